This design comes from an exercise in tuning for small area, a short achievable clock period and few clock cycles per item on the open sky130 flow, not from production work. Where RTL was checked, it was by simulation tests only, not by an equivalence proof against the original. Runs are listed by start time; runs that overlapped did not see each other's results, and the first one shown may already differ from the original design. The series may have gaps, and a smaller design here may also do less where the tests do not look. Only the layout flow was run in runs 2 to 4, 8, 11, 12, 18 to 25, 29 to 31 and 34; the RTL was not checked for function there.

==> flow/design.v <==
module BSW (
    clk, rst, start,
    i_Q, i_R,
    o_Q_al,
    o_R_al,
    detail_info,
    done
);
    parameter IDLE     = 3'b000;
    parameter SCOR     = 3'b001;
    parameter TRBK     = 3'b010;
    parameter READ     = 3'b011;
    parameter DONE     = 3'b100;
    parameter o        = 3'b001;
    parameter e        = 3'b001;
    parameter match    = 3'b010;
    parameter signed mismatch = 3'b111;
    integer  i;
    input clk, rst;
    input  [2:0] i_Q, i_R;
    input  start;
    output [2:0] o_Q_al, o_R_al;
    output reg [9 - 1:0] detail_info;           
    output reg done;
    reg [1:0] pe_type;
    reg [2:0] state, state_next;
    reg [9 - 1:0] max_score;
    reg [6:0] counter_read, counter_read_next;
    reg [8:0] counter_scor, counter_scor_next;
    reg [9:0] counter_out, counter_out_next;
    reg [2:0] genes_Q [0:    6 - 1];
    reg [2:0] genes_R [0:    6 - 1];
    reg [2:0] Q       [0: 64 - 1];
    reg [2:0] R       [0: 64 - 1];
    reg [2:0] Q_next  [0: 64 - 1];
    reg [2:0] R_next  [0: 64 - 1];
    reg [2:0] Q_al    [0: 64 * 2 - 1];
    reg [2:0] R_al    [0: 64 * 2 - 1];
    reg [5   - 1:0] id_finish,   id_tb,   id_tb_next;
    reg [8 - 1:0] addr_finish, addr_tb, addr_tb_next;
    reg [2:0] re_pos_tb;
    reg [7 - 1:0] i_tb, j_tb;
    reg [2:0] Q_al_in, R_al_in;
    wire [2:0] Q_al_tmp, R_al_tmp;
    reg wen [0: 6 - 1];   
    reg [8  - 1:0] addr_RAM [0 : 6 - 1];
    reg [9 - 1:0] max_score_tmp [0 : 6 - 2];
    reg [5    - 1:0] id_finish_tmp [0 : 6 - 2];
    reg [8  - 1:0] addr_finish_next;
    reg [9 - 1:0] max_score_next;
    reg [5    - 1:0] id_finish_next;
    reg [7    - 1:0] i_start, j_start, i_finish, j_finish;
    reg signed [9 - 1:0] H1    [0: 6 - 1];
    reg signed [9 - 1:0] H2    [0: 6 - 1];
    reg signed [9 - 1:0] H3    [0: 6 - 1];
    reg signed [9 - 1:0] D1    [0: 6 - 1];
    reg signed [9 - 1:0] I2    [0: 6 - 1];
    reg signed [9 - 1:0] D_p   [0: 6 - 1];
    reg signed [9 - 1:0] I_p   [0: 6 - 1];
    reg signed [9 - 1:0] H_p   [0: 6 - 1];
    reg signed [9 - 1:0] H_p_p [0: 6 - 1];
    wire clk_Q, rst_Q;
    wire [2:0] o_data [0: 6 - 1];
    wire [2:0] re_pos [0: 6 - 1];
    wire [7 - 1:0] i_finish_next, j_finish_next;
    wire signed [9 - 1:0] H [0: 6 - 1];
    wire signed [9 - 1:0] D [0: 6 - 1];
    wire signed [9 - 1:0] I [0: 6 - 1];
    wire done_next;
    reg [2:0] genes_R_input;
    reg [2:0] genes_R_next[0: 6-1];
    genvar j;
    generate
        for (j = 0; j < 6; j = j + 1) begin: PEs_inst
            PE PEs(H1[j], D1[j], H2[j], I2[j], H3[j], genes_Q[j], genes_R[j], pe_type, wen[j], D[j], I[j], H[j], re_pos[j]);
        end
        for (j = 0; j < 6; j = j + 1) begin: RAMs_inst
            RAM RAMs (clk, rst, wen[j], addr_RAM[j], re_pos[j], o_data[j]);
        end
    endgenerate
    always@(*) begin
        case (state)
            IDLE:
                if (start) state_next = READ;
                else       state_next = IDLE;
            SCOR:
                if (counter_scor == 2 * 64 - 1) state_next = TRBK;
                else                               state_next = SCOR;
            TRBK:
                if (done_next) state_next = DONE;
                else      state_next = TRBK;
            READ:
                if (counter_read == (64 - 2)) state_next = SCOR;
                else             state_next = READ;
            DONE:
                if (o_Q_al == 0) state_next = IDLE;
                else                            state_next = state;
            default: state_next = IDLE;
        endcase 
    end
    always@(posedge clk or posedge rst) begin
        if (rst) state <= IDLE;
        else     state <= state_next;
    end
    always@(*) begin
        if (state == READ) counter_read_next = counter_read + 1;
        else               counter_read_next = 0;
    end
    always@(posedge clk or posedge rst) begin
        if (rst) counter_read <= 0;
        else     counter_read <= counter_read_next;
    end
    always@(*) begin
        for (i = 0; i < 64 - 1; i = i + 1) begin
            if (state == READ) begin
                Q_next[i] = Q[i + 1];
                R_next[i] = R[i + 1];
            end else begin
                Q_next[i] = Q[i];
                R_next[i] = R[i];
            end
        end
    end
    always@(posedge clk or posedge rst) begin
        if (rst) begin
            for (i = 0; i < 64; i = i + 1) begin
                Q[i] <= 0;
                R[i] <= 0;
            end 
        end else begin
            for (i = 0; i < 64 - 1; i = i + 1) begin
                Q[i] <= Q_next[i];
                R[i] <= R_next[i];
            end
            if (state == IDLE || state == READ) begin
                Q[64 - 1] <= i_Q;
                R[64 - 1] <= i_R;
            end
        end
    end
    always @(*) begin
        for (i = 0; i < 6; i = i + 1) begin
            wen[i] = (counter_scor >= i && counter_scor < 2 * 64 - 6 + i) && (state == SCOR);
            addr_RAM[i] = (state == SCOR) ? (counter_scor - i) : addr_tb_next;
        end
    end
    wire y;
    assign y = ((pe_type == 1 && counter_scor != (2 * 64 - 6 - 1)) || (pe_type == 2 && counter_scor == 6 - 1));
    reg [2:0] genes_Q_next [0:6 - 1];
    always@(*) begin
        if (y) begin
            for (i = 0; i < 6 - 1; i = i + 1) genes_Q_next[i] = genes_Q[i + 1];
            genes_Q_next[6 - 1] = Q[((counter_scor - 6 + 1) >> 1) + 6];
        end else if (state == READ) begin
            for (i = 0; i < 6; i = i + 1) genes_Q_next[i] = Q[i + 1];
        end else begin
            for (i = 0; i < 6; i = i + 1) genes_Q_next[i] = genes_Q[i];
        end
    end
    always@(posedge clk or posedge rst) begin
        if (rst) begin
            for (i = 0; i < 6; i = i + 1) genes_Q[i] <= 0;
        end else begin
            for (i = 0; i < 6; i = i + 1) genes_Q[i] <= genes_Q_next[i];
        end
    end
    wire x;
    assign x = (pe_type == 0 || pe_type == 3 || (pe_type == 2 && counter_scor != 6 - 1) || (counter_scor == 2 * 64 - 6 - 1));
    always@(*) begin                                 
        if (x) begin 
            for (i = 0; i < 6 - 1; i = i + 1) begin
                genes_R_next[i + 1] = genes_R[i];
            end
            genes_R_next[0] = genes_R_input;
        end else begin
            for (i = 0; i < 6; i = i + 1)
                genes_R_next[i] = genes_R[i];      
        end
    end
    always@(*) begin
        if (state == READ) genes_R_input = R_next[0];
        else if (state == SCOR && counter_scor < 6 - 1) genes_R_input = R[counter_scor + 1];
        else genes_R_input = R[(counter_scor + 6) >> 1];
    end
    always@(posedge clk or posedge rst) begin
        if (rst) begin
            for (i = 0; i < 6; i = i + 1)
                genes_R[i] <= 0;
        end else begin
            for (i = 0; i < 6; i = i + 1)
                genes_R[i] <= genes_R_next[i];
        end
    end
    always@(*) begin
        if (state == SCOR) counter_scor_next = counter_scor + 1;
        else               counter_scor_next = 0;
    end
    always@(posedge clk or posedge rst) begin
        if (rst)    counter_scor <= 0;
        else        counter_scor <= counter_scor_next;
    end
    always@(*) begin
        for (i = 0; i < 6 - 1; i = i + 1) begin
            if (counter_scor < 6 || counter_scor >= 2 * 64 - 6) begin
                H1[i] = H_p[i];
                D1[i] = D_p[i];
            end else if (pe_type) begin
                H1[i] = H_p[i];
                D1[i] = D_p[i];
            end else begin
                H1[i] = H_p[i + 1];
                D1[i] = D_p[i + 1];
            end
        end
        if (counter_scor < 6 || counter_scor >= 2 * 64 - 6) begin
            H1[6 - 1] = H_p[6 - 1];
            D1[6 - 1] = D_p[6 - 1];
        end else if (pe_type) begin
            H1[6 - 1] = H_p[6 - 1];
            D1[6 - 1] = D_p[6 - 1];
        end else begin
            H1[6 - 1] = 0;
            D1[6 - 1] = 0;
        end
    end
    always@(*) begin
        for (i = 1; i < 6; i = i + 1) begin
            if (counter_scor < 6 || counter_scor >= 2 * 64 - 6) begin
                H2[i] = H_p[i - 1];
                I2[i] = I_p[i - 1];
            end else if (pe_type) begin
                H2[i] = H_p[i - 1];
                I2[i] = I_p[i - 1];
            end else begin
                H2[i] = H_p[i];
                I2[i] = I_p[i];
            end
        end
        if (counter_scor < 6 || counter_scor >= 2 * 64 - 6) begin
            H2[0] = 0;
            I2[0] = 0;
        end else if (pe_type) begin
            H2[0] = 0;
            I2[0] = 0;
        end else begin
            H2[0] = H_p[0];
            I2[0] = I_p[0];
        end
    end
    always@(*) begin
        for (i = 1; i < 6; i = i + 1) begin
            if (counter_scor < 6 || counter_scor >= 2 * 64 - 6)
                H3[i] = H_p_p[i - 1];
            else
                H3[i] = H_p_p[i];
        end
        if (counter_scor < 6 || counter_scor >= 2 * 64 - 6) 
            H3[0] = 0;
        else
            H3[0] = H_p_p[0];
    end
    always@(posedge clk or posedge rst) begin
        if (rst) begin
            for (i = 0; i < 6; i = i + 1) begin
                D_p[i]   <= 0;
                I_p[i]   <= 0;
                H_p[i]   <= 0;
                H_p_p[i] <= 0;
            end
        end else begin
            for(i = 0; i < 6; i = i + 1) begin
                D_p[i]   <= D[i];
                I_p[i]   <= I[i];
                H_p[i]   <= H[i];
                H_p_p[i] <= H_p[i];
            end
        end
    end
    always@(*) begin
        if (state != SCOR) pe_type = 2'b11;   
        else if (counter_scor >= 6 && counter_scor < 2 * 64 - 6) pe_type = {1'b0, counter_scor[0]};
        else               pe_type = 2'b10;
    end
    always@(*) begin
        if (H[0] >= H[1]) begin 
            max_score_tmp[0]   = H[0];
            id_finish_tmp[0]   = 0;
        end else begin
            max_score_tmp[0]   = H[1];
            id_finish_tmp[0]   = 1;
        end
        for (i = 0; i < 6 - 2; i = i + 1) begin
            if (max_score_tmp[i] >= H[i + 2]) begin
                max_score_tmp[i + 1] = max_score_tmp[i];
                id_finish_tmp[i + 1] = id_finish_tmp[i];
            end else begin
                max_score_tmp[i + 1] = H[i + 2];
                id_finish_tmp[i + 1] = i + 2;
            end
        end
        if (max_score_tmp[6 - 2] > max_score) begin
            max_score_next   = max_score_tmp[6 - 2];
            id_finish_next   = id_finish_tmp[6 - 2];
            addr_finish_next = counter_scor - id_finish_tmp[6 - 2];
        end else begin
            max_score_next   = max_score;
            id_finish_next   = id_finish;
            addr_finish_next = addr_finish;
        end
    end
    always@(posedge clk or posedge rst) begin
        if (rst) begin
            max_score   <= 0;
            id_finish   <= 0;
            addr_finish <= 0;
        end else begin
            max_score   <= max_score_next;
            id_finish   <= id_finish_next;
            addr_finish <= addr_finish_next;
        end
    end
    always@(*) begin
        re_pos_tb = 3'b000;
        for (i = 0; i < 6; i = i + 1)
            if (id_tb == i) re_pos_tb = o_data[i];
    end
    always@(*) begin
        if (state == SCOR && state_next == TRBK) id_tb_next = id_finish;
        else if (re_pos_tb == 1) id_tb_next = id_tb - 1;
        else if (re_pos_tb == 2) id_tb_next = id_tb - 1;
        else if (re_pos_tb == 3) id_tb_next = id_tb;
        else if (re_pos_tb == 4) id_tb_next = id_tb;
        else if (re_pos_tb == 5) id_tb_next = id_tb;
        else if (re_pos_tb == 6) id_tb_next = id_tb + 1;
        else if (re_pos_tb == 0) id_tb_next = id_tb;
        else if (re_pos_tb == 7) id_tb_next = id_tb;
        else                     id_tb_next = 0;
    end
    always@(*) begin
        if (state == SCOR && state_next == TRBK) addr_tb_next = addr_finish;
        else if (re_pos_tb == 1) addr_tb_next = addr_tb - 1;
        else if (re_pos_tb == 2) addr_tb_next = addr_tb;
        else if (re_pos_tb == 3) addr_tb_next = addr_tb - 1;
        else if (re_pos_tb == 4) addr_tb_next = addr_tb - 2;
        else if (re_pos_tb == 5) addr_tb_next = addr_tb - 1;
        else if (re_pos_tb == 6) addr_tb_next = addr_tb - 2;
        else if (re_pos_tb == 0) addr_tb_next = addr_tb;
        else if (re_pos_tb == 7) addr_tb_next = addr_tb;
        else                     addr_tb_next = 0;
    end
    always@(*) begin
        if (state != TRBK && state != DONE) begin
            i_tb = 0;
            j_tb = 0;
        end else if (addr_tb < 6 - id_tb) begin
            i_tb = id_tb;
            j_tb = addr_tb;
        end else if (addr_tb >= 2 * 64 - 6 - id_tb) begin
            i_tb = 64 - 6 + id_tb;
            j_tb = addr_tb + 6 - 64;
        end else begin
            i_tb = (1 + id_tb) + ((addr_tb - (6 - id_tb)) >> 1);
            j_tb = (6 - id_tb - 1) + ((addr_tb - (6 - id_tb - 1)) >> 1);
        end
    end
    always@(*) begin
        case (re_pos_tb) 
            3'b000:  begin Q_al_in = Q[i_tb]; R_al_in = R[j_tb]; end
            3'b001:  begin Q_al_in = Q[i_tb]; R_al_in = R[j_tb]; end
            3'b010:  begin Q_al_in = Q[i_tb]; R_al_in = 3'd5;    end
            3'b011:  begin Q_al_in = 3'd5;    R_al_in = R[j_tb]; end
            3'b100:  begin Q_al_in = Q[i_tb]; R_al_in = R[j_tb]; end
            3'b101:  begin Q_al_in = Q[i_tb]; R_al_in = 3'd5;    end
            3'b110:  begin Q_al_in = 3'd5;    R_al_in = R[j_tb]; end
            default: begin Q_al_in = 3'd0;    R_al_in = 3'd0;    end
        endcase
    end
    reg [2:0] Q_al_next    [0: 64 * 2 - 1];
    reg [2:0] R_al_next    [0: 64 * 2 - 1];
    always@(*) begin
        if (state == DONE) begin
            for (i = 0; i < 64 * 2; i = i + 1) begin
                Q_al_next[i] = Q_al[i];
                R_al_next[i] = R_al[i];
            end
        end else begin
            for (i = 1; i < 64 * 2; i = i + 1) begin
                Q_al_next[i] = Q_al[i - 1];
                R_al_next[i] = R_al[i - 1];
            end
            Q_al_next[0] = Q_al_in;
            R_al_next[0] = R_al_in;
        end
    end
    always@(posedge clk or posedge rst) begin
        if (rst) begin
            for (i = 0; i < 64 * 2; i = i + 1) begin
                Q_al[i] <= 0;
                R_al[i] <= 0;
            end
        end else begin
            for (i = 0; i < 64 * 2; i = i + 1) begin
                Q_al[i] <= Q_al_next[i];
                R_al[i] <= R_al_next[i];
            end
        end
    end
    always@(*) begin
        if (state == DONE) counter_out_next = counter_out + 1;
        else               counter_out_next = 0;
    end
    always@(posedge clk or posedge rst) begin
        if (rst) counter_out <= 0;
        else     counter_out <= counter_out_next;
    end
    assign o_Q_al = Q_al[counter_out];
    assign o_R_al = R_al[counter_out];
    assign i_finish_next = (counter_scor == 2 * 64) ? i_tb : i_finish;
    assign j_finish_next = (counter_scor == 2 * 64) ? j_tb : j_finish;
    always@(*) begin
        case (counter_out)
            11'd0: detail_info = {3'b0, i_start};
            11'd1: detail_info = {3'b0, j_start};
            11'd2: detail_info = {3'b0, i_finish};
            11'd3: detail_info = {3'b0, j_finish};
            11'd4: detail_info = max_score;
            default: detail_info = 0;
        endcase
    end
    always@(posedge clk or posedge rst) begin
        if (rst) begin
            id_tb    <= 0;
            addr_tb  <= 0;
            i_start  <= 0;
            j_start  <= 0;
            i_finish <= 0;
            j_finish <= 0;
            done     <= 0;
        end else begin
            id_tb    <= id_tb_next;
            addr_tb  <= addr_tb_next;
            i_start  <= i_tb;
            j_start  <= j_tb;
            i_finish <= i_finish_next;
            j_finish <= j_finish_next;
            done     <= done_next;
        end
    end
    assign done_next = (re_pos_tb == 0 || (i_tb == 0 && re_pos_tb == 2) || (i_tb == 0 && re_pos_tb == 1) || (j_tb == 0 && re_pos_tb == 3) || (j_tb == 0 && re_pos_tb == 1)) && (state == TRBK || state == DONE);
endmodule
module PE (
    input signed [9 - 1:0] H1, D1, H2, I2, H3, 
    input signed [2:0] Q, R, 
    input [1:0] pe_type,
    input enable,
    output signed [9 - 1:0] D, I, H,
    output reg [2:0] re_pos
);
    parameter signed [2:0] o        = 3'sb001;
    parameter signed [2:0] e        = 3'sb001;
    parameter signed [2:0] match    = 3'sb010;
    parameter signed [2:0] mismatch = 3'sb111;
    wire signed [2:0] delta;
    wire signed [9 - 1:0] tmp1, tmp2;
    wire signed [2:0] tmp3, tmp4;
    wire [1:0] re_pos_tmp;
    assign D = (!enable) ? 0 : ((H1 - o > D1 - e) ? H1 - o : D1 - e);
    assign I = (!enable) ? 0 : ((H2 - o > I2 - e) ? H2 - o : I2 - e);
    assign delta = (Q == R) ? match : mismatch;
    assign tmp1 = (0 >= I) ? 0 : I;
    assign tmp2 = (D >= H3 + delta) ? D : H3 + delta;
    assign tmp3 = (0 >= I) ? 0 : 2'd1;
    assign tmp4 = (D >= H3 + delta) ? 2'd3 : (H3 == 0 ? 2'd0 : 2'd2);
    assign H = (!enable) ? 0 : ((tmp1 >= tmp2) ? tmp1 : tmp2);
    assign re_pos_tmp = (tmp1 >= tmp2) ? tmp3 : tmp4;
    always@(*) begin
        case ({pe_type, re_pos_tmp})
            4'b0000: re_pos = 3'd0;
            4'b0001: re_pos = 3'd5;
            4'b0010: re_pos = 3'd4;
            4'b0011: re_pos = 3'd6;
            4'b0100: re_pos = 3'd0;
            4'b0101: re_pos = 3'd2;
            4'b0110: re_pos = 3'd4;
            4'b0111: re_pos = 3'd3;
            4'b1000: re_pos = 3'd0;
            4'b1001: re_pos = 3'd2;
            4'b1010: re_pos = 3'd1;
            4'b1011: re_pos = 3'd3;
            default: re_pos = 3'b000;
        endcase
    end
endmodule
module RAM (
    input clk, rst,
    input wen,
    input  [8 - 1:0] addr,
    input  [2:0] i_data,
    output reg [2:0] o_data
);
    integer i;
    reg [2:0] m [0:2*64-6-1];
    reg [2:0] m_next [0:2*64-6-1];
    reg [2:0] o_data_next;
    always@(*) begin
        for (i=0;i<2*64-6;i=i+1) begin
            m_next[i] = (wen && (i == addr)) ? i_data : m[i];
        end
    end
    always@(*) begin
        o_data_next = 3'b111;
        for (i=0;i<2*64-6;i=i+1) begin
            if (i == addr) o_data_next = m[i];
        end
    end
    always@(posedge clk or posedge rst) begin
        if (rst) begin
            for (i=0;i<2*64-6;i=i+1) begin
                m[i] <= 0;
            end
            o_data <= 0;
        end else begin
            for (i=0;i<2*64-6;i=i+1) begin
                m[i] <= m_next[i];
            end
            o_data <= o_data_next;
        end
    end
endmodule
==> flow/run.sh <==
#!/bin/bash
# synth_recipe.tcl (not shown) runs the flow's synth.tcl, then flattens the netlist and writes it again
# the make line also repeats each setting of config.mk as NAME=value (left out here)
make -C /OpenROAD-flow-scripts/flow DESIGN_CONFIG=/design/flow/config.mk WORK_HOME=/design/flow/orfs CLKGATE_MAP_FILE= SYNTH_SCRIPT=/design/flow/synth_recipe.tcl finish
==> flow/config.mk <==
export PLATFORM = sky130hd
export DESIGN_NAME = BSW
export DESIGN_NICKNAME = BSW
export VERILOG_FILES = /design/flow/design.v
export SDC_FILE = /design/flow/constraint.sdc
export NUM_CORES = 8
export LEC_CHECK = 0
export CAP_MARGIN = 50
export CORE_MARGIN = 2
export CORE_UTILIZATION = 40
export SLEW_MARGIN = 50
==> flow/constraint.sdc <==
create_clock -name core_clock -period 24.0 [get_ports {clk}]
set_input_delay 4.8000 -clock core_clock [delete_from_list [all_inputs] [get_ports {clk}]]
set_output_delay 4.8000 -clock core_clock [all_outputs]
set_load 0.01 [all_outputs]
==> notes.md, run 1 <==
Root Buffer clkbuf_16; antenna violations before repair 46; Synthesis Warnings 55; # fillers 47.2k; routed wire length 861000 um; number of global-route vias before repair 177k; via count 185k; die area 0.495 sq mm; relative slew slack 0.431; GRT overflow 0; met2 Usage GRT 0.495; most frequent cells in the layout nand2_1 (6665), dfrtp_1 (3707), o21ai_0 (2330), nor2_1 (1293), a21oi_1 (1018); I/O Buffers 24; Critical Path AT 23660 ps; run status timing/DRC/antenna clean; reg-to-reg slack, setup 1260 ps; Hold WC Path Type flip-flop to flip-flop; most common cell after layout, fill and taps aside nand2_1; TritonCTS Buffers 415; synthesized area 0.196 sq mm; fin crit period 22740 ps; Core ar. 0.487 sq mm; clock tree sinks 3709; WP data required 24920 ps; Mapped Nets 23.3k; register area share after synthesis 0.475; critical path class flip-flop to flip-flop; hpwl dp 592000 um; global routing's busiest layer met2; Placer Congestion 1.02; worst skew pair latency 1090 ps; Netlist cell types 116; Syn Inst Count 22.9k; setup_tns 0 ps; TritonRoute pass-1 iters 12; Antenna Violating Nets Remaining 0; dominant synthesized flop cell dfrtp_1; DRC violations left 0; Final Max Tran Viols 0; Die Y 703 um; utilization after layout 0.459; most used cell, CP a21o_1; slew of the pin with the lowest slew margin 850 ps; Post-synth EDFFs 0; fin crit share 0.947; MaxCap Viol Count 0; worst-path maximum fanout 16; Critical Path Max Stage Delay 600 ps; Avg Cell Area, Syn 8.53 sq um; Crit-path slowest cell or4_4; grt met3 use 0.0837; Clock Tree Buf Depth 4; Max Fclk 44.0 MHz; #FFs+latches synth 3709; grt met1 use 0.467; Clock Skews 136 ps; row count 256; share of cells above drive strength 1 0.116; Final setup viols 0; io pins 25; CTS tree done; first-pass GRT wire length 1250000 um; Fin. Hold Viols 0; CP Capture Type flip-flop; NumNets Final 23.3k; Max H-tree Level 5; Total Routing Usage GR 0.339; CTS clock-pin slew for the worst setup and hold paths 60 ps; P&R area growth vs syn 14.1%; Die Width 703 um; pin count of the biggest net entering global routing 120; vias per cell 6.25; post-synthesis async set-or-reset flop share 1.00; DR iter-0 viols 24.7k; Hold WS 447 ps; Initial Util 0.402; Worst Setup Start Kind flip-flop; post-DR wirelength/cell 29.0 um; hold_buf cts 0
-- cell families after synthesis --
logic type                 share of synthesized area
and+or+nand+nor                                0.203
AOI/OAI and AO/OA                              0.204
xor gates and xnor gates                      0.0135
DFF                                            0.475
adders and majority gates                     0.0270
muxes                                         0.0438
buffers and inverters                         0.0343
-- sequential cells by signal, summed over array words and instances, names as in the netlist, 54 cells and up --
| signal | cells |
|---|---|
| H_p_p | 54 |
| H_p | 54 |
| R | 192 |
| R_al | 384 |
| Q_al | 384 |
| I_p | 54 |
| Q | 192 |
| D_p | 54 |
| RAMs_inst.RAMs.m | 2196 |
-- per-stage QoR --
stage	std cells	setup WS [ps]	instance area [sq um]
finish	29700	1260	223000
floorplan	22900	-32470	196000
global route	29600	-43.6	223000
detailed placement	28900	754	208000
global placement	28800	450	206000
CTS	29600	623	222000
-- Yosys cell counts, drive strengths merged, types with 327 or more instances --
cell	count	share of area
nor2	1430	0.027
ha	413	0.026
nor3	379	0.0098
dfrtp	3709	0.47
nand3	364	0.0093
a21oi	1053	0.027
o21ai	2417	0.062
a22oi	416	0.016
mux2	541	0.031
nand2	6692	0.13
clkbuf	1173	0.023
o22ai	327	0.010
-- path summary, 6_finish.rpt --
kind | from | end | cells after the start
max in group asynchronous | rst | RAMs_inst[4].RAMs.m[93][1]$_DFFE_PP0P_ | 11
worst min-delay path | Q_al[34][0]$_DFFE_PP0N_ | Q_al[35][0]$_DFFE_PP0N_ | 2
worst max register to register | counter_scor[3]$_DFF_PP0_ | max_score[2]$_DFFE_PP0N_ | 120
min in group asynchronous | rst | R[40][1]$_DFFE_PP0P_ | 3
worst max-delay path | counter_scor[3]$_DFF_PP0_ | max_score[2]$_DFFE_PP0N_ | 120
worst min register to register | Q_al[34][0]$_DFFE_PP0N_ | Q_al[35][0]$_DFFE_PP0N_ | 2
-- layout make-up --
class | count | area [sq um] | area share
Inverter | 310 | 1170 | 0.00523
Tap cell | 6450 | 8070 | 0.0362
Sequential cell | 3709 | 92800 | 0.416
Multi-Input combinational cell | 17500 | 98600 | 0.442
Clock buffer | 587 | 12100 | 0.0542
Timing Repair Buffer | 917 | 8170 | 0.0366
Antenna cell | 27 | 67.6 | 0.000303
Clock inverter | 164 | 2200 | 0.00987
-- per-layer routing --
| metal | wire length, um | up-vias | share of wire |
|---|---|---|---|
| li1 | - | 80700 | - |
| met1 | 351000 | 90800 | 0.41 |
| met2 | 361000 | 11200 | 0.42 |
| met3 | 95100 | 2771 | 0.11 |
| met4 | 52600 | 26 | 0.061 |
| met5 | 179 | - | 0.00021 |
-- worst max-delay path, delay by kind of cell, from the launching register on --
kind | cells | cell delay [ps]
AO/OA/AOI/OAI | 72 | 13220
AND/OR/NAND/NOR | 21 | 3200
adder cells (fa/ha/maj) | 11 | 2970
buffers and inverters | 11 | 1680
multiplexers | 4 | 990
flip-flops | 1 | 400
XOR/XNOR | 1 | 170
-- what timing repair did --
| item | 4_1_cts | 5_1_grt |
|---|---|---|
| setup buffers | 0 | 6 |
| resized for setup | 0 | 35 |
| setup endpoints to repair | 0 | 20 |
Testbench counts, summed over its fixed seeds: cycles 104,000, items 320.
Power of run 1 is not shown: the default activity estimate is doubtful for this run.
==> inputs of run 2 (changes only) <==
==> flow/design.v (replaced) <==
module BSW (
    clk, rst, start,
    i_Q, i_R,
    o_Q_al,
    o_R_al,
    detail_info,
    done
);
    input clk, rst;
    input  [2:0] i_Q, i_R;
    input  start;
    output [2:0] o_Q_al, o_R_al;
    output [8:0] detail_info;
    output done;
    localparam [1:0] C_STOP = 2'd0, C_I = 2'd1, C_D = 2'd2, C_G = 2'd3;
    function [9:0] pe;
        input [7:0] A, B, C;
        input mt, vld;
        reg aGEb, selM;
        reg [7:0] mx, M, G, H;
        reg [8:0] cx;
        reg [1:0] code;
        begin
            aGEb = (A >= B);
            mx   = aGEb ? A : B;
            cx   = mt ? ({1'b0, C} + 9'd3) : {1'b0, C};
            selM = ({1'b0, mx} >= cx);
            M    = (mx == 8'd0) ? 8'd0 : mx - 8'd1;
            G    = mt ? C + 8'd2 : ((C == 8'd0) ? 8'd0 : C - 8'd1);
            H    = selM ? M : G;
            if (selM) code = (mx >= 8'd2) ? (aGEb ? C_I : C_D) : C_STOP;
            else      code = (mt ? (C != 8'd0) : (C >= 8'd2)) ? C_G : C_STOP;
            if (!vld) H = 8'd0;
            pe = {code, H};
        end
    endfunction
    function [1:0] mux64x2;
        input [127:0] v;
        input [5:0] s;
        reg [127:0] t;
        integer a, l;
        begin
            t = v;
            for (l = 0; l < 6; l = l + 1)
                for (a = 0; a < (32 >> l); a = a + 1)
                    t[2*a +: 2] = s[l] ? t[2*(2*a+1) +: 2] : t[2*(2*a) +: 2];
            mux64x2 = t[1:0];
        end
    endfunction
    function [23:0] mux16x24;
        input [383:0] v;
        input [3:0] s;
        reg [383:0] t;
        integer a, l;
        begin
            t = v;
            for (l = 0; l < 4; l = l + 1)
                for (a = 0; a < (8 >> l); a = a + 1)
                    t[24*a +: 24] = s[l] ? t[24*(2*a+1) +: 24] : t[24*(2*a) +: 24];
            mux16x24 = t[23:0];
        end
    endfunction
    reg       run;           
    reg [7:0] cyc;           
    always @(posedge clk or posedge rst) begin
        if (rst) begin
            run <= 1'b0;
            cyc <= 8'd0;
        end else if (!run) begin
            if (start) run <= 1'b1;
            cyc <= 8'd0;
        end else if (cyc != 8'hff) begin
            cyc <= cyc + 8'd1;
        end
    end
    wire in_phase = !run || (cyc < 8'd63);
    wire sc_phase = run && (cyc >= 8'd3) && (cyc <= 8'd66);
    wire [6:0] m  = cyc[6:0] - 7'd3;      
    reg [127:0] qv, rv;
    always @(posedge clk) begin
        qv <= {qv[125:0], in_phase ? i_Q[1:0] : qv[127:126]};
        rv <= {rv[125:0], in_phase ? i_R[1:0] : rv[127:126]};
    end
    reg  [47:0] hpe, hpo;     
    wire [47:0] he, ho;
    wire [11:0] ce_w, co_w;
    genvar p;
    generate
        for (p = 0; p < 6; p = p + 1) begin : g_pe
            wire [7:0] ie = {1'b0, m} + p - 2;
            wire [7:0] je = {1'b0, m} + 2 - p;
            wire [7:0] jo = {1'b0, m} + 3 - p;
            wire vi  = sc_phase && ($signed(ie) >= 0) && ($signed(ie) <= 63);
            wire ve  = vi && ($signed(je) >= 0) && ($signed(je) <= 63);
            wire vo  = vi && ($signed(jo) >= 0) && ($signed(jo) <= 63);
            wire mte = (qv[2*(5-p) +: 2] == rv[2*(1+p) +: 2]);
            wire mto = (qv[2*(5-p) +: 2] == rv[2*p +: 2]);
            wire [7:0] Bo;
            wire [7:0] Ae;
            if (p == 5) begin : g_b5
                assign Bo = 8'd0;
            end else begin : g_bn
                assign Bo = hpo[8*(p+1) +: 8];
            end
            if (p == 0) begin : g_a0
                assign Ae = 8'd0;
            end else begin : g_an
                assign Ae = he[8*(p-1) +: 8];
            end
            wire [9:0] re = pe(hpo[8*p +: 8], Bo, hpe[8*p +: 8], mte, ve);
            wire [9:0] ro = pe(Ae, he[8*p +: 8], hpo[8*p +: 8], mto, vo);
            assign he[8*p +: 8]   = re[7:0];
            assign ce_w[2*p +: 2] = re[9:8];
            assign ho[8*p +: 8]   = ro[7:0];
            assign co_w[2*p +: 2] = ro[9:8];
        end
    endgenerate
    always @(posedge clk) begin
        hpe <= he;
        hpo <= ho;
    end
    reg  [383:0] bank [0:3];
    wire [23:0]  new_word = {co_w, ce_w};
    always @(posedge clk) begin
        bank[0] <= {bank[3][359:0], sc_phase ? new_word : bank[3][383:360]};
        bank[1] <= bank[0];
        bank[2] <= bank[1];
        bank[3] <= bank[2];
    end
    reg [95:0] mh;
    reg [47:0] mi;
    reg [7:0] s1_h;
    reg [3:0] s1_i;          
    reg [7:0] best_h;
    reg [5:0] best_w;
    reg       best_par;
    reg [2:0] best_p;
    integer k;
    always @(*) begin
        for (k = 0; k < 6; k = k + 1) begin
            mh[8*k +: 8]       = hpe[8*k +: 8]; mi[4*k +: 4]       = {1'b0, k[2:0]};
            mh[8*(k+6) +: 8]   = hpo[8*k +: 8]; mi[4*(k+6) +: 4]   = {1'b1, k[2:0]};
        end
        for (k = 0; k < 6; k = k + 1) begin
            if (mh[8*(2*k) +: 8] >= mh[8*(2*k+1) +: 8]) begin
                mh[8*k +: 8] = mh[8*(2*k) +: 8];   mi[4*k +: 4] = mi[4*(2*k) +: 4];
            end else begin
                mh[8*k +: 8] = mh[8*(2*k+1) +: 8]; mi[4*k +: 4] = mi[4*(2*k+1) +: 4];
            end
        end
        for (k = 0; k < 3; k = k + 1) begin
            if (mh[8*(2*k) +: 8] >= mh[8*(2*k+1) +: 8]) begin
                mh[8*k +: 8] = mh[8*(2*k) +: 8];   mi[4*k +: 4] = mi[4*(2*k) +: 4];
            end else begin
                mh[8*k +: 8] = mh[8*(2*k+1) +: 8]; mi[4*k +: 4] = mi[4*(2*k+1) +: 4];
            end
        end
        if (mh[7:0] < mh[15:8]) begin
            mh[7:0] = mh[15:8]; mi[3:0] = mi[7:4];
        end
        if (mh[7:0] < mh[23:16]) begin
            mh[7:0] = mh[23:16]; mi[3:0] = mi[11:8];
        end
    end
    wire s2_phase = (cyc >= 8'd5) && (cyc <= 8'd68);
    always @(posedge clk) begin
        s1_h <= mh[7:0];
        s1_i <= mi[3:0];
        if (!run) begin
            best_h   <= 8'd0;
            best_w   <= 6'd0;
            best_par <= 1'b0;
            best_p   <= 3'd2;          
        end else if (s2_phase && (s1_h > best_h)) begin
            best_h   <= s1_h;
            best_w   <= cyc[5:0] - 6'd5;
            best_par <= s1_i[3];
            best_p   <= s1_i[2:0];
        end
    end
    reg        tb_act;
    reg [3:0]  tb_b;
    reg [5:0]  cin_e, cin_o;            
    wire       tb_first = run && (cyc == 8'd69);
    wire       tb_go    = tb_first || tb_act;
    wire [3:0] blk      = tb_first ? best_w[5:2] : tb_b;
    wire [5:0]  base = cyc[5:0] - 6'd7 - {blk, 2'b00};
    wire [95:0] bank_out;
    wire [95:0] wd;                       
    genvar j;
    generate
        for (j = 0; j < 4; j = j + 1) begin : g_bank
            wire [1:0] jj  = j;
            wire [1:0] off = jj - base[1:0];
            wire [5:0] pos = base + {4'd0, off};
            assign bank_out[24*j +: 24] = mux16x24(bank[j], pos[5:2]);
        end
        for (j = 0; j < 4; j = j + 1) begin : g_rot
            wire [1:0] jj = j;
            wire [1:0] bj = base[1:0] + 2'd3 - jj;
            assign wd[24*j +: 24] = bank_out[24*bj +: 24];
        end
    endgenerate
    reg  [5:0]  oE, oO;
    reg  [5:0]  cE, cO;
    reg  [1:0]  ce, co;
    reg  [15:0] blk_path;                
    reg         found;
    reg  [1:0]  f_k;
    reg         f_par;
    reg  [2:0]  f_p;
    reg  [23:0] w;
    integer kk, q;
    always @(*) begin
        cE = tb_first ? 6'd0 : cin_e;
        cO = tb_first ? 6'd0 : cin_o;
        found = 1'b0; f_k = 2'd0; f_par = 1'b0; f_p = 3'd0;
        blk_path = 16'd0;
        oE = 6'd0; oO = 6'd0;
        ce = 2'd0; co = 2'd0;
        for (kk = 3; kk >= 0; kk = kk - 1) begin
            w = wd[24*kk +: 24];
            for (q = 0; q < 6; q = q + 1)
                oO[q] = cO[q] | (tb_first && best_w[1:0] == kk && best_par && best_p == q);
            for (q = 0; q < 6; q = q + 1) begin
                oE[q] = cE[q] | (tb_first && best_w[1:0] == kk && !best_par && best_p == q)
                      | (oO[q] && w[12 + 2*q +: 2] == C_D);
                if (q < 5)
                    oE[q] = oE[q] | (oO[q + 1] && w[12 + 2*(q+1) +: 2] == C_I);
            end
            for (q = 0; q < 6; q = q + 1) begin
                cE[q] = oE[q] && w[2*q +: 2] == C_G;
                cO[q] = (oO[q] && w[12 + 2*q +: 2] == C_G)
                      | (oE[q] && w[2*q +: 2] == C_I);
                if (q > 0)
                    cO[q] = cO[q] | (oE[q - 1] && w[2*(q-1) +: 2] == C_D);
            end
            for (q = 0; q < 6; q = q + 1) begin
                ce = w[2*q +: 2];
                co = w[12 + 2*q +: 2];
                if (oE[q]) begin
                    blk_path[4*kk +: 2] = blk_path[4*kk +: 2] | {ce != C_D, ce != C_I};
                    if (ce == C_STOP) begin
                        found = 1'b1; f_k = kk; f_par = 1'b0; f_p = q;
                    end
                end
                if (oO[q]) begin
                    blk_path[4*kk + 2 +: 2] = blk_path[4*kk + 2 +: 2] | {co != C_D, co != C_I};
                    if (co == C_STOP) begin
                        found = 1'b1; f_k = kk; f_par = 1'b1; f_p = q;
                    end
                end
            end
        end
    end
    always @(posedge clk or posedge rst) begin
        if (rst) begin
            tb_act <= 1'b0;
            tb_b   <= 4'd0;
        end else begin
            if (!run) tb_act <= 1'b0;
            else if (tb_go) tb_act <= !found;
            if (tb_go) tb_b <= blk - 4'd1;
        end
    end
    always @(posedge clk) begin
        cin_e <= cE;
        cin_o <= cO;
    end
    reg [127:0] pev, pod;
    always @(posedge clk) begin
        if (tb_go) begin
            for (k = 0; k < 4; k = k + 1) begin
                pev[2*(4*blk + k) +: 2] <= blk_path[4*k +: 2];
                pod[2*(4*blk + k) +: 2] <= blk_path[4*k + 2 +: 2];
            end
        end
    end
    wire [5:0] f_w = {blk, f_k};
    wire [6:0] s_i = {1'b0, f_w} + f_p - 7'd2;
    wire [6:0] s_j = {1'b0, f_w} + 7'd2 - f_p + f_par;
    wire [6:0] s_d = {f_w, f_par};
    wire [6:0] e_i = {1'b0, best_w} + best_p - 7'd2;
    wire [6:0] e_j = {1'b0, best_w} + 7'd2 - best_p + best_par;
    wire [6:0] e_d = {best_w, best_par};
    reg        sa_act;           
    reg [6:0]  sa_d;
    reg [5:0]  sa_i, sa_j;
    reg        sb_act;           
    reg        sb_end;
    reg        sb_q, sb_r;
    reg [5:0]  sb_i, sb_j;
    reg [6:0]  ed;               
    reg [6:0]  st_i, st_j, fi_i, fi_j;
    reg [7:0]  score;
    reg [2:0]  dcnt;
    reg        done_r;
    reg [2:0]  oq, orr;
    reg [8:0]  det;
    wire [5:0] ev_idx = sa_d[6:1] + 6'd1;
    wire [5:0] od_idx = sa_d[6:1] + {5'd0, sa_d[0]};
    wire [1:0] ev_e = mux64x2(pev, ev_idx);
    wire [1:0] od_e = mux64x2(pod, od_idx);
    wire [1:0] e1 = sa_d[0] ? ev_e : od_e;
    wire [1:0] e2 = sa_d[0] ? od_e : ev_e;
    wire       use1 = (e1 != 2'b00);
    wire [1:0] nc = use1 ? e1 : e2;
    wire       last = (sa_d == ed);
    always @(posedge clk or posedge rst) begin
        if (rst) begin
            sa_act <= 1'b0;
            sb_act <= 1'b0;
            sb_end <= 1'b0;
            done_r <= 1'b0;
            dcnt   <= 3'd0;
        end else if (!run) begin
            sa_act <= 1'b0;
            sb_act <= 1'b0;
            sb_end <= 1'b0;
            done_r <= 1'b0;
            dcnt   <= 3'd0;
        end else begin
            if (tb_go && found) begin
                sa_act <= 1'b1;
                sb_act <= 1'b1;
                sb_end <= 1'b0;
            end else if (sa_act) begin
                if (last) begin
                    sa_act <= 1'b0;
                    sb_end <= 1'b1;
                end
            end
            if (sb_act) begin
                done_r <= 1'b1;
                if (dcnt != 3'd7) dcnt <= dcnt + 3'd1;
            end
        end
    end
    always @(posedge clk) begin
        if (tb_go && found) begin
            sa_d <= s_d;
            sa_i <= s_i[5:0];
            sa_j <= s_j[5:0];
            sb_q <= 1'b1;
            sb_r <= 1'b1;
            sb_i <= s_i[5:0];
            sb_j <= s_j[5:0];
            st_i <= s_i;
            st_j <= s_j;
        end else if (sa_act && !last) begin
            sa_d <= use1 ? sa_d + 7'd1 : sa_d + 7'd2;
            sa_i <= sa_i + {5'd0, nc[1]};
            sa_j <= sa_j + {5'd0, nc[0]};
            sb_q <= nc[1];
            sb_r <= nc[0];
            sb_i <= sa_i + {5'd0, nc[1]};
            sb_j <= sa_j + {5'd0, nc[0]};
        end
        if (tb_first) begin
            ed    <= e_d;
            fi_i  <= e_i;
            fi_j  <= e_j;
            score <= best_h;
        end
    end
    wire [5:0] qpos = cyc[5:0] - sb_i;
    wire [5:0] rpos = cyc[5:0] - sb_j;
    wire [1:0] qb = mux64x2(qv, qpos);
    wire [1:0] rb = mux64x2(rv, rpos);
    always @(posedge clk) begin
        if (sb_end) begin
            oq  <= 3'd0;
            orr <= 3'd0;
        end else begin
            oq  <= sb_q ? ((qb == 2'd0) ? 3'd4 : {1'b0, qb}) : 3'd5;
            orr <= sb_r ? ((rb == 2'd0) ? 3'd4 : {1'b0, rb}) : 3'd5;
        end
        case (dcnt)
            3'd0: det <= {2'b0, st_i};
            3'd1: det <= {2'b0, st_j};
            3'd2: det <= {2'b0, fi_i};
            3'd3: det <= {2'b0, fi_j};
            3'd4: det <= {1'b0, score};
            default: det <= 9'd0;
        endcase
    end
    assign o_Q_al      = oq;
    assign o_R_al      = orr;
    assign detail_info = det;
    assign done        = done_r;
endmodule
==> run 2 against run 1 <==
  * Cell count decreased by 60%
  * Highest routed layer unchanged
  * Global-route usage shrank 10 points
  * Sequential share of layout area is 2.5 points higher
  * Maximum frequency increased by 64%
  * Non-clock buffer count down 734
==> notes.md, run 2 <==
run status timing/DRC/antenna clean; Post-synth EDFFs 318 (+318); DRC violations left 0 (unchanged); critical path class flip-flop to flip-flop; Placer Congestion 1.03 (+0.13%); io pins 25 (unchanged); Clock Skews 120 ps (-15.8 ps); post-synthesis async set-or-reset flop share 0.00919 (-0.991); Initial Util 0.401 (-0.000658); Worst Setup Start Kind flip-flop; Hold Crit Start bank[0][16]$_DFF_P_; share of cells above drive strength 1 0.171 (+0.0552); Die Width 500 um (-29%); Root Buffer clkbuf_16; Mapped Nets 8926 (-62%); most used cell, CP ha_1; first-pass GRT wire length 450000 um (-64%); Max H-tree Level 4 (-1); area leader, netlist dfxtp_1; TritonCTS Buffers 222 (-47%); Syn Inst Count 8466 (-63%); Core ar. 0.245 sq mm (-50%); Crit-path slowest cell or3_2; vias per cell 5.79 (-7.4%); number of global-route vias before repair 68.2k (-61%); Antenna Violating Nets Remaining 0 (unchanged); fin crit period 13870 ps (-8870 ps); register area share after synthesis 0.498 (+0.0236); ranking of synthesized cells by instance count dfxtp_1 (1946), nand2_1 (651), mux4_2 (575); Final Max Tran Viols 0 (unchanged); Clock Tree Buf Depth 3 (-1); CP Capture Type flip-flop; Critical Path AT 14470 ps (-9190 ps); via count 68.8k (-63%); TritonRoute pass-1 iters 6 (-6); Final setup viols 0 (unchanged); I/O Buffers 21 (-13%); fin crit share 0.578 (-0.370); post-DR wirelength/cell 25.7 um (-12%); most frequent cells in the layout dfxtp_1 (1946), nand2_1 (647), mux4_2 (575), nor2_1 (454), ha_1 (436); Largest register FFs 1536 (-30%); #FFs+latches synth 2285 (-38%); share of the synthesized area in the top cell type 0.396 (-0.0787); WP data required 24610 ps (-310 ps); placed cell count 11.5k (-60%); hold_buf cts 0 (unchanged); Total Routing Usage GR 0.239 (-0.0998); Avg Cell Area, Syn 11.6 sq um (+36%); largest register by flop count bank; NumNets Final 8918 (-62%); Synthesis Warnings 2 (-96%); CTS clock-pin slew for the worst setup and hold paths 60 ps (about the same); Netlist cell types 114 (-1.7%); Reg2Reg Launch Point cyc[1]$_DFFE_PP0P_; GRT overflow 0 (unchanged); CTS resizes 0 (unchanged); most common cell after layout, fill and taps aside dfxtp_1; routed wire length 305000 um (-65%); Fin. Hold Viols 0 (unchanged); CTS tree done; pin count of the biggest net entering global routing 82 (-32%); row count 182 (-29%); synthesized area 0.0984 sq mm (-50%); MaxCap Viol Count 0 (unchanged); die area 0.250 sq mm (-49%); P&R area growth vs syn 12.9%; hpwl dp 218000 um (-63%); postcts setup bufs 0 (unchanged); setup_tns 0 ps (unchanged); DR iter-0 viols 6948 (-72%); Die Y 500 um (-29%); worst skew pair latency 940 ps (-150 ps); RSZ-0062 raised after global routing no; worst-path maximum fanout 50 (+34); Max Fclk 72.1 MHz (+64%); relative slew slack 0.439 (+0.00725); Critical Path Start cyc[1]$_DFFE_PP0P_; Hold WC Path Type flip-flop to flip-flop; dominant synthesized flop cell dfxtp_1; slew of the pin with the lowest slew margin 819 ps (-31.2 ps); antenna violations before repair 15 (-67%); leading post-synthesis cells by cell area dfxtp_1 (40%), mux4_2 (13%), edfxtp_1 (9.7%), ha_1 (5.7%), mux2i_1 (2.9%); Finished Layout Cells 11.9k (-60%); clock tree sinks 2285 (-38%); Critical Path Max Stage Delay 730 ps (+130 ps); most numerous cell in the Yosys netlist dfxtp_1
run 2: routing by layer:
| metal | share of wire | GRT usage | vias to the layer above |
|---|---|---|---|
| li1 | - | - | 31200 |
| met4 | 0.036 | 0.0864 | 10 |
| met2 | 0.45 | 0.374 | 2579 |
| met3 | 0.072 | 0.0435 | 493 |
| met1 | 0.44 | 0.330 | 34500 |
| met5 | 0.00058 | 0 | - |
run 2: path summary, 6_finish.rpt:
kind / endpoint / slack [ps] / depth (start not counted)
min in group asynchronous: run$_DFF_PP0_ / 4460 / 2
hold / removal: bank[1][16]$_DFF_P_ / 290 / 0
setup reg to reg: sb_j[5]$_DFFE_PP_ / 10130 / 39
hold reg to reg: bank[1][16]$_DFF_P_ / 290 / 0
max in group asynchronous: cyc[0]$_DFFE_PP0P_ / 19120 / 2
setup / recovery: sb_j[5]$_DFFE_PP_ / 10130 / 39
run 2: logic make-up (layout without fill, tap and decap cells):
group           count (synthesis)  after routing  share of synthesized area
other cells                     1              7                  0.0000381
fa+ha+maj                     451            451                     0.0578
compound gates               1627           1627                      0.109
mux                          1029           1029                      0.180
flops                        2285           2285                      0.498
buf+inv                       758            942                     0.0308
simple gates                 2032           2032                     0.0982
xor+xnor                      283            283                     0.0260
run 2: critical path, delay by kind of cell (launching register included):
family	cells	cell delay [ps]
buffers and inverters	7	2840
AOI/OAI and AO/OA	15	4120
and+or+nand+nor	6	2380
DFF	1	650
xor gates and xnor gates	3	460
adders and majority gates	5	1810
muxes	3	1280
run 2: layout make-up:
| cell class | instances | area (sq um) |
|---|---|---|
| antenna | 6 | 15.0 |
| clock buffer | 299 | 6210 |
| clock inverter | 117 | 1650 |
| fill | 22100 | 134000 |
| inverter | 343 | 1290 |
| multi-input combinational | 5423 | 47200 |
| sequential | 2285 | 49000 |
| tap | 3220 | 4030 |
| timing repair buffer | 183 | 1700 |
run 2: per-stage QoR:
step	util	hold slack [ps]	setup slack, ps	cell area [sq um]
floorplan	-	323	13310	98400
global placement	0.418	324	10190	102000
detailed placement	0.420	330	10290	103000
CTS	0.452	295	10290	111000
global route	0.453	295	9670	111000
finish	0.453	291	10130	111000
Power of run 2 is not shown: default switching activity piles up to over one toggle a cycle in this logic, so the estimate is an artifact.
## Run 3: large edit since run 2, in outline
flow/design.v: 391 -> 446 lines; modules unchanged: 0
  BSW: edited, 391 -> 446 lines, shown in part
==> module BSW, changes in run 3, first 44 of 573 lines <==
@@ -13,51 +13,40 @@
     output [8:0] detail_info;
     output done;
     localparam [1:0] C_STOP = 2'd0, C_I = 2'd1, C_D = 2'd2, C_G = 2'd3;
-    function [9:0] pe;
-        input [7:0] A, B, C;
-        input mt, vld;
-        reg aGEb, selM;
-        reg [7:0] mx, M, G, H;
-        reg [8:0] cx;
-        reg [1:0] code;
-        begin
-            aGEb = (A >= B);
-            mx   = aGEb ? A : B;
-            cx   = mt ? ({1'b0, C} + 9'd3) : {1'b0, C};
-            selM = ({1'b0, mx} >= cx);
-            M    = (mx == 8'd0) ? 8'd0 : mx - 8'd1;
-            G    = mt ? C + 8'd2 : ((C == 8'd0) ? 8'd0 : C - 8'd1);
-            H    = selM ? M : G;
-            if (selM) code = (mx >= 8'd2) ? (aGEb ? C_I : C_D) : C_STOP;
-            else      code = (mt ? (C != 8'd0) : (C >= 8'd2)) ? C_G : C_STOP;
-            if (!vld) H = 8'd0;
-            pe = {code, H};
-        end
-    endfunction
-    function [1:0] mux64x2;
-        input [127:0] v;
-        input [5:0] s;
-        reg [127:0] t;
-        integer a, l;
+    function ge8;
+        input [7:0] a, b;
+        reg [7:0] g, e;
+        reg [3:0] g1, e1;
+        reg [1:0] g2, e2;
+        integer t;
         begin
-            t = v;
-            for (l = 0; l < 6; l = l + 1)
-                for (a = 0; a < (32 >> l); a = a + 1)
-                    t[2*a +: 2] = s[l] ? t[2*(2*a+1) +: 2] : t[2*(2*a) +: 2];
-            mux64x2 = t[1:0];
+            g = a & ~b;
+            e = ~(a ^ b);
==> run 3 against run 2 <==
  * Worst setup slack better by 3500 ps
  * Sequential cell count up 1
  * Area after synthesis up 0.29%
  * Maximum frequency up 34%
  * Critical path depth down 16
  * Global-route usage up 8.4 points
  * Highest routed layer unchanged
  * Core utilization up 0.18 points
  * Critical path type unchanged
  * Synthesized cell count up 23%
  * Still clean on timing, DRC and antenna
  * Critical endpoint is now s_p[1]$_DFFE_PP_
==> notes.md, run 3 <==
Avg Cell Area, Syn 9.50 sq um (-18%); share of cells above drive strength 1 0.111 (-0.0599); register area share after synthesis 0.468 (-0.0297); Antenna Violating Nets Remaining 0 (unchanged); run status timing/DRC/antenna clean; CTS clock-pin slew for the worst setup and hold paths 70 ps (about the same); DP Worst Slack 14010 ps (+3720 ps); Hold WS 277 ps (-14.5 ps); Die Y 501 um (+0.14%); Fin. Hold Viols 0 (unchanged); P&R area growth vs syn 13.3%; Synthesis Warnings 1 (-1); Placer Congestion 1.02 (-0.41%); utilization after layout 0.455 (+0.00183); GRT overflow 0 (unchanged); leading post-synthesis cells by cell area dfxtp_1 (45%), a21oi_1 (4.6%), ha_1 (4.6%), mux2i_1 (3.9%), nand2_1 (3.2%); synthesized area 0.0987 sq mm (+0.29%); MaxCap Viol Count 0 (unchanged); routed wire length 421000 um (+38%); Finished Layout Cells 13.7k (+15%); die area 0.251 sq mm (+0.29%); fin crit share 0.431 (-0.147); Mapped Nets 10.8k (+21%); most frequent cells in the layout dfxtp_1 (2217), a21oi_1 (895), nand2_1 (844), nand3_1 (521), o21ai_0 (504); dominant synthesized flop cell dfxtp_1; Root Buffer clkbuf_16; hpwl dp 291000 um (+33%); final instance area 0.112 sq mm (+0.59%); share of the synthesized area in the top cell type 0.452 (+0.0560); final setup margin 13650 ps (+3520 ps); Clock Skews 116 ps (-3.89 ps); area leader, netlist dfxtp_1; number of global-route vias before repair 82.7k (+21%); Max H-tree Level 4 (unchanged); slew of the pin with the lowest slew margin 872 ps (+53.0 ps); Core ar. 0.246 sq mm (+0.19%); relative slew slack 0.414 (-0.0246); WP data required 24510 ps (-100 ps); TritonCTS Buffers 230 (+3.6%); hold_buf cts 0 (unchanged); Reg2Reg Launch Point cyc[1]$_DFFE_PP0P_; DRC violations left 0 (unchanged); CP Capture Type flip-flop; clock tree sinks 2286 (+0.044%); CTS resizes 0 (unchanged); critical path class flip-flop to flip-flop; Hold WC Path Type flip-flop to flip-flop; WHS Path Cells 0 (unchanged); Netlist cell types 117 (+2.6%); I/O Buffers 21 (unchanged); Hold Crit Start bank3[152]$_DFF_P_; Clock Tree Buf Depth 3 (unchanged); TritonRoute pass-1 iters 9 (+3); post-synthesis async set-or-reset flop share 0.00919 (about the same); Critical Path AT 10850 ps (-3620 ps); pin count of the biggest net entering global routing 140 (+71%); #FFs+latches synth 2286 (+0.044%); Max Fclk 96.7 MHz (+34%); Worst Setup Start Kind flip-flop; CTS tree done; ranking of synthesized cells by instance count dfxtp_1 (2228), a21oi_1 (914), nand2_1 (849); WHS Endpoint bank0[176]$_DFF_P_; reg-to-reg slack, setup 13650 ps (+3520 ps); setup_tns 0 ps (unchanged); Total Routing Usage GR 0.323 (+0.0844); most numerous cell in the Yosys netlist dfxtp_1; worst-path maximum fanout 96 (+92%); fin crit period 10350 ps (-3520 ps); NumNets Final 10.6k (+19%); first-pass GRT wire length 594000 um (+32%); antenna violations before repair 25 (+10); Worst Reg-to-Reg Cells 23 (-41%); Die Width 501 um (+0.14%); Placement Cell Area 0.103 sq mm (about the same); RSZ-0062 raised after global routing no; Final setup viols 0 (unchanged); post-DR wirelength/cell 30.7 um (+20%); placed cell count 13.2k (+15%); io pins 25 (unchanged); R2R Path End s_p[1]$_DFFE_PP_; Final Max Tran Viols 0 (unchanged); Initial Util 0.402 (+0.000422); Post-synth EDFFs 37 (-88%); vias per cell 6.34 (+9.5%); worst skew pair latency 950 ps (about the same); DR iter-0 viols 11.5k (+66%); postcts setup bufs 0 (unchanged); via count 86.8k (+26%); most common cell after layout, fill and taps aside dfxtp_1; Syn Inst Count 10.4k (+23%); row count 182 (unchanged)
run 3: cell type report:
type	instances	area [sq um]
fillers	23000	134000
multi-input cells	7067	49200
flip-flops and latches	2286	46300
clock buffers	334	6730
well taps	3220	4030
repair buffers	301	2650
clock inverters	97	1540
inverters	360	1370
diodes	15	37.5
run 3: worst max-delay path by stage:
| stage | start | endpoint | slack (ps) | cells after the start |
|---|---|---|---|---|
| 2_1_floorplan | hpe[26]$_DFF_P_ | s1_i[2]$_DFF_P_ | 15750 | 51 |
| 3_3_place_gp | best_w[2]$_SDFFE_PN0P_ | s_b[1]$_DFFE_PP_ | 13070 | 22 |
| 3_5_place_dp | cyc[1]$_DFFE_PP0P_ | s_b[1]$_DFFE_PP_ | 14010 | 22 |
| 4_1_cts | cyc[1]$_DFFE_PP0P_ | s_k[0]$_DFFE_PP_ | 13940 | 22 |
| 5_1_grt | cyc[1]$_DFFE_PP0P_ | s_p[0]$_DFFE_PP_ | 13490 | 23 |
| 6_report | cyc[1]$_DFFE_PP0P_ | s_p[1]$_DFFE_PP_ | 13650 | 23 |
run 3: critical path, cell delays in order (launching register included):
cell       delay (ps)
dfrtp_1           590
inv_1             150
ha_1              300
and4b_4           380
nand2_8           530
buf_6             540
buf_4             650
buf_12            290
buf_16            400
o21ai_2           290
mux2i_1           250
o221ai_1          350
or3_1             610
mux2i_1           260
a211oi_2          190
and2_1            260
a211oi_1          400
o221a_2           400
o32ai_1           170
or4_1             560
or3_1             440
nor4_1            630
o2111ai_1         300
o41a_1            720
run 3: kinds of logic (layout without fill, tap and decap cells):
family,count (synthesis),in the layout,synth area share
simple gates,2946,2946,0.147
compound gates,2911,2911,0.192
flops,2286,2286,0.468
buf+inv,1034,1092,0.0441
mux,581,581,0.0771
fa+ha+maj,373,373,0.0481
xor+xnor,255,255,0.0226
other cells,1,16,0.0000380
run 3: metal layers:
| layer | share of wire | global-route usage | routed length (um) | up-vias |
|---|---|---|---|---|
| met2 | 0.41 | 0.471 | 173000 | 5416 |
| met1 | 0.38 | 0.399 | 160000 | 42100 |
| li1 | - | - | - | 37700 |
| met5 | 0.00041 | 0.000193 | 173 | - |
| met4 | 0.090 | 0.244 | 38000 | 24 |
| met3 | 0.12 | 0.0988 | 49300 | 1530 |
Power of run 3 is left out for the same reason.
--- run 4: outline of the changes from run 3 ---
flow/design.v: 446 -> 478 lines; modules unchanged: 0
  BSW: edited, 446 -> 478 lines, shown in part
==> module BSW, changes in run 4, first 44 of 359 lines <==
@@ -15,38 +15,60 @@
     localparam [1:0] C_STOP = 2'd0, C_I = 2'd1, C_D = 2'd2, C_G = 2'd3;
     function ge8;
         input [7:0] a, b;
-        reg [7:0] g, e;
-        reg [3:0] g1, e1;
-        reg [1:0] g2, e2;
+        reg [7:0] g, l;
+        reg [3:0] g1, l1;
+        reg [1:0] g2, l2;
         integer t;
         begin
             g = a & ~b;
-            e = ~(a ^ b);
+            l = ~a & b;
             for (t = 0; t < 4; t = t + 1) begin
-                g1[t] = g[2*t+1] | (e[2*t+1] & g[2*t]);
-                e1[t] = e[2*t+1] & e[2*t];
+                g1[t] = g[2*t+1] | (~l[2*t+1] & g[2*t]);
+                l1[t] = l[2*t+1] | (~g[2*t+1] & l[2*t]);
             end
             for (t = 0; t < 2; t = t + 1) begin
-                g2[t] = g1[2*t+1] | (e1[2*t+1] & g1[2*t]);
-                e2[t] = e1[2*t+1] & e1[2*t];
+                g2[t] = g1[2*t+1] | (~l1[2*t+1] & g1[2*t]);
+                l2[t] = l1[2*t+1] | (~g1[2*t+1] & l1[2*t]);
             end
-            ge8 = g2[1] | (e2[1] & (g2[0] | e2[0]));
+            ge8 = ~(l2[1] | (~g2[1] & l2[0]));
         end
     endfunction
-    function [3:0] pe_core;
-        input [2:0] a, b;
-        input noA, noB, mt;
-        reg aGEb, selM;
-        reg [2:0] mx;
-        reg [1:0] u;
+    function [11:0] pe_cell;
+        input [3:0] ta, tb;
+        input noA, noB, mt, c0, c1;
+        reg aGEb, selM, sat, hz;
+        reg [3:0] tmx;
+        reg [2:0] tu, tv;
+        reg [1:0] v, code;
==> run 4 against run 3 <==
  * Via count down 29%
  * Area after synthesis decreased by 11%
  * Die area shrank 10%
  * Sequential share of layout area up 5.9 points
  * Register-to-register slack improved by 2200 ps
  * Clock-buffer cell count fell by 19
  * Routed wire length shrank 34%
  * Maximum frequency up 26%
  * Critical path depth fell by 3
  * First-iteration DRC count is 47% lower
  * Critical path type unchanged
==> notes.md, run 4 <==
worst-path maximum fanout 39 (-59%); P&R area growth vs syn 14.0%; Die Y 474 um (-5.4%); # fillers 19.9k (-14%); Root Buffer clkbuf_16; CP Capture Type flip-flop; Critical Path AT 8750 ps (-2100 ps); CTS clock-pin slew for the worst setup and hold paths 70 ps (about the same); dominant synthesized flop cell dfxtp_1; Hold Crit Start bank2[246]$_DFF_P_; Final setup viols 0 (unchanged); Total Routing Usage GR 0.244 (-0.0789); Die Width 474 um (-5.4%); I/O Buffers 21 (unchanged); first-pass GRT wire length 408000 um (-31%); CTS resizes 0 (unchanged); critical path class flip-flop to flip-flop; Reg area 0.0476 sq mm (+2.8%); synthesized area 0.0883 sq mm (-11%); CTS tree done; Post-synth EDFFs 37 (unchanged); final instance area 0.101 sq mm (-10%); TritonCTS Buffers 226 (-1.7%); clock tree sinks 2351 (+2.8%); DR iter-0 viols 6160 (-47%); Finished Layout Cells 10.8k (-21%); number of global-route vias before repair 60.5k (-27%); io pins 25 (unchanged); Syn Inst Count 7696 (-26%); Max Fclk 122 MHz (+26%); Core ar. 0.220 sq mm (-11%); Netlist cell types 116 (-0.85%); Worst Setup Start Kind flip-flop; routed wire length 279000 um (-34%); GRT overflow 0 (unchanged); RSZ-0062 raised after global routing no; share of cells above drive strength 1 0.158 (+0.0470); ranking of synthesized cells by instance count dfxtp_1 (2296), nand2_1 (660), nor2_1 (499); worst skew pair latency 910 ps (-40 ps); Placement Cell Area 0.0921 sq mm (-11%); die area 0.225 sq mm (-10%); MaxCap Viol Count 0 (unchanged); area leader, netlist dfxtp_1; Mapped Nets 7922 (-26%); Max H-tree Level 4 (unchanged); slew of the pin with the lowest slew margin 804 ps (-67.8 ps); register area share after synthesis 0.538 (+0.0697); leading post-synthesis cells by cell area dfxtp_1 (52%), mux4_2 (8.9%), mux2i_1 (3.9%), nand2_1 (2.8%), ha_1 (2.7%); Initial Util 0.402 (+0.000568); Critical Path Start rs[4]$_DFF_P_; Clock Skews 86.8 ps (-29.4 ps); TritonRoute pass-1 iters 8 (-1); relative slew slack 0.456 (+0.0416); postcts setup bufs 0 (unchanged); most numerous cell in the Yosys netlist dfxtp_1; Hold WC Path Type flip-flop to flip-flop; fin crit share 0.341 (-0.0902); DRC violations left 0 (unchanged); Synthesis Warnings 1 (unchanged); multi-input logic area 0.0383 sq mm (-22%); Fin. Hold Viols 0 (unchanged); run status timing/DRC/antenna clean; via count 61.6k (-29%); vias per cell 5.68 (-10%); Placer Congestion 1.03 (+0.61%); pin count of the biggest net entering global routing 75 (-46%); hpwl dp 204000 um (-30%); Avg Cell Area, Syn 11.5 sq um (+21%); Clock Tree Buf Depth 3 (unchanged); setup_tns 0 ps (unchanged); most frequent cells in the layout dfxtp_1 (2279), nand2_1 (659), nor2_1 (493), mux4_2 (349); hold_buf cts 0 (unchanged); row count 172 (-5.5%); #FFs+latches synth 2351 (+2.8%); WP data required 24570 ps (+60 ps); fin crit period 8180 ps (-2160 ps); placed cell count 10.4k (-21%); post-synthesis async set-or-reset flop share 0.00766 (-0.00153); Final Max Tran Viols 0 (unchanged); most common cell after layout, fill and taps aside dfxtp_1; utilization after layout 0.459 (+0.00354); Reg2Reg Launch Point rs[4]$_DFF_P_; post-DR wirelength/cell 25.8 um (-16%); NumNets Final 7989 (-25%); Antenna Violating Nets Remaining 0 (unchanged); antenna violations before repair 16 (-36%); share of the synthesized area in the top cell type 0.520 (+0.0686)
[run 4: cells by family (layout without fill, tap and decap cells)]
| group | Yosys count | after routing | synth area share |
|---|---|---|---|
| and+or+nand+nor | 1989 | 1989 | 0.106 |
| AOI/OAI and AO/OA | 1359 | 1359 | 0.109 |
| muxes | 858 | 858 | 0.154 |
| other | 1 | 9 | 0.0000425 |
| adders and majority gates | 272 | 272 | 0.0394 |
| xor gates and xnor gates | 182 | 182 | 0.0181 |
| DFF | 2351 | 2351 | 0.538 |
| buffers and inverters | 684 | 944 | 0.0352 |
[run 4: worst paths after layout]
check,to,slack [ps],cells past startpoint
setup / recovery,s_b[3]$_DFFE_PP_,15820,20
hold / removal,bank3[246]$_DFF_P_,310,0
setup reg to reg,s_b[3]$_DFFE_PP_,15820,20
hold reg to reg,bank3[246]$_DFF_P_,310,0
max in group asynchronous,st0$_DFF_PP0_,19340,2
min in group asynchronous,run$_DFF_PP0_,4270,2
[run 4: metal layers]
metal	track usage	part of all wire	vias up
met1	0.346	0.45	30700
li1	-	-	28100
met2	0.368	0.43	2351
met5	0	0.00016	-
met3	0.0476	0.077	451
met4	0.0929	0.039	6
[run 4: metrics by stage]
| step | hold WS, ps | setup slack [ps] |
|---|---|---|
| final | 309 | 15820 |
| after global routing | 296 | 15440 |
| after CTS | 287 | 15860 |
| after detailed placement | 331 | 15900 |
| after global placement | 325 | 15130 |
| after floorplan | 323 | 16090 |
[run 4: area by class of cell]
type                    count  share of cell area
multi-input cells        4661               0.380
repair buffers            178              0.0153
clock inverters           106              0.0176
clock buffers             315              0.0654
well taps                2871              0.0357
diodes                      8            0.000199
flip-flops and latches   2351               0.473
inverters                 345              0.0129
[run 4: critical path, cell delays in order (launching register included)]
cell and delay (ps):
dfxtp_4 580, buf_12 240, buf_6 490, buf_6 510, mux4_2 610, mux2i_1 200
mux2i_1 160, a222oi_1 400, dlymetal6s2s_1 250, clkbuf_1 180, nand3b_1 130, nand3_1 150
a31oi_1 450, o21ai_2 240, a221o_1 480, a221o_1 470, a222oi_1 450, o31ai_2 280
a211oi_2 630, o2111ai_1 280, o31a_1 530
Power of run 4 is not shown: the default activity estimate is doubtful for this run.
==> inputs of run 5 (changes only) <==
--- a/flow/design.v
+++ b/flow/design.v
@@ -84,8 +84,20 @@
             cyc <= cyc + 8'd1;
         end
     end
-    wire in_phase = !run || (cyc < 8'd63);
-    wire sc_phase = run && (cyc >= 8'd3) && (cyc <= 8'd66);
+    reg in_phase, sc_phase;
+    always @(posedge clk or posedge rst) begin
+        if (rst) begin
+            in_phase <= 1'b1;
+            sc_phase <= 1'b0;
+        end else if (!run) begin
+            in_phase <= 1'b1;
+            sc_phase <= 1'b0;
+        end else begin
+            if (cyc == 8'd62) in_phase <= 1'b0;
+            if (cyc == 8'd2)  sc_phase <= 1'b1;
+            if (cyc == 8'd66) sc_phase <= 1'b0;
+        end
+    end
     reg [2:0] m_lo;          
     reg [2:0] m_hi;          
     always @(posedge clk) begin
@@ -150,13 +162,13 @@
             end
             wire [11:0] ro = pe_cell(tao, due[4*p +: 4], p == 0, 1'b0, mto, co0, co1);
             wire [1:0] vo_ = ro[9:8];
-            wire [2:0] lo  = {1'b0, Co[1:0]} + {1'b0, vo_} + 3'd7;    
+            wire [1:0] lo  = {~(Co[1] ^ vo_[1] ^ (Co[0] | vo_[0])), ~(Co[0] ^ vo_[0])};
             wire [5:0] hi  = Co[7:2];
             wire [5:0] hip = hi + 6'd1;
             wire [5:0] him = hi - 6'd1;
-            wire       cyp = (Co[1:0] + vo_ >= 3'd5) ? 1'b1 : 1'b0;
-            wire       cym = (Co[1:0] == 2'd0) && (vo_ == 2'd0);
-            wire [7:0] Ho  = {cyp ? hip : cym ? him : hi, lo[1:0]};
+            wire       cyp = Co[1] & vo_[1] & (Co[0] | vo_[0]);
+            wire       cym = ~(Co[1] | Co[0] | vo_[1] | vo_[0]);
+            wire [7:0] Ho  = {cyp ? hip : cym ? him : hi, lo};
             assign ho[8*p +: 8]    = vo[p] ? Ho : 8'd0;
             assign co_w[2*p +: 2]  = ro[11:10];
             assign dlo_n[4*p +: 4] = vo[p] ? ro[7:4] : 4'b0001;
--- a/flow/config.mk
+++ b/flow/config.mk
@@ -5,6 +5,7 @@
 export SDC_FILE = /design/flow/constraint.sdc
 export NUM_CORES = 8
 export LEC_CHECK = 0
+export ABC_AREA = 1
 export CAP_MARGIN = 50
 export CORE_MARGIN = 2
 export CORE_UTILIZATION = 40
==> run 5 against run 4 <==
  * First-iteration DRC count increased by 11%
  * Maximum frequency rose by 21%
  * Routed wire length grew 5.3%
  * Hold slack improved by 1.9 ps
  * Non-clock buffer count decreased by 28
  * Clock skew down 13 ps
  * Critical path depth shrank 19
==> notes.md, run 5 <==
#FFs+latches synth 2353 (+0.085%); hpwl dp 192000 um (-5.9%); Netlist cell types 79 (-32%); Die Width 474 um (about the same); P&R area growth vs syn 12.5%; vias per cell 5.41 (-4.8%); grt met3 use 0.0435 (-0.00409); Clock Skews 73.5 ps (-13.3 ps); WP data required 19200 ps (-5370 ps); area leader, netlist dfxtp_1; synthesized area 0.0882 sq mm (about the same); Die Y 474 um (about the same); share of the synthesized area in the top cell type 0.521 (about the same); setup_tns 0 ps (unchanged); global routing's busiest layer met2; delay-heaviest family, CP buffers and inverters; crit path cell chain clkdlybuf4s50_1; CTS tree done; Finished Layout Cells 13.5k (+25%); Crit-path slowest cell clkdlybuf4s50_1; row count 172 (unchanged); Post-synth EDFFs 37 (unchanged); Mapped Nets 10.8k (+36%); DR iter-0 viols 6824 (+11%); Critical path buffers and inverters 1 (-4); Final setup viols 0 (unchanged); critical path class flip-flop to primary output; leading post-synthesis cells by cell area dfxtp_1 (52%), nand2_1 (7.6%), nor2_1 (5.8%), o21ai_0 (5.4%), nand3_1 (5.1%); DRC violations left 0 (unchanged); hold_buf cts 0 (unchanged); Core ar. 0.220 sq mm (unchanged); fin crit period 6770 ps (-1410 ps); routed wire length 294000 um (+5.3%); CTS clock-pin slew for the worst setup and hold paths 60 ps (about the same); antenna violations before repair 10 (-6); RSZ-0062 raised after global routing no; Critical Path AT 1970 ps (-6780 ps); Root Buffer clkbuf_16; Max Fclk 148 MHz (+21%); Stages on worst setup path 1 (-95%); Fin. Hold Viols 0 (unchanged); Placer Congestion 0.966 (-6.0%); worst-path maximum fanout 2 (-95%); CP Capture Type primary output; GRT overflow 0 (unchanged); most common cell after layout, fill and taps aside dfxtp_1; slew of the pin with the lowest slew margin 805 ps (+1.14 ps); DP Worst Slack 17590 ps (+1690 ps); Initial Util 0.402 (about the same); final setup margin 17230 ps (+1410 ps); CTS resizes 0 (unchanged); placed cell count 13.1k (+26%); Antenna Violating Nets Remaining 0 (unchanged); TritonRoute pass-1 iters 7 (-1); relative slew slack 0.460 (+0.00411); postcts setup bufs 0 (unchanged); WHS Path Cells 0 (unchanged); worst skew pair latency 910 ps (about the same); most numerous cell in the Yosys netlist dfxtp_1; post-DR wirelength/cell 21.7 um (-16%); reg-to-reg slack, setup 17440 ps (+1620 ps); post-synthesis async set-or-reset flop share 0.00850 (+0.000843); via count 73.2k (+19%); Max H-tree Level 4 (unchanged); die area 0.224 sq mm (about the same); Final Max Tran Viols 0 (unchanged); most frequent cells in the layout dfxtp_1 (2279), nand2_1 (1794), nor2_1 (1355), inv_1 (947), o21ai_0 (937); Syn Inst Count 10.6k (+37%); share of cells above drive strength 1 0.0732 (-0.0848); dominant synthesized flop cell dfxtp_1; met2 Usage GRT 0.410 (+0.0423); number of global-route vias before repair 71.2k (+18%); MaxCap Viol Count 0 (unchanged); I/O Buffers 21 (unchanged); Worst Reg-to-Reg Cells 30 (+50%); register area share after synthesis 0.539 (+0.00111); Synthesis Warnings 1 (unchanged); io pins 25 (unchanged); ranking of synthesized cells by instance count dfxtp_1 (2296), nand2_1 (1798), nor2_1 (1361); Total Routing Usage GR 0.256 (+0.0114); Hold WC Path Type flip-flop to flip-flop; Avg Cell Area, Syn 8.36 sq um (-27%); run status timing/DRC/antenna clean; pin count of the biggest net entering global routing 75 (unchanged); NumNets Final 10.7k (+33%); first-pass GRT wire length 438000 um (+7.5%); Clock Tree Buf Depth 3 (unchanged); TritonCTS Buffers 232 (+2.7%); fin crit share 0.282 (-0.0589); Worst Setup Start Kind flip-flop; clock tree sinks 2353 (+0.085%); Critical Path Max Stage Delay 620 ps (about the same); grt met1 use 0.340 (-0.00617)
## run 5: cell types whose count changed in the layout (fill, tap and decap cells not counted), moves of 73 or more
cell      change
nand2_1    +1135
nor2_1      +862
o21ai_0     +776
nand3_1     +710
inv_1       +618
mux4_2      -349
mux2i_1     -329
o211ai_1    +234
mux2_2      -112
o21ai_1     +102
xnor2_1      -95
o22ai_1      +91
nor2b_1      -90
nand2b_1     -73
## run 5: through the flow
stage	util	hold slack, ps	cell area [sq um]
floorplan	-	323	88200
global placement	0.412	327	90400
detailed placement	0.414	330	90900
CTS	0.452	308	99200
global route	0.452	314	99200
finish	0.452	311	99200
## run 5: kinds of logic after synthesis
group,after synthesis,synth area share
xor+xnor,97,0.00993
flops,2353,0.539
fa+ha+maj,205,0.0310
compound gates,2081,0.139
buf+inv,1483,0.0722
simple gates,4318,0.206
other cells,1,0.0000425
mux,19,0.00243
## run 5: layout make-up
cell class	count	area [sq um]
Inverter	991	3770
Sequential cell	2353	47600
Tap cell	2871	3590
Clock buffer	328	6760
Antenna cell	5	12.5
Timing Repair Buffer	150	1360
Multi-Input combinational cell	6721	34500
Fill cell	21300	120000
Clock inverter	108	1560
## run 5: worst paths after layout
| check | start | endpoint |
|---|---|---|
| worst max-delay path | done_r$_DFFE_PP0P_ | done |
| worst min-delay path | bank3[14]$_DFF_P_ | bank0[38]$_DFF_P_ |
| worst max register to register | rs[4]$_DFF_P_ | s_k[1]$_DFFE_PP_ |
| worst min register to register | bank3[14]$_DFF_P_ | bank0[38]$_DFF_P_ |
| max in group asynchronous | rst | in_phase$_DFFE_PP1P_ |
| min in group asynchronous | rst | run$_DFF_PP0_ |
## run 5: per-layer routing
| metal | vias up | routed length, um |
|---|---|---|
| met5 | - | 9 |
| met4 | 2 | 12900 |
| met3 | 628 | 22300 |
| met2 | 2725 | 132000 |
| met1 | 35100 | 127000 |
| li1 | 34800 | - |
Testbench counts for the RTL of run 5, summed over its fixed seeds: cycles 49,099, items 320.
Power of run 5 is not shown: the default activity estimate is doubtful for this run.
==> inputs of run 6 (changes only) <==
--- a/flow/config.mk
+++ b/flow/config.mk
@@ -8,5 +8,5 @@
 export ABC_AREA = 1
 export CAP_MARGIN = 50
 export CORE_MARGIN = 2
-export CORE_UTILIZATION = 40
+export CORE_UTILIZATION = 60
 export SLEW_MARGIN = 50
==> run 6 against run 5 <==
  * Clock-buffer cell count fell by 6
  * Non-clock buffer count fell by 13
  * Largest cell class unchanged
  * Synthesized cell count did not move
  * Clock skew rose by 1.8 ps
  * Register-to-register slack got worse by 140 ps
  * Highest routed layer unchanged
==> notes.md, run 6 <==
worst-path maximum fanout 54 (+52); ranking of synthesized cells by instance count dfxtp_1 (2296), nand2_1 (1798), nor2_1 (1361); P&R area growth vs syn 10.5%; Max Fclk 149 MHz (+1.0%); pin count of the biggest net entering global routing 121 (+61%); die area 0.150 sq mm (-33%); critical path class flip-flop to flip-flop; post-synthesis async set-or-reset flop share 0.00850 (unchanged); Core ar. 0.146 sq mm (-34%); slew of the pin with the lowest slew margin 871 ps (+66.4 ps); NumNets Final 10.6k (-0.22%); share of cells above drive strength 1 0.0704 (-0.00287); routed wire length 280000 um (-4.9%); synthesized area 0.0882 sq mm (unchanged); Critical Path AT 7240 ps (+5270 ps); antenna violations before repair 7 (-3); run status timing/DRC/antenna clean; RSZ-0062 raised after global routing no; # fillers 12.1k (-43%); Hold WC Path Type flip-flop to flip-flop; Worst Setup Start Kind flip-flop; DR iter-0 viols 6946 (+1.8%); capture point of the worst path s_b[2]$_DFFE_PP_; Post-synth EDFFs 37 (unchanged); TritonCTS Buffers 222 (-4.3%); io pins 25 (unchanged); Fin. Hold Viols 0 (unchanged); Avg Cell Area, Syn 8.36 sq um (unchanged); relative slew slack 0.419 (-0.0406); Critical Path Start rs[12]$_DFF_P_; R2R Path End s_b[2]$_DFFE_PP_; Clock Tree Buf Depth 3 (unchanged); Final Max Tran Viols 0 (unchanged); Mapped Nets 10.8k (unchanged); first-pass GRT wire length 419000 um (-4.5%); most used cell, CP nand2_1; most frequent cells in the layout dfxtp_1 (2279), nand2_1 (1795), nor2_1 (1358), inv_1 (946), o21ai_0 (933); CP Capture Type flip-flop; Final setup viols 0 (unchanged); Netlist cell types 79 (unchanged); Max H-tree Level 4 (unchanged); MaxCap Viol Count 0 (unchanged); fin crit period 6700 ps (-67.6 ps); DRC violations left 0 (unchanged); reg-to-reg slack, setup 17300 ps (-140 ps); dominant synthesized flop cell dfxtp_1; CTS clock-pin slew for the worst setup and hold paths 60 ps (about the same); final setup margin 17300 ps (+67.6 ps); clock tree sinks 2353 (unchanged); Die Width 387 um (-18%); Critical Path Max Stage Delay 720 ps (+100 ps); register area share after synthesis 0.539 (unchanged); Hold Crit Start bank3[91]$_DFF_P_; DP Worst Slack 17100 ps (-492 ps); WP data required 24540 ps (+5340 ps); setup_tns 0 ps (unchanged); antenna cell count 0 (-5); Syn Inst Count 10.6k (unchanged); CTS resizes 0 (unchanged); Synthesis Warnings 1 (unchanged); share of the synthesized area in the top cell type 0.521 (unchanged); row count 140 (-19%); via count 73.3k (+0.19%); fin crit share 0.279 (-0.00282); Placer Congestion 1.02 (+5.7%); Antenna Violating Nets Remaining 0 (unchanged); Total Routing Usage GR 0.362 (+0.107); CTS tree done; I/O Buffers 21 (unchanged); most numerous cell in the Yosys netlist dfxtp_1; #FFs+latches synth 2353 (unchanged); TritonRoute pass-1 iters 6 (-1); Die Y 387 um (-18%); postcts setup bufs 0 (unchanged); Reg2Reg Launch Point rs[12]$_DFF_P_; most common cell after layout, fill and taps aside dfxtp_1; hold_buf cts 0 (unchanged); area leader, netlist dfxtp_1; hpwl dp 181000 um (-5.5%); Clock Skews 75.3 ps (+1.77 ps); Root Buffer clkbuf_16; vias per cell 5.85 (+8.1%); Crit-path slowest cell buf_4; post-DR wirelength/cell 22.3 um (+2.7%); Initial Util 0.605 (+0.203); Worst Reg-to-Reg Cells 33 (+10%); worst skew pair latency 860 ps (-50 ps); GRT overflow 0 (unchanged); number of global-route vias before repair 69.7k (-2.0%); leading post-synthesis cells by cell area dfxtp_1 (52%), nand2_1 (7.6%), nor2_1 (5.8%), o21ai_0 (5.4%), nand3_1 (5.1%)
[run 6: cell type report]
type	instances	area, sq um	share of cell area
multi-input cells	6721	34500	0.354
flip-flops and latches	2353	47600	0.489
clock inverters	93	1280	0.0132
inverters	991	3760	0.0386
well taps	1917	2400	0.0246
clock buffers	322	6580	0.0676
repair buffers	137	1270	0.0131
[run 6: worst min path at each step]
stage / depth (start not counted) / slack, ps / to
after floorplan: 0 / 320 / bank2[118]$_DFF_P_
after global placement: 0 / 330 / bank2[202]$_DFF_P_
after detailed placement: 0 / 330 / bank2[23]$_DFF_P_
after CTS: 0 / 280 / bank0[115]$_DFF_P_
after global routing: 0 / 290 / bank2[115]$_DFF_P_
final: 0 / 290 / bank0[115]$_DFF_P_
[run 6: kinds of logic after synthesis]
logic type	Yosys count	synth area share
simple gates	4318	0.206
xor+xnor	97	0.00993
mux	19	0.00243
compound gates	2081	0.139
other cells	1	0.0000425
fa+ha+maj	205	0.0310
flops	2353	0.539
buf+inv	1483	0.0722
[run 6: metrics by stage]
| stage | hold WS (ps) | util | cell area, sq um | cells |
|---|---|---|---|---|
| final | 287 | 0.669 | 97500 | 12500 |
| after global routing | 292 | 0.669 | 97500 | 12500 |
| after floorplan | 323 | - | 88200 | 10600 |
| after CTS | 280 | 0.668 | 97400 | 12500 |
| after global placement | 327 | 0.612 | 89100 | 12100 |
| after detailed placement | 330 | 0.614 | 89500 | 12100 |
[run 6: routing by layer]
layer  vias up  track usage  part of all wire  wire (um)
li1      34700            -                 -          -
met1     34800        0.477              0.41     115000
met2      3114        0.580              0.45     126000
met4         4        0.174             0.053      14900
met3       677       0.0625             0.087      24400
met5         -            0          0.000082         23
[run 6: critical path, delay by kind of cell, from the launching register on]
kind                   cells  cell delay [ps]
and+or+nand+nor           27             3380
DFF                        1              380
buffers and inverters      6             2470
Power of run 6 is not shown: the default activity estimate is doubtful for this run.
==> inputs of run 7 (changes only) <==
--- a/flow/config.mk
+++ b/flow/config.mk
@@ -8,5 +8,6 @@
 export ABC_AREA = 1
 export CAP_MARGIN = 50
 export CORE_MARGIN = 2
-export CORE_UTILIZATION = 60
+export CORE_UTILIZATION = 40
+export CTS_BUF_LIST = sky130_fd_sc_hd__clkbuf_8
 export SLEW_MARGIN = 50
==> run 7 against run 6 <==
  * Still clean on timing, DRC and antenna
  * Clock skew increased by 2.7 ps
  * Worst setup slack got worse by 230 ps
  * Sequential share of layout area decreased by 0.69 points
  * Area after synthesis unchanged
  * Critical path depth decreased by 32
  * Cell count increased by 9.9%
  * Global-route usage decreased by 10 points
  * Sequential cell count unchanged
  * Critical endpoint is now done
==> notes.md, run 7 <==
capture point of the worst path done; Final Max Tran Viols 0 (unchanged); hold_buf cts 0 (unchanged); worst-path maximum fanout 2 (-96%); DRC violations left 0 (unchanged); via count 74.1k (+1.0%); pin count of the biggest net entering global routing 75 (-38%); Synthesis Warnings 1 (unchanged); slew of the pin with the lowest slew margin 818 ps (-53.2 ps); io pins 25 (unchanged); number of global-route vias before repair 72.7k (+4.2%); DR iter-0 viols 6955 (+0.13%); Critical Path Max Stage Delay 620 ps (-100 ps); Clock Skews 78.0 ps (+2.68 ps); TritonCTS Buffers 394 (+77%); most numerous cell in the Yosys netlist dfxtp_1; area leader, netlist dfxtp_1; CTS tree done; hpwl dp 192000 um (+5.8%); Critical path buffers and inverters 1 (-5); Total Routing Usage GR 0.258 (-0.104); vias per cell 5.38 (-8.0%); Placement Cell Area 0.0909 sq mm (+1.5%); utilization after layout 0.450 (-0.218); # fillers 21.5k (+78%); fin crit period 6930 ps (+231 ps); share of cells above drive strength 1 0.0866 (+0.0162); setup_tns 0 ps (unchanged); CTS clock-pin slew for the worst setup and hold paths 60 ps (about the same); CTS resizes 0 (unchanged); first-pass GRT wire length 443000 um (+5.9%); row count 172 (+23%); Die Width 474 um (+22%); clock tree sinks 2353 (unchanged); Post-synth EDFFs 37 (unchanged); Avg Cell Area, Syn 8.36 sq um (unchanged); Initial Util 0.402 (-0.203); DP Worst Slack 17590 ps (+492 ps); most common cell after layout, fill and taps aside dfxtp_1; P&R area growth vs syn 12.0%; Root Buffer clkbuf_8; synthesized area 0.0882 sq mm (unchanged); Hold WC Path Type flip-flop to flip-flop; ranking of synthesized cells by instance count dfxtp_1 (2296), nand2_1 (1798), nor2_1 (1361); post-DR wirelength/cell 21.6 um (-3.4%); Max Fclk 144 MHz (-3.3%); WP data required 19200 ps (-5340 ps); R2R Path End s_b[3]$_DFFE_PP_; Netlist cell types 79 (unchanged); Placer Congestion 0.966 (-5.4%); Mapped Nets 10.8k (unchanged); Syn Inst Count 10.6k (unchanged); leading post-synthesis cells by cell area dfxtp_1 (52%), nand2_1 (7.6%), nor2_1 (5.8%), o21ai_0 (5.4%), nand3_1 (5.1%); Critical Path AT 2130 ps (-5110 ps); final instance area 0.0989 sq mm (+1.4%); #FFs+latches synth 2353 (unchanged); routed wire length 297000 um (+6.1%); reg-to-reg slack, setup 17400 ps (+100 ps); Final setup viols 0 (unchanged); TritonRoute pass-1 iters 6 (unchanged); Die Y 474 um (+22%); Worst Setup Start Kind flip-flop; Clock Tree Buf Depth 4 (+1); relative slew slack 0.455 (+0.0355); Max H-tree Level 5 (+1); critical path class flip-flop to primary output; worst skew pair latency 1110 ps (+250 ps); multi-input logic area 0.0345 sq mm (about the same); Critical Path Start done_r$_DFFE_PP0P_; antenna violations before repair 9 (+2); post-synthesis async set-or-reset flop share 0.00850 (unchanged); RSZ-0062 raised after global routing no; Core ar. 0.220 sq mm (+51%); Fin. Hold Viols 0 (unchanged); MaxCap Viol Count 0 (unchanged); run status timing/DRC/antenna clean; Antenna Violating Nets Remaining 0 (unchanged); fin crit share 0.289 (+0.00961); Reg2Reg Launch Point rs[8]$_DFF_P_; crit path cell chain clkdlybuf4s50_1; die area 0.224 sq mm (+49%); share of the synthesized area in the top cell type 0.521 (unchanged); Worst Reg-to-Reg Cells 29 (-12%); Reg area 0.0476 sq mm (about the same); register area share after synthesis 0.539 (unchanged); Stages on worst setup path 1 (-97%); I/O Buffers 21 (unchanged); final setup margin 17070 ps (-231 ps); Crit-path slowest cell clkdlybuf4s50_1; dominant synthesized flop cell dfxtp_1; delay-heaviest family, CP buffers and inverters; CP Capture Type primary output; NumNets Final 10.8k (+1.7%); postcts setup bufs 0 (unchanged); most frequent cells in the layout dfxtp_1 (2279), nand2_1 (1794), nor2_1 (1355), inv_1 (1064), o21ai_0 (937); GRT overflow 0 (unchanged)
## run 7: cell families after synthesis
family                     synth area share
and+or+nand+nor                       0.206
DFF                                   0.539
AOI/OAI and AO/OA                     0.139
buffers and inverters                0.0722
adders and majority gates            0.0310
xor gates and xnor gates            0.00993
muxes                               0.00243
other                             0.0000425
## run 7: through the flow
| step | std cells | hold slack (ps) |
|---|---|---|
| 2_1_floorplan | 10600 | 323 |
| 3_3_place_gp | 13100 | 327 |
| 3_5_place_dp | 13100 | 330 |
| 4_1_cts | 13800 | 272 |
| 5_1_grt | 13800 | 281 |
| 6_report | 13800 | 286 |
## run 7: layer usage
layer,wire [um],up-vias,GRT usage
met5,0,-,0
met4,12800,0,0.114
met3,23700,655,0.0480
met2,133000,2950,0.413
met1,127000,35300,0.339
li1,-,35100,-
## run 7: how the worst min path moves through the flow
stage	endpoint	cells after the start	slack (ps)	startpoint
after floorplan	bank2[118]$_DFF_P_	0	320	bank1[118]$_DFF_P_
after CTS	bank1[143]$_DFF_P_	0	270	bank0[143]$_DFF_P_
after global placement	qv[58]$_DFF_P_	0	330	qv[56]$_DFF_P_
after global routing	bank1[143]$_DFF_P_	0	280	bank0[143]$_DFF_P_
final	bank0[119]$_DFF_P_	0	290	bank3[95]$_DFF_P_
after detailed placement	pr[103]$_DFF_P_	0	330	pr[87]$_DFF_P_
## run 7: cell type report
type	instances	area share
diodes	6	0.000152
clock buffers	502	0.0699
inverters	991	0.0381
flip-flops and latches	2353	0.482
multi-input cells	6721	0.349
clock inverters	175	0.0105
repair buffers	150	0.0138
well taps	2871	0.0363
## run 7: worst register-to-register path, delay by kind of cell, from the launching register on
kind	cells	cell delay [ps]
AND/OR/NAND/NOR	23	3300
flip-flops	1	500
AO/OA/AOI/OAI	2	460
buffers and inverters	4	2060
Power of run 7 is not shown: the default activity estimate is doubtful for this run.
==> inputs of run 8 (changes only) <==
--- a/flow/design.v
+++ b/flow/design.v
@@ -224,10 +224,13 @@
     wire t0  = b0 && c01 && c02;
     wire t1  = b1 && !c01 && c12;
     wire t2  = b2 && !c02 && !c12;
-    wire s2_phase = run && (cyc >= 8'd5) && (cyc <= 8'd68);
+    wire [7:0] h63 = hpe[23:16];
+    wire w63 = run && (cyc == 8'd67) && !ge8(best_h, h63) && !ge8(g0, h63)
+               && !ge8(g1, h63) && !ge8(g2, h63);
+    wire s2_phase = run && (cyc >= 8'd5) && (cyc <= 8'd67);
     wire       upd     = s2_phase && (t0 || t1 || t2);
     wire [5:0] w_now   = cyc[5:0] - 6'd5;
-    wire [5:0] best_wn = upd ? w_now : best_w;      
+    wire [5:0] best_wn = w63 ? 6'd63 : upd ? w_now : best_w;    
     always @(posedge clk) begin
         s1_h <= mh[23:0];
         s1_i <= mi[11:0];
@@ -236,6 +239,8 @@
             best_w   <= 6'd0;
             best_par <= 1'b0;
             best_p   <= 3'd2;          
+        end else if (w63) begin
+            best_h <= h63; best_w <= 6'd63; best_par <= 1'b0; best_p <= 3'd2;
         end else if (upd) begin
             best_w <= w_now;
             if (t0) begin
@@ -285,15 +290,15 @@
             tbf    <= 1'b0;
             tb_act <= 1'b0;
         end else begin
-            tbf <= run && (cyc == 8'd68);
+            tbf <= run && (cyc == 8'd67);
             if (!run) tb_act <= 1'b0;
             else if (tb_go) tb_act <= !found;
         end
     end
     always @(posedge clk) begin
-        if (cyc == 8'd68) begin
-            rs   <= {nbn, nbn, nbn + 4'd1, nbn + 4'd1};
-            rot  <= 2'd2;
+        if (cyc == 8'd67) begin
+            rs   <= {nbn, nbn, nbn, nbn + 4'd1};
+            rot  <= 2'd1;
             tb_b <= best_wn[5:2];
         end else begin
             for (k = 0; k < 4; k = k + 1)
@@ -366,10 +371,11 @@
     reg [3:0]   poff;
     always @(posedge clk) begin
         pr   <= {pr[239:0], tb_go ? blk_path : pr[255:240]};
-        poff <= (cyc == 8'd68) ? ~best_wn[5:2] : poff + 4'd1;
+        poff <= (cyc == 8'd67) ? ~best_wn[5:2] : poff + 4'd1;
     end
     reg        st0;              
     reg [3:0]  s_b;
+    reg [3:0]  s_pb;             
     reg [1:0]  s_k;
     reg        s_par;
     reg [2:0]  s_p;
@@ -391,7 +397,7 @@
     wire [6:0] e_j  = {1'b0, best_w} + 7'd2 - best_p + best_par;
     wire [6:0] e_d  = {best_w, best_par};
     wire [6:0] cd   = st0 ? s_d : sa_d;
-    wire [5:0] cpw  = st0 ? {s_b + poff, s_k} : sa_pw;
+    wire [5:0] cpw  = st0 ? {s_pb, s_k} : sa_pw;
     wire [5:0] ev_w = cpw + 6'd1;                
     wire [5:0] od_w = cpw + {5'd0, cd[0]};       
     function [1:0] mux64x2;
@@ -447,8 +453,9 @@
         end
     end
     always @(posedge clk) begin
-        if (tb_go && found) begin
+        if (tb_go) begin
             s_b   <= blk;
+            s_pb  <= blk + poff + 4'd1;
             s_k   <= f_k;
             s_par <= f_par;
             s_p   <= f_p;
--- a/flow/config.mk
+++ b/flow/config.mk
@@ -9,5 +9,4 @@
 export CAP_MARGIN = 50
 export CORE_MARGIN = 2
 export CORE_UTILIZATION = 40
-export CTS_BUF_LIST = sky130_fd_sc_hd__clkbuf_8
 export SLEW_MARGIN = 50
==> run 8 against run 7 <==
  * Core utilization up 0.13 points
  * Sequential cell count grew 4
  * Maximum frequency grew 3.0%
  * Largest cell class unchanged
  * Still clean on timing, DRC and antenna
  * Worst setup slack better by 200 ps
  * Synthesized cell count is 0.55% higher
==> notes.md, run 8 <==
Finished Layout Cells 13.6k (-1.0%); ranking of synthesized cells by instance count dfxtp_1 (2296), nand2_1 (1781), nor2_1 (1494); vias per cell 5.38 (about the same); fin crit period 6730 ps (-202 ps); DP Worst Slack 17590 ps (-2.10 ps); worst skew pair latency 910 ps (-200 ps); final instance area 0.0993 sq mm (+0.49%); GRT overflow 0 (unchanged); Core ar. 0.220 sq mm (+0.20%); row count 172 (unchanged); Avg Cell Area, Syn 8.35 sq um (about the same); Synthesis Warnings 1 (unchanged); worst-path maximum fanout 53 (+51); WP data required 24590 ps (+5390 ps); leading post-synthesis cells by cell area dfxtp_1 (52%), nand2_1 (7.5%), nor2_1 (6.3%), o21ai_0 (5.1%), nand3_1 (4.7%); pin count of the biggest net entering global routing 124 (+65%); Netlist cell types 76 (-3.8%); post-synthesis async set-or-reset flop share 0.00849 (-0.0000144); clock tree sinks 2357 (+0.17%); most frequent cells in the layout dfxtp_1 (2279), nand2_1 (1779), nor2_1 (1489), inv_1 (937), o21ai_0 (893); final setup margin 17270 ps (+202 ps); TritonRoute pass-1 iters 6 (unchanged); RSZ-0062 raised after global routing no; metal2 WL 128000 um (-3.9%); Clock Skews 97.1 ps (+19.2 ps); Final setup viols 0 (unchanged); slew of the pin with the lowest slew margin 793 ps (-25.6 ps); Initial Util 0.403 (+0.00131); fin crit share 0.280 (-0.00840); critical path class flip-flop to flip-flop; first-pass GRT wire length 434000 um (-2.0%); post-DR wirelength/cell 21.3 um (-1.4%); I/O Buffers 21 (unchanged); Placer Congestion 1.02 (+5.3%); antenna violations before repair 7 (-2); Placement Cell Area 0.0914 sq mm (+0.55%); NumNets Final 10.7k (-1.2%); MaxCap Viol Count 0 (unchanged); via count 73.4k (-0.94%); Antenna Violating Nets Remaining 0 (unchanged); CP Capture Type flip-flop; Root Buffer clkbuf_16; top layer in use met5; Total Routing Usage GR 0.252 (-0.00670); number of global-route vias before repair 70.8k (-2.5%); Worst Setup Start Kind flip-flop; placed cell count 13.2k (+0.96%); Max Fclk 149 MHz (+3.0%); share of cells above drive strength 1 0.0676 (-0.0190); Clock Tree Buf Depth 3 (-1); crit path cell chain buf_4 > buf_4 > buf_6 > o21ai_0 > o211ai_1 > nand3_1 > nand3_1 > nand2_1 > inv_1 > nand2_1 > nand2_1 > nor2_1 > nand2_1 > nand3_4 > nand2_2 > nand3_2 > nand2_1 > nand3_2 > a22oi_1 > nand3_2 > nand2_1 > nand2_1 > nor4_1 > nand3_1; Syn Inst Count 10.6k (+0.55%); hpwl dp 187000 um (-2.3%); relative slew slack 0.468 (+0.0131); most numerous cell in the Yosys netlist dfxtp_1; Max H-tree Level 4 (-1); Die Width 475 um (+0.26%); area leader, netlist dfxtp_1; share of the synthesized area in the top cell type 0.518 (-0.00271); run status timing/DRC/antenna clean; Crit-path slowest cell buf_4; Fin. Hold Viols 0 (unchanged); routed wire length 290000 um (-2.4%); TritonCTS Buffers 225 (-43%); WL met1 126000 um (-1.2%); register area share after synthesis 0.538 (-0.00145); Die Y 475 um (+0.26%); CTS clock-pin slew for the worst setup and hold paths 60 ps (about the same); CTS tree done; DRC violations left 0 (unchanged); #FFs+latches synth 2357 (+0.17%); die area 0.225 sq mm (+0.52%); most used cell, CP nand2_1; Post-synth EDFFs 41 (+11%); Mapped Nets 10.8k (+0.54%); most common cell after layout, fill and taps aside dfxtp_1; DR iter-0 viols 6066 (-13%); Critical Path Max Stage Delay 640 ps (+20 ps); postcts setup bufs 0 (unchanged); hold_buf cts 0 (unchanged); P&R area growth vs syn 12.0% (about the same); met3 WL post-DR 23300 um (-2.0%); io pins 25 (unchanged); CTS resizes 0 (unchanged); synthesized area 0.0887 sq mm (+0.52%); dominant synthesized flop cell dfxtp_1; setup_tns 0 ps (unchanged); Hold WC Path Type flip-flop to flip-flop; Final Max Tran Viols 0 (unchanged); Critical Path AT 7320 ps (+5190 ps)
## run 8: metal layers
metal,track usage,vias up
met1,0.335,35100
met2,0.399,2723
li1,-,34900
met3,0.0506,654
met5,0,-
met4,0.100,4
## run 8: path summary, 6_finish.rpt
path	to	cells past startpoint	slack, ps	startpoint
setup / recovery	s_p[2]$_DFFE_PN_	24	17270	rs[4]$_DFF_P_
hold / removal	bank1[341]$_DFF_P_	0	300	bank0[341]$_DFF_P_
setup reg to reg	s_p[2]$_DFFE_PN_	24	17270	rs[4]$_DFF_P_
hold reg to reg	bank1[341]$_DFF_P_	0	300	bank0[341]$_DFF_P_
max in group asynchronous	sc_phase$_DFFE_PP0P_	2	19210	rst
min in group asynchronous	dcnt[1]$_DFFE_PP0P_	2	4300	rst
## run 8: stage by stage
| stage | hold slack (ps) | util |
|---|---|---|
| final | 305 | 0.452 |
| after global routing | 305 | 0.452 |
| after CTS | 312 | 0.451 |
| after detailed placement | 331 | 0.415 |
| after global placement | 327 | 0.414 |
| after floorplan | 323 | - |
## run 8: logic make-up after synthesis
family                     count (synthesis)  share of synthesized area
other                                      1                  0.0000423
adders and majority gates                205                     0.0309
AOI/OAI and AO/OA                       2091                      0.141
muxes                                     24                    0.00303
and+or+nand+nor                         4355                      0.204
xor gates and xnor gates                 100                    0.00988
DFF                                     2357                      0.538
buffers and inverters                   1482                     0.0724
## run 8: layout make-up
class                      count  area [sq um]
fill                       21600        121000
multi-input combinational   6776         35000
sequential                  2357         47700
inverter                     982          3750
clock inverter                93          1330
tap                         2958          3700
antenna                        1          2.50
clock buffer                 319          6500
timing repair buffer         142          1340
## run 8: critical path: cells and delay by family, from the launching register on
| kind | cells | cell delay (ps) |
|---|---|---|
| and+or+nand+nor | 17 | 2930 |
| buffers and inverters | 4 | 1830 |
| AOI/OAI and AO/OA | 3 | 850 |
| DFF | 1 | 590 |
Power of run 8 is not shown: the default activity estimate is doubtful for this run.
==> inputs of run 9 (changes only) <==
--- a/flow/design.v
+++ b/flow/design.v
@@ -254,28 +254,26 @@
     end
     reg        tbf;                     
     reg        tb_act;
-    reg [3:0]  tb_b;
+    reg        rc;                      
+    reg [3:0]  blk;                     
     reg [5:0]  cin_e, cin_o;            
-    reg [15:0] rs;                      
-    reg [1:0]  rot;                     
-    wire       tb_go    = tbf || tb_act;
-    wire [3:0] blk      = tb_b;
-    wire [3:0] nbn      = ~best_wn[5:2];
-    function [23:0] mux16x24;
+    reg [5:0]  base;
+    wire       tb_go = tbf || tb_act;
+    wire [3:0] bE    = best_w[5:2];
+    wire [1:0] rot   = base[1:0];
+    reg  [63:0] oh;                     
+    function [23:0] sel16x24;
         input [383:0] v;
-        input [3:0] s;
-        reg [383:0] t;
-        integer a, l;
+        input [15:0] s;
+        integer a;
         begin
-            t = v;
-            for (l = 0; l < 4; l = l + 1)
-                for (a = 0; a < (8 >> l); a = a + 1)
-                    t[24*a +: 24] = s[l] ? t[24*(2*a+1) +: 24] : t[24*(2*a) +: 24];
-            mux16x24 = t[23:0];
+            sel16x24 = 24'd0;
+            for (a = 0; a < 16; a = a + 1)
+                sel16x24 = sel16x24 | (v[24*a +: 24] & {24{s[a]}});
         end
     endfunction
-    wire [95:0] bank_out = {mux16x24(bank3, rs[15:12]), mux16x24(bank2, rs[11:8]),
-                            mux16x24(bank1, rs[7:4]),   mux16x24(bank0, rs[3:0])};
+    wire [95:0] bank_out = {sel16x24(bank3, oh[63:48]), sel16x24(bank2, oh[47:32]),
+                            sel16x24(bank1, oh[31:16]), sel16x24(bank0, oh[15:0])};
     wire [95:0] wd;                       
     genvar j;
     generate
@@ -295,17 +293,26 @@
             else if (tb_go) tb_act <= !found;
         end
     end
+    reg [5:0] base_n;
+    wire [3:0] rhi_n = base_n[5:2] + 4'd1;
+    always @(*) begin
+        if (cyc == 8'd67)
+            base_n = 6'd61 - {best_wn[5:2], 2'b00};
+        else if (tb_go)
+            base_n = base + 6'd5;
+        else if (st0)
+            base_n = shift ? base - 6'd11 : base - 6'd7;
+        else
+            base_n = shift ? base - 6'd3 : base + 6'd1;
+    end
     always @(posedge clk) begin
-        if (cyc == 8'd67) begin
-            rs   <= {nbn, nbn, nbn, nbn + 4'd1};
-            rot  <= 2'd1;
-            tb_b <= best_wn[5:2];
-        end else begin
-            for (k = 0; k < 4; k = k + 1)
-                rs[4*k +: 4] <= rs[4*k +: 4] + ((rot == k) ? 4'd2 : 4'd1);
-            rot  <= rot + 2'd1;
-            tb_b <= tb_b - 4'd1;
-        end
+        base <= base_n;
+        if (cyc == 8'd67)   blk <= best_wn[5:2];
+        else if (tb_go)     blk <= blk - 4'd1;
+        else if (st0)       blk <= shift ? blk + 4'd3 : blk + 4'd2;
+        else if (shift)     blk <= blk + 4'd1;
+        for (k = 0; k < 64; k = k + 1)
+            oh[k] <= (((k / 16) < base_n[1:0]) ? rhi_n : base_n[5:2]) == (k % 16);
     end
     reg  [5:0]  oE, oO;
     reg  [5:0]  cE, cO;
@@ -313,18 +320,28 @@
     reg  [47:0] stop_hit;                
     reg  [23:0] w;
     integer kk, q;
+    wire [3:0] cst_r;
+    wire       inj = tbf || (rc && blk == bE);
     always @(*) begin
-        cE = tbf ? 6'd0 : cin_e;
-        cO = tbf ? 6'd0 : cin_o;
+        if (inj) begin
+            cE = 6'd0; cO = 6'd0;
+        end else if (rc) begin
+            for (q = 0; q < 6; q = q + 1) begin
+                cE[q] = (cst_r == q + 1);
+                cO[q] = (cst_r == q + 7);
+            end
+        end else begin
+            cE = cin_e; cO = cin_o;
+        end
         blk_path = 16'd0;
         stop_hit = 48'd0;
         oE = 6'd0; oO = 6'd0;
         for (kk = 3; kk >= 0; kk = kk - 1) begin
             w = wd[24*kk +: 24];
             for (q = 0; q < 6; q = q + 1)
-                oO[q] = cO[q] | (tbf && best_w[1:0] == kk && best_par && best_p == q);
+                oO[q] = cO[q] | (inj && best_w[1:0] == kk && best_par && best_p == q);
             for (q = 0; q < 6; q = q + 1) begin
-                oE[q] = cE[q] | (tbf && best_w[1:0] == kk && !best_par && best_p == q)
+                oE[q] = cE[q] | (inj && best_w[1:0] == kk && !best_par && best_p == q)
                       | (oO[q] && w[12 + 2*q +: 2] == C_D);
                 if (q < 5)
                     oE[q] = oE[q] | (oO[q + 1] && w[12 + 2*(q+1) +: 2] == C_I);
@@ -367,21 +384,28 @@
         cin_e <= cE;
         cin_o <= cO;
     end
-    reg [255:0] pr;
-    reg [3:0]   poff;
+    reg [63:0] cst;
+    reg [3:0]  cin_x;
+    always @(*) begin
+        cin_x = 4'd0;
+        for (q = 0; q < 6; q = q + 1) begin
+            if (cin_e[q]) cin_x = cin_x | (q + 1);
+            if (cin_o[q]) cin_x = cin_x | (q + 7);
+        end
+    end
     always @(posedge clk) begin
-        pr   <= {pr[239:0], tb_go ? blk_path : pr[255:240]};
-        poff <= (cyc == 8'd67) ? ~best_wn[5:2] : poff + 4'd1;
+        for (k = 0; k < 16; k = k + 1)
+            if (tb_act && blk == k) cst[4*k +: 4] <= cin_x;
     end
+    assign cst_r = cst[4*blk +: 4];
+    reg [15:0] pcur, pnext, pprev;
     reg        st0;              
     reg [3:0]  s_b;
-    reg [3:0]  s_pb;             
     reg [1:0]  s_k;
     reg        s_par;
     reg [2:0]  s_p;
     reg        sa_act;           
     reg [6:0]  sa_d;             
-    reg [5:0]  sa_pw;            
     reg [5:0]  sa_qp, sa_rp;     
     reg        sb_end;
     reg        sb_q, sb_r;
@@ -397,9 +421,6 @@
     wire [6:0] e_j  = {1'b0, best_w} + 7'd2 - best_p + best_par;
     wire [6:0] e_d  = {best_w, best_par};
     wire [6:0] cd   = st0 ? s_d : sa_d;
-    wire [5:0] cpw  = st0 ? {s_pb, s_k} : sa_pw;
-    wire [5:0] ev_w = cpw + 6'd1;                
-    wire [5:0] od_w = cpw + {5'd0, cd[0]};       
     function [1:0] mux64x2;
         input [127:0] v;
         input [5:0] s;
@@ -413,19 +434,15 @@
             mux64x2 = t[1:0];
         end
     endfunction
-    reg [127:0] pr_ev, pr_od;
-    always @(*) begin
-        for (k = 0; k < 64; k = k + 1) begin
-            pr_ev[2*k +: 2] = pr[4*k +: 2];
-            pr_od[2*k +: 2] = pr[4*k + 2 +: 2];
-        end
-    end
-    wire [1:0] ev_e = mux64x2(pr_ev, ev_w);
-    wire [1:0] od_e = mux64x2(pr_od, od_w);
-    wire [1:0] e1 = cd[0] ? ev_e : od_e;
-    wire [1:0] e2 = cd[0] ? od_e : ev_e;
-    wire       use1 = (e1 != 2'b00);
-    wire [1:0] nc = use1 ? e1 : e2;
+    wire [31:0] win  = {pnext, pcur};
+    wire [3:0]  i1   = {1'b0, cd[2:0]} + 4'd1;
+    wire [3:0]  i2   = {1'b0, cd[2:0]} + 4'd2;
+    wire [1:0]  e1   = win[2*i1 +: 2];
+    wire [1:0]  e2   = win[2*i2 +: 2];
+    wire        use1 = (e1 != 2'b00);
+    wire [1:0]  nc   = use1 ? e1 : e2;
+    wire [6:0]  nd   = use1 ? cd + 7'd1 : cd + 7'd2;
+    wire        shift = (st0 || sa_act) && !last && (nd[6:3] != cd[6:3]);
     wire       last = (cd == e_d);
     wire [5:0] cqp = st0 ? cyc[5:0] - s_i[5:0] : sa_qp;
     wire [5:0] crp = st0 ? cyc[5:0] - s_j[5:0] : sa_rp;
@@ -455,7 +472,6 @@
     always @(posedge clk) begin
         if (tb_go) begin
             s_b   <= blk;
-            s_pb  <= blk + poff + 4'd1;
             s_k   <= f_k;
             s_par <= f_par;
             s_p   <= f_p;
@@ -463,12 +479,26 @@
         if (st0 || sa_act) begin
             sb_q  <= nc[1];
             sb_r  <= nc[0];
-            sa_d  <= use1 ? cd + 7'd1 : cd + 7'd2;
-            sa_pw <= (use1 && !cd[0]) ? cpw + 6'd4 : cpw + 6'd5;
+            sa_d  <= nd;
             sa_qp <= cqp + {5'd0, !nc[1]};
             sa_rp <= crp + {5'd0, !nc[0]};
         end
     end
+    always @(posedge clk) begin
+        pprev <= blk_path;
+        if (tb_go) begin
+            pcur  <= blk_path;
+            pnext <= pprev;
+        end else if (shift) begin
+            pcur  <= pnext;
+        end else if (rc) begin
+            pnext <= blk_path;
+        end
+    end
+    always @(posedge clk or posedge rst) begin
+        if (rst) rc <= 1'b0;
+        else     rc <= run && shift;
+    end
     wire       o_q = st0 | sb_q;
     wire       o_r = st0 | sb_r;
     wire [1:0] qb  = mux64x2(qv, cqp);
==> run 9 against run 8 <==
  * Still clean
  * Register-to-register slack better by 330 ps
  * First-iteration DRC count up 17%
  * Sequential cell count down 107
  * Maximum frequency up 1.3%
  * Sequential share of layout area up 2.0 points
  * Hold slack worse by 18 ps
  * Via count down 7.5%
  * Non-clock buffer count up 4
  * Clock skew up 1.2 ps
  * Core utilization up 0.82 points
  * Critical path depth down 23
  * Die area down 8.1%
  * Critical path type is now flip-flop to primary output
==> notes.md, run 9 <==
met2 Usage GRT 0.429 (+0.0300); dominant synthesized flop cell dfxtp_1; CTS clock-pin slew for the worst setup and hold paths 70 ps (about the same); TritonCTS Buffers 220 (-2.2%); WP data required 19200 ps (-5390 ps); Critical path buffers and inverters 1 (-3); number of global-route vias before repair 63.9k (-9.9%); share of cells above drive strength 1 0.0784 (+0.0108); Root Buffer clkbuf_16; critical path class flip-flop to primary output; pin count of the biggest net entering global routing 70 (-44%); first-pass GRT wire length 430000 um (-0.85%); Worst Reg-to-Reg Cells 31 (+29%); post-DR wirelength/cell 24.2 um (+14%); setup_tns 0 ps (unchanged); Max Fclk 151 MHz (+1.3%); Max H-tree Level 4 (unchanged); grt met3 use 0.0582 (+0.00758); TritonRoute pass-1 iters 5 (-1); placed cell count 12.0k (-8.9%); Critical Path Max Stage Delay 590 ps (-50 ps); Stages on worst setup path 1 (-96%); Critical Path Start done_r$_DFFE_PP0P_; Antenna Violating Nets Remaining 0 (unchanged); most numerous cell in the Yosys netlist nand2_1; die area 0.207 sq mm (-8.1%); Fin. Hold Viols 0 (unchanged); slew of the pin with the lowest slew margin 877 ps (+84.6 ps); relative slew slack 0.411 (-0.0569); grt met1 use 0.383 (+0.0478); Final Max Tran Viols 0 (unchanged); NumNets Final 9789 (-8.5%); hold_buf cts 0 (unchanged); worst-path maximum fanout 2 (-96%); Critical Path AT 1840 ps (-5480 ps); P&R area growth vs syn 14.2%; Clock Tree Buf Depth 3 (unchanged); Post-synth EDFFs 129 (+210%); Syn Inst Count 9500 (-11%); crit path cell chain clkdlybuf4s50_1; routed wire length 301000 um (+3.9%); run status timing/DRC/antenna clean; ranking of synthesized cells by instance count nand2_1 (2693), dfxtp_1 (2100), nor2_1 (839); postcts setup bufs 0 (unchanged); Netlist cell types 81 (+6.6%); leading post-synthesis cells by cell area dfxtp_1 (52%), nand2_1 (12%), edfxtp_1 (4.8%), nor2_1 (3.9%), inv_1 (3.8%); Avg Cell Area, Syn 8.58 sq um (+2.7%); Reg2Reg Launch Point st0$_DFF_PP0_; Hold WC Path Type flip-flop to flip-flop; R2R Path End oh[22]$_DFF_P_; antenna violations before repair 8 (+1); Mapped Nets 9704 (-10%); area leader, netlist dfxtp_1; Total Routing Usage GR 0.285 (+0.0332); Crit-path slowest cell clkdlybuf4s50_1; Initial Util 0.403 (-0.000494); reg-to-reg slack, setup 17600 ps (+330 ps); clock tree sinks 2250 (-4.5%); synthesized area 0.0815 sq mm (-8.1%); Die Width 455 um (-4.1%); #FFs+latches synth 2250 (-4.5%); Final setup viols 0 (unchanged); capture point of the worst path done; register area share after synthesis 0.570 (+0.0321); CTS resizes 0 (unchanged); CTS tree done; DRC violations left 0 (unchanged); Die Y 455 um (-4.1%); CP Capture Type primary output; fin crit share 0.277 (-0.00365); Worst Setup Start Kind flip-flop; Synthesis Warnings 1 (unchanged); fin crit period 6640 ps (-87.6 ps); hpwl dp 198000 um (+5.8%); Core ar. 0.202 sq mm (-8.0%); most frequent cells in the layout nand2_1 (2691), dfxtp_1 (2037), nor2_1 (830), inv_1 (813), o21ai_0 (507); most common cell after layout, fill and taps aside nand2_1; I/O Buffers 21 (unchanged); # fillers 19.3k (-10%); worst skew pair latency 930 ps (+20 ps); delay-heaviest family, CP buffers and inverters; row count 165 (-4.1%); RSZ-0062 raised after global routing no; Placer Congestion 1.02 (+0.48%); GRT overflow 0 (unchanged); Clock Skews 98.4 ps (+1.21 ps); DR iter-0 viols 7067 (+17%); io pins 25 (unchanged); vias per cell 5.45 (+1.2%); share of the synthesized area in the top cell type 0.516 (-0.00232); via count 67.9k (-7.5%); MaxCap Viol Count 0 (unchanged); Finished Layout Cells 12.5k (-8.6%); global routing's busiest layer met2; post-synthesis async set-or-reset flop share 0.00933 (+0.000848)
-- run 9: cell count changes in the layout (fill, tap and decap cells not counted), moves of 46 or more --
cell      before   now
nor2_1      1489   830
dfxtp_1     2279  2037
nand3_1      838   358
a22o_1         0    88
o21ai_0      893   507
a221oi_1       8    80
o32ai_1       60     0
inv_1        937   813
dfxtp_2        5    51
nand2_1     1779  2691
o211ai_1     303    35
nand4_1       27   221
edfxtp_1      41   129
-- run 9: routing by layer --
layer	vias up	wire, um
met1	32500	127000
met3	745	28000
li1	31400	-
met4	0	18600
met5	-	0
met2	3169	128000
-- run 9: layout make-up --
type	instances	area (sq um)	share of cell area
repair buffers	146	1350	0.0145
clock buffers	315	6480	0.0697
inverters	847	3190	0.0343
well taps	2672	3340	0.0359
multi-input cells	6120	30800	0.331
clock inverters	95	1280	0.0138
diodes	6	15.0	0.000161
flip-flops and latches	2250	46500	0.500
-- run 9: worst min path at each step --
stage                  startpoint                  to  slack, ps  depth (start not counted)
4_1_cts        bank2[247]$_DFF_P_  bank3[247]$_DFF_P_        290                          0
5_1_grt        bank2[247]$_DFF_P_  bank3[247]$_DFF_P_        280                          0
3_3_place_gp       qv[25]$_DFF_P_      qv[27]$_DFF_P_        330                          0
6_report       bank2[247]$_DFF_P_  bank3[247]$_DFF_P_        290                          0
2_1_floorplan      qv[98]$_DFF_P_     qv[100]$_DFF_P_        330                          0
3_5_place_dp       rv[15]$_DFF_P_      rv[17]$_DFF_P_        330                          0
-- run 9: logic make-up after synthesis --
family,count (synthesis),share of synthesized area
flip-flops,2250,0.570
AND/OR/NAND/NOR,4415,0.227
other,1,0.0000460
adder cells (fa/ha/maj),196,0.0317
buffers and inverters,1130,0.0553
AO/OA/AOI/OAI,1423,0.107
XOR/XNOR,85,0.00914
-- run 9: metrics by stage --
step	utilization	cell area, sq um	hold WS (ps)	setup slack (ps)
2_1_floorplan	-	81500	326	18820
3_3_place_gp	0.419	84700	329	17600
3_5_place_dp	0.421	85100	330	17480
4_1_cts	0.459	92900	291	17270
5_1_grt	0.460	93000	284	16980
6_report	0.460	93000	286	17360
-- run 9: worst register-to-register path: cells and delay by family (launching register included) --
family | cells | cell delay [ps]
AO/OA/AOI/OAI | 8 | 1280
XOR/XNOR | 1 | 240
flip-flops | 1 | 340
buffers and inverters | 6 | 1650
AND/OR/NAND/NOR | 14 | 2200
adder cells (fa/ha/maj) | 2 | 590
Testbench counts for the RTL of run 9, summed over its fixed seeds: cycles 48,779, items 320.
Power of run 9 is not shown: the default activity estimate is doubtful for this run.
==> inputs of run 10 (changes only) <==
==> flow/flow/run.sh (new file) <==
#!/bin/bash
# Standard layout, with the port buffers made of buf_4 cells instead of the
# cell buffer_ports picks by default. Make's full output goes to flow.log;
# each tool's own logs stay under orfs/logs.
set -euo pipefail
export BUFFER_PORTS_ARGS="-buffer_cell sky130_fd_sc_hd__buf_4"
bash standard.sh > flow.log 2>&1
==> flow/standard.sh (new file) <==
#!/bin/bash
# synth_recipe.tcl (not shown) runs the flow's synth.tcl, then flattens the netlist and writes it again
# the make line also repeats each setting of config.mk as NAME=value (left out here)
make -C /OpenROAD-flow-scripts/flow DESIGN_CONFIG=/design/flow/config.mk WORK_HOME=/design/flow/orfs CLKGATE_MAP_FILE= SYNTH_SCRIPT=/design/flow/synth_recipe.tcl "${@:-finish}"
removed: flow/run.sh
==> run 10 against run 9 <==
  * Die area unchanged
  * Clock skew increased by 3.7 ps
  * Worst setup slack got worse by 120 ps
  * Still clean on timing, DRC and antenna
  * Highest routed layer is now met5
==> notes.md, run 10 <==
first-pass GRT wire length 426000 um (-1.1%); Die Width 455 um (unchanged); DP Worst Slack 17400 ps (-77.4 ps); most numerous cell in the Yosys netlist nand2_1; final setup margin 17240 ps (-122 ps); WP data required 24810 ps (+5610 ps); Netlist cell types 81 (unchanged); RSZ-0062 raised after global routing no; hold_buf cts 0 (unchanged); most frequent cells in the layout nand2_1 (2687), dfxtp_1 (2036), nor2_1 (830), inv_1 (812), o21ai_0 (516); #FFs+latches synth 2250 (unchanged); Max H-tree Level 4 (unchanged); Placer Congestion 1.01 (-1.5%); Root Buffer clkbuf_16; post-DR wirelength/cell 23.9 um (-1.1%); CTS tree done; pin count of the biggest net entering global routing 70 (unchanged); Mapped Nets 9704 (unchanged); TritonRoute pass-1 iters 6 (+1); CTS resizes 0 (unchanged); GRT overflow 0 (unchanged); post-synthesis async set-or-reset flop share 0.00933 (unchanged); # fillers 19.3k (+0.010%); Worst Reg-to-Reg Cells 32 (+3.2%); share of the synthesized area in the top cell type 0.516 (unchanged); dominant synthesized flop cell dfxtp_1; hpwl dp 195000 um (-1.4%); die area 0.207 sq mm (unchanged); leading post-synthesis cells by cell area dfxtp_1 (52%), nand2_1 (12%), edfxtp_1 (4.8%), nor2_1 (3.9%), inv_1 (3.8%); Syn Inst Count 9500 (unchanged); number of global-route vias before repair 63.4k (-0.67%); Reg2Reg Launch Point st0$_DFF_PP0_; WHS Path Cells 0 (unchanged); Die Y 455 um (unchanged); worst-path maximum fanout 40 (+38); row count 165 (unchanged); routed wire length 298000 um (-1.1%); most used cell, CP nand2_1; Clock Skews 102 ps (+3.70 ps); Final setup viols 0 (unchanged); DRC violations left 0 (unchanged); setup_tns 0 ps (unchanged); CP Capture Type flip-flop; postcts setup bufs 0 (unchanged); worst skew pair latency 930 ps (about the same); relative slew slack 0.435 (+0.0244); area leader, netlist dfxtp_1; Antenna Violating Nets Remaining 0 (unchanged); CTS clock-pin slew for the worst setup and hold paths 70 ps (about the same); Hold WS 267 ps (-19.0 ps); Final Max Tran Viols 0 (unchanged); Hold Crit Start bank1[352]$_DFF_P_; ranking of synthesized cells by instance count nand2_1 (2693), dfxtp_1 (2100), nor2_1 (839); Core ar. 0.202 sq mm (unchanged); reg-to-reg slack, setup 17240 ps (-360 ps); Clock Tree Buf Depth 3 (unchanged); R2R Path End oh[0]$_DFF_P_; TritonCTS Buffers 216 (-1.8%); critical path class flip-flop to flip-flop; register area share after synthesis 0.570 (unchanged); via count 67.4k (-0.68%); MaxCap Viol Count 0 (unchanged); DR iter-0 viols 7965 (+13%); Post-synth EDFFs 129 (unchanged); Crit-path slowest cell inv_1; Avg Cell Area, Syn 8.58 sq um (unchanged); antenna violations before repair 9 (+1); Fin. Hold Viols 0 (unchanged); Worst Setup Start Kind flip-flop; synthesized area 0.0815 sq mm (unchanged); vias per cell 5.42 (-0.65%); io pins 25 (unchanged); Total Routing Usage GR 0.281 (-0.00365); WHS Endpoint bank2[352]$_DFF_P_; clock tree sinks 2250 (unchanged); fin crit period 6760 ps (+122 ps); NumNets Final 9783 (-0.061%); P&R area growth vs syn 14.0%; Initial Util 0.403 (unchanged); fin crit share 0.282 (+0.00507); Synthesis Warnings 1 (unchanged); Hold WC Path Type flip-flop to flip-flop; most common cell after layout, fill and taps aside nand2_1; slew of the pin with the lowest slew margin 843 ps (-33.7 ps); run status timing/DRC/antenna clean; share of cells above drive strength 1 0.0807 (+0.00237); I/O Buffers 21 (unchanged); Critical Path AT 7570 ps (+5730 ps); Max Fclk 148 MHz (-1.8%); Critical Path Max Stage Delay 460 ps (-130 ps)
## run 10: cell count changes in the layout (fill, tap and decap cells not counted), moves of 8 or more
cell	previous run	this run
buf_4	88	112
clkdlybuf4s50_1	21	0
o21ai_1	71	61
o21ai_0	507	516
clkinv_2	49	41
clkinvlp_4	5	13
## run 10: how the worst max path moves through the flow
stage | from | to | slack (ps) | cells after the start
3_3_place_gp | st0$_DFF_PP0_ | oh[0]$_DFF_P_ | 17550 | 32
6_report | st0$_DFF_PP0_ | oh[0]$_DFF_P_ | 17240 | 32
2_1_floorplan | rst | cyc[0]$_DFFE_PP0P_ | 18820 | 1
4_1_cts | st0$_DFF_PP0_ | oh[0]$_DFF_P_ | 17370 | 32
5_1_grt | st0$_DFF_PP0_ | oh[1]$_DFF_P_ | 16590 | 32
3_5_place_dp | st0$_DFF_PP0_ | oh[0]$_DFF_P_ | 17400 | 32
## run 10: final cells by class
class / count / area (sq um) / area share
diodes: 4 / 10.0 / 0.000108
clock buffers: 316 / 6410 / 0.0690
clock inverters: 94 / 1310 / 0.0141
inverters: 847 / 3190 / 0.0343
multi-input cells: 6120 / 30900 / 0.332
flip-flops and latches: 2250 / 46500 / 0.501
well taps: 2672 / 3340 / 0.0360
repair buffers: 144 / 1250 / 0.0135
## run 10: worst max-delay path, delay by kind of cell, from the launching register on
family          cells  cell delay [ps]
simple gates       15             2350
compound gates      8             1290
flops               1              320
buf+inv             6             1860
xor+xnor            1              260
fa+ha+maj           2              560
## run 10: metrics by stage
step	util	std cells	area, sq um
final	0.459	12400	92900
after global routing	0.459	12400	92900
after CTS	0.459	12400	92800
after detailed placement	0.421	12000	85100
after global placement	0.418	12000	84600
after floorplan	-	9500	81500
## run 10: cell families (layout without fill, tap and decap cells)
| logic type | Yosys count | after routing | synth area share |
|---|---|---|---|
| AND/OR/NAND/NOR | 4415 | 4415 | 0.227 |
| flip-flops | 2250 | 2250 | 0.570 |
| AO/OA/AOI/OAI | 1423 | 1423 | 0.107 |
| buffers and inverters | 1130 | 1401 | 0.0553 |
| adder cells (fa/ha/maj) | 196 | 196 | 0.0317 |
| XOR/XNOR | 85 | 85 | 0.00914 |
| other | 1 | 5 | 0.0000460 |
## run 10: layer usage
metal	vias to the layer above	GRT usage	wire length, um
met2	3046	0.422	126000
met4	6	0.137	16300
met1	32300	0.382	126000
li1	31400	-	-
met3	679	0.0627	29300
met5	-	0	68
Power of run 10 is not shown: the default activity estimate is doubtful for this run.
==> inputs of run 11 (changes only) <==
--- a/flow/design.v
+++ b/flow/design.v
@@ -13,6 +13,7 @@
     output [8:0] detail_info;
     output done;
     localparam [1:0] C_STOP = 2'd0, C_I = 2'd1, C_D = 2'd2, C_G = 2'd3;
+    integer k;
     function ge8;
         input [7:0] a, b;
         reg [7:0] g, l;
@@ -71,6 +72,25 @@
             pe_cell = {code, v, tdl, tdu};
         end
     endfunction
+    function [7:0] addv;
+        input [7:0] C;
+        input [1:0] v;
+        reg [1:0] lo;
+        reg [5:0] hi, hip, him;
+        reg cyp, cym;
+        integer t;
+        begin
+            lo  = {~(C[1] ^ v[1] ^ (C[0] | v[0])), ~(C[0] ^ v[0])};
+            hi  = C[7:2];
+            for (t = 0; t < 6; t = t + 1) begin
+                hip[t] = hi[t] ^ (t == 0 ? 1'b1 : &(hi | ~((6'd1 << t) - 6'd1)));
+                him[t] = hi[t] ^ (t == 0 ? 1'b1 : ~|(hi & ((6'd1 << t) - 6'd1)));
+            end
+            cyp = C[1] & v[1] & (C[0] | v[0]);
+            cym = ~(C[1] | C[0] | v[1] | v[0]);
+            addv = {cyp ? hip : cym ? him : hi, lo};
+        end
+    endfunction
     reg       run;           
     reg [7:0] cyc;           
     always @(posedge clk or posedge rst) begin
@@ -121,9 +141,20 @@
     assign vo[4] = sc_phase && m_ge1 && m_le61;
     assign vo[5] = sc_phase && m_ge2 && m_le60;
     reg [127:0] qv, rv;
+    wire [1:0] q_in = in_phase ? i_Q[1:0] : qv[127:126];
+    wire [1:0] r_in = in_phase ? i_R[1:0] : rv[127:126];
     always @(posedge clk) begin
-        qv <= {qv[125:0], in_phase ? i_Q[1:0] : qv[127:126]};
-        rv <= {rv[125:0], in_phase ? i_R[1:0] : rv[127:126]};
+        qv <= {qv[125:0], q_in};
+        rv <= {rv[125:0], r_in};
+    end
+    wire [129:0] qx = {qv, q_in};         
+    wire [129:0] rx = {rv, r_in};
+    reg  [5:0] mt_e, mt_o;
+    always @(posedge clk) begin
+        for (k = 0; k < 6; k = k + 1) begin
+            mt_e[k] <= (qx[2*(5-k) +: 2] == rx[2*(1+k) +: 2]);
+            mt_o[k] <= (qx[2*(5-k) +: 2] == rx[2*k +: 2]);
+        end
     end
     reg  [47:0] hpe, hpo;     
     reg  [23:0] dlo, duo;     
@@ -133,8 +164,8 @@
     genvar p;
     generate
         for (p = 0; p < 6; p = p + 1) begin : g_pe
-            wire mte = (qv[2*(5-p) +: 2] == rv[2*(1+p) +: 2]);
-            wire mto = (qv[2*(5-p) +: 2] == rv[2*p +: 2]);
+            wire mte = mt_e[p];
+            wire mto = mt_o[p];
             wire [7:0] Ce  = hpe[8*p +: 8];
             wire       ce0 = (Ce == 8'd0);
             wire       ce1 = (Ce == 8'd1);
@@ -146,7 +177,7 @@
                 assign tbe = duo[4*(p+1) +: 4];
             end
             wire [11:0] re = pe_cell(tae, tbe, 1'b0, p == 5, mte, ce0, ce1);
-            wire [7:0]  He = Ce + {6'd0, re[9:8]} - 8'd1;
+            wire [7:0]  He = addv(Ce, re[9:8]);
             assign he[8*p +: 8]   = ve[p] ? He : 8'd0;
             assign ce_w[2*p +: 2] = re[11:10];
             assign dle[4*p +: 4]  = ve[p] ? re[7:4] : 4'b0001;
@@ -162,13 +193,7 @@
             end
             wire [11:0] ro = pe_cell(tao, due[4*p +: 4], p == 0, 1'b0, mto, co0, co1);
             wire [1:0] vo_ = ro[9:8];
-            wire [1:0] lo  = {~(Co[1] ^ vo_[1] ^ (Co[0] | vo_[0])), ~(Co[0] ^ vo_[0])};
-            wire [5:0] hi  = Co[7:2];
-            wire [5:0] hip = hi + 6'd1;
-            wire [5:0] him = hi - 6'd1;
-            wire       cyp = Co[1] & vo_[1] & (Co[0] | vo_[0]);
-            wire       cym = ~(Co[1] | Co[0] | vo_[1] | vo_[0]);
-            wire [7:0] Ho  = {cyp ? hip : cym ? him : hi, lo};
+            wire [7:0] Ho  = addv(Co, vo_);
             assign ho[8*p +: 8]    = vo[p] ? Ho : 8'd0;
             assign co_w[2*p +: 2]  = ro[11:10];
             assign dlo_n[4*p +: 4] = vo[p] ? ro[7:4] : 4'b0001;
@@ -197,7 +222,6 @@
     reg [5:0]  best_w;
     reg        best_par;
     reg [2:0]  best_p;
-    integer k;
     always @(*) begin
         for (k = 0; k < 6; k = k + 1) begin
             mh[8*k +: 8]     = hpe[8*k +: 8]; mi[4*k +: 4]     = {1'b0, k[2:0]};
@@ -255,6 +279,7 @@
     reg        tbf;                     
     reg        tb_act;
     reg        rc;                      
+    reg        shift_r;                 
     reg [3:0]  blk;                     
     reg [5:0]  cin_e, cin_o;            
     reg [5:0]  base;
@@ -301,16 +326,16 @@
         else if (tb_go)
             base_n = base + 6'd5;
         else if (st0)
-            base_n = shift ? base - 6'd11 : base - 6'd7;
+            base_n = base - 6'd7;
         else
-            base_n = shift ? base - 6'd3 : base + 6'd1;
+            base_n = shift_r ? base - 6'd3 : base + 6'd1;
     end
     always @(posedge clk) begin
         base <= base_n;
         if (cyc == 8'd67)   blk <= best_wn[5:2];
         else if (tb_go)     blk <= blk - 4'd1;
-        else if (st0)       blk <= shift ? blk + 4'd3 : blk + 4'd2;
-        else if (shift)     blk <= blk + 4'd1;
+        else if (st0)       blk <= blk + 4'd2;
+        else if (shift_r)   blk <= blk + 4'd1;
         for (k = 0; k < 64; k = k + 1)
             oh[k] <= (((k / 16) < base_n[1:0]) ? rhi_n : base_n[5:2]) == (k % 16);
     end
@@ -496,8 +521,13 @@
         end
     end
     always @(posedge clk or posedge rst) begin
-        if (rst) rc <= 1'b0;
-        else     rc <= run && shift;
+        if (rst) begin
+            shift_r <= 1'b0;
+            rc      <= 1'b0;
+        end else begin
+            shift_r <= run && shift;
+            rc      <= run && shift_r;
+        end
     end
     wire       o_q = st0 | sb_q;
     wire       o_r = st0 | sb_r;
==> run 11 against run 10 <==
  * Critical endpoint is now pnext[0]$_DFFE_PP_
  * First-iteration DRC count down 6.3%
  * Non-clock buffer count up 13
  * Area after synthesis down 1.1%
  * Global-route usage up 0.12 points
  * Sequential cell count up 13
  * Die area down 1.1%
  * Clock skew down 7.2 ps
  * Critical path depth down 3
  * Still clean
==> notes.md, run 11 <==
setup_tns 0 ps (unchanged); NumNets Final 9591 (-2.0%); Critical Path AT 6950 ps (-620 ps); Initial Util 0.403 (about the same); via count 67.3k (-0.18%); largest family of logic cells by synthesized area simple AND/OR/NAND/NOR gates; I/O Buffers 21 (unchanged); critical path class flip-flop to flip-flop; most numerous cell in the Yosys netlist nand2_1; Hold WS 289 ps (+21.9 ps); Fin. Hold Viols 0 (unchanged); DR iter-0 viols 7462 (-6.3%); final instance area 0.0921 sq mm (-0.93%); dominant synthesized flop cell dfxtp_1; Clock Skews 94.9 ps (-7.19 ps); first-pass GRT wire length 426000 um (about the same); DRC violations left 0 (unchanged); io pins 25 (unchanged); most used cell, CP nand2_1; fin crit share 0.264 (-0.0180); TritonCTS Buffers 222 (+2.8%); relative slew slack 0.434 (-0.000951); most common cell after layout, fill and taps aside nand2_1; Synthesis Warnings 1 (unchanged); Die Width 453 um (-0.55%); Post-Synth Adder-Cell Area 0.0164 (-0.0153); Syn Inst Count 9393 (-1.1%); utilization after layout 0.460 (+0.000867); slew of the pin with the lowest slew margin 840 ps (-3.51 ps); hold_buf cts 0 (unchanged); synthesized area 0.0806 sq mm (-1.1%); vias per cell 5.46 (+0.83%); area leader, netlist dfxtp_1; routed wire length 297000 um (-0.40%); Antenna Violating Nets Remaining 0 (unchanged); # fillers 19.2k (-0.67%); multiplexer area fraction after synthesis 0.00140 (+0.00140); Placer Congestion 0.996 (-1.2%); Die Y 453 um (-0.55%); share of the synthesized area in the top cell type 0.525 (+0.00877); share of cells above drive strength 1 0.0801 (-0.000625); MaxCap Viol Count 0 (unchanged); Netlist cell types 72 (-11%); Simple-Gate Fraction of Synth Area 0.224 (-0.00278); register area share after synthesis 0.580 (+0.00969); Final Max Tran Viols 0 (unchanged); pin count of the biggest net entering global routing 69 (-1.4%); Mapped Nets 9504 (-2.1%); fin crit period 6330 ps (-431 ps); CTS resizes 0 (unchanged); clock tree sinks 2263 (+0.58%); row count 164 (-0.61%); Hold WC Path Type flip-flop to flip-flop; leading post-synthesis cells by cell area dfxtp_1 (52%), nand2_1 (12%), edfxtp_1 (4.8%), nor2_1 (4.0%), inv_1 (3.8%); post-DR wirelength/cell 24.1 um (+0.61%); Max H-tree Level 4 (unchanged); ranking of synthesized cells by instance count nand2_1 (2656), dfxtp_1 (2112), nor2_1 (864); CTS tree done; run status timing/DRC/antenna clean; Post-synth EDFFs 129 (unchanged); Total Routing Usage GR 0.282 (+0.00124); CP Capture Type flip-flop; Avg Cell Area, Syn 8.58 sq um (about the same); WP data required 24610 ps (-200 ps); Core ar. 0.200 sq mm (-1.1%); Placement Cell Area 0.0841 sq mm (-1.1%); RSZ-0062 raised after global routing no; Final setup viols 0 (unchanged); worst skew pair latency 930 ps (about the same); #FFs+latches synth 2263 (+0.58%); die area 0.205 sq mm (-1.1%); most frequent cells in the layout nand2_1 (2652), dfxtp_1 (2048), nor2_1 (861), inv_1 (809), o21ai_0 (490); Crit-path slowest cell dfxtp_4; Critical path buffers and inverters 6 (unchanged); TritonRoute pass-1 iters 9 (+3); post-synthesis async set-or-reset flop share 0.00972 (+0.000388); Worst Setup Start Kind flip-flop; worst-path maximum fanout 62 (+55%); hpwl dp 196000 um (about the same); GRT overflow 0 (unchanged); Root Buffer clkbuf_16; P&R area growth vs syn 14.2%; number of global-route vias before repair 63.7k (+0.47%); CTS clock-pin slew for the worst setup and hold paths 70 ps (about the same); antenna violations before repair 30 (+21); Clock Tree Buf Depth 3 (unchanged); post-synthesis compound-gate area fraction 0.112 (+0.00530); Critical Path Max Stage Delay 780 ps (+320 ps); Synth Area in XOR/XNOR 0.00967 (+0.000537); Max Fclk 158 MHz (+6.8%); delay-heaviest family, CP simple AND/OR/NAND/NOR gates; postcts setup bufs 0 (unchanged)
run 11: cell types whose count changed in the layout (fill, tap and decap cells not counted), sizes merged, moves of 26 or more:
cell   before   now
ha        177    96
nand2    2741  2696
nand3     390   352
nor2      846   875
o21ai     585   559
o32ai       0    34
run 11: cell type report:
| type | count | area (sq um) | share of cell area |
|---|---|---|---|
| Clock buffer | 316 | 6520 | 0.0708 |
| Sequential cell | 2263 | 46800 | 0.508 |
| Multi-Input combinational cell | 6001 | 29500 | 0.321 |
| Inverter | 835 | 3150 | 0.0342 |
| Tap cell | 2656 | 3320 | 0.0361 |
| Clock inverter | 88 | 1320 | 0.0143 |
| Timing Repair Buffer | 157 | 1390 | 0.0151 |
| Antenna cell | 6 | 15.0 | 0.000163 |
run 11: final timing paths:
path / startpoint / to / slack (ps) / cells after the start
worst max-delay path: base[0]$_DFF_P_ / pnext[0]$_DFFE_PP_ / 17670 / 29
worst min-delay path: bank3[297]$_DFF_P_ / bank0[321]$_DFF_P_ / 290 / 0
max in group asynchronous: rst / sc_phase$_DFFE_PP0P_ / 19530 / 2
worst min register to register: bank3[297]$_DFF_P_ / bank0[321]$_DFF_P_ / 290 / 0
worst max register to register: base[0]$_DFF_P_ / pnext[0]$_DFFE_PP_ / 17670 / 29
min in group asynchronous: rst / done_r$_DFFE_PP0P_ / 4030 / 2
run 11: logic make-up after synthesis:
logic type                 count (synthesis)
xor gates and xnor gates                  89
buffers and inverters                   1129
adders and majority gates                102
other                                      1
muxes                                     10
DFF                                     2263
AOI/OAI and AO/OA                       1451
and+or+nand+nor                         4348
run 11: stage by stage:
stage | std cells | setup WS, ps
3_3_place_gp | 11900 | 17620
2_1_floorplan | 9393 | 18730
6_report | 12300 | 17670
4_1_cts | 12300 | 17660
3_5_place_dp | 11900 | 17810
5_1_grt | 12300 | 17230
run 11: routing by layer:
layer / global-route usage / wire, um / vias up
met3: 0.0580 / 28600 / 710
met1: 0.378 / 124000 / 32200
met5: 0 / 235 / -
met4: 0.137 / 16400 / 8
li1: - / - / 31100
met2: 0.433 / 128000 / 3244
Power of run 11 is not shown: the default activity estimate is doubtful for this run.
==> inputs of run 12 (changes only) <==
==> flow/run.sh (new file) <==
#!/bin/bash
# synth_recipe.tcl (not shown) runs the flow's synth.tcl, then flattens the netlist and writes it again
# the make line also repeats each setting of config.mk as NAME=value (left out here)
make -C /OpenROAD-flow-scripts/flow DESIGN_CONFIG=/design/flow/config.mk WORK_HOME=/design/flow/orfs CLKGATE_MAP_FILE= SYNTH_SCRIPT=/design/flow/synth_recipe.tcl finish
removed: flow/flow/run.sh
removed: flow/standard.sh
==> run 12 against run 11 <==
  * Register-to-register slack better by 380 ps
  * Worst setup slack worse by 370 ps
  * Die area unchanged
  * Routed wire length about the same
  * Largest cell class unchanged
  * Non-clock buffer count down 18
  * Critical path type is now flip-flop to primary output
  * Critical endpoint is now done
==> notes.md, run 12 <==
Initial Util 0.403 (unchanged); dominant synthesized flop cell dfxtp_1; relative slew slack 0.430 (-0.00402); hold_buf cts 0 (unchanged); Total Routing Usage GR 0.283 (+0.000747); Placer Congestion 1.02 (+2.8%); hpwl dp 196000 um (about the same); first-pass GRT wire length 425000 um (-0.25%); Clock Tree Buf Depth 3 (unchanged); TritonCTS Buffers 219 (-1.4%); synthesized area 0.0806 sq mm (unchanged); Clock Skews 125 ps (+29.9 ps); Syn Inst Count 9393 (unchanged); Antenna Violating Nets Remaining 0 (unchanged); Critical Path Max Stage Delay 660 ps (-120 ps); post-synthesis compound-gate area fraction 0.112 (unchanged); P&R area growth vs syn 14.5%; placed cell count 11.9k (-0.14%); CP Capture Type primary output; slew of the pin with the lowest slew margin 855 ps (+14.9 ps); Avg Cell Area, Syn 8.58 sq um (unchanged); Final Max Tran Viols 0 (unchanged); Core ar. 0.200 sq mm (unchanged); reg-to-reg slack, setup 18050 ps (+380 ps); Hold WC Path Type flip-flop to flip-flop; worst skew pair latency 940 ps (about the same); Max Fclk 149 MHz (-5.5%); CTS tree done; ranking of synthesized cells by instance count nand2_1 (2656), dfxtp_1 (2112), nor2_1 (864); routed wire length 297000 um (about the same); Finished Layout Cells 12.3k (-0.065%); TritonRoute pass-1 iters 7 (-2); CTS resizes 0 (unchanged); most numerous cell in the Yosys netlist nand2_1; run status timing/DRC/antenna clean; antenna violations before repair 17 (-43%); Synthesis Warnings 1 (unchanged); Post-synth EDFFs 129 (unchanged); die area 0.205 sq mm (unchanged); post-synthesis async set-or-reset flop share 0.00972 (unchanged); Die Y 453 um (unchanged); Fin. Hold Viols 0 (unchanged); io pins 25 (unchanged); MaxCap Viol Count 0 (unchanged); DR iter-0 viols 6971 (-6.6%); critical path class flip-flop to primary output; Critical path buffers and inverters 1 (-5); I/O Buffers 21 (unchanged); GRT overflow 0 (unchanged); Netlist cell types 72 (unchanged); RSZ-0062 raised after global routing no; share of the synthesized area in the top cell type 0.525 (unchanged); multiplexer area fraction after synthesis 0.00140 (unchanged); fin crit period 6700 ps (+369 ps); Final setup viols 0 (unchanged); most frequent cells in the layout nand2_1 (2650), dfxtp_1 (2048), nor2_1 (861), inv_1 (810), o21ai_0 (480); post-DR wirelength/cell 24.1 um (about the same); CTS clock-pin slew for the worst setup and hold paths 60 ps (about the same); largest family of logic cells by synthesized area simple AND/OR/NAND/NOR gates; most common cell after layout, fill and taps aside nand2_1; setup_tns 0 ps (unchanged); area leader, netlist dfxtp_1; number of global-route vias before repair 63.2k (-0.83%); row count 164 (unchanged); Root Buffer clkbuf_16; Worst Setup Start Kind flip-flop; Synth Area in XOR/XNOR 0.00967 (unchanged); vias per cell 5.44 (-0.32%); pin count of the biggest net entering global routing 76 (+10%); DRC violations left 0 (unchanged); NumNets Final 9570 (-0.22%); Mapped Nets 9504 (unchanged); Simple-Gate Fraction of Synth Area 0.224 (unchanged); crit path cell chain clkdlybuf4s50_1; Post-Synth Adder-Cell Area 0.0164 (unchanged); Critical Path AT 1900 ps (-5050 ps); fin crit share 0.279 (+0.0154); worst-path maximum fanout 2 (-97%); Crit-path slowest cell clkdlybuf4s50_1; register area share after synthesis 0.580 (unchanged); via count 67.0k (-0.38%); clock tree sinks 2263 (unchanged); leading post-synthesis cells by cell area dfxtp_1 (52%), nand2_1 (12%), edfxtp_1 (4.8%), nor2_1 (4.0%), inv_1 (3.8%); #FFs+latches synth 2263 (unchanged); Max H-tree Level 4 (unchanged); WP data required 19200 ps (-5410 ps); postcts setup bufs 0 (unchanged); share of cells above drive strength 1 0.0777 (-0.00243); Die Width 453 um (unchanged); delay-heaviest family, CP buffers and inverters
-- run 12: cell count changes in the layout (fill, tap and decap cells not counted), sizes merged, moves of 2 or more --
cell / previous run / this run
bufinv: 20 / 26
inv: 831 / 829
clkinv: 63 / 71
buf: 157 / 117
clkdlybuf4s50: 0 / 21
-- run 12: stage by stage --
step                setup WS [ps]  utilization  area (sq um)  hold WS [ps]
detailed placement          18090        0.421         84200           332
floorplan                   18730            -         80600           326
global route                17250        0.461         92200           260
global placement            17650        0.418         83600           329
finish                      17300        0.461         92200           258
CTS                         17260        0.461         92100           248
-- run 12: layout make-up --
type | count | area [sq um]
diodes | 5 | 12.5
multi-input cells | 6001 | 29600
fillers | 19200 | 108000
clock inverters | 100 | 1570
flip-flops and latches | 2263 | 46800
well taps | 2656 | 3320
clock buffers | 315 | 6420
repair buffers | 139 | 1340
inverters | 835 | 3150
-- run 12: worst paths after layout --
path / startpoint / end / cells after the start
min: bank3[72]$_DFF_P_ / bank0[96]$_DFF_P_ / 0
min in group asynchronous: rst / done_r$_DFFE_PP0P_ / 2
max in group asynchronous: rst / st0$_DFF_PP0_ / 2
min reg2reg: bank3[72]$_DFF_P_ / bank0[96]$_DFF_P_ / 0
max reg2reg: base[0]$_DFF_P_ / pnext[0]$_DFFE_PP_ / 31
max: done_r$_DFFE_PP0P_ / done / 1
-- run 12: kinds of logic (layout without fill, tap and decap cells) --
logic type / after synthesis / after routing
other: 1 / 6
buffers and inverters: 1129 / 1389
AND/OR/NAND/NOR: 4348 / 4348
XOR/XNOR: 89 / 89
AO/OA/AOI/OAI: 1451 / 1451
adder cells (fa/ha/maj): 102 / 102
flip-flops: 2263 / 2263
multiplexers: 10 / 10
-- run 12: layer usage --
metal / GRT usage / wire, um / vias to the layer above
met5: 0.00280 / 109 / -
met3: 0.0612 / 27600 / 754
met4: 0.153 / 18600 / 6
li1: - / - / 31100
met1: 0.376 / 124000 / 32100
met2: 0.428 / 126000 / 3104
Power of run 12 is not shown: the default activity estimate is doubtful for this run.
==> inputs of run 13 (changes only) <==
--- a/flow/design.v
+++ b/flow/design.v
@@ -287,6 +287,7 @@
     wire [3:0] bE    = best_w[5:2];
     wire [1:0] rot   = base[1:0];
     reg  [63:0] oh;                     
+    reg  [15:0] rsel;                   
     function [23:0] sel16x24;
         input [383:0] v;
         input [15:0] s;
@@ -303,9 +304,10 @@
     genvar j;
     generate
         for (j = 0; j < 4; j = j + 1) begin : g_rot
-            wire [1:0] jj = j;
-            wire [1:0] bj = rot + 2'd3 - jj;
-            assign wd[24*j +: 24] = bank_out[24*bj +: 24];
+            assign wd[24*j +: 24] = (bank_out[23:0]  & {24{rsel[4*j]}})
+                                  | (bank_out[47:24] & {24{rsel[4*j+1]}})
+                                  | (bank_out[71:48] & {24{rsel[4*j+2]}})
+                                  | (bank_out[95:72] & {24{rsel[4*j+3]}});
         end
     endgenerate
     always @(posedge clk or posedge rst) begin
@@ -338,6 +340,8 @@
         else if (shift_r)   blk <= blk + 4'd1;
         for (k = 0; k < 64; k = k + 1)
             oh[k] <= (((k / 16) < base_n[1:0]) ? rhi_n : base_n[5:2]) == (k % 16);
+        for (k = 0; k < 16; k = k + 1)
+            rsel[k] <= ((base_n[1:0] + 2'd3 - (k / 4)) & 2'd3) == (k % 4);
     end
     reg  [5:0]  oE, oO;
     reg  [5:0]  cE, cO;
==> flow/flow/run.sh (new file) <==
#!/bin/bash
# Standard layout, with the port buffers made of buf_4 cells instead of the
# cell buffer_ports picks by default. Make's full output goes to flow.log;
# each tool's own logs stay under orfs/logs.
set -euo pipefail
export BUFFER_PORTS_ARGS="-buffer_cell sky130_fd_sc_hd__buf_4"
bash standard.sh > flow.log 2>&1
==> flow/standard.sh (new file) <==
#!/bin/bash
# synth_recipe.tcl (not shown) runs the flow's synth.tcl, then flattens the netlist and writes it again
# the make line also repeats each setting of config.mk as NAME=value (left out here)
make -C /OpenROAD-flow-scripts/flow DESIGN_CONFIG=/design/flow/config.mk WORK_HOME=/design/flow/orfs CLKGATE_MAP_FILE= SYNTH_SCRIPT=/design/flow/synth_recipe.tcl "${@:-finish}"
--- a/flow/config.mk
+++ b/flow/config.mk
@@ -9,4 +9,6 @@
 export CAP_MARGIN = 50
 export CORE_MARGIN = 2
 export CORE_UTILIZATION = 40
+export CTS_CLUSTER_DIAMETER = 80
+export CTS_CLUSTER_SIZE = 30
 export SLEW_MARGIN = 50
removed: flow/run.sh
==> run 13 against run 12 <==
  * Worst setup slack improved by 540 ps
  * Non-clock buffer count rose by 13
  * Clock skew fell by 16 ps
  * Clock-buffer cell count fell by 198
  * Final area fell by 4.0%
  * Die area rose by 0.84%
  * Register-to-register slack improved by 500 ps
  * Routed wire length rose by 0.40%
  * Hold slack improved by 51 ps
  * Critical path depth did not move
==> notes.md, run 13 <==
Critical Path Max Stage Delay 400 ps (-260 ps); most common cell after layout, fill and taps aside nand2_1; MaxCap Viol Count 0 (unchanged); Critical Path AT 1360 ps (-540 ps); vias per cell 5.48 (+0.75%); most frequent cells in the layout nand2_1 (2309), dfxtp_1 (2052), nor2_1 (1139), inv_1 (843), o21ai_0 (473); NumNets Final 9498 (-0.75%); die area 0.207 sq mm (+0.84%); CTS clock-pin slew for the worst setup and hold paths 110 ps (+50 ps); DR iter-0 viols 7246 (+3.9%); Final setup viols 0 (unchanged); Synth Area in XOR/XNOR 0.00938 (-0.000296); GRT overflow 0 (unchanged); post-DR wirelength/cell 24.6 um (+2.0%); fin crit period 6160 ps (-544 ps); most numerous cell in the Yosys netlist nand2_1; Critical Path Start done_r$_DFFE_PP0P_; Worst Setup Start Kind flip-flop; Final Max Tran Viols 0 (unchanged); Crit-path slowest cell dfrtp_1; multiplexer area fraction after synthesis 0 (-0.00140); Placer Congestion 1.04 (+1.9%); pin count of the biggest net entering global routing 69 (-9.2%); Max Fclk 162 MHz (+8.8%); Syn Inst Count 9421 (+0.30%); Simple-Gate Fraction of Synth Area 0.222 (-0.00215); io pins 25 (unchanged); TritonCTS Buffers 104 (-53%); Avg Cell Area, Syn 8.62 sq um (+0.54%); hold_buf cts 0 (unchanged); Initial Util 0.402 (-0.000715); Total Routing Usage GR 0.281 (-0.00173); setup_tns 0 ps (unchanged); relative slew slack 0.450 (+0.0203); Critical path buffers and inverters 1 (unchanged); #FFs+latches synth 2267 (+0.18%); clock tree sinks 2267 (+0.18%); run status timing/DRC/antenna clean; routed wire length 298000 um (+0.40%); delay-heaviest family, CP flip-flops; worst-path maximum fanout 2 (unchanged); leading post-synthesis cells by cell area dfxtp_1 (52%), nand2_1 (11%), nor2_1 (5.3%), edfxtp_1 (4.8%), inv_1 (3.9%); Synthesis Warnings 1 (unchanged); TritonRoute pass-1 iters 6 (-1); CTS resizes 0 (unchanged); largest family of logic cells by synthesized area simple AND/OR/NAND/NOR gates; Clock Tree Buf Depth 3 (unchanged); Root Buffer clkbuf_16; Post-synth EDFFs 129 (unchanged); Post-Synth Adder-Cell Area 0.0164 (about the same); first-pass GRT wire length 425000 um (+0.16%); dominant synthesized flop cell dfxtp_1; ranking of synthesized cells by instance count nand2_1 (2314), dfxtp_1 (2116), nor2_1 (1143); share of the synthesized area in the top cell type 0.521 (-0.00340); Max H-tree Level 3 (-1); area leader, netlist dfxtp_1; CP Capture Type primary output; post-synthesis async set-or-reset flop share 0.00970 (-0.0000172); Core ar. 0.202 sq mm (+1.0%); P&R area growth vs syn 9.02%; antenna violations before repair 19 (+2); fin crit share 0.257 (-0.0226); Hold Crit Start bank1[344]$_DFF_P_; RSZ-0062 raised after global routing no; Hold WC Path Type flip-flop to flip-flop; postcts setup bufs 0 (unchanged); slew of the pin with the lowest slew margin 821 ps (-33.5 ps); Antenna Violating Nets Remaining 0 (unchanged); DRC violations left 0 (unchanged); Die Y 455 um (+0.42%); Netlist cell types 85 (+18%); Clock Skews 109 ps (-15.7 ps); Fin. Hold Viols 0 (unchanged); row count 165 (+0.61%); hpwl dp 202000 um (+3.2%); I/O Buffers 21 (unchanged); WP data required 19200 ps (about the same); Die Width 455 um (+0.42%); register area share after synthesis 0.576 (-0.00386); crit path cell chain buf_4; via count 66.5k (-0.82%); Reg2Reg Launch Point oh[56]$_DFF_P_; worst skew pair latency 840 ps (-100 ps); CTS tree done; post-synthesis compound-gate area fraction 0.118 (+0.00615); synthesized area 0.0813 sq mm (+0.84%); critical path class flip-flop to primary output; share of cells above drive strength 1 0.0666 (-0.0111); Mapped Nets 9532 (+0.29%); number of global-route vias before repair 62.8k (-0.67%)
==> run 13: metal layers <==
| layer | up-vias | global-route usage | wire, um |
|---|---|---|---|
| li1 | 30900 | - | - |
| met1 | 32000 | 0.369 | 123000 |
| met2 | 2855 | 0.440 | 130000 |
| met3 | 687 | 0.0531 | 26700 |
| met4 | 6 | 0.149 | 18600 |
| met5 | - | 0 | 40 |
==> run 13: logic make-up after synthesis <==
kind of cell	Yosys count
compound gates	1503
buf+inv	1170
xor+xnor	87
simple gates	4290
flops	2267
fa+ha+maj	103
other cells	1
==> run 13: worst paths after layout <==
kind	endpoint	slack, ps	cells after the start
worst max-delay path	done	17840	1
worst min-delay path	bank2[344]$_DFF_P_	310	0
worst max register to register	pnext[1]$_DFFE_PP_	18550	29
worst min register to register	bank2[344]$_DFF_P_	310	0
max in group asynchronous	sc_phase$_DFFE_PP0P_	19580	2
min in group asynchronous	sa_act$_DFFE_PP0P_	4010	2
==> run 13: metrics by stage <==
step                      std cells   util  worst slack [ps]  hold WS, ps  instance area, sq um
after floorplan                9421      -             18730          326                 81300
after global placement        11900  0.418             18190          328                 84400
after detailed placement      12000  0.421             18460          331                 85000
after CTS                     12100  0.438             17770          317                 88500
after global routing          12100  0.438             17780          323                 88600
final                         12100  0.438             17840          309                 88600
==> run 13: layout make-up <==
cell class / instances / area, sq um
fillers: 19700 / 114000
flip-flops and latches: 2267 / 46900
multi-input cells: 5984 / 30300
well taps: 2672 / 3340
inverters: 878 / 3310
clock buffers: 117 / 2750
repair buffers: 152 / 1250
clock inverters: 49 / 777
diodes: 3 / 7.51
Testbench counts for the RTL of run 13, summed over its fixed seeds: cycles 48,779, items 320.
Power of run 13 is not shown: the default activity estimate is doubtful for this run.
==> inputs of run 14 (changes only) <==
--- a/flow/config.mk
+++ b/flow/config.mk
@@ -9,6 +9,4 @@
 export CAP_MARGIN = 50
 export CORE_MARGIN = 2
 export CORE_UTILIZATION = 40
-export CTS_CLUSTER_DIAMETER = 80
-export CTS_CLUSTER_SIZE = 30
 export SLEW_MARGIN = 50
==> run 14 against run 13 <==
  * Sequential cell count unchanged
  * Critical path depth unchanged
  * Core utilization increased by 2.1 points
  * Maximum frequency decreased by 1.0%
  * Routed wire length increased by 1.5%
  * Synthesized cell count unchanged
  * Non-clock buffer count unchanged
  * Global-route usage increased by 0.44 points
  * Die area unchanged
  * Cell count increased by 2.0%
  * Largest cell class unchanged
  * Highest routed layer unchanged
==> notes.md, run 14 <==
run status timing/DRC/antenna clean; metal2 WL 132000 um (+1.8%); Max H-tree Level 4 (+1); routed wire length 302000 um (+1.5%); Crit-path slowest cell dfrtp_1; leading post-synthesis cells by cell area dfxtp_1 (52%), nand2_1 (11%), nor2_1 (5.3%), edfxtp_1 (4.8%), inv_1 (3.9%); worst skew pair latency 950 ps (+110 ps); Critical path buffers and inverters 1 (unchanged); most frequent cells in the layout nand2_1 (2309), dfxtp_1 (2052), nor2_1 (1139), inv_1 (843), o21ai_0 (474); R2R Path End st0$_DFF_PP0_; row count 165 (unchanged); post-DR wirelength/cell 24.5 um (-0.45%); postcts setup bufs 0 (unchanged); CTS tree done; P&R area growth vs syn 14.1%; Mapped Nets 9532 (unchanged); Syn Inst Count 9421 (unchanged); #FFs+latches synth 2267 (unchanged); WP data required 19200 ps (about the same); TritonRoute pass-1 iters 6 (unchanged); Netlist cell types 85 (unchanged); I/O Buffers 21 (unchanged); post-synthesis async set-or-reset flop share 0.00970 (unchanged); # fillers 19.3k (-2.0%); WL met1 122000 um (-0.62%); top layer in use met5; WHS Endpoint bank3[155]$_DFF_P_; relative slew slack 0.455 (+0.00432); TritonCTS Buffers 215 (+110%); most numerous cell in the Yosys netlist nand2_1; Antenna Violating Nets Remaining 0 (unchanged); Worst Reg-to-Reg Cells 29 (unchanged); WHS Path Cells 0 (unchanged); share of cells above drive strength 1 0.0865 (+0.0199); Max Fclk 161 MHz (-1.0%); crit path cell chain buf_4; Final Max Tran Viols 0 (unchanged); fin crit period 6220 ps (+62.0 ps); most common cell after layout, fill and taps aside nand2_1; Hold Crit Start bank2[155]$_DFF_P_; dominant synthesized flop cell dfxtp_1; area leader, netlist dfxtp_1; die area 0.207 sq mm (unchanged); fin crit share 0.259 (+0.00258); hold_buf cts 0 (unchanged); antenna violations before repair 21 (+2); share of the synthesized area in the top cell type 0.521 (unchanged); hpwl dp 202000 um (unchanged); synthesized area 0.0813 sq mm (unchanged); DRC violations left 0 (unchanged); clock tree sinks 2267 (unchanged); pin count of the biggest net entering global routing 69 (unchanged); via count 67.5k (+1.6%); Avg Cell Area, Syn 8.62 sq um (unchanged); number of global-route vias before repair 64.5k (+2.7%); Critical Path Max Stage Delay 380 ps (-20 ps); Final setup viols 0 (unchanged); vias per cell 5.46 (-0.42%); Initial Util 0.402 (unchanged); slew of the pin with the lowest slew margin 812 ps (-8.90 ps); NumNets Final 9609 (+1.2%); Die Y 455 um (unchanged); Fin. Hold Viols 0 (unchanged); met3 WL post-DR 29000 um (+8.5%); RSZ-0062 raised after global routing no; register area share after synthesis 0.576 (unchanged); Critical Path AT 1420 ps (+60 ps); Synthesis Warnings 1 (unchanged); Total Routing Usage GR 0.286 (+0.00435); Clock Skews 129 ps (+20.1 ps); Die Width 455 um (unchanged); critical path class flip-flop to primary output; worst-path maximum fanout 2 (unchanged); CTS clock-pin slew for the worst setup and hold paths 70 ps (-40 ps); MaxCap Viol Count 0 (unchanged); ranking of synthesized cells by instance count nand2_1 (2314), dfxtp_1 (2116), nor2_1 (1143); Core ar. 0.202 sq mm (unchanged); setup_tns 0 ps (unchanged); Root Buffer clkbuf_16; io pins 25 (unchanged); first-pass GRT wire length 432000 um (+1.5%); delay-heaviest family, CP flip-flops; Placer Congestion 1.04 (unchanged); Worst Setup Start Kind flip-flop; DR iter-0 viols 7355 (+1.5%); Post-synth EDFFs 129 (unchanged); reg-to-reg slack, setup 18620 ps (+70 ps); Reg2Reg Launch Point oh[56]$_DFF_P_; CP Capture Type primary output; CTS resizes 0 (unchanged); Clock Tree Buf Depth 3 (unchanged); GRT overflow 0 (unchanged); Hold WC Path Type flip-flop to flip-flop
run 14: cell counts after synthesis:
Identical to the previous run, type by type.
run 14: cell type report:
cell class                      instances  area (sq um)  share of cell area
Sequential cell                      2267         46900               0.506
Clock inverter                        104          1380              0.0149
Inverter                              878          3300              0.0356
Antenna cell                            3          7.51           0.0000809
Timing Repair Buffer                  152          1250              0.0134
Tap cell                             2672          3340              0.0360
Clock buffer                          305          6310              0.0681
Multi-Input combinational cell       5984         30300               0.326
run 14: how the worst max path moves through the flow:
stage / startpoint / to / cells after the start
floorplan: i_Q[1] / mt_o[5]$_DFF_P_ / 5
global placement: rst / sc_phase$_DFFE_PP0P_ / 2
detailed placement: i_Q[1] / mt_o[5]$_DFF_P_ / 6
CTS: done_r$_DFFE_PP0P_ / done / 1
global route: done_r$_DFFE_PP0P_ / done / 1
finish: done_r$_DFFE_PP0P_ / done / 1
run 14: routing by layer:
| metal | vias up | GRT usage |
|---|---|---|
| li1 | 31300 | - |
| met1 | 32300 | 0.366 |
| met2 | 3122 | 0.445 |
| met3 | 802 | 0.0637 |
| met4 | 12 | 0.159 |
| met5 | - | 0 |
run 14: kinds of logic (layout without fill, tap and decap cells):
| family | count (synthesis) | in the layout | synth area share |
|---|---|---|---|
| simple gates | 4290 | 4290 | 0.222 |
| flops | 2267 | 2267 | 0.576 |
| fa+ha+maj | 103 | 103 | 0.0164 |
| other cells | 1 | 4 | 0.0000462 |
| xor+xnor | 87 | 87 | 0.00938 |
| buf+inv | 1170 | 1439 | 0.0581 |
| compound gates | 1503 | 1503 | 0.118 |
run 14: per-stage QoR:
step                      utilization  cells  hold slack [ps]  area (sq um)  setup WS [ps]
final                           0.459  12400              233         92800          17780
after global routing            0.459  12400              270         92700          17720
after CTS                       0.459  12400              258         92700          17720
after detailed placement        0.421  12000              331         85000          18460
after global placement          0.418  11900              328         84400          18190
after floorplan                     -   9421              326         81300          18730
Power of run 14 is not shown: the default activity estimate is doubtful for this run.
==> inputs of run 15 (changes only) <==
--- a/flow/config.mk
+++ b/flow/config.mk
@@ -9,4 +9,6 @@
 export CAP_MARGIN = 50
 export CORE_MARGIN = 2
 export CORE_UTILIZATION = 40
+export CTS_CLUSTER_DIAMETER = 60
+export CTS_CLUSTER_SIZE = 30
 export SLEW_MARGIN = 50
==> run 15 against run 14 <==
  * Still clean
  * Cell count down 1.2%
  * Final area fell by 2.7%
  * Via count down 0.80%
  * Sequential cell count unchanged
  * Critical endpoint unchanged
==> notes.md, run 15 <==
share of the synthesized area in the top cell type 0.521 (unchanged); DR iter-0 viols 6999 (-4.8%); relative slew slack 0.444 (-0.0112); setup_tns 0 ps (unchanged); Worst Reg-to-Reg Cells 31 (+6.9%); Reg2Reg Launch Point oh[56]$_DFF_P_; GRT overflow 0 (unchanged); Max Fclk 162 MHz (+0.68%); Post-synth EDFFs 129 (unchanged); Stages on worst setup path 1 (unchanged); register area share after synthesis 0.576 (unchanged); CP Capture Type primary output; synthesized area 0.0813 sq mm (unchanged); R2R Path End pnext[1]$_DFFE_PP_; NumNets Final 9533 (-0.79%); reg-to-reg slack, setup 18600 ps (-20 ps); Root Buffer clkbuf_16; Clock Skews 72.7 ps (-56.5 ps); Critical Path AT 1380 ps (-40 ps); WP data required 19200 ps (about the same); routed wire length 299000 um (-1.0%); TritonRoute pass-1 iters 6 (unchanged); P&R area growth vs syn 11.0%; critical path class flip-flop to primary output; hpwl dp 202000 um (unchanged); capture point of the worst path done; Critical Path Start done_r$_DFFE_PP0P_; share of cells above drive strength 1 0.0751 (-0.0114); vias per cell 5.49 (+0.45%); Placer Congestion 1.04 (unchanged); hold_buf cts 0 (unchanged); Total Routing Usage GR 0.283 (-0.00314); clock tree sinks 2267 (unchanged); Max H-tree Level 4 (unchanged); most common cell after layout, fill and taps aside nand2_1; dominant synthesized flop cell dfxtp_1; Netlist cell types 85 (unchanged); fin crit period 6180 ps (-42.0 ps); ranking of synthesized cells by instance count nand2_1 (2314), dfxtp_1 (2116), nor2_1 (1143); die area 0.207 sq mm (unchanged); worst-path maximum fanout 2 (unchanged); slew of the pin with the lowest slew margin 827 ps (+14.6 ps); DRC violations left 0 (unchanged); largest family of logic cells by synthesized area simple AND/OR/NAND/NOR gates; Post-Synth Adder-Cell Area 0.0164 (unchanged); post-synthesis compound-gate area fraction 0.118 (unchanged); number of global-route vias before repair 63.1k (-2.2%); run status timing/DRC/antenna clean; Simple-Gate Fraction of Synth Area 0.222 (unchanged); Critical path buffers and inverters 1 (unchanged); I/O Buffers 21 (unchanged); io pins 25 (unchanged); Worst Setup Start Kind flip-flop; fin crit share 0.257 (-0.00175); RSZ-0062 raised after global routing no; post-DR wirelength/cell 24.5 um (+0.22%); first-pass GRT wire length 427000 um (-1.2%); Core ar. 0.202 sq mm (unchanged); Synthesis Warnings 1 (unchanged); leading post-synthesis cells by cell area dfxtp_1 (52%), nand2_1 (11%), nor2_1 (5.3%), edfxtp_1 (4.8%), inv_1 (3.9%); row count 165 (unchanged); via count 67.0k (-0.80%); Final Max Tran Viols 0 (unchanged); Syn Inst Count 9421 (unchanged); postcts setup bufs 0 (unchanged); Hold WC Path Type flip-flop to flip-flop; post-synthesis async set-or-reset flop share 0.00970 (unchanged); Die Width 455 um (unchanged); delay-heaviest family, CP flip-flops; antenna violations before repair 19 (-9.5%); #FFs+latches synth 2267 (unchanged); CTS resizes 0 (unchanged); Final setup viols 0 (unchanged); Synth Area in XOR/XNOR 0.00938 (unchanged); pin count of the biggest net entering global routing 69 (unchanged); worst skew pair latency 880 ps (-70 ps); Clock Tree Buf Depth 3 (unchanged); Die Y 455 um (unchanged); area leader, netlist dfxtp_1; TritonCTS Buffers 138 (-36%); most frequent cells in the layout nand2_1 (2309), dfxtp_1 (2052), nor2_1 (1138), inv_1 (843), o21ai_0 (474); # fillers 19.5k (+1.1%); CTS tree done; Avg Cell Area, Syn 8.62 sq um (unchanged); Antenna Violating Nets Remaining 0 (unchanged); Fin. Hold Viols 0 (unchanged); crit path cell chain buf_4; multiplexer area fraction after synthesis 0 (unchanged); MaxCap Viol Count 0 (unchanged); Crit-path slowest cell dfrtp_1; CTS clock-pin slew for the worst setup and hold paths 100 ps (+30 ps); Critical Path Max Stage Delay 390 ps (about the same); Mapped Nets 9532 (unchanged); most numerous cell in the Yosys netlist nand2_1; Initial Util 0.402 (unchanged)
==> run 15: cell families after synthesis <==
family | after synthesis
other cells | 1
xor+xnor | 87
compound gates | 1503
flops | 2267
buf+inv | 1170
fa+ha+maj | 103
simple gates | 4290
==> run 15: routing by layer <==
layer	GRT usage	share of wire	vias up
met5	0	0.00022	-
met4	0.149	0.061	10
met3	0.0566	0.091	712
met2	0.442	0.44	3020
met1	0.368	0.41	32100
li1	-	-	31100
==> run 15: layout make-up <==
type	instances	area, sq um	share of cell area
sequential	2267	46900	0.520
multi-input combinational	5984	30300	0.336
clock buffer	153	3650	0.0405
tap	2672	3340	0.0371
inverter	878	3310	0.0366
clock inverter	102	1480	0.0164
timing repair buffer	153	1250	0.0139
antenna	2	5.00	0.0000555
==> run 15: worst min-delay path by stage <==
stage,start,endpoint,slack [ps],depth (start not counted)
2_1_floorplan,qv[102]$_DFF_P_,qv[104]$_DFF_P_,330,0
3_3_place_gp,rv[121]$_DFF_P_,rv[123]$_DFF_P_,330,0
3_5_place_dp,qv[94]$_DFF_P_,qv[96]$_DFF_P_,330,0
4_1_cts,bank0[8]$_DFF_P_,bank1[8]$_DFF_P_,320,0
5_1_grt,bank0[8]$_DFF_P_,bank1[8]$_DFF_P_,320,0
6_report,bank0[8]$_DFF_P_,bank1[8]$_DFF_P_,310,0
==> run 15: per-stage QoR <==
step / cell area (sq um) / hold slack (ps) / utilization / worst slack, ps / instances
after floorplan: 81300 / 326 / - / 18730 / 9421
after global placement: 84400 / 328 / 0.418 / 18190 / 11900
after detailed placement: 85000 / 331 / 0.421 / 18460 / 12000
after CTS: 90100 / 318 / 0.446 / 17770 / 12200
after global routing: 90200 / 316 / 0.446 / 17790 / 12200
final: 90200 / 308 / 0.446 / 17820 / 12200
Power of run 15 is not shown: the default activity estimate is doubtful for this run.
==> inputs of run 16 (changes only) <==
--- a/flow/config.mk
+++ b/flow/config.mk
@@ -9,6 +9,6 @@
 export CAP_MARGIN = 50
 export CORE_MARGIN = 2
 export CORE_UTILIZATION = 40
-export CTS_CLUSTER_DIAMETER = 60
-export CTS_CLUSTER_SIZE = 30
+export CTS_CLUSTER_DIAMETER = 80
+export CTS_CLUSTER_SIZE = 25
 export SLEW_MARGIN = 50
==> run 16 against run 15 <==
  * Routed wire length shrank 0.29%
  * Final area shrank 1.7%
  * Non-clock buffer count is the same
  * Worst setup slack gained 6.2 ps
==> notes.md, run 16 <==
postcts setup bufs 0 (unchanged); setup_tns 0 ps (unchanged); # fillers 19.7k (+0.86%); io pins 25 (unchanged); Max Fclk 162 MHz (+0.10%); leading post-synthesis cells by cell area dfxtp_1 (52%), nand2_1 (11%), nor2_1 (5.3%), edfxtp_1 (4.8%), inv_1 (3.9%); worst skew pair latency 850 ps (-30 ps); run status timing/DRC/antenna clean; Netlist cell types 85 (unchanged); Critical path buffers and inverters 1 (unchanged); DR iter-0 viols 7349 (+5.0%); critical path class flip-flop to primary output; Max H-tree Level 3 (-1); Hold WC Path Type flip-flop to flip-flop; Die Y 455 um (unchanged); CTS resizes 0 (unchanged); GRT overflow 0 (unchanged); slew of the pin with the lowest slew margin 855 ps (+28.2 ps); I/O Buffers 21 (unchanged); antenna violations before repair 20 (+1); Placer Congestion 1.04 (unchanged); vias per cell 5.50 (+0.28%); Critical Path Max Stage Delay 390 ps (about the same); TritonRoute pass-1 iters 7 (+1); fin crit share 0.257 (-0.000258); WP data required 19200 ps (about the same); Initial Util 0.402 (unchanged); routed wire length 299000 um (-0.29%); Die Width 455 um (unchanged); Synthesis Warnings 1 (unchanged); CTS clock-pin slew for the worst setup and hold paths 100 ps (about the same); Final Max Tran Viols 0 (unchanged); MaxCap Viol Count 0 (unchanged); Fin. Hold Viols 0 (unchanged); relative slew slack 0.430 (-0.0137); Avg Cell Area, Syn 8.62 sq um (unchanged); post-synthesis async set-or-reset flop share 0.00970 (unchanged); via count 66.7k (-0.43%); row count 165 (unchanged); Final setup viols 0 (unchanged); most numerous cell in the Yosys netlist nand2_1; Clock Tree Buf Depth 3 (unchanged); NumNets Final 9509 (-0.25%); register area share after synthesis 0.576 (unchanged); synthesized area 0.0813 sq mm (unchanged); #FFs+latches synth 2267 (unchanged); CTS tree done; first-pass GRT wire length 426000 um (about the same); ranking of synthesized cells by instance count nand2_1 (2314), dfxtp_1 (2116), nor2_1 (1143); Post-synth EDFFs 129 (unchanged); dominant synthesized flop cell dfxtp_1; worst-path maximum fanout 2 (unchanged); Clock Skews 81.6 ps (+8.97 ps); Worst Setup Start Kind flip-flop; Antenna Violating Nets Remaining 0 (unchanged); most frequent cells in the layout nand2_1 (2309), dfxtp_1 (2052), nor2_1 (1138), inv_1 (843), o21ai_0 (474); DP Worst Slack 18460 ps (unchanged); hpwl dp 202000 um (unchanged); pin count of the biggest net entering global routing 69 (unchanged); most common cell after layout, fill and taps aside nand2_1; CP Capture Type primary output; Syn Inst Count 9421 (unchanged); DRC violations left 0 (unchanged); delay-heaviest family, CP flip-flops; clock tree sinks 2267 (unchanged); Root Buffer clkbuf_16; post-DR wirelength/cell 24.6 um (+0.43%); P&R area growth vs syn 9.08%; TritonCTS Buffers 114 (-17%); Reg area 0.0469 sq mm (unchanged); fin crit period 6170 ps (-6.20 ps); die area 0.207 sq mm (unchanged); hold_buf cts 0 (unchanged); Critical Path AT 1370 ps (about the same); multi-input logic area 0.0303 sq mm (about the same); RSZ-0062 raised after global routing no; crit path cell chain buf_4; share of the synthesized area in the top cell type 0.521 (unchanged); Mapped Nets 9532 (unchanged); number of global-route vias before repair 62.9k (-0.28%); final setup margin 17830 ps (+6.20 ps); Core ar. 0.202 sq mm (unchanged); area leader, netlist dfxtp_1; Total Routing Usage GR 0.282 (-0.000524); share of cells above drive strength 1 0.0659 (-0.00914); Crit-path slowest cell dfrtp_1
==> run 16: cell counts after synthesis <==
Identical to the previous run, type by type.
==> run 16: final cells by class <==
cell class	count	area share
flip-flops and latches	2267	0.529
multi-input cells	5984	0.341
well taps	2672	0.0377
inverters	878	0.0373
clock buffers	128	0.0332
repair buffers	153	0.0142
clock inverters	38	0.00702
diodes	4	0.000113
==> run 16: kinds of logic after synthesis <==
kind of cell,after synthesis,share of synthesized area
fa+ha+maj,103,0.0164
flops,2267,0.576
simple gates,4290,0.222
compound gates,1503,0.118
buf+inv,1170,0.0581
xor+xnor,87,0.00938
other cells,1,0.0000462
==> run 16: per-layer routing <==
| metal | GRT usage | part of all wire | routed length [um] | up-vias |
|---|---|---|---|---|
| li1 | - | - | - | 31000 |
| met1 | 0.371 | 0.41 | 123000 | 32000 |
| met2 | 0.443 | 0.44 | 130000 | 3012 |
| met3 | 0.0515 | 0.090 | 26900 | 709 |
| met4 | 0.145 | 0.062 | 18400 | 8 |
| met5 | 0 | 0.00062 | 186 | - |
==> run 16: path summary, 6_finish.rpt <==
kind / endpoint / slack (ps) / depth (start not counted) / start
setup / recovery: done / 17830 / 1 / done_r$_DFFE_PP0P_
hold / removal: bank0[166]$_DFF_P_ / 320 / 0 / bank3[142]$_DFF_P_
setup reg to reg: pnext[1]$_DFFE_PP_ / 18540 / 29 / oh[56]$_DFF_P_
hold reg to reg: bank0[166]$_DFF_P_ / 320 / 0 / bank3[142]$_DFF_P_
max in group asynchronous: sc_phase$_DFFE_PP0P_ / 19600 / 2 / rst
min in group asynchronous: sa_act$_DFFE_PP0P_ / 4000 / 2 / rst
==> run 16: stage by stage <==
stage,util,hold slack (ps),instance area (sq um),instances
finish,0.439,315,88600,12100
global route,0.439,324,88600,12100
floorplan,-,326,81300,9421
detailed placement,0.421,331,85000,12000
global placement,0.418,328,84400,11900
CTS,0.438,322,88600,12100
Power of run 16 is not shown: the default activity estimate is doubtful for this run.
==> inputs of run 17 (changes only) <==
--- a/flow/config.mk
+++ b/flow/config.mk
@@ -6,9 +6,9 @@
 export NUM_CORES = 8
 export LEC_CHECK = 0
 export ABC_AREA = 1
-export CAP_MARGIN = 50
+export CAP_MARGIN = 20
 export CORE_MARGIN = 2
 export CORE_UTILIZATION = 40
 export CTS_CLUSTER_DIAMETER = 80
 export CTS_CLUSTER_SIZE = 25
-export SLEW_MARGIN = 50
+export SLEW_MARGIN = 20
==> run 17 against run 16 <==
  * Area after synthesis did not move
  * Clock skew increased by 3.6 ps
  * Still clean on timing, DRC and antenna
  * Core utilization is 0.26 points lower
  * Maximum frequency about the same
  * Synthesized cell count unchanged
  * Die area is the same
==> notes.md, run 17 <==
run status timing/DRC/antenna clean; largest family of logic cells by synthesized area simple AND/OR/NAND/NOR gates; Clock Skews 85.3 ps (+3.65 ps); Avg Cell Area, Syn 8.62 sq um (unchanged); die area 0.207 sq mm (unchanged); leading post-synthesis cells by cell area dfxtp_1 (52%), nand2_1 (11%), nor2_1 (5.3%), edfxtp_1 (4.8%), inv_1 (3.9%); via count 66.6k (-0.19%); Antenna Violating Nets Remaining 0 (unchanged); Hold WC Path Type flip-flop to flip-flop; crit path cell chain buf_4; postcts setup bufs 0 (unchanged); row count 165 (unchanged); worst-path maximum fanout 2 (unchanged); antenna violations before repair 19 (-5.0%); Crit-path slowest cell dfrtp_1; WP data required 19200 ps (about the same); #FFs+latches synth 2267 (unchanged); CP Capture Type primary output; most frequent cells in the layout nand2_1 (2310), dfxtp_1 (2054), nor2_1 (1142), inv_1 (845), o21ai_0 (488); I/O Buffers 21 (unchanged); Clock Tree Buf Depth 3 (unchanged); GRT overflow 0 (unchanged); delay-heaviest family, CP flip-flops; Synth Area in XOR/XNOR 0.00938 (unchanged); vias per cell 5.50 (-0.12%); share of the synthesized area in the top cell type 0.521 (unchanged); fin crit period 6170 ps (+1.90 ps); Post-synth EDFFs 129 (unchanged); reg-to-reg slack, setup 18400 ps (-140 ps); NumNets Final 9501 (-0.084%); Core ar. 0.202 sq mm (unchanged); worst skew pair latency 850 ps (about the same); RSZ-0062 raised after global routing no; register area share after synthesis 0.576 (unchanged); CTS clock-pin slew for the worst setup and hold paths 100 ps (about the same); TritonCTS Buffers 114 (unchanged); Netlist cell types 85 (unchanged); CTS tree done; Die Width 455 um (unchanged); Critical path buffers and inverters 1 (unchanged); TritonRoute pass-1 iters 8 (+1); DRC violations left 0 (unchanged); slew of the pin with the lowest slew margin 1280 ps (+422 ps); post-synthesis async set-or-reset flop share 0.00970 (unchanged); Die Y 455 um (unchanged); Final Max Tran Viols 0 (unchanged); first-pass GRT wire length 425000 um (-0.33%); share of cells above drive strength 1 0.0593 (-0.00662); Reg area 0.0469 sq mm (about the same); post-DR wirelength/cell 24.6 um (about the same); DR iter-0 viols 7614 (+3.6%); CTS resizes 0 (unchanged); P&R area growth vs syn 8.44%; synthesized area 0.0813 sq mm (unchanged); fin crit share 0.257 (about the same); hpwl dp 201000 um (-0.63%); multiplexer area fraction after synthesis 0 (unchanged); Post-Synth Adder-Cell Area 0.0164 (unchanged); Max H-tree Level 3 (unchanged); Worst Setup Start Kind flip-flop; setup_tns 0 ps (unchanged); Critical Path Max Stage Delay 410 ps (+20 ps); critical path class flip-flop to primary output; Critical Path AT 1370 ps (about the same); Final setup viols 0 (unchanged); Total Routing Usage GR 0.281 (-0.000901); Initial Util 0.402 (unchanged); dominant synthesized flop cell dfxtp_1; multi-input logic area 0.0299 sq mm (-1.3%); Max Fclk 162 MHz (about the same); area leader, netlist dfxtp_1; relative slew slack 0.140 (-0.289); ranking of synthesized cells by instance count nand2_1 (2314), dfxtp_1 (2116), nor2_1 (1143); hold_buf cts 0 (unchanged); most common cell after layout, fill and taps aside nand2_1; Mapped Nets 9532 (unchanged); post-synthesis compound-gate area fraction 0.118 (unchanged); number of global-route vias before repair 62.5k (-0.73%); io pins 25 (unchanged); clock tree sinks 2267 (unchanged); # fillers 19.6k (-0.071%); Syn Inst Count 9421 (unchanged); Simple-Gate Fraction of Synth Area 0.222 (unchanged); Root Buffer clkbuf_16; MaxCap Viol Count 0 (unchanged); most numerous cell in the Yosys netlist nand2_1; pin count of the biggest net entering global routing 69 (unchanged); Synthesis Warnings 1 (unchanged); Fin. Hold Viols 0 (unchanged); routed wire length 298000 um (about the same); Placer Congestion 1.04 (unchanged)
## run 17: changes by cell type in the layout (fill, tap and decap cells not counted), moves of 13 or more
cell	change
buf_4	+15
buf_6	-16
nor3_1	+13
nor4_1	+17
o21ai_0	+14
o21ai_1	-13
## run 17: path summary, 6_finish.rpt
check	start	end	cells after the start
max in group asynchronous	rst	sc_phase$_DFFE_PP0P_	2
min in group asynchronous	rst	sa_act$_DFFE_PP0P_	2
worst min-delay path	bank3[167]$_DFF_P_	bank0[191]$_DFF_P_	0
worst min register to register	bank3[167]$_DFF_P_	bank0[191]$_DFF_P_	0
worst max register to register	oh[28]$_DFF_P_	st0$_DFF_PP0_	29
worst max-delay path	done_r$_DFFE_PP0P_	done	1
## run 17: metal layers
layer / global-route usage / up-vias / share of wire
met1: 0.370 / 32000 / 0.41
li1: - / 31000 / -
met3: 0.0527 / 659 / 0.090
met2: 0.442 / 2977 / 0.44
met4: 0.142 / 8 / 0.058
met5: 0 / - / 0.00022
## run 17: kinds of logic (layout without fill, tap and decap cells)
logic type      count (synthesis)  after routing
simple gates                 4290           4290
flops                        2267           2267
compound gates               1503           1503
buf+inv                      1170           1189
fa+ha+maj                     103            103
xor+xnor                       87             87
other cells                     1              5
## run 17: layout make-up
cell class / count / share of cell area
timing repair buffer: 145 / 0.0124
sequential: 2267 / 0.532
multi-input combinational: 5984 / 0.339
tap: 2672 / 0.0379
clock buffer: 127 / 0.0336
antenna: 4 / 0.000114
clock inverter: 39 / 0.00743
inverter: 878 / 0.0374
## run 17: metrics by stage
step | cells | area [sq um] | utilization | worst slack [ps] | hold slack, ps
after floorplan | 9421 | 81300 | - | 18730 | 326
after global placement | 11900 | 84400 | 0.418 | 18190 | 328
after detailed placement | 11900 | 84400 | 0.418 | 18180 | 331
after CTS | 12100 | 88100 | 0.436 | 17770 | 319
after global routing | 12100 | 88100 | 0.436 | 17780 | 327
final | 12100 | 88100 | 0.436 | 17830 | 320
Power of run 17 is not shown: the default activity estimate is doubtful for this run.
==> inputs of run 18 (changes only) <==
--- a/flow/design.v
+++ b/flow/design.v
@@ -495,7 +495,7 @@
                 sb_end <= last;
             end
             if (st0) done_r <= 1'b1;
-            if ((st0 || done_r) && dcnt != 3'd7) dcnt <= dcnt + 3'd1;
+            if ((st0 || dcnt != 3'd0) && dcnt != 3'd7) dcnt <= dcnt + 3'd1;
         end
     end
     always @(posedge clk) begin
==> run 18 against run 17 <==
  * Clock skew down 38 ps
  * Sequential cell count unchanged
  * Hold slack better by 17 ps
  * Maximum frequency down 0.66%
  * Clock-buffer cell count up 3
  * Still clean
  * Core utilization down 0.15 points
==> notes.md, run 18 <==
Simple-Gate Fraction of Synth Area 0.225 (+0.00292); Initial Util 0.402 (about the same); CP Capture Type primary output; Avg Cell Area, Syn 8.57 sq um (-0.62%); synthesized area 0.0813 sq mm (about the same); Critical Path AT 1410 ps (+40 ps); worst-path maximum fanout 2 (unchanged); antenna violations before repair 15 (-4); Root Buffer clkbuf_16; number of global-route vias before repair 62.1k (-0.58%); Post-synth EDFFs 129 (unchanged); pin count of the biggest net entering global routing 75 (+8.7%); share of the synthesized area in the top cell type 0.521 (about the same); Worst Setup Start Kind flip-flop; Final Max Tran Viols 0 (unchanged); vias per cell 5.45 (-0.79%); metal2 WL 128000 um (-2.4%); Core ar. 0.202 sq mm (unchanged); Max H-tree Level 3 (unchanged); slew of the pin with the lowest slew margin 1330 ps (+55.7 ps); delay-heaviest family, CP flip-flops; CTS tree done; dominant synthesized flop cell dfxtp_1; hold_buf cts 0 (unchanged); TritonCTS Buffers 110 (-3.5%); clock tree sinks 2267 (unchanged); Die Y 455 um (about the same); CTS resizes 0 (unchanged); die area 0.207 sq mm (about the same); post-synthesis async set-or-reset flop share 0.00970 (unchanged); Crit-path slowest cell dfrtp_1; share of cells above drive strength 1 0.0558 (-0.00357); Stages on worst setup path 1 (unchanged); I/O Buffers 21 (unchanged); most numerous cell in the Yosys netlist nand2_1; Critical path buffers and inverters 1 (unchanged); run status timing/DRC/antenna clean; RSZ-0062 raised after global routing no; Synth Area in XOR/XNOR 0.00916 (-0.000218); final setup margin 17790 ps (-40.8 ps); Fin. Hold Viols 0 (unchanged); register area share after synthesis 0.576 (about the same); #FFs+latches synth 2267 (unchanged); crit path cell chain buf_4; Syn Inst Count 9483 (+0.66%); relative slew slack 0.104 (-0.0369); Netlist cell types 78 (-8.2%); DR iter-0 viols 7658 (+0.58%); Synthesis Warnings 1 (unchanged); top layer in use met5; multiplexer area fraction after synthesis 0.00152 (+0.00152); Die Width 455 um (about the same); routed wire length 296000 um (-0.69%); area leader, netlist dfxtp_1; WP data required 19200 ps (about the same); # fillers 19.7k (+0.24%); fin crit share 0.259 (+0.00170); Total Routing Usage GR 0.279 (-0.00214); row count 165 (unchanged); Clock Tree Buf Depth 3 (unchanged); Worst Reg-to-Reg Cells 22 (-24%); largest family of logic cells by synthesized area simple AND/OR/NAND/NOR gates; io pins 25 (unchanged); Final setup viols 0 (unchanged); most common cell after layout, fill and taps aside nand2_1; setup_tns 0 ps (unchanged); post-DR wirelength/cell 24.3 um (-1.1%); Critical Path Max Stage Delay 440 ps (+30 ps); post-synthesis compound-gate area fraction 0.113 (-0.00536); most frequent cells in the layout nand2_1 (2373), dfxtp_1 (2054), nor2_1 (1139), inv_1 (883), o21ai_0 (501); DRC violations left 0 (unchanged); ranking of synthesized cells by instance count nand2_1 (2375), dfxtp_1 (2116), nor2_1 (1140); worst skew pair latency 830 ps (-20 ps); Placer Congestion 1.05 (+0.83%); DP Worst Slack 18170 ps (-14.3 ps); GRT overflow 0 (unchanged); hpwl dp 205000 um (+2.1%); critical path class flip-flop to primary output; Post-Synth Adder-Cell Area 0.0163 (-0.000128); WHS Path Cells 0 (unchanged); NumNets Final 9555 (+0.57%); fin crit period 6210 ps (+40.8 ps); CTS clock-pin slew for the worst setup and hold paths 100 ps (about the same); Antenna Violating Nets Remaining 0 (unchanged); Max Fclk 161 MHz (-0.66%); WL met1 127000 um (+3.0%); TritonRoute pass-1 iters 7 (-1); P&R area growth vs syn 8.04%; postcts setup bufs 0 (unchanged); met3 WL post-DR 26400 um (-1.5%); leading post-synthesis cells by cell area dfxtp_1 (52%), nand2_1 (11%), nor2_1 (5.3%), edfxtp_1 (4.8%), inv_1 (4.1%); Clock Skews 46.8 ps (-38.5 ps); Hold WC Path Type flip-flop to flip-flop; via count 66.3k (-0.37%); MaxCap Viol Count 0 (unchanged); Mapped Nets 9594 (+0.65%); first-pass GRT wire length 421000 um (-0.90%)
## run 18: path summary, 6_finish.rpt
path	endpoint	slack [ps]	startpoint
worst max-delay path	done	17790	done_r$_DFFE_PP0P_
worst min-delay path	qv[40]$_DFF_P_	340	qv[38]$_DFF_P_
worst max register to register	pcur[2]$_DFFE_PP_	18110	oh[63]$_DFF_P_
worst min register to register	qv[40]$_DFF_P_	340	qv[38]$_DFF_P_
max in group asynchronous	dcnt[1]$_DFFE_PP0P_	19430	rst
min in group asynchronous	cyc[1]$_DFFE_PP0P_	4090	rst
## run 18: metrics by stage
| stage | util | std cells | hold WS [ps] | instance area, sq um |
|---|---|---|---|---|
| 2_1_floorplan | - | 9483 | 326 | 81300 |
| 6_report | 0.434 | 12200 | 336 | 87800 |
| 5_1_grt | 0.434 | 12200 | 343 | 87800 |
| 4_1_cts | 0.434 | 12200 | 342 | 87800 |
| 3_3_place_gp | 0.418 | 12000 | 330 | 84500 |
| 3_5_place_dp | 0.418 | 12000 | 331 | 84500 |
## run 18: logic make-up (layout without fill, tap and decap cells)
logic type,Yosys count,in the layout
flops,2267,2267
other cells,1,8
compound gates,1453,1453
mux,11,11
buf+inv,1209,1214
simple gates,4355,4355
fa+ha+maj,102,102
xor+xnor,85,85
## run 18: routing by layer
metal	track usage	up-vias
met4	0.126	6
li1	-	31000
met5	0	-
met2	0.431	2904
met1	0.380	31800
met3	0.0498	621
## run 18: layout make-up
| cell class | count | area, sq um | area share |
|---|---|---|---|
| clock inverters | 26 | 365 | 0.00416 |
| well taps | 2672 | 3340 | 0.0381 |
| flip-flops and latches | 2267 | 46900 | 0.534 |
| diodes | 7 | 17.5 | 0.000199 |
| multi-input cells | 6007 | 29700 | 0.338 |
| clock buffers | 130 | 2960 | 0.0338 |
| inverters | 912 | 3440 | 0.0391 |
| repair buffers | 146 | 1100 | 0.0125 |
Power of run 18 is not shown: the default activity estimate is doubtful for this run.
==> inputs of run 19 (changes only) <==
--- a/flow/design.v
+++ b/flow/design.v
@@ -255,6 +255,8 @@
     wire       upd     = s2_phase && (t0 || t1 || t2);
     wire [5:0] w_now   = cyc[5:0] - 6'd5;
     wire [5:0] best_wn = w63 ? 6'd63 : upd ? w_now : best_w;    
+    wire       best_parn = w63 ? 1'b0 : !upd ? best_par : t0 ? s1_i[3] : t1 ? s1_i[7] : s1_i[11];
+    wire [2:0] best_pn   = w63 ? 3'd2 : !upd ? best_p : t0 ? s1_i[2:0] : t1 ? s1_i[6:4] : s1_i[10:8];
     always @(posedge clk) begin
         s1_h <= mh[23:0];
         s1_i <= mi[11:0];
@@ -276,16 +278,20 @@
             end
         end
     end
-    reg        tbf;                     
-    reg        tb_act;
+    reg        ps_act;                  
+    reg        ps_first;                
     reg        rc;                      
     reg        shift_r;                 
+    reg        strm;                    
+    reg        bchg;                    
     reg [3:0]  blk;                     
     reg [5:0]  cin_e, cin_o;            
     reg [5:0]  base;
-    wire       tb_go = tbf || tb_act;
-    wire [3:0] bE    = best_w[5:2];
-    wire [1:0] rot   = base[1:0];
+    reg [5:0]  pe_w;                    
+    reg        pe_par;
+    reg [2:0]  pe_p;
+    reg [4:0]  vtop;                    
+    wire [3:0] bE    = pe_w[5:2];
     reg  [63:0] oh;                     
     reg  [15:0] rsel;                   
     function [23:0] sel16x24;
@@ -310,39 +316,6 @@
                                   | (bank_out[95:72] & {24{rsel[4*j+3]}});
         end
     endgenerate
-    always @(posedge clk or posedge rst) begin
-        if (rst) begin
-            tbf    <= 1'b0;
-            tb_act <= 1'b0;
-        end else begin
-            tbf <= run && (cyc == 8'd67);
-            if (!run) tb_act <= 1'b0;
-            else if (tb_go) tb_act <= !found;
-        end
-    end
-    reg [5:0] base_n;
-    wire [3:0] rhi_n = base_n[5:2] + 4'd1;
-    always @(*) begin
-        if (cyc == 8'd67)
-            base_n = 6'd61 - {best_wn[5:2], 2'b00};
-        else if (tb_go)
-            base_n = base + 6'd5;
-        else if (st0)
-            base_n = base - 6'd7;
-        else
-            base_n = shift_r ? base - 6'd3 : base + 6'd1;
-    end
-    always @(posedge clk) begin
-        base <= base_n;
-        if (cyc == 8'd67)   blk <= best_wn[5:2];
-        else if (tb_go)     blk <= blk - 4'd1;
-        else if (st0)       blk <= blk + 4'd2;
-        else if (shift_r)   blk <= blk + 4'd1;
-        for (k = 0; k < 64; k = k + 1)
-            oh[k] <= (((k / 16) < base_n[1:0]) ? rhi_n : base_n[5:2]) == (k % 16);
-        for (k = 0; k < 16; k = k + 1)
-            rsel[k] <= ((base_n[1:0] + 2'd3 - (k / 4)) & 2'd3) == (k % 4);
-    end
     reg  [5:0]  oE, oO;
     reg  [5:0]  cE, cO;
     reg  [15:0] blk_path;                
@@ -350,7 +323,7 @@
     reg  [23:0] w;
     integer kk, q;
     wire [3:0] cst_r;
-    wire       inj = tbf || (rc && blk == bE);
+    wire       inj = (ps_act && ps_first) || (rc && blk == bE);
     always @(*) begin
         if (inj) begin
             cE = 6'd0; cO = 6'd0;
@@ -368,9 +341,9 @@
         for (kk = 3; kk >= 0; kk = kk - 1) begin
             w = wd[24*kk +: 24];
             for (q = 0; q < 6; q = q + 1)
-                oO[q] = cO[q] | (inj && best_w[1:0] == kk && best_par && best_p == q);
+                oO[q] = cO[q] | (inj && pe_w[1:0] == kk && pe_par && pe_p == q);
             for (q = 0; q < 6; q = q + 1) begin
-                oE[q] = cE[q] | (inj && best_w[1:0] == kk && !best_par && best_p == q)
+                oE[q] = cE[q] | (inj && pe_w[1:0] == kk && !pe_par && pe_p == q)
                       | (oO[q] && w[12 + 2*q +: 2] == C_D);
                 if (q < 5)
                     oE[q] = oE[q] | (oO[q + 1] && w[12 + 2*(q+1) +: 2] == C_I);
@@ -422,11 +395,74 @@
             if (cin_o[q]) cin_x = cin_x | (q + 7);
         end
     end
+    assign cst_r = cst[4*blk +: 4];
+    wire merge  = ps_act && !ps_first && ({1'b0, blk} < vtop) && (blk >= s_b)
+                  && (cin_x == cst_r);
+    wire ps_end = ps_act && (merge || found);      
+    wire free   = !ps_act || ps_end;
+    wire bnew   = upd || w63;                      
+    wire want   = bchg || bnew;
+    wire fin    = run && (cyc == 8'd67);           
+    wire ps_go  = run && !strm && (cyc >= 8'd6) && want && (!ps_act || fin);
+    wire abort  = ps_go && ps_act && !ps_end;
+    wire st_go  = run && !strm && (cyc >= 8'd67) && free && !want;
+    always @(posedge clk or posedge rst) begin
+        if (rst) begin
+            ps_act <= 1'b0;
+            strm   <= 1'b0;
+            bchg   <= 1'b1;
+            vtop   <= 5'd0;
+        end else if (!run) begin
+            ps_act <= 1'b0;
+            strm   <= 1'b0;
+            bchg   <= 1'b1;
+            vtop   <= 5'd0;
+        end else begin
+            if (ps_go)       ps_act <= 1'b1;
+            else if (ps_end) ps_act <= 1'b0;
+            if (st_go) strm <= 1'b1;
+            bchg <= want && !ps_go;
+            if (ps_end)
+                vtop <= {1'b0, bE};
+            else if (abort)
+                vtop <= (vtop < {1'b0, blk}) ? vtop : {1'b0, blk};
+        end
+    end
     always @(posedge clk) begin
+        ps_first <= ps_go;
+        if (ps_go) begin
+            pe_w   <= best_wn;
+            pe_par <= best_parn;
+            pe_p   <= best_pn;
+        end
+        cin_e <= cE;
+        cin_o <= cO;
         for (k = 0; k < 16; k = k + 1)
-            if (tb_act && blk == k) cst[4*k +: 4] <= cin_x;
+            if (ps_act && !ps_first && blk == k) cst[4*k +: 4] <= cin_x;
+    end
+    reg [5:0] base_n;
+    wire [3:0] rhi_n = base_n[5:2] + 4'd1;
+    always @(*) begin
+        if (ps_go)
+            base_n = cyc[5:0] - 6'd6 - {best_wn[5:2], 2'b00};
+        else if (ps_act)
+            base_n = base + 6'd5;
+        else if (st0)
+            base_n = cyc[5:0] - 6'd10 - {s_b, 2'b00};
+        else
+            base_n = shift_r ? base - 6'd3 : base + 6'd1;
+    end
+    always @(posedge clk) begin
+        base <= base_n;
+        if (ps_go)          blk <= best_wn[5:2];
+        else if (ps_act)    blk <= blk - 4'd1;
+        else if (st0)       blk <= s_b + 4'd1;
+        else if (shift_r)   blk <= blk + 4'd1;
+        for (k = 0; k < 64; k = k + 1)
+            oh[k] <= (((k / 16) < base_n[1:0]) ? rhi_n : base_n[5:2]) == (k % 16);
+        for (k = 0; k < 16; k = k + 1)
+            rsel[k] <= ((base_n[1:0] + 2'd3 - (k / 4)) & 2'd3) == (k % 4);
     end
-    assign cst_r = cst[4*blk +: 4];
     reg [15:0] pcur, pnext, pprev;
     reg        st0;              
     reg [3:0]  s_b;
@@ -489,7 +525,7 @@
             done_r <= 1'b0;
             dcnt   <= 3'd0;
         end else begin
-            st0 <= tb_go && found;
+            st0 <= st_go;
             if (st0 || sa_act) begin
                 sa_act <= !last;
                 sb_end <= last;
@@ -499,7 +535,9 @@
         end
     end
     always @(posedge clk) begin
-        if (tb_go) begin
+        if (!run) begin
+            s_b   <= 4'd0;
+        end else if (ps_act && !merge && found) begin
             s_b   <= blk;
             s_k   <= f_k;
             s_par <= f_par;
@@ -515,9 +553,11 @@
     end
     always @(posedge clk) begin
         pprev <= blk_path;
-        if (tb_go) begin
+        if (ps_act && !merge && found) begin
             pcur  <= blk_path;
             pnext <= pprev;
+        end else if (merge && blk == s_b) begin
+            pnext <= pprev;
         end else if (shift) begin
             pcur  <= pnext;
         end else if (rc) begin
==> run 19 against run 18 <==
  * Register-to-register slack worse by 1200 ps
  * Maximum frequency down 12%
  * Synthesized cell count up 0.89%
==> notes.md, run 19 <==
run status timing/DRC/antenna clean; hold_buf cts 0 (unchanged); RSZ-0062 raised after global routing no; final instance area 0.0892 sq mm (+1.6%); Antenna Violating Nets Remaining 0 (unchanged); Initial Util 0.403 (+0.000543); Clock Skews 85.9 ps (+39.1 ps); die area 0.210 sq mm (+1.3%); DP Worst Slack 17050 ps (-1120 ps); final setup margin 16900 ps (-884 ps); hpwl dp 199000 um (-2.7%); MaxCap Viol Count 0 (unchanged); WHS Endpoint bank1[369]$_DFF_P_; Die Width 458 um (+0.67%); Hold WC Path Type flip-flop to flip-flop; slew of the pin with the lowest slew margin 1280 ps (-56.1 ps); Netlist cell types 74 (-5.1%); register area share after synthesis 0.573 (-0.00278); area leader, netlist dfxtp_1; CTS tree done; most common cell after layout, fill and taps aside nand2_1; worst skew pair latency 860 ps (+30 ps); NumNets Final 9666 (+1.2%); Root Buffer clkbuf_16; Syn Inst Count 9567 (+0.89%); Hold WS 304 ps (-32.2 ps); Avg Cell Area, Syn 8.61 sq um (+0.47%); Worst Setup Start Kind flip-flop; I/O Buffers 21 (unchanged); Die Y 458 um (+0.67%); DRC violations left 0 (unchanged); post-DR wirelength/cell 24.3 um (-0.36%); fin crit period 7100 ps (+884 ps); Worst Reg-to-Reg Cells 32 (+45%); TritonCTS Buffers 115 (+4.5%); Max H-tree Level 3 (unchanged); first-pass GRT wire length 425000 um (+0.94%); ranking of synthesized cells by instance count nand2_1 (2336), dfxtp_1 (2121), nor2_1 (1142); Post-synth EDFFs 135 (+4.7%); CTS resizes 0 (unchanged); leading post-synthesis cells by cell area dfxtp_1 (52%), nand2_1 (11%), nor2_1 (5.2%), edfxtp_1 (4.9%), inv_1 (4.0%); vias per cell 5.51 (+0.98%); relative slew slack 0.141 (+0.0377); CTS clock-pin slew for the worst setup and hold paths 100 ps (about the same); row count 166 (+0.61%); Synthesis Warnings 13 (+12); CP Capture Type flip-flop; Mapped Nets 9696 (+1.1%); Placer Congestion 1.03 (-2.3%); share of the synthesized area in the top cell type 0.515 (-0.00577); Max Fclk 141 MHz (-12%); most frequent cells in the layout nand2_1 (2334), dfxtp_1 (2059), nor2_1 (1142), inv_1 (881), o21ai_0 (494); #FFs+latches synth 2283 (+0.71%); Clock Tree Buf Depth 3 (unchanged); Placement Cell Area 0.0856 sq mm (+1.4%); Final Max Tran Viols 0 (unchanged); WP data required 24390 ps (+5190 ps); reg-to-reg slack, setup 16900 ps (-1210 ps); most numerous cell in the Yosys netlist nand2_1; Fin. Hold Viols 0 (unchanged); Critical Path Max Stage Delay 530 ps (+90 ps); Reg2Reg Launch Point oh[6]$_DFF_P_; Critical Path AT 7490 ps (+6080 ps); post-synthesis async set-or-reset flop share 0.0118 (+0.00212); clock tree sinks 2283 (+0.71%); WHS Path Cells 0 (unchanged); DR iter-0 viols 7833 (+2.3%); io pins 25 (unchanged); share of cells above drive strength 1 0.0563 (+0.000542); dominant synthesized flop cell dfxtp_1; GRT overflow 0 (unchanged); most used cell, CP nand2_1; postcts setup bufs 0 (unchanged); setup_tns 0 ps (unchanged); Crit-path slowest cell dfxtp_2; pin count of the biggest net entering global routing 67 (-11%); synthesized area 0.0824 sq mm (+1.4%); TritonRoute pass-1 iters 6 (-1); via count 67.7k (+2.0%); fin crit share 0.296 (+0.0368); antenna violations before repair 15 (unchanged); routed wire length 298000 um (+0.67%); Final setup viols 0 (unchanged); number of global-route vias before repair 63.2k (+1.7%); P&R area growth vs syn 8.32%; Total Routing Usage GR 0.275 (-0.00420); worst-path maximum fanout 29 (+27); Core ar. 0.205 sq mm (+1.2%); Hold Crit Start bank0[369]$_DFF_P_; critical path class flip-flop to flip-flop; R2R Path End pnext[2]$_DFFE_PP_
[run 19: cell types whose count changed in the layout (fill, tap and decap cells not counted), sizes merged, moves of 7 or more]
cell,delta
a22o,+19
a221oi,+16
a31oi,-17
o21ai,+26
ha,+18
nand2,-45
nor3,-7
a21oi,+29
o221ai,+15
clkinv,+18
buf,+7
nand4,+10
xnor2,+14
nand3,-37
[run 19: how the worst max path moves through the flow]
| stage | startpoint | end | slack [ps] | cells after the start |
|---|---|---|---|---|
| floorplan | i_Q[1] | mt_o[5]$_DFF_P_ | 18590 | 4 |
| global placement | blk[1]$_DFFE_PP_ | pnext[4]$_DFFE_PP_ | 16980 | 29 |
| detailed placement | oh[55]$_DFF_P_ | pnext[4]$_DFFE_PP_ | 17050 | 34 |
| CTS | blk[1]$_DFFE_PP_ | pnext[0]$_DFFE_PP_ | 16980 | 29 |
| global route | oh[6]$_DFF_P_ | pnext[2]$_DFFE_PP_ | 16500 | 32 |
| finish | oh[6]$_DFF_P_ | pnext[2]$_DFFE_PP_ | 16900 | 32 |
[run 19: metal layers]
layer / vias to the layer above / wire [um] / track usage / share of wire
met1: 32400 / 125000 / 0.368 / 0.42
met2: 3007 / 130000 / 0.427 / 0.44
met3: 698 / 28100 / 0.0590 / 0.094
li1: 31500 / - / - / -
met4: 10 / 14800 / 0.118 / 0.050
met5: - / 64 / 0.00299 / 0.00021
[run 19: cells by family (layout without fill, tap and decap cells)]
logic type | count (synthesis) | in the layout | synth area share
and+or+nand+nor | 4273 | 4273 | 0.217
DFF | 2283 | 2283 | 0.573
AOI/OAI and AO/OA | 1562 | 1562 | 0.120
buffers and inverters | 1211 | 1236 | 0.0586
adders and majority gates | 121 | 121 | 0.0189
xor gates and xnor gates | 100 | 100 | 0.0106
muxes | 16 | 16 | 0.00219
other | 1 | 13 | 0.0000455
[run 19: layout make-up]
type	count	area (sq um)
Tap cell	2688	3360
Clock buffer	130	2930
Multi-Input combinational cell	6073	30400
Inverter	911	3430
Fill cell	19900	115000
Antenna cell	12	30.0
Timing Repair Buffer	153	1150
Clock inverter	42	652
Sequential cell	2283	47300
[run 19: stage by stage]
stage | std cells | util
floorplan | 9567 | -
global placement | 12100 | 0.418
detailed placement | 12100 | 0.418
CTS | 12300 | 0.436
global route | 12300 | 0.436
finish | 12300 | 0.436
[run 19: critical path, delay by kind of cell (launching register included)]
family                 cells  cell delay [ps]
AND/OR/NAND/NOR           26             4720
flip-flops                 1              530
buffers and inverters      4             1010
AO/OA/AOI/OAI              2              250
Power of run 19 is not shown: the default activity estimate is doubtful for this run.
==> inputs of run 20 (changes only) <==
--- a/flow/design.v
+++ b/flow/design.v
@@ -401,9 +401,10 @@
     wire ps_end = ps_act && (merge || found);      
     wire free   = !ps_act || ps_end;
     wire bnew   = upd || w63;                      
-    wire want   = bchg || bnew;
     wire fin    = run && (cyc == 8'd67);           
+    wire want   = bchg || (fin && bnew);
     wire ps_go  = run && !strm && (cyc >= 8'd6) && want && (!ps_act || fin);
+    wire [3:0] go_b = (fin && bnew) ? 4'd15 : best_w[5:2];
     wire abort  = ps_go && ps_act && !ps_end;
     wire st_go  = run && !strm && (cyc >= 8'd67) && free && !want;
     always @(posedge clk or posedge rst) begin
@@ -421,7 +422,7 @@
             if (ps_go)       ps_act <= 1'b1;
             else if (ps_end) ps_act <= 1'b0;
             if (st_go) strm <= 1'b1;
-            bchg <= want && !ps_go;
+            bchg <= ps_go ? (bnew && !fin) : (bchg || bnew);
             if (ps_end)
                 vtop <= {1'b0, bE};
             else if (abort)
@@ -431,9 +432,9 @@
     always @(posedge clk) begin
         ps_first <= ps_go;
         if (ps_go) begin
-            pe_w   <= best_wn;
-            pe_par <= best_parn;
-            pe_p   <= best_pn;
+            pe_w   <= fin ? best_wn   : best_w;
+            pe_par <= fin ? best_parn : best_par;
+            pe_p   <= fin ? best_pn   : best_p;
         end
         cin_e <= cE;
         cin_o <= cO;
@@ -444,7 +445,7 @@
     wire [3:0] rhi_n = base_n[5:2] + 4'd1;
     always @(*) begin
         if (ps_go)
-            base_n = cyc[5:0] - 6'd6 - {best_wn[5:2], 2'b00};
+            base_n = (fin && bnew) ? 6'd1 : cyc[5:0] - 6'd6 - {best_w[5:2], 2'b00};
         else if (ps_act)
             base_n = base + 6'd5;
         else if (st0)
@@ -454,7 +455,7 @@
     end
     always @(posedge clk) begin
         base <= base_n;
-        if (ps_go)          blk <= best_wn[5:2];
+        if (ps_go)          blk <= go_b;
         else if (ps_act)    blk <= blk - 4'd1;
         else if (st0)       blk <= s_b + 4'd1;
         else if (shift_r)   blk <= blk + 4'd1;
@@ -499,7 +500,7 @@
             mux64x2 = t[1:0];
         end
     endfunction
-    wire [31:0] win  = {pnext, pcur};
+    wire [31:0] win  = {pn_eff, pc_eff};
     wire [3:0]  i1   = {1'b0, cd[2:0]} + 4'd1;
     wire [3:0]  i2   = {1'b0, cd[2:0]} + 4'd2;
     wire [1:0]  e1   = win[2*i1 +: 2];
@@ -530,7 +531,7 @@
                 sa_act <= !last;
                 sb_end <= last;
             end
-            if (st0) done_r <= 1'b1;
+            done_r <= strm;              
             if ((st0 || dcnt != 3'd0) && dcnt != 3'd7) dcnt <= dcnt + 3'd1;
         end
     end
@@ -551,17 +552,20 @@
             sa_rp <= crp + {5'd0, !nc[0]};
         end
     end
+    reg [15:0] pprev2;
+    reg        fnd_r, mrg_r;
+    wire [15:0] pc_eff = fnd_r ? pprev : pcur;
+    wire [15:0] pn_eff = (fnd_r || mrg_r) ? pprev2 : pnext;
     always @(posedge clk) begin
-        pprev <= blk_path;
-        if (ps_act && !merge && found) begin
-            pcur  <= blk_path;
-            pnext <= pprev;
-        end else if (merge && blk == s_b) begin
-            pnext <= pprev;
-        end else if (shift) begin
-            pcur  <= pnext;
-        end else if (rc) begin
-            pnext <= blk_path;
+        pprev  <= blk_path;
+        pprev2 <= pprev;
+        fnd_r  <= ps_act && !merge && found;
+        mrg_r  <= merge && blk == s_b;
+        if (shift) begin
+            pcur  <= pn_eff;
+        end else begin
+            pcur  <= pc_eff;
+            pnext <= rc ? blk_path : pn_eff;
         end
     end
     always @(posedge clk or posedge rst) begin
==> run 20 against run 19 <==
  * Still clean
  * First-iteration DRC count decreased by 1.1%
  * Hold slack improved by 18 ps
  * Sequential share of layout area decreased by 0.26 points
  * Maximum frequency increased by 15%
  * Critical path depth decreased by 31
  * Clock-buffer cell count decreased by 3
  * Global-route usage increased by 0.61 points
==> notes.md, run 20 <==
register area share after synthesis 0.570 (-0.00269); critical path class flip-flop to primary output; Core ar. 0.207 sq mm (+1.1%); CTS tree done; TritonCTS Buffers 115 (unchanged); metal2 WL 136000 um (+4.6%); Reg area 0.0475 sq mm (+0.47%); # fillers 20.2k (+1.7%); Mapped Nets 9842 (+1.5%); TritonRoute pass-1 iters 6 (unchanged); most common cell after layout, fill and taps aside nand2_1; top layer in use met5; NumNets Final 9815 (+1.5%); hold_buf cts 0 (unchanged); share of cells above drive strength 1 0.0583 (+0.00196); CTS clock-pin slew for the worst setup and hold paths 100 ps (about the same); postcts setup bufs 0 (unchanged); synthesized area 0.0832 sq mm (+0.94%); Total Routing Usage GR 0.281 (+0.00611); WL met1 124000 um (-0.87%); Crit-path slowest cell dfrtp_1; run status timing/DRC/antenna clean; I/O Buffers 21 (unchanged); CP Capture Type primary output; Initial Util 0.402 (-0.000689); post-synthesis async set-or-reset flop share 0.0117 (-0.0000925); hpwl dp 205000 um (+3.1%); die area 0.212 sq mm (+0.93%); Final setup viols 0 (unchanged); Critical path buffers and inverters 1 (-3); met3 WL post-DR 29200 um (+4.0%); Avg Cell Area, Syn 8.56 sq um (-0.58%); RSZ-0062 raised after global routing no; Critical Path Max Stage Delay 370 ps (-160 ps); Root Buffer clkbuf_16; number of global-route vias before repair 64.9k (+2.8%); Critical Path AT 1350 ps (-6140 ps); dominant synthesized flop cell dfxtp_1; routed wire length 306000 um (+2.8%); Final Max Tran Viols 0 (unchanged); ranking of synthesized cells by instance count nand2_1 (2363), dfxtp_1 (2153), nor2_1 (1108); placed cell count 12.3k (+1.4%); leading post-synthesis cells by cell area dfxtp_1 (52%), nand2_1 (11%), nor2_1 (5.0%), edfxtp_1 (4.4%), inv_1 (4.1%); multi-input logic area 0.0309 sq mm (+1.7%); P&R area growth vs syn 8.36% (about the same); Fin. Hold Viols 0 (unchanged); Worst Setup Start Kind flip-flop; relative slew slack 0.0706 (-0.0706); DR iter-0 viols 7747 (-1.1%); most numerous cell in the Yosys netlist nand2_1; share of the synthesized area in the top cell type 0.518 (+0.00290); Hold WS 322 ps (+18.1 ps); fin crit share 0.256 (-0.0394); Synthesis Warnings 13 (unchanged); Clock Tree Buf Depth 3 (unchanged); antenna violations before repair 21 (+6); row count 167 (+0.60%); pin count of the biggest net entering global routing 72 (+7.5%); Max Fclk 163 MHz (+15%); slew of the pin with the lowest slew margin 1380 ps (+104 ps); WP data required 19200 ps (-5190 ps); crit path cell chain buf_4; Syn Inst Count 9713 (+1.5%); Die Width 460 um (+0.46%); delay-heaviest family, CP flip-flops; #FFs+latches synth 2301 (+0.79%); first-pass GRT wire length 436000 um (+2.5%); most frequent cells in the layout nand2_1 (2361), dfxtp_1 (2091), nor2_1 (1107), inv_1 (898), o21ai_0 (569); Antenna Violating Nets Remaining 0 (unchanged); MaxCap Viol Count 0 (unchanged); Die Y 460 um (+0.46%); setup_tns 0 ps (unchanged); post-DR wirelength/cell 24.6 um (+1.5%); Clock Skews 90.5 ps (+4.58 ps); Netlist cell types 77 (+4.1%); CTS resizes 0 (unchanged); Placer Congestion 0.982 (-4.5%); DRC violations left 0 (unchanged); GRT overflow 0 (unchanged); io pins 25 (unchanged); Post-synth EDFFs 121 (-10%); via count 69.1k (+2.1%); worst skew pair latency 860 ps (about the same); vias per cell 5.55 (+0.88%); area leader, netlist dfxtp_1; clock tree sinks 2301 (+0.79%); worst-path maximum fanout 1 (-97%); Hold WC Path Type flip-flop to flip-flop; Max H-tree Level 3 (unchanged); fin crit period 6150 ps (-946 ps); Finished Layout Cells 12.4k (+1.2%)
-- run 20: logic make-up (layout without fill, tap and decap cells) --
logic type                 after synthesis  after routing  synth area share
AOI/OAI and AO/OA                     1578           1578             0.118
other                                    1              9         0.0000451
adders and majority gates              120            120            0.0186
DFF                                   2301           2301             0.570
muxes                                   25             25           0.00301
buffers and inverters                 1237           1257            0.0600
xor gates and xnor gates                96             96            0.0101
and+or+nand+nor                       4355           4355             0.220
-- run 20: per-stage QoR --
step / util / area, sq um / setup WS, ps
global placement: 0.418 / 86500 / 18070
floorplan: - / 83200 / 18650
detailed placement: 0.418 / 86500 / 18060
global route: 0.436 / 90100 / 17400
CTS: 0.435 / 90000 / 17790
finish: 0.436 / 90100 / 17850
-- run 20: final cells by class --
class / instances / share of cell area
Clock buffer: 127 / 0.0328
Timing Repair Buffer: 163 / 0.0136
Clock inverter: 37 / 0.00668
Sequential cell: 2301 / 0.527
Inverter: 930 / 0.0388
Tap cell: 2704 / 0.0375
Multi-Input combinational cell: 6175 / 0.343
Antenna cell: 8 / 0.000222
-- run 20: path summary, 6_finish.rpt --
path                                          from                 to  slack [ps]  depth (start not counted)
worst max-delay path              done_r$_DFF_PP0_               done       17850                          1
worst min-delay path             bank1[86]$_DFF_P_  bank2[86]$_DFF_P_         320                          0
worst max register to register  cyc[1]$_DFFE_PP0P_      oh[9]$_DFF_P_       17910                         23
worst min register to register   bank1[86]$_DFF_P_  bank2[86]$_DFF_P_         320                          0
max in group asynchronous                      rst     bchg$_DFF_PP1_       19480                          3
min in group asynchronous                      rst   done_r$_DFF_PP0_        4090                          3
-- run 20: per-layer routing --
metal	global-route usage	vias to the layer above
met3	0.0562	751
met4	0.132	12
li1	-	31900
met5	0	-
met2	0.447	3216
met1	0.365	33200
Power of run 20 is not shown: the default activity estimate is doubtful for this run.
==> inputs of run 21 (changes only) <==
--- a/flow/design.v
+++ b/flow/design.v
@@ -104,18 +104,31 @@
             cyc <= cyc + 8'd1;
         end
     end
-    reg in_phase, sc_phase;
+    reg in_phase, sc_phase, s2_phase, fin, ps_ok, late;
     always @(posedge clk or posedge rst) begin
         if (rst) begin
             in_phase <= 1'b1;
             sc_phase <= 1'b0;
+            s2_phase <= 1'b0;
+            fin      <= 1'b0;
+            ps_ok    <= 1'b0;
+            late     <= 1'b0;
         end else if (!run) begin
             in_phase <= 1'b1;
             sc_phase <= 1'b0;
+            s2_phase <= 1'b0;
+            fin      <= 1'b0;
+            ps_ok    <= 1'b0;
+            late     <= 1'b0;
         end else begin
             if (cyc == 8'd62) in_phase <= 1'b0;
             if (cyc == 8'd2)  sc_phase <= 1'b1;
             if (cyc == 8'd66) sc_phase <= 1'b0;
+            if (cyc == 8'd4)  s2_phase <= 1'b1;
+            if (cyc == 8'd67) s2_phase <= 1'b0;
+            fin <= (cyc == 8'd66);
+            if (cyc == 8'd5)  ps_ok <= 1'b1;
+            if (cyc == 8'd66) late <= 1'b1;
         end
     end
     reg [2:0] m_lo;          
@@ -249,9 +262,8 @@
     wire t1  = b1 && !c01 && c12;
     wire t2  = b2 && !c02 && !c12;
     wire [7:0] h63 = hpe[23:16];
-    wire w63 = run && (cyc == 8'd67) && !ge8(best_h, h63) && !ge8(g0, h63)
+    wire w63 = fin && !ge8(best_h, h63) && !ge8(g0, h63)
                && !ge8(g1, h63) && !ge8(g2, h63);
-    wire s2_phase = run && (cyc >= 8'd5) && (cyc <= 8'd67);
     wire       upd     = s2_phase && (t0 || t1 || t2);
     wire [5:0] w_now   = cyc[5:0] - 6'd5;
     wire [5:0] best_wn = w63 ? 6'd63 : upd ? w_now : best_w;    
@@ -401,12 +413,11 @@
     wire ps_end = ps_act && (merge || found);      
     wire free   = !ps_act || ps_end;
     wire bnew   = upd || w63;                      
-    wire fin    = run && (cyc == 8'd67);           
     wire want   = bchg || (fin && bnew);
-    wire ps_go  = run && !strm && (cyc >= 8'd6) && want && (!ps_act || fin);
+    wire ps_go  = ps_ok && !strm && want && (!ps_act || fin);
     wire [3:0] go_b = (fin && bnew) ? 4'd15 : best_w[5:2];
     wire abort  = ps_go && ps_act && !ps_end;
-    wire st_go  = run && !strm && (cyc >= 8'd67) && free && !want;
+    wire st_go  = late && !strm && free && !want;
     always @(posedge clk or posedge rst) begin
         if (rst) begin
             ps_act <= 1'b0;
==> run 21 against run 20 <==
  * Via count is 1.5% lower
  * Global-route usage is 0.27 points lower
  * Area after synthesis is 0.24% higher
  * Non-clock buffer count is 13 lower
  * Worst setup slack worse by 120 ps
  * Clock-buffer cell count is 1 higher
  * Core utilization hardly changed
  * Critical path type is now flip-flop to flip-flop
  * Largest cell class unchanged
  * Highest routed layer unchanged
==> notes.md, run 21 <==
run status timing/DRC/antenna clean; CTS resizes 0 (unchanged); vias per cell 5.45 (-1.9%); slew of the pin with the lowest slew margin 1210 ps (-167 ps); Crit-path slowest cell inv_1; most used cell, CP inv_1; #FFs+latches synth 2305 (+0.17%); Root Buffer clkbuf_16; CP Capture Type flip-flop; most frequent cells in the layout nand2_1 (2344), dfxtp_1 (2092), nor2_1 (1116), inv_1 (894), o21ai_0 (538); number of global-route vias before repair 64.6k (-0.57%); ranking of synthesized cells by instance count nand2_1 (2346), dfxtp_1 (2153), nor2_1 (1117); hpwl dp 200000 um (-2.8%); critical path class flip-flop to flip-flop; register area share after synthesis 0.570 (about the same); # fillers 20.2k (-0.36%); die area 0.212 sq mm (+0.24%); Avg Cell Area, Syn 8.61 sq um (+0.59%); area leader, netlist dfxtp_1; most numerous cell in the Yosys netlist nand2_1; Synthesis Warnings 13 (unchanged); Die Width 461 um (+0.12%); WHS Endpoint bank0[180]$_DFF_P_; multi-input logic area 0.0309 sq mm (-0.13%); Critical path buffers and inverters 5 (+4); Antenna Violating Nets Remaining 0 (unchanged); dominant synthesized flop cell dfxtp_1; synthesized area 0.0834 sq mm (+0.24%); Final Max Tran Viols 0 (unchanged); clock tree sinks 2305 (+0.17%); Fin. Hold Viols 0 (unchanged); hold_buf cts 0 (unchanged); Reg area 0.0476 sq mm (+0.23%); worst-path maximum fanout 25 (+24); delay-heaviest family, CP simple AND/OR/NAND/NOR gates; relative slew slack 0.182 (+0.111); GRT overflow 0 (unchanged); NumNets Final 9779 (-0.37%); share of cells above drive strength 1 0.0573 (-0.000936); reg-to-reg slack, setup 17730 ps (-180 ps); MaxCap Viol Count 0 (unchanged); P&R area growth vs syn 8.29% (about the same); Reg2Reg Launch Point hpe[17]$_SDFF_PN0_; Syn Inst Count 9679 (-0.35%); DRC violations left 0 (unchanged); row count 167 (unchanged); crit path cell chain inv_1 > o22ai_1 > o21ai_0 > o221ai_1 > inv_1 > o221ai_1 > o221ai_1 > o221ai_1 > o211ai_1 > nor2_1 > nand2_1 > nand2_2 > nand2_2 > nand2_1 > nand2_1 > inv_1 > o21a_1 > ha_1 > inv_1 > xor2_1 > o21ai_0 > inv_1 > nand2_1 > nor2_1; Worst Setup Start Kind flip-flop; Final setup viols 0 (unchanged); io pins 25 (unchanged); Die Y 461 um (+0.12%); R2R Path End oh[32]$_DFF_P_; post-synthesis async set-or-reset flop share 0.0134 (+0.00171); setup_tns 0 ps (unchanged); postcts setup bufs 0 (unchanged); WP data required 24720 ps (+5520 ps); Worst Reg-to-Reg Cells 24 (+4.3%); pin count of the biggest net entering global routing 68 (-5.6%); Max H-tree Level 3 (unchanged); Critical Path Max Stage Delay 790 ps (+420 ps); routed wire length 302000 um (-1.4%); Core ar. 0.207 sq mm (+0.10%); worst skew pair latency 850 ps (about the same); Clock Tree Buf Depth 3 (unchanged); Placer Congestion 1.04 (+5.6%); Total Routing Usage GR 0.278 (-0.00265); DR iter-0 viols 8699 (+12%); Post-synth EDFFs 121 (unchanged); Clock Skews 79.3 ps (-11.2 ps); Initial Util 0.403 (+0.000555); TritonRoute pass-1 iters 7 (+1); Critical Path AT 6990 ps (+5640 ps); via count 68.1k (-1.5%); most common cell after layout, fill and taps aside nand2_1; first-pass GRT wire length 432000 um (-0.89%); Hold Crit Start bank3[156]$_DFF_P_; antenna violations before repair 26 (+24%); Hold WC Path Type flip-flop to flip-flop; fin crit period 6270 ps (+119 ps); Netlist cell types 84 (+9.1%); WHS Path Cells 0 (unchanged); Mapped Nets 9809 (-0.34%); post-DR wirelength/cell 24.2 um (-1.8%); leading post-synthesis cells by cell area dfxtp_1 (52%), nand2_1 (11%), nor2_1 (5.0%), edfxtp_1 (4.4%), inv_1 (4.0%); Max Fclk 159 MHz (-1.9%); share of the synthesized area in the top cell type 0.517 (-0.00124); RSZ-0062 raised after global routing no; CTS tree done; I/O Buffers 21 (unchanged); TritonCTS Buffers 116 (+0.87%); fin crit share 0.261 (+0.00496); CTS clock-pin slew for the worst setup and hold paths 100 ps (about the same)
run 21: changes by cell type after synthesis, moves of 17 or more:
| cell | change |
|---|---|
| nand4_1 | -31 |
| o21ai_0 | -31 |
| a22o_1 | +28 |
| o21ai_1 | +26 |
| clkbuf_1 | -19 |
| nand2_1 | -17 |
run 21: kinds of logic after synthesis:
| family | share of synthesized area |
|---|---|
| AO/OA/AOI/OAI | 0.119 |
| multiplexers | 0.00338 |
| flip-flops | 0.570 |
| XOR/XNOR | 0.0110 |
| adder cells (fa/ha/maj) | 0.0189 |
| other | 0.0000450 |
| AND/OR/NAND/NOR | 0.217 |
| buffers and inverters | 0.0605 |
run 21: per-stage QoR:
stage                     area (sq um)  instances  hold WS [ps]  setup WS (ps)  utilization
after floorplan                  83400       9679           310          18540            -
after global placement           86500      12300           313          17920        0.418
after detailed placement         86600      12300           315          17910        0.418
after CTS                        90200      12500           325          17790        0.436
after global routing             90200      12500           328          17370        0.436
final                            90300      12500           315          17730        0.436
run 21: how the worst max path moves through the flow:
stage                     slack [ps]               start  cells after the start            endpoint
after floorplan                18540                 rst                      1  cyc[0]$_DFFE_PP0P_
final                          17730  hpe[17]$_SDFF_PN0_                     24      oh[32]$_DFF_P_
after CTS                      17790    done_r$_DFF_PP0_                      1                done
after detailed placement       17910  hpe[17]$_SDFF_PN0_                     24      oh[34]$_DFF_P_
after global routing           17370  hpe[17]$_SDFF_PN0_                     26       oh[6]$_DFF_P_
after global placement         17920    blk[1]$_DFFE_PP_                     27    s_p[0]$_DFFE_PP_
run 21: layer usage:
layer,routed length (um),GRT usage,part of all wire,up-vias
met5,13,0,0.000043,-
met4,17400,0.138,0.057,2
met3,27700,0.0542,0.092,738
met2,133000,0.440,0.44,3034
met1,124000,0.362,0.41,32500
li1,-,-,-,31800
run 21: cell type report:
class / instances / area share
Antenna cell: 10 / 0.000277
Clock buffer: 128 / 0.0334
Clock inverter: 41 / 0.00715
Inverter: 923 / 0.0385
Multi-Input combinational cell: 6153 / 0.342
Sequential cell: 2305 / 0.527
Tap cell: 2788 / 0.0386
Timing Repair Buffer: 150 / 0.0124
Power of run 21 is not shown: the default activity estimate is doubtful for this run.
==> inputs of run 22 (changes only) <==
--- a/flow/design.v
+++ b/flow/design.v
@@ -453,7 +453,6 @@
             if (ps_act && !ps_first && blk == k) cst[4*k +: 4] <= cin_x;
     end
     reg [5:0] base_n;
-    wire [3:0] rhi_n = base_n[5:2] + 4'd1;
     always @(*) begin
         if (ps_go)
             base_n = (fin && bnew) ? 6'd1 : cyc[5:0] - 6'd6 - {best_w[5:2], 2'b00};
@@ -471,7 +470,8 @@
         else if (st0)       blk <= s_b + 4'd1;
         else if (shift_r)   blk <= blk + 4'd1;
         for (k = 0; k < 64; k = k + 1)
-            oh[k] <= (((k / 16) < base_n[1:0]) ? rhi_n : base_n[5:2]) == (k % 16);
+            oh[k] <= ((k / 16) < base_n[1:0]) ? (base_n[5:2] == ((k + 15) % 16))
+                                              : (base_n[5:2] == (k % 16));
         for (k = 0; k < 16; k = k + 1)
             rsel[k] <= ((base_n[1:0] + 2'd3 - (k / 4)) & 2'd3) == (k % 4);
     end
==> run 22 against run 21 <==
  * Still clean on timing, DRC and antenna
  * First-iteration DRC count is 2.2% lower
  * Sequential share of layout area is 0.24 points higher
  * Global-route usage is 0.24 points lower
  * Cell count is 0.54% lower
  * Area after synthesis is 0.39% lower
==> notes.md, run 22 <==
Netlist cell types 77 (-8.3%); CTS clock-pin slew for the worst setup and hold paths 100 ps (about the same); register area share after synthesis 0.572 (+0.00226); routed wire length 300000 um (-0.88%); Max Fclk 147 MHz (-7.8%); clock tree sinks 2305 (unchanged); multi-input logic area 0.0307 sq mm (-0.49%); Final setup viols 0 (unchanged); DRC violations left 0 (unchanged); Mapped Nets 9849 (+0.41%); share of the synthesized area in the top cell type 0.519 (+0.00205); post-synthesis async set-or-reset flop share 0.0134 (unchanged); Avg Cell Area, Syn 8.54 sq um (-0.85%); Critical Path Max Stage Delay 830 ps (+40 ps); fin crit share 0.284 (+0.0222); hold_buf cts 0 (unchanged); Finished Layout Cells 12.4k (-0.54%); number of global-route vias before repair 64.8k (+0.37%); leading post-synthesis cells by cell area dfxtp_1 (52%), nand2_1 (11%), nor2_1 (4.9%), edfxtp_1 (4.4%), inv_1 (4.0%); Clock Tree Buf Depth 3 (unchanged); post-DR wirelength/cell 24.1 um (-0.34%); area leader, netlist dfxtp_1; Placement Cell Area 0.0863 sq mm (-0.32%); setup_tns 0 ps (unchanged); row count 167 (unchanged); worst-path maximum fanout 22 (-12%); pin count of the biggest net entering global routing 79 (+16%); final instance area 0.0898 sq mm (-0.48%); Post-synth EDFFs 121 (unchanged); Worst Setup Start Kind flip-flop; Critical path buffers and inverters 6 (+1); TritonRoute pass-1 iters 6 (-1); #FFs+latches synth 2305 (unchanged); Initial Util 0.402 (-0.000778); # fillers 20.3k (+0.45%); critical path class flip-flop to flip-flop; Antenna Violating Nets Remaining 0 (unchanged); DR iter-0 viols 8506 (-2.2%); Core ar. 0.207 sq mm (-0.20%); Final Max Tran Viols 0 (unchanged); CP Capture Type flip-flop; Syn Inst Count 9723 (+0.45%); grt met1 use 0.372 (+0.0100); Fin. Hold Viols 0 (unchanged); run status timing/DRC/antenna clean; crit path cell chain inv_2 > o22ai_1 > o21ai_0 > o221ai_1 > inv_1 > o221ai_1 > a31oi_1 > a21oi_1 > o21ai_0 > nor4_4 > inv_2 > nand2_2 > nand2_2 > nand2_1 > nand2_2 > inv_1 > nand3_1 > nand2_1 > inv_1 > nor2_1 > inv_1 > nand2_1 > o21ai_0; grt met3 use 0.0533 (-0.000890); Placer Congestion 0.971 (-6.4%); synthesized area 0.0830 sq mm (-0.39%); fin crit period 6800 ps (+533 ps); Hold WS 282 ps (-33.3 ps); antenna violations before repair 14 (-46%); most common cell after layout, fill and taps aside nand2_1; Die Y 460 um (-0.20%); most used cell, CP inv_1; Hold WC Path Type flip-flop to flip-flop; relative slew slack 0.0778 (-0.104); Critical Path AT 7480 ps (+490 ps); TritonCTS Buffers 114 (-1.7%); NumNets Final 9801 (+0.22%); Crit-path slowest cell nor2_1; I/O Buffers 21 (unchanged); hpwl dp 195000 um (-2.5%); RSZ-0062 raised after global routing no; placed cell count 12.3k (-0.44%); io pins 25 (unchanged); worst skew pair latency 860 ps (about the same); MaxCap Viol Count 0 (unchanged); P&R area growth vs syn 8.19% (about the same); CTS resizes 0 (unchanged); most frequent cells in the layout nand2_1 (2439), dfxtp_1 (2091), nor2_1 (1088), inv_1 (893), o21ai_0 (604); global routing's busiest layer met2; GRT overflow 0 (unchanged); Max H-tree Level 3 (unchanged); share of cells above drive strength 1 0.0526 (-0.00475); WP data required 24680 ps (-40 ps); first-pass GRT wire length 429000 um (-0.55%); Root Buffer clkbuf_16; slew of the pin with the lowest slew margin 1370 ps (+156 ps); die area 0.211 sq mm (-0.39%); Die Width 460 um (-0.20%); Total Routing Usage GR 0.276 (-0.00243); postcts setup bufs 0 (unchanged); ranking of synthesized cells by instance count nand2_1 (2441), dfxtp_1 (2153), nor2_1 (1089); CTS tree done; delay-heaviest family, CP simple AND/OR/NAND/NOR gates; met2 Usage GRT 0.422 (-0.0183); dominant synthesized flop cell dfxtp_1; Clock Skews 86.8 ps (+7.53 ps); vias per cell 5.51 (+1.1%); Reg area 0.0476 sq mm (about the same); Synthesis Warnings 13 (unchanged); most numerous cell in the Yosys netlist nand2_1; via count 68.5k (+0.60%)
## run 22: cell types whose count changed in the layout (fill, tap and decap cells not counted), moves of 9 or more
cell / delta
a211oi_1: +12
nand2_1: +95
nand2_2: -13
nand3_1: -37
nand4_1: +23
nor2_1: -28
nor3_1: -10
o211ai_1: +9
o21ai_0: +66
o21ai_1: -23
o22ai_1: -12
## run 22: cells by family after synthesis
group,count (synthesis),share of synthesized area
simple gates,4318,0.216
flops,2305,0.572
compound gates,1622,0.121
buf+inv,1232,0.0585
fa+ha+maj,117,0.0182
xor+xnor,101,0.0107
mux,27,0.00326
other cells,1,0.0000452
## run 22: through the flow
| stage | utilization | worst slack [ps] |
|---|---|---|
| after global placement | 0.417 | 17330 |
| after floorplan | - | 18540 |
| after global routing | 0.435 | 16460 |
| final | 0.435 | 17200 |
| after detailed placement | 0.418 | 17290 |
| after CTS | 0.435 | 17200 |
## run 22: worst paths after layout
| kind | depth (start not counted) | endpoint | startpoint | slack (ps) |
|---|---|---|---|---|
| setup / recovery | 23 | oh[46]$_DFF_P_ | hpe[17]$_SDFF_PN0_ | 17200 |
| hold / removal | 0 | bank2[162]$_DFF_P_ | bank1[162]$_DFF_P_ | 280 |
| setup reg to reg | 23 | oh[46]$_DFF_P_ | hpe[17]$_SDFF_PN0_ | 17200 |
| hold reg to reg | 0 | bank2[162]$_DFF_P_ | bank1[162]$_DFF_P_ | 280 |
| max in group asynchronous | 3 | in_phase$_DFFE_PP1P_ | rst | 19540 |
| min in group asynchronous | 3 | done_r$_DFF_PP0_ | rst | 4070 |
## run 22: per-layer routing
| metal | wire length (um) | vias up |
|---|---|---|
| li1 | - | 31900 |
| met1 | 125000 | 32600 |
| met2 | 127000 | 3253 |
| met3 | 29800 | 708 |
| met4 | 17600 | 4 |
| met5 | 31 | - |
## run 22: area by class of cell
class,count,share of cell area
clock buffer,129,0.0331
sequential,2305,0.530
timing repair buffer,150,0.0125
antenna,5,0.000139
tap,2704,0.0377
clock inverter,33,0.00621
inverter,918,0.0384
multi-input combinational,6186,0.342
Power of run 22 is not shown: the default activity estimate is doubtful for this run.
==> inputs of run 23 (changes only) <==
--- a/flow/design.v
+++ b/flow/design.v
@@ -291,7 +291,6 @@
         end
     end
     reg        ps_act;                  
-    reg        ps_first;                
     reg        rc;                      
     reg        shift_r;                 
     reg        strm;                    
@@ -335,9 +334,9 @@
     reg  [23:0] w;
     integer kk, q;
     wire [3:0] cst_r;
-    wire       inj = (ps_act && ps_first) || (rc && blk == bE);
+    wire       inj = (ps_act || rc) && blk == bE;
     always @(*) begin
-        if (inj) begin
+        if (inj || (ps_act && blk > bE)) begin
             cE = 6'd0; cO = 6'd0;
         end else if (rc) begin
             for (q = 0; q < 6; q = q + 1) begin
@@ -408,16 +407,15 @@
         end
     end
     assign cst_r = cst[4*blk +: 4];
-    wire merge  = ps_act && !ps_first && ({1'b0, blk} < vtop) && (blk >= s_b)
+    wire merge  = ps_act && (blk < bE) && ({1'b0, blk} < vtop) && (blk >= s_b)
                   && (cin_x == cst_r);
     wire ps_end = ps_act && (merge || found);      
     wire free   = !ps_act || ps_end;
     wire bnew   = upd || w63;                      
-    wire want   = bchg || (fin && bnew);
-    wire ps_go  = ps_ok && !strm && want && (!ps_act || fin);
-    wire [3:0] go_b = (fin && bnew) ? 4'd15 : best_w[5:2];
+    wire ps_go  = ps_ok && !strm && (fin || (bchg && !ps_act));
+    wire [3:0] go_b = fin ? 4'd15 : best_w[5:2];
     wire abort  = ps_go && ps_act && !ps_end;
-    wire st_go  = late && !strm && free && !want;
+    wire st_go  = late && !fin && !strm && free;
     always @(posedge clk or posedge rst) begin
         if (rst) begin
             ps_act <= 1'b0;
@@ -441,7 +439,6 @@
         end
     end
     always @(posedge clk) begin
-        ps_first <= ps_go;
         if (ps_go) begin
             pe_w   <= fin ? best_wn   : best_w;
             pe_par <= fin ? best_parn : best_par;
@@ -450,12 +447,12 @@
         cin_e <= cE;
         cin_o <= cO;
         for (k = 0; k < 16; k = k + 1)
-            if (ps_act && !ps_first && blk == k) cst[4*k +: 4] <= cin_x;
+            if (ps_act && blk < bE && blk == k) cst[4*k +: 4] <= cin_x;
     end
     reg [5:0] base_n;
     always @(*) begin
         if (ps_go)
-            base_n = (fin && bnew) ? 6'd1 : cyc[5:0] - 6'd6 - {best_w[5:2], 2'b00};
+            base_n = fin ? 6'd1 : cyc[5:0] - 6'd6 - {best_w[5:2], 2'b00};
         else if (ps_act)
             base_n = base + 6'd5;
         else if (st0)
==> run 23 against run 22 <==
  * Still clean
  * Hold slack improved by 31 ps
  * Area after synthesis rose by 0.52%
  * Global-route usage about the same
  * Routed wire length barely moved
  * Core utilization up 0.094 points
  * Non-clock buffer count rose by 9
  * Sequential share of layout area is 0.29 points lower
  * Sequential cell count down 1
  * Clock skew is 37 ps lower
  * Register-to-register slack better by 910 ps
==> notes.md, run 23 <==
share of the synthesized area in the top cell type 0.516 (-0.00291); Final setup viols 0 (unchanged); area leader, netlist dfxtp_1; run status timing/DRC/antenna clean; final instance area 0.0903 sq mm (+0.52%); Simple-Gate Fraction of Synth Area 0.217 (+0.000971); row count 167 (unchanged); leading post-synthesis cells by cell area dfxtp_1 (52%), nand2_1 (11%), nor2_1 (4.7%), edfxtp_1 (4.4%), inv_1 (4.0%); Placer Congestion 1.02 (+4.8%); CTS tree done; Mapped Nets 9808 (-0.42%); dominant synthesized flop cell dfxtp_1; Critical Path AT 1320 ps (-6160 ps); P&R area growth vs syn 8.20% (about the same); Crit-path slowest cell dfrtp_1; ranking of synthesized cells by instance count nand2_1 (2347), dfxtp_1 (2152), nor2_1 (1041); slew of the pin with the lowest slew margin 1230 ps (-143 ps); most common cell after layout, fill and taps aside nand2_1; number of global-route vias before repair 64.2k (-0.92%); most numerous cell in the Yosys netlist nand2_1; via count 68.5k (+0.048%); DRC violations left 0 (unchanged); die area 0.212 sq mm (+0.51%); TritonRoute pass-1 iters 8 (+2); RSZ-0062 raised after global routing no; hpwl dp 196000 um (+0.82%); CTS clock-pin slew for the worst setup and hold paths 100 ps (about the same); MaxCap Viol Count 0 (unchanged); setup_tns 0 ps (unchanged); WHS Path Cells 0 (unchanged); largest family of logic cells by synthesized area simple AND/OR/NAND/NOR gates; fin crit share 0.255 (-0.0285); fin crit period 6120 ps (-684 ps); multiplexer area fraction after synthesis 0.00459 (+0.00133); Root Buffer clkbuf_16; NumNets Final 9780 (-0.21%); Worst Reg-to-Reg Cells 27 (+17%); post-synthesis async set-or-reset flop share 0.0135 (about the same); Post-Synth Adder-Cell Area 0.0188 (+0.000626); Placement Cell Area 0.0867 sq mm (+0.53%); first-pass GRT wire length 430000 um (about the same); CTS resizes 0 (unchanged); Initial Util 0.403 (+0.000855); Core ar. 0.207 sq mm (+0.30%); Netlist cell types 83 (+7.8%); share of cells above drive strength 1 0.0609 (+0.00837); synthesized area 0.0835 sq mm (+0.52%); Clock Tree Buf Depth 3 (unchanged); Worst Setup Start Kind flip-flop; antenna violations before repair 23 (+9); io pins 25 (unchanged); Hold WC Path Type flip-flop to flip-flop; Max Fclk 163 MHz (+11%); postcts setup bufs 0 (unchanged); Synthesis Warnings 13 (unchanged); hold_buf cts 0 (unchanged); WP data required 19200 ps (-5480 ps); Syn Inst Count 9678 (-0.46%); Total Routing Usage GR 0.275 (-0.000331); relative slew slack 0.175 (+0.0976); most frequent cells in the layout nand2_1 (2345), dfxtp_1 (2089), nor2_1 (1041), inv_1 (892), o21ai_0 (581); I/O Buffers 21 (unchanged); Antenna Violating Nets Remaining 0 (unchanged); DR iter-0 viols 8027 (-5.6%); Die Width 461 um (+0.26%); clock tree sinks 2304 (-0.043%); pin count of the biggest net entering global routing 76 (-3.8%); post-DR wirelength/cell 24.0 um (-0.51%); crit path cell chain buf_4; Avg Cell Area, Syn 8.62 sq um (+0.98%); worst skew pair latency 870 ps (about the same); GRT overflow 0 (unchanged); Fin. Hold Viols 0 (unchanged); vias per cell 5.49 (-0.46%); CP Capture Type primary output; Post-synth EDFFs 121 (unchanged); routed wire length 299000 um (about the same); Max H-tree Level 3 (unchanged); critical path class flip-flop to primary output; post-synthesis compound-gate area fraction 0.120 (-0.000785); worst-path maximum fanout 1 (-95%); register area share after synthesis 0.569 (-0.00318); delay-heaviest family, CP flip-flops; Critical path buffers and inverters 1 (-5); Die Y 461 um (+0.26%); Stages on worst setup path 1 (-96%); Critical Path Max Stage Delay 360 ps (-470 ps); TritonCTS Buffers 115 (+0.88%); #FFs+latches synth 2304 (-0.043%); Synth Area in XOR/XNOR 0.00976 (-0.000894); Clock Skews 49.7 ps (-37.1 ps); Final Max Tran Viols 0 (unchanged); # fillers 20.4k (+0.66%)
run 23: final timing paths:
path / start / end / slack (ps)
hold reg to reg: bank0[253]$_DFF_P_ / bank1[253]$_DFF_P_ / 310
max in group asynchronous: rst / bchg$_DFF_PP1_ / 19520
setup / recovery: done_r$_DFF_PP0_ / done / 17880
min in group asynchronous: rst / done_r$_DFF_PP0_ / 4090
hold / removal: bank0[253]$_DFF_P_ / bank1[253]$_DFF_P_ / 310
setup reg to reg: blk[1]$_DFFE_PP_ / s_k[0]$_DFFE_PP_ / 18110
run 23: cell type report:
type,count,area [sq um],share of cell area
timing repair buffer,159,1190,0.0132
sequential,2304,47600,0.527
tap,2788,3490,0.0386
inverter,922,3480,0.0386
multi-input combinational,6148,31000,0.343
clock buffer,126,2950,0.0327
clock inverter,40,587,0.00650
antenna,6,15.0,0.000166
run 23: cells by family (layout without fill, tap and decap cells):
logic type | count (synthesis) | after routing
other | 1 | 7
muxes | 37 | 37
DFF | 2304 | 2304
AOI/OAI and AO/OA | 1614 | 1614
xor gates and xnor gates | 93 | 93
buffers and inverters | 1226 | 1247
adders and majority gates | 122 | 122
and+or+nand+nor | 4281 | 4281
run 23: per-layer routing:
layer  share of wire  GRT usage
met1            0.42      0.368
met4           0.056      0.129
met2            0.43      0.427
met5         0.00012          0
met3           0.095     0.0541
run 23: per-stage QoR:
| step | hold slack [ps] | worst slack [ps] | utilization | instances |
|---|---|---|---|---|
| after floorplan | 310 | 18540 | - | 9678 |
| after global placement | 314 | 18260 | 0.418 | 12300 |
| after detailed placement | 315 | 18210 | 0.418 | 12300 |
| after CTS | 317 | 17820 | 0.436 | 12500 |
| after global routing | 330 | 17720 | 0.436 | 12500 |
| final | 313 | 17880 | 0.436 | 12500 |
Power of run 23 is not shown: the default activity estimate is doubtful for this run.
==> inputs of run 24 (changes only) <==
==> flow/flow/run.sh (replaced) <==
#!/bin/bash
# Standard layout, with the port buffers made of buf_4 cells instead of the
# cell buffer_ports picks by default, and timing repair aiming at 17.9 ns of
# setup slack (the clock period stays the design's). Make's full output goes
# to flow.log; each tool's own logs stay under orfs/logs.
set -euo pipefail
export BUFFER_PORTS_ARGS="-buffer_cell sky130_fd_sc_hd__buf_4"
export SETUP_SLACK_MARGIN=17.9
bash standard.sh > flow.log 2>&1
==> run 24 against run 23 <==
  * First-iteration DRC count is 0.25% lower
  * Routed wire length hardly changed
  * Register-to-register slack better by 90 ps
  * Non-clock buffer count rose by 1
  * Worst setup slack better by 3.5 ps
  * Global-route usage about the same
  * Synthesized cell count did not move
  * Via count decreased by 0.25%
  * Clock-buffer cell count is the same
  * Sequential cell count did not move
  * Largest cell class unchanged
  * Highest routed layer unchanged
==> notes.md, run 24 <==
run status timing/DRC/antenna clean; Clock Skews 52.7 ps (+3.02 ps); die area 0.212 sq mm (unchanged); row count 167 (unchanged); slew of the pin with the lowest slew margin 1230 ps (+4.64 ps); Hold WS 319 ps (+5.93 ps); Antenna Violating Nets Remaining 0 (unchanged); relative slew slack 0.172 (-0.00312); Root Buffer clkbuf_16; Die Width 461 um (unchanged); via count 68.4k (-0.25%); DRC violations left 0 (unchanged); leading post-synthesis cells by cell area dfxtp_1 (52%), nand2_1 (11%), nor2_1 (4.7%), edfxtp_1 (4.4%), inv_1 (4.0%); Total Routing Usage GR 0.275 (about the same); Clock Tree Buf Depth 3 (unchanged); first-pass GRT wire length 430000 um (about the same); pin count of the biggest net entering global routing 76 (unchanged); CTS clock-pin slew for the worst setup and hold paths 100 ps (about the same); delay-heaviest family, CP flip-flops; CTS tree done; Placement Cell Area 0.0867 sq mm (unchanged); # fillers 20.4k (-0.034%); NumNets Final 9781 (+0.010%); TritonCTS Buffers 115 (unchanged); post-synthesis async set-or-reset flop share 0.0135 (unchanged); dominant synthesized flop cell dfxtp_1; Worst Setup Start Kind flip-flop; Post-synth EDFFs 121 (unchanged); share of cells above drive strength 1 0.0627 (+0.00175); Max Fclk 163 MHz (about the same); most common cell after layout, fill and taps aside nand2_1; worst skew pair latency 870 ps (about the same); number of global-route vias before repair 64.2k (+0.019%); io pins 25 (unchanged); Hold WC Path Type flip-flop to flip-flop; Mapped Nets 9808 (unchanged); TritonRoute pass-1 iters 7 (-1); worst-path maximum fanout 1 (unchanged); Synthesis Warnings 13 (unchanged); antenna violations before repair 23 (unchanged); most frequent cells in the layout nand2_1 (2345), dfxtp_1 (2077), nor2_1 (1039), inv_1 (892), o21ai_0 (581); Max H-tree Level 3 (unchanged); Die Y 461 um (unchanged); crit path cell chain buf_6; most numerous cell in the Yosys netlist nand2_1; hpwl dp 196000 um (unchanged); Critical Path Max Stage Delay 380 ps (+20 ps); vias per cell 5.47 (-0.26%); Avg Cell Area, Syn 8.62 sq um (unchanged); Syn Inst Count 9678 (unchanged); WP data required 19200 ps (about the same); Final Max Tran Viols 0 (unchanged); routed wire length 300000 um (about the same); area leader, netlist dfxtp_1; Hold Crit Start bank3[106]$_DFF_P_; post-DR wirelength/cell 24.0 um (about the same); Crit-path slowest cell dfrtp_1; #FFs+latches synth 2304 (unchanged); Reg2Reg Launch Point oh[22]$_DFF_P_; RSZ-0062 raised after global routing yes; setup_tns 0 ps (unchanged); Initial Util 0.403 (unchanged); Placer Congestion 1.02 (unchanged); Critical Path Start done_r$_DFF_PP0_; fin crit period 6120 ps (-3.50 ps); Netlist cell types 83 (unchanged); Core ar. 0.207 sq mm (unchanged); synthesized area 0.0835 sq mm (unchanged); GRT overflow 0 (unchanged); Final setup viols 0 (unchanged); DR iter-0 viols 8007 (-0.25%); hold_buf cts 0 (unchanged); Critical Path AT 1320 ps (about the same); final instance area 0.0904 sq mm (+0.11%); P&R area growth vs syn 8.32%; fin crit share 0.255 (about the same); I/O Buffers 21 (unchanged); MaxCap Viol Count 0 (unchanged); Fin. Hold Viols 0 (unchanged); critical path class flip-flop to primary output; share of the synthesized area in the top cell type 0.516 (unchanged); register area share after synthesis 0.569 (unchanged); Finished Layout Cells 12.5k (+0.0080%); placed cell count 12.3k (unchanged); Critical path buffers and inverters 1 (unchanged); ranking of synthesized cells by instance count nand2_1 (2347), dfxtp_1 (2152), nor2_1 (1041); clock tree sinks 2304 (unchanged); CP Capture Type primary output
[run 24: cell counts after synthesis]
Identical to the previous run, type by type.
[run 24: worst paths after layout]
check                                  endpoint  slack, ps  cells after the start
max                                        done      17880                      1
min                          bank0[130]$_DFF_P_        320                      0
max reg2reg                    s_k[0]$_DFFE_PP_      18200                     28
min reg2reg                  bank0[130]$_DFF_P_        320                      0
max in group asynchronous  in_phase$_DFFE_PP1P_      19520                      3
min in group asynchronous      done_r$_DFF_PP0_       4090                      3
[run 24: kinds of logic after synthesis]
kind of cell,Yosys count,synth area share
flip-flops,2304,0.569
buffers and inverters,1226,0.0605
AND/OR/NAND/NOR,4281,0.217
adder cells (fa/ha/maj),122,0.0188
other,1,0.0000449
AO/OA/AOI/OAI,1614,0.120
multiplexers,37,0.00459
XOR/XNOR,93,0.00976
[run 24: through the flow]
stage                     worst slack (ps)  utilization
final                                17880        0.436
after global routing                 17830        0.436
after CTS                            17820        0.436
after detailed placement             18210        0.418
after global placement               18260        0.418
after floorplan                      18540            -
[run 24: cell type report]
cell class,count,area (sq um),share of cell area
clock buffers,126,2950,0.0326
inverters,922,3480,0.0385
flip-flops and latches,2304,47600,0.526
repair buffers,160,1260,0.0140
clock inverters,40,587,0.00649
well taps,2788,3490,0.0386
diodes,6,15.0,0.000166
multi-input cells,6148,31000,0.343
[run 24: repair_timing]
action	in CTS	in global routing
setup buffers	0	1
setup endpoints to repair	15	28
gates cloned	0	0
pin swaps	0	0
gates resized for setup	25	7
[run 24: per-layer routing]
layer / track usage / wire (um) / part of all wire
met1: 0.368 / 124000 / 0.41
met2: 0.427 / 130000 / 0.43
met3: 0.0542 / 28900 / 0.096
met4: 0.129 / 16500 / 0.055
met5: 0 / 42 / 0.00014
Power of run 24 is not shown: the default activity estimate is doubtful for this run.
==> inputs of run 25 (changes only) <==
--- a/flow/design.v
+++ b/flow/design.v
@@ -393,10 +393,6 @@
             if ((k % 6) & 4)                f_p[2] = f_p[2] | stop_hit[k];
         end
     end
-    always @(posedge clk) begin
-        cin_e <= cE;
-        cin_o <= cO;
-    end
     reg [63:0] cst;
     reg [3:0]  cin_x;
     always @(*) begin
@@ -416,6 +412,8 @@
     wire [3:0] go_b = fin ? 4'd15 : best_w[5:2];
     wire abort  = ps_go && ps_act && !ps_end;
     wire st_go  = late && !fin && !strm && free;
+    wire st_mg  = late && !fin && !strm && merge;
+    wire st0    = st0_r || st_mg;
     always @(posedge clk or posedge rst) begin
         if (rst) begin
             ps_act <= 1'b0;
@@ -453,18 +451,18 @@
     always @(*) begin
         if (ps_go)
             base_n = fin ? 6'd1 : cyc[5:0] - 6'd6 - {best_w[5:2], 2'b00};
-        else if (ps_act)
-            base_n = base + 6'd5;
         else if (st0)
             base_n = cyc[5:0] - 6'd10 - {s_b, 2'b00};
+        else if (ps_act)
+            base_n = base + 6'd5;
         else
             base_n = shift_r ? base - 6'd3 : base + 6'd1;
     end
     always @(posedge clk) begin
         base <= base_n;
         if (ps_go)          blk <= go_b;
-        else if (ps_act)    blk <= blk - 4'd1;
         else if (st0)       blk <= s_b + 4'd1;
+        else if (ps_act)    blk <= blk - 4'd1;
         else if (shift_r)   blk <= blk + 4'd1;
         for (k = 0; k < 64; k = k + 1)
             oh[k] <= ((k / 16) < base_n[1:0]) ? (base_n[5:2] == ((k + 15) % 16))
@@ -473,7 +471,7 @@
             rsel[k] <= ((base_n[1:0] + 2'd3 - (k / 4)) & 2'd3) == (k % 4);
     end
     reg [15:0] pcur, pnext, pprev;
-    reg        st0;              
+    reg        st0_r;            
     reg [3:0]  s_b;
     reg [1:0]  s_k;
     reg        s_par;
@@ -522,24 +520,24 @@
     wire [5:0] crp = st0 ? cyc[5:0] - s_j[5:0] : sa_rp;
     always @(posedge clk or posedge rst) begin
         if (rst) begin
-            st0    <= 1'b0;
+            st0_r  <= 1'b0;
             sa_act <= 1'b0;
             sb_end <= 1'b0;
             done_r <= 1'b0;
             dcnt   <= 3'd0;
         end else if (!run) begin
-            st0    <= 1'b0;
+            st0_r  <= 1'b0;
             sa_act <= 1'b0;
             sb_end <= 1'b0;
             done_r <= 1'b0;
             dcnt   <= 3'd0;
         end else begin
-            st0 <= st_go;
+            st0_r <= st_go && !st_mg;
             if (st0 || sa_act) begin
                 sa_act <= !last;
                 sb_end <= last;
             end
-            done_r <= strm;              
+            done_r <= strm || st_mg;     
             if ((st0 || dcnt != 3'd0) && dcnt != 3'd7) dcnt <= dcnt + 3'd1;
         end
     end
@@ -563,7 +561,7 @@
     reg [15:0] pprev2;
     reg        fnd_r, mrg_r;
     wire [15:0] pc_eff = fnd_r ? pprev : pcur;
-    wire [15:0] pn_eff = (fnd_r || mrg_r) ? pprev2 : pnext;
+    wire [15:0] pn_eff = (fnd_r || mrg_r) ? pprev2 : (merge && blk == s_b) ? pprev : pnext;
     always @(posedge clk) begin
         pprev  <= blk_path;
         pprev2 <= pprev;
==> flow/flow/run.sh (replaced) <==
#!/bin/bash
# Standard layout, with the port buffers made of buf_4 cells instead of the
# cell buffer_ports picks by default. Make's full output goes to flow.log;
# each tool's own logs stay under orfs/logs.
set -euo pipefail
export BUFFER_PORTS_ARGS="-buffer_cell sky130_fd_sc_hd__buf_4"
bash standard.sh > flow.log 2>&1
==> run 25 against run 24 <==
  * Hold slack worse by 18 ps
  * Global-route usage up 0.40 points
  * Largest cell class unchanged
  * Critical path depth up 25
  * Via count up 0.76%
  * Critical path type is now flip-flop to flip-flop
  * Final area up 0.33%
  * Synthesized cell count up 1.3%
  * Die area up 0.24%
  * Worst setup slack worse by 880 ps
  * Clock-buffer cell count down 1
  * Cell count up 0.82%
  * Still clean on timing, DRC and antenna
  * Sequential cell count unchanged
==> notes.md, run 25 <==
run status timing/DRC/antenna clean; grt met1 use 0.377 (+0.00850); register area share after synthesis 0.568 (-0.00138); Root Buffer clkbuf_16; Avg Cell Area, Syn 8.53 sq um (-1.0%); via count 68.9k (+0.76%); GRT overflow 0 (unchanged); post-DR wirelength/cell 24.1 um (+0.64%); most frequent cells in the layout nand2_1 (2393), dfxtp_1 (2091), nor2_1 (1081), inv_1 (941), o21ai_0 (630); Final Max Tran Viols 0 (unchanged); TritonCTS Buffers 117 (+1.7%); grt met3 use 0.0507 (-0.00348); synthesized area 0.0837 sq mm (+0.24%); WL met1 128000 um (+3.2%); TritonRoute pass-1 iters 7 (unchanged); Placer Congestion 0.980 (-3.7%); RSZ-0062 raised after global routing no; antenna violations before repair 16 (-30%); Clock Skews 79.1 ps (+26.4 ps); Core ar. 0.207 sq mm (+0.10%); Critical Path AT 7720 ps (+6400 ps); leading post-synthesis cells by cell area dfxtp_1 (51%), nand2_1 (11%), nor2_1 (4.9%), edfxtp_1 (4.3%), inv_1 (4.2%); fin crit period 7000 ps (+884 ps); worst-path maximum fanout 65 (+64); I/O Buffers 21 (unchanged); routed wire length 304000 um (+1.5%); Fin. Hold Viols 0 (unchanged); fin crit share 0.292 (+0.0368); most common cell after layout, fill and taps aside nand2_1; CTS clock-pin slew for the worst setup and hold paths 100 ps (about the same); CTS tree done; Final setup viols 0 (unchanged); DRC violations left 0 (unchanged); global routing's busiest layer met2; area leader, netlist dfxtp_1; share of the synthesized area in the top cell type 0.515 (-0.00125); NumNets Final 9888 (+1.1%); Crit-path slowest cell clkinv_1; Post-synth EDFFs 121 (unchanged); CP Capture Type flip-flop; critical path class flip-flop to flip-flop; relative slew slack 0.143 (-0.0290); Netlist cell types 85 (+2.4%); metal2 WL 131000 um (+0.70%); DR iter-0 viols 7800 (-2.6%); row count 167 (unchanged); Hold WC Path Type flip-flop to flip-flop; most used cell, CP buf_4; io pins 25 (unchanged); worst skew pair latency 840 ps (-30 ps); first-pass GRT wire length 436000 um (+1.5%); Critical path buffers and inverters 7 (+6); Die Y 461 um (+0.12%); post-synthesis async set-or-reset flop share 0.0135 (unchanged); hold_buf cts 0 (unchanged); clock tree sinks 2304 (unchanged); Clock Tree Buf Depth 3 (unchanged); MaxCap Viol Count 0 (unchanged); top layer in use met5; Synthesis Warnings 1 (-12); CTS resizes 0 (-100%); met3 WL post-DR 27400 um (-5.2%); Critical Path Max Stage Delay 690 ps (+310 ps); die area 0.213 sq mm (+0.24%); slew of the pin with the lowest slew margin 1280 ps (+50.5 ps); Initial Util 0.403 (+0.000571); P&R area growth vs syn 8.42% (about the same); ranking of synthesized cells by instance count nand2_1 (2394), dfxtp_1 (2152), nor2_1 (1081); vias per cell 5.47 (about the same); Die Width 461 um (+0.12%); most numerous cell in the Yosys netlist nand2_1; dominant synthesized flop cell dfxtp_1; postcts setup bufs 0 (unchanged); Worst Setup Start Kind flip-flop; share of cells above drive strength 1 0.0613 (-0.00137); number of global-route vias before repair 64.8k (+0.92%); WP data required 24720 ps (+5520 ps); Mapped Nets 9934 (+1.3%); delay-heaviest family, CP buffers and inverters; Total Routing Usage GR 0.279 (+0.00395); hpwl dp 201000 um (+2.6%); Antenna Violating Nets Remaining 0 (unchanged); Syn Inst Count 9803 (+1.3%); pin count of the biggest net entering global routing 81 (+6.6%); setup_tns 0 ps (unchanged); Max H-tree Level 3 (unchanged); met2 Usage GRT 0.429 (+0.00171); Max Fclk 143 MHz (-13%); #FFs+latches synth 2304 (unchanged)
run 25: changes by cell type after synthesis, sizes merged, moves of 27 or more:
cell and change:
buf -31, nand2 +46, o221ai +36, o211ai +41, o32ai -29, o21ai +55
mux2i -27, inv +59, clkbuf +47, nor2 +36
run 25: per-stage QoR:
| step | hold WS (ps) | worst slack (ps) | cell area (sq um) | util | cells |
|---|---|---|---|---|---|
| after detailed placement | 330 | 17020 | 87000 | 0.419 | 12400 |
| after CTS | 312 | 16980 | 90600 | 0.437 | 12600 |
| after global routing | 321 | 16280 | 90700 | 0.437 | 12600 |
| final | 300 | 17000 | 90700 | 0.437 | 12600 |
| after floorplan | 326 | 18540 | 83700 | - | 9803 |
| after global placement | 329 | 17010 | 87000 | 0.419 | 12400 |
run 25: worst paths after layout:
path                             startpoint              endpoint  slack (ps)  cells past startpoint
min                          rv[34]$_DFF_P_        rv[36]$_DFF_P_         300                      0
min reg2reg                  rv[34]$_DFF_P_        rv[36]$_DFF_P_         300                      0
max reg2reg                blk[0]$_DFFE_PP_      oq[0]$_SDFF_PP0_       17000                     26
min in group asynchronous               rst          rc$_DFF_PP0_        4090                      3
max in group asynchronous               rst  sc_phase$_DFFE_PP0P_       19510                      3
max                        blk[0]$_DFFE_PP_      oq[0]$_SDFF_PP0_       17000                     26
run 25: cells by family after synthesis:
| family | Yosys count | share of synthesized area |
|---|---|---|
| AOI/OAI and AO/OA | 1666 | 0.125 |
| muxes | 1 | 0.000135 |
| buffers and inverters | 1290 | 0.0617 |
| DFF | 2304 | 0.568 |
| xor gates and xnor gates | 88 | 0.00921 |
| and+or+nand+nor | 4331 | 0.218 |
| other | 1 | 0.0000448 |
| adders and majority gates | 122 | 0.0188 |
run 25: layout make-up:
class | instances | area (sq um)
clock inverters | 40 | 646
clock buffers | 125 | 2980
flip-flops and latches | 2304 | 47600
fillers | 20300 | 117000
repair buffers | 155 | 1160
well taps | 2788 | 3490
multi-input cells | 6209 | 31200
diodes | 5 | 12.5
inverters | 970 | 3650
run 25: worst reg2reg max path: stages (launching register included):
cell       delay (ps)
edfxtp_1          360
buf_4             270
inv_2             580
ha_1              260
nor2_1             40
o21ai_0           140
nand2_1           120
nor2_1            290
o2111ai_1         290
a211oi_2          240
and3_2            310
nand2_2            90
nand2_2           340
buf_4             440
nand2_1           170
o21ai_4            80
buf_4             530
clkinv_1          720
buf_4             480
o21ai_0           230
o221ai_1          150
o211ai_1          150
nand3_1           140
nand3_1           130
nand2_1           110
o21ai_0           170
inv_1              60
Power of run 25 is not shown: the default activity estimate is doubtful for this run.
==> inputs of run 26 (changes only) <==
--- a/flow/design.v
+++ b/flow/design.v
@@ -492,7 +492,7 @@
     wire [6:0] e_i  = {1'b0, best_w} + best_p - 7'd2;
     wire [6:0] e_j  = {1'b0, best_w} + 7'd2 - best_p + best_par;
     wire [6:0] e_d  = {best_w, best_par};
-    wire [6:0] cd   = st0 ? s_d : sa_d;
+    wire [6:0] cd   = st0_r ? s_d : sa_d;
     function [1:0] mux64x2;
         input [127:0] v;
         input [5:0] s;
@@ -516,8 +516,8 @@
     wire [6:0]  nd   = use1 ? cd + 7'd1 : cd + 7'd2;
     wire        shift = (st0 || sa_act) && !last && (nd[6:3] != cd[6:3]);
     wire       last = (cd == e_d);
-    wire [5:0] cqp = st0 ? cyc[5:0] - s_i[5:0] : sa_qp;
-    wire [5:0] crp = st0 ? cyc[5:0] - s_j[5:0] : sa_rp;
+    wire [5:0] cqp = st0_r ? cyc[5:0] - s_i[5:0] : sa_qp;
+    wire [5:0] crp = st0_r ? cyc[5:0] - s_j[5:0] : sa_rp;
     always @(posedge clk or posedge rst) begin
         if (rst) begin
             st0_r  <= 1'b0;
@@ -556,6 +556,12 @@
             sa_d  <= nd;
             sa_qp <= cqp + {5'd0, !nc[1]};
             sa_rp <= crp + {5'd0, !nc[0]};
+        end else if (!strm) begin
+            sb_q  <= 1'b1;
+            sb_r  <= 1'b1;
+            sa_d  <= s_d;
+            sa_qp <= cyc[5:0] + 6'd1 - s_i[5:0];
+            sa_rp <= cyc[5:0] + 6'd1 - s_j[5:0];
         end
     end
     reg [15:0] pprev2;
@@ -583,12 +589,12 @@
             rc      <= run && shift_r;
         end
     end
-    wire       o_q = st0 | sb_q;
-    wire       o_r = st0 | sb_r;
+    wire       o_q = st0_r | sb_q;
+    wire       o_r = st0_r | sb_r;
     wire [1:0] qb  = mux64x2(qv, cqp);
     wire [1:0] rb  = mux64x2(rv, crp);
     always @(posedge clk) begin
-        if (sb_end && !st0) begin
+        if (sb_end) begin
             oq  <= 3'd0;
             orr <= 3'd0;
         end else begin
==> run 26 against run 25 <==
  * Still clean
  * Maximum frequency grew 3.3%
  * Register-to-register slack gained 220 ps
  * Hold slack gained 13 ps
  * Area after synthesis is essentially flat
  * Final area is essentially flat
  * Global-route usage shrank 0.47 points
  * Routed wire length shrank 1.4%
==> notes.md, run 26 <==
hold_buf cts 0 (unchanged); most frequent cells in the layout nand2_1 (2387), dfxtp_1 (2090), nor2_1 (1103), inv_1 (910), o21ai_0 (611); placed cell count 12.4k (-0.089%); Critical path buffers and inverters 6 (-1); CTS clock-pin slew for the worst setup and hold paths 100 ps (about the same); Die Width 461 um (about the same); share of the synthesized area in the top cell type 0.515 (about the same); Worst Setup Start Kind flip-flop; synthesized area 0.0836 sq mm (about the same); area leader, netlist dfxtp_1; leading post-synthesis cells by cell area dfxtp_1 (52%), nand2_1 (11%), nor2_1 (4.9%), edfxtp_1 (4.3%), inv_1 (4.1%); clock tree sinks 2304 (unchanged); Initial Util 0.403 (about the same); CP Capture Type flip-flop; antenna violations before repair 21 (+5); pin count of the biggest net entering global routing 74 (-8.6%); row count 167 (unchanged); fin crit period 6780 ps (-224 ps); GRT overflow 0 (unchanged); Final setup viols 0 (unchanged); final setup margin 17220 ps (+224 ps); Die Y 461 um (about the same); Antenna Violating Nets Remaining 0 (unchanged); worst-path maximum fanout 34 (-48%); critical path class flip-flop to flip-flop; I/O Buffers 21 (unchanged); P&R area growth vs syn 8.33% (about the same); Avg Cell Area, Syn 8.55 sq um (+0.14%); via count 69.1k (+0.36%); Post-synth EDFFs 121 (unchanged); share of cells above drive strength 1 0.0551 (-0.00625); delay-heaviest family, CP simple AND/OR/NAND/NOR gates; Max Fclk 148 MHz (+3.3%); dominant synthesized flop cell dfxtp_1; post-DR wirelength/cell 23.8 um (-1.3%); first-pass GRT wire length 430000 um (-1.3%); worst skew pair latency 860 ps (+20 ps); multi-input logic area 0.0312 sq mm (about the same); routed wire length 300000 um (-1.4%); TritonCTS Buffers 117 (unchanged); register area share after synthesis 0.568 (about the same); CTS resizes 0 (unchanged); DP Worst Slack 17240 ps (+222 ps); ranking of synthesized cells by instance count nand2_1 (2390), dfxtp_1 (2152), nor2_1 (1103); setup_tns 0 ps (unchanged); Reg area 0.0476 sq mm (about the same); WP data required 24700 ps (-20 ps); Fin. Hold Viols 0 (unchanged); fin crit share 0.282 (-0.00933); vias per cell 5.49 (+0.40%); die area 0.213 sq mm (about the same); most numerous cell in the Yosys netlist nand2_1; relative slew slack 0.167 (+0.0240); NumNets Final 9890 (+0.020%); slew of the pin with the lowest slew margin 1250 ps (-33.5 ps); DRC violations left 0 (unchanged); run status timing/DRC/antenna clean; Critical Path Start blk[1]$_DFFE_PP_; Critical Path Max Stage Delay 910 ps (+220 ps); CTS tree done; Core ar. 0.207 sq mm (unchanged); most common cell after layout, fill and taps aside nand2_1; postcts setup bufs 0 (unchanged); Placer Congestion 1.01 (+2.9%); hpwl dp 201000 um (about the same); Finished Layout Cells 12.6k (-0.040%); Total Routing Usage GR 0.275 (-0.00467); MaxCap Viol Count 0 (unchanged); Critical Path AT 7480 ps (-240 ps); Clock Skews 68.4 ps (-10.6 ps); #FFs+latches synth 2304 (unchanged); Stages on worst setup path 26 (unchanged); capture point of the worst path pcur[2]$_DFF_P_; Final Max Tran Viols 0 (unchanged); Hold WC Path Type flip-flop to flip-flop; Netlist cell types 73 (-14%); most used cell, CP nand2_1; reg-to-reg slack, setup 17220 ps (+220 ps); Mapped Nets 9933 (-0.010%); Reg2Reg Launch Point blk[1]$_DFFE_PP_; Clock Tree Buf Depth 3 (unchanged); io pins 25 (unchanged); R2R Path End pcur[2]$_DFF_P_; Root Buffer clkbuf_16; number of global-route vias before repair 64.4k (-0.67%); TritonRoute pass-1 iters 6 (-1); DR iter-0 viols 7999 (+2.6%); Syn Inst Count 9788 (-0.15%); # fillers 20.4k (+0.27%); post-synthesis async set-or-reset flop share 0.0135 (unchanged); Synthesis Warnings 1 (unchanged); Crit-path slowest cell edfxtp_1; RSZ-0062 raised after global routing no; Max H-tree Level 3 (unchanged); Worst Reg-to-Reg Cells 26 (unchanged)
[run 26: stage by stage]
stage	util	cell area [sq um]	hold slack, ps
finish	0.437	90600	313
global route	0.437	90600	325
CTS	0.437	90600	315
detailed placement	0.419	87000	330
global placement	0.419	86900	329
floorplan	-	83600	326
[run 26: how the worst min path moves through the flow]
stage / startpoint / endpoint / cells past startpoint
after floorplan: pprev[0]$_DFF_P_ / pprev2[0]$_DFF_P_ / 0
after global placement: pprev[0]$_DFF_P_ / pprev2[0]$_DFF_P_ / 0
after detailed placement: qv[11]$_DFF_P_ / qv[13]$_DFF_P_ / 0
after CTS: bank2[326]$_DFF_P_ / bank3[326]$_DFF_P_ / 0
after global routing: bank1[212]$_DFF_P_ / bank2[212]$_DFF_P_ / 0
final: bank2[309]$_DFF_P_ / bank3[309]$_DFF_P_ / 0
[run 26: kinds of logic after synthesis]
logic type	synth area share
fa+ha+maj	0.0213
buf+inv	0.0606
compound gates	0.124
flops	0.568
xor+xnor	0.0103
mux	0.00127
other cells	0.0000448
simple gates	0.215
[run 26: final cells by class]
type / count / area share
tap: 2788 / 0.0385
multi-input combinational: 6222 / 0.344
timing repair buffer: 162 / 0.0134
clock inverter: 33 / 0.00649
inverter: 938 / 0.0389
clock buffer: 130 / 0.0334
antenna: 14 / 0.000387
sequential: 2304 / 0.525
[run 26: worst reg2reg max path, cell delays in order, from the launching register on]
cell,delay [ps]
edfxtp_1,910
inv_1,660
ha_1,490
nand3_1,80
o21ai_0,70
a31oi_1,150
inv_1,80
nand3_1,70
nor4_1,60
nand3_1,170
inv_1,150
nand2_2,340
clkinv_1,650
o21ai_0,340
o21ai_0,150
o21ai_0,190
nand3_1,110
nand2_1,100
nand2_1,230
inv_1,200
nand2_1,100
o2111ai_1,130
nand2_1,100
nand2_2,610
inv_2,290
nand2_1,110
o21ai_1,70
[run 26: routing by layer]
metal | share of wire | routed length, um | GRT usage
met5 | 0 | 0 | 0
met3 | 0.095 | 28400 | 0.0540
met1 | 0.43 | 129000 | 0.379
met2 | 0.43 | 128000 | 0.416
met4 | 0.049 | 14700 | 0.119
Testbench counts for the RTL of run 26, summed over its fixed seeds: cycles 44,498, items 320.
Power of run 26 is not shown: the default activity estimate is doubtful for this run.
==> inputs of run 27 (changes only) <==
--- a/flow/design.v
+++ b/flow/design.v
@@ -412,8 +412,6 @@
     wire [3:0] go_b = fin ? 4'd15 : best_w[5:2];
     wire abort  = ps_go && ps_act && !ps_end;
     wire st_go  = late && !fin && !strm && free;
-    wire st_mg  = late && !fin && !strm && merge;
-    wire st0    = st0_r || st_mg;
     always @(posedge clk or posedge rst) begin
         if (rst) begin
             ps_act <= 1'b0;
@@ -451,18 +449,18 @@
     always @(*) begin
         if (ps_go)
             base_n = fin ? 6'd1 : cyc[5:0] - 6'd6 - {best_w[5:2], 2'b00};
-        else if (st0)
-            base_n = cyc[5:0] - 6'd10 - {s_b, 2'b00};
         else if (ps_act)
             base_n = base + 6'd5;
+        else if (st0)
+            base_n = cyc[5:0] - 6'd10 - {s_b, 2'b00};
         else
             base_n = shift_r ? base - 6'd3 : base + 6'd1;
     end
     always @(posedge clk) begin
         base <= base_n;
         if (ps_go)          blk <= go_b;
-        else if (st0)       blk <= s_b + 4'd1;
         else if (ps_act)    blk <= blk - 4'd1;
+        else if (st0)       blk <= s_b + 4'd1;
         else if (shift_r)   blk <= blk + 4'd1;
         for (k = 0; k < 64; k = k + 1)
             oh[k] <= ((k / 16) < base_n[1:0]) ? (base_n[5:2] == ((k + 15) % 16))
@@ -471,7 +469,7 @@
             rsel[k] <= ((base_n[1:0] + 2'd3 - (k / 4)) & 2'd3) == (k % 4);
     end
     reg [15:0] pcur, pnext, pprev;
-    reg        st0_r;            
+    reg        st0;              
     reg [3:0]  s_b;
     reg [1:0]  s_k;
     reg        s_par;
@@ -492,7 +490,7 @@
     wire [6:0] e_i  = {1'b0, best_w} + best_p - 7'd2;
     wire [6:0] e_j  = {1'b0, best_w} + 7'd2 - best_p + best_par;
     wire [6:0] e_d  = {best_w, best_par};
-    wire [6:0] cd   = st0_r ? s_d : sa_d;
+    wire [6:0] cd   = st0 ? s_d : sa_d;
     function [1:0] mux64x2;
         input [127:0] v;
         input [5:0] s;
@@ -516,28 +514,28 @@
     wire [6:0]  nd   = use1 ? cd + 7'd1 : cd + 7'd2;
     wire        shift = (st0 || sa_act) && !last && (nd[6:3] != cd[6:3]);
     wire       last = (cd == e_d);
-    wire [5:0] cqp = st0_r ? cyc[5:0] - s_i[5:0] : sa_qp;
-    wire [5:0] crp = st0_r ? cyc[5:0] - s_j[5:0] : sa_rp;
+    wire [5:0] cqp = st0 ? cyc[5:0] - s_i[5:0] : sa_qp;
+    wire [5:0] crp = st0 ? cyc[5:0] - s_j[5:0] : sa_rp;
     always @(posedge clk or posedge rst) begin
         if (rst) begin
-            st0_r  <= 1'b0;
+            st0    <= 1'b0;
             sa_act <= 1'b0;
             sb_end <= 1'b0;
             done_r <= 1'b0;
             dcnt   <= 3'd0;
         end else if (!run) begin
-            st0_r  <= 1'b0;
+            st0    <= 1'b0;
             sa_act <= 1'b0;
             sb_end <= 1'b0;
             done_r <= 1'b0;
             dcnt   <= 3'd0;
         end else begin
-            st0_r <= st_go && !st_mg;
+            st0 <= st_go;
             if (st0 || sa_act) begin
                 sa_act <= !last;
                 sb_end <= last;
             end
-            done_r <= strm || st_mg;     
+            done_r <= strm;              
             if ((st0 || dcnt != 3'd0) && dcnt != 3'd7) dcnt <= dcnt + 3'd1;
         end
     end
@@ -556,18 +554,12 @@
             sa_d  <= nd;
             sa_qp <= cqp + {5'd0, !nc[1]};
             sa_rp <= crp + {5'd0, !nc[0]};
-        end else if (!strm) begin
-            sb_q  <= 1'b1;
-            sb_r  <= 1'b1;
-            sa_d  <= s_d;
-            sa_qp <= cyc[5:0] + 6'd1 - s_i[5:0];
-            sa_rp <= cyc[5:0] + 6'd1 - s_j[5:0];
         end
     end
     reg [15:0] pprev2;
     reg        fnd_r, mrg_r;
     wire [15:0] pc_eff = fnd_r ? pprev : pcur;
-    wire [15:0] pn_eff = (fnd_r || mrg_r) ? pprev2 : (merge && blk == s_b) ? pprev : pnext;
+    wire [15:0] pn_eff = (fnd_r || mrg_r) ? pprev2 : pnext;
     always @(posedge clk) begin
         pprev  <= blk_path;
         pprev2 <= pprev;
@@ -589,12 +581,12 @@
             rc      <= run && shift_r;
         end
     end
-    wire       o_q = st0_r | sb_q;
-    wire       o_r = st0_r | sb_r;
+    wire       o_q = st0 | sb_q;
+    wire       o_r = st0 | sb_r;
     wire [1:0] qb  = mux64x2(qv, cqp);
     wire [1:0] rb  = mux64x2(rv, crp);
     always @(posedge clk) begin
-        if (sb_end) begin
+        if (sb_end && !st0) begin
             oq  <= 3'd0;
             orr <= 3'd0;
         end else begin
==> run 27 against run 26 <==
  * Global-route usage rose by 0.16 points
  * Maximum frequency increased by 7.5%
  * Non-clock buffer count rose by 2
  * Clock-buffer cell count increased by 2
  * Die area decreased by 0.23%
  * Synthesized cell count decreased by 1.1%
  * First-iteration DRC count fell by 2.1%
  * Register-to-register slack improved by 480 ps
  * Critical path depth grew 3
  * Highest routed layer is now met5
==> notes.md, run 27 <==
register area share after synthesis 0.569 (+0.00129); clock tree sinks 2304 (unchanged); Post-synth EDFFs 121 (unchanged); relative slew slack 0.193 (+0.0257); Initial Util 0.403 (-0.000511); #FFs+latches synth 2304 (unchanged); Final setup viols 0 (unchanged); Final Max Tran Viols 0 (unchanged); MaxCap Viol Count 0 (unchanged); Core ar. 0.207 sq mm (-0.10%); Die Y 461 um (-0.11%); most frequent cells in the layout nand2_1 (2345), dfxtp_1 (2089), nor2_1 (1041), inv_1 (892), o21ai_0 (582); Antenna Violating Nets Remaining 0 (unchanged); most common cell after layout, fill and taps aside nand2_1; hpwl dp 203000 um (+0.91%); CTS resizes 0 (unchanged); antenna violations before repair 25 (+19%); Hold WC Path Type flip-flop to flip-flop; Placer Congestion 0.952 (-5.6%); post-synthesis async set-or-reset flop share 0.0135 (unchanged); share of cells above drive strength 1 0.0627 (+0.00762); vias per cell 5.45 (-0.64%); Syn Inst Count 9678 (-1.1%); Fin. Hold Viols 0 (unchanged); row count 167 (unchanged); NumNets Final 9790 (-1.0%); most used cell, CP nand2_1; pin count of the biggest net entering global routing 76 (+2.7%); Netlist cell types 83 (+14%); synthesized area 0.0835 sq mm (-0.23%); Root Buffer clkbuf_16; Critical Path AT 6790 ps (-690 ps); DRC violations left 0 (unchanged); CTS clock-pin slew for the worst setup and hold paths 90 ps (about the same); Crit-path slowest cell nor2_1; die area 0.212 sq mm (-0.23%); TritonRoute pass-1 iters 8 (+2); Avg Cell Area, Syn 8.62 sq um (+0.91%); Clock Skews 128 ps (+60.0 ps); dominant synthesized flop cell dfxtp_1; number of global-route vias before repair 64.8k (+0.63%); fin crit period 6300 ps (-476 ps); Max Fclk 159 MHz (+7.5%); critical path class flip-flop to flip-flop; worst-path maximum fanout 13 (-62%); I/O Buffers 21 (unchanged); # fillers 20.5k (+0.68%); Max H-tree Level 3 (unchanged); Total Routing Usage GR 0.276 (+0.00156); CTS tree done; run status timing/DRC/antenna clean; most numerous cell in the Yosys netlist nand2_1; Clock Tree Buf Depth 3 (unchanged); DR iter-0 viols 7829 (-2.1%); postcts setup bufs 0 (unchanged); ranking of synthesized cells by instance count nand2_1 (2347), dfxtp_1 (2152), nor2_1 (1041); TritonCTS Buffers 120 (+2.6%); Worst Setup Start Kind flip-flop; first-pass GRT wire length 431000 um (+0.25%); hold_buf cts 0 (unchanged); slew of the pin with the lowest slew margin 1200 ps (-47.9 ps); Die Width 461 um (-0.11%); P&R area growth vs syn 8.64%; share of the synthesized area in the top cell type 0.516 (+0.00117); GRT overflow 0 (unchanged); WP data required 24480 ps (-220 ps); Critical path buffers and inverters 1 (-5); area leader, netlist dfxtp_1; CP Capture Type flip-flop; Synthesis Warnings 1 (unchanged); leading post-synthesis cells by cell area dfxtp_1 (52%), nand2_1 (11%), nor2_1 (4.7%), edfxtp_1 (4.4%), inv_1 (4.0%); post-DR wirelength/cell 24.0 um (+0.56%); via count 68.2k (-1.3%); routed wire length 300000 um (about the same); io pins 25 (unchanged); fin crit share 0.263 (-0.0198); worst skew pair latency 870 ps (about the same); delay-heaviest family, CP simple AND/OR/NAND/NOR gates; setup_tns 0 ps (unchanged); Critical Path Max Stage Delay 720 ps (-190 ps); Mapped Nets 9808 (-1.3%); RSZ-0062 raised after global routing no
[run 27: cell type report]
cell class	count	area [sq um]	area share
antenna	7	17.5	0.000193
clock buffer	132	3100	0.0342
clock inverter	46	774	0.00854
inverter	922	3480	0.0384
multi-input combinational	6148	31000	0.342
sequential	2304	47600	0.525
tap	2788	3490	0.0385
timing repair buffer	164	1230	0.0136
[run 27: worst paths after layout]
kind | startpoint | endpoint | slack [ps] | depth (start not counted)
min in group asynchronous | rst | dcnt[2]$_DFFE_PP0P_ | 4110 | 3
worst max register to register | oh[39]$_DFF_P_ | s_p[0]$_DFFE_PP_ | 17700 | 29
worst max-delay path | oh[39]$_DFF_P_ | s_p[0]$_DFFE_PP_ | 17700 | 29
max in group asynchronous | rst | done_r$_DFF_PP0_ | 19460 | 3
worst min-delay path | rv[80]$_DFF_P_ | rv[82]$_DFF_P_ | 280 | 0
worst min register to register | rv[80]$_DFF_P_ | rv[82]$_DFF_P_ | 280 | 0
[run 27: logic make-up (layout without fill, tap and decap cells)]
logic type	count (synthesis)	after routing	share of synthesized area
and+or+nand+nor	4281	4281	0.217
buffers and inverters	1226	1264	0.0605
other	1	8	0.0000449
adders and majority gates	122	122	0.0188
xor gates and xnor gates	93	93	0.00976
muxes	37	37	0.00459
DFF	2304	2304	0.569
AOI/OAI and AO/OA	1614	1614	0.120
[run 27: routing by layer]
layer	global-route usage	vias to the layer above	wire (um)
met5	0	-	38
met4	0.128	6	15700
met3	0.0470	669	28000
met2	0.435	3010	131000
met1	0.369	32600	125000
li1	-	31900	-
[run 27: per-stage QoR]
step	instance area (sq um)	worst slack (ps)	hold WS, ps	util	cells
finish	90700	17700	282	0.437	12500
global route	90700	17510	311	0.437	12500
CTS	90600	17830	280	0.437	12500
detailed placement	86800	18050	321	0.419	12300
global placement	86800	17980	311	0.419	12300
floorplan	83500	18540	310	-	9678
Testbench counts for the RTL of run 27, summed over its fixed seeds: cycles 44,818, items 320.
Power of run 27 is not shown: the default activity estimate is doubtful for this run.
==> inputs of run 28 (changes only) <==
==> flow/design.v: back to that of run 26 <==
==> flow/flow/run.sh (replaced) <==
#!/bin/bash
# Standard layout, with the port buffers made of buf_4 cells instead of the
# cell buffer_ports picks by default, and timing repair aiming at 18.2 ns of
# setup slack (the clock period stays the design's). Make's full output goes
# to flow.log; each tool's own logs stay under orfs/logs.
set -euo pipefail
export BUFFER_PORTS_ARGS="-buffer_cell sky130_fd_sc_hd__buf_4"
export SETUP_SLACK_MARGIN=18.2
bash standard.sh > flow.log 2>&1
==> run 28 against run 27 <==
  * Die area up 0.23%
  * Sequential share of layout area down 0.068 points
  * Cell count up 0.63%
  * Clock skew down 62 ps
  * Global-route usage down 0.12 points
  * Via count up 1.2%
  * Clock-buffer cell count down 2
  * Area after synthesis up 0.23%
  * Routed wire length up 0.28%
  * Core utilization about the same
  * Final area up 0.18%
  * Register-to-register slack better by 710 ps
  * Highest routed layer is now met4
==> notes.md, run 28 <==
run status timing/DRC/antenna clean; most common cell after layout, fill and taps aside nand2_1; Core ar. 0.207 sq mm (+0.10%); synthesized area 0.0836 sq mm (+0.23%); ranking of synthesized cells by instance count nand2_1 (2390), dfxtp_1 (2152), nor2_1 (1103); Root Buffer clkbuf_16; fin crit share 0.255 (-0.00765); WHS Endpoint bank1[207]$_DFF_P_; Netlist cell types 73 (-12%); hold_buf cts 0 (unchanged); Crit-path slowest cell dfrtp_1; I/O Buffers 21 (unchanged); Placer Congestion 1.01 (+5.9%); vias per cell 5.49 (+0.57%); MaxCap Viol Count 0 (unchanged); routed wire length 301000 um (+0.28%); Final Max Tran Viols 0 (unchanged); CP Capture Type primary output; crit path cell chain buf_6; delay-heaviest family, CP flip-flops; Reg2Reg Launch Point oh[44]$_DFF_P_; Post-synth EDFFs 121 (unchanged); WP data required 19200 ps (-5280 ps); Clock Skews 66.6 ps (-61.8 ps); Worst Reg-to-Reg Cells 28 (-3.4%); CTS tree done; io pins 25 (unchanged); WHS Path Cells 0 (unchanged); antenna violations before repair 21 (-16%); reg-to-reg slack, setup 18410 ps (+710 ps); Critical path buffers and inverters 1 (unchanged); Syn Inst Count 9788 (+1.1%); Critical Path Start done_r$_DFF_PP0_; relative slew slack 0.131 (-0.0618); most frequent cells in the layout nand2_1 (2386), dfxtp_1 (2077), nor2_1 (1099), inv_1 (909), o21ai_0 (611); CTS clock-pin slew for the worst setup and hold paths 100 ps (about the same); DRC violations left 0 (unchanged); via count 69.1k (+1.2%); R2R Path End s_b[3]$_SDFFE_PN0P_; Worst Setup Start Kind flip-flop; Hold WC Path Type flip-flop to flip-flop; share of cells above drive strength 1 0.0585 (-0.00417); hpwl dp 201000 um (-0.91%); share of the synthesized area in the top cell type 0.515 (-0.00117); register area share after synthesis 0.568 (-0.00129); DR iter-0 viols 7969 (+1.8%); Critical Path AT 1320 ps (-5470 ps); #FFs+latches synth 2304 (unchanged); TritonCTS Buffers 117 (-2.5%); post-DR wirelength/cell 23.9 um (-0.35%); Critical Path Max Stage Delay 380 ps (-340 ps); worst-path maximum fanout 1 (-12); most numerous cell in the Yosys netlist nand2_1; # fillers 20.3k (-0.80%); leading post-synthesis cells by cell area dfxtp_1 (52%), nand2_1 (11%), nor2_1 (4.9%), edfxtp_1 (4.3%), inv_1 (4.1%); worst skew pair latency 850 ps (-20 ps); Fin. Hold Viols 0 (unchanged); utilization after layout 0.438 (about the same); area leader, netlist dfxtp_1; slew of the pin with the lowest slew margin 1300 ps (+102 ps); Max Fclk 163 MHz (+3.0%); Final setup viols 0 (unchanged); fin crit period 6120 ps (-183 ps); P&R area growth vs syn 8.58% (about the same); Total Routing Usage GR 0.275 (-0.00122); Die Width 461 um (+0.11%); Mapped Nets 9933 (+1.3%); RSZ-0062 raised after global routing yes; Clock Tree Buf Depth 3 (unchanged); dominant synthesized flop cell dfxtp_1; critical path class flip-flop to primary output; Hold Crit Start bank0[207]$_DFF_P_; GRT overflow 0 (unchanged); setup_tns 0 ps (unchanged); NumNets Final 9895 (+1.1%); Avg Cell Area, Syn 8.55 sq um (-0.90%); number of global-route vias before repair 64.4k (-0.54%); TritonRoute pass-1 iters 7 (-1); die area 0.213 sq mm (+0.23%); Die Y 461 um (+0.11%); Initial Util 0.403 (+0.000511); Synthesis Warnings 1 (unchanged); Antenna Violating Nets Remaining 0 (unchanged); pin count of the biggest net entering global routing 74 (-2.6%); row count 167 (unchanged); Max H-tree Level 3 (unchanged); clock tree sinks 2304 (unchanged); first-pass GRT wire length 431000 um (-0.14%); post-synthesis async set-or-reset flop share 0.0135 (unchanged)
-- run 28: cell count changes in the layout (fill, tap and decap cells not counted), sizes merged, moves of 21 or more --
cell,previous run,this run
nor2,1057,1110
nand3,345,298
o21ai,603,631
nand4,183,207
nor3,165,141
mux2i,27,5
a22o,113,134
-- run 28: timing repair --
item / CTS / global route
resized for setup: 36 / 22
gates cloned: 1 / 0
buffers inserted: 4 / 0
endpoints found under the setup margin: 82 / 84
-- run 28: cells by family (layout without fill, tap and decap cells) --
logic type / after synthesis / count (layout) / share of synthesized area
compound gates: 1672 / 1672 / 0.124
xor+xnor: 98 / 98 / 0.0103
fa+ha+maj: 138 / 138 / 0.0213
buf+inv: 1262 / 1268 / 0.0606
flops: 2304 / 2304 / 0.568
mux: 10 / 10 / 0.00127
other cells: 1 / 9 / 0.0000448
simple gates: 4303 / 4303 / 0.215
-- run 28: worst reg2reg max path, delay by kind of cell (launching register included) --
family                 cells  cell delay [ps]
and+or+nand+nor           24             3500
DFF                        1              840
buffers and inverters      1              600
AOI/OAI and AO/OA          3              600
-- run 28: area by class of cell --
class | count | area, sq um | share of cell area
timing repair inverter | 1 | 7.51 | 0.0000827
multi-input combinational | 6222 | 31300 | 0.344
tap | 2788 | 3490 | 0.0384
sequential | 2304 | 47600 | 0.524
clock inverter | 33 | 588 | 0.00647
clock buffer | 130 | 3030 | 0.0333
inverter | 938 | 3530 | 0.0389
antenna | 8 | 20.0 | 0.000220
timing repair buffer | 166 | 1300 | 0.0144
-- run 28: worst max path at each step --
stage	depth (start not counted)	slack, ps	to
2_1_floorplan	1	18540	cyc[0]$_DFFE_PP0P_
3_3_place_gp	26	17260	pcur[11]$_DFF_P_
3_5_place_dp	26	17240	pcur[11]$_DFF_P_
4_1_cts	1	17800	done
5_1_grt	1	17810	done
6_report	1	17880	done
-- run 28: routing by layer --
layer,global-route usage,wire length (um)
met1,0.379,129000
met2,0.417,127000
met3,0.0542,28900
met5,0,0
met4,0.120,15400
-- run 28: stage by stage --
stage	instance area (sq um)	worst slack, ps	hold slack (ps)	instances
3_3_place_gp	86900	17260	329	12400
3_5_place_dp	87000	17240	330	12400
2_1_floorplan	83600	18540	326	9788
6_report	90800	17880	319	12600
4_1_cts	90700	17800	315	12600
5_1_grt	90800	17810	326	12600
Testbench counts for the RTL of run 28, summed over its fixed seeds: cycles 44,498, items 320.
Power of run 28 is not shown: the default activity estimate is doubtful for this run.
==> inputs of run 29 (changes only) <==
--- a/flow/design.v
+++ b/flow/design.v
@@ -304,6 +304,11 @@
     reg [4:0]  vtop;                    
     wire [3:0] bE    = pe_w[5:2];
     reg  [63:0] oh;                     
+    always @(*) begin
+        for (k = 0; k < 64; k = k + 1)
+            oh[k] = ((k / 16) < base[1:0]) ? (base[5:2] == ((k + 15) % 16))
+                                           : (base[5:2] == (k % 16));
+    end
     reg  [15:0] rsel;                   
     function [23:0] sel16x24;
         input [383:0] v;
@@ -393,7 +398,7 @@
             if ((k % 6) & 4)                f_p[2] = f_p[2] | stop_hit[k];
         end
     end
-    reg [63:0] cst;
+    reg [59:0] cst;                    
     reg [3:0]  cin_x;
     always @(*) begin
         cin_x = 4'd0;
@@ -402,7 +407,7 @@
             if (cin_o[q]) cin_x = cin_x | (q + 7);
         end
     end
-    assign cst_r = cst[4*blk +: 4];
+    assign cst_r = (blk == 4'd15) ? 4'd0 : cst[4*blk +: 4];
     wire merge  = ps_act && (blk < bE) && ({1'b0, blk} < vtop) && (blk >= s_b)
                   && (cin_x == cst_r);
     wire ps_end = ps_act && (merge || found);      
@@ -444,7 +449,7 @@
         end
         cin_e <= cE;
         cin_o <= cO;
-        for (k = 0; k < 16; k = k + 1)
+        for (k = 0; k < 15; k = k + 1)
             if (ps_act && blk < bE && blk == k) cst[4*k +: 4] <= cin_x;
     end
     reg [5:0] base_n;
@@ -464,9 +469,6 @@
         else if (st0)       blk <= s_b + 4'd1;
         else if (ps_act)    blk <= blk - 4'd1;
         else if (shift_r)   blk <= blk + 4'd1;
-        for (k = 0; k < 64; k = k + 1)
-            oh[k] <= ((k / 16) < base_n[1:0]) ? (base_n[5:2] == ((k + 15) % 16))
-                                              : (base_n[5:2] == (k % 16));
         for (k = 0; k < 16; k = k + 1)
             rsel[k] <= ((base_n[1:0] + 2'd3 - (k / 4)) & 2'd3) == (k % 4);
     end
==> flow/flow/run.sh (replaced) <==
#!/bin/bash
# Standard layout, with these changes: the output flip-flops get their
# cell type's strongest drive (flow/upsize.tcl, after synthesis), the port
# buffers are buf_4 cells, and timing repair aims at 18.2 ns of setup slack
# (the clock period stays the design's). Each tool's output goes to a log
# here; the flow's own logs stay under orfs/logs.
set -euo pipefail
export BUFFER_PORTS_ARGS="-buffer_cell sky130_fd_sc_hd__buf_4"
export SETUP_SLACK_MARGIN=18.2
bash standard.sh synth > synth.log 2>&1
RES=orfs/results/$FLOW_PLATFORM/BSW/base openroad -no_init -exit flow/upsize.tcl > upsize.log 2>&1
bash standard.sh > flow.log 2>&1
==> flow/flow/upsize.tcl (new file) <==
# Give the flip-flops that drive the output ports the strongest drive of
# their own cell type (only the drive strength changes).
read_db $::env(RES)/1_synth.odb
foreach inst [get_cells *] {
  set name [get_full_name $inst]
  set ref [get_property $inst ref_name]
  if {[regexp {^(done_r|oq\[|orr\[|det\[)} $name]} {
    if {$ref eq "sky130_fd_sc_hd__dfrtp_1"} {
      replace_cell $inst sky130_fd_sc_hd__dfrtp_4
      puts "upsized $name $ref -> dfrtp_4"
    } elseif {$ref eq "sky130_fd_sc_hd__dfxtp_1"} {
      replace_cell $inst sky130_fd_sc_hd__dfxtp_4
      puts "upsized $name $ref -> dfxtp_4"
    }
  }
}
write_db $::env(RES)/1_synth.odb
==> run 29 against run 28 <==
  * Hold slack worse by 18 ps
  * Still clean on timing, DRC and antenna
  * Register-to-register slack worse by 100 ps
  * Non-clock buffer count is 88 higher
  * Maximum frequency is 2.1% lower
  * Die area is 0.15% higher
  * Largest cell class unchanged
  * Critical path type unchanged
  * Area after synthesis is 0.15% higher
  * Final area is 2.7% higher
  * Cell count is 5.7% higher
==> notes.md, run 29 <==
ranking of synthesized cells by instance count nand2_1 (3080), dfxtp_1 (2088), nor2_1 (1267); hpwl dp 217000 um (+8.0%); routed wire length 320000 um (+6.6%); placed cell count 13.0k (+4.9%); Antenna Violating Nets Remaining 0 (unchanged); Finished Layout Cells 13.3k (+5.7%); most frequent cells in the layout nand2_1 (3015), dfxtp_1 (2070), nor2_1 (1212), inv_1 (880), o21ai_0 (605); synthesized area 0.0838 sq mm (+0.15%); Netlist cell types 72 (-1.4%); multiplexer area fraction after synthesis 0.000119 (-0.00115); row count 167 (unchanged); TritonCTS Buffers 110 (-6.0%); share of the synthesized area in the top cell type 0.499 (-0.0161); area leader, netlist dfxtp_1; Clock Skews 49.4 ps (-17.3 ps); run status timing/DRC/antenna clean; Synthesis Warnings 1 (unchanged); worst skew pair latency 830 ps (-20 ps); Die Width 462 um (about the same); fin crit period 6250 ps (+132 ps); Critical Path AT 1450 ps (+130 ps); Max Fclk 160 MHz (-2.1%); CTS tree done; die area 0.213 sq mm (+0.15%); DRC violations left 0 (unchanged); met2 Usage GRT 0.453 (+0.0359); first-pass GRT wire length 451000 um (+4.7%); post-DR wirelength/cell 24.1 um (+0.88%); WHS Path Cells 0 (unchanged); Critical Path Max Stage Delay 500 ps (+120 ps); Mapped Nets 10.6k (+6.4%); Die Y 462 um (about the same); crit path cell chain buf_6; P&R area growth vs syn 11.4%; pin count of the biggest net entering global routing 82 (+11%); GRT overflow 0 (unchanged); CTS clock-pin slew for the worst setup and hold paths 100 ps (about the same); share of cells above drive strength 1 0.0700 (+0.0115); Initial Util 0.403 (about the same); MaxCap Viol Count 0 (unchanged); WHS Endpoint bank1[74]$_DFF_P_; clock tree sinks 2236 (-3.0%); WP data required 19200 ps (about the same); Placer Congestion 1.01 (unchanged); Critical path buffers and inverters 1 (unchanged); global routing's busiest layer met2; register area share after synthesis 0.550 (-0.0176); Core ar. 0.208 sq mm (+0.10%); Clock Tree Buf Depth 3 (unchanged); grt met3 use 0.0614 (+0.00720); TritonRoute pass-1 iters 8 (+1); DR iter-0 viols 7918 (-0.64%); post-synthesis compound-gate area fraction 0.111 (-0.0128); Crit-path slowest cell dfrtp_2; antenna violations before repair 21 (unchanged); Hold WC Path Type flip-flop to flip-flop; Worst Setup Start Kind flip-flop; CP Capture Type primary output; Simple-Gate Fraction of Synth Area 0.247 (+0.0323); number of global-route vias before repair 67.3k (+4.5%); Post-Synth Adder-Cell Area 0.0213 (about the same); Avg Cell Area, Syn 8.04 sq um (-6.0%); io pins 25 (unchanged); I/O Buffers 21 (unchanged); Total Routing Usage GR 0.288 (+0.0129); largest family of logic cells by synthesized area simple AND/OR/NAND/NOR gates; Hold Crit Start bank0[74]$_DFF_P_; vias per cell 5.43 (-0.96%); relative slew slack 0.191 (+0.0602); post-synthesis async set-or-reset flop share 0.0139 (+0.000409); Worst Reg-to-Reg Cells 36 (+29%); Max H-tree Level 3 (unchanged); worst-path maximum fanout 1 (unchanged); critical path class flip-flop to primary output; utilization after layout 0.449 (+0.0115); Syn Inst Count 10.4k (+6.5%); leading post-synthesis cells by cell area dfxtp_1 (50%), nand2_1 (14%), nor2_1 (5.7%), edfxtp_1 (4.2%), inv_1 (4.0%); NumNets Final 10.6k (+7.1%); via count 72.3k (+4.6%); R2R Path End fnd_r$_DFF_P_; slew of the pin with the lowest slew margin 1200 ps (-99.5 ps); Synth Area in XOR/XNOR 0.0104 (+0.0000891); Reg2Reg Launch Point base[5]$_DFF_P_; delay-heaviest family, CP flip-flops; most numerous cell in the Yosys netlist nand2_1; fin crit share 0.260 (+0.00549); Final setup viols 0 (unchanged); Post-synth EDFFs 117 (-3.3%); most common cell after layout, fill and taps aside nand2_1; setup_tns 0 ps (unchanged); dominant synthesized flop cell dfxtp_1; #FFs+latches synth 2236 (-3.0%); RSZ-0062 raised after global routing yes; Root Buffer clkbuf_16; grt met1 use 0.372 (-0.00730); Final Max Tran Viols 0 (unchanged); Fin. Hold Viols 0 (unchanged); reg-to-reg slack, setup 18310 ps (-100 ps)
==> run 29: changes by cell type after synthesis, moves of 17 or more <==
cell,previous run,this run
a22o_1,134,56
nor2_1,1103,1267
nand2_1,2390,3080
nor4_1,61,37
nor3_1,136,153
dfxtp_1,2152,2088
a221oi_1,82,20
o21ai_1,17,47
inv_1,913,887
nand4_1,207,131
nand3_1,266,340
clkbuf_1,183,200
==> run 29: worst max path at each step <==
stage,start,endpoint,slack [ps],depth (start not counted)
2_1_floorplan,rst,cyc[0]$_DFFE_PP0P_,18540,1
3_3_place_gp,base[4]$_DFF_P_,s_k[0]$_DFFE_PP_,16730,34
3_5_place_dp,base[4]$_DFF_P_,s_k[0]$_DFFE_PP_,16630,34
4_1_cts,done_r$_DFF_PP0_,done,17700,1
5_1_grt,done_r$_DFF_PP0_,done,17730,1
6_report,done_r$_DFF_PP0_,done,17750,1
==> run 29: layout make-up <==
cell class	instances	area, sq um
repair buffers	254	2760
fillers	20500	114000
multi-input cells	6921	34000
flip-flops and latches	2236	46100
inverters	925	3530
diodes	20	50.0
repair inverters	1	7.51
clock inverters	29	474
well taps	2788	3490
clock buffers	128	2870
==> run 29: logic make-up after synthesis <==
logic type / after synthesis
flip-flops: 2236
adder cells (fa/ha/maj): 138
AND/OR/NAND/NOR: 5121
AO/OA/AOI/OAI: 1559
other: 1
buffers and inverters: 1268
XOR/XNOR: 99
multiplexers: 1
==> run 29: metal layers <==
| metal | part of all wire | up-vias |
|---|---|---|
| met4 | 0.064 | 12 |
| met2 | 0.44 | 3340 |
| li1 | - | 33800 |
| met3 | 0.10 | 901 |
| met1 | 0.40 | 34200 |
| met5 | 0.00024 | - |
==> run 29: metrics by stage <==
stage	hold slack, ps	instance area, sq um	worst slack, ps
detailed placement	330	87100	16630
global route	302	93300	17730
global placement	331	87100	16730
floorplan	323	83800	18540
finish	301	93300	17750
CTS	302	91500	17700
==> run 29: repair_timing <==
item,4_1_cts,5_1_grt
buffers inserted,13,85
resized for setup,251,180
setup endpoints to repair,91,92
hold buffers,0,0
cloned,1,7
pin swaps,12,40
Power of run 29 is not shown: the default activity estimate is doubtful for this run.
==> inputs of run 30 (changes only) <==
==> flow/flow/run.sh (replaced) <==
#!/bin/bash
# Standard layout, with the port buffers made of buf_4 cells instead of the
# cell buffer_ports picks by default, and timing repair aiming at 18.2 ns of
# setup slack (the clock period stays the design's). Make's full output goes
# to flow.log; each tool's own logs stay under orfs/logs.
set -euo pipefail
export BUFFER_PORTS_ARGS="-buffer_cell sky130_fd_sc_hd__buf_4"
export SETUP_SLACK_MARGIN=18.2
bash standard.sh > flow.log 2>&1
removed: flow/flow/upsize.tcl
==> run 30 against run 29 <==
  * Still clean on timing, DRC and antenna
  * Non-clock buffer count did not move
  * Cell count did not move
  * Critical path depth did not move
  * Via count did not move
  * Core utilization did not move
  * Routed wire length did not move
  * Largest cell class unchanged
  * Register-to-register slack barely moved
  * Highest routed layer unchanged
==> notes.md, run 30 <==
post-synthesis async set-or-reset flop share 0.0139 (unchanged); critical path class flip-flop to primary output; Critical Path AT 1450 ps (about the same); final setup margin 17750 ps (unchanged); slew of the pin with the lowest slew margin 1200 ps (unchanged); leading post-synthesis cells by cell area dfxtp_1 (50%), nand2_1 (14%), nor2_1 (5.7%), edfxtp_1 (4.2%), inv_1 (4.0%); Synthesis Warnings 1 (unchanged); via count 72.3k (unchanged); Antenna Violating Nets Remaining 0 (unchanged); Mapped Nets 10.6k (unchanged); worst-path maximum fanout 1 (unchanged); Finished Layout Cells 13.3k (unchanged); P&R area growth vs syn 11.4% (unchanged); delay-heaviest family, CP flip-flops; MaxCap Viol Count 0 (unchanged); register area share after synthesis 0.550 (unchanged); Final setup viols 0 (unchanged); run status timing/DRC/antenna clean; TritonCTS Buffers 110 (unchanged); io pins 25 (unchanged); synthesized area 0.0838 sq mm (unchanged); Netlist cell types 72 (unchanged); Worst Setup Start Kind flip-flop; NumNets Final 10.6k (unchanged); most frequent cells in the layout nand2_1 (3015), dfxtp_1 (2070), nor2_1 (1212), inv_1 (880), o21ai_0 (605); DP Worst Slack 16630 ps (unchanged); worst skew pair latency 830 ps (about the same); CTS tree done; Die Width 462 um (unchanged); post-DR wirelength/cell 24.1 um (unchanged); Post-synth EDFFs 117 (unchanged); TritonRoute pass-1 iters 8 (unchanged); setup_tns 0 ps (unchanged); Final Max Tran Viols 0 (unchanged); relative slew slack 0.191 (unchanged); Clock Skews 49.4 ps (unchanged); dominant synthesized flop cell dfxtp_1; Initial Util 0.403 (unchanged); I/O Buffers 21 (unchanged); most common cell after layout, fill and taps aside nand2_1; pin count of the biggest net entering global routing 82 (unchanged); Hold WC Path Type flip-flop to flip-flop; Critical path buffers and inverters 1 (unchanged); Max Fclk 160 MHz (unchanged); area leader, netlist dfxtp_1; Placer Congestion 1.01 (unchanged); fin crit share 0.260 (unchanged); share of the synthesized area in the top cell type 0.499 (unchanged); Core ar. 0.208 sq mm (unchanged); Crit-path slowest cell dfrtp_2; GRT overflow 0 (unchanged); DRC violations left 0 (unchanged); CP Capture Type primary output; Syn Inst Count 10.4k (unchanged); row count 167 (unchanged); Die Y 462 um (unchanged); Avg Cell Area, Syn 8.04 sq um (unchanged); #FFs+latches synth 2236 (unchanged); fin crit period 6250 ps (unchanged); routed wire length 320000 um (unchanged); # fillers 20.5k (unchanged); Total Routing Usage GR 0.288 (unchanged); first-pass GRT wire length 451000 um (unchanged); number of global-route vias before repair 67.3k (unchanged); clock tree sinks 2236 (unchanged); Max H-tree Level 3 (unchanged); crit path cell chain buf_6; antenna violations before repair 21 (unchanged); CTS clock-pin slew for the worst setup and hold paths 100 ps (about the same); Critical Path Max Stage Delay 500 ps (about the same); placed cell count 13.0k (unchanged); Fin. Hold Viols 0 (unchanged); ranking of synthesized cells by instance count nand2_1 (3080), dfxtp_1 (2088), nor2_1 (1267); RSZ-0062 raised after global routing yes; Root Buffer clkbuf_16; most numerous cell in the Yosys netlist nand2_1; DR iter-0 viols 7918 (unchanged); vias per cell 5.43 (unchanged); share of cells above drive strength 1 0.0700 (unchanged); WP data required 19200 ps (about the same); hpwl dp 217000 um (unchanged); die area 0.213 sq mm (unchanged); Clock Tree Buf Depth 3 (unchanged)
run 30: final timing paths:
path / to / slack [ps] / start / depth (start not counted)
max: done / 17750 / done_r$_DFF_PP0_ / 1
min: bank1[74]$_DFF_P_ / 300 / bank0[74]$_DFF_P_ / 0
max reg2reg: fnd_r$_DFF_P_ / 18310 / base[5]$_DFF_P_ / 36
min reg2reg: bank1[74]$_DFF_P_ / 300 / bank0[74]$_DFF_P_ / 0
max in group asynchronous: done_r$_DFF_PP0_ / 19430 / rst / 3
min in group asynchronous: run$_DFF_PP0_ / 4130 / rst / 3
run 30: cells by family after synthesis:
logic type,Yosys count,synth area share
muxes,1,0.000119
other,1,0.0000448
adders and majority gates,138,0.0213
buffers and inverters,1268,0.0597
DFF,2236,0.550
AOI/OAI and AO/OA,1559,0.111
xor gates and xnor gates,99,0.0104
and+or+nand+nor,5121,0.247
run 30: layout make-up:
class | instances | area, sq um | share of cell area
Antenna cell | 20 | 50.0 | 0.000536
Clock buffer | 128 | 2870 | 0.0308
Clock inverter | 29 | 474 | 0.00508
Inverter | 925 | 3530 | 0.0378
Multi-Input combinational cell | 6921 | 34000 | 0.364
Sequential cell | 2236 | 46100 | 0.494
Tap cell | 2788 | 3490 | 0.0374
Timing Repair Buffer | 254 | 2760 | 0.0296
Timing Repair inverter | 1 | 7.51 | 0.0000805
run 30: per-stage QoR:
| step | util | cell area [sq um] | hold slack [ps] |
|---|---|---|---|
| finish | 0.449 | 93300 | 301 |
| global route | 0.449 | 93300 | 302 |
| CTS | 0.441 | 91500 | 302 |
| detailed placement | 0.419 | 87100 | 330 |
| global placement | 0.419 | 87100 | 331 |
| floorplan | - | 83800 | 323 |
run 30: per-layer routing:
layer | vias up | track usage | routed length [um]
met1 | 34200 | 0.372 | 128000
li1 | 33800 | - | -
met4 | 12 | 0.149 | 20600
met2 | 3340 | 0.453 | 140000
met5 | - | 0 | 77
met3 | 901 | 0.0614 | 32000
run 30: what timing repair did:
action,in CTS,in global routing
pin swaps,12,40
hold buffers,0,0
buffers inserted,13,85
cloned,1,7
setup endpoints to repair,91,92
gates resized for setup,251,180
Power of run 30 is not shown: the default activity estimate is doubtful for this run.
==> inputs of run 31 (changes only) <==
--- a/flow/config.mk
+++ b/flow/config.mk
@@ -10,5 +10,5 @@
 export CORE_MARGIN = 2
 export CORE_UTILIZATION = 40
 export CTS_CLUSTER_DIAMETER = 80
-export CTS_CLUSTER_SIZE = 25
+export CTS_CLUSTER_SIZE = 30
 export SLEW_MARGIN = 20
==> run 31 against run 30 <==
  * Critical path type unchanged
  * Largest cell class unchanged
  * First-iteration DRC count is 9.2% higher
  * Die area stayed put
  * Synthesized cell count stayed put
  * Non-clock buffer count is 3 lower
==> notes.md, run 31 <==
crit path cell chain buf_6; Max Fclk 160 MHz (about the same); MaxCap Viol Count 0 (unchanged); Final Max Tran Viols 0 (unchanged); Avg Cell Area, Syn 8.04 sq um (unchanged); Critical Path AT 1450 ps (about the same); worst-path maximum fanout 1 (unchanged); run status timing/DRC/antenna clean; die area 0.213 sq mm (unchanged); area leader, netlist dfxtp_1; CP Capture Type primary output; utilization after layout 0.450 (+0.000573); WHS Path Cells 0 (unchanged); leading post-synthesis cells by cell area dfxtp_1 (50%), nand2_1 (14%), nor2_1 (5.7%), edfxtp_1 (4.2%), inv_1 (4.0%); hpwl dp 217000 um (unchanged); Final setup viols 0 (unchanged); Total Routing Usage GR 0.288 (about the same); post-DR wirelength/cell 24.0 um (-0.21%); Post-synth EDFFs 117 (unchanged); Root Buffer clkbuf_16; Netlist cell types 72 (unchanged); row count 167 (unchanged); critical path class flip-flop to primary output; CTS tree done; Placer Congestion 1.01 (unchanged); Initial Util 0.403 (unchanged); Hold WC Path Type flip-flop to flip-flop; RSZ-0062 raised after global routing yes; Syn Inst Count 10.4k (unchanged); number of global-route vias before repair 67.1k (-0.32%); slew of the pin with the lowest slew margin 1360 ps (+154 ps); Reg2Reg Launch Point s_par$_DFFE_PP_; DP Worst Slack 16630 ps (unchanged); CTS clock-pin slew for the worst setup and hold paths 120 ps (+20 ps); Max H-tree Level 3 (unchanged); Core ar. 0.208 sq mm (unchanged); relative slew slack 0.0865 (-0.105); # fillers 20.5k (+0.26%); Die Width 462 um (unchanged); Worst Reg-to-Reg Cells 17 (-53%); Critical path buffers and inverters 1 (unchanged); routed wire length 320000 um (about the same); post-synthesis async set-or-reset flop share 0.0139 (unchanged); Mapped Nets 10.6k (unchanged); Clock Skews 59.4 ps (+10.0 ps); io pins 25 (unchanged); fin crit period 6250 ps (+0.400 ps); R2R Path End orr[0]$_SDFF_PP0_; TritonRoute pass-1 iters 9 (+1); WP data required 19200 ps (about the same); clock tree sinks 2236 (unchanged); dominant synthesized flop cell dfxtp_1; P&R area growth vs syn 11.5%; fin crit share 0.260 (about the same); Critical Path Max Stage Delay 520 ps (+20 ps); I/O Buffers 21 (unchanged); Synthesis Warnings 1 (unchanged); Crit-path slowest cell dfrtp_2; Clock Tree Buf Depth 3 (unchanged); worst skew pair latency 810 ps (-20 ps); Antenna Violating Nets Remaining 0 (unchanged); first-pass GRT wire length 451000 um (about the same); Hold Crit Start bank0[74]$_DFF_P_; pin count of the biggest net entering global routing 82 (unchanged); reg-to-reg slack, setup 18320 ps (about the same); setup_tns 0 ps (unchanged); final setup margin 17750 ps (-0.400 ps); DR iter-0 viols 8646 (+9.2%); Fin. Hold Viols 0 (unchanged); ranking of synthesized cells by instance count nand2_1 (3080), dfxtp_1 (2088), nor2_1 (1267); hold_buf cts 0 (unchanged); share of the synthesized area in the top cell type 0.499 (unchanged); antenna violations before repair 23 (+9.5%); register area share after synthesis 0.550 (unchanged); TritonCTS Buffers 102 (-7.3%); #FFs+latches synth 2236 (unchanged); GRT overflow 0 (unchanged); Worst Setup Start Kind flip-flop; most common cell after layout, fill and taps aside nand2_1; most numerous cell in the Yosys netlist nand2_1; synthesized area 0.0838 sq mm (unchanged); Die Y 462 um (unchanged); vias per cell 5.45 (+0.31%); WHS Endpoint bank1[74]$_DFF_P_; via count 72.6k (+0.44%); delay-heaviest family, CP flip-flops; NumNets Final 10.6k (-0.094%); most frequent cells in the layout nand2_1 (3011), dfxtp_1 (2070), nor2_1 (1210), inv_1 (879), o21ai_0 (604); DRC violations left 0 (unchanged); share of cells above drive strength 1 0.0717 (+0.00171)
==> run 31: cell counts after synthesis <==
No cell type changed its count.
==> run 31: what timing repair did <==
item                                    CTS  global route
pin swaps                                10            38
buffers inserted                         13            82
cloned                                    2             7
resized for setup                       253           169
endpoints found under the setup margin   91            93
==> run 31: cells by family (layout without fill, tap and decap cells) <==
group                    count (synthesis)  count (layout)  synth area share
XOR/XNOR                                99              99            0.0104
flip-flops                            2236            2236             0.550
multiplexers                             1               1          0.000119
AO/OA/AOI/OAI                         1559            1559             0.111
adder cells (fa/ha/maj)                138             138            0.0213
other                                    1              23         0.0000448
buffers and inverters                 1268            1351            0.0597
AND/OR/NAND/NOR                       5121            5124             0.247
==> run 31: final cells by class <==
type                       count  area, sq um  area share
sequential                  2236        46100       0.494
multi-input combinational   6922        34100       0.364
inverter                     925         3530      0.0378
tap                         2788         3490      0.0373
clock buffer                 118         2700      0.0288
timing repair buffer         251         2640      0.0283
clock inverter                56          816     0.00873
antenna                       22         55.1    0.000589
timing repair inverter         1         5.00   0.0000536
==> run 31: how the worst max path moves through the flow <==
| stage | startpoint | endpoint | slack (ps) | cells past startpoint |
|---|---|---|---|---|
| finish | done_r$_DFF_PP0_ | done | 17750 | 1 |
| global route | done_r$_DFF_PP0_ | done | 17730 | 1 |
| CTS | done_r$_DFF_PP0_ | done | 17720 | 1 |
| detailed placement | base[4]$_DFF_P_ | s_k[0]$_DFFE_PP_ | 16630 | 34 |
| global placement | base[4]$_DFF_P_ | s_k[0]$_DFFE_PP_ | 16730 | 34 |
| floorplan | rst | cyc[0]$_DFFE_PP0P_ | 18540 | 1 |
==> run 31: routing by layer <==
layer | global-route usage | up-vias | routed length, um
li1 | - | 33800 | -
met4 | 0.142 | 6 | 20000
met5 | 0 | - | 42
met1 | 0.376 | 34300 | 127000
met2 | 0.457 | 3552 | 141000
met3 | 0.0550 | 906 | 31800
==> run 31: metrics by stage <==
stage	std cells	hold slack [ps]	instance area, sq um
2_1_floorplan	10400	323	83800
3_5_place_dp	13000	330	87100
5_1_grt	13300	290	93400
4_1_cts	13200	288	91700
3_3_place_gp	13000	331	87100
6_report	13300	289	93400
Power of run 31 is not shown: the default activity estimate is doubtful for this run.
==> inputs of run 32 (changes only) <==
--- a/flow/design.v
+++ b/flow/design.v
@@ -304,11 +304,6 @@
     reg [4:0]  vtop;                    
     wire [3:0] bE    = pe_w[5:2];
     reg  [63:0] oh;                     
-    always @(*) begin
-        for (k = 0; k < 64; k = k + 1)
-            oh[k] = ((k / 16) < base[1:0]) ? (base[5:2] == ((k + 15) % 16))
-                                           : (base[5:2] == (k % 16));
-    end
     reg  [15:0] rsel;                   
     function [23:0] sel16x24;
         input [383:0] v;
@@ -398,7 +393,7 @@
             if ((k % 6) & 4)                f_p[2] = f_p[2] | stop_hit[k];
         end
     end
-    reg [59:0] cst;                    
+    reg [63:0] cst;
     reg [3:0]  cin_x;
     always @(*) begin
         cin_x = 4'd0;
@@ -407,7 +402,7 @@
             if (cin_o[q]) cin_x = cin_x | (q + 7);
         end
     end
-    assign cst_r = (blk == 4'd15) ? 4'd0 : cst[4*blk +: 4];
+    assign cst_r = cst[4*blk +: 4];
     wire merge  = ps_act && (blk < bE) && ({1'b0, blk} < vtop) && (blk >= s_b)
                   && (cin_x == cst_r);
     wire ps_end = ps_act && (merge || found);      
@@ -449,7 +444,7 @@
         end
         cin_e <= cE;
         cin_o <= cO;
-        for (k = 0; k < 15; k = k + 1)
+        for (k = 0; k < 16; k = k + 1)
             if (ps_act && blk < bE && blk == k) cst[4*k +: 4] <= cin_x;
     end
     reg [5:0] base_n;
@@ -469,6 +464,9 @@
         else if (st0)       blk <= s_b + 4'd1;
         else if (ps_act)    blk <= blk - 4'd1;
         else if (shift_r)   blk <= blk + 4'd1;
+        for (k = 0; k < 64; k = k + 1)
+            oh[k] <= ((k / 16) < base_n[1:0]) ? (base_n[5:2] == ((k + 15) % 16))
+                                              : (base_n[5:2] == (k % 16));
         for (k = 0; k < 16; k = k + 1)
             rsel[k] <= ((base_n[1:0] + 2'd3 - (k / 4)) & 2'd3) == (k % 4);
     end
--- a/flow/config.mk
+++ b/flow/config.mk
@@ -8,7 +8,7 @@
 export ABC_AREA = 1
 export CAP_MARGIN = 20
 export CORE_MARGIN = 2
-export CORE_UTILIZATION = 40
+export CORE_UTILIZATION = 50
 export CTS_CLUSTER_DIAMETER = 80
-export CTS_CLUSTER_SIZE = 30
+export CTS_CLUSTER_SIZE = 25
 export SLEW_MARGIN = 20
==> run 32 against run 31 <==
  * Non-clock buffer count down 82
  * Critical path type unchanged
  * Highest routed layer unchanged
  * Cell count down 9.6%
  * Area after synthesis down 0.15%
==> notes.md, run 32 <==
Core ar. 0.167 sq mm (-20%); utilization after layout 0.543 (+0.0927); relative slew slack 0.133 (+0.0462); CTS clock-pin slew for the worst setup and hold paths 100 ps (-20 ps); hpwl dp 216000 um (-0.64%); first-pass GRT wire length 440000 um (-2.4%); Die Y 413 um (-11%); Fin. Hold Viols 0 (unchanged); most numerous cell in the Yosys netlist nand2_1; Worst Setup Start Kind flip-flop; synthesized area 0.0836 sq mm (-0.15%); Mapped Nets 9933 (-6.0%); Netlist cell types 73 (+1.4%); hold_buf cts 0 (unchanged); Max Fclk 159 MHz (-0.64%); Clock Tree Buf Depth 3 (unchanged); vias per cell 5.75 (+5.5%); register area share after synthesis 0.568 (+0.0176); Final Max Tran Viols 0 (unchanged); placed cell count 11.8k (-9.1%); antenna violations before repair 17 (-26%); Critical Path AT 1490 ps (+40 ps); Synthesis Warnings 1 (unchanged); post-synthesis async set-or-reset flop share 0.0135 (-0.000409); row count 150 (-10%); NumNets Final 9898 (-6.5%); Hold WC Path Type flip-flop to flip-flop; Antenna Violating Nets Remaining 0 (unchanged); most common cell after layout, fill and taps aside nand2_1; Clock Skews 79.4 ps (+20.0 ps); leading post-synthesis cells by cell area dfxtp_1 (52%), nand2_1 (11%), nor2_1 (4.9%), edfxtp_1 (4.3%), inv_1 (4.1%); pin count of the biggest net entering global routing 85 (+3.7%); Max H-tree Level 3 (unchanged); Final setup viols 0 (unchanged); Die Width 413 um (-11%); Placer Congestion 1.03 (+2.2%); number of global-route vias before repair 64.1k (-4.6%); DRC violations left 0 (unchanged); WP data required 19200 ps (about the same); reg-to-reg slack, setup 18310 ps (about the same); fin crit share 0.262 (+0.00168); worst skew pair latency 880 ps (+70 ps); die area 0.171 sq mm (-20%); clock tree sinks 2304 (+3.0%); Finished Layout Cells 12.0k (-9.6%); CP Capture Type primary output; critical path class flip-flop to primary output; setup_tns 0 ps (unchanged); most frequent cells in the layout nand2_1 (2387), dfxtp_1 (2076), nor2_1 (1091), inv_1 (910), o21ai_0 (610); Total Routing Usage GR 0.358 (+0.0698); share of cells above drive strength 1 0.0618 (-0.00996); Avg Cell Area, Syn 8.55 sq um (+6.3%); via count 69.2k (-4.7%); share of the synthesized area in the top cell type 0.515 (+0.0161); Syn Inst Count 9788 (-6.1%); fin crit period 6290 ps (+40.3 ps); DR iter-0 viols 7471 (-14%); Critical path buffers and inverters 1 (unchanged); RSZ-0062 raised after global routing yes; crit path cell chain buf_6; run status timing/DRC/antenna clean; worst-path maximum fanout 1 (unchanged); I/O Buffers 21 (unchanged); io pins 25 (unchanged); Critical Path Max Stage Delay 500 ps (-20 ps); #FFs+latches synth 2304 (+3.0%); routed wire length 313000 um (-2.1%); TritonCTS Buffers 117 (+15%); Root Buffer clkbuf_16; slew of the pin with the lowest slew margin 1290 ps (-67.6 ps); TritonRoute pass-1 iters 8 (-1); ranking of synthesized cells by instance count nand2_1 (2390), dfxtp_1 (2152), nor2_1 (1103); Crit-path slowest cell dfrtp_2; GRT overflow 0 (unchanged); delay-heaviest family, CP flip-flops; dominant synthesized flop cell dfxtp_1; CTS tree done; Post-synth EDFFs 121 (+3.4%); P&R area growth vs syn 8.09%; area leader, netlist dfxtp_1; post-DR wirelength/cell 26.0 um (+8.4%); Initial Util 0.502 (+0.0986); MaxCap Viol Count 0 (unchanged)
[run 32: final cells by class]
cell class                 count  area [sq um]
timing repair buffer         169          1340
clock buffer                 131          3040
multi-input combinational   6222         31400
tap                         2204          2760
inverter                     938          3540
sequential                  2304         47600
antenna                       23          57.6
fill                       15600         76200
clock inverter                43           699
timing repair inverter         1          7.51
[run 32: cells by family after synthesis]
group | count (synthesis) | synth area share
AO/OA/AOI/OAI | 1672 | 0.124
XOR/XNOR | 98 | 0.0103
adder cells (fa/ha/maj) | 138 | 0.0213
buffers and inverters | 1262 | 0.0606
flip-flops | 2304 | 0.568
multiplexers | 10 | 0.00127
other | 1 | 0.0000448
AND/OR/NAND/NOR | 4303 | 0.215
[run 32: timing repair]
action,CTS,global route
buffers inserted,3,3
cloned,1,0
pin swaps,0,0
gates resized for setup,49,37
setup endpoints to repair,105,87
[run 32: path summary, 6_finish.rpt]
path | startpoint | end | cells after the start
setup reg to reg | oh[63]$_DFF_P_ | s_p[2]$_DFFE_PP_ | 25
hold reg to reg | bank1[158]$_DFF_P_ | bank2[158]$_DFF_P_ | 0
min in group asynchronous | rst | done_r$_DFF_PP0_ | 3
hold / removal | bank1[158]$_DFF_P_ | bank2[158]$_DFF_P_ | 0
max in group asynchronous | rst | rc$_DFF_PP0_ | 3
setup / recovery | done_r$_DFF_PP0_ | done | 1
[run 32: metal layers]
metal / global-route usage / wire (um) / up-vias
li1: - / - / 32200
met1: 0.463 / 127000 / 33100
met2: 0.572 / 140000 / 3081
met3: 0.0596 / 25700 / 751
met4: 0.193 / 20600 / 12
met5: 0 / 84 / -
[run 32: per-stage QoR]
step / hold slack, ps / cell area [sq um] / setup WS, ps
after detailed placement: 331 / 86300 / 17110
final: 308 / 90400 / 17710
after CTS: 300 / 90200 / 17670
after global routing: 313 / 90400 / 17690
after global placement: 330 / 86200 / 17130
after floorplan: 326 / 83600 / 18540
Testbench counts for the RTL of run 32, summed over its fixed seeds: cycles 44,498, items 320.
Power of run 32 is not shown: the default activity estimate is doubtful for this run.
==> inputs of run 33 (changes only) <==
--- a/flow/config.mk
+++ b/flow/config.mk
@@ -8,7 +8,7 @@
 export ABC_AREA = 1
 export CAP_MARGIN = 20
 export CORE_MARGIN = 2
-export CORE_UTILIZATION = 50
-export CTS_CLUSTER_DIAMETER = 80
-export CTS_CLUSTER_SIZE = 25
+export CORE_UTILIZATION = 40
+export CTS_CLUSTER_DIAMETER = 100
+export CTS_CLUSTER_SIZE = 30
 export SLEW_MARGIN = 20
==> run 33 against run 32 <==
  * Hold slack improved by 7.0 ps
  * Core utilization decreased by 11 points
  * Still clean on timing, DRC and antenna
  * Sequential share of layout area up 0.15 points
  * Global-route usage is 8.3 points lower
  * Clock skew down 11 ps
  * Via count decreased by 0.20%
  * Maximum frequency rose by 2.7%
==> notes.md, run 33 <==
run status timing/DRC/antenna clean; fin crit period 6130 ps (-164 ps); Clock Skews 68.0 ps (-11.4 ps); CP Capture Type primary output; post-synthesis compound-gate area fraction 0.124 (unchanged); most common cell after layout, fill and taps aside nand2_1; worst skew pair latency 840 ps (-40 ps); synthesized area 0.0836 sq mm (unchanged); critical path class flip-flop to primary output; number of global-route vias before repair 64.0k (-0.031%); Critical Path AT 1330 ps (-160 ps); DP Worst Slack 17240 ps (+131 ps); Die Y 461 um (+12%); Max Fclk 163 MHz (+2.7%); Crit-path slowest cell dfxtp_4; Final setup viols 0 (unchanged); register area share after synthesis 0.568 (unchanged); Post-synth EDFFs 121 (unchanged); via count 69.0k (-0.20%); dominant synthesized flop cell dfxtp_1; setup_tns 0 ps (unchanged); Initial Util 0.403 (-0.0988); TritonCTS Buffers 94 (-20%); share of the synthesized area in the top cell type 0.515 (unchanged); Hold WC Path Type flip-flop to flip-flop; I/O Buffers 21 (unchanged); first-pass GRT wire length 430000 um (-2.4%); antenna violations before repair 23 (+6); Critical Path Max Stage Delay 400 ps (-100 ps); Core ar. 0.207 sq mm (+24%); RSZ-0062 raised after global routing yes; Antenna Violating Nets Remaining 0 (unchanged); Post-Synth Adder-Cell Area 0.0213 (unchanged); crit path cell chain buf_6; share of cells above drive strength 1 0.0545 (-0.00728); Avg Cell Area, Syn 8.55 sq um (unchanged); clock tree sinks 2304 (unchanged); Final Max Tran Viols 0 (unchanged); ranking of synthesized cells by instance count nand2_1 (2390), dfxtp_1 (2152), nor2_1 (1103); most numerous cell in the Yosys netlist nand2_1; Syn Inst Count 9788 (unchanged); Total Routing Usage GR 0.275 (-0.0833); Max H-tree Level 3 (unchanged); WP data required 19200 ps (about the same); MaxCap Viol Count 0 (unchanged); io pins 25 (unchanged); row count 167 (+11%); DRC violations left 0 (unchanged); delay-heaviest family, CP flip-flops; DR iter-0 viols 8261 (+11%); NumNets Final 9871 (-0.27%); fin crit share 0.255 (-0.00684); Fin. Hold Viols 0 (unchanged); Synthesis Warnings 1 (unchanged); leading post-synthesis cells by cell area dfxtp_1 (52%), nand2_1 (11%), nor2_1 (4.9%), edfxtp_1 (4.3%), inv_1 (4.1%); post-DR wirelength/cell 23.9 um (-8.3%); Netlist cell types 73 (unchanged); hpwl dp 201000 um (-6.8%); Clock Tree Buf Depth 3 (unchanged); Simple-Gate Fraction of Synth Area 0.215 (unchanged); pin count of the biggest net entering global routing 74 (-13%); largest family of logic cells by synthesized area simple AND/OR/NAND/NOR gates; Synth Area in XOR/XNOR 0.0103 (unchanged); Die Width 461 um (+12%); TritonRoute pass-1 iters 6 (-2); Worst Setup Start Kind flip-flop; post-synthesis async set-or-reset flop share 0.0135 (unchanged); slew of the pin with the lowest slew margin 1220 ps (-69.8 ps); area leader, netlist dfxtp_1; relative slew slack 0.186 (+0.0537); Placer Congestion 1.01 (-2.1%); final setup margin 17870 ps (+164 ps); CTS tree done; most frequent cells in the layout nand2_1 (2387), dfxtp_1 (2077), nor2_1 (1099), inv_1 (909), o21ai_0 (611); Mapped Nets 9933 (unchanged); routed wire length 300000 um (-4.3%); GRT overflow 0 (unchanged); #FFs+latches synth 2304 (unchanged); die area 0.213 sq mm (+25%); hold_buf cts 0 (unchanged); worst-path maximum fanout 1 (unchanged); CTS clock-pin slew for the worst setup and hold paths 110 ps (about the same); # fillers 20.4k (+31%); P&R area growth vs syn 7.74%; vias per cell 5.50 (-4.3%); multiplexer area fraction after synthesis 0.00127 (unchanged); Root Buffer clkbuf_16; Critical path buffers and inverters 1 (unchanged)
-- run 33: cell type report --
| cell class | instances | area, sq um | area share |
|---|---|---|---|
| clock buffer | 107 | 2420 | 0.0269 |
| timing repair buffer | 165 | 1300 | 0.0144 |
| clock inverter | 23 | 504 | 0.00560 |
| timing repair inverter | 1 | 7.51 | 0.0000833 |
| sequential | 2304 | 47600 | 0.528 |
| tap | 2788 | 3490 | 0.0387 |
| multi-input combinational | 6222 | 31300 | 0.347 |
| antenna | 8 | 20.0 | 0.000222 |
| inverter | 938 | 3530 | 0.0392 |
-- run 33: worst paths after layout --
| check | from | end | slack (ps) | depth (start not counted) |
|---|---|---|---|---|
| min in group asynchronous | rst | done_r$_DFF_PP0_ | 4060 | 3 |
| max in group asynchronous | rst | sc_phase$_DFFE_PP0P_ | 19510 | 3 |
| min reg2reg | bank2[45]$_DFF_P_ | bank3[45]$_DFF_P_ | 320 | 0 |
| max | det[2]$_DFF_P_ | detail_info[2] | 17870 | 1 |
| max reg2reg | oh[9]$_DFF_P_ | s_b[3]$_SDFFE_PN0P_ | 18420 | 27 |
| min | bank2[45]$_DFF_P_ | bank3[45]$_DFF_P_ | 320 | 0 |
-- run 33: metrics by stage --
step | hold WS, ps | cells | util | area [sq um]
floorplan | 326 | 9788 | - | 83600
global placement | 329 | 12400 | 0.419 | 86900
detailed placement | 330 | 12400 | 0.419 | 87000
CTS | 304 | 12500 | 0.434 | 90000
global route | 316 | 12500 | 0.434 | 90100
finish | 315 | 12600 | 0.434 | 90100
-- run 33: per-layer routing --
layer,track usage,part of all wire
met5,0,0
met4,0.121,0.052
met3,0.0478,0.094
met2,0.417,0.42
met1,0.381,0.43
-- run 33: repair_timing --
item,CTS,global route
cloned,1,0
resized for setup,35,21
setup buffers,3,0
setup endpoints to repair,85,82
-- run 33: cells by family (layout without fill, tap and decap cells) --
| kind of cell | after synthesis | count (layout) |
|---|---|---|
| multiplexers | 10 | 10 |
| AO/OA/AOI/OAI | 1672 | 1672 |
| buffers and inverters | 1262 | 1234 |
| flip-flops | 2304 | 2304 |
| adder cells (fa/ha/maj) | 138 | 138 |
| AND/OR/NAND/NOR | 4303 | 4303 |
| other | 1 | 9 |
| XOR/XNOR | 98 | 98 |
Power of run 33 is not shown: the default activity estimate is doubtful for this run.
==> inputs of run 34 (changes only) <==
--- a/flow/design.v
+++ b/flow/design.v
@@ -393,7 +393,7 @@
             if ((k % 6) & 4)                f_p[2] = f_p[2] | stop_hit[k];
         end
     end
-    reg [63:0] cst;
+    reg [59:0] cst;                    
     reg [3:0]  cin_x;
     always @(*) begin
         cin_x = 4'd0;
@@ -402,7 +402,7 @@
             if (cin_o[q]) cin_x = cin_x | (q + 7);
         end
     end
-    assign cst_r = cst[4*blk +: 4];
+    assign cst_r = (blk == 4'd15) ? 4'd0 : cst[4*blk +: 4];
     wire merge  = ps_act && (blk < bE) && ({1'b0, blk} < vtop) && (blk >= s_b)
                   && (cin_x == cst_r);
     wire ps_end = ps_act && (merge || found);      
@@ -444,7 +444,7 @@
         end
         cin_e <= cE;
         cin_o <= cO;
-        for (k = 0; k < 16; k = k + 1)
+        for (k = 0; k < 15; k = k + 1)
             if (ps_act && blk < bE && blk == k) cst[4*k +: 4] <= cin_x;
     end
     reg [5:0] base_n;
--- a/flow/config.mk
+++ b/flow/config.mk
@@ -9,6 +9,6 @@
 export CAP_MARGIN = 20
 export CORE_MARGIN = 2
 export CORE_UTILIZATION = 40
-export CTS_CLUSTER_DIAMETER = 100
-export CTS_CLUSTER_SIZE = 30
+export CTS_CLUSTER_DIAMETER = 80
+export CTS_CLUSTER_SIZE = 25
 export SLEW_MARGIN = 20
==> run 34 against run 33 <==
  * Worst setup slack got worse by 140 ps
  * Global-route usage increased by 0.70 points
  * Still clean
  * Cell count decreased by 1.6%
  * Hold slack improved by 13 ps
  * Critical path depth unchanged
  * Sequential share of layout area decreased by 0.20 points
  * Via count decreased by 0.33%
  * Highest routed layer is now met5
  * Sequential cell count decreased by 4
  * Core utilization increased by 0.24 points
  * Area after synthesis decreased by 0.82%
  * Clock skew decreased by 18 ps
  * Clock-buffer cell count increased by 21
==> notes.md, run 34 <==
DRC violations left 0 (unchanged); CTS tree done; synthesized area 0.0830 sq mm (-0.82%); MaxCap Viol Count 0 (unchanged); multi-input logic area 0.0312 sq mm (-0.32%); crit path cell chain buf_6; most numerous cell in the Yosys netlist nand2_1; Final setup viols 0 (unchanged); Clock Tree Buf Depth 3 (unchanged); Antenna Violating Nets Remaining 0 (unchanged); most common cell after layout, fill and taps aside nand2_1; WL met1 125000 um (-3.0%); CTS clock-pin slew for the worst setup and hold paths 100 ps (about the same); hpwl dp 206000 um (+2.3%); Fin. Hold Viols 0 (unchanged); WP data required 19200 ps (about the same); P&R area growth vs syn 8.80%; antenna violations before repair 16 (-30%); TritonRoute pass-1 iters 9 (+3); row count 167 (unchanged); Stages on worst setup path 1 (unchanged); delay-heaviest family, CP flip-flops; Avg Cell Area, Syn 8.62 sq um (+0.85%); DR iter-0 viols 8052 (-2.5%); Critical Path Start done_r$_DFF_PP0_; share of the synthesized area in the top cell type 0.519 (+0.00426); met3 WL post-DR 30200 um (+7.1%); # fillers 20.3k (-0.78%); post-synthesis async set-or-reset flop share 0.0135 (+0.0000234); area leader, netlist dfxtp_1; Hold WC Path Type flip-flop to flip-flop; CP Capture Type primary output; via count 68.8k (-0.33%); clock tree sinks 2300 (-0.17%); Root Buffer clkbuf_16; share of cells above drive strength 1 0.0614 (+0.00686); io pins 25 (unchanged); number of global-route vias before repair 64.0k (-0.12%); Initial Util 0.401 (-0.00169); Worst Reg-to-Reg Cells 27 (unchanged); metal2 WL 133000 um (+4.5%); Reg2Reg Launch Point oh[8]$_DFF_P_; Placer Congestion 0.988 (-1.9%); Mapped Nets 9771 (-1.6%); reg-to-reg slack, setup 18460 ps (+40 ps); I/O Buffers 21 (unchanged); first-pass GRT wire length 435000 um (+1.3%); critical path class flip-flop to primary output; R2R Path End pnext[2]$_DFFE_PN_; vias per cell 5.57 (+1.3%); slew of the pin with the lowest slew margin 1300 ps (+75.0 ps); Reg area 0.0475 sq mm (-0.23%); relative slew slack 0.133 (-0.0538); Critical Path AT 1460 ps (+130 ps); Critical path buffers and inverters 1 (unchanged); RSZ-0062 raised after global routing yes; worst skew pair latency 850 ps (about the same); Die Width 459 um (-0.41%); NumNets Final 9725 (-1.5%); hold_buf cts 0 (unchanged); utilization after layout 0.437 (+0.00244); TritonCTS Buffers 117 (+24%); Max H-tree Level 3 (unchanged); die area 0.211 sq mm (-0.81%); post-DR wirelength/cell 24.9 um (+4.3%); Crit-path slowest cell dfrtp_2; top layer in use met5; routed wire length 308000 um (+2.6%); fin crit period 6260 ps (+138 ps); leading post-synthesis cells by cell area dfxtp_1 (52%), nand2_1 (11%), nor2_1 (4.9%), edfxtp_1 (4.2%), inv_1 (3.7%); capture point of the worst path done; Worst Setup Start Kind flip-flop; run status timing/DRC/antenna clean; Final Max Tran Viols 0 (unchanged); worst-path maximum fanout 1 (unchanged); setup_tns 0 ps (unchanged); Post-synth EDFFs 117 (-3.3%); most frequent cells in the layout nand2_1 (2337), dfxtp_1 (2075), nor2_1 (1081), inv_1 (822), o21ai_0 (580); ranking of synthesized cells by instance count nand2_1 (2344), dfxtp_1 (2152), nor2_1 (1089); pin count of the biggest net entering global routing 68 (-8.1%); GRT overflow 0 (unchanged); Max Fclk 160 MHz (-2.2%); Clock Skews 49.6 ps (-18.5 ps); Synthesis Warnings 1 (unchanged); register area share after synthesis 0.571 (+0.00325); Core ar. 0.207 sq mm (-0.40%); Die Y 459 um (-0.41%); Total Routing Usage GR 0.281 (+0.00695); Critical Path Max Stage Delay 490 ps (+90 ps); #FFs+latches synth 2300 (-0.17%); Netlist cell types 80 (+9.6%); fin crit share 0.261 (+0.00575); dominant synthesized flop cell dfxtp_1; Syn Inst Count 9626 (-1.7%)
[run 34: worst register-to-register path, stage by stage (launching register included)]
cell	delay (ps)
dfxtp_2	580
buf_4	400
nand2_1	120
nand3_1	80
a221oi_1	420
nand3_1	290
nand2_1	140
nand2_1	70
nor2_2	440
inv_1	160
a31oi_1	360
nand2_1	200
a21oi_2	170
nand2_2	100
nand2_1	90
nand2_2	80
a21oi_2	190
nand2_2	110
nand2_1	70
nand2_1	110
inv_1	120
a21oi_1	50
a21oi_1	160
o221ai_1	170
a21oi_1	200
o21ai_0	240
nand2_1	120
nand2_1	50
[run 34: logic make-up after synthesis]
kind of cell / share of synthesized area
AND/OR/NAND/NOR: 0.210
other: 0.0000452
adder cells (fa/ha/maj): 0.0214
buffers and inverters: 0.0563
AO/OA/AOI/OAI: 0.131
flip-flops: 0.571
XOR/XNOR: 0.0108
[run 34: routing by layer]
metal	global-route usage	up-vias
met5	0	-
met4	0.144	4
met3	0.0565	753
met2	0.436	3256
met1	0.372	32900
li1	-	31900
[run 34: area by class of cell]
cell class              instances  share of cell area
clock inverters                42             0.00710
flip-flops and latches       2300               0.526
clock buffers                 128              0.0337
diodes                         19            0.000527
well taps                    2704              0.0375
multi-input cells            6145               0.345
inverters                     856              0.0358
repair buffers                160              0.0142
[run 34: repair_timing]
| item | CTS | global route |
|---|---|---|
| buffers inserted | 2 | 2 |
| pin swaps | 1 | 1 |
| resized for setup | 39 | 26 |
| endpoints found under the setup margin | 55 | 90 |
[run 34: worst min-delay path by stage]
stage                        from            endpoint  slack (ps)  cells past startpoint
6_report       bank2[170]$_DFF_P_  bank3[170]$_DFF_P_         330                      0
3_5_place_dp      qv[118]$_DFF_P_     qv[120]$_DFF_P_         330                      0
3_3_place_gp       qv[86]$_DFF_P_      qv[88]$_DFF_P_         330                      0
2_1_floorplan     qv[102]$_DFF_P_     qv[104]$_DFF_P_         330                      0
4_1_cts        bank3[136]$_DFF_P_  bank0[160]$_DFF_P_         330                      0
5_1_grt        bank3[224]$_DFF_P_  bank0[248]$_DFF_P_         340                      0
[run 34: stage by stage]
step                std cells  setup slack (ps)  hold WS, ps  instance area [sq um]
floorplan                9626             18540          326                  83000
global placement        12200             17740          330                  86300
detailed placement      12200             17750          330                  86300
CTS                     12300             17700          332                  90100
global route            12400             17710          337                  90300
finish                  12400             17740          328                  90300
Power of run 34 is not shown: the default activity estimate is doubtful for this run.
==> inputs of run 35 (changes only) <==
--- a/flow/design.v
+++ b/flow/design.v
@@ -160,15 +160,6 @@
         qv <= {qv[125:0], q_in};
         rv <= {rv[125:0], r_in};
     end
-    wire [129:0] qx = {qv, q_in};         
-    wire [129:0] rx = {rv, r_in};
-    reg  [5:0] mt_e, mt_o;
-    always @(posedge clk) begin
-        for (k = 0; k < 6; k = k + 1) begin
-            mt_e[k] <= (qx[2*(5-k) +: 2] == rx[2*(1+k) +: 2]);
-            mt_o[k] <= (qx[2*(5-k) +: 2] == rx[2*k +: 2]);
-        end
-    end
     reg  [47:0] hpe, hpo;     
     reg  [23:0] dlo, duo;     
     wire [47:0] he, ho;
@@ -177,8 +168,8 @@
     genvar p;
     generate
         for (p = 0; p < 6; p = p + 1) begin : g_pe
-            wire mte = mt_e[p];
-            wire mto = mt_o[p];
+            wire mte = (qv[2*(5-p) +: 2] == rv[2*(1+p) +: 2]);
+            wire mto = (qv[2*(5-p) +: 2] == rv[2*p +: 2]);
             wire [7:0] Ce  = hpe[8*p +: 8];
             wire       ce0 = (Ce == 8'd0);
             wire       ce1 = (Ce == 8'd1);
==> run 35 against run 34 <==
  * Routed wire length grew 1.5%
  * Die area shrank 0.29%
  * Still clean
  * Critical path depth is the same
  * Clock-buffer cell count shrank 6
  * Maximum frequency grew 0.99%
  * Cell count shrank 0.55%
  * Sequential cell count shrank 12
  * Critical path type unchanged
  * Non-clock buffer count grew 17
  * Highest routed layer unchanged
  * Hold slack lost 10 ps
  * First-iteration DRC count shrank 0.20%
  * Core utilization grew 0.20 points
==> notes.md, run 35 <==
Simple-Gate Fraction of Synth Area 0.209 (-0.000304); DRC violations left 0 (unchanged); delay-heaviest family, CP flip-flops; fin crit share 0.258 (-0.00257); multiplexer area fraction after synthesis 0.00153 (+0.00153); WP data required 19200 ps (about the same); leading post-synthesis cells by cell area dfxtp_1 (52%), nand2_1 (11%), nor2_1 (4.5%), edfxtp_1 (4.2%), o21ai_0 (3.8%); number of global-route vias before repair 64.1k (+0.18%); vias per cell 5.60 (+0.61%); Critical Path Max Stage Delay 450 ps (-40 ps); pin count of the biggest net entering global routing 73 (+7.4%); fin crit period 6200 ps (-61.6 ps); Critical Path AT 1400 ps (-60 ps); I/O Buffers 21 (unchanged); Avg Cell Area, Syn 8.64 sq um (+0.23%); Clock Skews 77.2 ps (+27.6 ps); multi-input logic area 0.0311 sq mm (about the same); Syn Inst Count 9576 (-0.52%); Final setup viols 0 (unchanged); clock tree sinks 2288 (-0.52%); critical path class flip-flop to primary output; CTS clock-pin slew for the worst setup and hold paths 100 ps (about the same); Max H-tree Level 3 (unchanged); Reg area 0.0473 sq mm (-0.44%); share of cells above drive strength 1 0.0655 (+0.00412); Final Max Tran Viols 0 (unchanged); Synth Area in XOR/XNOR 0.00932 (-0.00145); row count 166 (-0.60%); grt met1 use 0.394 (+0.0226); DR iter-0 viols 8036 (-0.20%); TritonCTS Buffers 113 (-3.4%); Placer Congestion 1.01 (+2.7%); Core ar. 0.205 sq mm (-0.80%); share of the synthesized area in the top cell type 0.518 (-0.00137); ranking of synthesized cells by instance count nand2_1 (2341), dfxtp_1 (2140), nor2_1 (1001); post-synthesis compound-gate area fraction 0.131 (+0.000733); io pins 25 (unchanged); setup_tns 0 ps (unchanged); Worst Setup Start Kind flip-flop; most frequent cells in the layout nand2_1 (2337), dfxtp_1 (2063), nor2_1 (979), inv_1 (807), o21ai_0 (622); P&R area growth vs syn 8.75% (about the same); global routing's busiest layer met2; TritonRoute pass-1 iters 6 (-3); #FFs+latches synth 2288 (-0.52%); post-synthesis async set-or-reset flop share 0.0135 (+0.0000707); most numerous cell in the Yosys netlist nand2_1; largest family of logic cells by synthesized area simple AND/OR/NAND/NOR gates; crit path cell chain buf_6; Antenna Violating Nets Remaining 0 (unchanged); most common cell after layout, fill and taps aside nand2_1; run status timing/DRC/antenna clean; hpwl dp 211000 um (+2.6%); Total Routing Usage GR 0.288 (+0.00625); antenna violations before repair 21 (+5); slew of the pin with the lowest slew margin 1250 ps (-46.8 ps); via count 68.8k (+0.052%); CTS tree done; met2 Usage GRT 0.438 (+0.00153); die area 0.210 sq mm (-0.29%); Root Buffer clkbuf_16; reg-to-reg slack, setup 18380 ps (-80 ps); Die Y 459 um (-0.15%); CP Capture Type primary output; Die Width 459 um (-0.15%); Hold WC Path Type flip-flop to flip-flop; Synthesis Warnings 1 (unchanged); synthesized area 0.0827 sq mm (-0.29%); GRT overflow 0 (unchanged); first-pass GRT wire length 442000 um (+1.5%); Initial Util 0.403 (+0.00205); Post-synth EDFFs 117 (unchanged); Clock Tree Buf Depth 3 (unchanged); routed wire length 312000 um (+1.5%); grt met3 use 0.0607 (+0.00418); Mapped Nets 9721 (-0.51%); RSZ-0062 raised after global routing yes; post-DR wirelength/cell 25.4 um (+2.0%); Post-Synth Adder-Cell Area 0.0213 (-0.0000580); NumNets Final 9692 (-0.34%); dominant synthesized flop cell dfxtp_1; register area share after synthesis 0.570 (-0.00122); worst-path maximum fanout 1 (unchanged); Fin. Hold Viols 0 (unchanged); worst skew pair latency 860 ps (about the same); relative slew slack 0.168 (+0.0350); Netlist cell types 74 (-7.5%); MaxCap Viol Count 0 (unchanged); # fillers 19.8k (-2.2%); Critical path buffers and inverters 1 (unchanged); area leader, netlist dfxtp_1; Max Fclk 161 MHz (+0.99%); Crit-path slowest cell dfrtp_1
## run 35: cell types whose count changed after synthesis, sizes merged, moves of 12 or more
cell	delta
nor2	-97
o21ai	+46
nand3	+45
clkbuf	-25
a21oi	-22
buf	+22
a211oi	+21
xor2	-19
inv	-15
or2	+15
nor4	-13
dfxtp	-12
## run 35: worst paths after layout
check	startpoint	endpoint	depth (start not counted)
setup / recovery	done_r$_DFF_PP0_	done	1
hold / removal	bank0[242]$_DFF_P_	bank1[242]$_DFF_P_	0
setup reg to reg	oh[46]$_DFF_P_	pnext[1]$_DFFE_PN_	26
hold reg to reg	bank0[242]$_DFF_P_	bank1[242]$_DFF_P_	0
max in group asynchronous	rst	ps_act$_DFFE_PP0P_	3
min in group asynchronous	rst	vtop[0]$_DFFE_PP0P_	3
## run 35: cell families (layout without fill, tap and decap cells)
| group | after synthesis | in the layout |
|---|---|---|
| mux | 12 | 12 |
| other cells | 1 | 9 |
| fa+ha+maj | 136 | 136 |
| compound gates | 1734 | 1734 |
| flops | 2288 | 2288 |
| simple gates | 4150 | 4150 |
| buf+inv | 1167 | 1181 |
| xor+xnor | 88 | 88 |
## run 35: cell type report
cell class | instances | area share
well taps | 2688 | 0.0374
diodes | 8 | 0.000223
repair buffers | 177 | 0.0171
clock inverters | 36 | 0.00612
flip-flops and latches | 2288 | 0.526
repair inverters | 1 | 0.0000556
inverters | 845 | 0.0355
multi-input cells | 6121 | 0.346
clock buffers | 122 | 0.0320
## run 35: metrics by stage
stage / area, sq um / util / hold WS [ps] / cells / worst slack, ps
final: 90000 / 0.439 / 318 / 12300 / 17800
after global routing: 89900 / 0.439 / 329 / 12300 / 17780
after CTS: 89400 / 0.436 / 318 / 12300 / 17770
after detailed placement: 85900 / 0.419 / 332 / 12100 / 17370
after global placement: 85900 / 0.419 / 329 / 12100 / 17450
after floorplan: 82700 / - / 326 / 9576 / 18540
## run 35: routing by layer
layer  routed length, um  vias to the layer above
li1                    -                    31800
met5                 314                        -
met4               14900                       10
met3               32200                      586
met1              132000                    33100
met2              133000                     3297
## run 35: timing repair
action	CTS	global route
resized for setup	36	81
setup buffers	1	21
cloned	0	1
pin swaps	0	5
endpoints found under the setup margin	65	103
hold buffers	0	0
Testbench counts for the RTL of run 35, summed over its fixed seeds: cycles 44,498, items 320.
Power of run 35 is not shown: the default activity estimate is doubtful for this run.
==> inputs of run 36 (changes only) <==
--- a/flow/design.v
+++ b/flow/design.v
@@ -160,6 +160,15 @@
         qv <= {qv[125:0], q_in};
         rv <= {rv[125:0], r_in};
     end
+    wire [129:0] qx = {qv, q_in};         
+    wire [129:0] rx = {rv, r_in};
+    reg  [5:0] mt_e, mt_o;
+    always @(posedge clk) begin
+        for (k = 0; k < 6; k = k + 1) begin
+            mt_e[k] <= (qx[2*(5-k) +: 2] == rx[2*(1+k) +: 2]);
+            mt_o[k] <= (qx[2*(5-k) +: 2] == rx[2*k +: 2]);
+        end
+    end
     reg  [47:0] hpe, hpo;     
     reg  [23:0] dlo, duo;     
     wire [47:0] he, ho;
@@ -168,8 +177,8 @@
     genvar p;
     generate
         for (p = 0; p < 6; p = p + 1) begin : g_pe
-            wire mte = (qv[2*(5-p) +: 2] == rv[2*(1+p) +: 2]);
-            wire mto = (qv[2*(5-p) +: 2] == rv[2*p +: 2]);
+            wire mte = mt_e[p];
+            wire mto = mt_o[p];
             wire [7:0] Ce  = hpe[8*p +: 8];
             wire       ce0 = (Ce == 8'd0);
             wire       ce1 = (Ce == 8'd1);
@@ -384,7 +393,7 @@
             if ((k % 6) & 4)                f_p[2] = f_p[2] | stop_hit[k];
         end
     end
-    reg [59:0] cst;                    
+    reg [63:0] cst;
     reg [3:0]  cin_x;
     always @(*) begin
         cin_x = 4'd0;
@@ -393,7 +402,7 @@
             if (cin_o[q]) cin_x = cin_x | (q + 7);
         end
     end
-    assign cst_r = (blk == 4'd15) ? 4'd0 : cst[4*blk +: 4];
+    assign cst_r = cst[4*blk +: 4];
     wire merge  = ps_act && (blk < bE) && ({1'b0, blk} < vtop) && (blk >= s_b)
                   && (cin_x == cst_r);
     wire ps_end = ps_act && (merge || found);      
@@ -435,7 +444,7 @@
         end
         cin_e <= cE;
         cin_o <= cO;
-        for (k = 0; k < 15; k = k + 1)
+        for (k = 0; k < 16; k = k + 1)
             if (ps_act && blk < bE && blk == k) cst[4*k +: 4] <= cin_x;
     end
     reg [5:0] base_n;
==> flow/flow/run.sh (replaced) <==
#!/bin/bash
# Standard layout, with these changes: the output flip-flops get their
# cell type's strongest drive (flow/upsize.tcl, after synthesis), the port
# buffers are buf_4 cells, and timing repair aims at 18.2 ns of setup slack
# (the clock period stays the design's). Each tool's output goes to a log
# here; the flow's own logs stay under orfs/logs.
set -euo pipefail
export BUFFER_PORTS_ARGS="-buffer_cell sky130_fd_sc_hd__buf_4"
export SETUP_SLACK_MARGIN=18.2
bash standard.sh synth > synth.log 2>&1
RES=orfs/results/$FLOW_PLATFORM/BSW/base openroad -no_init -exit flow/upsize.tcl > upsize.log 2>&1
bash standard.sh > flow.log 2>&1
==> flow/flow/upsize.tcl (new file) <==
# Give the flip-flop that drives the done port the strongest drive of its
# cell type (only the drive strength changes).
read_db $::env(RES)/1_synth.odb
read_liberty $::env(FLOW_HOME)/platforms/$::env(FLOW_PLATFORM)/lib/sky130_fd_sc_hd__tt_025C_1v80.lib
foreach inst [get_cells *] {
  set name [get_full_name $inst]
  set ref [get_property $inst ref_name]
  if {[regexp {^done_r} $name] && $ref eq "sky130_fd_sc_hd__dfrtp_1"} {
    replace_cell $inst sky130_fd_sc_hd__dfrtp_4
    puts "upsized $name $ref -> dfrtp_4"
  }
}
write_db $::env(RES)/1_synth.odb
==> run 36 against run 35 <==
  * Maximum frequency down 0.48%
  * Sequential cell count is 16 higher
  * Non-clock buffer count decreased by 12
  * Worst setup slack worse by 30 ps
  * Hold slack got worse by 23 ps
  * First-iteration DRC count decreased by 6.0%
  * Die area grew 1.1%
  * Sequential share of layout area down 0.19 points
  * Critical path depth unchanged
  * Largest cell class unchanged
==> notes.md, run 36 <==
run status timing/DRC/antenna clean; delay-heaviest family, CP flip-flops; row count 167 (+0.60%); CTS clock-pin slew for the worst setup and hold paths 90 ps (about the same); routed wire length 300000 um (-3.9%); Mapped Nets 9933 (+2.2%); Total Routing Usage GR 0.275 (-0.0126); share of the synthesized area in the top cell type 0.515 (-0.00289); slew of the pin with the lowest slew margin 1200 ps (-53.0 ps); Placer Congestion 0.968 (-4.6%); setup_tns 0 ps (unchanged); critical path class flip-flop to primary output; multi-input logic area 0.0313 sq mm (+0.45%); DRC violations left 0 (unchanged); Avg Cell Area, Syn 8.55 sq um (-1.1%); Netlist cell types 73 (-1.4%); #FFs+latches synth 2304 (+0.70%); CTS tree done; Die Width 461 um (+0.56%); worst-path maximum fanout 1 (unchanged); NumNets Final 9894 (+2.1%); MaxCap Viol Count 0 (unchanged); crit path cell chain buf_6; CP Capture Type primary output; Root Buffer clkbuf_16; worst skew pair latency 850 ps (about the same); Post-synth EDFFs 121 (+3.4%); Clock Tree Buf Depth 3 (unchanged); via count 68.8k (-0.093%); Critical Path Start done_r$_DFF_PP0_; Critical Path Max Stage Delay 480 ps (+30 ps); Initial Util 0.403 (about the same); # fillers 20.3k (+2.6%); most common cell after layout, fill and taps aside nand2_1; post-DR wirelength/cell 23.9 um (-6.2%); first-pass GRT wire length 431000 um (-2.4%); Synthesis Warnings 1 (unchanged); GRT overflow 0 (unchanged); WHS Path Cells 0 (unchanged); Core ar. 0.207 sq mm (+1.2%); Fin. Hold Viols 0 (unchanged); Hold WC Path Type flip-flop to flip-flop; register area share after synthesis 0.568 (-0.00203); Final setup viols 0 (unchanged); number of global-route vias before repair 64.6k (+0.74%); Reg2Reg Launch Point oh[61]$_DFF_P_; ranking of synthesized cells by instance count nand2_1 (2390), dfxtp_1 (2152), nor2_1 (1103); most frequent cells in the layout nand2_1 (2386), dfxtp_1 (2076), nor2_1 (1095), inv_1 (909), o21ai_0 (612); Critical Path AT 1430 ps (+30 ps); fin crit period 6230 ps (+30.1 ps); post-synthesis async set-or-reset flop share 0.0135 (-0.0000941); I/O Buffers 21 (unchanged); Max H-tree Level 3 (unchanged); share of cells above drive strength 1 0.0594 (-0.00608); Clock Skews 85.6 ps (+8.43 ps); Hold Crit Start bank1[172]$_DFF_P_; dominant synthesized flop cell dfxtp_1; Worst Reg-to-Reg Cells 26 (unchanged); most numerous cell in the Yosys netlist nand2_1; TritonRoute pass-1 iters 6 (unchanged); leading post-synthesis cells by cell area dfxtp_1 (52%), nand2_1 (11%), nor2_1 (4.9%), edfxtp_1 (4.3%), inv_1 (4.1%); P&R area growth vs syn 8.65% (about the same); TritonCTS Buffers 117 (+3.5%); Syn Inst Count 9788 (+2.2%); Final Max Tran Viols 0 (unchanged); synthesized area 0.0837 sq mm (+1.1%); Reg area 0.0476 sq mm (+0.68%); Antenna Violating Nets Remaining 0 (unchanged); WP data required 19200 ps (about the same); Critical path buffers and inverters 1 (unchanged); utilization after layout 0.438 (-0.000753); RSZ-0062 raised after global routing yes; DR iter-0 viols 7552 (-6.0%); antenna violations before repair 12 (-43%); Max Fclk 160 MHz (-0.48%); Crit-path slowest cell dfrtp_4; Stages on worst setup path 1 (unchanged); hpwl dp 201000 um (-5.1%); hold_buf cts 0 (unchanged); pin count of the biggest net entering global routing 81 (+11%); Die Y 461 um (+0.56%); area leader, netlist dfxtp_1; io pins 25 (unchanged); fin crit share 0.260 (+0.00125); relative slew slack 0.198 (+0.0305); clock tree sinks 2304 (+0.70%); Worst Setup Start Kind flip-flop; vias per cell 5.46 (-2.5%); die area 0.213 sq mm (+1.1%)
run 36: cell types whose count changed in the layout (fill, tap and decap cells not counted), sizes merged, moves of 21 or more:
cell    previous run  this run
inv              845       947
o22ai            145       166
a211oi            46        21
a22o             103       134
nor2            1012      1110
a221oi           155        82
o21ai            662       631
nand2           2375      2423
run 36: cells by family (layout without fill, tap and decap cells):
logic type / count (synthesis) / after routing / share of synthesized area
xor+xnor: 98 / 98 / 0.0103
flops: 2304 / 2304 / 0.568
simple gates: 4303 / 4303 / 0.215
buf+inv: 1262 / 1271 / 0.0606
other cells: 1 / 5 / 0.0000448
compound gates: 1672 / 1672 / 0.124
mux: 10 / 10 / 0.00127
fa+ha+maj: 138 / 138 / 0.0213
run 36: layout make-up:
class                           count  share of cell area
Sequential cell                  2304               0.524
Multi-Input combinational cell   6222               0.344
Inverter                          938              0.0390
Tap cell                         2788              0.0384
Clock buffer                      126              0.0332
Timing Repair Buffer              165              0.0143
Clock inverter                     41             0.00724
Antenna cell                        4            0.000110
Timing Repair inverter              1           0.0000826
run 36: path summary, 6_finish.rpt:
kind                                             end  slack (ps)
worst max register to register      s_k[1]$_DFFE_PP_       18450
min in group asynchronous           done_r$_DFF_PP0_        4070
max in group asynchronous       sc_phase$_DFFE_PP0P_       19530
worst max-delay path                            done       17770
worst min-delay path              bank2[172]$_DFF_P_         300
worst min register to register    bank2[172]$_DFF_P_         300
run 36: through the flow:
step	setup WS [ps]	cells	hold slack (ps)	area, sq um
floorplan	18440	9788	326	83700
global placement	17230	12400	329	86900
detailed placement	17160	12400	330	87000
CTS	17700	12600	302	90800
global route	17710	12600	303	90900
finish	17770	12600	295	90900
run 36: metal layers:
layer	track usage	wire length (um)	vias to the layer above	share of wire
li1	-	-	32200	-
met1	0.374	128000	33000	0.43
met2	0.424	130000	2915	0.43
met3	0.0523	27400	625	0.091
met4	0.121	15300	6	0.051
met5	0	54	-	0.00018
run 36: timing repair:
action                     4_1_cts  5_1_grt
gates cloned                     1        0
setup endpoints to repair       90       85
setup buffers                    3        1
gates resized for setup         35       27
run 36: worst register-to-register path, stage by stage (launching register included):
cell and delay, ps:
dfxtp_2 570, buf_4 390, nand2_1 130, nand4_1 90, a21oi_1 140, nand4_1 140
nor3_1 910, o211ai_1 390, nor2_1 270, nand2_1 100, nand3_2 120, nand2_1 60
nand2_1 180, a21oi_2 100, nand2_2 120, nand2_1 80, nand3_2 140, nand2_2 90
nand3_4 120, nand2_1 90, nand3_2 150, nand3_1 130, nand2_1 150, inv_2 80
nand2_1 90, nand2_2 140, nor2_2 300
Testbench counts for the RTL of run 36, summed over its fixed seeds: cycles 44,498, items 320.
Power of run 36 is not shown: the default activity estimate is doubtful for this run.
==> inputs of run 37 (changes only) <==
--- a/flow/design.v
+++ b/flow/design.v
@@ -160,15 +160,6 @@
         qv <= {qv[125:0], q_in};
         rv <= {rv[125:0], r_in};
     end
-    wire [129:0] qx = {qv, q_in};         
-    wire [129:0] rx = {rv, r_in};
-    reg  [5:0] mt_e, mt_o;
-    always @(posedge clk) begin
-        for (k = 0; k < 6; k = k + 1) begin
-            mt_e[k] <= (qx[2*(5-k) +: 2] == rx[2*(1+k) +: 2]);
-            mt_o[k] <= (qx[2*(5-k) +: 2] == rx[2*k +: 2]);
-        end
-    end
     reg  [47:0] hpe, hpo;     
     reg  [23:0] dlo, duo;     
     wire [47:0] he, ho;
@@ -177,8 +168,8 @@
     genvar p;
     generate
         for (p = 0; p < 6; p = p + 1) begin : g_pe
-            wire mte = mt_e[p];
-            wire mto = mt_o[p];
+            wire mte = (qv[2*(5-p) +: 2] == rv[2*(1+p) +: 2]);
+            wire mto = (qv[2*(5-p) +: 2] == rv[2*p +: 2]);
             wire [7:0] Ce  = hpe[8*p +: 8];
             wire       ce0 = (Ce == 8'd0);
             wire       ce1 = (Ce == 8'd1);
@@ -393,7 +384,7 @@
             if ((k % 6) & 4)                f_p[2] = f_p[2] | stop_hit[k];
         end
     end
-    reg [63:0] cst;
+    reg [59:0] cst;                    
     reg [3:0]  cin_x;
     always @(*) begin
         cin_x = 4'd0;
@@ -402,7 +393,7 @@
             if (cin_o[q]) cin_x = cin_x | (q + 7);
         end
     end
-    assign cst_r = cst[4*blk +: 4];
+    assign cst_r = (blk == 4'd15) ? 4'd0 : cst[4*blk +: 4];
     wire merge  = ps_act && (blk < bE) && ({1'b0, blk} < vtop) && (blk >= s_b)
                   && (cin_x == cst_r);
     wire ps_end = ps_act && (merge || found);      
@@ -444,7 +435,7 @@
         end
         cin_e <= cE;
         cin_o <= cO;
-        for (k = 0; k < 16; k = k + 1)
+        for (k = 0; k < 15; k = k + 1)
             if (ps_act && blk < bE && blk == k) cst[4*k +: 4] <= cin_x;
     end
     reg [5:0] base_n;
--- a/flow/config.mk
+++ b/flow/config.mk
@@ -9,6 +9,6 @@
 export CAP_MARGIN = 20
 export CORE_MARGIN = 2
 export CORE_UTILIZATION = 40
-export CTS_CLUSTER_DIAMETER = 80
-export CTS_CLUSTER_SIZE = 25
+export CTS_CLUSTER_DIAMETER = 90
+export CTS_CLUSTER_SIZE = 28
 export SLEW_MARGIN = 20
==> run 37 against run 36 <==
  * Still clean on timing, DRC and antenna
  * Routed wire length grew 4.1%
  * Synthesized cell count fell by 2.2%
  * Global-route usage up 1.3 points
==> notes.md, run 37 <==
crit path cell chain buf_6; Final setup viols 0 (unchanged); Critical Path AT 1430 ps (about the same); io pins 25 (unchanged); Synthesis Warnings 1 (unchanged); first-pass GRT wire length 443000 um (+2.8%); Post-synth EDFFs 117 (-3.3%); Simple-Gate Fraction of Synth Area 0.209 (-0.00521); Crit-path slowest cell dfrtp_4; dominant synthesized flop cell dfxtp_1; leading post-synthesis cells by cell area dfxtp_1 (52%), nand2_1 (11%), nor2_1 (4.5%), edfxtp_1 (4.2%), o21ai_0 (3.8%); Post-Synth Adder-Cell Area 0.0213 (about the same); fin crit share 0.259 (about the same); Die Width 459 um (-0.55%); I/O Buffers 21 (unchanged); DR iter-0 viols 7850 (+3.9%); multiplexer area fraction after synthesis 0.00153 (+0.000256); antenna violations before repair 17 (+5); NumNets Final 9680 (-2.2%); post-DR wirelength/cell 25.5 um (+6.8%); ranking of synthesized cells by instance count nand2_1 (2341), dfxtp_1 (2140), nor2_1 (1001); most numerous cell in the Yosys netlist nand2_1; row count 166 (-0.60%); relative slew slack 0.159 (-0.0389); CTS clock-pin slew for the worst setup and hold paths 110 ps (+20 ps); Mapped Nets 9721 (-2.1%); number of global-route vias before repair 64.7k (+0.28%); critical path class flip-flop to primary output; run status timing/DRC/antenna clean; Syn Inst Count 9576 (-2.2%); grt met1 use 0.379 (+0.00521); WP data required 19200 ps (about the same); Core ar. 0.205 sq mm (-1.2%); Placement Cell Area 0.0859 sq mm (-1.2%); Worst Setup Start Kind flip-flop; TritonRoute pass-1 iters 8 (+2); most frequent cells in the layout nand2_1 (2335), dfxtp_1 (2065), nor2_1 (980), inv_1 (807), o21ai_0 (624); Max H-tree Level 3 (unchanged); Synth Area in XOR/XNOR 0.00932 (-0.000943); delay-heaviest family, CP flip-flops; register area share after synthesis 0.570 (+0.00203); RSZ-0062 raised after global routing yes; Clock Skews 57.9 ps (-27.7 ps); Die Y 459 um (-0.55%); CP Capture Type primary output; area leader, netlist dfxtp_1; via count 68.8k (+0.035%); post-synthesis async set-or-reset flop share 0.0135 (+0.0000941); Critical Path Max Stage Delay 500 ps (+20 ps); worst skew pair latency 810 ps (-40 ps); Max Fclk 161 MHz (about the same); die area 0.210 sq mm (-1.1%); TritonCTS Buffers 102 (-13%); Root Buffer clkbuf_16; DRC violations left 0 (unchanged); most common cell after layout, fill and taps aside nand2_1; Hold WC Path Type flip-flop to flip-flop; P&R area growth vs syn 8.23%; global routing's busiest layer met2; synthesized area 0.0827 sq mm (-1.1%); clock tree sinks 2288 (-0.69%); setup_tns 0 ps (unchanged); share of cells above drive strength 1 0.0634 (+0.00400); fin crit period 6230 ps (-5.10 ps); Netlist cell types 74 (+1.4%); hold_buf cts 0 (unchanged); # fillers 20.1k (-1.2%); #FFs+latches synth 2288 (-0.69%); routed wire length 313000 um (+4.1%); GRT overflow 0 (unchanged); Hold WS 322 ps (+26.8 ps); Final Max Tran Viols 0 (unchanged); Initial Util 0.404 (about the same); CTS tree done; share of the synthesized area in the top cell type 0.518 (+0.00289); Avg Cell Area, Syn 8.64 sq um (+1.1%); Placer Congestion 1.01 (+4.7%); MaxCap Viol Count 0 (unchanged); pin count of the biggest net entering global routing 69 (-15%); hpwl dp 211000 um (+5.0%); worst-path maximum fanout 1 (unchanged); vias per cell 5.61 (+2.6%); Total Routing Usage GR 0.288 (+0.0133); met2 Usage GRT 0.443 (+0.0184); Clock Tree Buf Depth 3 (unchanged); Critical path buffers and inverters 1 (unchanged); grt met3 use 0.0625 (+0.0102); Fin. Hold Viols 0 (unchanged); final instance area 0.0895 sq mm (-1.5%); post-synthesis compound-gate area fraction 0.131 (+0.00740); slew of the pin with the lowest slew margin 1250 ps (+56.0 ps); largest family of logic cells by synthesized area simple AND/OR/NAND/NOR gates; Antenna Violating Nets Remaining 0 (unchanged)
## run 37: layer usage
layer | vias up | part of all wire
met5 | - | 0.00034
met1 | 32900 | 0.41
li1 | 31800 | -
met2 | 3297 | 0.43
met3 | 792 | 0.10
met4 | 6 | 0.064
## run 37: path summary, 6_finish.rpt
| kind | slack, ps | depth (start not counted) | startpoint | endpoint |
|---|---|---|---|---|
| min | 320 | 0 | qv[93]$_DFF_P_ | qv[95]$_DFF_P_ |
| min in group asynchronous | 4120 | 3 | rst | st0_r$_DFF_PP0_ |
| max | 17770 | 1 | done_r$_DFF_PP0_ | done |
| max reg2reg | 18380 | 17 | s_b[0]$_SDFFE_PN0P_ | oq[2]$_SDFF_PP0_ |
| max in group asynchronous | 19490 | 3 | rst | done_r$_DFF_PP0_ |
| min reg2reg | 320 | 0 | qv[93]$_DFF_P_ | qv[95]$_DFF_P_ |
## run 37: kinds of logic (layout without fill, tap and decap cells)
kind of cell | after synthesis | count (layout)
buffers and inverters | 1167 | 1164
muxes | 12 | 12
AOI/OAI and AO/OA | 1734 | 1734
adders and majority gates | 136 | 136
and+or+nand+nor | 4150 | 4150
xor gates and xnor gates | 88 | 88
other | 1 | 9
DFF | 2288 | 2288
## run 37: through the flow
step                      setup WS [ps]  utilization  instances
after floorplan                   18440            -       9576
after global placement            17260        0.419      12100
after detailed placement          17250        0.419      12100
after CTS                         17690        0.435      12200
after global routing              17720        0.437      12300
final                             17770        0.437      12300
## run 37: timing repair
action | in CTS | in global routing
pin swaps | 0 | 1
resized for setup | 37 | 68
setup endpoints to repair | 79 | 90
setup buffers | 1 | 17
cloned | 0 | 1
## run 37: layout make-up
class | count | area (sq um) | area share
Timing Repair Buffer | 176 | 1480 | 0.0165
Clock inverter | 28 | 445 | 0.00498
Sequential cell | 2288 | 47300 | 0.528
Antenna cell | 8 | 20.0 | 0.000224
Clock buffer | 114 | 2640 | 0.0295
Tap cell | 2688 | 3360 | 0.0376
Timing Repair inverter | 1 | 5.00 | 0.0000559
Multi-Input combinational cell | 6121 | 31100 | 0.348
Inverter | 845 | 3190 | 0.0356
Testbench counts for the RTL of run 37, summed over its fixed seeds: cycles 44,498, items 320.
Power of run 37 is not shown: the default activity estimate is doubtful for this run.
==> inputs of run 38 (changes only) <==
==> flow/flow/run.sh (replaced) <==
#!/bin/bash
# Standard layout, with the port buffers made of buf_4 cells instead of the
# cell buffer_ports picks by default, and timing repair aiming at 18.2 ns of
# setup slack (the clock period stays the design's). Make's full output goes
# to flow.log; each tool's own logs stay under orfs/logs.
set -euo pipefail
export BUFFER_PORTS_ARGS="-buffer_cell sky130_fd_sc_hd__buf_4"
export SETUP_SLACK_MARGIN=18.2
bash standard.sh > flow.log 2>&1
--- a/flow/config.mk
+++ b/flow/config.mk
@@ -9,6 +9,7 @@
 export CAP_MARGIN = 20
 export CORE_MARGIN = 2
 export CORE_UTILIZATION = 40
-export CTS_CLUSTER_DIAMETER = 90
-export CTS_CLUSTER_SIZE = 28
+export CTS_CLUSTER_DIAMETER = 80
+export CTS_CLUSTER_SIZE = 25
+export PLACE_DENSITY = 0.75
 export SLEW_MARGIN = 20
removed: flow/flow/upsize.tcl
==> run 38 against run 37 <==
  * Still clean
  * Core utilization decreased by 0.13 points
  * Clock skew increased by 47 ps
  * Global-route usage decreased by 2.6 points
  * Maximum frequency increased by 1.8%
  * First-iteration DRC count increased by 14%
  * Register-to-register slack about the same
  * Non-clock buffer count decreased by 6
  * Worst setup slack improved by 110 ps
  * Clock-buffer cell count increased by 5
  * Highest routed layer unchanged
==> notes.md, run 38 <==
Die Y 459 um (about the same); die area 0.210 sq mm (about the same); # fillers 19.4k (-3.3%); io pins 25 (unchanged); slew of the pin with the lowest slew margin 1300 ps (+52.6 ps); Initial Util 0.403 (about the same); Netlist cell types 74 (unchanged); GRT overflow 0 (unchanged); via count 70.0k (+1.8%); most numerous cell in the Yosys netlist nand2_1; Synthesis Warnings 1 (unchanged); Antenna Violating Nets Remaining 0 (unchanged); Max H-tree Level 3 (unchanged); hold_buf cts 0 (unchanged); metal2 WL 116000 um (-13%); Clock Skews 105 ps (+46.8 ps); Critical Path AT 1320 ps (-110 ps); ranking of synthesized cells by instance count nand2_1 (2341), dfxtp_1 (2140), nor2_1 (1001); Mapped Nets 9721 (unchanged); relative slew slack 0.124 (-0.0353); antenna violations before repair 7 (-10); setup_tns 0 ps (unchanged); area leader, netlist dfxtp_1; share of cells above drive strength 1 0.0553 (-0.00807); clock tree sinks 2288 (unchanged); DRC violations left 0 (unchanged); WP data required 19200 ps (about the same); vias per cell 5.71 (+1.8%); Root Buffer clkbuf_16; Die Width 459 um (about the same); dominant synthesized flop cell dfxtp_1; RSZ-0062 raised after global routing yes; most common cell after layout, fill and taps aside nand2_1; run status timing/DRC/antenna clean; Crit-path slowest cell dfrtp_1; P&R area growth vs syn 7.92%; Avg Cell Area, Syn 8.64 sq um (about the same); routed wire length 286000 um (-8.4%); most frequent cells in the layout nand2_1 (2335), dfxtp_1 (2117), nor2_1 (983), inv_1 (807), o21ai_0 (627); Hold WC Path Type flip-flop to flip-flop; Core ar. 0.205 sq mm (unchanged); TritonCTS Buffers 105 (+2.9%); pin count of the biggest net entering global routing 74 (+7.2%); DR iter-0 viols 8929 (+14%); Final Max Tran Viols 0 (unchanged); first-pass GRT wire length 414000 um (-6.5%); Fin. Hold Viols 0 (unchanged); multi-input logic area 0.0311 sq mm (-0.15%); fin crit period 6120 ps (-110 ps); CTS clock-pin slew for the worst setup and hold paths 100 ps (about the same); worst skew pair latency 860 ps (+50 ps); Syn Inst Count 9576 (unchanged); I/O Buffers 21 (unchanged); post-synthesis async set-or-reset flop share 0.0135 (unchanged); Clock Tree Buf Depth 3 (unchanged); share of the synthesized area in the top cell type 0.518 (unchanged); Max Fclk 163 MHz (+1.8%); top layer in use met5; Placer Congestion 1.05 (+3.4%); delay-heaviest family, CP flip-flops; row count 166 (unchanged); register area share after synthesis 0.570 (unchanged); Critical path buffers and inverters 1 (unchanged); Critical Path Max Stage Delay 400 ps (-100 ps); Total Routing Usage GR 0.262 (-0.0263); fin crit share 0.255 (-0.00460); MaxCap Viol Count 0 (unchanged); CTS tree done; Final setup viols 0 (unchanged); Reg area 0.0472 sq mm (-0.20%); leading post-synthesis cells by cell area dfxtp_1 (52%), nand2_1 (11%), nor2_1 (4.5%), edfxtp_1 (4.2%), o21ai_0 (3.8%); number of global-route vias before repair 65.6k (+1.4%); met3 WL post-DR 39600 um (+27%); CP Capture Type primary output; post-DR wirelength/cell 23.3 um (-8.4%); synthesized area 0.0827 sq mm (about the same); hpwl dp 193000 um (-8.1%); Post-synth EDFFs 117 (unchanged); worst-path maximum fanout 1 (unchanged); TritonRoute pass-1 iters 8 (unchanged); crit path cell chain buf_6; #FFs+latches synth 2288 (unchanged); critical path class flip-flop to primary output; WL met1 113000 um (-12%); Worst Setup Start Kind flip-flop; NumNets Final 9677 (-0.031%)
-- run 38: changes by cell type in the layout (fill, tap and decap cells not counted), sizes merged --
cell    before  now
clkinv      28   23
diode        8   10
bufinv       1    2
inv        842  833
clkbuf     115  121
buf        175  168
-- run 38: final cells by class --
class / count / share of cell area
multi-input combinational: 6121 / 0.348
timing repair inverter: 1 / 0.0000561
inverter: 845 / 0.0357
tap: 2688 / 0.0377
antenna: 10 / 0.000280
clock buffer: 119 / 0.0308
clock inverter: 15 / 0.00348
timing repair buffer: 170 / 0.0155
sequential: 2288 / 0.528
-- run 38: per-stage QoR --
| stage | cells | hold slack [ps] | instance area, sq um | setup slack, ps | utilization |
|---|---|---|---|---|---|
| global route | 12200 | 288 | 89200 | 17850 | 0.435 |
| floorplan | 9576 | 326 | 82700 | 18540 | - |
| detailed placement | 12100 | 331 | 85800 | 17200 | 0.418 |
| CTS | 12200 | 273 | 88900 | 17880 | 0.434 |
| global placement | 12100 | 328 | 85800 | 17370 | 0.418 |
| finish | 12300 | 270 | 89300 | 17880 | 0.435 |
-- run 38: cell families after synthesis --
kind of cell               after synthesis  synth area share
buffers and inverters                 1167            0.0571
and+or+nand+nor                       4150             0.209
adders and majority gates              136            0.0213
DFF                                   2288             0.570
muxes                                   12           0.00153
xor gates and xnor gates                88           0.00932
AOI/OAI and AO/OA                     1734             0.131
other                                    1         0.0000453
-- run 38: worst paths after layout --
path / startpoint / endpoint / slack, ps / depth (start not counted)
min reg2reg: bank3[52]$_DFF_P_ / bank0[76]$_DFF_P_ / 270 / 0
max in group asynchronous: rst / bchg$_DFF_PP1_ / 19530 / 3
min: bank3[52]$_DFF_P_ / bank0[76]$_DFF_P_ / 270 / 0
max reg2reg: oh[15]$_DFF_P_ / s_b[3]$_SDFFE_PN0P_ / 18380 / 29
min in group asynchronous: rst / vtop[2]$_DFFE_PP0P_ / 4100 / 3
max: done_r$_DFF_PP0_ / done / 17880 / 1
-- run 38: repair_timing --
action	CTS	global route
endpoints found under the hold margin	0	0
pin swaps	0	1
resized for setup	32	43
setup endpoints to repair	70	95
buffers inserted	1	9
cloned	0	1
-- run 38: metal layers --
metal / GRT usage / up-vias
met5: 0.00299 / -
met4: 0.138 / 10
met3: 0.0820 / 928
met2: 0.379 / 4229
met1: 0.349 / 33100
li1: - / 31800
Power of run 38 is not shown: the default activity estimate is doubtful for this run.
==> inputs of run 39 (changes only) <==
--- a/flow/config.mk
+++ b/flow/config.mk
@@ -6,10 +6,9 @@
 export NUM_CORES = 8
 export LEC_CHECK = 0
 export ABC_AREA = 1
-export CAP_MARGIN = 20
+export CAP_MARGIN = 10
 export CORE_MARGIN = 2
 export CORE_UTILIZATION = 40
 export CTS_CLUSTER_DIAMETER = 80
 export CTS_CLUSTER_SIZE = 25
-export PLACE_DENSITY = 0.75
-export SLEW_MARGIN = 20
+export SLEW_MARGIN = 10
==> run 39 against run 38 <==
  * Still clean
  * Routed wire length rose by 9.0%
  * Non-clock buffer count shrank 7
  * First-iteration DRC count fell by 11%
  * Critical path depth unchanged
  * Area after synthesis did not move
  * Clock skew decreased by 29 ps
  * Global-route usage rose by 2.5 points
  * Sequential share of layout area down 0.28 points
  * Synthesized cell count did not move
  * Final area increased by 0.77%
  * Critical endpoint unchanged
==> notes.md, run 39 <==
Hold WS 311 ps (+41.4 ps); worst skew pair latency 840 ps (-20 ps); pin count of the biggest net entering global routing 73 (-1.4%); area leader, netlist dfxtp_1; Avg Cell Area, Syn 8.64 sq um (unchanged); delay-heaviest family, CP flip-flops; NumNets Final 9681 (+0.041%); die area 0.210 sq mm (unchanged); Worst Setup Start Kind flip-flop; Hold WC Path Type flip-flop to flip-flop; DRC violations left 0 (unchanged); Die Y 459 um (unchanged); Total Routing Usage GR 0.287 (+0.0253); run status timing/DRC/antenna clean; io pins 25 (unchanged); CTS clock-pin slew for the worst setup and hold paths 90 ps (about the same); I/O Buffers 21 (unchanged); Core ar. 0.205 sq mm (unchanged); CP Capture Type primary output; ranking of synthesized cells by instance count nand2_1 (2341), dfxtp_1 (2140), nor2_1 (1001); antenna violations before repair 23 (+16); synthesized area 0.0827 sq mm (unchanged); critical path class flip-flop to primary output; Placer Congestion 1.01 (-3.2%); share of cells above drive strength 1 0.0653 (+0.00997); Critical Path AT 1380 ps (+60 ps); Netlist cell types 74 (unchanged); post-synthesis async set-or-reset flop share 0.0135 (unchanged); Synthesis Warnings 1 (unchanged); DR iter-0 viols 7946 (-11%); row count 166 (unchanged); #FFs+latches synth 2288 (unchanged); Max H-tree Level 3 (unchanged); first-pass GRT wire length 442000 um (+6.6%); most numerous cell in the Yosys netlist nand2_1; Max Fclk 162 MHz (-1.0%); CTS tree done; Syn Inst Count 9576 (unchanged); clock tree sinks 2288 (unchanged); RSZ-0062 raised after global routing yes; vias per cell 5.61 (-1.7%); GRT overflow 0 (unchanged); fin crit share 0.258 (+0.00267); most frequent cells in the layout nand2_1 (2336), dfxtp_1 (2063), nor2_1 (979), inv_1 (807), o21ai_0 (623); TritonRoute pass-1 iters 6 (-2); Crit-path slowest cell dfrtp_1; fin crit period 6180 ps (+64.0 ps); Final setup viols 0 (unchanged); relative slew slack 0.137 (+0.0126); crit path cell chain buf_6; Critical path buffers and inverters 1 (unchanged); Critical Path Max Stage Delay 440 ps (+40 ps); Final Max Tran Viols 0 (unchanged); share of the synthesized area in the top cell type 0.518 (unchanged); slew of the pin with the lowest slew margin 1280 ps (-20.7 ps); Initial Util 0.403 (unchanged); setup_tns 0 ps (unchanged); Die Width 459 um (unchanged); register area share after synthesis 0.570 (unchanged); Root Buffer clkbuf_16; post-DR wirelength/cell 25.4 um (+8.7%); hpwl dp 211000 um (+9.2%); P&R area growth vs syn 8.75%; WP data required 19200 ps (about the same); TritonCTS Buffers 116 (+10%); Post-synth EDFFs 117 (unchanged); Mapped Nets 9721 (unchanged); worst-path maximum fanout 1 (unchanged); MaxCap Viol Count 0 (unchanged); Antenna Violating Nets Remaining 0 (unchanged); Fin. Hold Viols 0 (unchanged); Clock Tree Buf Depth 3 (unchanged); number of global-route vias before repair 64.3k (-2.1%); routed wire length 312000 um (+9.0%); via count 69.0k (-1.5%); dominant synthesized flop cell dfxtp_1; most common cell after layout, fill and taps aside nand2_1; Clock Skews 76.1 ps (-28.6 ps); leading post-synthesis cells by cell area dfxtp_1 (52%), nand2_1 (11%), nor2_1 (4.5%), edfxtp_1 (4.2%), o21ai_0 (3.8%)
-- run 39: cell types whose count changed in the layout (fill, tap and decap cells not counted), moves of 5 or more --
cell       previous run  this run
inv_6                 2        11
dfxtp_4               0        18
dfxtp_2              23        59
buf_6                20        39
dfxtp_1            2117      2063
buf_4               145       120
nor4_1               51        57
clkbuf_16           107       116
nor4_2               15        10
-- run 39: cells by family (layout without fill, tap and decap cells) --
logic type,count (synthesis),in the layout,synth area share
mux,12,12,0.00153
simple gates,4150,4150,0.209
fa+ha+maj,136,136,0.0213
buf+inv,1167,1176,0.0571
other cells,1,15,0.0000453
flops,2288,2288,0.570
xor+xnor,88,88,0.00932
compound gates,1734,1734,0.131
-- run 39: path summary, 6_finish.rpt --
check	startpoint	end	slack (ps)	depth (start not counted)
max	done_r$_DFF_PP0_	done	17820	1
min	qv[107]$_DFF_P_	qv[109]$_DFF_P_	310	0
max reg2reg	oh[55]$_DFF_P_	pnext[1]$_DFFE_PN_	18420	27
min reg2reg	qv[107]$_DFF_P_	qv[109]$_DFF_P_	310	0
max in group asynchronous	rst	ps_act$_DFFE_PP0P_	19490	3
min in group asynchronous	rst	run$_DFF_PP0_	4110	3
-- run 39: timing repair --
action / CTS / global route
gates cloned: 0 / 1
resized for setup: 37 / 84
endpoints found under the hold margin: 0 / 0
endpoints found under the setup margin: 62 / 98
pin swaps: 0 / 4
hold buffers: 0 / 0
buffers inserted: 1 / 9
-- run 39: through the flow --
step                      area (sq um)  cells  utilization  worst slack [ps]
after global routing             89900  12300        0.439             17780
after global placement           85900  12100        0.419             17450
after floorplan                  82700   9576            -             18540
after CTS                        89500  12300        0.437             17760
final                            90000  12300        0.439             17820
after detailed placement         85900  12100        0.419             17400
-- run 39: area by class of cell --
cell class / count / area (sq um)
clock buffers: 125 / 2960
clock inverters: 42 / 598
multi-input cells: 6121 / 31100
well taps: 2688 / 3360
repair buffers: 163 / 1410
repair inverters: 1 / 5.00
inverters: 845 / 3190
diodes: 14 / 35.0
fillers: 19900 / 115000
flip-flops and latches: 2288 / 47300
-- run 39: metal layers --
| layer | GRT usage | part of all wire | wire (um) |
|---|---|---|---|
| met4 | 0.129 | 0.050 | 15500 |
| met5 | 0 | 0.000087 | 27 |
| met3 | 0.0618 | 0.10 | 31700 |
| met1 | 0.392 | 0.42 | 132000 |
| met2 | 0.435 | 0.43 | 133000 |
Power of run 39 is not shown: the default activity estimate is doubtful for this run.
==> inputs of run 40 (changes only) <==
==> flow/config.mk (replaced) <==
export PLATFORM = sky130hd
export DESIGN_NAME = BSW
export DESIGN_NICKNAME = BSW
export VERILOG_FILES = /design/flow/design.v
export SDC_FILE = /design/flow/constraint.sdc
export NUM_CORES = 8
export LEC_CHECK = 0
export ABC_AREA = 1
export CAP_MARGIN = 20
export CORE_MARGIN = 2
export CORE_UTILIZATION = 40
export CTS_CLUSTER_DIAMETER = 60
export CTS_CLUSTER_SIZE = 28
export PLACE_DENSITY = 0.8
export SLEW_MARGIN = 20
==> run 40 against run 39 <==
  * Core utilization rose by 0.10 points
  * Hold slack improved by 6.7 ps
  * Sequential share of layout area fell by 0.17 points
  * Sequential cell count did not move
  * Clock-buffer cell count rose by 8
  * First-iteration DRC count rose by 20%
==> notes.md, run 40 <==
run status timing/DRC/antenna clean; most numerous cell in the Yosys netlist nand2_1; P&R area growth vs syn 9.00%; Reg2Reg Launch Point oh[20]$_DFF_P_; antenna violations before repair 8 (-65%); die area 0.210 sq mm (unchanged); Finished Layout Cells 12.3k (+0.14%); number of global-route vias before repair 62.9k (-2.1%); CTS clock-pin slew for the worst setup and hold paths 110 ps (+20 ps); vias per cell 5.63 (+0.28%); most frequent cells in the layout nand2_1 (2336), dfxtp_1 (2062), nor2_1 (995), inv_1 (808), o21ai_0 (626); crit path cell chain buf_6; leading post-synthesis cells by cell area dfxtp_1 (52%), nand2_1 (11%), nor2_1 (4.5%), edfxtp_1 (4.2%), o21ai_0 (3.8%); DRC violations left 0 (unchanged); dominant synthesized flop cell dfxtp_1; Die Width 459 um (unchanged); Clock Tree Buf Depth 3 (unchanged); clock tree sinks 2288 (unchanged); relative slew slack 0.122 (-0.0150); Post-synth EDFFs 117 (unchanged); Die Y 459 um (unchanged); first-pass GRT wire length 396000 um (-10%); row count 166 (unchanged); I/O Buffers 21 (unchanged); Total Routing Usage GR 0.251 (-0.0364); worst-path maximum fanout 1 (unchanged); Placer Congestion 1.09 (+7.2%); Crit-path slowest cell dfrtp_1; Fin. Hold Viols 0 (unchanged); Worst Reg-to-Reg Cells 24 (-11%); Syn Inst Count 9576 (unchanged); Max H-tree Level 3 (unchanged); critical path class flip-flop to primary output; Stages on worst setup path 1 (unchanged); worst skew pair latency 840 ps (about the same); setup_tns 0 ps (unchanged); Critical Path AT 1300 ps (-80 ps); post-synthesis async set-or-reset flop share 0.0135 (unchanged); Antenna Violating Nets Remaining 0 (unchanged); Synthesis Warnings 1 (unchanged); pin count of the biggest net entering global routing 81 (+11%); area leader, netlist dfxtp_1; io pins 25 (unchanged); share of the synthesized area in the top cell type 0.518 (unchanged); Hold Crit Start bank0[64]$_DFF_P_; most common cell after layout, fill and taps aside nand2_1; TritonCTS Buffers 119 (+2.6%); fin crit period 6100 ps (-82.4 ps); Hold WC Path Type flip-flop to flip-flop; CP Capture Type primary output; utilization after layout 0.440 (+0.00102); routed wire length 275000 um (-12%); Critical Path Max Stage Delay 380 ps (-60 ps); Max Fclk 164 MHz (+1.4%); WHS Endpoint bank1[64]$_DFF_P_; Netlist cell types 74 (unchanged); fin crit share 0.254 (-0.00343); RSZ-0062 raised after global routing yes; Core ar. 0.205 sq mm (unchanged); MaxCap Viol Count 0 (unchanged); hpwl dp 183000 um (-13%); Final setup viols 0 (unchanged); slew of the pin with the lowest slew margin 1310 ps (+24.2 ps); reg-to-reg slack, setup 18330 ps (-90 ps); Root Buffer clkbuf_16; final setup margin 17900 ps (+82.4 ps); DR iter-0 viols 9535 (+20%); Final Max Tran Viols 0 (unchanged); DP Worst Slack 17740 ps (+344 ps); WHS Path Cells 0 (unchanged); Clock Skews 72.9 ps (-3.19 ps); NumNets Final 9678 (-0.031%); TritonRoute pass-1 iters 6 (unchanged); Mapped Nets 9721 (unchanged); Worst Setup Start Kind flip-flop; WP data required 19200 ps (about the same); ranking of synthesized cells by instance count nand2_1 (2341), dfxtp_1 (2140), nor2_1 (1001); Critical path buffers and inverters 1 (unchanged); GRT overflow 0 (unchanged); synthesized area 0.0827 sq mm (unchanged); placed cell count 12.1k (+0.0083%); Avg Cell Area, Syn 8.64 sq um (unchanged); R2R Path End s_p[0]$_DFFE_PP_; via count 69.3k (+0.41%); #FFs+latches synth 2288 (unchanged); CTS tree done; delay-heaviest family, CP flip-flops; register area share after synthesis 0.570 (unchanged); hold_buf cts 0 (unchanged); share of cells above drive strength 1 0.0646 (-0.000683); post-DR wirelength/cell 22.3 um (-12%); Initial Util 0.403 (unchanged)
[run 40: cell count changes in the layout (fill, tap and decap cells not counted), moves of 4 or more]
cell,delta
nor2_1,+16
buf_4,+22
clkinv_16,+4
nor2_2,-10
inv_16,+6
dfxtp_4,-18
dfxtp_2,+19
clkinv_8,+5
clkbuf_16,+4
nor2_4,-6
diode_2,-7
buf_6,-24
[run 40: routing by layer]
layer | vias up | track usage | wire length (um)
li1 | 31800 | - | -
met1 | 32300 | 0.328 | 106000
met2 | 4159 | 0.376 | 115000
met3 | 960 | 0.0596 | 35300
met4 | 8 | 0.149 | 19000
met5 | - | 0.00138 | 80
[run 40: how the worst max path moves through the flow]
stage	endpoint	start	slack, ps
final	done	done_r$_DFF_PP0_	17900
after global routing	done	done_r$_DFF_PP0_	17870
after CTS	done	done_r$_DFF_PP0_	17840
after detailed placement	sa_rp[5]$_DFFE_PP_	blk[0]$_DFFE_PP_	17740
after global placement	sa_rp[5]$_DFFE_PP_	blk[0]$_DFFE_PP_	17860
after floorplan	cyc[0]$_DFFE_PP0P_	rst	18540
[run 40: logic make-up after synthesis]
| kind of cell | after synthesis | synth area share |
|---|---|---|
| adders and majority gates | 136 | 0.0213 |
| xor gates and xnor gates | 88 | 0.00932 |
| DFF | 2288 | 0.570 |
| and+or+nand+nor | 4150 | 0.209 |
| other | 1 | 0.0000453 |
| buffers and inverters | 1167 | 0.0571 |
| muxes | 12 | 0.00153 |
| AOI/OAI and AO/OA | 1734 | 0.131 |
[run 40: timing repair]
item / 4_1_cts / 5_1_grt
resized for setup: 30 / 22
setup buffers: 3 / 1
endpoints found under the hold margin: 0 / 0
cloned: 0 / 0
endpoints found under the setup margin: 44 / 92
pin swaps: 0 / 0
[run 40: per-stage QoR]
stage / cell area, sq um / hold WS (ps)
final: 90200 / 318
after global routing: 90100 / 323
after CTS: 90000 / 328
after detailed placement: 85800 / 330
after global placement: 85800 / 328
after floorplan: 82700 / 326
[run 40: final cells by class]
cell class | count | area [sq um]
diodes | 7 | 17.5
fillers | 19200 | 115000
well taps | 2688 | 3360
flip-flops and latches | 2288 | 47200
clock inverters | 64 | 1020
multi-input cells | 6121 | 31000
repair buffers | 158 | 1250
clock buffers | 133 | 3090
inverters | 845 | 3180
Power of run 40 is not shown: the default activity estimate is doubtful for this run.
==> inputs of run 41 (changes only) <==
--- a/flow/config.mk
+++ b/flow/config.mk
@@ -9,7 +9,7 @@
 export CAP_MARGIN = 20
 export CORE_MARGIN = 2
 export CORE_UTILIZATION = 40
-export CTS_CLUSTER_DIAMETER = 60
-export CTS_CLUSTER_SIZE = 28
-export PLACE_DENSITY = 0.8
+export CTS_CLUSTER_DIAMETER = 80
+export CTS_CLUSTER_SIZE = 25
+export PLACE_DENSITY = 0.88
 export SLEW_MARGIN = 20
==> run 41 against run 40 <==
  * Largest cell class unchanged
  * Area after synthesis did not move
  * Cell count fell by 0.28%
  * Hold slack got worse by 3.9 ps
  * Critical endpoint unchanged
  * Critical path type unchanged
  * Final area fell by 1.0%
==> notes.md, run 41 <==
DP Worst Slack 18130 ps (+383 ps); Antenna Violating Nets Remaining 0 (unchanged); delay-heaviest family, CP flip-flops; Placer Congestion 1.08 (-0.48%); Crit-path slowest cell dfrtp_1; fin crit share 0.254 (about the same); Total Routing Usage GR 0.253 (+0.00235); run status timing/DRC/antenna clean; synthesized area 0.0827 sq mm (unchanged); vias per cell 5.76 (+2.3%); Critical Path AT 1300 ps (about the same); DRC violations left 0 (unchanged); CTS clock-pin slew for the worst setup and hold paths 100 ps (about the same); Hold WC Path Type flip-flop to flip-flop; area leader, netlist dfxtp_1; Mapped Nets 9721 (unchanged); slew of the pin with the lowest slew margin 1330 ps (+21.9 ps); post-synthesis async set-or-reset flop share 0.0135 (unchanged); most common cell after layout, fill and taps aside nand2_1; WP data required 19200 ps (about the same); crit path cell chain buf_6; CP Capture Type primary output; # fillers 18.7k (-2.5%); #FFs+latches synth 2288 (unchanged); I/O Buffers 21 (unchanged); Post-synth EDFFs 117 (unchanged); Critical Path Max Stage Delay 390 ps (about the same); Placement Cell Area 0.0858 sq mm (about the same); row count 166 (unchanged); Reg area 0.0472 sq mm (about the same); antenna violations before repair 10 (+2); DR iter-0 viols 10.1k (+5.7%); Final setup viols 0 (unchanged); die area 0.210 sq mm (unchanged); Max Fclk 164 MHz (about the same); post-DR wirelength/cell 22.6 um (+1.3%); worst-path maximum fanout 1 (unchanged); critical path class flip-flop to primary output; Synthesis Warnings 1 (unchanged); relative slew slack 0.107 (-0.0147); TritonCTS Buffers 107 (-10%); clock tree sinks 2288 (unchanged); Fin. Hold Viols 0 (unchanged); via count 70.7k (+2.0%); CTS tree done; first-pass GRT wire length 402000 um (+1.4%); io pins 25 (unchanged); Clock Tree Buf Depth 3 (unchanged); Die Y 459 um (unchanged); MaxCap Viol Count 0 (unchanged); Core ar. 0.205 sq mm (unchanged); final setup margin 17900 ps (+2.20 ps); Initial Util 0.403 (unchanged); routed wire length 278000 um (+1.0%); Clock Skews 79.9 ps (+6.97 ps); share of the synthesized area in the top cell type 0.518 (unchanged); hold_buf cts 0 (unchanged); worst skew pair latency 830 ps (about the same); NumNets Final 9672 (-0.062%); pin count of the biggest net entering global routing 69 (-15%); utilization after layout 0.435 (-0.00457); Final Max Tran Viols 0 (unchanged); Critical path buffers and inverters 1 (unchanged); ranking of synthesized cells by instance count nand2_1 (2341), dfxtp_1 (2140), nor2_1 (1001); Die Width 459 um (unchanged); Syn Inst Count 9576 (unchanged); leading post-synthesis cells by cell area dfxtp_1 (52%), nand2_1 (11%), nor2_1 (4.5%), edfxtp_1 (4.2%), o21ai_0 (3.8%); hpwl dp 182000 um (-0.27%); P&R area growth vs syn 7.87%; most numerous cell in the Yosys netlist nand2_1; Avg Cell Area, Syn 8.64 sq um (unchanged); register area share after synthesis 0.570 (unchanged); placed cell count 12.1k (-0.025%); setup_tns 0 ps (unchanged); fin crit period 6100 ps (-2.20 ps); Root Buffer clkbuf_16; Finished Layout Cells 12.3k (-0.28%); Max H-tree Level 3 (unchanged); multi-input logic area 0.0309 sq mm (-0.23%); dominant synthesized flop cell dfxtp_1; Hold WS 314 ps (-3.95 ps); TritonRoute pass-1 iters 14 (+8); number of global-route vias before repair 64.7k (+2.8%); RSZ-0062 raised after global routing yes; final instance area 0.0892 sq mm (-1.0%); Worst Setup Start Kind flip-flop; GRT overflow 0 (unchanged); most frequent cells in the layout nand2_1 (2338), dfxtp_1 (2066), nor2_1 (999), inv_1 (807), o21ai_0 (625); share of cells above drive strength 1 0.0584 (-0.00625); Netlist cell types 74 (unchanged)
-- run 41: cell types whose count changed in the layout (fill, tap and decap cells not counted), moves of 3 or more --
| cell | previous run | this run |
|---|---|---|
| diode_2 | 7 | 23 |
| clkbuf_16 | 120 | 108 |
| inv_16 | 9 | 1 |
| inv_6 | 8 | 2 |
| inv_8 | 7 | 1 |
| clkinv_16 | 9 | 4 |
| clkinv_8 | 10 | 5 |
| clkinv_4 | 5 | 1 |
| dfxtp_1 | 2062 | 2066 |
| dfxtp_2 | 78 | 74 |
| nor2_1 | 995 | 999 |
| clkinvlp_4 | 7 | 4 |
| nor2_2 | 14 | 11 |
-- run 41: cell families (layout without fill, tap and decap cells) --
family	after synthesis	after routing	share of synthesized area
AOI/OAI and AO/OA	1734	1734	0.131
adders and majority gates	136	136	0.0213
xor gates and xnor gates	88	88	0.00932
and+or+nand+nor	4150	4150	0.209
muxes	12	12	0.00153
buffers and inverters	1167	1150	0.0571
other	1	24	0.0000453
DFF	2288	2288	0.570
-- run 41: path summary, 6_finish.rpt --
check	start	to	slack, ps	cells after the start
worst max-delay path	done_r$_DFF_PP0_	done	17900	1
worst min-delay path	bank0[275]$_DFF_P_	bank1[275]$_DFF_P_	310	0
worst max register to register	oh[42]$_DFF_P_	s_p[2]$_DFFE_PP_	18380	28
worst min register to register	bank0[275]$_DFF_P_	bank1[275]$_DFF_P_	310	0
max in group asynchronous	rst	bchg$_DFF_PP1_	19510	3
min in group asynchronous	rst	cyc[2]$_DFFE_PP0P_	4110	3
-- run 41: layout make-up --
cell class	count	share of cell area
timing repair inverter	1	0.0000561
multi-input combinational	6121	0.347
antenna	23	0.000645
tap	2688	0.0377
sequential	2288	0.529
inverter	845	0.0357
clock inverter	24	0.00457
timing repair buffer	163	0.0144
clock buffer	117	0.0309
-- run 41: worst reg2reg max path: cells and delay by family, from the launching register on --
kind            cells  cell delay (ps)
compound gates      2              850
simple gates       25             3460
flops               1              630
buf+inv             1              410
-- run 41: per-layer routing --
| metal | vias up | share of wire | track usage |
|---|---|---|---|
| li1 | 31800 | - | - |
| met1 | 32700 | 0.37 | 0.325 |
| met2 | 5013 | 0.41 | 0.370 |
| met4 | 6 | 0.075 | 0.157 |
| met3 | 1174 | 0.14 | 0.0780 |
| met5 | - | 0.00036 | 0.00207 |
-- run 41: what timing repair did --
action	in CTS	in global routing
gates resized for setup	21	17
cloned	0	1
buffers inserted	1	8
endpoints found under the setup margin	17	83
Power of run 41 is not shown: the default activity estimate is doubtful for this run.
==> inputs of run 42 (changes only) <==
--- a/flow/config.mk
+++ b/flow/config.mk
@@ -9,6 +9,7 @@
 export CAP_MARGIN = 20
 export CORE_MARGIN = 2
 export CORE_UTILIZATION = 40
+export CTS_BUF_LIST = sky130_fd_sc_hd__clkbuf_8 sky130_fd_sc_hd__clkbuf_16
 export CTS_CLUSTER_DIAMETER = 80
 export CTS_CLUSTER_SIZE = 25
 export PLACE_DENSITY = 0.88
==> run 42 against run 41 <==
  * Clock skew increased by 1.5 ps
  * Final area about the same
  * Via count about the same
  * Routed wire length about the same
  * Highest routed layer unchanged
==> notes.md, run 42 <==
first-pass GRT wire length 402000 um (unchanged); DRC violations left 0 (unchanged); Worst Reg-to-Reg Cells 28 (unchanged); dominant synthesized flop cell dfxtp_1; worst skew pair latency 840 ps (about the same); Critical Path AT 1290 ps (about the same); fin crit share 0.254 (about the same); leading post-synthesis cells by cell area dfxtp_1 (52%), nand2_1 (11%), nor2_1 (4.5%), edfxtp_1 (4.2%), o21ai_0 (3.8%); Worst Setup Start Kind flip-flop; post-DR wirelength/cell 22.6 um (about the same); Syn Inst Count 9576 (unchanged); I/O Buffers 21 (unchanged); Die Y 459 um (unchanged); Final Max Tran Viols 0 (unchanged); relative slew slack 0.111 (+0.00438); CTS tree done; MaxCap Viol Count 0 (unchanged); io pins 25 (unchanged); antenna violations before repair 10 (unchanged); Final setup viols 0 (unchanged); CTS clock-pin slew for the worst setup and hold paths 90 ps (about the same); number of global-route vias before repair 64.7k (unchanged); final instance area 0.0892 sq mm (about the same); die area 0.210 sq mm (unchanged); worst-path maximum fanout 1 (unchanged); TritonCTS Buffers 107 (unchanged); Clock Tree Buf Depth 3 (unchanged); slew of the pin with the lowest slew margin 1320 ps (-6.51 ps); Crit-path slowest cell dfrtp_1; hpwl dp 182000 um (unchanged); pin count of the biggest net entering global routing 69 (unchanged); Clock Skews 81.4 ps (+1.54 ps); P&R area growth vs syn 7.87% (about the same); Critical path buffers and inverters 1 (unchanged); Hold WC Path Type flip-flop to flip-flop; DR iter-0 viols 10.0k (-0.25%); utilization after layout 0.435 (about the same); Die Width 459 um (unchanged); NumNets Final 9672 (unchanged); share of cells above drive strength 1 0.0584 (unchanged); most numerous cell in the Yosys netlist nand2_1; most common cell after layout, fill and taps aside nand2_1; # fillers 18.7k (-0.021%); Initial Util 0.403 (unchanged); delay-heaviest family, CP flip-flops; Fin. Hold Viols 0 (unchanged); WHS Endpoint bank1[275]$_DFF_P_; Antenna Violating Nets Remaining 0 (unchanged); Max Fclk 164 MHz (about the same); Reg2Reg Launch Point oh[42]$_DFF_P_; clock tree sinks 2288 (unchanged); WP data required 19200 ps (about the same); vias per cell 5.76 (about the same); fin crit period 6090 ps (-3.20 ps); Mapped Nets 9721 (unchanged); synthesized area 0.0827 sq mm (unchanged); Max H-tree Level 3 (unchanged); crit path cell chain buf_6; Core ar. 0.205 sq mm (unchanged); Netlist cell types 74 (unchanged); run status timing/DRC/antenna clean; routed wire length 278000 um (about the same); CP Capture Type primary output; row count 166 (unchanged); #FFs+latches synth 2288 (unchanged); share of the synthesized area in the top cell type 0.518 (unchanged); Hold WS 309 ps (-4.98 ps); R2R Path End s_p[2]$_DFFE_PP_; Total Routing Usage GR 0.253 (unchanged); post-synthesis async set-or-reset flop share 0.0135 (unchanged); TritonRoute pass-1 iters 11 (-3); via count 70.7k (+0.020%); Post-synth EDFFs 117 (unchanged); Critical Path Max Stage Delay 390 ps (about the same); most frequent cells in the layout nand2_1 (2338), dfxtp_1 (2066), nor2_1 (999), inv_1 (814), o21ai_0 (625); GRT overflow 0 (unchanged); reg-to-reg slack, setup 18380 ps (about the same); RSZ-0062 raised after global routing yes; area leader, netlist dfxtp_1; Synthesis Warnings 1 (unchanged); Root Buffer clkbuf_16; setup_tns 0 ps (unchanged); Placement Cell Area 0.0858 sq mm (unchanged); register area share after synthesis 0.570 (unchanged); Hold Crit Start bank0[275]$_DFF_P_; WHS Path Cells 0 (unchanged); Avg Cell Area, Syn 8.64 sq um (unchanged); critical path class flip-flop to primary output; Placer Congestion 1.08 (unchanged); ranking of synthesized cells by instance count nand2_1 (2341), dfxtp_1 (2140), nor2_1 (1001)
## run 42: cell count changes in the layout (fill, tap and decap cells not counted)
cell / delta
diode_2: +1
inv_1: +7
clkbuf_1: -7
## run 42: final cells by class
type	instances	area [sq um]	area share
sequential	2288	47200	0.529
multi-input combinational	6121	30900	0.347
tap	2688	3360	0.0377
inverter	845	3190	0.0357
clock buffer	110	2730	0.0306
timing repair buffer	163	1280	0.0144
clock inverter	31	434	0.00487
antenna	24	60.1	0.000673
timing repair inverter	1	5.00	0.0000561
## run 42: layer usage
layer  track usage  wire length [um]  up-vias
met3        0.0780             40400     1174
met5       0.00207                71        -
met1         0.325            103000    32700
li1              -                 -    31800
met2         0.370            114000     5024
met4         0.157             20300        4
## run 42: logic make-up after synthesis
group,after synthesis,share of synthesized area
AO/OA/AOI/OAI,1734,0.131
flip-flops,2288,0.570
other,1,0.0000453
AND/OR/NAND/NOR,4150,0.209
XOR/XNOR,88,0.00932
adder cells (fa/ha/maj),136,0.0213
buffers and inverters,1167,0.0571
multiplexers,12,0.00153
## run 42: repair_timing
item | 4_1_cts | 5_1_grt
buffers inserted | 1 | 8
endpoints found under the setup margin | 17 | 83
gates resized for setup | 21 | 17
hold buffers | 0 | 0
gates cloned | 0 | 1
pin swaps | 0 | 0
## run 42: worst max-delay path by stage
stage	startpoint	to	slack [ps]	depth (start not counted)
after floorplan	rst	cyc[0]$_DFFE_PP0P_	18540	1
after global placement	blk[1]$_DFFE_PP_	sa_rp[5]$_DFFE_PP_	18250	27
after detailed placement	blk[1]$_DFFE_PP_	sa_rp[5]$_DFFE_PP_	18130	27
after CTS	done_r$_DFF_PP0_	done	17870	1
after global routing	done_r$_DFF_PP0_	done	17880	1
final	done_r$_DFF_PP0_	done	17910	1
## run 42: stage by stage
stage | worst slack, ps | std cells
after detailed placement | 18130 | 12100
after floorplan | 18540 | 9576
after global routing | 17880 | 12200
final | 17910 | 12300
after global placement | 18250 | 12100
after CTS | 17870 | 12200
Power of run 42 is not shown: the default activity estimate is doubtful for this run.
==> inputs of run 43 (changes only) <==
--- a/flow/config.mk
+++ b/flow/config.mk
@@ -9,8 +9,7 @@
 export CAP_MARGIN = 20
 export CORE_MARGIN = 2
 export CORE_UTILIZATION = 40
-export CTS_BUF_LIST = sky130_fd_sc_hd__clkbuf_8 sky130_fd_sc_hd__clkbuf_16
 export CTS_CLUSTER_DIAMETER = 80
 export CTS_CLUSTER_SIZE = 25
-export PLACE_DENSITY = 0.88
+export PLACE_DENSITY = 0.93
 export SLEW_MARGIN = 20
==> run 43 against run 42 <==
  * Critical endpoint unchanged
  * Synthesized cell count is the same
  * Clock-buffer cell count increased by 13
  * Routed wire length increased by 1.8%
  * Highest routed layer unchanged
==> notes.md, run 43 <==
register area share after synthesis 0.570 (unchanged); Clock Tree Buf Depth 3 (unchanged); TritonCTS Buffers 113 (+5.6%); run status timing/DRC/antenna clean; CTS tree done; Total Routing Usage GR 0.258 (+0.00437); WP data required 19200 ps (about the same); row count 166 (unchanged); worst skew pair latency 890 ps (+50 ps); Max Fclk 163 MHz (-0.52%); routed wire length 283000 um (+1.8%); Clock Skews 118 ps (+36.1 ps); RSZ-0062 raised after global routing yes; leading post-synthesis cells by cell area dfxtp_1 (52%), nand2_1 (11%), nor2_1 (4.5%), edfxtp_1 (4.2%), o21ai_0 (3.8%); most numerous cell in the Yosys netlist nand2_1; Hold WC Path Type flip-flop to flip-flop; fin crit period 6130 ps (+32.0 ps); slew of the pin with the lowest slew margin 1380 ps (+60.5 ps); Die Width 459 um (unchanged); ranking of synthesized cells by instance count nand2_1 (2341), dfxtp_1 (2140), nor2_1 (1001); P&R area growth vs syn 8.24%; pin count of the biggest net entering global routing 79 (+14%); Netlist cell types 74 (unchanged); TritonRoute pass-1 iters 9 (-2); Mapped Nets 9721 (unchanged); vias per cell 5.83 (+1.2%); fin crit share 0.255 (+0.00133); hpwl dp 186000 um (+1.8%); setup_tns 0 ps (unchanged); NumNets Final 9667 (-0.052%); # fillers 18.4k (-1.4%); Critical Path AT 1330 ps (+40 ps); DRC violations left 0 (unchanged); die area 0.210 sq mm (unchanged); Avg Cell Area, Syn 8.64 sq um (unchanged); Critical path buffers and inverters 1 (unchanged); share of cells above drive strength 1 0.0606 (+0.00227); Final Max Tran Viols 0 (unchanged); CP Capture Type primary output; post-DR wirelength/cell 23.0 um (+1.9%); capture point of the worst path done; antenna violations before repair 22 (+12); Critical Path Start done_r$_DFF_PP0_; Worst Setup Start Kind flip-flop; Reg2Reg Launch Point oh[29]$_DFF_P_; number of global-route vias before repair 66.7k (+3.2%); Critical Path Max Stage Delay 390 ps (about the same); Post-synth EDFFs 117 (unchanged); Initial Util 0.403 (unchanged); post-synthesis async set-or-reset flop share 0.0135 (unchanged); GRT overflow 0 (unchanged); Stages on worst setup path 1 (unchanged); crit path cell chain buf_6; relative slew slack 0.0692 (-0.0421); most common cell after layout, fill and taps aside nand2_1; area leader, netlist dfxtp_1; synthesized area 0.0827 sq mm (unchanged); delay-heaviest family, CP flip-flops; share of the synthesized area in the top cell type 0.518 (unchanged); dominant synthesized flop cell dfxtp_1; R2R Path End s_k[1]$_DFFE_PP_; via count 71.5k (+1.1%); first-pass GRT wire length 410000 um (+1.9%); MaxCap Viol Count 0 (unchanged); Synthesis Warnings 1 (unchanged); Placer Congestion 1.07 (-1.0%); Crit-path slowest cell dfrtp_1; Die Y 459 um (unchanged); Core ar. 0.205 sq mm (unchanged); Root Buffer clkbuf_16; most frequent cells in the layout nand2_1 (2335), dfxtp_1 (2064), nor2_1 (995), inv_1 (807), o21ai_0 (627); #FFs+latches synth 2288 (unchanged); Final setup viols 0 (unchanged); Fin. Hold Viols 0 (unchanged); Antenna Violating Nets Remaining 0 (unchanged); reg-to-reg slack, setup 18360 ps (-20 ps); DR iter-0 viols 11.1k (+10%); clock tree sinks 2288 (unchanged); Worst Reg-to-Reg Cells 25 (-11%); io pins 25 (unchanged); Syn Inst Count 9576 (unchanged); CTS clock-pin slew for the worst setup and hold paths 100 ps (about the same); Max H-tree Level 3 (unchanged); I/O Buffers 21 (unchanged); critical path class flip-flop to primary output; worst-path maximum fanout 1 (unchanged); Hold WS 309 ps (+0.159 ps)
## run 43: timing repair
action | in CTS | in global routing
gates cloned | 0 | 1
endpoints found under the setup margin | 38 | 79
hold buffers | 0 | 0
resized for setup | 26 | 22
buffers inserted | 1 | 7
## run 43: area by class of cell
class                      count  area [sq um]  share of cell area
antenna                       11          27.5            0.000307
clock buffer                 123          2870              0.0320
clock inverter                34           621             0.00693
inverter                     845          3190              0.0356
multi-input combinational   6121         31000               0.347
sequential                  2288         47200               0.527
tap                         2688          3360              0.0376
timing repair buffer         152          1200              0.0134
timing repair inverter         1          5.00           0.0000559
## run 43: per-layer routing
layer | track usage | wire [um]
met1 | 0.323 | 102000
met2 | 0.373 | 114000
met3 | 0.0828 | 41600
met4 | 0.180 | 24300
met5 | 0.00804 | 315
## run 43: stage by stage
stage | setup WS, ps | std cells | util | cell area (sq um)
after floorplan | 18540 | 9576 | - | 82700
after global placement | 17920 | 12100 | 0.418 | 85700
after detailed placement | 17840 | 12100 | 0.418 | 85700
after CTS | 17870 | 12200 | 0.436 | 89300
after global routing | 17840 | 12300 | 0.437 | 89500
final | 17870 | 12300 | 0.437 | 89500
## run 43: how the worst min path moves through the flow
stage,startpoint,to,cells past startpoint
6_report,qv[71]$_DFF_P_,qv[73]$_DFF_P_,0
5_1_grt,qv[71]$_DFF_P_,qv[73]$_DFF_P_,0
4_1_cts,qv[71]$_DFF_P_,qv[73]$_DFF_P_,0
3_5_place_dp,rv[86]$_DFF_P_,rv[88]$_DFF_P_,0
3_3_place_gp,qv[50]$_DFF_P_,qv[52]$_DFF_P_,0
2_1_floorplan,pprev[0]$_DFF_P_,pprev2[0]$_DFF_P_,0
## run 43: cells by family (layout without fill, tap and decap cells)
kind of cell / after synthesis / in the layout / synth area share
and+or+nand+nor: 4150 / 4150 / 0.209
muxes: 12 / 12 / 0.00153
other: 1 / 12 / 0.0000453
buffers and inverters: 1167 / 1155 / 0.0571
DFF: 2288 / 2288 / 0.570
adders and majority gates: 136 / 136 / 0.0213
xor gates and xnor gates: 88 / 88 / 0.00932
AOI/OAI and AO/OA: 1734 / 1734 / 0.131
Power of run 43 is not shown: the default activity estimate is doubtful for this run.
==> inputs of run 44 (changes only) <==
==> flow/flow/run.sh (replaced) <==
#!/bin/bash
# Standard layout, with the port buffers made of buf_4 cells instead of the
# cell buffer_ports picks by default, and timing repair aiming at 18.0 ns of
# setup slack (the clock period stays the design's). Make's full output goes
# to flow.log; each tool's own logs stay under orfs/logs.
set -euo pipefail
export BUFFER_PORTS_ARGS="-buffer_cell sky130_fd_sc_hd__buf_4"
export SETUP_SLACK_MARGIN=18.0
bash standard.sh > flow.log 2>&1
--- a/flow/config.mk
+++ b/flow/config.mk
@@ -11,5 +11,5 @@
 export CORE_UTILIZATION = 40
 export CTS_CLUSTER_DIAMETER = 80
 export CTS_CLUSTER_SIZE = 25
-export PLACE_DENSITY = 0.93
+export PLACE_DENSITY = 0.88
 export SLEW_MARGIN = 20
==> run 44 against run 43 <==
  * Sequential cell count did not move
  * Still clean on timing, DRC and antenna
  * Hold slack worse by 2.2 ps
  * Die area unchanged
  * First-iteration DRC count decreased by 10%
  * Final area decreased by 0.43%
  * Via count fell by 1.4%
  * Register-to-register slack worse by 200 ps
  * Cell count hardly changed
  * Area after synthesis did not move
  * Clock skew shrank 32 ps
==> notes.md, run 44 <==
Worst Setup Start Kind flip-flop; number of global-route vias before repair 64.6k (-3.1%); share of cells above drive strength 1 0.0576 (-0.00308); CTS tree done; ranking of synthesized cells by instance count nand2_1 (2341), dfxtp_1 (2140), nor2_1 (1001); I/O Buffers 21 (unchanged); worst skew pair latency 840 ps (-50 ps); share of the synthesized area in the top cell type 0.518 (unchanged); run status timing/DRC/antenna clean; Hold WS 307 ps (-2.25 ps); most frequent cells in the layout nand2_1 (2338), dfxtp_1 (2066), nor2_1 (1001), inv_1 (807), o21ai_0 (625); P&R area growth vs syn 7.77%; routed wire length 278000 um (-1.8%); largest family of logic cells by synthesized area simple AND/OR/NAND/NOR gates; DRC violations left 0 (unchanged); RSZ-0062 raised after global routing yes; fin crit period 6100 ps (-27.4 ps); delay-heaviest family, CP flip-flops; pin count of the biggest net entering global routing 69 (-13%); Synthesis Warnings 1 (unchanged); Finished Layout Cells 12.3k (-0.082%); TritonCTS Buffers 107 (-5.3%); first-pass GRT wire length 402000 um (-1.9%); antenna violations before repair 10 (-55%); via count 70.5k (-1.4%); critical path class flip-flop to primary output; hpwl dp 182000 um (-1.8%); synthesized area 0.0827 sq mm (unchanged); TritonRoute pass-1 iters 8 (-1); Final Max Tran Viols 0 (unchanged); Fin. Hold Viols 0 (unchanged); dominant synthesized flop cell dfxtp_1; final setup margin 17900 ps (+27.4 ps); Critical Path AT 1300 ps (-30 ps); placed cell count 12.1k (+0.074%); io pins 25 (unchanged); Clock Skews 85.2 ps (-32.3 ps); Initial Util 0.403 (unchanged); Core ar. 0.205 sq mm (unchanged); multiplexer area fraction after synthesis 0.00153 (unchanged); clock tree sinks 2288 (unchanged); crit path cell chain buf_6; CP Capture Type primary output; Die Y 459 um (unchanged); Total Routing Usage GR 0.253 (-0.00448); Antenna Violating Nets Remaining 0 (unchanged); post-DR wirelength/cell 22.7 um (-1.7%); Die Width 459 um (unchanged); Critical Path Max Stage Delay 390 ps (about the same); Crit-path slowest cell dfrtp_1; Placer Congestion 1.08 (+1.0%); Simple-Gate Fraction of Synth Area 0.209 (unchanged); Clock Tree Buf Depth 3 (unchanged); #FFs+latches synth 2288 (unchanged); worst-path maximum fanout 1 (unchanged); die area 0.210 sq mm (unchanged); Netlist cell types 74 (unchanged); slew of the pin with the lowest slew margin 1340 ps (-41.2 ps); Avg Cell Area, Syn 8.64 sq um (unchanged); Hold WC Path Type flip-flop to flip-flop; Critical path buffers and inverters 1 (unchanged); Max Fclk 164 MHz (+0.45%); Max H-tree Level 3 (unchanged); relative slew slack 0.0969 (+0.0277); most common cell after layout, fill and taps aside nand2_1; most numerous cell in the Yosys netlist nand2_1; post-synthesis compound-gate area fraction 0.131 (unchanged); Syn Inst Count 9576 (unchanged); MaxCap Viol Count 0 (unchanged); DP Worst Slack 18130 ps (+283 ps); vias per cell 5.75 (-1.3%); DR iter-0 viols 9897 (-10%); NumNets Final 9668 (+0.010%); GRT overflow 0 (unchanged); area leader, netlist dfxtp_1; Final setup viols 0 (unchanged); WP data required 19200 ps (about the same); register area share after synthesis 0.570 (unchanged); Synth Area in XOR/XNOR 0.00932 (unchanged); post-synthesis async set-or-reset flop share 0.0135 (unchanged); Root Buffer clkbuf_16; setup_tns 0 ps (unchanged); CTS clock-pin slew for the worst setup and hold paths 90 ps (about the same); Mapped Nets 9721 (unchanged); leading post-synthesis cells by cell area dfxtp_1 (52%), nand2_1 (11%), nor2_1 (4.5%), edfxtp_1 (4.2%), o21ai_0 (3.8%); Post-synth EDFFs 117 (unchanged); fin crit share 0.254 (-0.00114); row count 166 (unchanged); Post-Synth Adder-Cell Area 0.0213 (unchanged)
==> run 44: cell counts after synthesis <==
No cell type changed its count.
==> run 44: cell type report <==
cell class                 instances  area (sq um)
timing repair buffer             159          1250
fill                           18700        116000
inverter                         845          3180
multi-input combinational       6121         30900
antenna                           10          25.0
clock buffer                     117          2760
timing repair inverter             1          5.00
sequential                      2288         47200
clock inverter                    24           408
tap                             2688          3360
==> run 44: cells by family after synthesis <==
logic type,Yosys count
simple gates,4150
flops,2288
compound gates,1734
buf+inv,1167
fa+ha+maj,136
xor+xnor,88
mux,12
other cells,1
==> run 44: per-stage QoR <==
step | cell area [sq um] | util
after floorplan | 82700 | -
after global placement | 85800 | 0.418
after detailed placement | 85800 | 0.418
final | 89100 | 0.435
after CTS | 89000 | 0.434
after global routing | 89100 | 0.435
==> run 44: final timing paths <==
kind / depth (start not counted) / endpoint / slack (ps) / startpoint
min in group asynchronous: 3 / cyc[2]$_DFFE_PP0P_ / 4110 / rst
max in group asynchronous: 3 / bchg$_DFF_PP1_ / 19500 / rst
worst min-delay path: 0 / bank3[378]$_DFF_P_ / 310 / bank2[378]$_DFF_P_
worst max-delay path: 1 / done / 17900 / done_r$_DFF_PP0_
worst max register to register: 30 / s_p[2]$_DFFE_PP_ / 18160 / oh[56]$_DFF_P_
worst min register to register: 0 / bank3[378]$_DFF_P_ / 310 / bank2[378]$_DFF_P_
==> run 44: layer usage <==
layer / up-vias / wire, um / GRT usage
met2: 4841 / 113000 / 0.370
li1: 31800 / - / -
met5: - / 91 / 0.00207
met3: 1205 / 40000 / 0.0781
met1: 32700 / 104000 / 0.325
met4: 6 / 21400 / 0.157
==> run 44: timing repair <==
action,in CTS,in global routing
pin swaps,0,0
buffers inserted,0,5
endpoints found under the setup margin,15,85
hold buffers,0,0
gates resized for setup,21,12
gates cloned,0,1
Power of run 44 is not shown: the default activity estimate is doubtful for this run.
==> inputs of run 45 (changes only) <==
==> flow/flow/run.sh (replaced) <==
#!/bin/bash
# Standard layout, with the port buffers made of buf_4 cells instead of the
# cell buffer_ports picks by default, and timing repair aiming at 18.2 ns of
# setup slack (the clock period stays the design's). Make's full output goes
# to flow.log; each tool's own logs stay under orfs/logs.
set -euo pipefail
export BUFFER_PORTS_ARGS="-buffer_cell sky130_fd_sc_hd__buf_4"
export SETUP_SLACK_MARGIN=18.2
bash standard.sh > flow.log 2>&1
--- a/flow/config.mk
+++ b/flow/config.mk
@@ -11,5 +11,6 @@
 export CORE_UTILIZATION = 40
 export CTS_CLUSTER_DIAMETER = 80
 export CTS_CLUSTER_SIZE = 25
+export GPL_ROUTABILITY_DRIVEN = 0
 export PLACE_DENSITY = 0.88
 export SLEW_MARGIN = 20
==> run 45 against run 44 <==
  * Via count rose by 1.4%
  * Sequential share of layout area is 0.11 points higher
  * Maximum frequency decreased by 0.48%
  * Cell count is 0.12% lower
  * Critical path type unchanged
  * Critical endpoint unchanged
  * Highest routed layer unchanged
==> notes.md, run 45 <==
pin count of the biggest net entering global routing 78 (+13%); Syn Inst Count 9576 (unchanged); Clock Tree Buf Depth 3 (unchanged); crit path cell chain buf_6; Critical Path Max Stage Delay 390 ps (about the same); Fin. Hold Viols 0 (unchanged); share of the synthesized area in the top cell type 0.518 (unchanged); CTS clock-pin slew for the worst setup and hold paths 100 ps (about the same); first-pass GRT wire length 394000 um (-1.9%); # fillers 18.5k (-0.81%); NumNets Final 9646 (-0.23%); CTS tree done; Antenna Violating Nets Remaining 0 (unchanged); post-synthesis async set-or-reset flop share 0.0135 (unchanged); fin crit period 6130 ps (+29.5 ps); final setup margin 17870 ps (-29.5 ps); via count 71.4k (+1.4%); placed cell count 12.1k (-0.13%); Synthesis Warnings 1 (unchanged); #FFs+latches synth 2288 (unchanged); synthesized area 0.0827 sq mm (unchanged); Critical Path AT 1330 ps (+30 ps); Crit-path slowest cell dfrtp_1; antenna violations before repair 13 (+3); io pins 25 (unchanged); Netlist cell types 74 (unchanged); DRC violations left 0 (unchanged); TritonRoute pass-1 iters 17 (+9); worst skew pair latency 850 ps (about the same); worst-path maximum fanout 1 (unchanged); MaxCap Viol Count 0 (unchanged); relative slew slack 0.137 (+0.0403); Clock Skews 80.5 ps (-4.70 ps); Core ar. 0.205 sq mm (unchanged); Avg Cell Area, Syn 8.64 sq um (unchanged); Total Routing Usage GR 0.247 (-0.00647); Final Max Tran Viols 0 (unchanged); critical path class flip-flop to primary output; dominant synthesized flop cell dfxtp_1; hold_buf cts 0 (unchanged); Max Fclk 163 MHz (-0.48%); setup_tns 0 ps (unchanged); register area share after synthesis 0.570 (unchanged); fin crit share 0.255 (+0.00123); Worst Setup Start Kind flip-flop; most frequent cells in the layout nand2_1 (2337), dfxtp_1 (2064), nor2_1 (999), inv_1 (808), o21ai_0 (626); DP Worst Slack 17840 ps (-291 ps); share of cells above drive strength 1 0.0555 (-0.00206); clock tree sinks 2288 (unchanged); delay-heaviest family, CP flip-flops; P&R area growth vs syn 7.56%; Die Y 459 um (unchanged); most numerous cell in the Yosys netlist nand2_1; most common cell after layout, fill and taps aside nand2_1; Die Width 459 um (unchanged); Post-synth EDFFs 117 (unchanged); row count 166 (unchanged); TritonCTS Buffers 107 (unchanged); Critical path buffers and inverters 1 (unchanged); Hold WC Path Type flip-flop to flip-flop; Hold WS 302 ps (-4.95 ps); GRT overflow 0 (unchanged); die area 0.210 sq mm (unchanged); Final setup viols 0 (unchanged); Root Buffer clkbuf_16; RSZ-0062 raised after global routing yes; Initial Util 0.403 (unchanged); Mapped Nets 9721 (unchanged); DR iter-0 viols 11.3k (+14%); routed wire length 272000 um (-2.0%); post-DR wirelength/cell 22.2 um (-1.9%); slew of the pin with the lowest slew margin 1280 ps (-61.5 ps); leading post-synthesis cells by cell area dfxtp_1 (52%), nand2_1 (11%), nor2_1 (4.5%), edfxtp_1 (4.2%), o21ai_0 (3.8%); ranking of synthesized cells by instance count nand2_1 (2341), dfxtp_1 (2140), nor2_1 (1001); Finished Layout Cells 12.2k (-0.12%); number of global-route vias before repair 65.1k (+0.65%); area leader, netlist dfxtp_1; run status timing/DRC/antenna clean; CP Capture Type primary output; I/O Buffers 21 (unchanged); hpwl dp 174000 um (-4.6%); Max H-tree Level 3 (unchanged); WP data required 19200 ps (about the same); vias per cell 5.84 (+1.5%)
run 45: routing by layer:
layer  global-route usage  wire length [um]  up-vias
li1                     -                 -    31800
met2                0.352            108000     5550
met1                0.305             96100    32600
met5              0.00230               108        -
met4                0.171             24100       10
met3               0.0940             44200     1532
run 45: worst paths after layout:
kind                                    start                   to  slack (ps)  cells past startpoint
setup reg to reg             rsel[12]$_DFF_P_      s_par$_DFFE_PP_       18160                     26
setup / recovery             done_r$_DFF_PP0_                 done       17870                      1
min in group asynchronous                 rst  vtop[2]$_DFFE_PP0P_        4080                      3
hold / removal             bank3[166]$_DFF_P_   bank0[190]$_DFF_P_         300                      0
max in group asynchronous                 rst       bchg$_DFF_PP1_       19540                      3
hold reg to reg            bank3[166]$_DFF_P_   bank0[190]$_DFF_P_         300                      0
run 45: cell families after synthesis:
| kind of cell | count (synthesis) | synth area share |
|---|---|---|
| and+or+nand+nor | 4150 | 0.209 |
| DFF | 2288 | 0.570 |
| adders and majority gates | 136 | 0.0213 |
| buffers and inverters | 1167 | 0.0571 |
| muxes | 12 | 0.00153 |
| AOI/OAI and AO/OA | 1734 | 0.131 |
| other | 1 | 0.0000453 |
| xor gates and xnor gates | 88 | 0.00932 |
run 45: stage by stage:
stage	cell area (sq um)	util
after floorplan	82700	-
after global placement	85600	0.418
after detailed placement	85600	0.418
after CTS	88800	0.433
after global routing	88900	0.434
final	89000	0.434
run 45: layout make-up:
type | count | area (sq um) | share of cell area
Timing Repair inverter | 1 | 5.00 | 0.0000563
Tap cell | 2688 | 3360 | 0.0378
Multi-Input combinational cell | 6121 | 30900 | 0.348
Clock buffer | 118 | 2740 | 0.0308
Sequential cell | 2288 | 47200 | 0.531
Antenna cell | 19 | 47.5 | 0.000534
Timing Repair Buffer | 137 | 1090 | 0.0123
Inverter | 845 | 3180 | 0.0358
Clock inverter | 21 | 367 | 0.00412
run 45: what timing repair did:
action	CTS	global route
setup buffers	0	2
endpoints found under the setup margin	31	104
gates resized for setup	29	12
gates cloned	0	1
endpoints found under the hold margin	0	0
Power of run 45 is not shown: the default activity estimate is doubtful for this run.
==> inputs of run 46 (changes only) <==
--- a/flow/config.mk
+++ b/flow/config.mk
@@ -10,7 +10,6 @@
 export CORE_MARGIN = 2
 export CORE_UTILIZATION = 40
 export CTS_CLUSTER_DIAMETER = 80
-export CTS_CLUSTER_SIZE = 25
-export GPL_ROUTABILITY_DRIVEN = 0
+export CTS_CLUSTER_SIZE = 22
 export PLACE_DENSITY = 0.88
 export SLEW_MARGIN = 20
==> run 46 against run 45 <==
  * Still clean on timing, DRC and antenna
  * Die area stayed put
  * Sequential cell count did not move
  * Worst setup slack worse by 2.6 ps
  * Maximum frequency about the same
  * Critical path depth unchanged
  * Non-clock buffer count is 27 higher
  * Sequential share of layout area decreased by 0.26 points
  * Critical endpoint unchanged
==> notes.md, run 46 <==
via count 70.5k (-1.3%); #FFs+latches synth 2288 (unchanged); DR iter-0 viols 9738 (-14%); Finished Layout Cells 12.3k (+0.27%); critical path class flip-flop to primary output; crit path cell chain buf_6; Max H-tree Level 3 (unchanged); Die Width 459 um (unchanged); register area share after synthesis 0.570 (unchanged); area leader, netlist dfxtp_1; antenna violations before repair 12 (-1); WHS Path Cells 0 (unchanged); worst skew pair latency 820 ps (-30 ps); MaxCap Viol Count 0 (unchanged); Syn Inst Count 9576 (unchanged); CP Capture Type primary output; leading post-synthesis cells by cell area dfxtp_1 (52%), nand2_1 (11%), nor2_1 (4.5%), edfxtp_1 (4.2%), o21ai_0 (3.8%); pin count of the biggest net entering global routing 69 (-12%); Mapped Nets 9721 (unchanged); post-DR wirelength/cell 22.6 um (+1.7%); row count 166 (unchanged); share of cells above drive strength 1 0.0589 (+0.00343); post-synthesis async set-or-reset flop share 0.0135 (unchanged); dominant synthesized flop cell dfxtp_1; Clock Tree Buf Depth 3 (unchanged); Netlist cell types 74 (unchanged); WP data required 19200 ps (about the same); Clock Skews 74.2 ps (-6.27 ps); Hold WC Path Type flip-flop to flip-flop; Placer Congestion 1.08; delay-heaviest family, CP flip-flops; Critical Path AT 1330 ps (about the same); RSZ-0062 raised after global routing yes; Critical path buffers and inverters 1 (unchanged); number of global-route vias before repair 65.0k (-0.094%); fin crit period 6130 ps (+2.60 ps); Initial Util 0.403 (unchanged); relative slew slack 0.133 (-0.00383); Final setup viols 0 (unchanged); Root Buffer clkbuf_16; Worst Reg-to-Reg Cells 28 (+7.7%); Avg Cell Area, Syn 8.64 sq um (unchanged); synthesized area 0.0827 sq mm (unchanged); worst-path maximum fanout 1 (unchanged); Max Fclk 163 MHz (about the same); NumNets Final 9683 (+0.38%); vias per cell 5.75 (-1.6%); die area 0.210 sq mm (unchanged); GRT overflow 0 (unchanged); I/O Buffers 21 (unchanged); Crit-path slowest cell dfrtp_1; DRC violations left 0 (unchanged); placed cell count 12.1k (+0.13%); P&R area growth vs syn 8.08%; Critical Path Max Stage Delay 390 ps (about the same); io pins 25 (unchanged); CTS tree done; Core ar. 0.205 sq mm (unchanged); Synthesis Warnings 1 (unchanged); Critical Path Start done_r$_DFF_PP0_; ranking of synthesized cells by instance count nand2_1 (2341), dfxtp_1 (2140), nor2_1 (1001); TritonCTS Buffers 117 (+9.3%); share of the synthesized area in the top cell type 0.518 (unchanged); setup_tns 0 ps (unchanged); WHS Endpoint bank3[7]$_DFF_P_; CTS clock-pin slew for the worst setup and hold paths 90 ps (about the same); Final Max Tran Viols 0 (unchanged); R2R Path End s_p[1]$_DFFE_PP_; first-pass GRT wire length 402000 um (+1.9%); TritonRoute pass-1 iters 10 (-7); Post-synth EDFFs 117 (unchanged); most frequent cells in the layout nand2_1 (2338), dfxtp_1 (2066), nor2_1 (1000), inv_1 (807), o21ai_0 (626); clock tree sinks 2288 (unchanged); Antenna Violating Nets Remaining 0 (unchanged); fin crit share 0.255 (about the same); most common cell after layout, fill and taps aside nand2_1; slew of the pin with the lowest slew margin 1290 ps (+5.69 ps); hold_buf cts 0 (unchanged); Die Y 459 um (unchanged); Fin. Hold Viols 0 (unchanged); most numerous cell in the Yosys netlist nand2_1; routed wire length 277000 um (+2.0%); run status timing/DRC/antenna clean; Hold WS 301 ps (-1.04 ps); Reg2Reg Launch Point oh[42]$_DFF_P_; hpwl dp 182000 um (+4.9%); Worst Setup Start Kind flip-flop; reg-to-reg slack, setup 18370 ps (+210 ps); Total Routing Usage GR 0.253 (+0.00634); Hold Crit Start bank2[7]$_DFF_P_
==> run 46: changes by cell type in the layout (fill, tap and decap cells not counted), moves of 3 or more <==
cell        previous run  this run
clkinvlp_4             1         4
nor3_1               135       131
diode_2               19        13
clkbuf_1              10        13
clkbuf_16            108       118
inv_16                 5         1
nor3_2                 5         9
buf_4                120       144
==> run 46: layout make-up <==
cell class	instances	area [sq um]
antenna	13	32.5
clock buffer	133	3030
clock inverter	18	314
fill	18600	116000
inverter	845	3190
multi-input combinational	6121	30900
sequential	2288	47200
tap	2688	3360
timing repair buffer	164	1300
timing repair inverter	1	5.00
==> run 46: routing by layer <==
| layer | GRT usage | part of all wire | vias to the layer above |
|---|---|---|---|
| met5 | 0.00230 | 0.00087 | - |
| met4 | 0.167 | 0.080 | 12 |
| met3 | 0.0825 | 0.15 | 1223 |
| met2 | 0.366 | 0.40 | 4907 |
| met1 | 0.322 | 0.37 | 32600 |
| li1 | - | - | 31800 |
==> run 46: stage by stage <==
step	utilization	cell area, sq um	setup slack, ps
finish	0.436	89400	17870
global route	0.436	89400	17840
CTS	0.435	89200	17830
detailed placement	0.418	85800	18130
global placement	0.418	85800	18250
floorplan	-	82700	18540
==> run 46: logic make-up after synthesis <==
family	synth area share
XOR/XNOR	0.00932
AO/OA/AOI/OAI	0.131
AND/OR/NAND/NOR	0.209
other	0.0000453
flip-flops	0.570
buffers and inverters	0.0571
multiplexers	0.00153
adder cells (fa/ha/maj)	0.0213
==> run 46: timing repair <==
item | CTS | global route
setup endpoints to repair | 18 | 87
hold endpoints to repair | 0 | 0
buffers inserted | 1 | 9
resized for setup | 21 | 17
cloned | 0 | 1
==> run 46: worst max path at each step <==
| stage | endpoint | slack, ps | cells past startpoint |
|---|---|---|---|
| 2_1_floorplan | cyc[0]$_DFFE_PP0P_ | 18540 | 1 |
| 3_3_place_gp | sa_rp[5]$_DFFE_PP_ | 18250 | 27 |
| 3_5_place_dp | sa_rp[5]$_DFFE_PP_ | 18130 | 27 |
| 4_1_cts | done | 17830 | 1 |
| 5_1_grt | done | 17840 | 1 |
| 6_report | done | 17870 | 1 |
Power of run 46 is not shown: the default activity estimate is doubtful for this run.
==> inputs of run 47 (changes only) <==
--- a/flow/config.mk
+++ b/flow/config.mk
@@ -5,11 +5,11 @@
 export SDC_FILE = /design/flow/constraint.sdc
 export NUM_CORES = 8
 export LEC_CHECK = 0
-export ABC_AREA = 1
+export ABC_CLOCK_PERIOD_IN_PS = 5000
 export CAP_MARGIN = 20
 export CORE_MARGIN = 2
 export CORE_UTILIZATION = 40
 export CTS_CLUSTER_DIAMETER = 80
-export CTS_CLUSTER_SIZE = 22
+export CTS_CLUSTER_SIZE = 25
 export PLACE_DENSITY = 0.88
 export SLEW_MARGIN = 20
==> run 47 against run 46 <==
  * First-iteration DRC count is 7.3% lower
  * Critical path depth is the same
  * Largest cell class unchanged
  * Critical endpoint unchanged
  * Routed wire length increased by 2.0%
==> notes.md, run 47 <==
CP Capture Type primary output; TritonCTS Buffers 108 (-7.7%); Final setup viols 0 (unchanged); I/O Buffers 21 (unchanged); Root Buffer clkbuf_16; CTS clock-pin slew for the worst setup and hold paths 90 ps (about the same); antenna violations before repair 6 (-6); final instance area 0.0898 sq mm (+0.50%); post-DR wirelength/cell 28.4 um (+25%); fin crit period 6140 ps (+5.50 ps); Critical Path AT 1340 ps (about the same); share of the synthesized area in the top cell type 0.530 (+0.0118); first-pass GRT wire length 404000 um (+0.54%); Max H-tree Level 3 (unchanged); Fin. Hold Viols 0 (unchanged); Antenna Violating Nets Remaining 0 (unchanged); post-synthesis async set-or-reset flop share 0.0135 (unchanged); Simple-Gate Fraction of Synth Area 0.0935 (-0.116); Critical Path Max Stage Delay 430 ps (+40 ps); Crit-path slowest cell dfrtp_1; WP data required 19200 ps (about the same); Netlist cell types 125 (+69%); clock tree sinks 2288 (unchanged); #FFs+latches synth 2288 (unchanged); DR iter-0 viols 9027 (-7.3%); # fillers 17.7k (-5.0%); routed wire length 283000 um (+2.0%); Max Fclk 163 MHz (about the same); Die Width 454 um (-1.1%); vias per cell 6.31 (+9.8%); Clock Skews 106 ps (+32.0 ps); slew of the pin with the lowest slew margin 1330 ps (+48.0 ps); leading post-synthesis cells by cell area dfxtp_1 (53%), a22o_1 (4.8%), a221oi_1 (4.8%), edfxtp_1 (4.3%), mux2i_1 (2.5%); largest family of logic cells by synthesized area compound AO/OA/AOI/OAI gates; most frequent cells in the layout dfxtp_1 (2119), a22o_1 (443), a221oi_1 (420), nor2_1 (416), nand2_1 (377); P&R area growth vs syn 11.1%; Critical path buffers and inverters 1 (unchanged); number of global-route vias before repair 61.1k (-6.0%); RSZ-0062 raised after global routing yes; relative slew slack 0.110 (-0.0229); Hold Crit Start bank2[257]$_DFF_P_; Core ar. 0.201 sq mm (-1.7%); Avg Cell Area, Syn 11.3 sq um (+31%); Mapped Nets 7296 (-25%); DRC violations left 0 (unchanged); worst skew pair latency 840 ps (+20 ps); row count 165 (-0.60%); dominant synthesized flop cell dfxtp_1; post-synthesis compound-gate area fraction 0.189 (+0.0578); Reg2Reg Launch Point oh[30]$_DFF_P_; critical path class flip-flop to primary output; most numerous cell in the Yosys netlist dfxtp_1; CTS tree done; Die Y 454 um (-1.1%); pin count of the biggest net entering global routing 71 (+2.9%); TritonRoute pass-1 iters 9 (-1); multiplexer area fraction after synthesis 0.0516 (+0.0501); most common cell after layout, fill and taps aside dfxtp_1; io pins 25 (unchanged); Post-synth EDFFs 117 (unchanged); Worst Setup Start Kind flip-flop; Hold WC Path Type flip-flop to flip-flop; GRT overflow 0 (unchanged); via count 62.9k (-11%); Placer Congestion 1.03 (-4.9%); crit path cell chain buf_6; utilization after layout 0.446 (+0.00981); die area 0.206 sq mm (-2.2%); setup_tns 0 ps (unchanged); fin crit share 0.256 (about the same); synthesized area 0.0809 sq mm (-2.2%); delay-heaviest family, CP flip-flops; Clock Tree Buf Depth 3 (unchanged); Post-Synth Adder-Cell Area 0.0319 (+0.0106); register area share after synthesis 0.583 (+0.0130); worst-path maximum fanout 1 (unchanged); Synth Area in XOR/XNOR 0.0209 (+0.0116); MaxCap Viol Count 0 (unchanged); Critical Path Start done_r$_DFF_PP0_; Initial Util 0.401 (-0.00214); share of cells above drive strength 1 0.118 (+0.0591); NumNets Final 7405 (-24%); Syn Inst Count 7151 (-25%); Total Routing Usage GR 0.264 (+0.0108); hpwl dp 182000 um (-0.30%); run status timing/DRC/antenna clean; Placement Cell Area 0.0840 sq mm (-2.1%); area leader, netlist dfxtp_1; ranking of synthesized cells by instance count dfxtp_1 (2140), a22o_1 (444), a221oi_1 (442); Synthesis Warnings 1 (unchanged); Final Max Tran Viols 0 (unchanged)
-- run 47: cell types whose count changed in the layout (fill, tap and decap cells not counted), moves of 102 or more --
cell	before	now
nand2_1	2338	377
inv_1	807	278
nor2_1	1000	416
o22ai_1	145	30
a22o_1	103	443
nand3_1	273	104
a221oi_1	155	420
buf_4	144	265
o21ai_0	626	177
a22oi_1	18	120
mux2i_1	7	197
-- run 47: worst paths after layout --
path                       slack, ps  cells after the start             endpoint
setup / recovery               17860                      1                 done
hold / removal                   270                      0   bank3[257]$_DFF_P_
setup reg to reg               18200                     20  vtop[2]$_DFFE_PP0P_
hold reg to reg                  270                      0   bank3[257]$_DFF_P_
max in group asynchronous      19380                      3       bchg$_DFF_PP1_
min in group asynchronous       4180                      3   cyc[4]$_DFFE_PP0P_
-- run 47: cells by family (layout without fill, tap and decap cells) --
| logic type | Yosys count | count (layout) |
|---|---|---|
| DFF | 2288 | 2288 |
| AOI/OAI and AO/OA | 1979 | 1979 |
| and+or+nand+nor | 1542 | 1542 |
| buffers and inverters | 621 | 763 |
| muxes | 311 | 311 |
| adders and majority gates | 216 | 216 |
| xor gates and xnor gates | 193 | 193 |
| other | 1 | 6 |
-- run 47: layout make-up --
cell class	instances	area (sq um)	share of cell area
Clock inverter	23	392	0.00436
Sequential cell	2288	47200	0.525
Tap cell	2672	3340	0.0372
Clock buffer	120	2770	0.0308
Antenna cell	5	12.5	0.000139
Timing Repair Buffer	332	2750	0.0307
Inverter	288	1090	0.0121
Multi-Input combinational cell	4242	32300	0.360
-- run 47: per-stage QoR --
step	hold WS, ps	std cells	worst slack, ps
after floorplan	326	7151	18540
after global routing	286	9965	17830
after global placement	329	9623	16730
after detailed placement	332	9625	16630
final	271	9970	17860
after CTS	271	9878	17820
-- run 47: timing repair --
item                       4_1_cts  5_1_grt
setup endpoints to repair      107      108
resized for setup              128      142
setup buffers                  110       80
hold buffers                     0        0
pin swaps                       60       49
gates cloned                     0        1
-- run 47: routing by layer --
| layer | up-vias | global-route usage | share of wire |
|---|---|---|---|
| met5 | - | 0.00140 | 0.00023 |
| met4 | 10 | 0.188 | 0.089 |
| met3 | 1358 | 0.0779 | 0.13 |
| met2 | 4352 | 0.399 | 0.42 |
| met1 | 30300 | 0.321 | 0.36 |
| li1 | 26900 | - | - |
Power of run 47 is not shown: the default activity estimate is doubtful for this run.
==> inputs of run 48 (changes only) <==
--- a/flow/config.mk
+++ b/flow/config.mk
@@ -5,7 +5,7 @@
 export SDC_FILE = /design/flow/constraint.sdc
 export NUM_CORES = 8
 export LEC_CHECK = 0
-export ABC_CLOCK_PERIOD_IN_PS = 5000
+export ABC_CLOCK_PERIOD_IN_PS = 3500
 export CAP_MARGIN = 20
 export CORE_MARGIN = 2
 export CORE_UTILIZATION = 40
==> run 48 against run 47 <==
  * Highest routed layer unchanged
  * First-iteration DRC count unchanged
  * Largest cell class unchanged
  * Still clean on timing, DRC and antenna
  * Cell count stayed put
  * Hold slack unchanged
==> notes.md, run 48 <==
WHS Endpoint bank3[257]$_DFF_P_; Post-synth EDFFs 117 (unchanged); met3 WL post-DR 36500 um (unchanged); most numerous cell in the Yosys netlist dfxtp_1; Initial Util 0.401 (unchanged); R2R Path End vtop[2]$_DFFE_PP0P_; delay-heaviest family, CP flip-flops; most frequent cells in the layout dfxtp_1 (2119), a22o_1 (443), a221oi_1 (420), nor2_1 (416), nand2_1 (377); reg-to-reg slack, setup 18200 ps (about the same); hpwl dp 182000 um (unchanged); NumNets Final 7405 (unchanged); Die Width 454 um (unchanged); CTS tree done; TritonCTS Buffers 108 (unchanged); via count 62.9k (unchanged); crit path cell chain buf_6; WHS Path Cells 0 (unchanged); Stages on worst setup path 1 (unchanged); P&R area growth vs syn 11.1% (unchanged); first-pass GRT wire length 404000 um (unchanged); share of the synthesized area in the top cell type 0.530 (unchanged); Fin. Hold Viols 0 (unchanged); Netlist cell types 125 (unchanged); DR iter-0 viols 9027 (unchanged); register area share after synthesis 0.583 (unchanged); number of global-route vias before repair 61.1k (unchanged); Total Routing Usage GR 0.264 (unchanged); CTS clock-pin slew for the worst setup and hold paths 90 ps (about the same); Clock Tree Buf Depth 3 (unchanged); MaxCap Viol Count 0 (unchanged); critical path class flip-flop to primary output; Reg area 0.0472 sq mm (unchanged); Clock Skews 106 ps (unchanged); routed wire length 283000 um (unchanged); Critical Path AT 1340 ps (about the same); # fillers 17.7k (unchanged); Core ar. 0.201 sq mm (unchanged); Final Max Tran Viols 0 (unchanged); leading post-synthesis cells by cell area dfxtp_1 (53%), a22o_1 (4.8%), a221oi_1 (4.8%), edfxtp_1 (4.3%), mux2i_1 (2.5%); Worst Setup Start Kind flip-flop; Finished Layout Cells 9970 (unchanged); Critical path buffers and inverters 1 (unchanged); Mapped Nets 7296 (unchanged); I/O Buffers 21 (unchanged); Crit-path slowest cell dfrtp_1; dominant synthesized flop cell dfxtp_1; antenna violations before repair 6 (unchanged); row count 165 (unchanged); hold_buf cts 0 (unchanged); Antenna Violating Nets Remaining 0 (unchanged); Max H-tree Level 3 (unchanged); placed cell count 9625 (unchanged); Hold Crit Start bank2[257]$_DFF_P_; #FFs+latches synth 2288 (unchanged); Root Buffer clkbuf_16; run status timing/DRC/antenna clean; Worst Reg-to-Reg Cells 20 (unchanged); multi-input logic area 0.0323 sq mm (unchanged); Max Fclk 163 MHz (unchanged); Avg Cell Area, Syn 11.3 sq um (unchanged); top layer in use met5; worst-path maximum fanout 1 (unchanged); RSZ-0062 raised after global routing yes; synthesized area 0.0809 sq mm (unchanged); TritonRoute pass-1 iters 9 (unchanged); clock tree sinks 2288 (unchanged); Hold WS 271 ps (unchanged); CP Capture Type primary output; GRT overflow 0 (unchanged); post-synthesis async set-or-reset flop share 0.0135 (unchanged); ranking of synthesized cells by instance count dfxtp_1 (2140), a22o_1 (444), a221oi_1 (442); pin count of the biggest net entering global routing 71 (unchanged); Syn Inst Count 7151 (unchanged); share of cells above drive strength 1 0.118 (unchanged); vias per cell 6.31 (unchanged); fin crit share 0.256 (unchanged); Final setup viols 0 (unchanged); Placer Congestion 1.03 (unchanged); Reg2Reg Launch Point oh[30]$_DFF_P_; relative slew slack 0.110 (unchanged); Synthesis Warnings 1 (unchanged); area leader, netlist dfxtp_1; Critical Path Max Stage Delay 430 ps (about the same); slew of the pin with the lowest slew margin 1330 ps (unchanged); post-DR wirelength/cell 28.4 um (unchanged); io pins 25 (unchanged); Hold WC Path Type flip-flop to flip-flop; die area 0.206 sq mm (unchanged); worst skew pair latency 840 ps (about the same); DRC violations left 0 (unchanged); Die Y 454 um (unchanged); setup_tns 0 ps (unchanged); metal2 WL 120000 um (unchanged); fin crit period 6140 ps (unchanged); WP data required 19200 ps (about the same); most common cell after layout, fill and taps aside dfxtp_1; WL met1 101000 um (unchanged)
==> run 48: cell counts in the layout (fill, tap and decap cells not counted) <==
No cell type changed its count.
==> run 48: routing by layer <==
metal / vias up / global-route usage
met3: 1358 / 0.0779
met5: - / 0.00140
li1: 26900 / -
met4: 10 / 0.188
met2: 4352 / 0.399
met1: 30300 / 0.321
==> run 48: area by class of cell <==
type                       instances  share of cell area
tap                             2672              0.0372
multi-input combinational       4242               0.360
clock inverter                    23             0.00436
timing repair buffer             332              0.0307
clock buffer                     120              0.0308
antenna                            5            0.000139
inverter                         288              0.0121
sequential                      2288               0.525
==> run 48: worst max path at each step <==
stage,from,end
3_3_place_gp,blk[0]$_DFFE_PP_,s_k[0]$_DFFE_PP_
2_1_floorplan,rst,cyc[0]$_DFFE_PP0P_
3_5_place_dp,blk[0]$_DFFE_PP_,s_k[0]$_DFFE_PP_
4_1_cts,done_r$_DFF_PP0_,done
5_1_grt,done_r$_DFF_PP0_,done
6_report,done_r$_DFF_PP0_,done
==> run 48: what timing repair did <==
| item | in CTS | in global routing |
|---|---|---|
| resized for setup | 128 | 142 |
| buffers inserted | 110 | 80 |
| endpoints found under the setup margin | 107 | 108 |
| pin swaps | 60 | 49 |
| gates cloned | 0 | 1 |
==> run 48: metrics by stage <==
| step | utilization | cell area, sq um | setup slack (ps) |
|---|---|---|---|
| global placement | 0.417 | 83900 | 16730 |
| global route | 0.446 | 89800 | 17830 |
| detailed placement | 0.417 | 84000 | 16630 |
| floorplan | - | 80900 | 18540 |
| finish | 0.446 | 89800 | 17860 |
| CTS | 0.439 | 88500 | 17820 |
==> run 48: worst reg2reg max path: stages (launching register included) <==
cell	delay, ps
dfxtp_1	340
buf_6	260
a22o_1	340
a221oi_2	310
nand4_1	170
buf_4	210
a22o_1	280
o211ai_1	240
o221a_2	320
nand2_2	80
a222oi_1	510
o221ai_4	270
o31ai_4	380
nand3_4	210
buf_4	190
a21oi_2	260
o21ai_1	180
a211oi_4	380
buf_4	220
a41oi_1	190
a211oi_1	330
==> run 48: cell families after synthesis <==
logic type,after synthesis,synth area share
other,1,0.0000464
flip-flops,2288,0.583
XOR/XNOR,193,0.0209
multiplexers,311,0.0516
AO/OA/AOI/OAI,1979,0.189
AND/OR/NAND/NOR,1542,0.0935
buffers and inverters,621,0.0300
adder cells (fa/ha/maj),216,0.0319
Power of run 48 is not shown: the default activity estimate is doubtful for this run.
==> inputs of run 49 (changes only) <==
==> flow/flow/run.sh (replaced) <==
#!/bin/bash
# Standard layout, with the port buffers made of buf_4 cells instead of the
# cell buffer_ports picks by default. Make's full output goes to flow.log;
# each tool's own logs stay under orfs/logs.
set -euo pipefail
export BUFFER_PORTS_ARGS="-buffer_cell sky130_fd_sc_hd__buf_4"
bash standard.sh > flow.log 2>&1
--- a/flow/config.mk
+++ b/flow/config.mk
@@ -5,11 +5,12 @@
 export SDC_FILE = /design/flow/constraint.sdc
 export NUM_CORES = 8
 export LEC_CHECK = 0
-export ABC_CLOCK_PERIOD_IN_PS = 3500
+export ABC_AREA = 1
 export CAP_MARGIN = 20
 export CORE_MARGIN = 2
 export CORE_UTILIZATION = 40
 export CTS_CLUSTER_DIAMETER = 80
 export CTS_CLUSTER_SIZE = 25
 export PLACE_DENSITY = 0.88
+export SETUP_SLACK_MARGIN = 5
 export SLEW_MARGIN = 20
==> run 49 against run 48 <==
  * Clock skew is 24 ps lower
  * Critical endpoint is now s_p[2]$_DFFE_PP_
  * Largest cell class unchanged
  * Sequential cell count unchanged
  * Worst setup slack gained 11 ps
  * Still clean
  * Cell count rose by 23%
  * Hold slack improved by 34 ps
  * Core utilization down 1.2 points
==> notes.md, run 49 <==
register area share after synthesis 0.570 (-0.0130); RSZ-0062 raised after global routing no; Root Buffer clkbuf_16; Hold Crit Start bank2[378]$_DFF_P_; slew of the pin with the lowest slew margin 1310 ps (-20.0 ps); Synthesis Warnings 1 (unchanged); Die Width 459 um (+1.1%); share of the synthesized area in the top cell type 0.518 (-0.0118); Crit-path slowest cell o21ai_0; clock tree sinks 2288 (unchanged); final setup margin 17880 ps (+11.5 ps); share of cells above drive strength 1 0.0552 (-0.0629); Hold WS 305 ps (+34.4 ps); via count 70.5k (+12%); P&R area growth vs syn 7.63%; CTS tree done; ranking of synthesized cells by instance count nand2_1 (2341), dfxtp_1 (2140), nor2_1 (1001); post-DR wirelength/cell 22.6 um (-20%); Clock Tree Buf Depth 3 (unchanged); Placer Congestion 1.08 (+5.1%); first-pass GRT wire length 402000 um (-0.50%); Final setup viols 0 (unchanged); vias per cell 5.75 (-8.8%); I/O Buffers 21 (unchanged); fin crit share 0.255 (-0.000479); Max Fclk 163 MHz (+0.19%); Avg Cell Area, Syn 8.64 sq um (-24%); Critical Path AT 6530 ps (+5190 ps); Initial Util 0.403 (+0.00214); most common cell after layout, fill and taps aside nand2_1; reg-to-reg slack, setup 17880 ps (-320 ps); Clock Skews 82.4 ps (-23.8 ps); setup_tns 0 ps (unchanged); most used cell, CP nand2_2; pin count of the biggest net entering global routing 69 (-2.8%); CTS resizes 0 (-100%); synthesized area 0.0827 sq mm (+2.3%); Antenna Violating Nets Remaining 0 (unchanged); Reg2Reg Launch Point oh[42]$_DFF_P_; Fin. Hold Viols 0 (unchanged); WP data required 24410 ps (+5210 ps); hold_buf cts 0 (unchanged); io pins 25 (unchanged); Hold WC Path Type flip-flop to flip-flop; die area 0.210 sq mm (+2.3%); TritonRoute pass-1 iters 7 (-2); Max H-tree Level 3 (unchanged); CP Capture Type flip-flop; post-synthesis async set-or-reset flop share 0.0135 (unchanged); Total Routing Usage GR 0.253 (-0.0106); number of global-route vias before repair 64.6k (+5.8%); most frequent cells in the layout nand2_1 (2338), dfxtp_1 (2077), nor2_1 (1001), inv_1 (809), o21ai_0 (626); Mapped Nets 9721 (+33%); WHS Endpoint bank3[378]$_DFF_P_; fin crit period 6120 ps (-11.5 ps); DP Worst Slack 18130 ps (+1500 ps); TritonCTS Buffers 107 (-0.93%); Worst Reg-to-Reg Cells 29 (+45%); Post-synth EDFFs 117 (unchanged); R2R Path End s_p[2]$_DFFE_PP_; #FFs+latches synth 2288 (unchanged); Core ar. 0.205 sq mm (+1.7%); worst-path maximum fanout 13 (+12); GRT overflow 0 (unchanged); Worst Setup Start Kind flip-flop; row count 166 (+0.61%); NumNets Final 9662 (+30%); Final Max Tran Viols 0 (unchanged); routed wire length 277000 um (-2.1%); leading post-synthesis cells by cell area dfxtp_1 (52%), nand2_1 (11%), nor2_1 (4.5%), edfxtp_1 (4.2%), o21ai_0 (3.8%); Die Y 459 um (+1.1%); Syn Inst Count 9576 (+34%); hpwl dp 182000 um (+0.30%); dominant synthesized flop cell dfxtp_1; MaxCap Viol Count 0 (unchanged); relative slew slack 0.117 (+0.00661); most numerous cell in the Yosys netlist nand2_1; antenna violations before repair 10 (+4); WHS Path Cells 0 (unchanged); CTS clock-pin slew for the worst setup and hold paths 100 ps (about the same); run status timing/DRC/antenna clean; postcts setup bufs 0 (-100%); worst skew pair latency 840 ps (about the same); DRC violations left 0 (unchanged); critical path class flip-flop to flip-flop; area leader, netlist dfxtp_1; Critical Path Max Stage Delay 910 ps (+480 ps); Netlist cell types 74 (-41%); DR iter-0 viols 9946 (+10%)
==> run 49: cell types whose count changed in the layout (fill, tap and decap cells not counted), sizes merged, moves of 114 or more <==
cell	change
o22ai	+114
inv	+544
mux2i	-199
nand3	+195
nand2	+1992
a221oi	-292
buf	-177
nor2	+590
a22oi	-128
o21ai	+453
a22o	-341
==> run 49: final cells by class <==
class | count | area, sq um
Clock inverter | 24 | 408
Sequential cell | 2288 | 47200
Clock buffer | 117 | 2760
Timing Repair Buffer | 154 | 1160
Antenna cell | 18 | 45.0
Multi-Input combinational cell | 6121 | 30900
Tap cell | 2688 | 3360
Inverter | 845 | 3180
Fill cell | 18700 | 116000
==> run 49: worst max path at each step <==
stage | to | from | depth (start not counted) | slack, ps
final | s_p[2]$_DFFE_PP_ | oh[42]$_DFF_P_ | 29 | 17880
after global routing | sa_rp[4]$_DFFE_PP_ | blk[1]$_DFFE_PP_ | 27 | 17500
after detailed placement | sa_rp[5]$_DFFE_PP_ | blk[1]$_DFFE_PP_ | 27 | 18130
after CTS | done | done_r$_DFF_PP0_ | 1 | 17870
after global placement | sa_rp[5]$_DFFE_PP_ | blk[1]$_DFFE_PP_ | 27 | 18250
after floorplan | cyc[0]$_DFFE_PP0P_ | rst | 1 | 18540
==> run 49: routing by layer <==
metal / share of wire / GRT usage / routed length (um)
met1: 0.37 / 0.325 / 103000
met2: 0.41 / 0.369 / 113000
met3: 0.14 / 0.0781 / 40000
met4: 0.076 / 0.157 / 21100
met5: 0.00019 / 0.00207 / 52
==> run 49: kinds of logic after synthesis <==
kind of cell | share of synthesized area
flops | 0.570
other cells | 0.0000453
mux | 0.00153
buf+inv | 0.0571
fa+ha+maj | 0.0213
compound gates | 0.131
simple gates | 0.209
xor+xnor | 0.00932
==> run 49: metrics by stage <==
stage,instances,cell area [sq um],util
finish,12300,89000,0.434
global route,12200,89000,0.434
CTS,12200,88900,0.434
detailed placement,12100,85800,0.418
global placement,12100,85800,0.418
floorplan,9576,82700,-
==> run 49: worst max-delay path, delay by kind of cell, from the launching register on <==
family	cells	cell delay (ps)
buffers and inverters	3	590
and+or+nand+nor	24	3290
AOI/OAI and AO/OA	2	1220
DFF	1	620
Power of run 49 is not shown: the default activity estimate is doubtful for this run.
==> inputs of run 50 (changes only) <==
==> flow/flow/run.sh (replaced) <==
#!/bin/bash
# Standard layout, with the port buffers made of buf_4 cells instead of the
# cell buffer_ports picks by default, and timing repair aiming at 18.5 ns of
# setup slack (the clock period stays the design's). Make's full output goes
# to flow.log; each tool's own logs stay under orfs/logs.
set -euo pipefail
export BUFFER_PORTS_ARGS="-buffer_cell sky130_fd_sc_hd__buf_4"
export SETUP_SLACK_MARGIN=18.5
bash standard.sh > flow.log 2>&1
--- a/flow/config.mk
+++ b/flow/config.mk
@@ -12,5 +12,4 @@
 export CTS_CLUSTER_DIAMETER = 80
 export CTS_CLUSTER_SIZE = 25
 export PLACE_DENSITY = 0.88
-export SETUP_SLACK_MARGIN = 5
 export SLEW_MARGIN = 20
==> run 50 against run 49 <==
  * First-iteration DRC count down 2.0%
  * Die area unchanged
  * Clock skew down 1.9 ps
  * Non-clock buffer count up 17
  * Highest routed layer unchanged
  * Core utilization up 0.18 points
  * Still clean
  * Worst setup slack better by 24 ps
  * Routed wire length up 0.28%
  * Maximum frequency up 0.39%
  * Sequential cell count unchanged
==> notes.md, run 50 <==
Critical Path Max Stage Delay 390 ps (-520 ps); hpwl dp 182000 um (unchanged); Netlist cell types 74 (unchanged); Hold Crit Start bank2[378]$_DFF_P_; slew of the pin with the lowest slew margin 1340 ps (+27.9 ps); critical path class flip-flop to primary output; register area share after synthesis 0.570 (unchanged); WP data required 19200 ps (-5210 ps); I/O Buffers 21 (unchanged); most frequent cells in the layout nand2_1 (2335), dfxtp_1 (2066), nor2_1 (989), inv_1 (807), o21ai_0 (625); number of global-route vias before repair 64.7k (+0.12%); dominant synthesized flop cell dfxtp_1; Final setup viols 0 (unchanged); TritonRoute pass-1 iters 9 (+2); post-DR wirelength/cell 22.6 um (+0.14%); vias per cell 5.75 (about the same); most numerous cell in the Yosys netlist nand2_1; Final Max Tran Viols 0 (unchanged); crit path cell chain buf_6; ranking of synthesized cells by instance count nand2_1 (2341), dfxtp_1 (2140), nor2_1 (1001); Avg Cell Area, Syn 8.64 sq um (unchanged); Critical path buffers and inverters 1 (-2); Synthesis Warnings 1 (unchanged); clock tree sinks 2288 (unchanged); pin count of the biggest net entering global routing 69 (unchanged); Mapped Nets 9721 (unchanged); Critical Path AT 1300 ps (-5230 ps); Initial Util 0.403 (unchanged); post-synthesis async set-or-reset flop share 0.0135 (unchanged); RSZ-0062 raised after global routing yes; via count 70.5k (+0.077%); CTS clock-pin slew for the worst setup and hold paths 90 ps (about the same); Critical Path Start done_r$_DFF_PP0_; Die Width 459 um (unchanged); die area 0.210 sq mm (unchanged); Max H-tree Level 3 (unchanged); Clock Skews 80.5 ps (-1.87 ps); relative slew slack 0.101 (-0.0158); P&R area growth vs syn 8.08%; Fin. Hold Viols 0 (unchanged); delay-heaviest family, CP flip-flops; Placer Congestion 1.08 (unchanged); CP Capture Type primary output; Reg2Reg Launch Point oh[54]$_DFF_P_; MaxCap Viol Count 0 (unchanged); Die Y 459 um (unchanged); most common cell after layout, fill and taps aside nand2_1; TritonCTS Buffers 107 (unchanged); Syn Inst Count 9576 (unchanged); first-pass GRT wire length 402000 um (about the same); CTS tree done; share of cells above drive strength 1 0.0608 (+0.00565); Hold WC Path Type flip-flop to flip-flop; Total Routing Usage GR 0.253 (about the same); Clock Tree Buf Depth 3 (unchanged); NumNets Final 9680 (+0.19%); setup_tns 0 ps (unchanged); reg-to-reg slack, setup 18640 ps (+760 ps); GRT overflow 0 (unchanged); Max Fclk 164 MHz (+0.39%); share of the synthesized area in the top cell type 0.518 (unchanged); Post-synth EDFFs 117 (unchanged); Antenna Violating Nets Remaining 0 (unchanged); Worst Setup Start Kind flip-flop; worst skew pair latency 840 ps (about the same); routed wire length 278000 um (+0.28%); area leader, netlist dfxtp_1; leading post-synthesis cells by cell area dfxtp_1 (52%), nand2_1 (11%), nor2_1 (4.5%), edfxtp_1 (4.2%), o21ai_0 (3.8%); Root Buffer clkbuf_16; run status timing/DRC/antenna clean; hold_buf cts 0 (unchanged); DR iter-0 viols 9746 (-2.0%); row count 166 (unchanged); Crit-path slowest cell dfrtp_1; DRC violations left 0 (unchanged); fin crit share 0.254 (-0.000983); worst-path maximum fanout 1 (-12); Core ar. 0.205 sq mm (unchanged); #FFs+latches synth 2288 (unchanged); antenna violations before repair 16 (+6); synthesized area 0.0827 sq mm (unchanged); fin crit period 6100 ps (-23.6 ps); io pins 25 (unchanged)
## run 50: logic make-up (layout without fill, tap and decap cells)
| kind of cell | Yosys count | in the layout | synth area share |
|---|---|---|---|
| AND/OR/NAND/NOR | 4150 | 4150 | 0.209 |
| flip-flops | 2288 | 2288 | 0.570 |
| AO/OA/AOI/OAI | 1734 | 1734 | 0.131 |
| buffers and inverters | 1167 | 1158 | 0.0571 |
| adder cells (fa/ha/maj) | 136 | 136 | 0.0213 |
| XOR/XNOR | 88 | 88 | 0.00932 |
| multiplexers | 12 | 12 | 0.00153 |
| other | 1 | 18 | 0.0000453 |
## run 50: cell type report
| class | count | area, sq um |
|---|---|---|
| repair inverters | 1 | 5.00 |
| diodes | 17 | 42.5 |
| clock buffers | 117 | 2760 |
| flip-flops and latches | 2288 | 47200 |
| multi-input cells | 6121 | 31000 |
| inverters | 845 | 3190 |
| well taps | 2688 | 3360 |
| repair buffers | 171 | 1370 |
| clock inverters | 24 | 408 |
| fillers | 18600 | 116000 |
## run 50: worst paths after layout
path / to / depth (start not counted)
max: done / 1
min: bank3[378]$_DFF_P_ / 0
max reg2reg: s_p[2]$_DFFE_PP_ / 31
min reg2reg: bank3[378]$_DFF_P_ / 0
max in group asynchronous: bchg$_DFF_PP1_ / 3
min in group asynchronous: cyc[2]$_DFFE_PP0P_ / 3
## run 50: layer usage
layer	vias to the layer above	GRT usage	routed length, um
met3	1207	0.0827	40000
li1	31800	-	-
met1	32700	0.323	103000
met5	-	0.00207	107
met2	4832	0.370	113000
met4	12	0.157	21100
## run 50: per-stage QoR
stage / util / cells / setup WS (ps) / cell area [sq um] / hold WS (ps)
floorplan: - / 9576 / 18540 / 82700 / 326
global placement: 0.418 / 12100 / 18250 / 85800 / 329
detailed placement: 0.418 / 12100 / 18130 / 85800 / 332
CTS: 0.434 / 12200 / 17880 / 89000 / 318
global route: 0.436 / 12300 / 17870 / 89400 / 321
finish: 0.436 / 12300 / 17900 / 89400 / 305
## run 50: repair_timing
item / 4_1_cts / 5_1_grt
buffers inserted: 1 / 16
gates resized for setup: 27 / 46
endpoints found under the setup margin: 63 / 101
cloned: 1 / 0
pin swaps: 0 / 5
endpoints found under the hold margin: 0 / 0
Power of run 50 is not shown: the default activity estimate is doubtful for this run.

==> what the ideal ports hide <==
In the flow no input, the clock included, has a driving cell. The finished layouts below were timed again as built, in two steps.
Step 1: set_driving_cell puts a clkbuf_16 on clk and a buf_2 on each other input, an assumption about the parent block.
Step 2 adds t to the input delays and takes it off the output delays; t is the mean of the earliest and latest rising clock arrival at the registers after step 1. Input paths then give back, and output paths get back, about the clock's delay inside the block.
a / b / c = ideal ports / drivers / drivers and shift; a / b = the first two.
run | t (ns) | slack for setup (ns) | clock arrival spread, ns
run 1 | 1.146 | 1.264 / 1.264 / 1.264 | 0.139 / 0.139
run 2 | 0.987 | 10.134 / 10.134 / 10.134 | 0.126 / 0.127
run 3 | 0.990 | 13.654 / 13.654 / 13.654 | 0.117 / 0.117
run 4 | 0.966 | 15.818 / 15.818 / 15.818 | 0.089 / 0.089
run 5 | 0.967 | 17.231 / 17.135 / 17.437 | 0.073 / 0.074
run 6 | 0.916 | 17.299 / 17.213 / 17.299 | 0.088 / 0.089
run 7 | 1.152 | 17.068 / 16.982 / 17.400 | 0.088 / 0.088
run 8 | 0.943 | 17.270 / 17.235 / 17.270 | 0.100 / 0.100
run 9 | 0.962 | 17.358 / 17.273 / 17.596 | 0.103 / 0.103
run 10 | 0.971 | 17.236 / 17.236 / 17.236 | 0.118 / 0.118
run 11 | 0.975 | 17.667 / 17.618 / 17.667 | 0.100 / 0.100
run 12 | 0.963 | 17.298 / 17.209 / 18.054 | 0.130 / 0.130
run 13 | 0.872 | 17.842 / 17.757 / 18.479 | 0.112 / 0.112
run 14 | 0.968 | 17.780 / 17.692 / 18.444 | 0.129 / 0.129
run 15 | 0.930 | 17.822 / 17.730 / 18.461 | 0.078 / 0.078
run 16 | 0.892 | 17.828 / 17.745 / 18.459 | 0.086 / 0.086
run 17 | 0.898 | 17.826 / 17.740 / 18.293 | 0.088 / 0.089
run 18 | 0.905 | 17.785 / 17.691 / 18.115 | 0.047 / 0.047
run 19 | 0.906 | 16.901 / 16.901 / 16.901 | 0.094 / 0.093
run 20 | 0.896 | 17.847 / 17.764 / 17.907 | 0.090 / 0.091
run 21 | 0.901 | 17.728 / 17.728 / 17.728 | 0.083 / 0.084
run 22 | 0.904 | 17.196 / 17.196 / 17.196 | 0.100 / 0.100
run 23 | 0.931 | 17.880 / 17.791 / 18.111 | 0.057 / 0.057
run 24 | 0.936 | 17.883 / 17.794 / 18.204 | 0.059 / 0.058
run 25 | 0.888 | 16.999 / 16.999 / 16.999 | 0.088 / 0.088
run 26 | 0.916 | 17.223 / 17.223 / 17.223 | 0.076 / 0.076
run 27 | 0.900 | 17.698 / 17.698 / 17.698 | 0.128 / 0.128
run 28 | 0.909 | 17.882 / 17.793 / 18.273 | 0.071 / 0.071
run 29 | 0.892 | 17.750 / 17.660 / 18.301 | 0.050 / 0.050
run 30 | 0.892 | 17.750 / 17.660 / 18.301 | 0.050 / 0.050
run 31 | 0.865 | 17.750 / 17.662 / 18.322 | 0.060 / 0.060
run 32 | 0.931 | 17.709 / 17.617 / 18.309 | 0.085 / 0.085
run 33 | 0.904 | 17.874 / 17.785 / 18.294 | 0.079 / 0.079
run 34 | 0.920 | 17.735 / 17.642 / 18.363 | 0.050 / 0.050
run 35 | 0.912 | 17.797 / 17.708 / 18.375 | 0.079 / 0.079
run 36 | 0.906 | 17.767 / 17.673 / 18.231 | 0.090 / 0.090
run 37 | 0.883 | 17.772 / 17.681 / 18.385 | 0.072 / 0.072
run 38 | 0.899 | 17.882 / 17.783 / 18.385 | 0.119 / 0.119
run 39 | 0.897 | 17.818 / 17.730 / 18.424 | 0.082 / 0.082
run 40 | 0.888 | 17.901 / 17.815 / 18.332 | 0.084 / 0.084
run 41 | 0.891 | 17.903 / 17.807 / 18.376 | 0.086 / 0.086
run 42 | 0.893 | 17.906 / 17.810 / 18.379 | 0.087 / 0.087
run 43 | 0.921 | 17.874 / 17.788 / 18.355 | 0.119 / 0.119
run 44 | 0.894 | 17.902 / 17.807 / 18.163 | 0.087 / 0.088
run 45 | 0.893 | 17.872 / 17.786 / 18.161 | 0.082 / 0.082
run 46 | 0.872 | 17.869 / 17.786 / 18.370 | 0.081 / 0.082
run 47 | 0.865 | 17.864 / 17.783 / 18.197 | 0.106 / 0.106
run 48 | 0.865 | 17.864 / 17.783 / 18.197 | 0.106 / 0.106
run 49 | 0.891 | 17.876 / 17.806 / 17.876 | 0.087 / 0.087
run 50 | 0.893 | 17.899 / 17.804 / 18.643 | 0.083 / 0.083
After both steps setup and hold are still met in every run listed. Setup slack includes reset recovery checks.
